Source: an optimization exercise on an open RTL-to-GDS flow (aim: small area). Production flows keep margins and buffers that such runs may drop.
Only simulation tests tie the RTL to the original design; equivalence was not proved.
Runs are listed by start time; runs that overlapped did not see each other's results, and the first one shown may already differ from the original design.
Not every run is shown, and edits may drop behaviour that the tests do not exercise.
No activity file was given, so power comes from the tool's default toggle rates.

==> flow/design.v <==
module font_rom ( input [10:0]	addr,
						output logic [7:0]	data
					 );
	always_comb
	begin
		case (addr)
			11'h000: data = 8'b00000000;
			11'h001: data = 8'b00000000;
			11'h002: data = 8'b00000000;
			11'h003: data = 8'b00000000;
			11'h004: data = 8'b00000000;
			11'h005: data = 8'b00000000;
			11'h006: data = 8'b00000000;
			11'h007: data = 8'b00000000;
			11'h008: data = 8'b00000000;
			11'h009: data = 8'b00000000;
			11'h00a: data = 8'b00000000;
			11'h00b: data = 8'b00000000;
			11'h00c: data = 8'b00000000;
			11'h00d: data = 8'b00000000;
			11'h00e: data = 8'b00000000;
			11'h00f: data = 8'b00000000;
			11'h010: data = 8'b00000000;
			11'h011: data = 8'b00000000;
			11'h012: data = 8'b01111110;
			11'h013: data = 8'b10000001;
			11'h014: data = 8'b10100101;
			11'h015: data = 8'b10000001;
			11'h016: data = 8'b10000001;
			11'h017: data = 8'b10111101;
			11'h018: data = 8'b10011001;
			11'h019: data = 8'b10000001;
			11'h01a: data = 8'b10000001;
			11'h01b: data = 8'b01111110;
			11'h01c: data = 8'b00000000;
			11'h01d: data = 8'b00000000;
			11'h01e: data = 8'b00000000;
			11'h01f: data = 8'b00000000;
			11'h020: data = 8'b00000000;
			11'h021: data = 8'b00000000;
			11'h022: data = 8'b01111110;
			11'h023: data = 8'b11111111;
			11'h024: data = 8'b11011011;
			11'h025: data = 8'b11111111;
			11'h026: data = 8'b11111111;
			11'h027: data = 8'b11000011;
			11'h028: data = 8'b11100111;
			11'h029: data = 8'b11111111;
			11'h02a: data = 8'b11111111;
			11'h02b: data = 8'b01111110;
			11'h02c: data = 8'b00000000;
			11'h02d: data = 8'b00000000;
			11'h02e: data = 8'b00000000;
			11'h02f: data = 8'b00000000;
			11'h030: data = 8'b00000000;
			11'h031: data = 8'b00000000;
			11'h032: data = 8'b00000000;
			11'h033: data = 8'b00000000;
			11'h034: data = 8'b01101100;
			11'h035: data = 8'b11111110;
			11'h036: data = 8'b11111110;
			11'h037: data = 8'b11111110;
			11'h038: data = 8'b11111110;
			11'h039: data = 8'b01111100;
			11'h03a: data = 8'b00111000;
			11'h03b: data = 8'b00010000;
			11'h03c: data = 8'b00000000;
			11'h03d: data = 8'b00000000;
			11'h03e: data = 8'b00000000;
			11'h03f: data = 8'b00000000;
			11'h040: data = 8'b00000000;
			11'h041: data = 8'b00000000;
			11'h042: data = 8'b00000000;
			11'h043: data = 8'b00000000;
			11'h044: data = 8'b00010000;
			11'h045: data = 8'b00111000;
			11'h046: data = 8'b01111100;
			11'h047: data = 8'b11111110;
			11'h048: data = 8'b01111100;
			11'h049: data = 8'b00111000;
			11'h04a: data = 8'b00010000;
			11'h04b: data = 8'b00000000;
			11'h04c: data = 8'b00000000;
			11'h04d: data = 8'b00000000;
			11'h04e: data = 8'b00000000;
			11'h04f: data = 8'b00000000;
			11'h050: data = 8'b00000000;
			11'h051: data = 8'b00000000;
			11'h052: data = 8'b00000000;
			11'h053: data = 8'b00011000;
			11'h054: data = 8'b00111100;
			11'h055: data = 8'b00111100;
			11'h056: data = 8'b11100111;
			11'h057: data = 8'b11100111;
			11'h058: data = 8'b11100111;
			11'h059: data = 8'b00011000;
			11'h05a: data = 8'b00011000;
			11'h05b: data = 8'b00111100;
			11'h05c: data = 8'b00000000;
			11'h05d: data = 8'b00000000;
			11'h05e: data = 8'b00000000;
			11'h05f: data = 8'b00000000;
			11'h060: data = 8'b00000000;
			11'h061: data = 8'b00000000;
			11'h062: data = 8'b00000000;
			11'h063: data = 8'b00011000;
			11'h064: data = 8'b00111100;
			11'h065: data = 8'b01111110;
			11'h066: data = 8'b11111111;
			11'h067: data = 8'b11111111;
			11'h068: data = 8'b01111110;
			11'h069: data = 8'b00011000;
			11'h06a: data = 8'b00011000;
			11'h06b: data = 8'b00111100;
			11'h06c: data = 8'b00000000;
			11'h06d: data = 8'b00000000;
			11'h06e: data = 8'b00000000;
			11'h06f: data = 8'b00000000;
			11'h070: data = 8'b00000000;
			11'h071: data = 8'b00000000;
			11'h072: data = 8'b00000000;
			11'h073: data = 8'b00000000;
			11'h074: data = 8'b00000000;
			11'h075: data = 8'b00000000;
			11'h076: data = 8'b00011000;
			11'h077: data = 8'b00111100;
			11'h078: data = 8'b00111100;
			11'h079: data = 8'b00011000;
			11'h07a: data = 8'b00000000;
			11'h07b: data = 8'b00000000;
			11'h07c: data = 8'b00000000;
			11'h07d: data = 8'b00000000;
			11'h07e: data = 8'b00000000;
			11'h07f: data = 8'b00000000;
			11'h080: data = 8'b11111111;
			11'h081: data = 8'b11111111;
			11'h082: data = 8'b11111111;
			11'h083: data = 8'b11111111;
			11'h084: data = 8'b11111111;
			11'h085: data = 8'b11111111;
			11'h086: data = 8'b11100111;
			11'h087: data = 8'b11000011;
			11'h088: data = 8'b11000011;
			11'h089: data = 8'b11100111;
			11'h08a: data = 8'b11111111;
			11'h08b: data = 8'b11111111;
			11'h08c: data = 8'b11111111;
			11'h08d: data = 8'b11111111;
			11'h08e: data = 8'b11111111;
			11'h08f: data = 8'b11111111;
			11'h090: data = 8'b00000000;
			11'h091: data = 8'b00000000;
			11'h092: data = 8'b00000000;
			11'h093: data = 8'b00000000;
			11'h094: data = 8'b00000000;
			11'h095: data = 8'b00111100;
			11'h096: data = 8'b01100110;
			11'h097: data = 8'b01000010;
			11'h098: data = 8'b01000010;
			11'h099: data = 8'b01100110;
			11'h09a: data = 8'b00111100;
			11'h09b: data = 8'b00000000;
			11'h09c: data = 8'b00000000;
			11'h09d: data = 8'b00000000;
			11'h09e: data = 8'b00000000;
			11'h09f: data = 8'b00000000;
			11'h0a0: data = 8'b11111111;
			11'h0a1: data = 8'b11111111;
			11'h0a2: data = 8'b11111111;
			11'h0a3: data = 8'b11111111;
			11'h0a4: data = 8'b11111111;
			11'h0a5: data = 8'b11000011;
			11'h0a6: data = 8'b10011001;
			11'h0a7: data = 8'b10111101;
			11'h0a8: data = 8'b10111101;
			11'h0a9: data = 8'b10011001;
			11'h0aa: data = 8'b11000011;
			11'h0ab: data = 8'b11111111;
			11'h0ac: data = 8'b11111111;
			11'h0ad: data = 8'b11111111;
			11'h0ae: data = 8'b11111111;
			11'h0af: data = 8'b11111111;
			11'h0b0: data = 8'b00000000;
			11'h0b1: data = 8'b00000000;
			11'h0b2: data = 8'b00011110;
			11'h0b3: data = 8'b00001110;
			11'h0b4: data = 8'b00011010;
			11'h0b5: data = 8'b00110010;
			11'h0b6: data = 8'b01111000;
			11'h0b7: data = 8'b11001100;
			11'h0b8: data = 8'b11001100;
			11'h0b9: data = 8'b11001100;
			11'h0ba: data = 8'b11001100;
			11'h0bb: data = 8'b01111000;
			11'h0bc: data = 8'b00000000;
			11'h0bd: data = 8'b00000000;
			11'h0be: data = 8'b00000000;
			11'h0bf: data = 8'b00000000;
			11'h0c0: data = 8'b00000000;
			11'h0c1: data = 8'b00000000;
			11'h0c2: data = 8'b00111100;
			11'h0c3: data = 8'b01100110;
			11'h0c4: data = 8'b01100110;
			11'h0c5: data = 8'b01100110;
			11'h0c6: data = 8'b01100110;
			11'h0c7: data = 8'b00111100;
			11'h0c8: data = 8'b00011000;
			11'h0c9: data = 8'b01111110;
			11'h0ca: data = 8'b00011000;
			11'h0cb: data = 8'b00011000;
			11'h0cc: data = 8'b00000000;
			11'h0cd: data = 8'b00000000;
			11'h0ce: data = 8'b00000000;
			11'h0cf: data = 8'b00000000;
			11'h0d0: data = 8'b00000000;
			11'h0d1: data = 8'b00000000;
			11'h0d2: data = 8'b00111111;
			11'h0d3: data = 8'b00110011;
			11'h0d4: data = 8'b00111111;
			11'h0d5: data = 8'b00110000;
			11'h0d6: data = 8'b00110000;
			11'h0d7: data = 8'b00110000;
			11'h0d8: data = 8'b00110000;
			11'h0d9: data = 8'b01110000;
			11'h0da: data = 8'b11110000;
			11'h0db: data = 8'b11100000;
			11'h0dc: data = 8'b00000000;
			11'h0dd: data = 8'b00000000;
			11'h0de: data = 8'b00000000;
			11'h0df: data = 8'b00000000;
			11'h0e0: data = 8'b00000000;
			11'h0e1: data = 8'b00000000;
			11'h0e2: data = 8'b01111111;
			11'h0e3: data = 8'b01100011;
			11'h0e4: data = 8'b01111111;
			11'h0e5: data = 8'b01100011;
			11'h0e6: data = 8'b01100011;
			11'h0e7: data = 8'b01100011;
			11'h0e8: data = 8'b01100011;
			11'h0e9: data = 8'b01100111;
			11'h0ea: data = 8'b11100111;
			11'h0eb: data = 8'b11100110;
			11'h0ec: data = 8'b11000000;
			11'h0ed: data = 8'b00000000;
			11'h0ee: data = 8'b00000000;
			11'h0ef: data = 8'b00000000;
			11'h0f0: data = 8'b00000000;
			11'h0f1: data = 8'b00000000;
			11'h0f2: data = 8'b00000000;
			11'h0f3: data = 8'b00011000;
			11'h0f4: data = 8'b00011000;
			11'h0f5: data = 8'b11011011;
			11'h0f6: data = 8'b00111100;
			11'h0f7: data = 8'b11100111;
			11'h0f8: data = 8'b00111100;
			11'h0f9: data = 8'b11011011;
			11'h0fa: data = 8'b00011000;
			11'h0fb: data = 8'b00011000;
			11'h0fc: data = 8'b00000000;
			11'h0fd: data = 8'b00000000;
			11'h0fe: data = 8'b00000000;
			11'h0ff: data = 8'b00000000;
			11'h100: data = 8'b00000000;
			11'h101: data = 8'b10000000;
			11'h102: data = 8'b11000000;
			11'h103: data = 8'b11100000;
			11'h104: data = 8'b11110000;
			11'h105: data = 8'b11111000;
			11'h106: data = 8'b11111110;
			11'h107: data = 8'b11111000;
			11'h108: data = 8'b11110000;
			11'h109: data = 8'b11100000;
			11'h10a: data = 8'b11000000;
			11'h10b: data = 8'b10000000;
			11'h10c: data = 8'b00000000;
			11'h10d: data = 8'b00000000;
			11'h10e: data = 8'b00000000;
			11'h10f: data = 8'b00000000;
			11'h110: data = 8'b00000000;
			11'h111: data = 8'b00000010;
			11'h112: data = 8'b00000110;
			11'h113: data = 8'b00001110;
			11'h114: data = 8'b00011110;
			11'h115: data = 8'b00111110;
			11'h116: data = 8'b11111110;
			11'h117: data = 8'b00111110;
			11'h118: data = 8'b00011110;
			11'h119: data = 8'b00001110;
			11'h11a: data = 8'b00000110;
			11'h11b: data = 8'b00000010;
			11'h11c: data = 8'b00000000;
			11'h11d: data = 8'b00000000;
			11'h11e: data = 8'b00000000;
			11'h11f: data = 8'b00000000;
			11'h120: data = 8'b00000000;
			11'h121: data = 8'b00000000;
			11'h122: data = 8'b00011000;
			11'h123: data = 8'b00111100;
			11'h124: data = 8'b01111110;
			11'h125: data = 8'b00011000;
			11'h126: data = 8'b00011000;
			11'h127: data = 8'b00011000;
			11'h128: data = 8'b01111110;
			11'h129: data = 8'b00111100;
			11'h12a: data = 8'b00011000;
			11'h12b: data = 8'b00000000;
			11'h12c: data = 8'b00000000;
			11'h12d: data = 8'b00000000;
			11'h12e: data = 8'b00000000;
			11'h12f: data = 8'b00000000;
			11'h130: data = 8'b00000000;
			11'h131: data = 8'b00000000;
			11'h132: data = 8'b01100110;
			11'h133: data = 8'b01100110;
			11'h134: data = 8'b01100110;
			11'h135: data = 8'b01100110;
			11'h136: data = 8'b01100110;
			11'h137: data = 8'b01100110;
			11'h138: data = 8'b01100110;
			11'h139: data = 8'b00000000;
			11'h13a: data = 8'b01100110;
			11'h13b: data = 8'b01100110;
			11'h13c: data = 8'b00000000;
			11'h13d: data = 8'b00000000;
			11'h13e: data = 8'b00000000;
			11'h13f: data = 8'b00000000;
			11'h140: data = 8'b00000000;
			11'h141: data = 8'b00000000;
			11'h142: data = 8'b01111111;
			11'h143: data = 8'b11011011;
			11'h144: data = 8'b11011011;
			11'h145: data = 8'b11011011;
			11'h146: data = 8'b01111011;
			11'h147: data = 8'b00011011;
			11'h148: data = 8'b00011011;
			11'h149: data = 8'b00011011;
			11'h14a: data = 8'b00011011;
			11'h14b: data = 8'b00011011;
			11'h14c: data = 8'b00000000;
			11'h14d: data = 8'b00000000;
			11'h14e: data = 8'b00000000;
			11'h14f: data = 8'b00000000;
			11'h150: data = 8'b00000000;
			11'h151: data = 8'b01111100;
			11'h152: data = 8'b11000110;
			11'h153: data = 8'b01100000;
			11'h154: data = 8'b00111000;
			11'h155: data = 8'b01101100;
			11'h156: data = 8'b11000110;
			11'h157: data = 8'b11000110;
			11'h158: data = 8'b01101100;
			11'h159: data = 8'b00111000;
			11'h15a: data = 8'b00001100;
			11'h15b: data = 8'b11000110;
			11'h15c: data = 8'b01111100;
			11'h15d: data = 8'b00000000;
			11'h15e: data = 8'b00000000;
			11'h15f: data = 8'b00000000;
			11'h160: data = 8'b00000000;
			11'h161: data = 8'b00000000;
			11'h162: data = 8'b00000000;
			11'h163: data = 8'b00000000;
			11'h164: data = 8'b00000000;
			11'h165: data = 8'b00000000;
			11'h166: data = 8'b00000000;
			11'h167: data = 8'b00000000;
			11'h168: data = 8'b11111110;
			11'h169: data = 8'b11111110;
			11'h16a: data = 8'b11111110;
			11'h16b: data = 8'b11111110;
			11'h16c: data = 8'b00000000;
			11'h16d: data = 8'b00000000;
			11'h16e: data = 8'b00000000;
			11'h16f: data = 8'b00000000;
			11'h170: data = 8'b00000000;
			11'h171: data = 8'b00000000;
			11'h172: data = 8'b00011000;
			11'h173: data = 8'b00111100;
			11'h174: data = 8'b01111110;
			11'h175: data = 8'b00011000;
			11'h176: data = 8'b00011000;
			11'h177: data = 8'b00011000;
			11'h178: data = 8'b01111110;
			11'h179: data = 8'b00111100;
			11'h17a: data = 8'b00011000;
			11'h17b: data = 8'b01111110;
			11'h17c: data = 8'b00110000;
			11'h17d: data = 8'b00000000;
			11'h17e: data = 8'b00000000;
			11'h17f: data = 8'b00000000;
			11'h180: data = 8'b00000000;
			11'h181: data = 8'b00000000;
			11'h182: data = 8'b00011000;
			11'h183: data = 8'b00111100;
			11'h184: data = 8'b01111110;
			11'h185: data = 8'b00011000;
			11'h186: data = 8'b00011000;
			11'h187: data = 8'b00011000;
			11'h188: data = 8'b00011000;
			11'h189: data = 8'b00011000;
			11'h18a: data = 8'b00011000;
			11'h18b: data = 8'b00011000;
			11'h18c: data = 8'b00000000;
			11'h18d: data = 8'b00000000;
			11'h18e: data = 8'b00000000;
			11'h18f: data = 8'b00000000;
			11'h190: data = 8'b00000000;
			11'h191: data = 8'b00000000;
			11'h192: data = 8'b00011000;
			11'h193: data = 8'b00011000;
			11'h194: data = 8'b00011000;
			11'h195: data = 8'b00011000;
			11'h196: data = 8'b00011000;
			11'h197: data = 8'b00011000;
			11'h198: data = 8'b00011000;
			11'h199: data = 8'b01111110;
			11'h19a: data = 8'b00111100;
			11'h19b: data = 8'b00011000;
			11'h19c: data = 8'b00000000;
			11'h19d: data = 8'b00000000;
			11'h19e: data = 8'b00000000;
			11'h19f: data = 8'b00000000;
			11'h1a0: data = 8'b00000000;
			11'h1a1: data = 8'b00000000;
			11'h1a2: data = 8'b00000000;
			11'h1a3: data = 8'b00000000;
			11'h1a4: data = 8'b00000000;
			11'h1a5: data = 8'b00011000;
			11'h1a6: data = 8'b00001100;
			11'h1a7: data = 8'b11111110;
			11'h1a8: data = 8'b00001100;
			11'h1a9: data = 8'b00011000;
			11'h1aa: data = 8'b00000000;
			11'h1ab: data = 8'b00000000;
			11'h1ac: data = 8'b00000000;
			11'h1ad: data = 8'b00000000;
			11'h1ae: data = 8'b00000000;
			11'h1af: data = 8'b00000000;
			11'h1b0: data = 8'b00000000;
			11'h1b1: data = 8'b00000000;
			11'h1b2: data = 8'b00000000;
			11'h1b3: data = 8'b00000000;
			11'h1b4: data = 8'b00000000;
			11'h1b5: data = 8'b00110000;
			11'h1b6: data = 8'b01100000;
			11'h1b7: data = 8'b11111110;
			11'h1b8: data = 8'b01100000;
			11'h1b9: data = 8'b00110000;
			11'h1ba: data = 8'b00000000;
			11'h1bb: data = 8'b00000000;
			11'h1bc: data = 8'b00000000;
			11'h1bd: data = 8'b00000000;
			11'h1be: data = 8'b00000000;
			11'h1bf: data = 8'b00000000;
			11'h1c0: data = 8'b00000000;
			11'h1c1: data = 8'b00000000;
			11'h1c2: data = 8'b00000000;
			11'h1c3: data = 8'b00000000;
			11'h1c4: data = 8'b00000000;
			11'h1c5: data = 8'b00000000;
			11'h1c6: data = 8'b11000000;
			11'h1c7: data = 8'b11000000;
			11'h1c8: data = 8'b11000000;
			11'h1c9: data = 8'b11111110;
			11'h1ca: data = 8'b00000000;
			11'h1cb: data = 8'b00000000;
			11'h1cc: data = 8'b00000000;
			11'h1cd: data = 8'b00000000;
			11'h1ce: data = 8'b00000000;
			11'h1cf: data = 8'b00000000;
			11'h1d0: data = 8'b00000000;
			11'h1d1: data = 8'b00000000;
			11'h1d2: data = 8'b00000000;
			11'h1d3: data = 8'b00000000;
			11'h1d4: data = 8'b00000000;
			11'h1d5: data = 8'b00100100;
			11'h1d6: data = 8'b01100110;
			11'h1d7: data = 8'b11111111;
			11'h1d8: data = 8'b01100110;
			11'h1d9: data = 8'b00100100;
			11'h1da: data = 8'b00000000;
			11'h1db: data = 8'b00000000;
			11'h1dc: data = 8'b00000000;
			11'h1dd: data = 8'b00000000;
			11'h1de: data = 8'b00000000;
			11'h1df: data = 8'b00000000;
			11'h1e0: data = 8'b00000000;
			11'h1e1: data = 8'b00000000;
			11'h1e2: data = 8'b00000000;
			11'h1e3: data = 8'b00000000;
			11'h1e4: data = 8'b00010000;
			11'h1e5: data = 8'b00111000;
			11'h1e6: data = 8'b00111000;
			11'h1e7: data = 8'b01111100;
			11'h1e8: data = 8'b01111100;
			11'h1e9: data = 8'b11111110;
			11'h1ea: data = 8'b11111110;
			11'h1eb: data = 8'b00000000;
			11'h1ec: data = 8'b00000000;
			11'h1ed: data = 8'b00000000;
			11'h1ee: data = 8'b00000000;
			11'h1ef: data = 8'b00000000;
			11'h1f0: data = 8'b00000000;
			11'h1f1: data = 8'b00000000;
			11'h1f2: data = 8'b00000000;
			11'h1f3: data = 8'b00000000;
			11'h1f4: data = 8'b11111110;
			11'h1f5: data = 8'b11111110;
			11'h1f6: data = 8'b01111100;
			11'h1f7: data = 8'b01111100;
			11'h1f8: data = 8'b00111000;
			11'h1f9: data = 8'b00111000;
			11'h1fa: data = 8'b00010000;
			11'h1fb: data = 8'b00000000;
			11'h1fc: data = 8'b00000000;
			11'h1fd: data = 8'b00000000;
			11'h1fe: data = 8'b00000000;
			11'h1ff: data = 8'b00000000;
			11'h200: data = 8'b00000000;
			11'h201: data = 8'b00000000;
			11'h202: data = 8'b00000000;
			11'h203: data = 8'b00000000;
			11'h204: data = 8'b00000000;
			11'h205: data = 8'b00000000;
			11'h206: data = 8'b00000000;
			11'h207: data = 8'b00000000;
			11'h208: data = 8'b00000000;
			11'h209: data = 8'b00000000;
			11'h20a: data = 8'b00000000;
			11'h20b: data = 8'b00000000;
			11'h20c: data = 8'b00000000;
			11'h20d: data = 8'b00000000;
			11'h20e: data = 8'b00000000;
			11'h20f: data = 8'b00000000;
			11'h210: data = 8'b00000000;
			11'h211: data = 8'b00000000;
			11'h212: data = 8'b00011000;
			11'h213: data = 8'b00111100;
			11'h214: data = 8'b00111100;
			11'h215: data = 8'b00111100;
			11'h216: data = 8'b00011000;
			11'h217: data = 8'b00011000;
			11'h218: data = 8'b00011000;
			11'h219: data = 8'b00000000;
			11'h21a: data = 8'b00011000;
			11'h21b: data = 8'b00011000;
			11'h21c: data = 8'b00000000;
			11'h21d: data = 8'b00000000;
			11'h21e: data = 8'b00000000;
			11'h21f: data = 8'b00000000;
			11'h220: data = 8'b00000000;
			11'h221: data = 8'b01100110;
			11'h222: data = 8'b01100110;
			11'h223: data = 8'b01100110;
			11'h224: data = 8'b00100100;
			11'h225: data = 8'b00000000;
			11'h226: data = 8'b00000000;
			11'h227: data = 8'b00000000;
			11'h228: data = 8'b00000000;
			11'h229: data = 8'b00000000;
			11'h22a: data = 8'b00000000;
			11'h22b: data = 8'b00000000;
			11'h22c: data = 8'b00000000;
			11'h22d: data = 8'b00000000;
			11'h22e: data = 8'b00000000;
			11'h22f: data = 8'b00000000;
			11'h230: data = 8'b00000000;
			11'h231: data = 8'b00000000;
			11'h232: data = 8'b00000000;
			11'h233: data = 8'b01101100;
			11'h234: data = 8'b01101100;
			11'h235: data = 8'b11111110;
			11'h236: data = 8'b01101100;
			11'h237: data = 8'b01101100;
			11'h238: data = 8'b01101100;
			11'h239: data = 8'b11111110;
			11'h23a: data = 8'b01101100;
			11'h23b: data = 8'b01101100;
			11'h23c: data = 8'b00000000;
			11'h23d: data = 8'b00000000;
			11'h23e: data = 8'b00000000;
			11'h23f: data = 8'b00000000;
			11'h240: data = 8'b00011000;
			11'h241: data = 8'b00011000;
			11'h242: data = 8'b01111100;
			11'h243: data = 8'b11000110;
			11'h244: data = 8'b11000010;
			11'h245: data = 8'b11000000;
			11'h246: data = 8'b01111100;
			11'h247: data = 8'b00000110;
			11'h248: data = 8'b00000110;
			11'h249: data = 8'b10000110;
			11'h24a: data = 8'b11000110;
			11'h24b: data = 8'b01111100;
			11'h24c: data = 8'b00011000;
			11'h24d: data = 8'b00011000;
			11'h24e: data = 8'b00000000;
			11'h24f: data = 8'b00000000;
			11'h250: data = 8'b00000000;
			11'h251: data = 8'b00000000;
			11'h252: data = 8'b00000000;
			11'h253: data = 8'b00000000;
			11'h254: data = 8'b11000010;
			11'h255: data = 8'b11000110;
			11'h256: data = 8'b00001100;
			11'h257: data = 8'b00011000;
			11'h258: data = 8'b00110000;
			11'h259: data = 8'b01100000;
			11'h25a: data = 8'b11000110;
			11'h25b: data = 8'b10000110;
			11'h25c: data = 8'b00000000;
			11'h25d: data = 8'b00000000;
			11'h25e: data = 8'b00000000;
			11'h25f: data = 8'b00000000;
			11'h260: data = 8'b00000000;
			11'h261: data = 8'b00000000;
			11'h262: data = 8'b00111000;
			11'h263: data = 8'b01101100;
			11'h264: data = 8'b01101100;
			11'h265: data = 8'b00111000;
			11'h266: data = 8'b01110110;
			11'h267: data = 8'b11011100;
			11'h268: data = 8'b11001100;
			11'h269: data = 8'b11001100;
			11'h26a: data = 8'b11001100;
			11'h26b: data = 8'b01110110;
			11'h26c: data = 8'b00000000;
			11'h26d: data = 8'b00000000;
			11'h26e: data = 8'b00000000;
			11'h26f: data = 8'b00000000;
			11'h270: data = 8'b00000000;
			11'h271: data = 8'b00110000;
			11'h272: data = 8'b00110000;
			11'h273: data = 8'b00110000;
			11'h274: data = 8'b01100000;
			11'h275: data = 8'b00000000;
			11'h276: data = 8'b00000000;
			11'h277: data = 8'b00000000;
			11'h278: data = 8'b00000000;
			11'h279: data = 8'b00000000;
			11'h27a: data = 8'b00000000;
			11'h27b: data = 8'b00000000;
			11'h27c: data = 8'b00000000;
			11'h27d: data = 8'b00000000;
			11'h27e: data = 8'b00000000;
			11'h27f: data = 8'b00000000;
			11'h280: data = 8'b00000000;
			11'h281: data = 8'b00000000;
			11'h282: data = 8'b00001100;
			11'h283: data = 8'b00011000;
			11'h284: data = 8'b00110000;
			11'h285: data = 8'b00110000;
			11'h286: data = 8'b00110000;
			11'h287: data = 8'b00110000;
			11'h288: data = 8'b00110000;
			11'h289: data = 8'b00110000;
			11'h28a: data = 8'b00011000;
			11'h28b: data = 8'b00001100;
			11'h28c: data = 8'b00000000;
			11'h28d: data = 8'b00000000;
			11'h28e: data = 8'b00000000;
			11'h28f: data = 8'b00000000;
			11'h290: data = 8'b00000000;
			11'h291: data = 8'b00000000;
			11'h292: data = 8'b00110000;
			11'h293: data = 8'b00011000;
			11'h294: data = 8'b00001100;
			11'h295: data = 8'b00001100;
			11'h296: data = 8'b00001100;
			11'h297: data = 8'b00001100;
			11'h298: data = 8'b00001100;
			11'h299: data = 8'b00001100;
			11'h29a: data = 8'b00011000;
			11'h29b: data = 8'b00110000;
			11'h29c: data = 8'b00000000;
			11'h29d: data = 8'b00000000;
			11'h29e: data = 8'b00000000;
			11'h29f: data = 8'b00000000;
			11'h2a0: data = 8'b00000000;
			11'h2a1: data = 8'b00000000;
			11'h2a2: data = 8'b00000000;
			11'h2a3: data = 8'b00000000;
			11'h2a4: data = 8'b00000000;
			11'h2a5: data = 8'b01100110;
			11'h2a6: data = 8'b00111100;
			11'h2a7: data = 8'b11111111;
			11'h2a8: data = 8'b00111100;
			11'h2a9: data = 8'b01100110;
			11'h2aa: data = 8'b00000000;
			11'h2ab: data = 8'b00000000;
			11'h2ac: data = 8'b00000000;
			11'h2ad: data = 8'b00000000;
			11'h2ae: data = 8'b00000000;
			11'h2af: data = 8'b00000000;
			11'h2b0: data = 8'b00000000;
			11'h2b1: data = 8'b00000000;
			11'h2b2: data = 8'b00000000;
			11'h2b3: data = 8'b00000000;
			11'h2b4: data = 8'b00000000;
			11'h2b5: data = 8'b00011000;
			11'h2b6: data = 8'b00011000;
			11'h2b7: data = 8'b01111110;
			11'h2b8: data = 8'b00011000;
			11'h2b9: data = 8'b00011000;
			11'h2ba: data = 8'b00000000;
			11'h2bb: data = 8'b00000000;
			11'h2bc: data = 8'b00000000;
			11'h2bd: data = 8'b00000000;
			11'h2be: data = 8'b00000000;
			11'h2bf: data = 8'b00000000;
			11'h2c0: data = 8'b00000000;
			11'h2c1: data = 8'b00000000;
			11'h2c2: data = 8'b00000000;
			11'h2c3: data = 8'b00000000;
			11'h2c4: data = 8'b00000000;
			11'h2c5: data = 8'b00000000;
			11'h2c6: data = 8'b00000000;
			11'h2c7: data = 8'b00000000;
			11'h2c8: data = 8'b00000000;
			11'h2c9: data = 8'b00011000;
			11'h2ca: data = 8'b00011000;
			11'h2cb: data = 8'b00011000;
			11'h2cc: data = 8'b00110000;
			11'h2cd: data = 8'b00000000;
			11'h2ce: data = 8'b00000000;
			11'h2cf: data = 8'b00000000;
			11'h2d0: data = 8'b00000000;
			11'h2d1: data = 8'b00000000;
			11'h2d2: data = 8'b00000000;
			11'h2d3: data = 8'b00000000;
			11'h2d4: data = 8'b00000000;
			11'h2d5: data = 8'b00000000;
			11'h2d6: data = 8'b00000000;
			11'h2d7: data = 8'b01111110;
			11'h2d8: data = 8'b00000000;
			11'h2d9: data = 8'b00000000;
			11'h2da: data = 8'b00000000;
			11'h2db: data = 8'b00000000;
			11'h2dc: data = 8'b00000000;
			11'h2dd: data = 8'b00000000;
			11'h2de: data = 8'b00000000;
			11'h2df: data = 8'b00000000;
			11'h2e0: data = 8'b00000000;
			11'h2e1: data = 8'b00000000;
			11'h2e2: data = 8'b00000000;
			11'h2e3: data = 8'b00000000;
			11'h2e4: data = 8'b00000000;
			11'h2e5: data = 8'b00000000;
			11'h2e6: data = 8'b00000000;
			11'h2e7: data = 8'b00000000;
			11'h2e8: data = 8'b00000000;
			11'h2e9: data = 8'b00000000;
			11'h2ea: data = 8'b00011000;
			11'h2eb: data = 8'b00011000;
			11'h2ec: data = 8'b00000000;
			11'h2ed: data = 8'b00000000;
			11'h2ee: data = 8'b00000000;
			11'h2ef: data = 8'b00000000;
			11'h2f0: data = 8'b00000000;
			11'h2f1: data = 8'b00000000;
			11'h2f2: data = 8'b00000000;
			11'h2f3: data = 8'b00000000;
			11'h2f4: data = 8'b00000010;
			11'h2f5: data = 8'b00000110;
			11'h2f6: data = 8'b00001100;
			11'h2f7: data = 8'b00011000;
			11'h2f8: data = 8'b00110000;
			11'h2f9: data = 8'b01100000;
			11'h2fa: data = 8'b11000000;
			11'h2fb: data = 8'b10000000;
			11'h2fc: data = 8'b00000000;
			11'h2fd: data = 8'b00000000;
			11'h2fe: data = 8'b00000000;
			11'h2ff: data = 8'b00000000;
			11'h300: data = 8'b00000000;
			11'h301: data = 8'b00000000;
			11'h302: data = 8'b01111100;
			11'h303: data = 8'b11000110;
			11'h304: data = 8'b11000110;
			11'h305: data = 8'b11001110;
			11'h306: data = 8'b11011110;
			11'h307: data = 8'b11110110;
			11'h308: data = 8'b11100110;
			11'h309: data = 8'b11000110;
			11'h30a: data = 8'b11000110;
			11'h30b: data = 8'b01111100;
			11'h30c: data = 8'b00000000;
			11'h30d: data = 8'b00000000;
			11'h30e: data = 8'b00000000;
			11'h30f: data = 8'b00000000;
			11'h310: data = 8'b00000000;
			11'h311: data = 8'b00000000;
			11'h312: data = 8'b00011000;
			11'h313: data = 8'b00111000;
			11'h314: data = 8'b01111000;
			11'h315: data = 8'b00011000;
			11'h316: data = 8'b00011000;
			11'h317: data = 8'b00011000;
			11'h318: data = 8'b00011000;
			11'h319: data = 8'b00011000;
			11'h31a: data = 8'b00011000;
			11'h31b: data = 8'b01111110;
			11'h31c: data = 8'b00000000;
			11'h31d: data = 8'b00000000;
			11'h31e: data = 8'b00000000;
			11'h31f: data = 8'b00000000;
			11'h320: data = 8'b00000000;
			11'h321: data = 8'b00000000;
			11'h322: data = 8'b01111100;
			11'h323: data = 8'b11000110;
			11'h324: data = 8'b00000110;
			11'h325: data = 8'b00001100;
			11'h326: data = 8'b00011000;
			11'h327: data = 8'b00110000;
			11'h328: data = 8'b01100000;
			11'h329: data = 8'b11000000;
			11'h32a: data = 8'b11000110;
			11'h32b: data = 8'b11111110;
			11'h32c: data = 8'b00000000;
			11'h32d: data = 8'b00000000;
			11'h32e: data = 8'b00000000;
			11'h32f: data = 8'b00000000;
			11'h330: data = 8'b00000000;
			11'h331: data = 8'b00000000;
			11'h332: data = 8'b01111100;
			11'h333: data = 8'b11000110;
			11'h334: data = 8'b00000110;
			11'h335: data = 8'b00000110;
			11'h336: data = 8'b00111100;
			11'h337: data = 8'b00000110;
			11'h338: data = 8'b00000110;
			11'h339: data = 8'b00000110;
			11'h33a: data = 8'b11000110;
			11'h33b: data = 8'b01111100;
			11'h33c: data = 8'b00000000;
			11'h33d: data = 8'b00000000;
			11'h33e: data = 8'b00000000;
			11'h33f: data = 8'b00000000;
			11'h340: data = 8'b00000000;
			11'h341: data = 8'b00000000;
			11'h342: data = 8'b00001100;
			11'h343: data = 8'b00011100;
			11'h344: data = 8'b00111100;
			11'h345: data = 8'b01101100;
			11'h346: data = 8'b11001100;
			11'h347: data = 8'b11111110;
			11'h348: data = 8'b00001100;
			11'h349: data = 8'b00001100;
			11'h34a: data = 8'b00001100;
			11'h34b: data = 8'b00011110;
			11'h34c: data = 8'b00000000;
			11'h34d: data = 8'b00000000;
			11'h34e: data = 8'b00000000;
			11'h34f: data = 8'b00000000;
			11'h350: data = 8'b00000000;
			11'h351: data = 8'b00000000;
			11'h352: data = 8'b11111110;
			11'h353: data = 8'b11000000;
			11'h354: data = 8'b11000000;
			11'h355: data = 8'b11000000;
			11'h356: data = 8'b11111100;
			11'h357: data = 8'b00000110;
			11'h358: data = 8'b00000110;
			11'h359: data = 8'b00000110;
			11'h35a: data = 8'b11000110;
			11'h35b: data = 8'b01111100;
			11'h35c: data = 8'b00000000;
			11'h35d: data = 8'b00000000;
			11'h35e: data = 8'b00000000;
			11'h35f: data = 8'b00000000;
			11'h360: data = 8'b00000000;
			11'h361: data = 8'b00000000;
			11'h362: data = 8'b00111000;
			11'h363: data = 8'b01100000;
			11'h364: data = 8'b11000000;
			11'h365: data = 8'b11000000;
			11'h366: data = 8'b11111100;
			11'h367: data = 8'b11000110;
			11'h368: data = 8'b11000110;
			11'h369: data = 8'b11000110;
			11'h36a: data = 8'b11000110;
			11'h36b: data = 8'b01111100;
			11'h36c: data = 8'b00000000;
			11'h36d: data = 8'b00000000;
			11'h36e: data = 8'b00000000;
			11'h36f: data = 8'b00000000;
			11'h370: data = 8'b00000000;
			11'h371: data = 8'b00000000;
			11'h372: data = 8'b11111110;
			11'h373: data = 8'b11000110;
			11'h374: data = 8'b00000110;
			11'h375: data = 8'b00000110;
			11'h376: data = 8'b00001100;
			11'h377: data = 8'b00011000;
			11'h378: data = 8'b00110000;
			11'h379: data = 8'b00110000;
			11'h37a: data = 8'b00110000;
			11'h37b: data = 8'b00110000;
			11'h37c: data = 8'b00000000;
			11'h37d: data = 8'b00000000;
			11'h37e: data = 8'b00000000;
			11'h37f: data = 8'b00000000;
			11'h380: data = 8'b00000000;
			11'h381: data = 8'b00000000;
			11'h382: data = 8'b01111100;
			11'h383: data = 8'b11000110;
			11'h384: data = 8'b11000110;
			11'h385: data = 8'b11000110;
			11'h386: data = 8'b01111100;
			11'h387: data = 8'b11000110;
			11'h388: data = 8'b11000110;
			11'h389: data = 8'b11000110;
			11'h38a: data = 8'b11000110;
			11'h38b: data = 8'b01111100;
			11'h38c: data = 8'b00000000;
			11'h38d: data = 8'b00000000;
			11'h38e: data = 8'b00000000;
			11'h38f: data = 8'b00000000;
			11'h390: data = 8'b00000000;
			11'h391: data = 8'b00000000;
			11'h392: data = 8'b01111100;
			11'h393: data = 8'b11000110;
			11'h394: data = 8'b11000110;
			11'h395: data = 8'b11000110;
			11'h396: data = 8'b01111110;
			11'h397: data = 8'b00000110;
			11'h398: data = 8'b00000110;
			11'h399: data = 8'b00000110;
			11'h39a: data = 8'b00001100;
			11'h39b: data = 8'b01111000;
			11'h39c: data = 8'b00000000;
			11'h39d: data = 8'b00000000;
			11'h39e: data = 8'b00000000;
			11'h39f: data = 8'b00000000;
			11'h3a0: data = 8'b00000000;
			11'h3a1: data = 8'b00000000;
			11'h3a2: data = 8'b00000000;
			11'h3a3: data = 8'b00000000;
			11'h3a4: data = 8'b00011000;
			11'h3a5: data = 8'b00011000;
			11'h3a6: data = 8'b00000000;
			11'h3a7: data = 8'b00000000;
			11'h3a8: data = 8'b00000000;
			11'h3a9: data = 8'b00011000;
			11'h3aa: data = 8'b00011000;
			11'h3ab: data = 8'b00000000;
			11'h3ac: data = 8'b00000000;
			11'h3ad: data = 8'b00000000;
			11'h3ae: data = 8'b00000000;
			11'h3af: data = 8'b00000000;
			11'h3b0: data = 8'b00000000;
			11'h3b1: data = 8'b00000000;
			11'h3b2: data = 8'b00000000;
			11'h3b3: data = 8'b00000000;
			11'h3b4: data = 8'b00011000;
			11'h3b5: data = 8'b00011000;
			11'h3b6: data = 8'b00000000;
			11'h3b7: data = 8'b00000000;
			11'h3b8: data = 8'b00000000;
			11'h3b9: data = 8'b00011000;
			11'h3ba: data = 8'b00011000;
			11'h3bb: data = 8'b00110000;
			11'h3bc: data = 8'b00000000;
			11'h3bd: data = 8'b00000000;
			11'h3be: data = 8'b00000000;
			11'h3bf: data = 8'b00000000;
			11'h3c0: data = 8'b00000000;
			11'h3c1: data = 8'b00000000;
			11'h3c2: data = 8'b00000000;
			11'h3c3: data = 8'b00000110;
			11'h3c4: data = 8'b00001100;
			11'h3c5: data = 8'b00011000;
			11'h3c6: data = 8'b00110000;
			11'h3c7: data = 8'b01100000;
			11'h3c8: data = 8'b00110000;
			11'h3c9: data = 8'b00011000;
			11'h3ca: data = 8'b00001100;
			11'h3cb: data = 8'b00000110;
			11'h3cc: data = 8'b00000000;
			11'h3cd: data = 8'b00000000;
			11'h3ce: data = 8'b00000000;
			11'h3cf: data = 8'b00000000;
			11'h3d0: data = 8'b00000000;
			11'h3d1: data = 8'b00000000;
			11'h3d2: data = 8'b00000000;
			11'h3d3: data = 8'b00000000;
			11'h3d4: data = 8'b00000000;
			11'h3d5: data = 8'b01111110;
			11'h3d6: data = 8'b00000000;
			11'h3d7: data = 8'b00000000;
			11'h3d8: data = 8'b01111110;
			11'h3d9: data = 8'b00000000;
			11'h3da: data = 8'b00000000;
			11'h3db: data = 8'b00000000;
			11'h3dc: data = 8'b00000000;
			11'h3dd: data = 8'b00000000;
			11'h3de: data = 8'b00000000;
			11'h3df: data = 8'b00000000;
			11'h3e0: data = 8'b00000000;
			11'h3e1: data = 8'b00000000;
			11'h3e2: data = 8'b00000000;
			11'h3e3: data = 8'b01100000;
			11'h3e4: data = 8'b00110000;
			11'h3e5: data = 8'b00011000;
			11'h3e6: data = 8'b00001100;
			11'h3e7: data = 8'b00000110;
			11'h3e8: data = 8'b00001100;
			11'h3e9: data = 8'b00011000;
			11'h3ea: data = 8'b00110000;
			11'h3eb: data = 8'b01100000;
			11'h3ec: data = 8'b00000000;
			11'h3ed: data = 8'b00000000;
			11'h3ee: data = 8'b00000000;
			11'h3ef: data = 8'b00000000;
			11'h3f0: data = 8'b00000000;
			11'h3f1: data = 8'b00000000;
			11'h3f2: data = 8'b01111100;
			11'h3f3: data = 8'b11000110;
			11'h3f4: data = 8'b11000110;
			11'h3f5: data = 8'b00001100;
			11'h3f6: data = 8'b00011000;
			11'h3f7: data = 8'b00011000;
			11'h3f8: data = 8'b00011000;
			11'h3f9: data = 8'b00000000;
			11'h3fa: data = 8'b00011000;
			11'h3fb: data = 8'b00011000;
			11'h3fc: data = 8'b00000000;
			11'h3fd: data = 8'b00000000;
			11'h3fe: data = 8'b00000000;
			11'h3ff: data = 8'b00000000;
			11'h400: data = 8'b00000000;
			11'h401: data = 8'b00000000;
			11'h402: data = 8'b01111100;
			11'h403: data = 8'b11000110;
			11'h404: data = 8'b11000110;
			11'h405: data = 8'b11000110;
			11'h406: data = 8'b11011110;
			11'h407: data = 8'b11011110;
			11'h408: data = 8'b11011110;
			11'h409: data = 8'b11011100;
			11'h40a: data = 8'b11000000;
			11'h40b: data = 8'b01111100;
			11'h40c: data = 8'b00000000;
			11'h40d: data = 8'b00000000;
			11'h40e: data = 8'b00000000;
			11'h40f: data = 8'b00000000;
			11'h410: data = 8'b00000000;
			11'h411: data = 8'b00000000;
			11'h412: data = 8'b00010000;
			11'h413: data = 8'b00111000;
			11'h414: data = 8'b01101100;
			11'h415: data = 8'b11000110;
			11'h416: data = 8'b11000110;
			11'h417: data = 8'b11111110;
			11'h418: data = 8'b11000110;
			11'h419: data = 8'b11000110;
			11'h41a: data = 8'b11000110;
			11'h41b: data = 8'b11000110;
			11'h41c: data = 8'b00000000;
			11'h41d: data = 8'b00000000;
			11'h41e: data = 8'b00000000;
			11'h41f: data = 8'b00000000;
			11'h420: data = 8'b00000000;
			11'h421: data = 8'b00000000;
			11'h422: data = 8'b11111100;
			11'h423: data = 8'b01100110;
			11'h424: data = 8'b01100110;
			11'h425: data = 8'b01100110;
			11'h426: data = 8'b01111100;
			11'h427: data = 8'b01100110;
			11'h428: data = 8'b01100110;
			11'h429: data = 8'b01100110;
			11'h42a: data = 8'b01100110;
			11'h42b: data = 8'b11111100;
			11'h42c: data = 8'b00000000;
			11'h42d: data = 8'b00000000;
			11'h42e: data = 8'b00000000;
			11'h42f: data = 8'b00000000;
			11'h430: data = 8'b00000000;
			11'h431: data = 8'b00000000;
			11'h432: data = 8'b00111100;
			11'h433: data = 8'b01100110;
			11'h434: data = 8'b11000010;
			11'h435: data = 8'b11000000;
			11'h436: data = 8'b11000000;
			11'h437: data = 8'b11000000;
			11'h438: data = 8'b11000000;
			11'h439: data = 8'b11000010;
			11'h43a: data = 8'b01100110;
			11'h43b: data = 8'b00111100;
			11'h43c: data = 8'b00000000;
			11'h43d: data = 8'b00000000;
			11'h43e: data = 8'b00000000;
			11'h43f: data = 8'b00000000;
			11'h440: data = 8'b00000000;
			11'h441: data = 8'b00000000;
			11'h442: data = 8'b11111000;
			11'h443: data = 8'b01101100;
			11'h444: data = 8'b01100110;
			11'h445: data = 8'b01100110;
			11'h446: data = 8'b01100110;
			11'h447: data = 8'b01100110;
			11'h448: data = 8'b01100110;
			11'h449: data = 8'b01100110;
			11'h44a: data = 8'b01101100;
			11'h44b: data = 8'b11111000;
			11'h44c: data = 8'b00000000;
			11'h44d: data = 8'b00000000;
			11'h44e: data = 8'b00000000;
			11'h44f: data = 8'b00000000;
			11'h450: data = 8'b00000000;
			11'h451: data = 8'b00000000;
			11'h452: data = 8'b11111110;
			11'h453: data = 8'b01100110;
			11'h454: data = 8'b01100010;
			11'h455: data = 8'b01101000;
			11'h456: data = 8'b01111000;
			11'h457: data = 8'b01101000;
			11'h458: data = 8'b01100000;
			11'h459: data = 8'b01100010;
			11'h45a: data = 8'b01100110;
			11'h45b: data = 8'b11111110;
			11'h45c: data = 8'b00000000;
			11'h45d: data = 8'b00000000;
			11'h45e: data = 8'b00000000;
			11'h45f: data = 8'b00000000;
			11'h460: data = 8'b00000000;
			11'h461: data = 8'b00000000;
			11'h462: data = 8'b11111110;
			11'h463: data = 8'b01100110;
			11'h464: data = 8'b01100010;
			11'h465: data = 8'b01101000;
			11'h466: data = 8'b01111000;
			11'h467: data = 8'b01101000;
			11'h468: data = 8'b01100000;
			11'h469: data = 8'b01100000;
			11'h46a: data = 8'b01100000;
			11'h46b: data = 8'b11110000;
			11'h46c: data = 8'b00000000;
			11'h46d: data = 8'b00000000;
			11'h46e: data = 8'b00000000;
			11'h46f: data = 8'b00000000;
			11'h470: data = 8'b00000000;
			11'h471: data = 8'b00000000;
			11'h472: data = 8'b00111100;
			11'h473: data = 8'b01100110;
			11'h474: data = 8'b11000010;
			11'h475: data = 8'b11000000;
			11'h476: data = 8'b11000000;
			11'h477: data = 8'b11011110;
			11'h478: data = 8'b11000110;
			11'h479: data = 8'b11000110;
			11'h47a: data = 8'b01100110;
			11'h47b: data = 8'b00111010;
			11'h47c: data = 8'b00000000;
			11'h47d: data = 8'b00000000;
			11'h47e: data = 8'b00000000;
			11'h47f: data = 8'b00000000;
			11'h480: data = 8'b00000000;
			11'h481: data = 8'b00000000;
			11'h482: data = 8'b11000110;
			11'h483: data = 8'b11000110;
			11'h484: data = 8'b11000110;
			11'h485: data = 8'b11000110;
			11'h486: data = 8'b11111110;
			11'h487: data = 8'b11000110;
			11'h488: data = 8'b11000110;
			11'h489: data = 8'b11000110;
			11'h48a: data = 8'b11000110;
			11'h48b: data = 8'b11000110;
			11'h48c: data = 8'b00000000;
			11'h48d: data = 8'b00000000;
			11'h48e: data = 8'b00000000;
			11'h48f: data = 8'b00000000;
			11'h490: data = 8'b00000000;
			11'h491: data = 8'b00000000;
			11'h492: data = 8'b00111100;
			11'h493: data = 8'b00011000;
			11'h494: data = 8'b00011000;
			11'h495: data = 8'b00011000;
			11'h496: data = 8'b00011000;
			11'h497: data = 8'b00011000;
			11'h498: data = 8'b00011000;
			11'h499: data = 8'b00011000;
			11'h49a: data = 8'b00011000;
			11'h49b: data = 8'b00111100;
			11'h49c: data = 8'b00000000;
			11'h49d: data = 8'b00000000;
			11'h49e: data = 8'b00000000;
			11'h49f: data = 8'b00000000;
			11'h4a0: data = 8'b00000000;
			11'h4a1: data = 8'b00000000;
			11'h4a2: data = 8'b00011110;
			11'h4a3: data = 8'b00001100;
			11'h4a4: data = 8'b00001100;
			11'h4a5: data = 8'b00001100;
			11'h4a6: data = 8'b00001100;
			11'h4a7: data = 8'b00001100;
			11'h4a8: data = 8'b11001100;
			11'h4a9: data = 8'b11001100;
			11'h4aa: data = 8'b11001100;
			11'h4ab: data = 8'b01111000;
			11'h4ac: data = 8'b00000000;
			11'h4ad: data = 8'b00000000;
			11'h4ae: data = 8'b00000000;
			11'h4af: data = 8'b00000000;
			11'h4b0: data = 8'b00000000;
			11'h4b1: data = 8'b00000000;
			11'h4b2: data = 8'b11100110;
			11'h4b3: data = 8'b01100110;
			11'h4b4: data = 8'b01100110;
			11'h4b5: data = 8'b01101100;
			11'h4b6: data = 8'b01111000;
			11'h4b7: data = 8'b01111000;
			11'h4b8: data = 8'b01101100;
			11'h4b9: data = 8'b01100110;
			11'h4ba: data = 8'b01100110;
			11'h4bb: data = 8'b11100110;
			11'h4bc: data = 8'b00000000;
			11'h4bd: data = 8'b00000000;
			11'h4be: data = 8'b00000000;
			11'h4bf: data = 8'b00000000;
			11'h4c0: data = 8'b00000000;
			11'h4c1: data = 8'b00000000;
			11'h4c2: data = 8'b11110000;
			11'h4c3: data = 8'b01100000;
			11'h4c4: data = 8'b01100000;
			11'h4c5: data = 8'b01100000;
			11'h4c6: data = 8'b01100000;
			11'h4c7: data = 8'b01100000;
			11'h4c8: data = 8'b01100000;
			11'h4c9: data = 8'b01100010;
			11'h4ca: data = 8'b01100110;
			11'h4cb: data = 8'b11111110;
			11'h4cc: data = 8'b00000000;
			11'h4cd: data = 8'b00000000;
			11'h4ce: data = 8'b00000000;
			11'h4cf: data = 8'b00000000;
			11'h4d0: data = 8'b00000000;
			11'h4d1: data = 8'b00000000;
			11'h4d2: data = 8'b11000011;
			11'h4d3: data = 8'b11100111;
			11'h4d4: data = 8'b11111111;
			11'h4d5: data = 8'b11111111;
			11'h4d6: data = 8'b11011011;
			11'h4d7: data = 8'b11000011;
			11'h4d8: data = 8'b11000011;
			11'h4d9: data = 8'b11000011;
			11'h4da: data = 8'b11000011;
			11'h4db: data = 8'b11000011;
			11'h4dc: data = 8'b00000000;
			11'h4dd: data = 8'b00000000;
			11'h4de: data = 8'b00000000;
			11'h4df: data = 8'b00000000;
			11'h4e0: data = 8'b00000000;
			11'h4e1: data = 8'b00000000;
			11'h4e2: data = 8'b11000110;
			11'h4e3: data = 8'b11100110;
			11'h4e4: data = 8'b11110110;
			11'h4e5: data = 8'b11111110;
			11'h4e6: data = 8'b11011110;
			11'h4e7: data = 8'b11001110;
			11'h4e8: data = 8'b11000110;
			11'h4e9: data = 8'b11000110;
			11'h4ea: data = 8'b11000110;
			11'h4eb: data = 8'b11000110;
			11'h4ec: data = 8'b00000000;
			11'h4ed: data = 8'b00000000;
			11'h4ee: data = 8'b00000000;
			11'h4ef: data = 8'b00000000;
			11'h4f0: data = 8'b00000000;
			11'h4f1: data = 8'b00000000;
			11'h4f2: data = 8'b01111100;
			11'h4f3: data = 8'b11000110;
			11'h4f4: data = 8'b11000110;
			11'h4f5: data = 8'b11000110;
			11'h4f6: data = 8'b11000110;
			11'h4f7: data = 8'b11000110;
			11'h4f8: data = 8'b11000110;
			11'h4f9: data = 8'b11000110;
			11'h4fa: data = 8'b11000110;
			11'h4fb: data = 8'b01111100;
			11'h4fc: data = 8'b00000000;
			11'h4fd: data = 8'b00000000;
			11'h4fe: data = 8'b00000000;
			11'h4ff: data = 8'b00000000;
			11'h500: data = 8'b00000000;
			11'h501: data = 8'b00000000;
			11'h502: data = 8'b11111100;
			11'h503: data = 8'b01100110;
			11'h504: data = 8'b01100110;
			11'h505: data = 8'b01100110;
			11'h506: data = 8'b01111100;
			11'h507: data = 8'b01100000;
			11'h508: data = 8'b01100000;
			11'h509: data = 8'b01100000;
			11'h50a: data = 8'b01100000;
			11'h50b: data = 8'b11110000;
			11'h50c: data = 8'b00000000;
			11'h50d: data = 8'b00000000;
			11'h50e: data = 8'b00000000;
			11'h50f: data = 8'b00000000;
			11'h510: data = 8'b00000000;
			11'h511: data = 8'b00000000;
			11'h512: data = 8'b01111100;
			11'h513: data = 8'b11000110;
			11'h514: data = 8'b11000110;
			11'h515: data = 8'b11000110;
			11'h516: data = 8'b11000110;
			11'h517: data = 8'b11000110;
			11'h518: data = 8'b11000110;
			11'h519: data = 8'b11010110;
			11'h51a: data = 8'b11011110;
			11'h51b: data = 8'b01111100;
			11'h51c: data = 8'b00001100;
			11'h51d: data = 8'b00001110;
			11'h51e: data = 8'b00000000;
			11'h51f: data = 8'b00000000;
			11'h520: data = 8'b00000000;
			11'h521: data = 8'b00000000;
			11'h522: data = 8'b11111100;
			11'h523: data = 8'b01100110;
			11'h524: data = 8'b01100110;
			11'h525: data = 8'b01100110;
			11'h526: data = 8'b01111100;
			11'h527: data = 8'b01101100;
			11'h528: data = 8'b01100110;
			11'h529: data = 8'b01100110;
			11'h52a: data = 8'b01100110;
			11'h52b: data = 8'b11100110;
			11'h52c: data = 8'b00000000;
			11'h52d: data = 8'b00000000;
			11'h52e: data = 8'b00000000;
			11'h52f: data = 8'b00000000;
			11'h530: data = 8'b00000000;
			11'h531: data = 8'b00000000;
			11'h532: data = 8'b01111100;
			11'h533: data = 8'b11000110;
			11'h534: data = 8'b11000110;
			11'h535: data = 8'b01100000;
			11'h536: data = 8'b00111000;
			11'h537: data = 8'b00001100;
			11'h538: data = 8'b00000110;
			11'h539: data = 8'b11000110;
			11'h53a: data = 8'b11000110;
			11'h53b: data = 8'b01111100;
			11'h53c: data = 8'b00000000;
			11'h53d: data = 8'b00000000;
			11'h53e: data = 8'b00000000;
			11'h53f: data = 8'b00000000;
			11'h540: data = 8'b00000000;
			11'h541: data = 8'b00000000;
			11'h542: data = 8'b11111111;
			11'h543: data = 8'b11011011;
			11'h544: data = 8'b10011001;
			11'h545: data = 8'b00011000;
			11'h546: data = 8'b00011000;
			11'h547: data = 8'b00011000;
			11'h548: data = 8'b00011000;
			11'h549: data = 8'b00011000;
			11'h54a: data = 8'b00011000;
			11'h54b: data = 8'b00111100;
			11'h54c: data = 8'b00000000;
			11'h54d: data = 8'b00000000;
			11'h54e: data = 8'b00000000;
			11'h54f: data = 8'b00000000;
			11'h550: data = 8'b00000000;
			11'h551: data = 8'b00000000;
			11'h552: data = 8'b11000110;
			11'h553: data = 8'b11000110;
			11'h554: data = 8'b11000110;
			11'h555: data = 8'b11000110;
			11'h556: data = 8'b11000110;
			11'h557: data = 8'b11000110;
			11'h558: data = 8'b11000110;
			11'h559: data = 8'b11000110;
			11'h55a: data = 8'b11000110;
			11'h55b: data = 8'b01111100;
			11'h55c: data = 8'b00000000;
			11'h55d: data = 8'b00000000;
			11'h55e: data = 8'b00000000;
			11'h55f: data = 8'b00000000;
			11'h560: data = 8'b00000000;
			11'h561: data = 8'b00000000;
			11'h562: data = 8'b11000011;
			11'h563: data = 8'b11000011;
			11'h564: data = 8'b11000011;
			11'h565: data = 8'b11000011;
			11'h566: data = 8'b11000011;
			11'h567: data = 8'b11000011;
			11'h568: data = 8'b11000011;
			11'h569: data = 8'b01100110;
			11'h56a: data = 8'b00111100;
			11'h56b: data = 8'b00011000;
			11'h56c: data = 8'b00000000;
			11'h56d: data = 8'b00000000;
			11'h56e: data = 8'b00000000;
			11'h56f: data = 8'b00000000;
			11'h570: data = 8'b00000000;
			11'h571: data = 8'b00000000;
			11'h572: data = 8'b11000011;
			11'h573: data = 8'b11000011;
			11'h574: data = 8'b11000011;
			11'h575: data = 8'b11000011;
			11'h576: data = 8'b11000011;
			11'h577: data = 8'b11011011;
			11'h578: data = 8'b11011011;
			11'h579: data = 8'b11111111;
			11'h57a: data = 8'b01100110;
			11'h57b: data = 8'b01100110;
			11'h57c: data = 8'b00000000;
			11'h57d: data = 8'b00000000;
			11'h57e: data = 8'b00000000;
			11'h57f: data = 8'b00000000;
			11'h580: data = 8'b00000000;
			11'h581: data = 8'b00000000;
			11'h582: data = 8'b11000011;
			11'h583: data = 8'b11000011;
			11'h584: data = 8'b01100110;
			11'h585: data = 8'b00111100;
			11'h586: data = 8'b00011000;
			11'h587: data = 8'b00011000;
			11'h588: data = 8'b00111100;
			11'h589: data = 8'b01100110;
			11'h58a: data = 8'b11000011;
			11'h58b: data = 8'b11000011;
			11'h58c: data = 8'b00000000;
			11'h58d: data = 8'b00000000;
			11'h58e: data = 8'b00000000;
			11'h58f: data = 8'b00000000;
			11'h590: data = 8'b00000000;
			11'h591: data = 8'b00000000;
			11'h592: data = 8'b11000011;
			11'h593: data = 8'b11000011;
			11'h594: data = 8'b11000011;
			11'h595: data = 8'b01100110;
			11'h596: data = 8'b00111100;
			11'h597: data = 8'b00011000;
			11'h598: data = 8'b00011000;
			11'h599: data = 8'b00011000;
			11'h59a: data = 8'b00011000;
			11'h59b: data = 8'b00111100;
			11'h59c: data = 8'b00000000;
			11'h59d: data = 8'b00000000;
			11'h59e: data = 8'b00000000;
			11'h59f: data = 8'b00000000;
			11'h5a0: data = 8'b00000000;
			11'h5a1: data = 8'b00000000;
			11'h5a2: data = 8'b11111111;
			11'h5a3: data = 8'b11000011;
			11'h5a4: data = 8'b10000110;
			11'h5a5: data = 8'b00001100;
			11'h5a6: data = 8'b00011000;
			11'h5a7: data = 8'b00110000;
			11'h5a8: data = 8'b01100000;
			11'h5a9: data = 8'b11000001;
			11'h5aa: data = 8'b11000011;
			11'h5ab: data = 8'b11111111;
			11'h5ac: data = 8'b00000000;
			11'h5ad: data = 8'b00000000;
			11'h5ae: data = 8'b00000000;
			11'h5af: data = 8'b00000000;
			11'h5b0: data = 8'b00000000;
			11'h5b1: data = 8'b00000000;
			11'h5b2: data = 8'b00111100;
			11'h5b3: data = 8'b00110000;
			11'h5b4: data = 8'b00110000;
			11'h5b5: data = 8'b00110000;
			11'h5b6: data = 8'b00110000;
			11'h5b7: data = 8'b00110000;
			11'h5b8: data = 8'b00110000;
			11'h5b9: data = 8'b00110000;
			11'h5ba: data = 8'b00110000;
			11'h5bb: data = 8'b00111100;
			11'h5bc: data = 8'b00000000;
			11'h5bd: data = 8'b00000000;
			11'h5be: data = 8'b00000000;
			11'h5bf: data = 8'b00000000;
			11'h5c0: data = 8'b00000000;
			11'h5c1: data = 8'b00000000;
			11'h5c2: data = 8'b00000000;
			11'h5c3: data = 8'b10000000;
			11'h5c4: data = 8'b11000000;
			11'h5c5: data = 8'b11100000;
			11'h5c6: data = 8'b01110000;
			11'h5c7: data = 8'b00111000;
			11'h5c8: data = 8'b00011100;
			11'h5c9: data = 8'b00001110;
			11'h5ca: data = 8'b00000110;
			11'h5cb: data = 8'b00000010;
			11'h5cc: data = 8'b00000000;
			11'h5cd: data = 8'b00000000;
			11'h5ce: data = 8'b00000000;
			11'h5cf: data = 8'b00000000;
			11'h5d0: data = 8'b00000000;
			11'h5d1: data = 8'b00000000;
			11'h5d2: data = 8'b00111100;
			11'h5d3: data = 8'b00001100;
			11'h5d4: data = 8'b00001100;
			11'h5d5: data = 8'b00001100;
			11'h5d6: data = 8'b00001100;
			11'h5d7: data = 8'b00001100;
			11'h5d8: data = 8'b00001100;
			11'h5d9: data = 8'b00001100;
			11'h5da: data = 8'b00001100;
			11'h5db: data = 8'b00111100;
			11'h5dc: data = 8'b00000000;
			11'h5dd: data = 8'b00000000;
			11'h5de: data = 8'b00000000;
			11'h5df: data = 8'b00000000;
			11'h5e0: data = 8'b00010000;
			11'h5e1: data = 8'b00111000;
			11'h5e2: data = 8'b01101100;
			11'h5e3: data = 8'b11000110;
			11'h5e4: data = 8'b00000000;
			11'h5e5: data = 8'b00000000;
			11'h5e6: data = 8'b00000000;
			11'h5e7: data = 8'b00000000;
			11'h5e8: data = 8'b00000000;
			11'h5e9: data = 8'b00000000;
			11'h5ea: data = 8'b00000000;
			11'h5eb: data = 8'b00000000;
			11'h5ec: data = 8'b00000000;
			11'h5ed: data = 8'b00000000;
			11'h5ee: data = 8'b00000000;
			11'h5ef: data = 8'b00000000;
			11'h5f0: data = 8'b00000000;
			11'h5f1: data = 8'b00000000;
			11'h5f2: data = 8'b00000000;
			11'h5f3: data = 8'b00000000;
			11'h5f4: data = 8'b00000000;
			11'h5f5: data = 8'b00000000;
			11'h5f6: data = 8'b00000000;
			11'h5f7: data = 8'b00000000;
			11'h5f8: data = 8'b00000000;
			11'h5f9: data = 8'b00000000;
			11'h5fa: data = 8'b00000000;
			11'h5fb: data = 8'b00000000;
			11'h5fc: data = 8'b00000000;
			11'h5fd: data = 8'b11111111;
			11'h5fe: data = 8'b00000000;
			11'h5ff: data = 8'b00000000;
			11'h600: data = 8'b00110000;
			11'h601: data = 8'b00110000;
			11'h602: data = 8'b00011000;
			11'h603: data = 8'b00000000;
			11'h604: data = 8'b00000000;
			11'h605: data = 8'b00000000;
			11'h606: data = 8'b00000000;
			11'h607: data = 8'b00000000;
			11'h608: data = 8'b00000000;
			11'h609: data = 8'b00000000;
			11'h60a: data = 8'b00000000;
			11'h60b: data = 8'b00000000;
			11'h60c: data = 8'b00000000;
			11'h60d: data = 8'b00000000;
			11'h60e: data = 8'b00000000;
			11'h60f: data = 8'b00000000;
			11'h610: data = 8'b00000000;
			11'h611: data = 8'b00000000;
			11'h612: data = 8'b00000000;
			11'h613: data = 8'b00000000;
			11'h614: data = 8'b00000000;
			11'h615: data = 8'b01111000;
			11'h616: data = 8'b00001100;
			11'h617: data = 8'b01111100;
			11'h618: data = 8'b11001100;
			11'h619: data = 8'b11001100;
			11'h61a: data = 8'b11001100;
			11'h61b: data = 8'b01110110;
			11'h61c: data = 8'b00000000;
			11'h61d: data = 8'b00000000;
			11'h61e: data = 8'b00000000;
			11'h61f: data = 8'b00000000;
			11'h620: data = 8'b00000000;
			11'h621: data = 8'b00000000;
			11'h622: data = 8'b11100000;
			11'h623: data = 8'b01100000;
			11'h624: data = 8'b01100000;
			11'h625: data = 8'b01111000;
			11'h626: data = 8'b01101100;
			11'h627: data = 8'b01100110;
			11'h628: data = 8'b01100110;
			11'h629: data = 8'b01100110;
			11'h62a: data = 8'b01100110;
			11'h62b: data = 8'b01111100;
			11'h62c: data = 8'b00000000;
			11'h62d: data = 8'b00000000;
			11'h62e: data = 8'b00000000;
			11'h62f: data = 8'b00000000;
			11'h630: data = 8'b00000000;
			11'h631: data = 8'b00000000;
			11'h632: data = 8'b00000000;
			11'h633: data = 8'b00000000;
			11'h634: data = 8'b00000000;
			11'h635: data = 8'b01111100;
			11'h636: data = 8'b11000110;
			11'h637: data = 8'b11000000;
			11'h638: data = 8'b11000000;
			11'h639: data = 8'b11000000;
			11'h63a: data = 8'b11000110;
			11'h63b: data = 8'b01111100;
			11'h63c: data = 8'b00000000;
			11'h63d: data = 8'b00000000;
			11'h63e: data = 8'b00000000;
			11'h63f: data = 8'b00000000;
			11'h640: data = 8'b00000000;
			11'h641: data = 8'b00000000;
			11'h642: data = 8'b00011100;
			11'h643: data = 8'b00001100;
			11'h644: data = 8'b00001100;
			11'h645: data = 8'b00111100;
			11'h646: data = 8'b01101100;
			11'h647: data = 8'b11001100;
			11'h648: data = 8'b11001100;
			11'h649: data = 8'b11001100;
			11'h64a: data = 8'b11001100;
			11'h64b: data = 8'b01110110;
			11'h64c: data = 8'b00000000;
			11'h64d: data = 8'b00000000;
			11'h64e: data = 8'b00000000;
			11'h64f: data = 8'b00000000;
			11'h650: data = 8'b00000000;
			11'h651: data = 8'b00000000;
			11'h652: data = 8'b00000000;
			11'h653: data = 8'b00000000;
			11'h654: data = 8'b00000000;
			11'h655: data = 8'b01111100;
			11'h656: data = 8'b11000110;
			11'h657: data = 8'b11111110;
			11'h658: data = 8'b11000000;
			11'h659: data = 8'b11000000;
			11'h65a: data = 8'b11000110;
			11'h65b: data = 8'b01111100;
			11'h65c: data = 8'b00000000;
			11'h65d: data = 8'b00000000;
			11'h65e: data = 8'b00000000;
			11'h65f: data = 8'b00000000;
			11'h660: data = 8'b00000000;
			11'h661: data = 8'b00000000;
			11'h662: data = 8'b00111000;
			11'h663: data = 8'b01101100;
			11'h664: data = 8'b01100100;
			11'h665: data = 8'b01100000;
			11'h666: data = 8'b11110000;
			11'h667: data = 8'b01100000;
			11'h668: data = 8'b01100000;
			11'h669: data = 8'b01100000;
			11'h66a: data = 8'b01100000;
			11'h66b: data = 8'b11110000;
			11'h66c: data = 8'b00000000;
			11'h66d: data = 8'b00000000;
			11'h66e: data = 8'b00000000;
			11'h66f: data = 8'b00000000;
			11'h670: data = 8'b00000000;
			11'h671: data = 8'b00000000;
			11'h672: data = 8'b00000000;
			11'h673: data = 8'b00000000;
			11'h674: data = 8'b00000000;
			11'h675: data = 8'b01110110;
			11'h676: data = 8'b11001100;
			11'h677: data = 8'b11001100;
			11'h678: data = 8'b11001100;
			11'h679: data = 8'b11001100;
			11'h67a: data = 8'b11001100;
			11'h67b: data = 8'b01111100;
			11'h67c: data = 8'b00001100;
			11'h67d: data = 8'b11001100;
			11'h67e: data = 8'b01111000;
			11'h67f: data = 8'b00000000;
			11'h680: data = 8'b00000000;
			11'h681: data = 8'b00000000;
			11'h682: data = 8'b11100000;
			11'h683: data = 8'b01100000;
			11'h684: data = 8'b01100000;
			11'h685: data = 8'b01101100;
			11'h686: data = 8'b01110110;
			11'h687: data = 8'b01100110;
			11'h688: data = 8'b01100110;
			11'h689: data = 8'b01100110;
			11'h68a: data = 8'b01100110;
			11'h68b: data = 8'b11100110;
			11'h68c: data = 8'b00000000;
			11'h68d: data = 8'b00000000;
			11'h68e: data = 8'b00000000;
			11'h68f: data = 8'b00000000;
			11'h690: data = 8'b00000000;
			11'h691: data = 8'b00000000;
			11'h692: data = 8'b00011000;
			11'h693: data = 8'b00011000;
			11'h694: data = 8'b00000000;
			11'h695: data = 8'b00111000;
			11'h696: data = 8'b00011000;
			11'h697: data = 8'b00011000;
			11'h698: data = 8'b00011000;
			11'h699: data = 8'b00011000;
			11'h69a: data = 8'b00011000;
			11'h69b: data = 8'b00111100;
			11'h69c: data = 8'b00000000;
			11'h69d: data = 8'b00000000;
			11'h69e: data = 8'b00000000;
			11'h69f: data = 8'b00000000;
			11'h6a0: data = 8'b00000000;
			11'h6a1: data = 8'b00000000;
			11'h6a2: data = 8'b00000110;
			11'h6a3: data = 8'b00000110;
			11'h6a4: data = 8'b00000000;
			11'h6a5: data = 8'b00001110;
			11'h6a6: data = 8'b00000110;
			11'h6a7: data = 8'b00000110;
			11'h6a8: data = 8'b00000110;
			11'h6a9: data = 8'b00000110;
			11'h6aa: data = 8'b00000110;
			11'h6ab: data = 8'b00000110;
			11'h6ac: data = 8'b01100110;
			11'h6ad: data = 8'b01100110;
			11'h6ae: data = 8'b00111100;
			11'h6af: data = 8'b00000000;
			11'h6b0: data = 8'b00000000;
			11'h6b1: data = 8'b00000000;
			11'h6b2: data = 8'b11100000;
			11'h6b3: data = 8'b01100000;
			11'h6b4: data = 8'b01100000;
			11'h6b5: data = 8'b01100110;
			11'h6b6: data = 8'b01101100;
			11'h6b7: data = 8'b01111000;
			11'h6b8: data = 8'b01111000;
			11'h6b9: data = 8'b01101100;
			11'h6ba: data = 8'b01100110;
			11'h6bb: data = 8'b11100110;
			11'h6bc: data = 8'b00000000;
			11'h6bd: data = 8'b00000000;
			11'h6be: data = 8'b00000000;
			11'h6bf: data = 8'b00000000;
			11'h6c0: data = 8'b00000000;
			11'h6c1: data = 8'b00000000;
			11'h6c2: data = 8'b00111000;
			11'h6c3: data = 8'b00011000;
			11'h6c4: data = 8'b00011000;
			11'h6c5: data = 8'b00011000;
			11'h6c6: data = 8'b00011000;
			11'h6c7: data = 8'b00011000;
			11'h6c8: data = 8'b00011000;
			11'h6c9: data = 8'b00011000;
			11'h6ca: data = 8'b00011000;
			11'h6cb: data = 8'b00111100;
			11'h6cc: data = 8'b00000000;
			11'h6cd: data = 8'b00000000;
			11'h6ce: data = 8'b00000000;
			11'h6cf: data = 8'b00000000;
			11'h6d0: data = 8'b00000000;
			11'h6d1: data = 8'b00000000;
			11'h6d2: data = 8'b00000000;
			11'h6d3: data = 8'b00000000;
			11'h6d4: data = 8'b00000000;
			11'h6d5: data = 8'b11100110;
			11'h6d6: data = 8'b11111111;
			11'h6d7: data = 8'b11011011;
			11'h6d8: data = 8'b11011011;
			11'h6d9: data = 8'b11011011;
			11'h6da: data = 8'b11011011;
			11'h6db: data = 8'b11011011;
			11'h6dc: data = 8'b00000000;
			11'h6dd: data = 8'b00000000;
			11'h6de: data = 8'b00000000;
			11'h6df: data = 8'b00000000;
			11'h6e0: data = 8'b00000000;
			11'h6e1: data = 8'b00000000;
			11'h6e2: data = 8'b00000000;
			11'h6e3: data = 8'b00000000;
			11'h6e4: data = 8'b00000000;
			11'h6e5: data = 8'b11011100;
			11'h6e6: data = 8'b01100110;
			11'h6e7: data = 8'b01100110;
			11'h6e8: data = 8'b01100110;
			11'h6e9: data = 8'b01100110;
			11'h6ea: data = 8'b01100110;
			11'h6eb: data = 8'b01100110;
			11'h6ec: data = 8'b00000000;
			11'h6ed: data = 8'b00000000;
			11'h6ee: data = 8'b00000000;
			11'h6ef: data = 8'b00000000;
			11'h6f0: data = 8'b00000000;
			11'h6f1: data = 8'b00000000;
			11'h6f2: data = 8'b00000000;
			11'h6f3: data = 8'b00000000;
			11'h6f4: data = 8'b00000000;
			11'h6f5: data = 8'b01111100;
			11'h6f6: data = 8'b11000110;
			11'h6f7: data = 8'b11000110;
			11'h6f8: data = 8'b11000110;
			11'h6f9: data = 8'b11000110;
			11'h6fa: data = 8'b11000110;
			11'h6fb: data = 8'b01111100;
			11'h6fc: data = 8'b00000000;
			11'h6fd: data = 8'b00000000;
			11'h6fe: data = 8'b00000000;
			11'h6ff: data = 8'b00000000;
			11'h700: data = 8'b00000000;
			11'h701: data = 8'b00000000;
			11'h702: data = 8'b00000000;
			11'h703: data = 8'b00000000;
			11'h704: data = 8'b00000000;
			11'h705: data = 8'b11011100;
			11'h706: data = 8'b01100110;
			11'h707: data = 8'b01100110;
			11'h708: data = 8'b01100110;
			11'h709: data = 8'b01100110;
			11'h70a: data = 8'b01100110;
			11'h70b: data = 8'b01111100;
			11'h70c: data = 8'b01100000;
			11'h70d: data = 8'b01100000;
			11'h70e: data = 8'b11110000;
			11'h70f: data = 8'b00000000;
			11'h710: data = 8'b00000000;
			11'h711: data = 8'b00000000;
			11'h712: data = 8'b00000000;
			11'h713: data = 8'b00000000;
			11'h714: data = 8'b00000000;
			11'h715: data = 8'b01110110;
			11'h716: data = 8'b11001100;
			11'h717: data = 8'b11001100;
			11'h718: data = 8'b11001100;
			11'h719: data = 8'b11001100;
			11'h71a: data = 8'b11001100;
			11'h71b: data = 8'b01111100;
			11'h71c: data = 8'b00001100;
			11'h71d: data = 8'b00001100;
			11'h71e: data = 8'b00011110;
			11'h71f: data = 8'b00000000;
			11'h720: data = 8'b00000000;
			11'h721: data = 8'b00000000;
			11'h722: data = 8'b00000000;
			11'h723: data = 8'b00000000;
			11'h724: data = 8'b00000000;
			11'h725: data = 8'b11011100;
			11'h726: data = 8'b01110110;
			11'h727: data = 8'b01100110;
			11'h728: data = 8'b01100000;
			11'h729: data = 8'b01100000;
			11'h72a: data = 8'b01100000;
			11'h72b: data = 8'b11110000;
			11'h72c: data = 8'b00000000;
			11'h72d: data = 8'b00000000;
			11'h72e: data = 8'b00000000;
			11'h72f: data = 8'b00000000;
			11'h730: data = 8'b00000000;
			11'h731: data = 8'b00000000;
			11'h732: data = 8'b00000000;
			11'h733: data = 8'b00000000;
			11'h734: data = 8'b00000000;
			11'h735: data = 8'b01111100;
			11'h736: data = 8'b11000110;
			11'h737: data = 8'b01100000;
			11'h738: data = 8'b00111000;
			11'h739: data = 8'b00001100;
			11'h73a: data = 8'b11000110;
			11'h73b: data = 8'b01111100;
			11'h73c: data = 8'b00000000;
			11'h73d: data = 8'b00000000;
			11'h73e: data = 8'b00000000;
			11'h73f: data = 8'b00000000;
			11'h740: data = 8'b00000000;
			11'h741: data = 8'b00000000;
			11'h742: data = 8'b00010000;
			11'h743: data = 8'b00110000;
			11'h744: data = 8'b00110000;
			11'h745: data = 8'b11111100;
			11'h746: data = 8'b00110000;
			11'h747: data = 8'b00110000;
			11'h748: data = 8'b00110000;
			11'h749: data = 8'b00110000;
			11'h74a: data = 8'b00110110;
			11'h74b: data = 8'b00011100;
			11'h74c: data = 8'b00000000;
			11'h74d: data = 8'b00000000;
			11'h74e: data = 8'b00000000;
			11'h74f: data = 8'b00000000;
			11'h750: data = 8'b00000000;
			11'h751: data = 8'b00000000;
			11'h752: data = 8'b00000000;
			11'h753: data = 8'b00000000;
			11'h754: data = 8'b00000000;
			11'h755: data = 8'b11001100;
			11'h756: data = 8'b11001100;
			11'h757: data = 8'b11001100;
			11'h758: data = 8'b11001100;
			11'h759: data = 8'b11001100;
			11'h75a: data = 8'b11001100;
			11'h75b: data = 8'b01110110;
			11'h75c: data = 8'b00000000;
			11'h75d: data = 8'b00000000;
			11'h75e: data = 8'b00000000;
			11'h75f: data = 8'b00000000;
			11'h760: data = 8'b00000000;
			11'h761: data = 8'b00000000;
			11'h762: data = 8'b00000000;
			11'h763: data = 8'b00000000;
			11'h764: data = 8'b00000000;
			11'h765: data = 8'b11000011;
			11'h766: data = 8'b11000011;
			11'h767: data = 8'b11000011;
			11'h768: data = 8'b11000011;
			11'h769: data = 8'b01100110;
			11'h76a: data = 8'b00111100;
			11'h76b: data = 8'b00011000;
			11'h76c: data = 8'b00000000;
			11'h76d: data = 8'b00000000;
			11'h76e: data = 8'b00000000;
			11'h76f: data = 8'b00000000;
			11'h770: data = 8'b00000000;
			11'h771: data = 8'b00000000;
			11'h772: data = 8'b00000000;
			11'h773: data = 8'b00000000;
			11'h774: data = 8'b00000000;
			11'h775: data = 8'b11000011;
			11'h776: data = 8'b11000011;
			11'h777: data = 8'b11000011;
			11'h778: data = 8'b11011011;
			11'h779: data = 8'b11011011;
			11'h77a: data = 8'b11111111;
			11'h77b: data = 8'b01100110;
			11'h77c: data = 8'b00000000;
			11'h77d: data = 8'b00000000;
			11'h77e: data = 8'b00000000;
			11'h77f: data = 8'b00000000;
			11'h780: data = 8'b00000000;
			11'h781: data = 8'b00000000;
			11'h782: data = 8'b00000000;
			11'h783: data = 8'b00000000;
			11'h784: data = 8'b00000000;
			11'h785: data = 8'b11000011;
			11'h786: data = 8'b01100110;
			11'h787: data = 8'b00111100;
			11'h788: data = 8'b00011000;
			11'h789: data = 8'b00111100;
			11'h78a: data = 8'b01100110;
			11'h78b: data = 8'b11000011;
			11'h78c: data = 8'b00000000;
			11'h78d: data = 8'b00000000;
			11'h78e: data = 8'b00000000;
			11'h78f: data = 8'b00000000;
			11'h790: data = 8'b00000000;
			11'h791: data = 8'b00000000;
			11'h792: data = 8'b00000000;
			11'h793: data = 8'b00000000;
			11'h794: data = 8'b00000000;
			11'h795: data = 8'b11000110;
			11'h796: data = 8'b11000110;
			11'h797: data = 8'b11000110;
			11'h798: data = 8'b11000110;
			11'h799: data = 8'b11000110;
			11'h79a: data = 8'b11000110;
			11'h79b: data = 8'b01111110;
			11'h79c: data = 8'b00000110;
			11'h79d: data = 8'b00001100;
			11'h79e: data = 8'b11111000;
			11'h79f: data = 8'b00000000;
			11'h7a0: data = 8'b00000000;
			11'h7a1: data = 8'b00000000;
			11'h7a2: data = 8'b00000000;
			11'h7a3: data = 8'b00000000;
			11'h7a4: data = 8'b00000000;
			11'h7a5: data = 8'b11111110;
			11'h7a6: data = 8'b11001100;
			11'h7a7: data = 8'b00011000;
			11'h7a8: data = 8'b00110000;
			11'h7a9: data = 8'b01100000;
			11'h7aa: data = 8'b11000110;
			11'h7ab: data = 8'b11111110;
			11'h7ac: data = 8'b00000000;
			11'h7ad: data = 8'b00000000;
			11'h7ae: data = 8'b00000000;
			11'h7af: data = 8'b00000000;
			11'h7b0: data = 8'b00000000;
			11'h7b1: data = 8'b00000000;
			11'h7b2: data = 8'b00001110;
			11'h7b3: data = 8'b00011000;
			11'h7b4: data = 8'b00011000;
			11'h7b5: data = 8'b00011000;
			11'h7b6: data = 8'b01110000;
			11'h7b7: data = 8'b00011000;
			11'h7b8: data = 8'b00011000;
			11'h7b9: data = 8'b00011000;
			11'h7ba: data = 8'b00011000;
			11'h7bb: data = 8'b00001110;
			11'h7bc: data = 8'b00000000;
			11'h7bd: data = 8'b00000000;
			11'h7be: data = 8'b00000000;
			11'h7bf: data = 8'b00000000;
			11'h7c0: data = 8'b00000000;
			11'h7c1: data = 8'b00000000;
			11'h7c2: data = 8'b00011000;
			11'h7c3: data = 8'b00011000;
			11'h7c4: data = 8'b00011000;
			11'h7c5: data = 8'b00011000;
			11'h7c6: data = 8'b00000000;
			11'h7c7: data = 8'b00011000;
			11'h7c8: data = 8'b00011000;
			11'h7c9: data = 8'b00011000;
			11'h7ca: data = 8'b00011000;
			11'h7cb: data = 8'b00011000;
			11'h7cc: data = 8'b00000000;
			11'h7cd: data = 8'b00000000;
			11'h7ce: data = 8'b00000000;
			11'h7cf: data = 8'b00000000;
			11'h7d0: data = 8'b00000000;
			11'h7d1: data = 8'b00000000;
			11'h7d2: data = 8'b01110000;
			11'h7d3: data = 8'b00011000;
			11'h7d4: data = 8'b00011000;
			11'h7d5: data = 8'b00011000;
			11'h7d6: data = 8'b00001110;
			11'h7d7: data = 8'b00011000;
			11'h7d8: data = 8'b00011000;
			11'h7d9: data = 8'b00011000;
			11'h7da: data = 8'b00011000;
			11'h7db: data = 8'b01110000;
			11'h7dc: data = 8'b00000000;
			11'h7dd: data = 8'b00000000;
			11'h7de: data = 8'b00000000;
			11'h7df: data = 8'b00000000;
			11'h7e0: data = 8'b00000000;
			11'h7e1: data = 8'b00000000;
			11'h7e2: data = 8'b01110110;
			11'h7e3: data = 8'b11011100;
			11'h7e4: data = 8'b00000000;
			11'h7e5: data = 8'b00000000;
			11'h7e6: data = 8'b00000000;
			11'h7e7: data = 8'b00000000;
			11'h7e8: data = 8'b00000000;
			11'h7e9: data = 8'b00000000;
			11'h7ea: data = 8'b00000000;
			11'h7eb: data = 8'b00000000;
			11'h7ec: data = 8'b00000000;
			11'h7ed: data = 8'b00000000;
			11'h7ee: data = 8'b00000000;
			11'h7ef: data = 8'b00000000;
			11'h7f0: data = 8'b00000000;
			11'h7f1: data = 8'b00000000;
			11'h7f2: data = 8'b00000000;
			11'h7f3: data = 8'b00000000;
			11'h7f4: data = 8'b00010000;
			11'h7f5: data = 8'b00111000;
			11'h7f6: data = 8'b01101100;
			11'h7f7: data = 8'b11000110;
			11'h7f8: data = 8'b11000110;
			11'h7f9: data = 8'b11000110;
			11'h7fa: data = 8'b11111110;
			11'h7fb: data = 8'b00000000;
			11'h7fc: data = 8'b00000000;
			11'h7fd: data = 8'b00000000;
			11'h7fe: data = 8'b00000000;
			11'h7ff: data = 8'b00000000;
			default: data = 8'b00000000;
		endcase
	end
endmodule
module score_ram(
		input [9:0] score,
		input [31:0] counter,
		input [7:0] lives,
		input [7:0] data_In,
		input [7:0] write_address, read_address,
		input win, lose,
		input we, Clk,
		output logic [7:0] data_Out
);
	logic [7:0] mem [255:0];
	logic [9:0] temp_score;
	logic [7:0] hundreds;
	logic [7:0] tens;
	logic [7:0] ones;
	logic [31:0] temp_counter;
	logic [7:0] chundreds;
	logic [7:0] ctens;
	logic [7:0] cones;
	always_comb
		begin
			temp_score = score;
			ones <= temp_score % 10;
			temp_score /= 10;
			tens <= temp_score % 10;
			temp_score /= 10;
			hundreds <= temp_score % 10;
			temp_counter = counter;
			cones <= temp_counter % 10;
			temp_counter /= 10;
			ctens <= temp_counter % 10;
			temp_counter /= 10;
			chundreds <= temp_counter % 10;
		end
	always_ff @ (posedge Clk) begin
		if (we)
			mem[write_address] <= data_In;
		data_Out<= mem[read_address];
		mem[0] <= 8'h53;  
		mem[1] <= 8'h63;  
		mem[2] <= 8'h6f;  
		mem[3] <= 8'h72;  
		mem[4] <= 8'h65;  
		mem[5] <= 8'h3a;  
		mem[6] <= 8'h00;
		mem[7] <= 8'h30 + hundreds;
		mem[8] <= 8'h30 + tens;
		mem[9] <= 8'h30 + ones;
		mem[10] <= 8'h00;
		for(int i = 11; i < 25; i+= 1)
			begin
				mem[i] <= 8'h00;
			end
		mem[25] <= 8'h4c;  
		mem[26] <= 8'h69;  
		mem[27] <= 8'h76;  
		mem[28] <= 8'h65;  
		mem[29] <= 8'h73;  
		mem[30] <= 8'h3a;  
		mem[31] <= 8'h00;
		mem[32] <= 8'h33 - lives;
		for(int j = 33; j < 80; j+= 1)
			begin
				mem[j] <= 8'h00;
			end
		mem[80] <= 8'h54;  
		mem[81] <= 8'h69;  
		mem[82] <= 8'h6d;  
		mem[83] <= 8'h65;  
		mem[84] <= 8'h72;  
		mem[85] <= 8'h3a;  
		mem[86] <= 8'h00;
		mem[87] <= 8'h30 + chundreds;
		mem[88] <= 8'h30 + ctens;
		mem[89] <= 8'h30 + cones;
		for (int k = 90; k < 105; k++)
			begin
				mem[k] <= 8'h00;
			end
		mem[105] <= 8'h53;  
		mem[106] <= 8'h74;  
		mem[107] <= 8'h61;  
		mem[108] <= 8'h74;  
		mem[109] <= 8'h75;  
		mem[110] <= 8'h73;  
		mem[111] <= 8'h3a;  
		mem[112] <= 8'h00;
		if(win || lose)
			begin
				mem[113] <= 8'h47;  
				mem[114] <= 8'h61;  
				mem[115] <= 8'h6d;  
				mem[116] <= 8'h65;  
				mem[117] <= 8'h00; 
			end
		else
			begin
				mem[113] <= 8'h50;  
				mem[114] <= 8'h6c;  
				mem[115] <= 8'h61;  
				mem[116] <= 8'h79;  
				mem[117] <= 8'h21;  
			end
		if(win)
			begin
				mem[118] <= 8'h57;  
				mem[119] <= 8'h6f;  
				mem[120] <= 8'h6e;  
				mem[121] <= 8'h00;  
			end
		else if (lose)
			begin
				mem[118] <= 8'h4f;  
				mem[119] <= 8'h76;  
				mem[120] <= 8'h65;  
				mem[121] <= 8'h72;  
			end
		else
			begin
				mem[118] <= 8'h00;
				mem[119] <= 8'h00;
				mem[120] <= 8'h00;
				mem[121] <= 8'h00;
			end
		for(int l = 122; l < 256; l++)
			begin
				mem[l] = 8'h00;
			end
	end
endmodule
module  pacman_ram
(
		input [23:0] data_In,
		input [11:0] write_address, read_address,
		input we, Clk,
		output logic [23:0] data_Out
);
logic [23:0] mem [0:4095];
initial
begin
	 $readmemh("pac.hex", mem);
end
always_ff @ (posedge Clk) begin
	data_Out<= mem[read_address];
end
endmodule
module  items_ram
(
		input [23:0] data_In,
		input [11:0] write_address, read_address,
		input we, Clk,
		output logic [23:0] data_Out
);
logic [23:0] mem [0:4095];
initial
begin
	 $readmemh("items.hex", mem);
end
always_ff @ (posedge Clk) begin
	data_Out<= mem[read_address];
end
endmodule
module  redghost_ram
(
		input [23:0] data_In,
		input [9:0] write_address, read_address,
		input we, Clk,
		output logic [23:0] data_Out
);
logic [23:0] mem [0:675];
initial
begin
	$readmemh("redghost.hex", mem);
end
always_ff @ (posedge Clk) begin
	data_Out<= mem[read_address];
end
endmodule
module  orangeghost_ram
(
		input [23:0] data_In,
		input [9:0] write_address, read_address,
		input we, Clk,
		output logic [23:0] data_Out
);
logic [23:0] mem [0:675];
initial
begin
	$readmemh("orangeghost.hex", mem);
end
always_ff @ (posedge Clk) begin
	data_Out<= mem[read_address];
end
endmodule
module  blueghost_ram
(
		input [23:0] data_In,
		input [9:0] write_address, read_address,
		input we, Clk,
		output logic [23:0] data_Out
);
logic [23:0] mem [0:675];
initial
begin
	$readmemh("blueghost.hex", mem);
end
always_ff @ (posedge Clk) begin
	data_Out<= mem[read_address];
end
endmodule
module  color_mapper ( input        [9:0] BallX, BallY, DrawX, DrawY, Ball_size,
							  input 			[9:0] redghostX, redghostY, redghost_size,
							  input 			[9:0] orangeghostX, orangeghostY, orangeghost_size,
							  input 			[9:0] blueghostX, blueghostY, blueghost_size,
							  input maze_px,
							  input			[9:0] score,
							  input			[3:0] fruits,
							  input			[7:0] lives,
							  input			[63:0] counter,
							  input 			[31:0] dots_left,
							  input win, lose,
								input logic blank, Clk, VGA_Clk,
								input logic [3:0] l_dirX, l_dirY,
                       output logic [7:0]  Red, Green, Blue);
    logic ball_on;
	logic [0:31][9:0] dX;
	logic [0:31][9:0] dY;
	assign dX = {
		10'd90,    
		10'd175,
		10'd220,
		10'd307,
		10'd18,
		10'd90,
		10'd307,
		10'd379,
		10'd18,
		10'd135,
		10'd258,
		10'd379,
		10'd90,
		10'd307,
		10'd90,
		10'd307,
		10'd90,
		10'd307,
		10'd90,
		10'd307,
		10'd18,
		10'd135,
		10'd262,
		10'd379,
		10'd18,
		10'd135,
		10'd258,
		10'd379,
		10'd85,    
		10'd175,
		10'd220,
		10'd302
	};
	assign dY = {
		10'd20,
		10'd20,
		10'd20,
		10'd20,
		10'd48,
		10'd48,
		10'd48,
		10'd48,
		10'd120,
		10'd120,
		10'd120,
		10'd120,
		10'd148,
		10'd148,
		10'd186,
		10'd186,
		10'd228,
		10'd228,
		10'd258,
		10'd258,
		10'd292,
		10'd292,
		10'd292,
		10'd292,
		10'd380,
		10'd380,
		10'd380,
		10'd380,
		10'd423,
		10'd423,
		10'd423,
		10'd423
	};
    int DistX, DistY, Size;
	 int RedX, RedY, RedSize;
	 int OrangeX, OrangeY;
	 int BlueX, BlueY;
	 assign DistX = DrawX - BallX;
    assign DistY = DrawY - BallY;
    assign Size = Ball_size;
	 assign RedX = DrawX - redghostX;
	 assign RedY = DrawY - redghostY;
	 assign RedSize = redghost_size;
	 assign OrangeX = DrawX - orangeghostX;
	 assign OrangeY = DrawY - orangeghostY;
	 assign BlueX = DrawX - blueghostX;
	 assign BlueY = DrawY - blueghostY;
	 logic map_mask;
	 logic [7:0] font_data_out;
	 logic [7:0] font_read_addr;
	 logic text_mask;
	 logic [10:0] sprite_addr;
	 logic [7:0] sprite_data;
	 logic [9:0] font_y;
	 logic [23:0] pacman_color;
	 logic [11:0] pacman_addr;
	 logic [23:0] items_color;
	 logic [11:0] items_addr;
	 logic apple_mask;
	 logic peas_mask;
	 logic grapes_mask;
	 logic drink_mask;
	 logic [23:0] redghost_color;
	 logic [8:0] redghost_addr;
	 logic redghost_mask;
	 logic [23:0] orangeghost_color;
	 logic [8:0] orangeghost_addr;
	 logic orangeghost_mask;
	 logic [23:0] blueghost_color;
	 logic [8:0] blueghost_addr;
	 logic blueghost_mask;
	 logic dots_mask;
	 score_ram sr(.win(win), .lose(lose), .score(score), .lives(lives), .counter(counter), .data_In(), .write_address(), .read_address(font_read_addr), .we(1'b0), .Clk(Clk), .data_Out(font_data_out));
	 assign map_mask = maze_px;   
	 font_rom fr(.addr(sprite_addr), .data(sprite_data));
	 pacman_ram pr(.data_In(), .write_address(), .read_address(pacman_addr), .we(1'b0), .Clk(Clk), .data_Out(pacman_color));
	 items_ram ir(.data_In(), .write_address(), .read_address(items_addr), .we(1'b0), .Clk(Clk), .data_Out(items_color));
	 redghost_ram rr(.data_In(), .write_address(), .read_address(redghost_addr), .we(1'b0), .Clk(Clk), .data_Out(redghost_color));
	 orangeghost_ram orr(.data_In(), .write_address(), .read_address(orangeghost_addr), .we(1'b0), .Clk(Clk), .data_Out(orangeghost_color));
	 blueghost_ram bgr(.data_In(), .write_address(), .read_address(blueghost_addr), .we(1'b0), .Clk(Clk), .data_Out(blueghost_color));
    always_comb
    begin:PacMan_outline
        if ( ( DistX*DistX + DistY*DistY) <= (Size * Size) ) 
            ball_on = 1'b1;
        else 
            ball_on = 1'b0;
     end
	  always_comb
	  begin:rg_outline
	   if((RedX*RedX + RedY*RedY) <= (RedSize * RedSize))
			redghost_mask = 1'b1;
		else
			redghost_mask = 1'b0;
		end
	  always_comb
	  begin:og_outline
		if((OrangeX*OrangeX + OrangeY*OrangeY) <= (orangeghost_size * orangeghost_size))
			orangeghost_mask = 1'b1;
		else
			orangeghost_mask = 1'b0;
		end
	  always_comb
	  begin:bg_outline
		if((BlueX*BlueX + BlueY*BlueY) <= (blueghost_size * blueghost_size))
			blueghost_mask = 1'b1;
		else
			blueghost_mask = 1'b0;
		end
	 always_comb
	 begin
		if(fruits[0] == 0)
			begin
				if(DrawX >= 12 && DrawX <= 38 && DrawY >= 10 && DrawY <= 35)
					apple_mask = 1'b1;
				else
					apple_mask = 1'b0;
			end
		else
			apple_mask = 1'b0;
		if(fruits[1] == 0)
			begin
				if(DrawX >= 371 && DrawX <= 396 && DrawY >= 10 && DrawY <= 34)
					peas_mask = 1'b1;
				else
					peas_mask = 1'b0;
			end
		else
			peas_mask = 1'b0;
		if(fruits[2] == 0)
			begin
				if(DrawX >= 12 && DrawX <= 38 && DrawY >= 414 && DrawY <= 439)
					grapes_mask = 1'b1;
				else
					grapes_mask = 1'b0;
			end
		else
			grapes_mask = 1'b0;
		if(fruits[3] == 0)
			begin
				if(DrawX >= 370 && DrawX <= 396 && DrawY >= 413 && DrawY <= 439)
					drink_mask = 1'b1;
				else
					drink_mask = 1'b0;
			end
		else
			drink_mask = 1'b0;
	 end
	always_comb
	begin
		dots_mask = 1'b0;
		for(int dots_i = 0; dots_i < 32; dots_i++)
			begin
				if(DrawX <= dX[dots_i] + 5 && DrawX >= dX[dots_i] && 
					DrawY <= dY[dots_i] + 5 && DrawY >= dY[dots_i] && dots_left[dots_i] == 1'b0)
					begin
						if((DrawX == dX[dots_i] && DrawY == dY[dots_i]) ||  
						   (DrawX == dX[dots_i] + 5 && DrawY == dY[dots_i]) ||  
							(DrawX == dX[dots_i] && DrawY == dY[dots_i] + 5) ||  
							(DrawX == dX[dots_i] + 5 && DrawY == dY[dots_i] + 5))  
							dots_mask = 1'b0;
						else
							dots_mask = 1'b1;					
					end
			end
	end
	always_comb
	begin: Text_outline
		font_y = 10'b0;
		font_read_addr = 6'b0;
		sprite_addr = 11'b0;
		text_mask = 1'b0;
		if(DrawY > 447)
			begin
				font_y = DrawY-447;
				font_read_addr = font_y[9:4] * 80 + DrawX[9:3];
				sprite_addr = 16 * font_data_out + (DrawY[3:0]);
				if(sprite_data[7 - DrawX[2:0]] == 1'b1)
					text_mask = 1'b1;
			end
	end
    always_ff @(posedge VGA_Clk)
    begin:RGB_Display
		Red <= 8'h00;
		Green <= 8'h00;
		Blue <= 8'h00;
		if(blank == 0)
			begin
				Red <= 8'h00;
				Green <= 8'h00;
				Blue <= 8'h00;
			end
		else
			begin
				if(DrawX > 404)
					begin
						Red <= 8'h00;
						Green <= 8'h00;
						Blue <= 8'h00;
					end
				else
					begin
					if ((ball_on == 1'b1)) 
						begin
							if(l_dirX == 0 && l_dirY == 0)
								pacman_addr <= (DrawY-(BallY-Ball_size)) * 26 + DrawX-(BallX-Ball_size) + (2*676);
							if(l_dirX == 1 || l_dirX == 3)
								begin
									if(l_dirX == 3)
										begin
										pacman_addr <= (DrawY-(BallY-Ball_size)) * 26 + DrawX-(BallX-Ball_size);
										end
									else
										begin
										pacman_addr <= (DrawY-(BallY-Ball_size)) * 26 + DrawX-(BallX-Ball_size) + 676 + 1;
										end
								end
							if(l_dirY == 1 || l_dirY == 3)
								begin
									if(l_dirY == 3)
										begin
										pacman_addr <= (DrawY-(BallY-Ball_size)) * 26 + DrawX-(BallX-Ball_size) + (3*676);
										end
									else
										begin
										pacman_addr <= (DrawY-(BallY-Ball_size) - 1) * 26 + DrawX-(BallX-Ball_size) + (2*676);
										end
								end
							Red <= pacman_color[23:16];
							Green <= pacman_color[15:8];
							Blue <= pacman_color[7:0];
						end
					else if ((redghost_mask == 1'b1))
						begin
							redghost_addr <= (DrawY-(redghostY-redghost_size)) * 26 + DrawX-(redghostX-redghost_size);
							Red <= redghost_color[23:16];
							Green <= redghost_color[15:8];
							Blue <= redghost_color[7:0];
						end
					else if ((orangeghost_mask == 1'b1))
						begin
							orangeghost_addr <= (DrawY-(orangeghostY-orangeghost_size)) * 26 + DrawX-(orangeghostX-orangeghost_size);
							Red <= orangeghost_color[23:16];
							Green <= orangeghost_color[15:8];
							Blue <= orangeghost_color[7:0];
						end
					else if ((blueghost_mask == 1'b1))
						begin
							blueghost_addr <= (DrawY-(blueghostY-blueghost_size)) * 26 + DrawX-(blueghostX-blueghost_size);
							Red <= blueghost_color[23:16];
							Green <= blueghost_color[15:8];
							Blue <= blueghost_color[7:0];
						end
					else if ((apple_mask == 1'b1))
						begin
							items_addr <= (DrawY-10) * 26 + (DrawX-12) - 1;
							Red <= items_color[23:16];
							Green <= items_color[15:8];
							Blue <= items_color[7:0];
						end
					else if ((peas_mask == 1'b1))
						begin
							items_addr <= (DrawY-10) * 26 + (DrawX-370) + 676 - 2;
							Red <= items_color[23:16];
							Green <= items_color[15:8];
							Blue <= items_color[7:0];
						end
					else if ((grapes_mask == 1'b1))
						begin
							items_addr <= (DrawY-413-4) * 26 + (DrawX-12) + (2*676);
							Red <= items_color[23:16];
							Green <= items_color[15:8];
							Blue <= items_color[7:0];
						end
					else if ((drink_mask == 1'b1))
						begin
							items_addr <= (DrawY-413-4) * 26 + (DrawX-370) + (3*676);
							Red <= items_color[23:16];
							Green <= items_color[15:8];
							Blue <= items_color[7:0];
						end
					else if ((dots_mask == 1'b1))
						begin
							Red <= 8'hff;
							Green <= 8'hff;
							Blue <= 8'h00;
						end
					else if ((text_mask == 1'b1))
						begin
							Red <= 8'hff;
							Green <= 8'hff;
							Blue <= 8'hff;
						end
					else if((map_mask == 1'b1))
						begin 
							Red <= 8'h47; 
							Green <= 8'hb7;
							Blue <= 8'hae;
						end
					else
						begin
							Red <= 8'h00; 
							Green <= 8'h00;
							Blue <= 8'h00;			
						end
					end
			end
    end 
endmodule
module pixel_renderer (
	input  logic        clk,
	input  logic [9:0]  draw_x, draw_y,
	input  logic        blank,
	input  logic        maze_px,
	input  logic [9:0]  pac_x, pac_y,
	input  logic [3:0]  pac_dir_x, pac_dir_y,
	input  logic [9:0]  rg_x, rg_y,
	input  logic [9:0]  og_x, og_y,
	input  logic [9:0]  bg_x, bg_y,
	input  logic [9:0]  score,
	input  logic [3:0]  fruits,
	input  logic [7:0]  lives,
	input  logic [31:0] timer,
	input  logic [31:0] dots_left,
	input  logic        win, lose,
	output logic [7:0]  red, green, blue
);
	color_mapper cm(.Clk(clk), .VGA_Clk(clk), .maze_px(maze_px),
		.blueghostX(bg_x), .blueghostY(bg_y), .blueghost_size(10'd13),
		.redghostX(rg_x), .redghostY(rg_y), .redghost_size(10'd13),
		.orangeghostX(og_x), .orangeghostY(og_y), .orangeghost_size(10'd13),
		.BallX(pac_x), .BallY(pac_y), .DrawX(draw_x), .DrawY(draw_y), .Ball_size(10'd13),
		.Red(red), .Green(green), .Blue(blue), .blank(blank), .l_dirX(pac_dir_x), .l_dirY(pac_dir_y),
		.score(score), .fruits(fruits), .lives(lives), .counter({32'd0, timer}),
		.lose(lose), .win(win), .dots_left(dots_left));
endmodule
==> flow/blueghost.hex <==
000000
000000
000000
000000
000000
000000
000000
000000
000000
00ffff
00ffff
00ffff
00ffff
00ffff
00ffff
00ffff
00ffff
000000
000000
000000
000000
000000
000000
000000
000000
000000
000000
000000
000000
000000
000000
000000
000000
000000
000000
00ffff
00ffff
00ffff
00ffff
00ffff
00ffff
00ffff
00ffff
000000
000000
000000
000000
000000
000000
000000
000000
000000
000000
000000
000000
000000
000000
000000
00ffff
00ffff
00ffff
00ffff
00ffff
00ffff
00ffff
00ffff
00ffff
00ffff
00ffff
00ffff
00ffff
00ffff
000000
000000
000000
000000
000000
000000
000000
000000
000000
000000
000000
000000
00ffff
00ffff
00ffff
00ffff
00ffff
00ffff
00ffff
00ffff
00ffff
00ffff
00ffff
00ffff
00ffff
00ffff
000000
000000
000000
000000
000000
000000
000000
000000
000000
000000
00ffff
00ffff
00ffff
00ffff
00ffff
00ffff
00ffff
00ffff
00ffff
00ffff
00ffff
00ffff
00ffff
00ffff
00ffff
00ffff
00ffff
00ffff
000000
000000
000000
000000
000000
000000
000000
000000
00ffff
00ffff
00ffff
00ffff
00ffff
00ffff
00ffff
00ffff
00ffff
00ffff
00ffff
00ffff
00ffff
00ffff
00ffff
00ffff
00ffff
00ffff
000000
000000
000000
000000
000000
000000
00ffff
00ffff
00ffff
00ffff
00ffff
00ffff
00ffff
00ffff
00ffff
00ffff
00ffff
00ffff
00ffff
00ffff
00ffff
00ffff
00ffff
00ffff
00ffff
00ffff
00ffff
00ffff
000000
000000
000000
000000
00ffff
00ffff
00ffff
00ffff
dedeff
dedeff
dedeff
00ffff
00ffff
00ffff
00ffff
00ffff
00ffff
00ffff
00ffff
dedeff
dedeff
dedeff
00ffff
00ffff
00ffff
00ffff
000000
000000
000000
000000
00ffff
00ffff
00ffff
00ffff
dedeff
dedeff
dedeff
00ffff
00ffff
00ffff
00ffff
00ffff
00ffff
00ffff
00ffff
dedeff
dedeff
dedeff
00ffff
00ffff
00ffff
00ffff
000000
000000
000000
000000
00ffff
00ffff
dedeff
dedeff
dedeff
dedeff
dedeff
dedeff
dedeff
00ffff
00ffff
00ffff
00ffff
dedeff
dedeff
dedeff
dedeff
dedeff
dedeff
dedeff
00ffff
00ffff
000000
000000
000000
000000
00ffff
00ffff
dedeff
dedeff
dedeff
dedeff
dedeff
dedeff
dedeff
00ffff
00ffff
00ffff
00ffff
dedeff
dedeff
dedeff
dedeff
dedeff
dedeff
dedeff
00ffff
00ffff
000000
000000
00ffff
00ffff
00ffff
00ffff
dedeff
dedeff
dedeff
dedeff
dedeff
dedeff
dedeff
00ffff
00ffff
00ffff
00ffff
dedeff
dedeff
dedeff
dedeff
dedeff
dedeff
dedeff
00ffff
00ffff
00ffff
00ffff
00ffff
00ffff
00ffff
00ffff
dedeff
dedeff
dedeff
dedeff
dedeff
dedeff
dedeff
00ffff
00ffff
00ffff
00ffff
dedeff
dedeff
dedeff
dedeff
dedeff
dedeff
dedeff
00ffff
00ffff
00ffff
00ffff
00ffff
00ffff
00ffff
00ffff
dedeff
dedeff
2121ff
2121ff
2121ff
dedeff
dedeff
00ffff
00ffff
00ffff
00ffff
dedeff
dedeff
2121ff
2121ff
2121ff
dedeff
dedeff
00ffff
00ffff
00ffff
00ffff
00ffff
00ffff
00ffff
00ffff
dedeff
dedeff
2121ff
2121ff
2121ff
dedeff
dedeff
00ffff
00ffff
00ffff
00ffff
dedeff
dedeff
2121ff
2121ff
2121ff
dedeff
dedeff
00ffff
00ffff
00ffff
00ffff
00ffff
00ffff
00ffff
00ffff
00ffff
00ffff
2121ff
2121ff
2121ff
00ffff
00ffff
00ffff
00ffff
00ffff
00ffff
00ffff
00ffff
2121ff
2121ff
2121ff
00ffff
00ffff
00ffff
00ffff
00ffff
00ffff
00ffff
00ffff
00ffff
00ffff
00ffff
00ffff
2121ff
2121ff
2121ff
00ffff
00ffff
00ffff
00ffff
00ffff
00ffff
00ffff
00ffff
2121ff
2121ff
2121ff
00ffff
00ffff
00ffff
00ffff
00ffff
00ffff
00ffff
00ffff
00ffff
00ffff
00ffff
00ffff
00ffff
00ffff
00ffff
00ffff
00ffff
00ffff
00ffff
00ffff
00ffff
00ffff
00ffff
00ffff
00ffff
00ffff
00ffff
00ffff
00ffff
00ffff
00ffff
00ffff
00ffff
00ffff
00ffff
00ffff
00ffff
00ffff
00ffff
00ffff
00ffff
00ffff
00ffff
00ffff
00ffff
00ffff
00ffff
00ffff
00ffff
00ffff
00ffff
00ffff
00ffff
00ffff
00ffff
00ffff
00ffff
00ffff
00ffff
00ffff
00ffff
00ffff
00ffff
00ffff
00ffff
00ffff
00ffff
00ffff
00ffff
00ffff
00ffff
00ffff
00ffff
00ffff
00ffff
00ffff
00ffff
00ffff
00ffff
00ffff
00ffff
00ffff
00ffff
00ffff
00ffff
00ffff
00ffff
00ffff
00ffff
00ffff
00ffff
00ffff
00ffff
00ffff
00ffff
00ffff
00ffff
00ffff
00ffff
00ffff
00ffff
00ffff
00ffff
00ffff
00ffff
00ffff
00ffff
00ffff
00ffff
00ffff
00ffff
00ffff
00ffff
00ffff
00ffff
00ffff
00ffff
00ffff
00ffff
00ffff
00ffff
00ffff
00ffff
00ffff
00ffff
00ffff
00ffff
00ffff
00ffff
00ffff
00ffff
00ffff
00ffff
00ffff
00ffff
00ffff
00ffff
00ffff
00ffff
00ffff
000000
000000
00ffff
00ffff
00ffff
00ffff
00ffff
000000
000000
000000
000000
00ffff
00ffff
00ffff
00ffff
00ffff
000000
000000
00ffff
00ffff
00ffff
00ffff
00ffff
00ffff
00ffff
00ffff
000000
000000
00ffff
00ffff
00ffff
00ffff
00ffff
000000
000000
000000
000000
00ffff
00ffff
00ffff
00ffff
00ffff
000000
000000
00ffff
00ffff
00ffff
00ffff
00ffff
00ffff
000000
000000
000000
000000
000000
00ffff
00ffff
00ffff
00ffff
000000
000000
000000
000000
00ffff
00ffff
00ffff
00ffff
000000
000000
000000
000000
000000
00ffff
00ffff
00ffff
00ffff
000000
000000
000000
000000
000000
00ffff
00ffff
00ffff
00ffff
000000
000000
000000
000000
00ffff
00ffff
00ffff
00ffff
000000
000000
000000
000000
000000
00ffff
00ffff
==> flow/items.hex <==
000000
000000
000000
000000
000000
000000
000000
000000
000000
000000
000000
000000
000000
b76751
b76751
000000
000000
000000
000000
000000
000000
000000
000000
000000
000000
000000
000000
000000
000000
000000
000000
000000
000000
000000
000000
000000
000000
000000
000000
b76751
b76751
000000
000000
000000
000000
000000
000000
000000
000000
000000
000000
000000
000000
000000
ff0000
ff0000
ff0000
ff0000
ff0000
ff0000
ff0000
000000
000000
b76751
b76751
000000
000000
ff0000
ff0000
ff0000
ff0000
ff0000
ff0000
ff0000
000000
000000
000000
000000
000000
000000
ff0000
ff0000
ff0000
ff0000
ff0000
ff0000
ff0000
000000
000000
b76751
b76751
000000
000000
ff0000
ff0000
ff0000
ff0000
ff0000
ff0000
ff0000
000000
000000
000000
000000
ff0000
ff0000
ff0000
ff0000
ff0000
ff0000
ff0000
ff0000
ff0000
ff0000
ff0000
b76751
b76751
ff0000
ff0000
ff0000
ff0000
ff0000
ff0000
ff0000
ff0000
ff0000
ff0000
ff0000
000000
000000
ff0000
ff0000
ff0000
ff0000
ff0000
ff0000
ff0000
ff0000
ff0000
ff0000
ff0000
b76751
b76751
ff0000
ff0000
ff0000
ff0000
ff0000
ff0000
ff0000
ff0000
ff0000
ff0000
ff0000
000000
000000
ff0000
ff0000
ff0000
ff0000
ff0000
ff0000
ff0000
ff0000
ff0000
ff0000
ff0000
ff0000
ff0000
ff0000
ff0000
ff0000
ff0000
ff0000
ff0000
ff0000
ff0000
ff0000
ff0000
ff0000
ff0000
ff0000
ff0000
ff0000
ff0000
ff0000
ff0000
ff0000
ff0000
ff0000
ff0000
ff0000
ff0000
ff0000
ff0000
ff0000
ff0000
ff0000
ff0000
ff0000
ff0000
ff0000
ff0000
ff0000
ff0000
ff0000
ff0000
ff0000
ff0000
ff0000
ff0000
ff0000
ff0000
ff0000
ff0000
ff0000
ff0000
ff0000
ff0000
ff0000
ff0000
ff0000
ff0000
ff0000
ff0000
ff0000
ff0000
ff0000
ff0000
ff0000
ff0000
ff0000
ff0000
ff0000
ff0000
ff0000
ff0000
ff0000
ff0000
ff0000
ff0000
ff0000
ff0000
ff0000
ff0000
ff0000
ff0000
ff0000
ff0000
ff0000
ff0000
ff0000
ff0000
ff0000
ff0000
ff0000
ff0000
ff0000
ff0000
ff0000
ff0000
ff0000
ff0000
ff0000
ff0000
ff0000
ff0000
ff0000
ff0000
ff0000
ff0000
ff0000
ff0000
ff0000
ff0000
ff0000
ff0000
ff0000
ff0000
ff0000
ff0000
ff0000
ff0000
ff0000
ff0000
ff0000
ff0000
ff0000
ff0000
ff0000
ff0000
ff0000
ff0000
ff0000
ff0000
ff0000
ff0000
ff0000
ff0000
ff0000
ff0000
ff0000
ff0000
ff0000
ff0000
ff0000
ff0000
ff0000
ff0000
ff0000
ff0000
ff0000
ff0000
ff0000
ff0000
ff0000
ff0000
ff0000
ff0000
ff0000
ff0000
ff0000
ff0000
ff0000
ff0000
ff0000
ff0000
ff0000
ff0000
ff0000
ff0000
ff0000
ff0000
ff0000
ff0000
ff0000
ff0000
ff0000
ff0000
ff0000
ff0000
ff0000
ff0000
ff0000
ff0000
ff0000
ff0000
ff0000
ff0000
ff0000
ff0000
ff0000
ff0000
ff0000
ff0000
ff0000
ff0000
dedeff
dedeff
dedeff
ff0000
ff0000
ff0000
ff0000
ff0000
ff0000
ff0000
ff0000
ff0000
ff0000
ff0000
ff0000
ff0000
ff0000
ff0000
ff0000
ff0000
ff0000
ff0000
ff0000
ff0000
ff0000
ff0000
dedeff
dedeff
dedeff
ff0000
ff0000
ff0000
ff0000
ff0000
ff0000
ff0000
ff0000
ff0000
ff0000
ff0000
ff0000
ff0000
ff0000
ff0000
ff0000
ff0000
ff0000
ff0000
ff0000
ff0000
ff0000
ff0000
dedeff
dedeff
dedeff
ff0000
ff0000
ff0000
ff0000
ff0000
ff0000
ff0000
ff0000
ff0000
ff0000
ff0000
ff0000
ff0000
ff0000
ff0000
ff0000
ff0000
ff0000
ff0000
ff0000
ff0000
ff0000
ff0000
dedeff
dedeff
dedeff
ff0000
ff0000
ff0000
ff0000
000000
000000
ff0000
ff0000
ff0000
ff0000
ff0000
ff0000
ff0000
ff0000
ff0000
ff0000
ff0000
ff0000
ff0000
ff0000
ff0000
dedeff
dedeff
ff0000
ff0000
ff0000
ff0000
ff0000
000000
000000
000000
000000
ff0000
ff0000
ff0000
ff0000
ff0000
ff0000
ff0000
ff0000
ff0000
ff0000
ff0000
ff0000
ff0000
ff0000
ff0000
dedeff
dedeff
ff0000
ff0000
ff0000
ff0000
ff0000
000000
000000
000000
000000
ff0000
ff0000
ff0000
ff0000
ff0000
ff0000
ff0000
ff0000
ff0000
ff0000
ff0000
ff0000
ff0000
ff0000
ff0000
ff0000
ff0000
ff0000
ff0000
ff0000
ff0000
ff0000
000000
000000
000000
000000
ff0000
ff0000
ff0000
ff0000
ff0000
ff0000
ff0000
ff0000
ff0000
ff0000
ff0000
ff0000
ff0000
ff0000
ff0000
ff0000
ff0000
ff0000
ff0000
ff0000
ff0000
ff0000
000000
000000
000000
000000
ff0000
ff0000
ff0000
ff0000
ff0000
ff0000
ff0000
ff0000
ff0000
ff0000
ff0000
ff0000
ff0000
ff0000
ff0000
ff0000
ff0000
ff0000
ff0000
ff0000
ff0000
ff0000
000000
000000
000000
000000
000000
000000
ff0000
ff0000
ff0000
ff0000
ff0000
ff0000
ff0000
ff0000
ff0000
ff0000
ff0000
ff0000
ff0000
ff0000
ff0000
ff0000
ff0000
ff0000
000000
000000
000000
000000
000000
000000
000000
000000
ff0000
ff0000
ff0000
ff0000
ff0000
ff0000
ff0000
ff0000
ff0000
ff0000
ff0000
ff0000
ff0000
ff0000
ff0000
ff0000
ff0000
ff0000
000000
000000
000000
000000
000000
000000
000000
000000
000000
000000
ff0000
ff0000
ff0000
ff0000
ff0000
000000
000000
ff0000
ff0000
ff0000
ff0000
ff0000
ff0000
000000
000000
000000
000000
000000
000000
000000
000000
000000
000000
000000
000000
000000
ff0000
ff0000
ff0000
ff0000
ff0000
000000
000000
ff0000
ff0000
ff0000
ff0000
ff0000
ff0000
000000
000000
000000
000000
000000
000000
000000
000000
000000
000000
000000
000000
000000
000000
000000
000000
000000
000000
000000
000000
000000
000000
000000
00ff00
00ff00
00ff00
009700
009700
000000
000000
00ff00
00ff00
00ff00
000000
000000
000000
000000
000000
000000
000000
000000
000000
000000
000000
000000
000000
000000
000000
000000
00ff00
00ff00
00ff00
009700
009700
000000
000000
00ff00
00ff00
00ff00
000000
000000
000000
000000
000000
000000
000000
000000
000000
000000
000000
000000
000000
009700
009700
00ff00
dedeff
dedeff
009700
00ff00
00ff00
00ff00
00ff00
00ff00
000000
000000
000000
000000
000000
000000
000000
000000
000000
000000
000000
000000
000000
009700
009700
009700
009700
00ff00
dedeff
dedeff
00ff00
00ff00
00ff00
00ff00
00ff00
00ff00
000000
000000
000000
000000
000000
000000
000000
000000
000000
000000
000000
000000
000000
009700
009700
009700
009700
00ff00
dedeff
dedeff
00ff00
00ff00
00ff00
00ff00
00ff00
00ff00
000000
000000
000000
000000
000000
000000
000000
000000
000000
000000
000000
000000
00ff00
00ff00
00ff00
009700
009700
009700
00ff00
00ff00
00ff00
00ff00
00ff00
009700
009700
00ff00
000000
000000
000000
000000
000000
000000
000000
000000
000000
000000
00ff00
00ff00
dedeff
009700
009700
00ff00
00ff00
00ff00
00ff00
00ff00
00ff00
009700
009700
00ff00
00ff00
000000
000000
000000
000000
000000
000000
000000
000000
000000
000000
000000
00ff00
00ff00
dedeff
009700
009700
00ff00
00ff00
00ff00
00ff00
00ff00
00ff00
009700
009700
00ff00
00ff00
000000
000000
000000
000000
000000
000000
000000
000000
000000
009700
009700
00ff00
00ff00
dedeff
00ff00
00ff00
00ff00
00ff00
00ff00
00ff00
00ff00
00ff00
00ff00
00ff00
00ff00
00ff00
000000
000000
000000
000000
000000
000000
000000
000000
009700
009700
009700
009700
009700
00ff00
00ff00
00ff00
00ff00
00ff00
00ff00
009700
009700
00ff00
00ff00
00ff00
000000
000000
000000
000000
000000
000000
000000
000000
000000
000000
009700
009700
009700
009700
009700
00ff00
00ff00
00ff00
00ff00
00ff00
00ff00
009700
009700
00ff00
00ff00
00ff00
000000
000000
000000
000000
000000
000000
000000
000000
00ff00
00ff00
00ff00
009700
009700
009700
009700
00ff00
00ff00
00ff00
00ff00
00ff00
00ff00
009700
009700
00ff00
00ff00
00ff00
000000
000000
000000
000000
000000
000000
000000
00ff00
dedeff
dedeff
009700
00ff00
00ff00
00ff00
00ff00
00ff00
00ff00
00ff00
009700
009700
009700
00ff00
00ff00
00ff00
000000
000000
000000
000000
000000
000000
000000
000000
000000
00ff00
dedeff
dedeff
009700
00ff00
00ff00
00ff00
00ff00
00ff00
00ff00
00ff00
009700
009700
009700
00ff00
00ff00
00ff00
000000
000000
000000
000000
000000
000000
000000
000000
000000
00ff00
dedeff
dedeff
00ff00
00ff00
00ff00
00ff00
00ff00
00ff00
00ff00
00ff00
00ff00
00ff00
00ff00
00ff00
00ff00
000000
000000
000000
000000
000000
000000
000000
000000
000000
000000
00ff00
dedeff
dedeff
00ff00
00ff00
00ff00
00ff00
00ff00
00ff00
00ff00
00ff00
00ff00
00ff00
00ff00
00ff00
00ff00
000000
000000
000000
000000
000000
000000
000000
000000
000000
000000
009700
00ff00
00ff00
00ff00
00ff00
00ff00
009700
009700
00ff00
00ff00
00ff00
00ff00
00ff00
00ff00
000000
000000
000000
000000
000000
000000
000000
000000
000000
000000
000000
000000
009700
00ff00
00ff00
00ff00
009700
009700
00ff00
00ff00
00ff00
00ff00
00ff00
000000
000000
000000
000000
000000
000000
000000
000000
000000
000000
000000
000000
000000
000000
000000
009700
00ff00
00ff00
00ff00
009700
009700
00ff00
00ff00
00ff00
00ff00
00ff00
000000
000000
000000
000000
000000
000000
000000
000000
000000
000000
000000
000000
000000
000000
000000
00ff00
00ff00
00ff00
00ff00
00ff00
00ff00
00ff00
00ff00
000000
000000
000000
000000
000000
000000
000000
000000
000000
000000
000000
000000
000000
000000
000000
000000
000000
000000
00ff00
00ff00
00ff00
000000
000000
000000
000000
000000
000000
000000
000000
000000
000000
000000
000000
000000
000000
000000
000000
000000
000000
000000
000000
000000
000000
000000
00ff00
00ff00
00ff00
000000
000000
000000
000000
000000
000000
000000
000000
000000
000000
000000
000000
000000
000000
000000
000000
000000
000000
000000
000000
000000
00ff00
00ff00
000000
000000
000000
000000
000000
000000
000000
000000
000000
000000
000000
000000
000000
000000
000000
000000
000000
000000
000000
000000
000000
000000
000000
000000
000000
000000
000000
000000
000000
000000
000000
000000
000000
000000
000000
000000
000000
000000
000000
000000
000000
000000
000000
000000
000000
000000
000000
000000
000000
000000
000000
000000
000000
000000
000000
000000
000000
000000
000000
000000
000000
000000
000000
000000
000000
000000
000000
000000
000000
000000
000000
000000
000000
000000
000000
000000
000000
000000
000000
000000
000000
000000
000000
000000
000000
000000
000000
000000
000000
000000
000000
000000
b76751
b76751
000000
000000
000000
000000
000000
000000
000000
000000
000000
000000
000000
000000
000000
000000
000000
000000
000000
000000
b76751
b76751
b76751
b76751
b76751
b76751
000000
000000
000000
000000
000000
000000
000000
000000
000000
000000
000000
000000
000000
000000
000000
000000
000000
000000
000000
000000
b76751
b76751
b76751
b76751
b76751
b76751
000000
000000
000000
000000
000000
000000
000000
000000
000000
000000
000000
000000
000000
000000
000000
000000
000000
000000
000000
000000
000000
000000
000000
b76751
b76751
000000
000000
000000
000000
000000
000000
000000
000000
000000
000000
000000
000000
000000
000000
000000
000000
b747ff
b747ff
b747ff
000000
000000
000000
b747ff
b747ff
b747ff
b747ff
000000
000000
000000
b747ff
b747ff
b747ff
000000
000000
000000
000000
000000
000000
000000
000000
000000
000000
b747ff
b747ff
b747ff
000000
000000
000000
b747ff
b747ff
b747ff
b747ff
000000
000000
000000
b747ff
b747ff
b747ff
000000
000000
000000
000000
000000
000000
000000
000000
b747ff
b747ff
dedeff
dedeff
dedeff
b747ff
b747ff
b747ff
dedeff
dedeff
dedeff
dedeff
b747ff
b747ff
b747ff
dedeff
dedeff
dedeff
b747ff
b747ff
000000
000000
000000
000000
000000
000000
b747ff
b747ff
dedeff
b747ff
b747ff
b747ff
b747ff
b747ff
dedeff
dedeff
b747ff
b747ff
b747ff
b747ff
b747ff
dedeff
b747ff
b747ff
b747ff
b747ff
000000
000000
000000
000000
000000
000000
b747ff
b747ff
dedeff
b747ff
b747ff
b747ff
b747ff
b747ff
dedeff
dedeff
b747ff
b747ff
b747ff
b747ff
b747ff
dedeff
b747ff
b747ff
b747ff
b747ff
000000
000000
000000
000000
000000
000000
000000
000000
b747ff
b747ff
b747ff
000000
000000
000000
b747ff
b747ff
b747ff
b747ff
000000
000000
000000
b747ff
b747ff
b747ff
000000
000000
000000
000000
000000
000000
000000
000000
000000
000000
000000
000000
000000
b747ff
b747ff
b747ff
000000
000000
000000
000000
b747ff
b747ff
b747ff
000000
000000
000000
000000
000000
000000
000000
000000
000000
000000
000000
000000
000000
000000
000000
000000
b747ff
b747ff
b747ff
000000
000000
000000
000000
b747ff
b747ff
b747ff
000000
000000
000000
000000
000000
000000
000000
000000
000000
000000
000000
000000
000000
000000
b747ff
b747ff
dedeff
dedeff
dedeff
b747ff
b747ff
b747ff
b747ff
dedeff
dedeff
dedeff
b747ff
000000
000000
000000
000000
000000
000000
000000
000000
000000
000000
000000
000000
000000
b747ff
b747ff
dedeff
dedeff
b747ff
b747ff
b747ff
b747ff
b747ff
dedeff
b747ff
b747ff
b747ff
000000
000000
000000
000000
000000
000000
000000
000000
000000
000000
000000
000000
000000
b747ff
b747ff
dedeff
dedeff
b747ff
b747ff
b747ff
b747ff
b747ff
dedeff
b747ff
b747ff
b747ff
000000
000000
000000
000000
000000
000000
000000
000000
000000
000000
000000
000000
000000
000000
000000
b747ff
b747ff
b747ff
000000
000000
000000
000000
b747ff
b747ff
b747ff
000000
000000
000000
000000
000000
000000
000000
000000
000000
000000
000000
000000
000000
000000
000000
000000
000000
000000
000000
b747ff
b747ff
b747ff
b747ff
000000
000000
000000
000000
000000
000000
000000
000000
000000
000000
000000
000000
000000
000000
000000
000000
000000
000000
000000
000000
000000
000000
b747ff
b747ff
b747ff
b747ff
000000
000000
000000
000000
000000
000000
000000
000000
000000
000000
000000
000000
000000
000000
000000
000000
000000
000000
000000
000000
000000
b747ff
dedeff
dedeff
dedeff
dedeff
b747ff
000000
000000
000000
000000
000000
000000
000000
000000
000000
000000
000000
000000
000000
000000
000000
000000
000000
000000
000000
000000
b747ff
dedeff
dedeff
b747ff
b747ff
b747ff
000000
000000
000000
000000
000000
000000
000000
000000
000000
000000
000000
000000
000000
000000
000000
000000
000000
000000
000000
000000
b747ff
dedeff
dedeff
b747ff
b747ff
b747ff
000000
000000
000000
000000
000000
000000
000000
000000
000000
000000
000000
000000
000000
000000
000000
000000
000000
000000
000000
000000
000000
b747ff
b747ff
b747ff
b747ff
000000
000000
000000
000000
000000
000000
000000
000000
000000
000000
000000
000000
000000
000000
000000
000000
000000
000000
000000
000000
000000
000000
000000
000000
000000
000000
000000
000000
000000
000000
000000
000000
000000
000000
000000
000000
000000
000000
000000
000000
000000
000000
000000
000000
000000
000000
000000
000000
000000
000000
000000
000000
000000
000000
000000
000000
000000
000000
000000
000000
000000
000000
000000
000000
000000
000000
000000
000000
ffff00
ffff00
ffff00
ffff00
ffff00
000000
000000
000000
000000
000000
000000
000000
000000
000000
000000
000000
000000
000000
000000
000000
000000
000000
000000
000000
000000
000000
ffff00
ffff00
ffff00
ffff00
ffff00
000000
000000
000000
000000
000000
000000
000000
000000
000000
000000
000000
000000
000000
000000
000000
000000
000000
000000
000000
ffff00
ffff00
ffff00
ffff00
ffff00
ffff00
ffff00
ffff00
ffff00
000000
000000
000000
000000
000000
000000
000000
000000
000000
000000
000000
000000
000000
000000
000000
000000
000000
ffff00
ffff00
ffff00
ffff00
ffff00
ffff00
ffff00
ffff00
ffff00
000000
000000
000000
000000
000000
000000
000000
000000
000000
000000
000000
000000
000000
000000
000000
000000
000000
ffff00
ffff00
ffff00
ffff00
ffff00
ffff00
dedeff
ffff01
ffff01
000000
000000
000000
000000
000000
000000
000000
dedeff
dedeff
000000
000000
000000
000000
000000
000000
000000
000000
ffff00
ffff00
ffff00
ffff00
ffff00
ffff00
dedeff
ffff01
ffff01
000000
000000
000000
000000
000000
000000
000000
dedeff
dedeff
000000
000000
000000
000000
000000
000000
000000
000000
ffff00
ffff00
ffff00
ffff00
ffff00
ffff00
dedeff
b747ff
b747ff
b747ff
b747ff
b747ff
b747ff
b747ff
b747ff
b747ff
dedeff
dedeff
000000
000000
000000
000000
000000
000000
000000
000000
ffff00
ffff00
ffff00
ffff00
ffff00
ffff00
dedeff
b747ff
b747ff
b747ff
b747ff
b747ff
b747ff
b747ff
b747ff
b747ff
dedeff
dedeff
000000
000000
000000
000000
000000
000000
000000
000000
000000
000000
ffff00
ffff00
ffff00
ffff00
dedeff
b747ff
b747ff
b747ff
b747ff
b747ff
b747ff
b747ff
b747ff
b747ff
dedeff
dedeff
000000
000000
000000
000000
000000
000000
000000
000000
000000
000000
ffff00
ffff00
ffff00
ffff00
dedeff
b747ff
b747ff
b747ff
b747ff
b747ff
b747ff
b747ff
b747ff
b747ff
dedeff
dedeff
000000
000000
000000
000000
000000
000000
000000
000000
000000
000000
000000
000000
000000
000000
dedeff
b747ff
b747ff
b747ff
b747ff
b747ff
b747ff
b747ff
b747ff
b747ff
dedeff
dedeff
000000
000000
000000
000000
000000
000000
000000
000000
000000
000000
000000
000000
000000
000000
dedeff
b747ff
b747ff
b747ff
b747ff
b747ff
b747ff
b747ff
b747ff
b747ff
dedeff
dedeff
000000
000000
000000
000000
000000
000000
000000
000000
000000
000000
000000
000000
000000
000000
dedeff
b747ff
b747ff
b747ff
b747ff
b747ff
b747ff
dedeff
b747ff
b747ff
dedeff
dedeff
000000
000000
000000
000000
000000
000000
000000
000000
000000
000000
000000
000000
000000
000000
dedeff
b747ff
b747ff
b747ff
b747ff
b747ff
b747ff
dedeff
b747ff
b747ff
dedeff
dedeff
000000
000000
000000
000000
000000
000000
000000
000000
000000
000000
000000
000000
000000
000000
dedeff
b747ff
b747ff
b747ff
b747ff
b747ff
b747ff
dedeff
b747ff
b747ff
dedeff
dedeff
000000
000000
000000
000000
000000
000000
000000
000000
000000
000000
000000
000000
000000
000000
dedeff
b747ff
b747ff
b747ff
b747ff
dedeff
dedeff
b747ff
b747ff
b747ff
dedeff
dedeff
000000
000000
000000
000000
000000
000000
000000
000000
000000
000000
000000
000000
000000
000000
dedeff
b747ff
b747ff
b747ff
b747ff
dedeff
dedeff
b747ff
b747ff
b747ff
dedeff
dedeff
000000
000000
000000
000000
000000
000000
000000
000000
000000
000000
000000
000000
000000
000000
dedeff
dedeff
dedeff
b747ff
b747ff
b747ff
b747ff
b747ff
dedeff
dedeff
dedeff
dedeff
000000
000000
000000
000000
000000
000000
000000
000000
000000
000000
000000
000000
000000
000000
dedeff
dedeff
dedeff
b747ff
b747ff
b747ff
b747ff
b747ff
dedeff
dedeff
dedeff
dedeff
000000
000000
000000
000000
000000
000000
000000
000000
000000
000000
000000
000000
000000
000000
000000
dedeff
dedeff
dedeff
dedeff
dedeff
dedeff
dedeff
dedeff
dedeff
000000
000000
000000
000000
000000
000000
000000
000000
000000
000000
000000
000000
000000
000000
000000
000000
000000
dedeff
dedeff
dedeff
dedeff
dedeff
dedeff
dedeff
dedeff
dedeff
000000
000000
000000
000000
000000
000000
000000
000000
000000
000000
000000
000000
000000
000000
000000
000000
000000
000000
000000
000000
000000
dedeff
dedeff
000000
000000
000000
000000
000000
000000
000000
000000
000000
000000
000000
000000
000000
000000
000000
000000
000000
000000
000000
000000
000000
000000
000000
000000
dedeff
dedeff
000000
000000
000000
000000
000000
000000
000000
000000
000000
000000
000000
000000
000000
000000
000000
000000
000000
000000
000000
000000
000000
000000
000000
000000
dedeff
dedeff
000000
000000
000000
000000
000000
000000
000000
000000
000000
000000
000000
000000
000000
000000
000000
000000
000000
000000
000000
000000
000000
000000
000000
000000
dedeff
dedeff
000000
000000
000000
000000
000000
000000
000000
000000
000000
000000
000000
000000
000000
000000
000000
000000
000000
000000
000000
000000
dedeff
dedeff
dedeff
dedeff
dedeff
dedeff
dedeff
dedeff
dedeff
000000
000000
000000
000000
000000
000000
000000
000000
000000
000000
000000
000000
000000
000000
000000
000000
000000
dedeff
dedeff
dedeff
dedeff
dedeff
dedeff
dedeff
dedeff
dedeff
000000
000000
000000
000000
000000
000000
000000
000000
000000
000000
000000
000000
000000
000000
000000
000000
000000
000000
000000
000000
000000
000000
000000
000000
000000
000000
000000
000000
000000
000000
000000
000000
000000
000000
000000
000000
000000
000000
000000
000000
000000
000000
000000
000000
000000
000000
000000
000000
000000
000000
000000
000000
000000
000000
000000
000000
000000
000000
000000
000000
000000
000000
000000
000000
000000
000000
000000
000000
000000
000000
000000
000000
000000
000000
000000
000000
000000
000000
000000
000000
000000
000000
000000
000000
000000
000000
000000
000000
000000
000000
000000
000000
000000
000000
000000
000000
000000
000000
000000
000000
000000
000000
000000
000000
000000
000000
000000
000000
000000
000000
000000
000000
000000
000000
000000
000000
000000
000000
000000
000000
000000
000000
000000
000000
000000
000000
000000
000000
000000
000000
000000
000000
000000
000000
000000
000000
000000
000000
000000
000000
000000
000000
000000
000000
000000
000000
000000
000000
000000
000000
000000
000000
000000
000000
000000
000000
000000
000000
000000
000000
000000
000000
000000
000000
000000
000000
000000
000000
000000
000000
000000
000000
000000
000000
000000
000000
000000
000000
000000
000000
000000
000000
000000
000000
000000
000000
000000
000000
000000
000000
000000
000000
000000
000000
000000
000000
000000
000000
000000
000000
000000
000000
000000
000000
000000
000000
000000
000000
000000
000000
000000
000000
000000
000000
000000
000000
000000
000000
000000
000000
000000
000000
000000
000000
000000
000000
000000
000000
000000
000000
000000
000000
000000
000000
000000
000000
000000
000000
000000
000000
000000
000000
000000
000000
000000
000000
000000
000000
000000
000000
000000
000000
000000
000000
000000
000000
000000
000000
000000
000000
000000
000000
000000
000000
000000
000000
000000
000000
000000
000000
000000
000000
000000
000000
000000
000000
000000
000000
000000
000000
000000
000000
000000
000000
000000
000000
000000
000000
000000
000000
000000
000000
000000
000000
000000
000000
000000
000000
000000
000000
000000
000000
000000
000000
000000
000000
000000
000000
000000
000000
000000
000000
000000
000000
000000
000000
000000
000000
000000
000000
000000
000000
000000
000000
000000
000000
000000
000000
000000
000000
000000
000000
000000
000000
000000
000000
000000
000000
000000
000000
000000
000000
000000
000000
000000
000000
000000
000000
000000
000000
000000
000000
000000
000000
000000
000000
000000
000000
000000
000000
000000
000000
000000
000000
000000
000000
000000
000000
000000
000000
000000
000000
000000
000000
000000
000000
000000
000000
000000
000000
000000
000000
000000
000000
000000
000000
000000
000000
000000
000000
000000
000000
000000
000000
000000
000000
000000
000000
000000
000000
000000
000000
000000
000000
000000
000000
000000
000000
000000
000000
000000
000000
000000
000000
000000
000000
000000
000000
000000
000000
000000
000000
000000
000000
000000
000000
000000
000000
000000
000000
000000
000000
000000
000000
000000
000000
000000
000000
000000
000000
000000
000000
000000
000000
000000
000000
000000
000000
000000
000000
000000
000000
000000
000000
000000
000000
000000
000000
000000
000000
000000
000000
000000
000000
000000
000000
000000
000000
000000
000000
000000
000000
000000
000000
000000
000000
000000
000000
000000
000000
000000
000000
000000
000000
000000
000000
000000
000000
000000
000000
000000
000000
000000
000000
000000
000000
000000
000000
000000
000000
000000
000000
000000
000000
000000
000000
000000
000000
000000
000000
000000
000000
000000
000000
000000
000000
000000
000000
000000
000000
000000
000000
000000
000000
000000
000000
000000
000000
000000
000000
000000
000000
000000
000000
000000
000000
000000
000000
000000
000000
000000
000000
000000
000000
000000
000000
000000
000000
000000
000000
000000
000000
000000
000000
000000
000000
000000
000000
000000
000000
000000
000000
000000
000000
000000
000000
000000
000000
000000
000000
000000
000000
000000
000000
000000
000000
000000
000000
000000
000000
000000
000000
000000
000000
000000
000000
000000
000000
000000
000000
000000
000000
000000
000000
000000
000000
000000
000000
000000
000000
000000
000000
000000
000000
000000
000000
000000
000000
000000
000000
000000
000000
000000
000000
000000
000000
000000
000000
000000
000000
000000
000000
000000
000000
000000
000000
000000
000000
000000
000000
000000
000000
000000
000000
000000
000000
000000
000000
000000
000000
000000
000000
000000
000000
000000
000000
000000
000000
000000
000000
000000
000000
000000
000000
000000
000000
000000
000000
000000
000000
000000
000000
000000
000000
000000
000000
000000
000000
000000
000000
000000
000000
000000
000000
000000
000000
000000
000000
000000
000000
000000
000000
000000
000000
000000
000000
000000
000000
000000
000000
000000
000000
000000
000000
000000
000000
000000
000000
000000
000000
000000
000000
000000
000000
000000
000000
000000
000000
000000
000000
000000
000000
000000
000000
000000
000000
000000
000000
000000
000000
000000
000000
000000
000000
000000
000000
000000
000000
000000
000000
000000
000000
000000
000000
000000
000000
000000
000000
000000
000000
000000
000000
000000
000000
000000
000000
000000
000000
000000
000000
000000
000000
000000
000000
000000
000000
000000
000000
000000
000000
000000
000000
000000
000000
000000
000000
000000
000000
000000
000000
000000
000000
000000
000000
000000
000000
000000
000000
000000
000000
000000
000000
000000
000000
000000
000000
000000
000000
000000
000000
000000
000000
000000
000000
000000
000000
000000
000000
000000
000000
000000
000000
000000
000000
000000
000000
000000
000000
000000
000000
000000
000000
000000
000000
000000
000000
000000
000000
000000
000000
000000
000000
000000
000000
000000
000000
000000
000000
000000
000000
000000
000000
000000
000000
000000
000000
000000
000000
000000
000000
000000
000000
000000
000000
000000
000000
000000
000000
000000
000000
000000
000000
000000
000000
000000
000000
000000
000000
000000
000000
000000
000000
000000
000000
000000
000000
000000
000000
000000
000000
000000
000000
000000
000000
000000
000000
000000
000000
000000
000000
000000
000000
000000
000000
000000
000000
000000
000000
000000
000000
000000
000000
000000
000000
000000
000000
000000
000000
000000
000000
000000
000000
000000
000000
000000
000000
000000
000000
000000
000000
000000
000000
000000
000000
000000
000000
000000
000000
000000
000000
000000
000000
000000
000000
000000
000000
000000
000000
000000
000000
000000
000000
000000
000000
000000
000000
000000
000000
000000
000000
000000
000000
000000
000000
000000
000000
000000
000000
000000
000000
000000
000000
000000
000000
000000
000000
000000
000000
000000
000000
000000
000000
000000
000000
000000
000000
000000
000000
000000
000000
000000
000000
000000
000000
000000
000000
000000
000000
000000
000000
000000
000000
000000
000000
000000
000000
000000
000000
000000
000000
000000
000000
000000
000000
000000
000000
000000
000000
000000
000000
000000
000000
000000
000000
000000
000000
000000
000000
000000
000000
000000
000000
000000
000000
000000
000000
000000
000000
000000
000000
000000
000000
000000
000000
000000
000000
000000
000000
000000
000000
000000
000000
000000
000000
000000
000000
000000
000000
000000
000000
000000
000000
000000
000000
000000
000000
000000
000000
000000
000000
000000
000000
000000
000000
000000
000000
000000
000000
000000
000000
000000
000000
000000
000000
000000
000000
000000
000000
000000
000000
000000
000000
000000
000000
000000
000000
000000
000000
000000
000000
000000
000000
000000
000000
000000
000000
000000
000000
000000
000000
000000
000000
000000
000000
000000
000000
000000
000000
000000
000000
000000
000000
000000
000000
000000
000000
000000
000000
000000
000000
000000
000000
000000
000000
000000
000000
000000
000000
000000
000000
000000
000000
000000
000000
000000
000000
000000
000000
000000
000000
000000
000000
000000
000000
000000
000000
000000
000000
000000
000000
000000
000000
000000
000000
000000
000000
000000
000000
000000
000000
000000
000000
000000
000000
000000
000000
000000
000000
000000
000000
000000
000000
000000
000000
000000
000000
000000
000000
000000
000000
000000
000000
000000
000000
000000
000000
000000
000000
000000
000000
000000
000000
000000
000000
000000
000000
000000
000000
000000
000000
000000
000000
000000
000000
000000
000000
000000
000000
000000
000000
000000
000000
000000
000000
000000
000000
000000
000000
000000
000000
000000
000000
000000
000000
000000
000000
000000
000000
000000
000000
000000
000000
000000
000000
000000
000000
000000
000000
000000
000000
000000
000000
000000
000000
000000
000000
000000
000000
000000
000000
000000
000000
000000
000000
000000
000000
000000
000000
000000
000000
000000
000000
000000
000000
000000
000000
000000
000000
000000
000000
000000
000000
000000
000000
000000
000000
000000
000000
000000
000000
000000
000000
000000
000000
000000
000000
000000
000000
000000
000000
000000
000000
000000
000000
000000
000000
000000
000000
000000
000000
000000
000000
000000
000000
000000
000000
000000
000000
000000
000000
000000
000000
000000
000000
000000
000000
000000
000000
000000
000000
000000
000000
000000
000000
000000
000000
000000
000000
000000
000000
000000
000000
000000
000000
000000
000000
000000
000000
000000
000000
000000
000000
000000
000000
000000
000000
000000
000000
000000
000000
000000
000000
000000
000000
000000
000000
000000
000000
000000
000000
000000
000000
000000
000000
000000
000000
000000
000000
000000
000000
000000
000000
000000
000000
000000
000000
000000
000000
000000
000000
000000
000000
000000
000000
000000
000000
000000
000000
000000
000000
000000
000000
000000
000000
000000
000000
000000
000000
000000
000000
000000
000000
000000
000000
000000
000000
000000
000000
000000
000000
000000
000000
000000
000000
000000
000000
000000
000000
000000
000000
000000
000000
000000
000000
000000
000000
000000
000000
000000
000000
000000
000000
000000
000000
000000
000000
000000
000000
000000
000000
000000
000000
000000
000000
000000
000000
000000
000000
000000
000000
000000
000000
000000
000000
000000
000000
000000
000000
000000
000000
000000
==> flow/orangeghost.hex <==
000000
000000
000000
000000
000000
000000
000000
000000
000000
ffB852
ffB852
ffB852
ffB852
ffB852
ffB852
ffB852
ffB852
000000
000000
000000
000000
000000
000000
000000
000000
000000
000000
000000
000000
000000
000000
000000
000000
000000
000000
ffB852
ffB852
ffB852
ffB852
ffB852
ffB852
ffB852
ffB852
000000
000000
000000
000000
000000
000000
000000
000000
000000
000000
000000
000000
000000
000000
000000
ffB852
ffB852
ffB852
ffB852
ffB852
ffB852
ffB852
ffB852
ffB852
ffB852
ffB852
ffB852
ffB852
ffB852
000000
000000
000000
000000
000000
000000
000000
000000
000000
000000
000000
000000
ffB852
ffB852
ffB852
ffB852
ffB852
ffB852
ffB852
ffB852
ffB852
ffB852
ffB852
ffB852
ffB852
ffB852
000000
000000
000000
000000
000000
000000
000000
000000
000000
000000
ffB852
ffB852
ffB852
ffB852
ffB852
ffB852
ffB852
ffB852
ffB852
ffB852
ffB852
ffB852
ffB852
ffB852
ffB852
ffB852
ffB852
ffB852
000000
000000
000000
000000
000000
000000
000000
000000
ffB852
ffB852
ffB852
ffB852
ffB852
ffB852
ffB852
ffB852
ffB852
ffB852
ffB852
ffB852
ffB852
ffB852
ffB852
ffB852
ffB852
ffB852
000000
000000
000000
000000
000000
000000
ffB852
ffB852
ffB852
ffB852
ffB852
ffB852
ffB852
ffB852
ffB852
ffB852
ffB852
ffB852
ffB852
ffB852
ffB852
ffB852
ffB852
ffB852
ffB852
ffB852
ffB852
ffB852
000000
000000
000000
000000
ffB852
ffB852
ffB852
ffB852
dedeff
dedeff
dedeff
ffB852
ffB852
ffB852
ffB852
ffB852
ffB852
ffB852
ffB852
dedeff
dedeff
dedeff
ffB852
ffB852
ffB852
ffB852
000000
000000
000000
000000
ffB852
ffB852
ffB852
ffB852
dedeff
dedeff
dedeff
ffB852
ffB852
ffB852
ffB852
ffB852
ffB852
ffB852
ffB852
dedeff
dedeff
dedeff
ffB852
ffB852
ffB852
ffB852
000000
000000
000000
000000
ffB852
ffB852
dedeff
dedeff
dedeff
dedeff
dedeff
dedeff
dedeff
ffB852
ffB852
ffB852
ffB852
dedeff
dedeff
dedeff
dedeff
dedeff
dedeff
dedeff
ffB852
ffB852
000000
000000
000000
000000
ffB852
ffB852
dedeff
dedeff
dedeff
dedeff
dedeff
dedeff
dedeff
ffB852
ffB852
ffB852
ffB852
dedeff
dedeff
dedeff
dedeff
dedeff
dedeff
dedeff
ffB852
ffB852
000000
000000
ffB852
ffB852
ffB852
ffB852
dedeff
dedeff
dedeff
dedeff
dedeff
dedeff
dedeff
ffB852
ffB852
ffB852
ffB852
dedeff
dedeff
dedeff
dedeff
dedeff
dedeff
dedeff
ffB852
ffB852
ffB852
ffB852
ffB852
ffB852
ffB852
ffB852
dedeff
dedeff
dedeff
dedeff
dedeff
dedeff
dedeff
ffB852
ffB852
ffB852
ffB852
dedeff
dedeff
dedeff
dedeff
dedeff
dedeff
dedeff
ffB852
ffB852
ffB852
ffB852
ffB852
ffB852
ffB852
ffB852
dedeff
dedeff
2121ff
2121ff
2121ff
dedeff
dedeff
ffB852
ffB852
ffB852
ffB852
dedeff
dedeff
2121ff
2121ff
2121ff
dedeff
dedeff
ffB852
ffB852
ffB852
ffB852
ffB852
ffB852
ffB852
ffB852
dedeff
dedeff
2121ff
2121ff
2121ff
dedeff
dedeff
ffB852
ffB852
ffB852
ffB852
dedeff
dedeff
2121ff
2121ff
2121ff
dedeff
dedeff
ffB852
ffB852
ffB852
ffB852
ffB852
ffB852
ffB852
ffB852
ffB852
ffB852
2121ff
2121ff
2121ff
ffB852
ffB852
ffB852
ffB852
ffB852
ffB852
ffB852
ffB852
2121ff
2121ff
2121ff
ffB852
ffB852
ffB852
ffB852
ffB852
ffB852
ffB852
ffB852
ffB852
ffB852
ffB852
ffB852
2121ff
2121ff
2121ff
ffB852
ffB852
ffB852
ffB852
ffB852
ffB852
ffB852
ffB852
2121ff
2121ff
2121ff
ffB852
ffB852
ffB852
ffB852
ffB852
ffB852
ffB852
ffB852
ffB852
ffB852
ffB852
ffB852
ffB852
ffB852
ffB852
ffB852
ffB852
ffB852
ffB852
ffB852
ffB852
ffB852
ffB852
ffB852
ffB852
ffB852
ffB852
ffB852
ffB852
ffB852
ffB852
ffB852
ffB852
ffB852
ffB852
ffB852
ffB852
ffB852
ffB852
ffB852
ffB852
ffB852
ffB852
ffB852
ffB852
ffB852
ffB852
ffB852
ffB852
ffB852
ffB852
ffB852
ffB852
ffB852
ffB852
ffB852
ffB852
ffB852
ffB852
ffB852
ffB852
ffB852
ffB852
ffB852
ffB852
ffB852
ffB852
ffB852
ffB852
ffB852
ffB852
ffB852
ffB852
ffB852
ffB852
ffB852
ffB852
ffB852
ffB852
ffB852
ffB852
ffB852
ffB852
ffB852
ffB852
ffB852
ffB852
ffB852
ffB852
ffB852
ffB852
ffB852
ffB852
ffB852
ffB852
ffB852
ffB852
ffB852
ffB852
ffB852
ffB852
ffB852
ffB852
ffB852
ffB852
ffB852
ffB852
ffB852
ffB852
ffB852
ffB852
ffB852
ffB852
ffB852
ffB852
ffB852
ffB852
ffB852
ffB852
ffB852
ffB852
ffB852
ffB852
ffB852
ffB852
ffB852
ffB852
ffB852
ffB852
ffB852
ffB852
ffB852
ffB852
ffB852
ffB852
ffB852
ffB852
ffB852
ffB852
ffB852
000000
000000
ffB852
ffB852
ffB852
ffB852
ffB852
000000
000000
000000
000000
ffB852
ffB852
ffB852
ffB852
ffB852
000000
000000
ffB852
ffB852
ffB852
ffB852
ffB852
ffB852
ffB852
ffB852
000000
000000
ffB852
ffB852
ffB852
ffB852
ffB852
000000
000000
000000
000000
ffB852
ffB852
ffB852
ffB852
ffB852
000000
000000
ffB852
ffB852
ffB852
ffB852
ffB852
ffB852
000000
000000
000000
000000
000000
ffB852
ffB852
ffB852
ffB852
000000
000000
000000
000000
ffB852
ffB852
ffB852
ffB852
000000
000000
000000
000000
000000
ffB852
ffB852
ffB852
ffB852
000000
000000
000000
000000
000000
ffB852
ffB852
ffB852
ffB852
000000
000000
000000
000000
ffB852
ffB852
ffB852
ffB852
000000
000000
000000
000000
000000
ffB852
ffB852
==> flow/pac.hex <==
000000
000000
000000
000000
000000
000000
000000
000000
ffff00
ffff00
ffff00
ffff00
ffff00
ffff00
ffff00
ffff00
ffff00
ffff00
000000
000000
000000
000000
000000
000000
000000
000000
000000
000000
000000
000000
000000
000000
000000
000000
ffff00
ffff00
ffff00
ffff00
ffff00
ffff00
ffff00
ffff00
ffff00
ffff00
000000
000000
000000
000000
000000
000000
000000
000000
000000
000000
000000
000000
ffff00
ffff00
ffff00
ffff00
ffff00
ffff00
ffff00
ffff00
ffff00
ffff00
ffff00
ffff00
ffff00
ffff00
ffff00
ffff00
ffff00
ffff00
000000
000000
000000
000000
000000
000000
000000
000000
ffff00
ffff00
ffff00
ffff00
ffff00
ffff00
ffff00
ffff00
ffff00
ffff00
ffff00
ffff00
ffff00
ffff00
ffff00
ffff00
ffff00
ffff00
000000
000000
000000
000000
000000
000000
ffff00
ffff00
ffff00
ffff00
ffff00
ffff00
ffff00
ffff00
ffff00
ffff00
ffff00
ffff00
ffff00
ffff00
ffff00
ffff00
ffff00
ffff00
ffff00
ffff00
ffff00
ffff00
000000
000000
000000
000000
ffff00
ffff00
ffff00
ffff00
ffff00
ffff00
ffff00
ffff00
ffff00
ffff00
ffff00
ffff00
ffff00
ffff00
ffff00
ffff00
ffff00
ffff00
ffff00
ffff00
ffff00
ffff00
000000
000000
000000
000000
ffff00
ffff00
ffff00
ffff00
ffff00
ffff00
ffff00
ffff00
ffff00
ffff00
ffff00
ffff00
ffff00
ffff00
ffff00
ffff00
ffff00
ffff00
ffff00
ffff00
ffff00
ffff00
000000
000000
000000
000000
ffff00
ffff00
ffff00
ffff00
ffff00
ffff00
ffff00
ffff00
ffff00
ffff00
ffff00
ffff00
ffff00
ffff00
ffff00
ffff00
ffff00
ffff00
ffff00
ffff00
ffff00
ffff00
000000
000000
ffff00
ffff00
ffff00
ffff00
ffff00
ffff00
ffff00
ffff00
ffff00
ffff00
ffff00
ffff00
ffff00
ffff00
ffff00
ffff00
ffff00
ffff00
ffff00
ffff00
000000
000000
000000
000000
000000
000000
ffff00
ffff00
ffff00
ffff00
ffff00
ffff00
ffff00
ffff00
ffff00
ffff00
ffff00
ffff00
ffff00
ffff00
ffff00
ffff00
ffff00
ffff00
ffff00
ffff00
000000
000000
000000
000000
000000
000000
ffff00
ffff00
ffff00
ffff00
ffff00
ffff00
ffff00
ffff00
ffff00
ffff00
ffff00
ffff00
ffff00
ffff00
ffff00
ffff00
000000
000000
000000
000000
000000
000000
000000
000000
000000
000000
ffff00
ffff00
ffff00
ffff00
ffff00
ffff00
ffff00
ffff00
ffff00
ffff00
ffff00
ffff00
ffff00
ffff00
ffff00
ffff00
000000
000000
000000
000000
000000
000000
000000
000000
000000
000000
ffff00
ffff00
ffff00
ffff00
ffff00
ffff00
ffff00
ffff00
ffff00
ffff00
ffff00
ffff00
000000
000000
000000
000000
000000
000000
000000
000000
000000
000000
000000
000000
000000
000000
ffff00
ffff00
ffff00
ffff00
ffff00
ffff00
ffff00
ffff00
ffff00
ffff00
ffff00
ffff00
000000
000000
000000
000000
000000
000000
000000
000000
000000
000000
000000
000000
000000
000000
ffff00
ffff00
ffff00
ffff00
ffff00
ffff00
ffff00
ffff00
ffff00
ffff00
ffff00
ffff00
ffff00
ffff00
ffff00
ffff00
000000
000000
000000
000000
000000
000000
000000
000000
000000
000000
ffff00
ffff00
ffff00
ffff00
ffff00
ffff00
ffff00
ffff00
ffff00
ffff00
ffff00
ffff00
ffff00
ffff00
ffff00
ffff00
000000
000000
000000
000000
000000
000000
000000
000000
000000
000000
ffff00
ffff00
ffff00
ffff00
ffff00
ffff00
ffff00
ffff00
ffff00
ffff00
ffff00
ffff00
ffff00
ffff00
ffff00
ffff00
ffff00
ffff00
ffff00
ffff00
000000
000000
000000
000000
000000
000000
ffff00
ffff00
ffff00
ffff00
ffff00
ffff00
ffff00
ffff00
ffff00
ffff00
ffff00
ffff00
ffff00
ffff00
ffff00
ffff00
ffff00
ffff00
ffff00
ffff00
000000
000000
000000
000000
000000
000000
000000
000000
ffff00
ffff00
ffff00
ffff00
ffff00
ffff00
ffff00
ffff00
ffff00
ffff00
ffff00
ffff00
ffff00
ffff00
ffff00
ffff00
ffff00
ffff00
ffff00
ffff00
ffff00
ffff00
000000
000000
000000
000000
ffff00
ffff00
ffff00
ffff00
ffff00
ffff00
ffff00
ffff00
ffff00
ffff00
ffff00
ffff00
ffff00
ffff00
ffff00
ffff00
ffff00
ffff00
ffff00
ffff00
ffff00
ffff00
000000
000000
000000
000000
ffff00
ffff00
ffff00
ffff00
ffff00
ffff00
ffff00
ffff00
ffff00
ffff00
ffff00
ffff00
ffff00
ffff00
ffff00
ffff00
ffff00
ffff00
ffff00
ffff00
ffff00
ffff00
000000
000000
000000
000000
ffff00
ffff00
ffff00
ffff00
ffff00
ffff00
ffff00
ffff00
ffff00
ffff00
ffff00
ffff00
ffff00
ffff00
ffff00
ffff00
ffff00
ffff00
ffff00
ffff00
ffff00
ffff00
000000
000000
000000
000000
000000
000000
ffff00
ffff00
ffff00
ffff00
ffff00
ffff00
ffff00
ffff00
ffff00
ffff00
ffff00
ffff00
ffff00
ffff00
ffff00
ffff00
ffff00
ffff00
000000
000000
000000
000000
000000
000000
000000
000000
ffff00
ffff00
ffff00
ffff00
ffff00
ffff00
ffff00
ffff00
ffff00
ffff00
ffff00
ffff00
ffff00
ffff00
ffff00
ffff00
ffff00
ffff00
000000
000000
000000
000000
000000
000000
000000
000000
000000
000000
000000
000000
ffff00
ffff00
ffff00
ffff00
ffff00
ffff00
ffff00
ffff00
ffff00
ffff00
000000
000000
000000
000000
000000
000000
000000
000000
000000
000000
000000
000000
000000
000000
000000
000000
ffff00
ffff00
ffff00
ffff00
ffff00
ffff00
ffff00
ffff00
ffff00
ffff00
000000
000000
000000
000000
000000
000000
000000
000000
000000
000000
000000
000000
000000
000000
000000
000000
ffff00
ffff00
ffff00
ffff00
ffff00
ffff00
ffff00
ffff00
ffff00
ffff00
000000
000000
000000
000000
000000
000000
000000
000000
000000
000000
000000
000000
000000
000000
000000
000000
ffff00
ffff00
ffff00
ffff00
ffff00
ffff00
ffff00
ffff00
ffff00
ffff00
000000
000000
000000
000000
000000
000000
000000
000000
000000
000000
000000
000000
ffff00
ffff00
ffff00
ffff00
ffff00
ffff00
ffff00
ffff00
ffff00
ffff00
ffff00
ffff00
ffff00
ffff00
ffff00
ffff00
ffff00
ffff00
000000
000000
000000
000000
000000
000000
000000
000000
ffff00
ffff00
ffff00
ffff00
ffff00
ffff00
ffff00
ffff00
ffff00
ffff00
ffff00
ffff00
ffff00
ffff00
ffff00
ffff00
ffff00
ffff00
000000
000000
000000
000000
000000
000000
ffff00
ffff00
ffff00
ffff00
ffff00
ffff00
ffff00
ffff00
ffff00
ffff00
ffff00
ffff00
ffff00
ffff00
ffff00
ffff00
ffff00
ffff00
ffff00
ffff00
ffff00
ffff00
000000
000000
000000
000000
ffff00
ffff00
ffff00
ffff00
ffff00
ffff00
ffff00
ffff00
ffff00
ffff00
ffff00
ffff00
ffff00
ffff00
ffff00
ffff00
ffff00
ffff00
ffff00
ffff00
ffff00
ffff00
000000
000000
000000
000000
ffff00
ffff00
ffff00
ffff00
ffff00
ffff00
ffff00
ffff00
ffff00
ffff00
ffff00
ffff00
ffff00
ffff00
ffff00
ffff00
ffff00
ffff00
ffff00
ffff00
ffff00
ffff00
000000
000000
000000
000000
ffff00
ffff00
ffff00
ffff00
ffff00
ffff00
ffff00
ffff00
ffff00
ffff00
ffff00
ffff00
ffff00
ffff00
ffff00
ffff00
ffff00
ffff00
ffff00
ffff00
ffff00
ffff00
000000
000000
000000
000000
000000
000000
000000
000000
ffff00
ffff00
ffff00
ffff00
ffff00
ffff00
ffff00
ffff00
ffff00
ffff00
ffff00
ffff00
ffff00
ffff00
ffff00
ffff00
ffff00
ffff00
ffff00
ffff00
000000
000000
000000
000000
000000
000000
ffff00
ffff00
ffff00
ffff00
ffff00
ffff00
ffff00
ffff00
ffff00
ffff00
ffff00
ffff00
ffff00
ffff00
ffff00
ffff00
ffff00
ffff00
ffff00
ffff00
000000
000000
000000
000000
000000
000000
000000
000000
000000
000000
ffff00
ffff00
ffff00
ffff00
ffff00
ffff00
ffff00
ffff00
ffff00
ffff00
ffff00
ffff00
ffff00
ffff00
ffff00
ffff00
000000
000000
000000
000000
000000
000000
000000
000000
000000
000000
ffff00
ffff00
ffff00
ffff00
ffff00
ffff00
ffff00
ffff00
ffff00
ffff00
ffff00
ffff00
ffff00
ffff00
ffff00
ffff00
000000
000000
000000
000000
000000
000000
000000
000000
000000
000000
000000
000000
000000
000000
ffff00
ffff00
ffff00
ffff00
ffff00
ffff00
ffff00
ffff00
ffff00
ffff00
ffff00
ffff00
000000
000000
000000
000000
000000
000000
000000
000000
000000
000000
000000
000000
000000
000000
ffff00
ffff00
ffff00
ffff00
ffff00
ffff00
ffff00
ffff00
ffff00
ffff00
ffff00
ffff00
000000
000000
000000
000000
000000
000000
000000
000000
000000
000000
ffff00
ffff00
ffff00
ffff00
ffff00
ffff00
ffff00
ffff00
ffff00
ffff00
ffff00
ffff00
ffff00
ffff00
ffff00
ffff00
000000
000000
000000
000000
000000
000000
000000
000000
000000
000000
ffff00
ffff00
ffff00
ffff00
ffff00
ffff00
ffff00
ffff00
ffff00
ffff00
ffff00
ffff00
ffff00
ffff00
ffff00
ffff00
000000
000000
000000
000000
000000
000000
ffff00
ffff00
ffff00
ffff00
ffff00
ffff00
ffff00
ffff00
ffff00
ffff00
ffff00
ffff00
ffff00
ffff00
ffff00
ffff00
ffff00
ffff00
ffff00
ffff00
000000
000000
000000
000000
000000
000000
ffff00
ffff00
ffff00
ffff00
ffff00
ffff00
ffff00
ffff00
ffff00
ffff00
ffff00
ffff00
ffff00
ffff00
ffff00
ffff00
ffff00
ffff00
ffff00
ffff00
000000
000000
ffff00
ffff00
ffff00
ffff00
ffff00
ffff00
ffff00
ffff00
ffff00
ffff00
ffff00
ffff00
ffff00
ffff00
ffff00
ffff00
ffff00
ffff00
ffff00
ffff00
ffff00
ffff00
000000
000000
000000
000000
ffff00
ffff00
ffff00
ffff00
ffff00
ffff00
ffff00
ffff00
ffff00
ffff00
ffff00
ffff00
ffff00
ffff00
ffff00
ffff00
ffff00
ffff00
ffff00
ffff00
ffff00
ffff00
000000
000000
000000
000000
ffff00
ffff00
ffff00
ffff00
ffff00
ffff00
ffff00
ffff00
ffff00
ffff00
ffff00
ffff00
ffff00
ffff00
ffff00
ffff00
ffff00
ffff00
ffff00
ffff00
ffff00
ffff00
000000
000000
000000
000000
ffff00
ffff00
ffff00
ffff00
ffff00
ffff00
ffff00
ffff00
ffff00
ffff00
ffff00
ffff00
ffff00
ffff00
ffff00
ffff00
ffff00
ffff00
ffff00
ffff00
ffff00
ffff00
000000
000000
000000
000000
000000
000000
ffff00
ffff00
ffff00
ffff00
ffff00
ffff00
ffff00
ffff00
ffff00
ffff00
ffff00
ffff00
ffff00
ffff00
ffff00
ffff00
ffff00
ffff00
000000
000000
000000
000000
000000
000000
000000
000000
ffff00
ffff00
ffff00
ffff00
ffff00
ffff00
ffff00
ffff00
ffff00
ffff00
ffff00
ffff00
ffff00
ffff00
ffff00
ffff00
ffff00
ffff00
000000
000000
000000
000000
000000
000000
000000
000000
000000
000000
000000
000000
ffff00
ffff00
ffff00
ffff00
ffff00
ffff00
ffff00
ffff00
ffff00
ffff00
000000
000000
000000
000000
000000
000000
000000
000000
000000
000000
000000
000000
000000
000000
000000
000000
ffff00
ffff00
ffff00
ffff00
ffff00
ffff00
ffff00
ffff00
ffff00
ffff00
000000
000000
000000
000000
000000
000000
000000
000000
000000
000000
000000
000000
000000
000000
000000
000000
000000
000000
000000
000000
000000
000000
000000
000000
000000
000000
000000
000000
000000
000000
000000
000000
000000
000000
000000
000000
000000
000000
000000
000000
000000
000000
000000
000000
000000
000000
000000
000000
000000
000000
000000
000000
000000
000000
000000
000000
000000
000000
000000
000000
000000
000000
000000
000000
ffff00
ffff00
ffff00
ffff00
000000
000000
000000
000000
000000
000000
000000
000000
000000
000000
ffff00
ffff00
ffff00
ffff00
000000
000000
000000
000000
000000
000000
000000
000000
ffff00
ffff00
ffff00
ffff00
000000
000000
000000
000000
000000
000000
000000
000000
000000
000000
ffff00
ffff00
ffff00
ffff00
000000
000000
000000
000000
000000
000000
ffff00
ffff00
ffff00
ffff00
ffff00
ffff00
000000
000000
000000
000000
000000
000000
000000
000000
000000
000000
ffff00
ffff00
ffff00
ffff00
ffff00
ffff00
000000
000000
000000
000000
ffff00
ffff00
ffff00
ffff00
ffff00
ffff00
000000
000000
000000
000000
000000
000000
000000
000000
000000
000000
ffff00
ffff00
ffff00
ffff00
ffff00
ffff00
000000
000000
000000
000000
ffff00
ffff00
ffff00
ffff00
ffff00
ffff00
ffff00
ffff00
000000
000000
000000
000000
000000
000000
ffff00
ffff00
ffff00
ffff00
ffff00
ffff00
ffff00
ffff00
000000
000000
000000
000000
ffff00
ffff00
ffff00
ffff00
ffff00
ffff00
ffff00
ffff00
000000
000000
000000
000000
000000
000000
ffff00
ffff00
ffff00
ffff00
ffff00
ffff00
ffff00
ffff00
000000
000000
ffff00
ffff00
ffff00
ffff00
ffff00
ffff00
ffff00
ffff00
ffff00
ffff00
000000
000000
000000
000000
000000
000000
ffff00
ffff00
ffff00
ffff00
ffff00
ffff00
ffff00
ffff00
ffff00
ffff00
ffff00
ffff00
ffff00
ffff00
ffff00
ffff00
ffff00
ffff00
ffff00
ffff00
000000
000000
000000
000000
000000
000000
ffff00
ffff00
ffff00
ffff00
ffff00
ffff00
ffff00
ffff00
ffff00
ffff00
ffff00
ffff00
ffff00
ffff00
ffff00
ffff00
ffff00
ffff00
ffff00
ffff00
ffff00
ffff00
000000
000000
ffff00
ffff00
ffff00
ffff00
ffff00
ffff00
ffff00
ffff00
ffff00
ffff00
ffff00
ffff00
ffff00
ffff00
ffff00
ffff00
ffff00
ffff00
ffff00
ffff00
ffff00
ffff00
ffff00
ffff00
000000
000000
ffff00
ffff00
ffff00
ffff00
ffff00
ffff00
ffff00
ffff00
ffff00
ffff00
ffff00
ffff00
ffff00
ffff00
ffff00
ffff00
ffff00
ffff00
ffff00
ffff00
ffff00
ffff00
ffff00
ffff00
000000
000000
ffff00
ffff00
ffff00
ffff00
ffff00
ffff00
ffff00
ffff00
ffff00
ffff00
ffff00
ffff00
ffff00
ffff00
ffff00
ffff00
ffff00
ffff00
ffff00
ffff00
ffff00
ffff00
ffff00
ffff00
000000
000000
ffff00
ffff00
ffff00
ffff00
ffff00
ffff00
ffff00
ffff00
ffff00
ffff00
ffff00
ffff00
ffff00
ffff00
ffff00
ffff00
ffff00
ffff00
ffff00
ffff00
ffff00
ffff00
ffff00
ffff00
ffff00
ffff00
ffff00
ffff00
ffff00
ffff00
ffff00
ffff00
ffff00
ffff00
ffff00
ffff00
ffff00
ffff00
ffff00
ffff00
ffff00
ffff00
ffff00
ffff00
ffff00
ffff00
ffff00
ffff00
ffff00
ffff00
ffff00
ffff00
ffff00
ffff00
ffff00
ffff00
ffff00
ffff00
ffff00
ffff00
ffff00
ffff00
ffff00
ffff00
ffff00
ffff00
ffff00
ffff00
ffff00
ffff00
ffff00
ffff00
ffff00
ffff00
ffff00
ffff00
ffff00
ffff00
ffff00
ffff00
ffff00
ffff00
ffff00
ffff00
ffff00
ffff00
ffff00
ffff00
ffff00
ffff00
ffff00
ffff00
ffff00
ffff00
ffff00
ffff00
ffff00
ffff00
ffff00
ffff00
ffff00
ffff00
ffff00
ffff00
ffff00
ffff00
ffff00
ffff00
ffff00
ffff00
ffff00
ffff00
ffff00
ffff00
ffff00
ffff00
000000
000000
ffff00
ffff00
ffff00
ffff00
ffff00
ffff00
ffff00
ffff00
ffff00
ffff00
ffff00
ffff00
ffff00
ffff00
ffff00
ffff00
ffff00
ffff00
ffff00
ffff00
ffff00
ffff00
000000
000000
000000
000000
ffff00
ffff00
ffff00
ffff00
ffff00
ffff00
ffff00
ffff00
ffff00
ffff00
ffff00
ffff00
ffff00
ffff00
ffff00
ffff00
ffff00
ffff00
ffff00
ffff00
ffff00
ffff00
000000
000000
000000
000000
ffff00
ffff00
ffff00
ffff00
ffff00
ffff00
ffff00
ffff00
ffff00
ffff00
ffff00
ffff00
ffff00
ffff00
ffff00
ffff00
ffff00
ffff00
ffff00
ffff00
ffff00
ffff00
000000
000000
000000
000000
ffff00
ffff00
ffff00
ffff00
ffff00
ffff00
ffff00
ffff00
ffff00
ffff00
ffff00
ffff00
ffff00
ffff00
ffff00
ffff00
ffff00
ffff00
ffff00
ffff00
ffff00
ffff00
000000
000000
000000
000000
000000
000000
ffff00
ffff00
ffff00
ffff00
ffff00
ffff00
ffff00
ffff00
ffff00
ffff00
ffff00
ffff00
ffff00
ffff00
ffff00
ffff00
ffff00
ffff00
000000
000000
000000
000000
000000
000000
000000
000000
ffff00
ffff00
ffff00
ffff00
ffff00
ffff00
ffff00
ffff00
ffff00
ffff00
ffff00
ffff00
ffff00
ffff00
ffff00
ffff00
ffff00
ffff00
000000
000000
000000
000000
000000
000000
000000
000000
000000
000000
000000
000000
ffff00
ffff00
ffff00
ffff00
ffff00
ffff00
ffff00
ffff00
ffff00
ffff00
000000
000000
000000
000000
000000
000000
000000
000000
000000
000000
000000
000000
000000
000000
000000
000000
ffff00
ffff00
ffff00
ffff00
ffff00
ffff00
ffff00
ffff00
ffff00
ffff00
000000
000000
000000
000000
000000
000000
000000
000000
000000
000000
000000
000000
000000
000000
000000
000000
ffff00
ffff00
ffff00
ffff00
ffff00
ffff00
ffff00
ffff00
ffff00
ffff00
000000
000000
000000
000000
000000
000000
000000
000000
000000
000000
000000
000000
000000
000000
000000
000000
ffff00
ffff00
ffff00
ffff00
ffff00
ffff00
ffff00
ffff00
ffff00
ffff00
000000
000000
000000
000000
000000
000000
000000
000000
000000
000000
000000
000000
ffff00
ffff00
ffff00
ffff00
ffff00
ffff00
ffff00
ffff00
ffff00
ffff00
ffff00
ffff00
ffff00
ffff00
ffff00
ffff00
ffff00
ffff00
000000
000000
000000
000000
000000
000000
000000
000000
ffff00
ffff00
ffff00
ffff00
ffff00
ffff00
ffff00
ffff00
ffff00
ffff00
ffff00
ffff00
ffff00
ffff00
ffff00
ffff00
ffff00
ffff00
000000
000000
000000
000000
000000
000000
ffff00
ffff00
ffff00
ffff00
ffff00
ffff00
ffff00
ffff00
ffff00
ffff00
ffff00
ffff00
ffff00
ffff00
ffff00
ffff00
ffff00
ffff00
ffff00
ffff00
ffff00
ffff00
000000
000000
000000
000000
ffff00
ffff00
ffff00
ffff00
ffff00
ffff00
ffff00
ffff00
ffff00
ffff00
ffff00
ffff00
ffff00
ffff00
ffff00
ffff00
ffff00
ffff00
ffff00
ffff00
ffff00
ffff00
000000
000000
000000
000000
ffff00
ffff00
ffff00
ffff00
ffff00
ffff00
ffff00
ffff00
ffff00
ffff00
ffff00
ffff00
ffff00
ffff00
ffff00
ffff00
ffff00
ffff00
ffff00
ffff00
ffff00
ffff00
000000
000000
000000
000000
ffff00
ffff00
ffff00
ffff00
ffff00
ffff00
ffff00
ffff00
ffff00
ffff00
ffff00
ffff00
ffff00
ffff00
ffff00
ffff00
ffff00
ffff00
ffff00
ffff00
ffff00
ffff00
000000
000000
ffff00
ffff00
ffff00
ffff00
ffff00
ffff00
ffff00
ffff00
ffff00
ffff00
ffff00
ffff00
ffff00
ffff00
ffff00
ffff00
ffff00
ffff00
ffff00
ffff00
ffff00
ffff00
ffff00
ffff00
ffff00
ffff00
ffff00
ffff00
ffff00
ffff00
ffff00
ffff00
ffff00
ffff00
ffff00
ffff00
ffff00
ffff00
ffff00
ffff00
ffff00
ffff00
ffff00
ffff00
ffff00
ffff00
ffff00
ffff00
ffff00
ffff00
ffff00
ffff00
ffff00
ffff00
ffff00
ffff00
ffff00
ffff00
ffff00
ffff00
ffff00
ffff00
ffff00
ffff00
ffff00
ffff00
ffff00
ffff00
ffff00
ffff00
ffff00
ffff00
ffff00
ffff00
ffff00
ffff00
ffff00
ffff00
ffff00
ffff00
ffff00
ffff00
ffff00
ffff00
ffff00
ffff00
ffff00
ffff00
ffff00
ffff00
ffff00
ffff00
ffff00
ffff00
ffff00
ffff00
ffff00
ffff00
ffff00
ffff00
ffff00
ffff00
ffff00
ffff00
ffff00
ffff00
ffff00
ffff00
ffff00
ffff00
ffff00
ffff00
ffff00
ffff00
ffff00
ffff00
000000
000000
ffff00
ffff00
ffff00
ffff00
ffff00
ffff00
ffff00
ffff00
ffff00
ffff00
ffff00
ffff00
ffff00
ffff00
ffff00
ffff00
ffff00
ffff00
ffff00
ffff00
ffff00
ffff00
ffff00
ffff00
000000
000000
ffff00
ffff00
ffff00
ffff00
ffff00
ffff00
ffff00
ffff00
ffff00
ffff00
ffff00
ffff00
ffff00
ffff00
ffff00
ffff00
ffff00
ffff00
ffff00
ffff00
ffff00
ffff00
ffff00
ffff00
000000
000000
ffff00
ffff00
ffff00
ffff00
ffff00
ffff00
ffff00
ffff00
ffff00
ffff00
ffff00
ffff00
ffff00
ffff00
ffff00
ffff00
ffff00
ffff00
ffff00
ffff00
ffff00
ffff00
ffff00
ffff00
000000
000000
ffff00
ffff00
ffff00
ffff00
ffff00
ffff00
ffff00
ffff00
ffff00
ffff00
ffff00
ffff00
ffff00
ffff00
ffff00
ffff00
ffff00
ffff00
ffff00
ffff00
ffff00
ffff00
000000
000000
000000
000000
000000
000000
ffff00
ffff00
ffff00
ffff00
ffff00
ffff00
ffff00
ffff00
ffff00
ffff00
ffff00
ffff00
ffff00
ffff00
ffff00
ffff00
ffff00
ffff00
ffff00
ffff00
000000
000000
000000
000000
000000
000000
ffff00
ffff00
ffff00
ffff00
ffff00
ffff00
ffff00
ffff00
ffff00
ffff00
000000
000000
ffff00
ffff00
ffff00
ffff00
ffff00
ffff00
ffff00
ffff00
000000
000000
000000
000000
000000
000000
ffff00
ffff00
ffff00
ffff00
ffff00
ffff00
ffff00
ffff00
000000
000000
000000
000000
ffff00
ffff00
ffff00
ffff00
ffff00
ffff00
ffff00
ffff00
000000
000000
000000
000000
000000
000000
ffff00
ffff00
ffff00
ffff00
ffff00
ffff00
ffff00
ffff00
000000
000000
000000
000000
ffff00
ffff00
ffff00
ffff00
ffff00
ffff00
000000
000000
000000
000000
000000
000000
000000
000000
000000
000000
ffff00
ffff00
ffff00
ffff00
ffff00
ffff00
000000
000000
000000
000000
ffff00
ffff00
ffff00
ffff00
ffff00
ffff00
000000
000000
000000
000000
000000
000000
000000
000000
000000
000000
ffff00
ffff00
ffff00
ffff00
ffff00
ffff00
000000
000000
000000
000000
000000
000000
ffff00
ffff00
ffff00
ffff00
000000
000000
000000
000000
000000
000000
000000
000000
000000
000000
ffff00
ffff00
ffff00
ffff00
000000
000000
000000
000000
000000
000000
000000
000000
ffff00
ffff00
ffff00
ffff00
000000
000000
000000
000000
000000
000000
000000
000000
000000
000000
ffff00
ffff00
ffff00
ffff00
000000
000000
000000
000000
000000
000000
000000
000000
000000
000000
000000
000000
000000
000000
000000
000000
000000
000000
000000
000000
000000
000000
000000
000000
000000
000000
000000
000000
000000
000000
000000
000000
000000
000000
000000
000000
000000
000000
000000
000000
000000
000000
000000
000000
000000
000000
000000
000000
000000
000000
000000
000000
000000
000000
000000
000000
000000
000000
000000
000000
000000
000000
000000
000000
000000
000000
000000
000000
000000
000000
000000
000000
000000
000000
000000
000000
000000
000000
000000
000000
000000
000000
000000
000000
000000
000000
000000
000000
000000
000000
000000
000000
000000
000000
000000
000000
000000
000000
000000
000000
000000
000000
000000
000000
000000
000000
000000
000000
000000
000000
000000
000000
000000
000000
000000
000000
000000
000000
000000
000000
000000
000000
000000
000000
000000
000000
000000
000000
000000
000000
000000
000000
000000
000000
000000
000000
000000
000000
000000
000000
000000
000000
000000
000000
000000
000000
000000
000000
000000
000000
000000
000000
000000
000000
000000
000000
000000
000000
000000
000000
000000
000000
000000
000000
000000
000000
000000
000000
000000
000000
000000
000000
000000
000000
000000
000000
000000
000000
000000
000000
000000
000000
000000
000000
000000
000000
000000
000000
000000
000000
000000
000000
000000
000000
000000
000000
000000
000000
000000
000000
000000
000000
000000
000000
000000
000000
000000
000000
000000
000000
000000
000000
000000
000000
000000
000000
000000
000000
000000
000000
000000
000000
000000
000000
000000
000000
000000
000000
000000
000000
000000
000000
000000
000000
000000
000000
000000
000000
000000
000000
000000
000000
000000
000000
000000
000000
000000
000000
000000
000000
000000
000000
000000
000000
000000
000000
000000
000000
000000
000000
000000
000000
000000
000000
000000
000000
000000
000000
000000
000000
000000
000000
000000
000000
000000
000000
000000
000000
000000
000000
000000
000000
000000
000000
000000
000000
000000
000000
000000
000000
000000
000000
000000
000000
000000
000000
000000
000000
000000
000000
000000
000000
000000
000000
000000
000000
000000
000000
000000
000000
000000
000000
000000
000000
000000
000000
000000
000000
000000
000000
000000
000000
000000
000000
000000
000000
000000
000000
000000
000000
000000
000000
000000
000000
000000
000000
000000
000000
000000
000000
000000
000000
000000
000000
000000
000000
000000
000000
000000
000000
000000
000000
000000
000000
000000
000000
000000
000000
000000
000000
000000
000000
000000
000000
000000
000000
000000
000000
000000
000000
000000
000000
000000
000000
000000
000000
000000
000000
000000
000000
000000
000000
000000
000000
000000
000000
000000
000000
000000
000000
000000
000000
000000
000000
000000
000000
000000
000000
000000
000000
000000
000000
000000
000000
000000
000000
000000
000000
000000
000000
000000
000000
000000
000000
000000
000000
000000
000000
000000
000000
000000
000000
000000
000000
000000
000000
000000
000000
000000
000000
000000
000000
000000
000000
000000
000000
000000
000000
000000
000000
000000
000000
000000
000000
000000
000000
000000
000000
000000
000000
000000
000000
000000
000000
000000
000000
000000
000000
000000
000000
000000
000000
000000
000000
000000
000000
000000
000000
000000
000000
000000
000000
000000
000000
000000
000000
000000
000000
000000
000000
000000
000000
000000
000000
000000
000000
000000
000000
000000
000000
000000
000000
000000
000000
000000
000000
000000
000000
000000
000000
000000
000000
000000
000000
000000
000000
000000
000000
000000
000000
000000
000000
000000
000000
000000
000000
000000
000000
000000
000000
000000
000000
000000
000000
000000
000000
000000
000000
000000
000000
000000
000000
000000
000000
000000
000000
000000
000000
000000
000000
000000
000000
000000
000000
000000
000000
000000
000000
000000
000000
000000
000000
000000
000000
000000
000000
000000
000000
000000
000000
000000
000000
000000
000000
000000
000000
000000
000000
000000
000000
000000
000000
000000
000000
000000
000000
000000
000000
000000
000000
000000
000000
000000
000000
000000
000000
000000
000000
000000
000000
000000
000000
000000
000000
000000
000000
000000
000000
000000
000000
000000
000000
000000
000000
000000
000000
000000
000000
000000
000000
000000
000000
000000
000000
000000
000000
000000
000000
000000
000000
000000
000000
000000
000000
000000
000000
000000
000000
000000
000000
000000
000000
000000
000000
000000
000000
000000
000000
000000
000000
000000
000000
000000
000000
000000
000000
000000
000000
000000
000000
000000
000000
000000
000000
000000
000000
000000
000000
000000
000000
000000
000000
000000
000000
000000
000000
000000
000000
000000
000000
000000
000000
000000
000000
000000
000000
000000
000000
000000
000000
000000
000000
000000
000000
000000
000000
000000
000000
000000
000000
000000
000000
000000
000000
000000
000000
000000
000000
000000
000000
000000
000000
000000
000000
000000
000000
000000
000000
000000
000000
000000
000000
000000
000000
000000
000000
000000
000000
000000
000000
000000
000000
000000
000000
000000
000000
000000
000000
000000
000000
000000
000000
000000
000000
000000
000000
000000
000000
000000
000000
000000
000000
000000
000000
000000
000000
000000
000000
000000
000000
000000
000000
000000
000000
000000
000000
000000
000000
000000
000000
000000
000000
000000
000000
000000
000000
000000
000000
000000
000000
000000
000000
000000
000000
000000
000000
000000
000000
000000
000000
000000
000000
000000
000000
000000
000000
000000
000000
000000
000000
000000
000000
000000
000000
000000
000000
000000
000000
000000
000000
000000
000000
000000
000000
000000
000000
000000
000000
000000
000000
000000
000000
000000
000000
000000
000000
000000
000000
000000
000000
000000
000000
000000
000000
000000
000000
000000
000000
000000
000000
000000
000000
000000
000000
000000
000000
000000
000000
000000
000000
000000
000000
000000
000000
000000
000000
000000
000000
000000
000000
000000
000000
000000
000000
000000
000000
000000
000000
000000
000000
000000
000000
000000
000000
000000
000000
000000
000000
000000
000000
000000
000000
000000
000000
000000
000000
000000
000000
000000
000000
000000
000000
000000
000000
000000
000000
000000
000000
000000
000000
000000
000000
000000
000000
000000
000000
000000
000000
000000
000000
000000
000000
000000
000000
000000
000000
000000
000000
000000
000000
000000
000000
000000
000000
000000
000000
000000
000000
000000
000000
000000
000000
000000
000000
000000
000000
000000
000000
000000
000000
000000
000000
000000
000000
000000
000000
000000
000000
000000
000000
000000
000000
000000
000000
000000
000000
000000
000000
000000
000000
000000
000000
000000
000000
000000
000000
000000
000000
000000
000000
000000
000000
000000
000000
000000
000000
000000
000000
000000
000000
000000
000000
000000
000000
000000
000000
000000
000000
000000
000000
000000
000000
000000
000000
000000
000000
000000
000000
000000
000000
000000
000000
000000
000000
000000
000000
000000
000000
000000
000000
000000
000000
000000
000000
000000
000000
000000
000000
000000
000000
000000
000000
000000
000000
000000
000000
000000
000000
000000
000000
000000
000000
000000
000000
000000
000000
000000
000000
000000
000000
000000
000000
000000
000000
000000
000000
000000
000000
000000
000000
000000
000000
000000
000000
000000
000000
000000
000000
000000
000000
000000
000000
000000
000000
000000
000000
000000
000000
000000
000000
000000
000000
000000
000000
000000
000000
000000
000000
000000
000000
000000
000000
000000
000000
000000
000000
000000
000000
000000
000000
000000
000000
000000
000000
000000
000000
000000
000000
000000
000000
000000
000000
000000
000000
000000
000000
000000
000000
000000
000000
000000
000000
000000
000000
000000
000000
000000
000000
000000
000000
000000
000000
000000
000000
000000
000000
000000
000000
000000
000000
000000
000000
000000
000000
000000
000000
000000
000000
000000
000000
000000
000000
000000
000000
000000
000000
000000
000000
000000
000000
000000
000000
000000
000000
000000
000000
000000
000000
000000
000000
000000
000000
000000
000000
000000
000000
000000
000000
000000
000000
000000
000000
000000
000000
000000
000000
000000
000000
000000
000000
000000
000000
000000
000000
000000
000000
000000
000000
000000
000000
000000
000000
000000
000000
000000
000000
000000
000000
000000
000000
000000
000000
000000
000000
000000
000000
000000
000000
000000
000000
000000
000000
000000
000000
000000
000000
000000
000000
000000
000000
000000
000000
000000
000000
000000
000000
000000
000000
000000
000000
000000
000000
000000
000000
000000
000000
000000
000000
000000
000000
000000
000000
000000
000000
000000
000000
000000
000000
000000
000000
000000
000000
000000
000000
000000
000000
000000
000000
000000
000000
000000
000000
000000
000000
000000
000000
000000
000000
000000
000000
000000
000000
000000
000000
000000
000000
000000
000000
000000
000000
000000
000000
000000
000000
000000
000000
000000
000000
000000
000000
000000
000000
000000
000000
000000
000000
000000
000000
000000
000000
000000
000000
000000
000000
000000
000000
000000
000000
000000
000000
000000
000000
000000
000000
000000
000000
000000
000000
000000
000000
000000
000000
000000
000000
000000
000000
000000
000000
000000
000000
000000
000000
000000
000000
000000
000000
000000
000000
000000
000000
000000
000000
000000
000000
000000
000000
000000
000000
000000
000000
000000
000000
000000
000000
000000
000000
000000
000000
000000
000000
000000
000000
000000
000000
000000
000000
000000
000000
000000
000000
000000
000000
000000
000000
000000
000000
000000
000000
000000
000000
000000
000000
000000
000000
000000
000000
000000
000000
000000
000000
000000
000000
000000
000000
000000
000000
000000
000000
000000
000000
000000
000000
000000
000000
000000
000000
000000
000000
000000
000000
000000
000000
000000
000000
000000
000000
000000
000000
000000
000000
000000
000000
000000
000000
000000
000000
000000
000000
000000
000000
000000
000000
000000
000000
000000
000000
000000
000000
000000
000000
000000
000000
000000
000000
000000
000000
000000
000000
000000
000000
000000
000000
000000
000000
000000
000000
000000
000000
==> flow/redghost.hex <==
000000
000000
000000
000000
000000
000000
000000
000000
000000
ff0000
ff0000
ff0000
ff0000
ff0000
ff0000
ff0000
ff0000
000000
000000
000000
000000
000000
000000
000000
000000
000000
000000
000000
000000
000000
000000
000000
000000
000000
000000
ff0000
ff0000
ff0000
ff0000
ff0000
ff0000
ff0000
ff0000
000000
000000
000000
000000
000000
000000
000000
000000
000000
000000
000000
000000
000000
000000
000000
ff0000
ff0000
ff0000
ff0000
ff0000
ff0000
ff0000
ff0000
ff0000
ff0000
ff0000
ff0000
ff0000
ff0000
000000
000000
000000
000000
000000
000000
000000
000000
000000
000000
000000
000000
ff0000
ff0000
ff0000
ff0000
ff0000
ff0000
ff0000
ff0000
ff0000
ff0000
ff0000
ff0000
ff0000
ff0000
000000
000000
000000
000000
000000
000000
000000
000000
000000
000000
ff0000
ff0000
ff0000
ff0000
ff0000
ff0000
ff0000
ff0000
ff0000
ff0000
ff0000
ff0000
ff0000
ff0000
ff0000
ff0000
ff0000
ff0000
000000
000000
000000
000000
000000
000000
000000
000000
ff0000
ff0000
ff0000
ff0000
ff0000
ff0000
ff0000
ff0000
ff0000
ff0000
ff0000
ff0000
ff0000
ff0000
ff0000
ff0000
ff0000
ff0000
000000
000000
000000
000000
000000
000000
ff0000
ff0000
ff0000
ff0000
ff0000
ff0000
ff0000
ff0000
ff0000
ff0000
ff0000
ff0000
ff0000
ff0000
ff0000
ff0000
ff0000
ff0000
ff0000
ff0000
ff0000
ff0000
000000
000000
000000
000000
ff0000
ff0000
ff0000
ff0000
dedeff
dedeff
dedeff
ff0000
ff0000
ff0000
ff0000
ff0000
ff0000
ff0000
ff0000
dedeff
dedeff
dedeff
ff0000
ff0000
ff0000
ff0000
000000
000000
000000
000000
ff0000
ff0000
ff0000
ff0000
dedeff
dedeff
dedeff
ff0000
ff0000
ff0000
ff0000
ff0000
ff0000
ff0000
ff0000
dedeff
dedeff
dedeff
ff0000
ff0000
ff0000
ff0000
000000
000000
000000
000000
ff0000
ff0000
dedeff
dedeff
dedeff
dedeff
dedeff
dedeff
dedeff
ff0000
ff0000
ff0000
ff0000
dedeff
dedeff
dedeff
dedeff
dedeff
dedeff
dedeff
ff0000
ff0000
000000
000000
000000
000000
ff0000
ff0000
dedeff
dedeff
dedeff
dedeff
dedeff
dedeff
dedeff
ff0000
ff0000
ff0000
ff0000
dedeff
dedeff
dedeff
dedeff
dedeff
dedeff
dedeff
ff0000
ff0000
000000
000000
ff0000
ff0000
ff0000
ff0000
dedeff
dedeff
dedeff
dedeff
dedeff
dedeff
dedeff
ff0000
ff0000
ff0000
ff0000
dedeff
dedeff
dedeff
dedeff
dedeff
dedeff
dedeff
ff0000
ff0000
ff0000
ff0000
ff0000
ff0000
ff0000
ff0000
dedeff
dedeff
dedeff
dedeff
dedeff
dedeff
dedeff
ff0000
ff0000
ff0000
ff0000
dedeff
dedeff
dedeff
dedeff
dedeff
dedeff
dedeff
ff0000
ff0000
ff0000
ff0000
ff0000
ff0000
ff0000
ff0000
dedeff
dedeff
2121ff
2121ff
2121ff
dedeff
dedeff
ff0000
ff0000
ff0000
ff0000
dedeff
dedeff
2121ff
2121ff
2121ff
dedeff
dedeff
ff0000
ff0000
ff0000
ff0000
ff0000
ff0000
ff0000
ff0000
dedeff
dedeff
2121ff
2121ff
2121ff
dedeff
dedeff
ff0000
ff0000
ff0000
ff0000
dedeff
dedeff
2121ff
2121ff
2121ff
dedeff
dedeff
ff0000
ff0000
ff0000
ff0000
ff0000
ff0000
ff0000
ff0000
ff0000
ff0000
2121ff
2121ff
2121ff
ff0000
ff0000
ff0000
ff0000
ff0000
ff0000
ff0000
ff0000
2121ff
2121ff
2121ff
ff0000
ff0000
ff0000
ff0000
ff0000
ff0000
ff0000
ff0000
ff0000
ff0000
ff0000
ff0000
2121ff
2121ff
2121ff
ff0000
ff0000
ff0000
ff0000
ff0000
ff0000
ff0000
ff0000
2121ff
2121ff
2121ff
ff0000
ff0000
ff0000
ff0000
ff0000
ff0000
ff0000
ff0000
ff0000
ff0000
ff0000
ff0000
ff0000
ff0000
ff0000
ff0000
ff0000
ff0000
ff0000
ff0000
ff0000
ff0000
ff0000
ff0000
ff0000
ff0000
ff0000
ff0000
ff0000
ff0000
ff0000
ff0000
ff0000
ff0000
ff0000
ff0000
ff0000
ff0000
ff0000
ff0000
ff0000
ff0000
ff0000
ff0000
ff0000
ff0000
ff0000
ff0000
ff0000
ff0000
ff0000
ff0000
ff0000
ff0000
ff0000
ff0000
ff0000
ff0000
ff0000
ff0000
ff0000
ff0000
ff0000
ff0000
ff0000
ff0000
ff0000
ff0000
ff0000
ff0000
ff0000
ff0000
ff0000
ff0000
ff0000
ff0000
ff0000
ff0000
ff0000
ff0000
ff0000
ff0000
ff0000
ff0000
ff0000
ff0000
ff0000
ff0000
ff0000
ff0000
ff0000
ff0000
ff0000
ff0000
ff0000
ff0000
ff0000
ff0000
ff0000
ff0000
ff0000
ff0000
ff0000
ff0000
ff0000
ff0000
ff0000
ff0000
ff0000
ff0000
ff0000
ff0000
ff0000
ff0000
ff0000
ff0000
ff0000
ff0000
ff0000
ff0000
ff0000
ff0000
ff0000
ff0000
ff0000
ff0000
ff0000
ff0000
ff0000
ff0000
ff0000
ff0000
ff0000
ff0000
ff0000
ff0000
ff0000
ff0000
ff0000
ff0000
000000
000000
ff0000
ff0000
ff0000
ff0000
ff0000
000000
000000
000000
000000
ff0000
ff0000
ff0000
ff0000
ff0000
000000
000000
ff0000
ff0000
ff0000
ff0000
ff0000
ff0000
ff0000
ff0000
000000
000000
ff0000
ff0000
ff0000
ff0000
ff0000
000000
000000
000000
000000
ff0000
ff0000
ff0000
ff0000
ff0000
000000
000000
ff0000
ff0000
ff0000
ff0000
ff0000
ff0000
000000
000000
000000
000000
000000
ff0000
ff0000
ff0000
ff0000
000000
000000
000000
000000
ff0000
ff0000
ff0000
ff0000
000000
000000
000000
000000
000000
ff0000
ff0000
ff0000
ff0000
000000
000000
000000
000000
000000
ff0000
ff0000
ff0000
ff0000
000000
000000
000000
000000
ff0000
ff0000
ff0000
ff0000
000000
000000
000000
000000
000000
ff0000
ff0000
==> flow/run.sh <==
#!/bin/bash
# synth_recipe.tcl (not shown) runs the flow's synth.tcl, then flattens the netlist and writes it again
# the make line also repeats each setting of config.mk as NAME=value (left out here)
make -C /OpenROAD-flow-scripts/flow DESIGN_CONFIG=/design/flow/config.mk WORK_HOME=/design/flow/orfs CLKGATE_MAP_FILE= SYNTH_SCRIPT=/design/flow/synth_recipe.tcl finish
==> flow/config.mk <==
export PLATFORM = sky130hd
export DESIGN_NAME = pixel_renderer
export DESIGN_NICKNAME = pixel_renderer
export VERILOG_FILES = /design/flow/design.v
export SDC_FILE = /design/flow/constraint.sdc
export NUM_CORES = 4
export LEC_CHECK = 0
export CAP_MARGIN = 20
export CORE_MARGIN = 2
export CORE_UTILIZATION = 40
export PLACE_DENSITY = 0.6
export SLEW_MARGIN = 20
export SYNTH_MEMORY_MAX_BITS = 1048576
==> flow/constraint.sdc <==
create_clock -name core_clock -period 25.0 [get_ports {clk}]
set_input_delay 5.0000 -clock core_clock [delete_from_list [all_inputs] [get_ports {clk}]]
set_output_delay 5.0000 -clock core_clock [all_outputs]
set_load 0.01 [all_outputs]
==> impl_metrics.env, run 1 <==
export IMPL_synth_cell_type_count=165
export IMPL_unrepaired_setup_endpoints_after_global_routing="false"
export IMPL_layout_cells_most_common_list="inv_1, fa_1, ha_1"
export IMPL_cpPeakStageDelay_ns=1.07
export IMPL_numCtsBuffers=17
export IMPL_final_max_slew_violation_count=0
export IMPL_antenna_found_initial=33
export IMPL_clock_sinks=156
export IMPL_timing_setup_tns_ns=0
export IMPL_crit_path_top_delay_cell="clkdlybuf4s50_1"
export IMPL_kind_of_end_point_of_the_critical_path="flip-flop"
export IMPL_clkLatencyLatePin_ns=0.51
export IMPL_gate_count_post_synth=12840
export IMPL_synth_adder_area_share_pct=45.65
export IMPL_startpoint_type="input pin"
export IMPL_port_buffers=221
export IMPL_route_detailed_wl_per_inst_um=22.37
export IMPL_grt_max_degree=71
export IMPL_grt_use_total_pct=27.07
export IMPL_post_cts_resize_count=0
export IMPL_dpl_hpwl_mm=293.5
export IMPL_tritoncts_clock_tree="yes"
export IMPL_drt_pass1_iterations=9
export IMPL_hold_buffers_post_cts=0
export IMPL_route_final_wire_length_mm=361.5
export IMPL_synth_simple_gate_area_share_pct=13.57
export IMPL_max_cap_violations=0
export IMPL_grt_pass1_wl_mm=554.8
export IMPL_worstPathRequired_ns=25.42
export IMPL_final_period_minus_worst_setup_slack_ns=21.55
export IMPL_critical_path_buf_inv_count=3
export IMPL_cp_top_family="compound AO/OA/AOI/OAI gates"
export IMPL_combined_area_of_the_multi_input_logic_cells_mm2=0.08931
export IMPL_timing_final_setup_violations=0
export IMPL_mostFrequentLayoutCell="inv_1"
export IMPL_grt_met1_usage_pct=37.15
export IMPL_first_global_vias=90370
export IMPL_post_synth_xor_area_fraction_pct=5.188
export IMPL_status="timing/DRC/antenna clean"
export IMPL_clock_root_buffer="clkbuf_16"
export IMPL_timing_setup_critical_path_class="input pin to flip-flop"
export IMPL_synth_top_family_by_area="adder cells"
export IMPL_first_iter_violations=10550
export IMPL_die_height_um=514.9
export IMPL_seq_area_mm2=0.003655
export IMPL_layout_drive_gt1_share_pct=4.126
export IMPL_number_of_setup_buffers_added_after_cts=0
export IMPL_min_period_over_period_pct=86.20
export IMPL_synth_edff_count=53
export IMPL_cts_path_max_buffers=2
export IMPL_achievable_frequency_mhz=46.40
export IMPL_detail_route_vias_per_cell=5.730
export IMPL_mappedNetlistArea_mm2=0.1044
export IMPL_synth_compound_gate_area_share_pct=19.93
export IMPL_gpl_final_weighted_congestion=1.104
export IMPL_ant_nets=0
export IMPL_rows=187
export IMPL_chipWidth_um=514.9
export IMPL_grtUsageMet2_pct=41.27
export IMPL_final_hold_viol_count=0
export IMPL_overflow=0
export IMPL_finish_net_count=15740
export IMPL_nFillCells=26360
export IMPL_met3_usage_pct=5.338
export IMPL_clkSlewWorstSetupHoldPaths_ns=0.09
export IMPL_mux_contribution_to_synthesized_area_pct=1.038
export IMPL_type_of_the_tightest_min_delay_check="flip-flop to flip-flop"
export IMPL_die_area_mm2=0.2651
export IMPL_drt_drc_violations_left=0
export IMPL_worst_clock_skew_ns=0.01988
export IMPL_maxSlewHeadroom_pct=15.49
export IMPL_initial_core_util_pct=40.24
export IMPL_worstMarginPinSlew_ns=1.248
export IMPL_worstPathArrival_ns=21.97
export IMPL_postSynthAreaPerCell_um2=8.132
export IMPL_top_usage_layer="met2"
export IMPL_critPathMaxFanout=28
export IMPL_async_reset_ff_share_pct=0
export IMPL_detailroute_via_count=92600
export IMPL_area_growth_pct=5.985
export IMPL_core_area_mm2=0.2595
export IMPL_postSynthRegisterBits=156
export IMPL_htree_num_levels=4
export IMPL_i_o_pin_count=223
export IMPL_yosys_warnings=12
export IMPL_synth_yosys_seq_area_share_pct=3.499
export IMPL_synthFlopType="dfxtp_1"
worst paths after layout:
check | startpoint | end | slack [ns] | depth (start not counted)
max reg2reg | cm.sr.data_Out[0]$_SDFF_PP0_ | cm.Green[0]$_SDFF_PP0_ | 16.68 | 24
min | cm.ir.data_Out[6]$_DFF_P_ | cm.Blue[6]$_SDFF_PP0_ | 0.56 | 4
min reg2reg | cm.ir.data_Out[6]$_DFF_P_ | cm.Blue[6]$_SDFF_PP0_ | 0.56 | 4
max | timer[30] | cm.sr.mem[87][5]$_DFF_P_ | 3.45 | 46
synth_stat cells, types with 136 or more instances:
cell      number  area [µm²]
a211oi_1     136        1021
a21o_1       174        1306
a21oi_1      781        3909
a31oi_1      154       963.4
clkbuf_1     400        1501
fa_1        1647       32970
ha_1        1161       14530
inv_1       2374        8911
nand2_1      991        3720
nand3_1      237        1186
nor2_1       909        3412
nor3_1       244        1221
o21ai_0      632        3163
xnor2_1      471        4125
xor2_1       140        1226
registers in the layout, indices dropped and copies added, names as in the netlist, 7 cells and up:
name                 count
cm.sr.data_Out           7
cm.blueghost_addr        9
cm.pacman_addr          11
cm.redghost_addr         9
cm.ir.data_Out          12
cm.sr.mem               54
cm.orangeghost_addr      9
cm.items_addr           12
metrics by stage:
| stage | hold slack [ns] | cells | worst slack, ns | instance area, µm² | utilization, % |
|---|---|---|---|---|---|
| 2_1_floorplan | 0.4271 | 12850 | 5.356 | 104400 | - |
| 3_3_place_gp | 0.5421 | 16120 | 3.084 | 110000 | 42.40 |
| 3_5_place_dp | 0.5315 | 16120 | 3.045 | 110000 | 42.40 |
| 4_1_cts | 0.5508 | 16150 | 3.560 | 110600 | 42.63 |
| 5_1_grt | 0.5789 | 16150 | 1.747 | 110600 | 42.64 |
| 6_report | 0.5575 | 16160 | 3.450 | 110700 | 42.64 |
worst min-delay path, stage by stage (launching register included):
cell     delay, ns
dfxtp_1       0.30
nand2_1       0.05
nand2_1       0.05
nand2_1       0.05
o21ai_0       0.06
per-layer routing:
layer,share of wire (%),wire [µm],up-vias
met5,0.023,82,-
met2,43,156600,4070
met4,5.5,19880,14
met3,8.5,30860,958
li1,-,-,42740
met1,43,154100,44820
kinds of logic (layout without fill, tap and decap cells):
kind of cell / Yosys count / count (layout)
other: 2 / 25
DFF: 156 / 156
xor gates and xnor gates: 615 / 615
AOI/OAI and AO/OA: 3098 / 3098
muxes: 96 / 96
adders and majority gates: 2824 / 2824
and+or+nand+nor: 3059 / 3059
buffers and inverters: 2988 / 2886
area by class of cell:
type / instances / share of cell area, %
multi-input combinational: 9706 / 80.72
inverter: 2418 / 8.207
tap: 3402 / 3.847
antenna: 11 / 0.02488
clock buffer: 18 / 0.3969
clock inverter: 14 / 0.1334
sequential: 156 / 3.303
timing repair buffer: 436 / 3.372
Power of run 1 is left out: the tool's default activity adds up to more than one toggle a clock period on the data nets, which glitch-free logic cannot reach.
==> run 2: too many edits to list; what changed since run 1 <==
flow/design.v: 2655 -> 6055 lines; modules unchanged: 0
  font_rom: edited, 2058 -> 1092 lines, not shown
  score_ram: edited, 130 -> 82 lines
  pacman_rom: new, 2357 lines, shown in part
  items_rom: new, 1292 lines, not shown
  ghost_rom: new, 546 lines, not shown
  palette: new, 21 lines
  circle_rom: new, 536 lines, not shown
  sprite_hit: new, 14 lines
  pixel_renderer: edited, 27 -> 115 lines
  removed: pacman_ram, items_ram, redghost_ram, orangeghost_ram, blueghost_ram, color_mapper
==> module score_ram as of run 2 <==
module score_ram (
	input  logic        clk,
	input  logic [9:0]  draw_x, draw_y,
	input  logic [9:0]  score,
	input  logic [31:0] timer,
	input  logic [7:0]  lives,
	input  logic        win, lose,
	output logic [6:0]  chr
);
	logic [9:0] sc_q, tm_q;
	logic [6:0] lv_q;
	logic       win_q, lose_q;
	logic [28:0] y;
	logic [12:0] s1;
	logic [8:0]  s2;
	logic [7:0]  s3;
	logic [6:0]  m125;
	assign y  = timer[31:3];
	assign s1 = y[6:0] + 13'd3 * y[13:7] + 13'd9 * y[20:14] + 13'd27 * y[27:21] + 13'd81 * y[28];
	assign s2 = s1[6:0] + 9'd3 * s1[12:7];
	assign s3 = s2[6:0] + 8'd3 * s2[8:7];
	assign m125 = (s3 >= 8'd125) ? 7'(s3 - 8'd125) : s3[6:0];
	always_ff @(posedge clk) begin
		sc_q   <= score;
		tm_q   <= {m125, timer[2:0]};
		lv_q   <= lives[6:0];
		win_q  <= win;
		lose_q <= lose;
	end
	logic [9:0] fy;
	logic [7:0] ra;
	assign fy = draw_y - 10'd447;
	always_comb begin
		if (draw_y > 10'd447)
			ra = {4'(fy[7:4] * 3'd5), 4'd0} + {1'b0, draw_x[9:3]};
		else
			ra = 8'd0;
	end
	logic [9:0]  v;
	logic [15:0] bcd;
	logic [3:0]  dig;
	assign v = ra[6] ? tm_q : sc_q;    
	always_comb begin
		bcd = 16'd0;
		for (int i = 9; i >= 0; i--) begin
			if (bcd[3:0] >= 4'd5) bcd[3:0] = bcd[3:0] + 4'd3;
			if (bcd[7:4] >= 4'd5) bcd[7:4] = bcd[7:4] + 4'd3;
			if (bcd[11:8] >= 4'd5) bcd[11:8] = bcd[11:8] + 4'd3;
			bcd = {bcd[14:0], v[i]};
		end
	end
	always_comb begin
		case (ra[1:0])
			2'd3:    dig = bcd[11:8];    
			2'd0:    dig = bcd[7:4];     
			default: dig = bcd[3:0];     
		endcase
	end
	logic [6:0] c;
	always_comb begin
		case (ra)
			8'd0: c = 7'h53; 8'd1: c = 7'h63; 8'd2: c = 7'h6f; 8'd3: c = 7'h72; 8'd4: c = 7'h65; 8'd5: c = 7'h3a;
			8'd7, 8'd8, 8'd9, 8'd87, 8'd88, 8'd89: c = {3'b011, dig};
			8'd25: c = 7'h4c; 8'd26: c = 7'h69; 8'd27: c = 7'h76; 8'd28: c = 7'h65; 8'd29: c = 7'h73; 8'd30: c = 7'h3a;
			8'd32: c = 7'h33 - lv_q;
			8'd80: c = 7'h54; 8'd81: c = 7'h69; 8'd82: c = 7'h6d; 8'd83: c = 7'h65; 8'd84: c = 7'h72; 8'd85: c = 7'h3a;
			8'd105: c = 7'h53; 8'd106: c = 7'h74; 8'd107: c = 7'h61; 8'd108: c = 7'h74; 8'd109: c = 7'h75;
			8'd110: c = 7'h73; 8'd111: c = 7'h3a;
			8'd113: c = (win_q | lose_q) ? 7'h47 : 7'h50;
			8'd114: c = (win_q | lose_q) ? 7'h61 : 7'h6c;
			8'd115: c = (win_q | lose_q) ? 7'h6d : 7'h61;
			8'd116: c = (win_q | lose_q) ? 7'h65 : 7'h79;
			8'd117: c = (win_q | lose_q) ? 7'h00 : 7'h21;
			8'd118: c = win_q ? 7'h57 : lose_q ? 7'h4f : 7'h00;
			8'd119: c = win_q ? 7'h6f : lose_q ? 7'h76 : 7'h00;
			8'd120: c = win_q ? 7'h6e : lose_q ? 7'h65 : 7'h00;
			8'd121: c = win_q ? 7'h00 : lose_q ? 7'h72 : 7'h00;
			default: c = 7'h00;
		endcase
	end
	always_ff @(posedge clk) chr <= c;
endmodule
==> module pacman_rom as of run 2, first 82 of 2357 lines <==
module pacman_rom (input logic [12:0] a, output logic [0:0] d);
	always_comb begin
		case (a)
			13'd8: d = 1'd1;
			13'd9: d = 1'd1;
			13'd10: d = 1'd1;
			13'd11: d = 1'd1;
			13'd12: d = 1'd1;
			13'd13: d = 1'd1;
			13'd14: d = 1'd1;
			13'd15: d = 1'd1;
			13'd16: d = 1'd1;
			13'd17: d = 1'd1;
			13'd40: d = 1'd1;
			13'd41: d = 1'd1;
			13'd42: d = 1'd1;
			13'd43: d = 1'd1;
			13'd44: d = 1'd1;
			13'd45: d = 1'd1;
			13'd46: d = 1'd1;
			13'd47: d = 1'd1;
			13'd48: d = 1'd1;
			13'd49: d = 1'd1;
			13'd68: d = 1'd1;
			13'd69: d = 1'd1;
			13'd70: d = 1'd1;
			13'd71: d = 1'd1;
			13'd72: d = 1'd1;
			13'd73: d = 1'd1;
			13'd74: d = 1'd1;
			13'd75: d = 1'd1;
			13'd76: d = 1'd1;
			13'd77: d = 1'd1;
			13'd78: d = 1'd1;
			13'd79: d = 1'd1;
			13'd80: d = 1'd1;
			13'd81: d = 1'd1;
			13'd82: d = 1'd1;
			13'd83: d = 1'd1;
			13'd84: d = 1'd1;
			13'd85: d = 1'd1;
			13'd100: d = 1'd1;
			13'd101: d = 1'd1;
			13'd102: d = 1'd1;
			13'd103: d = 1'd1;
			13'd104: d = 1'd1;
			13'd105: d = 1'd1;
			13'd106: d = 1'd1;
			13'd107: d = 1'd1;
			13'd108: d = 1'd1;
			13'd109: d = 1'd1;
			13'd110: d = 1'd1;
			13'd111: d = 1'd1;
			13'd112: d = 1'd1;
			13'd113: d = 1'd1;
			13'd114: d = 1'd1;
			13'd115: d = 1'd1;
			13'd116: d = 1'd1;
			13'd117: d = 1'd1;
			13'd130: d = 1'd1;
			13'd131: d = 1'd1;
			13'd132: d = 1'd1;
			13'd133: d = 1'd1;
			13'd134: d = 1'd1;
			13'd135: d = 1'd1;
			13'd136: d = 1'd1;
			13'd137: d = 1'd1;
			13'd138: d = 1'd1;
			13'd139: d = 1'd1;
			13'd140: d = 1'd1;
			13'd141: d = 1'd1;
			13'd142: d = 1'd1;
			13'd143: d = 1'd1;
			13'd144: d = 1'd1;
			13'd145: d = 1'd1;
			13'd146: d = 1'd1;
			13'd147: d = 1'd1;
			13'd148: d = 1'd1;
			13'd149: d = 1'd1;
			13'd150: d = 1'd1;
			13'd151: d = 1'd1;
			13'd162: d = 1'd1;
==> module palette as of run 2 <==
module palette (input logic [3:0] i, output logic [23:0] rgb);
	always_comb begin
		case (i)
			4'd0: rgb = 24'h000000;
			4'd1: rgb = 24'hffff00;
			4'd2: rgb = 24'hffffff;
			4'd3: rgb = 24'h47b7ae;
			4'd4: rgb = 24'hff0000;
			4'd5: rgb = 24'hffb852;
			4'd6: rgb = 24'h00ffff;
			4'd7: rgb = 24'hdedeff;
			4'd8: rgb = 24'h2121ff;
			4'd9: rgb = 24'hb747ff;
			4'd10: rgb = 24'h00ff00;
			4'd11: rgb = 24'h009700;
			4'd12: rgb = 24'hb76751;
			4'd13: rgb = 24'hffff01;
			default: rgb = 24'h000000;
		endcase
	end
endmodule
==> module sprite_hit as of run 2 <==
module sprite_hit (
	input  logic [9:0] draw_x, draw_y, cx, cy,
	output logic       on,
	output logic [4:0] r, c
);
	logic [11:0] ux, uy;
	logic        circ;
	assign ux = {2'b0, draw_x} - {2'b0, cx} + 12'd13;
	assign uy = {2'b0, draw_y} - {2'b0, cy} + 12'd13;
	assign c  = ux[4:0];
	assign r  = uy[4:0];
	circle_rom cr(.a({r, c}), .d(circ));
	assign on = (ux <= 12'd26) && (uy <= 12'd26) && circ;
endmodule
==> module pixel_renderer as of run 2 <==
module pixel_renderer (
	input  logic        clk,
	input  logic [9:0]  draw_x, draw_y,
	input  logic        blank,
	input  logic        maze_px,
	input  logic [9:0]  pac_x, pac_y,
	input  logic [3:0]  pac_dir_x, pac_dir_y,
	input  logic [9:0]  rg_x, rg_y,
	input  logic [9:0]  og_x, og_y,
	input  logic [9:0]  bg_x, bg_y,
	input  logic [9:0]  score,
	input  logic [3:0]  fruits,
	input  logic [7:0]  lives,
	input  logic [31:0] timer,
	input  logic [31:0] dots_left,
	input  logic        win, lose,
	output logic [7:0]  red, green, blue
);
	logic vis;
	assign vis = blank && (draw_x <= 10'd404);
	logic pac_on, rg_on, og_on, bg_on;
	logic [4:0] pac_r, pac_c, rg_r, rg_c, og_r, og_c, bg_r, bg_c;
	sprite_hit hp(.draw_x(draw_x), .draw_y(draw_y), .cx(pac_x), .cy(pac_y), .on(pac_on), .r(pac_r), .c(pac_c));
	sprite_hit hr(.draw_x(draw_x), .draw_y(draw_y), .cx(rg_x),  .cy(rg_y),  .on(rg_on),  .r(rg_r),  .c(rg_c));
	sprite_hit ho(.draw_x(draw_x), .draw_y(draw_y), .cx(og_x),  .cy(og_y),  .on(og_on),  .r(og_r),  .c(og_c));
	sprite_hit hb(.draw_x(draw_x), .draw_y(draw_y), .cx(bg_x),  .cy(bg_y),  .on(bg_on),  .r(bg_r),  .c(bg_c));
	logic x13, y13, pac_en;
	logic [2:0] mode;
	assign x13 = (pac_dir_x == 4'd1) || (pac_dir_x == 4'd3);
	assign y13 = (pac_dir_y == 4'd1) || (pac_dir_y == 4'd3);
	assign pac_en = x13 || y13 || (pac_dir_x == 4'd0 && pac_dir_y == 4'd0);
	assign mode = y13 ? (pac_dir_y == 4'd3 ? 3'd4 : 3'd3) : x13 ? (pac_dir_x == 4'd3 ? 3'd0 : 3'd1) : 3'd2;
	logic pac_px;
	pacman_rom pr(.a({mode, pac_r, pac_c}), .d(pac_px));
	logic [4:0] g_r, g_c;
	logic [1:0] g_px;
	always_comb begin
		if (rg_on)      begin g_r = rg_r; g_c = rg_c; end
		else if (og_on) begin g_r = og_r; g_c = og_c; end
		else            begin g_r = bg_r; g_c = bg_c; end
	end
	ghost_rom gr(.a({g_r, g_c}), .d(g_px));
	logic apple, peas, grapes, drink, it_on;
	assign apple  = !fruits[0] && draw_x >= 10'd12  && draw_x <= 10'd38  && draw_y >= 10'd10  && draw_y <= 10'd35;
	assign peas   = !fruits[1] && draw_x >= 10'd371 && draw_x <= 10'd396 && draw_y >= 10'd10  && draw_y <= 10'd34;
	assign grapes = !fruits[2] && draw_x >= 10'd12  && draw_x <= 10'd38  && draw_y >= 10'd414 && draw_y <= 10'd439;
	assign drink  = !fruits[3] && draw_x >= 10'd370 && draw_x <= 10'd396 && draw_y >= 10'd413 && draw_y <= 10'd439;
	assign it_on = apple || peas || grapes || drink;
	logic [1:0] box;
	assign box = apple ? 2'd0 : peas ? 2'd1 : grapes ? 2'd2 : 2'd3;
	logic [3:0] it_px;
	items_rom ir(.a({box, draw_x[4:0], draw_y[4:0]}), .d(it_px));
	logic [0:31][9:0] DX, DY;
	assign DX = {10'd90, 10'd175, 10'd220, 10'd307, 10'd18, 10'd90, 10'd307, 10'd379,
		10'd18, 10'd135, 10'd258, 10'd379, 10'd90, 10'd307, 10'd90, 10'd307, 10'd90, 10'd307, 10'd90, 10'd307,
		10'd18, 10'd135, 10'd262, 10'd379, 10'd18, 10'd135, 10'd258, 10'd379, 10'd85, 10'd175, 10'd220, 10'd302};
	assign DY = {10'd20, 10'd20, 10'd20, 10'd20, 10'd48, 10'd48, 10'd48, 10'd48,
		10'd120, 10'd120, 10'd120, 10'd120, 10'd148, 10'd148, 10'd186, 10'd186, 10'd228, 10'd228, 10'd258, 10'd258,
		10'd292, 10'd292, 10'd292, 10'd292, 10'd380, 10'd380, 10'd380, 10'd380, 10'd423, 10'd423, 10'd423, 10'd423};
	logic dot_on;
	always_comb begin
		dot_on = 1'b0;
		for (int i = 0; i < 32; i++)
			if (!dots_left[i] && draw_x >= DX[i] && draw_x <= DX[i] + 10'd5 && draw_y >= DY[i] && draw_y <= DY[i] + 10'd5
			    && !((draw_x == DX[i] || draw_x == DX[i] + 10'd5) && (draw_y == DY[i] || draw_y == DY[i] + 10'd5)))
				dot_on = 1'b1;
	end
	logic [6:0] chr;
	logic [7:0] font_row;
	logic text_on;
	score_ram sr(.clk(clk), .draw_x(draw_x), .draw_y(draw_y), .score(score), .timer(timer), .lives(lives),
		.win(win), .lose(lose), .chr(chr));
	font_rom fr(.a({chr, draw_y[3:0]}), .d(font_row));
	assign text_on = (draw_y > 10'd447) && font_row[~draw_x[2:0]];
	logic       p_pac, d_pac;
	logic [1:0] p_rg, p_og, p_bg, d_rg, d_og, d_bg;
	logic [3:0] p_it, d_it;
	always_ff @(posedge clk) begin
		if (vis) begin
			if (pac_on) begin
				if (pac_en) p_pac <= pac_px;
			end else if (rg_on) p_rg <= g_px;
			else if (og_on) p_og <= g_px;
			else if (bg_on) p_bg <= g_px;
			else if (it_on) p_it <= it_px;
		end
		d_pac <= p_pac;
		d_rg <= p_rg;
		d_og <= p_og;
		d_bg <= p_bg;
		d_it <= p_it;
	end
	function automatic logic [3:0] ghost_col(input logic [1:0] g, input logic [3:0] b);
		case (g)
			2'd0: ghost_col = 4'd0;
			2'd1: ghost_col = b;
			2'd2: ghost_col = 4'd7;
			default: ghost_col = 4'd8;
		endcase
	endfunction
	logic [3:0] idx;
	always_ff @(posedge clk) begin
		if (!vis)         idx <= 4'd0;
		else if (pac_on)  idx <= d_pac ? 4'd1 : 4'd0;
		else if (rg_on)   idx <= ghost_col(d_rg, 4'd4);
		else if (og_on)   idx <= ghost_col(d_og, 4'd5);
		else if (bg_on)   idx <= ghost_col(d_bg, 4'd6);
		else if (it_on)   idx <= d_it;
		else if (dot_on)  idx <= 4'd1;
		else if (text_on) idx <= 4'd2;
		else if (maze_px) idx <= 4'd3;
		else              idx <= 4'd0;
	end
	palette pl(.i(idx), .rgb({red, green, blue}));
endmodule
removed: flow/blueghost.hex
removed: flow/items.hex
removed: flow/orangeghost.hex
removed: flow/pac.hex
removed: flow/redghost.hex
--- a/flow/config.mk
+++ b/flow/config.mk
@@ -5,6 +5,7 @@
 export SDC_FILE = /design/flow/constraint.sdc
 export NUM_CORES = 4
 export LEC_CHECK = 0
+export ABC_AREA = 1
 export CAP_MARGIN = 20
 export CORE_MARGIN = 2
 export CORE_UTILIZATION = 40
==> impl_metrics.env, run 2 <==
export IMPL_status="timing/DRC/antenna clean"
export IMPL_die_area_mm2=0.06860
export IMPL_final_max_slew_violation_count=0
export IMPL_final_period_minus_worst_setup_slack_ns=14.94
export IMPL_cp_top_family="adder cells"
export IMPL_synth_top_cells_by_count="nand2_1, inv_1, nor2_1"
export IMPL_final_hold_viol_count=0
export IMPL_postSynthAreaPerCell_um2=5.674
export IMPL_mappedNetlistArea_mm2=0.02661
export IMPL_worst_clock_skew_ns=0.003028
export IMPL_type_of_the_tightest_min_delay_check="flip-flop to flip-flop"
export IMPL_r2r_setup_slack_ns=18.80
export IMPL_clkSlewWorstSetupHoldPaths_ns=0.06
export IMPL_yosys_warnings=8
export IMPL_chipWidth_um=261.9
export IMPL_seq_area_mm2=0.001356
export IMPL_top_usage_layer="met2"
export IMPL_async_reset_ff_share_pct=0
export IMPL_cpPeakStageDelay_ns=0.57
export IMPL_numCtsBuffers=9
export IMPL_area_growth_pct=13.53
export IMPL_detail_route_vias_per_cell=6.218
export IMPL_post_cts_resize_count=0
export IMPL_mostFrequentLayoutCell="nand2_1"
export IMPL_synthDominantCellAreaShare_pct=13.17
export IMPL_synth_cell_type_count=76
export IMPL_die_height_um=261.9
export IMPL_combined_area_of_the_multi_input_logic_cells_mm2=0.02146
export IMPL_worstPathRequired_ns=25.29
export IMPL_area_contributors_post_synth="ha_1, nand2_1, inv_1, nor2_1, o21ai_0"
export IMPL_synth_edff_count=11
export IMPL_gpl_final_weighted_congestion=1.126
export IMPL_crit_path_top_delay_cell="fa_1"
export IMPL_worstSetupPathDepth=47
export IMPL_critical_path_reg2reg_endpoint="sr.chr[3]$_DFF_P_"
export IMPL_cts_path_max_buffers=2
export IMPL_worst_path_most_repeated_cell="inv_1"
export IMPL_dpl_hpwl_mm=117.7
export IMPL_grt_max_degree=57
export IMPL_grt_met1_usage_pct=52.32
export IMPL_layout_cells_most_common_list="nand2_1, inv_1, nor2_1"
export IMPL_min_period_over_period_pct=59.75
export IMPL_fin_util_pct=45.87
export IMPL_postSynthRegisterBits=62
export IMPL_achievable_frequency_mhz=66.95
export IMPL_largestRegisters="sr.sc_q: 10 flops, sr.tm_q: 10 flops"
export IMPL_synthFlopType="dfxtp_1"
export IMPL_hold_buffers_post_cts=0
export IMPL_first_iter_violations=4538
export IMPL_gate_count_post_synth=4690
export IMPL_dpl_cell_area_mm2=0.02989
export IMPL_first_global_vias=32830
export IMPL_timing_hold_worst_start="p_bg[1]$_DFFE_PP_"
export IMPL_timing_setup_tns_ns=0
export IMPL_max_cap_violations=0
export IMPL_htree_num_levels=3
export IMPL_startpoint_type="input pin"
export IMPL_worstPathArrival_ns=15.23
export IMPL_reg2reg_depth=48
export IMPL_critical_path_buf_inv_count=11
export IMPL_critical_path_reg2reg_startpoint="sr.tm_q[8]$_DFF_P_"
export IMPL_number_of_setup_buffers_added_after_cts=0
export IMPL_maxSlewHeadroom_pct=18.53
export IMPL_drt_pass1_iterations=6
export IMPL_critPathMaxFanout=6
export IMPL_grtUsageMet2_pct=64.37
export IMPL_kind_of_end_point_of_the_critical_path="flip-flop"
export IMPL_port_buffers=221
export IMPL_core_area_mm2=0.06586
export IMPL_ant_nets=0
export IMPL_clkLatencyLatePin_ns=0.36
export IMPL_i_o_pin_count=223
export IMPL_timing_setup_critical_path_class="input pin to flip-flop"
export IMPL_synth_most_common_cell="nand2_1"
export IMPL_met3_usage_pct=13.09
export IMPL_worst_hold_path_endpoint="d_bg[1]$_DFF_P_"
export IMPL_nFillCells=7211
export IMPL_antenna_found_initial=12
export IMPL_initial_core_util_pct=40.40
export IMPL_detailroute_via_count=35680
export IMPL_unrepaired_setup_endpoints_after_global_routing="false"
export IMPL_clock_sinks=62
export IMPL_finish_net_count=5378
export IMPL_rows=94
export IMPL_grt_pass1_wl_mm=213.1
export IMPL_worstHoldPathCells=0
export IMPL_grt_use_total_pct=42.14
export IMPL_drt_drc_violations_left=0
export IMPL_worstMarginPinSlew_ns=1.209
export IMPL_route_detailed_wl_per_inst_um=26.13
export IMPL_synth_yosys_seq_area_share_pct=5.078
export IMPL_clock_root_buffer="clkbuf_16"
export IMPL_overflow=0
export IMPL_post_synth_top_area_cell="ha_1"
export IMPL_layout_drive_gt1_share_pct=5.285
export IMPL_route_final_wire_length_mm=149.9
export IMPL_timing_final_setup_violations=0
export IMPL_tritoncts_clock_tree="yes"
export IMPL_post_route_standard_cell_area_excluding_fillers_mm2=0.03021
run 2: worst max path at each step:
| stage | start | to | slack [ns] |
|---|---|---|---|
| detailed placement | timer[26] | sr.tm_q[7]$_DFF_P_ | 9.82 |
| global placement | timer[26] | sr.tm_q[7]$_DFF_P_ | 10.08 |
| CTS | timer[26] | sr.tm_q[7]$_DFF_P_ | 10.18 |
| global route | timer[26] | sr.tm_q[7]$_DFF_P_ | 9.42 |
| finish | timer[26] | sr.tm_q[7]$_DFF_P_ | 10.06 |
| floorplan | timer[25] | sr.tm_q[7]$_DFF_P_ | 11.18 |
run 2: cell families (layout without fill, tap and decap cells):
family          count (synthesis)  count (layout)  share of synthesized area (%)
simple gates                 2013            2013                          32.91
compound gates               1172            1172                          27.05
buf+inv                       992            1165                          14.32
fa+ha+maj                     321             321                          16.25
xor+xnor                      129             129                          4.359
flops                          62              62                          5.078
mux                             1               1                        0.03762
other cells                     0              11                              0
run 2: metal layers:
layer	up-vias	wire length, µm
met5	-	64
met4	10	10130
met3	593	18550
met2	2468	62850
met1	16470	58330
li1	16140	-
run 2: through the flow:
stage,std cells,hold WS [ns],setup slack [ns]
3_5_place_dp,5711,0.3269,9.824
4_1_cts,5727,0.3389,10.18
2_1_floorplan,4690,0.3233,11.18
5_1_grt,5727,0.3440,9.416
6_report,5738,0.3395,10.06
3_3_place_gp,5711,0.3249,10.08
run 2: final cells by class:
cell class                      instances  area share [%]
Multi-Input combinational cell       3636           71.03
Inverter                              848           10.54
Timing Repair Buffer                  301           9.319
Sequential cell                        62           4.490
Tap cell                              864           3.578
Clock buffer                           10          0.7579
Clock inverter                          6          0.2029
Antenna cell                           11         0.09112
Power of run 2 is left out for the same reason.
--- run 3: outline of the changes from run 2 ---
flow/design.v: 6055 -> 16085 lines; modules unchanged: 0
  pixel_renderer: edited, 115 -> 16085 lines, shown in part
  removed: font_rom, score_ram, pacman_rom, items_rom, ghost_rom, palette, circle_rom, sprite_hit
==> module pixel_renderer as of run 3, first 13 of 16085 lines <==
module pixel_renderer(clk, draw_x, draw_y, blank, maze_px, pac_x, pac_y, pac_dir_x, pac_dir_y, rg_x, rg_y, og_x, og_y, bg_x, bg_y, score, fruits, lives, timer, dots_left, win
, lose, red, green, blue);
  wire n1, n2, n3, n4, n5, n6, n7, n8, n9, n10, n11, n12, n13, n14, n15, n16, n17, n18, n19, n20, n21, n22, n23, n24;
  wire n25, n26, n27, n28, n29, n30, n31, n32, n33, n34, n35, n36, n37, n38, n39, n40, n41, n42, n43, n44, n45, n46, n47, n48;
  wire n49, n50, n51, n52, n53, n54, n55, n56, n57, n58, n59, n60, n61, n62, n63, n64, n65, n66, n67, n68, n69, n70, n71, n72;
  wire n73, n74, n75, n76, n77, n78, n79, n80, n81, n82, n83, n84, n85, n86, n87, n88, n89, n90, n91, n92, n93, n94, n95, n96;
  wire n97, n98, n99, n100, n101, n102, n103, n104, n105, n106, n107, n108, n109, n110, n111, n112, n113, n114, n115, n116, n117, n118, n119, n120;
  wire n121, n122, n123, n124, n125, n126, n127, n128, n129, n130, n131, n132, n133, n134, n135, n136, n137, n138, n139, n140, n141, n142, n143, n144;
  wire n145, n146, n147, n148, n149, n150, n151, n152, n153, n154, n155, n156, n157, n158, n159, n160, n161, n162, n163, n164, n165, n166, n167, n168;
  wire n169, n170, n171, n172, n173, n174, n175, n176, n177, n178, n179, n180, n181, n182, n183, n184, n185, n186, n187, n188, n189, n190, n191, n192;
  wire n193, n194, n195, n196, n197, n198, n199, n200, n201, n202, n203, n204, n205, n206, n207, n208, n209, n210, n211, n212, n213, n214, n215, n216;
  wire n217, n218, n219, n220, n221, n222, n223, n224, n225, n226, n227, n228, n229, n230, n231, n232, n233, n234, n235, n236, n237, n238, n239, n240;
  wire n241, n242, n243, n244, n245, n246, n247, n248, n249, n250, n251, n252, n253, n254, n255, n256, n257, n258, n259, n260, n261, n262, n263, n264;
==> impl_metrics.env, run 3 <==
export IMPL_status="timing/DRC/antenna clean"
export IMPL_pwr_share_comb_pct=84.3
export IMPL_synth_top_cells_by_count="nand2_1, inv_1, nor2_1"
export IMPL_ant_nets=0
export IMPL_mostFrequentLayoutCell="nand2_1"
export IMPL_r2r_setup_slack_ns=20.78
export IMPL_layout_drive_gt1_share_pct=3.951
export IMPL_number_of_setup_buffers_added_after_cts=0
export IMPL_port_buffers=221
export IMPL_peak_supply_drop_mv=0.1351
export IMPL_type_of_the_tightest_min_delay_check="flip-flop to flip-flop"
export IMPL_layout_cells_most_common_list="nand2_1, inv_1, nor2_1"
export IMPL_worstPathRequired_ns=25.23
export IMPL_synth_edff_count=11
export IMPL_clock_root_buffer="clkbuf_16"
export IMPL_synthDominantCellAreaShare_pct=13.39
export IMPL_cpPeakStageDelay_ns=0.68
export IMPL_p_clk_share_pct=7.8
export IMPL_first_global_vias=26310
export IMPL_post_cts_resize_count=0
export IMPL_postSynthRegisterBits=62
export IMPL_power_leakage_nw=11.76
export IMPL_swShare_pct=57.87
export IMPL_max_cap_violations=0
export IMPL_hold_buffers_post_cts=0
export IMPL_overflow=0
export IMPL_synth_cell_type_count=73
export IMPL_critPathMaxFanout=34
export IMPL_design_power_total_mw=1.679
export IMPL_grt_max_degree=46
export IMPL_async_reset_ff_share_pct=0
export IMPL_numCtsBuffers=9
export IMPL_worstMarginPinSlew_ns=1.082
export IMPL_worstPathArrival_ns=12.88
export IMPL_seq_area_mm2=0.001353
export IMPL_rows=83
export IMPL_route_final_wire_length_mm=116.6
export IMPL_nFillCells=5707
export IMPL_synth_most_common_cell="nand2_1"
export IMPL_core_area_mm2=0.05120
export IMPL_die_height_um=231.3
export IMPL_postSynthAreaPerCell_um2=5.668
export IMPL_unrepaired_setup_endpoints_after_global_routing="false"
export IMPL_die_area_mm2=0.05350
export IMPL_area_contributors_post_synth="nand2_1, inv_1, ha_1, nor2_1, fa_1"
export IMPL_antenna_found_initial=5
export IMPL_timing_final_setup_violations=0
export IMPL_dp_worst_setup_slack_ns=12.11
export IMPL_finish_net_count=4271
export IMPL_detailroute_via_count=27850
export IMPL_tritoncts_clock_tree="yes"
export IMPL_largestRegisters="sr.sc_q: 10 flops, sr.tm_q: 10 flops"
export IMPL_clkLatencyLatePin_ns=0.35
export IMPL_combined_area_of_the_multi_input_logic_cells_mm2=0.01631
export IMPL_gpl_final_weighted_congestion=1.113
export IMPL_synthFlopType="dfxtp_1"
export IMPL_mappedNetlistArea_mm2=0.02066
export IMPL_setup_ws_ns=12.35
export IMPL_startpoint_type="input pin"
export IMPL_instances_no_fill=4504
export IMPL_detail_route_vias_per_cell=6.183
export IMPL_post_place_cells=4487
export IMPL_clock_sinks=62
export IMPL_dpl_hpwl_mm=89.79
export IMPL_timing_setup_critical_path_class="input pin to flip-flop"
export IMPL_drt_pass1_iterations=9
export IMPL_synth_yosys_seq_area_share_pct=6.539
export IMPL_drt_drc_violations_left=0
export IMPL_first_iter_violations=4463
export IMPL_yosys_warnings=1
export IMPL_powerDensity_mw_per_mm2=70.18
export IMPL_p_switching_mw=0.9719
export IMPL_clkSlewWorstSetupHoldPaths_ns=0.05
export IMPL_crit_path_top_delay_cell="fa_1"
export IMPL_timing_setup_tns_ns=0
export IMPL_final_max_slew_violation_count=0
export IMPL_gate_count_post_synth=3646
export IMPL_i_o_pin_count=223
export IMPL_achievable_frequency_mhz=79.07
export IMPL_worst_path_most_repeated_cell="nand2_1"
export IMPL_worst_clock_skew_ns=0.005138
export IMPL_chipWidth_um=231.3
export IMPL_area_growth_pct=15.79
export IMPL_route_detailed_wl_per_inst_um=25.89
export IMPL_initial_core_util_pct=40.36
export IMPL_post_synth_top_area_cell="nand2_1"
export IMPL_grt_use_total_pct=42.58
export IMPL_min_period_over_period_pct=50.58
export IMPL_kind_of_end_point_of_the_critical_path="flip-flop"
export IMPL_power_report_internal_total_mw=0.7074
export IMPL_final_period_minus_worst_setup_slack_ns=12.65
export IMPL_maxSlewHeadroom_pct=27.67
export IMPL_grt_pass1_wl_mm=169.9
export IMPL_cts_path_max_buffers=2
export IMPL_htree_num_levels=3
export IMPL_final_hold_viol_count=0
export IMPL_share_seq_of_total_power_pct=7.9
[run 3: cell types whose count changed in the layout (fill, tap and decap cells not counted), moves of 26 or more]
cell	change
nor2_1	-52
nand4_1	-35
a21oi_1	-118
o21ai_0	-54
inv_1	-159
ha_1	-105
xor2_1	-72
buf_4	-26
nand2_1	-156
xnor2_1	-27
fa_1	+38
[run 3: final timing paths]
kind,cells after the start,end,startpoint
min,0,d_og[1]$_DFF_P_,p_og[1]$_DFFE_PP_
min reg2reg,0,d_og[1]$_DFF_P_,p_og[1]$_DFFE_PP_
max reg2reg,33,sr.chr[1]$_DFF_P_,sr.tm_q[6]$_DFF_P_
max,46,sr.chr[1]$_DFF_P_,draw_y[0]
[run 3: stage by stage]
step / hold slack (ns) / utilization [%] / instance area, µm²
2_1_floorplan: 0.3233 / - / 20660
3_3_place_gp: 0.3235 / 46.12 / 23610
3_5_place_dp: 0.3269 / 46.12 / 23610
4_1_cts: 0.3400 / 46.73 / 23920
5_1_grt: 0.3397 / 46.73 / 23920
6_report: 0.3399 / 46.74 / 23930
[run 3: kinds of logic (layout without fill, tap and decap cells)]
| family | after synthesis | in the layout | share of synthesized area (%) |
|---|---|---|---|
| xor+xnor | 26 | 26 | 1.102 |
| compound gates | 834 | 834 | 24.26 |
| other cells | 0 | 2 | 0 |
| fa+ha+maj | 255 | 255 | 18.30 |
| flops | 62 | 62 | 6.539 |
| simple gates | 1685 | 1685 | 35.01 |
| buf+inv | 779 | 955 | 14.55 |
| mux | 5 | 5 | 0.2422 |
[run 3: final cells by class]
type,instances,area share (%)
diodes,2,0.02092
clock buffers,14,1.281
clock inverters,1,0.02615
inverters,666,10.46
multi-input cells,2805,68.16
flip-flops and latches,62,5.653
well taps,680,3.556
repair buffers,274,10.85
[run 3: power by group through the flow]
stage          registers [mW]  logic [mW]  clock network, mW
4_1_cts                 0.132        1.38              0.132
2_1_floorplan           0.132       0.997                  0
6_report                0.132        1.42              0.131
3_5_place_dp            0.134        1.38                  0
5_1_grt                 0.133        1.62              0.137
3_3_place_gp            0.134        1.37                  0
[run 3: worst max-delay path, delay by kind of cell]
family          cells  cell delay, ns
compound gates      2            0.47
xor+xnor            1            0.16
fa+ha+maj           5            1.85
buf+inv            10            2.12
simple gates       28            3.18
[run 3: metal layers]
| metal | track usage, % | routed length [µm] | up-vias |
|---|---|---|---|
| met2 | 63.48 | 47180 | 2097 |
| li1 | - | - | 12440 |
| met4 | 23.99 | 8307 | 6 |
| met1 | 53.56 | 45260 | 12720 |
| met3 | 14.23 | 15810 | 581 |
| met5 | 0 | 38 | - |
--- run 4: outline of the changes from run 3 ---
flow/design.v: 16085 -> 13804 lines; modules unchanged: 0
  pixel_renderer: edited, 16085 -> 13804 lines, shown in part
==> module pixel_renderer as of run 4, first 13 of 13804 lines <==
module pixel_renderer(clk, draw_x, draw_y, blank, maze_px, pac_x, pac_y, pac_dir_x, pac_dir_y, rg_x, rg_y, og_x, og_y, bg_x, bg_y, score, fruits, lives, timer, dots_left, win
, lose, red, green, blue);
  wire n1, n2, n3, n4, n5, n6, n7, n8, n9, n10, n11, n12, n13, n14, n15, n16, n17, n18, n19, n20, n21, n22, n23, n24;
  wire n25, n26, n27, n28, n29, n30, n31, n32, n33, n34, n35, n36, n37, n38, n39, n40, n41, n42, n43, n44, n45, n46, n47, n48;
  wire n49, n50, n51, n52, n53, n54, n55, n56, n57, n58, n59, n60, n61, n62, n63, n64, n65, n66, n67, n68, n69, n70, n71, n72;
  wire n73, n74, n75, n76, n77, n78, n79, n80, n81, n82, n83, n84, n85, n86, n87, n88, n89, n90, n91, n92, n93, n94, n95, n96;
  wire n97, n98, n99, n100, n101, n102, n103, n104, n105, n106, n107, n108, n109, n110, n111, n112, n113, n114, n115, n116, n117, n118, n119, n120;
  wire n121, n122, n123, n124, n125, n126, n127, n128, n129, n130, n131, n132, n133, n134, n135, n136, n137, n138, n139, n140, n141, n142, n143, n144;
  wire n145, n146, n147, n148, n149, n150, n151, n152, n153, n154, n155, n156, n157, n158, n159, n160, n161, n162, n163, n164, n165, n166, n167, n168;
  wire n169, n170, n171, n172, n173, n174, n175, n176, n177, n178, n179, n180, n181, n182, n183, n184, n185, n186, n187, n188, n189, n190, n191, n192;
  wire n193, n194, n195, n196, n197, n198, n199, n200, n201, n202, n203, n204, n205, n206, n207, n208, n209, n210, n211, n212, n213, n214, n215, n216;
  wire n217, n218, n219, n220, n221, n222, n223, n224, n225, n226, n227, n228, n229, n230, n231, n232, n233, n234, n235, n236, n237, n238, n239, n240;
  wire n241, n242, n243, n244, n245, n246, n247, n248, n249, n250, n251, n252, n253, n254, n255, n256, n257, n258, n259, n260, n261, n262, n263, n264;
==> impl_metrics.env, run 4 <==
export IMPL_status="timing/DRC/antenna clean"
export IMPL_crit_path_top_delay_cell="fa_1"
export IMPL_timing_critical_path_from="timer[10]"
export IMPL_clkLatencyLatePin_ns=0.36
export IMPL_mostFrequentLayoutCell="nand2_1"
export IMPL_timing_setup_critical_path_class="input pin to flip-flop"
export IMPL_hold_buffers_post_cts=0
export IMPL_timing_final_setup_violations=0
export IMPL_nFillCells=4764
export IMPL_synth_top_family_by_area="simple AND/OR/NAND/NOR gates"
export IMPL_kind_of_end_point_of_the_critical_path="flip-flop"
export IMPL_synthDominantCellAreaShare_pct=14.41
export IMPL_grt_max_degree=32
export IMPL_rows=79
export IMPL_min_period_over_period_pct=50.27
export IMPL_drt_pass1_iterations=10
export IMPL_synth_edff_count=11
export IMPL_synth_simple_gate_area_share_pct=33.76
export IMPL_detail_route_vias_per_cell=6.480
export IMPL_worstPathRequired_ns=25.25
export IMPL_layout_drive_gt1_share_pct=5.056
export IMPL_core_area_mm2=0.04636
export IMPL_synth_adder_area_share_pct=17.20
export IMPL_die_area_mm2=0.04842
export IMPL_postSynthRegisterBits=62
export IMPL_detailroute_via_count=26130
export IMPL_swShare_pct=58.01
export IMPL_port_buffers=221
export IMPL_area_contributors_post_synth="ha_1, nand2_1, inv_1, nor2_1, nand3_1"
export IMPL_share_seq_of_total_power_pct=9.4
export IMPL_grt_pass1_wl_mm=161.2
export IMPL_max_cap_violations=0
export IMPL_timing_hold_ws_ns=0.3452
export IMPL_pwr_share_comb_pct=81.8
export IMPL_clock_root_buffer="clkbuf_16"
export IMPL_first_iter_violations=4096
export IMPL_synth_cell_type_count=73
export IMPL_critical_path_reg2reg_startpoint="sr.chr[1]$_DFF_P_"
export IMPL_antenna_found_initial=5
export IMPL_powerDensity_mw_per_mm2=62.31
export IMPL_unrepaired_setup_endpoints_after_global_routing="false"
export IMPL_post_synth_top_area_cell="ha_1"
export IMPL_worst_clock_skew_ns=0.009294
export IMPL_startpoint_type="input pin"
export IMPL_maxSlewHeadroom_pct=13.34
export IMPL_overflow=0
export IMPL_initial_core_util_pct=40.27
export IMPL_synth_top_cells_by_count="nand2_1, inv_1, nor2_1"
export IMPL_number_of_setup_buffers_added_after_cts=0
export IMPL_tritoncts_clock_tree="yes"
export IMPL_largestRegisters="sr.sc_q: 10 flops, sr.tm_q: 10 flops"
export IMPL_critPathMaxFanout=3
export IMPL_gate_count_post_synth=3222
export IMPL_ant_nets=0
export IMPL_chipWidth_um=220.0
export IMPL_drt_drc_violations_left=0
export IMPL_synthFlopType="dfxtp_1"
export IMPL_first_global_vias=24590
export IMPL_synth_compound_gate_area_share_pct=24.54
export IMPL_achievable_frequency_mhz=79.57
export IMPL_die_height_um=220.0
export IMPL_p_switching_mw=0.7914
export IMPL_final_hold_viol_count=0
export IMPL_i_o_pin_count=223
export IMPL_clkSlewWorstSetupHoldPaths_ns=0.06
export IMPL_worst_path_most_repeated_cell="inv_1"
export IMPL_post_cts_resize_count=0
export IMPL_peak_supply_drop_mv=0.09887
export IMPL_numCtsBuffers=9
export IMPL_power_report_internal_total_mw=0.5728
export IMPL_async_reset_ff_share_pct=0
export IMPL_timing_setup_tns_ns=0
export IMPL_mappedNetlistArea_mm2=0.01867
export IMPL_dpl_hpwl_mm=86.34
export IMPL_layout_cells_most_common_list="nand2_1, inv_1, nor2_1"
export IMPL_type_of_the_tightest_min_delay_check="flip-flop to flip-flop"
export IMPL_route_detailed_wl_per_inst_um=28.02
export IMPL_grt_use_total_pct=45.53
export IMPL_htree_num_levels=3
export IMPL_finish_net_count=3857
export IMPL_post_synth_xor_area_fraction_pct=2.989
export IMPL_clock_sinks=62
export IMPL_worstPathArrival_ns=12.81
export IMPL_area_growth_pct=17.26
export IMPL_worstMarginPinSlew_ns=1.290
export IMPL_gpl_final_weighted_congestion=1.131
export IMPL_route_final_wire_length_mm=113.0
export IMPL_postSynthAreaPerCell_um2=5.795
export IMPL_seq_area_mm2=0.001351
export IMPL_timing_hold_worst_start="p_bg[1]$_DFFE_PP_"
export IMPL_synth_most_common_cell="nand2_1"
export IMPL_mux_contribution_to_synthesized_area_pct=0.1139
export IMPL_synth_yosys_seq_area_share_pct=7.238
export IMPL_combined_area_of_the_multi_input_logic_cells_mm2=0.01468
export IMPL_cts_path_max_buffers=2
export IMPL_final_max_slew_violation_count=0
export IMPL_power_leakage_nw=10.72
export IMPL_yosys_warnings=1
export IMPL_final_period_minus_worst_setup_slack_ns=12.57
export IMPL_cpPeakStageDelay_ns=0.50
export IMPL_p_clk_share_pct=8.8
==> run 4: cell types whose count changed in the layout (fill, tap and decap cells not counted), moves of 11 or more <==
cell / previous run / this run
nand2_1: 737 / 620
nor2_1: 471 / 357
inv_1: 643 / 547
o21ai_0: 306 / 232
fa_1: 79 / 26
ha_1: 175 / 215
a21oi_1: 206 / 187
xnor2_1: 7 / 26
xor2_1: 19 / 34
a211oi_1: 24 / 10
nand3_1: 253 / 240
nor3_1: 82 / 70
a31oi_1: 44 / 33
nand3b_1: 6 / 17
==> run 4: kinds of logic (layout without fill, tap and decap cells) <==
kind of cell	after synthesis	in the layout
compound gates	742	742
xor+xnor	62	62
fa+ha+maj	241	241
buf+inv	674	874
flops	62	62
mux	2	2
other cells	0	4
simple gates	1439	1439
==> run 4: final timing paths <==
path | to | slack, ns | cells past startpoint
worst max register to register | idx[0]$_SDFF_PP0_ | 19.32 | 18
worst min-delay path | d_bg[1]$_DFF_P_ | 0.35 | 0
worst max-delay path | sr.tm_q[4]$_DFF_P_ | 12.43 | 41
worst min register to register | d_bg[1]$_DFF_P_ | 0.35 | 0
==> run 4: through the flow <==
step | worst slack [ns] | instances | util (%) | power, mW | instance area (µm²)
6_report | 12.43 | 4033 | 47.23 | 1.364 | 21890
5_1_grt | 11.90 | 4029 | 47.21 | 1.474 | 21880
4_1_cts | 12.45 | 4029 | 47.19 | 1.325 | 21880
3_5_place_dp | 12.07 | 4013 | 46.60 | 1.202 | 21600
3_3_place_gp | 12.30 | 4013 | 46.60 | 1.155 | 21600
2_1_floorplan | 13.14 | 3222 | - | 0.8810 | 18670
==> run 4: power by group through the flow <==
stage / Clock [mW] / Combinational, mW / Sequential (mW)
after floorplan: 0 / 0.753 / 0.128
after global placement: 0 / 1.02 / 0.130
after detailed placement: 0 / 1.07 / 0.130
after CTS: 0.120 / 1.08 / 0.128
after global routing: 0.124 / 1.22 / 0.129
final: 0.120 / 1.12 / 0.128
==> run 4: metal layers <==
| layer | vias up | track usage (%) | wire length [µm] |
|---|---|---|---|
| met3 | 657 | 14.35 | 15470 |
| li1 | 11200 | - | - |
| met5 | - | 0 | 95 |
| met4 | 14 | 31.23 | 9728 |
| met1 | 11980 | 56.27 | 42120 |
| met2 | 2283 | 67.05 | 45590 |
==> run 4: area by class of cell <==
type,count,share of cell area (%)
inverter,581,9.984
antenna,4,0.04572
sequential,62,6.172
timing repair buffer,277,12.00
clock inverter,6,0.2172
multi-input combinational,2486,67.06
clock buffer,10,1.046
tap,607,3.469
==> run 4: critical path, delay by kind of cell <==
family / cells / cell delay (ns)
buffers and inverters: 11 / 0.98
AO/OA/AOI/OAI: 8 / 1.55
AND/OR/NAND/NOR: 5 / 0.57
adder cells (fa/ha/maj): 16 / 4.54
XOR/XNOR: 1 / 0.16
## Run 5: large edit since run 4, in outline
flow/design.v: 13804 -> 8975 lines; modules unchanged: 0
  font_rom: new, 3984 lines, shown in part
  score_ram: new, 84 lines
  pacman_rom: new, 2357 lines, not shown
  items_rom: new, 1292 lines, not shown
  ghost_rom: new, 546 lines, not shown
  nib_res: new, 22 lines
  palette: new, 21 lines
  circle_rom: new, 536 lines, not shown
  sprite_hit: new, 15 lines
  pixel_renderer: edited, 13804 -> 118 lines
==> module font_rom as of run 5, first 80 of 3984 lines <==
module font_rom (input logic [13:0] a, output logic [0:0] d);
	always_comb begin
		case (a)
			14'd145: d = 1'd1;
			14'd146: d = 1'd1;
			14'd147: d = 1'd1;
			14'd148: d = 1'd1;
			14'd149: d = 1'd1;
			14'd150: d = 1'd1;
			14'd152: d = 1'd1;
			14'd159: d = 1'd1;
			14'd160: d = 1'd1;
			14'd162: d = 1'd1;
			14'd165: d = 1'd1;
			14'd167: d = 1'd1;
			14'd168: d = 1'd1;
			14'd175: d = 1'd1;
			14'd176: d = 1'd1;
			14'd183: d = 1'd1;
			14'd184: d = 1'd1;
			14'd186: d = 1'd1;
			14'd187: d = 1'd1;
			14'd188: d = 1'd1;
			14'd189: d = 1'd1;
			14'd191: d = 1'd1;
			14'd192: d = 1'd1;
			14'd195: d = 1'd1;
			14'd196: d = 1'd1;
			14'd199: d = 1'd1;
			14'd200: d = 1'd1;
			14'd207: d = 1'd1;
			14'd208: d = 1'd1;
			14'd215: d = 1'd1;
			14'd217: d = 1'd1;
			14'd218: d = 1'd1;
			14'd219: d = 1'd1;
			14'd220: d = 1'd1;
			14'd221: d = 1'd1;
			14'd222: d = 1'd1;
			14'd273: d = 1'd1;
			14'd274: d = 1'd1;
			14'd275: d = 1'd1;
			14'd276: d = 1'd1;
			14'd277: d = 1'd1;
			14'd278: d = 1'd1;
			14'd280: d = 1'd1;
			14'd281: d = 1'd1;
			14'd282: d = 1'd1;
			14'd283: d = 1'd1;
			14'd284: d = 1'd1;
			14'd285: d = 1'd1;
			14'd286: d = 1'd1;
			14'd287: d = 1'd1;
			14'd288: d = 1'd1;
			14'd289: d = 1'd1;
			14'd291: d = 1'd1;
			14'd292: d = 1'd1;
			14'd294: d = 1'd1;
			14'd295: d = 1'd1;
			14'd296: d = 1'd1;
			14'd297: d = 1'd1;
			14'd298: d = 1'd1;
			14'd299: d = 1'd1;
			14'd300: d = 1'd1;
			14'd301: d = 1'd1;
			14'd302: d = 1'd1;
			14'd303: d = 1'd1;
			14'd304: d = 1'd1;
			14'd305: d = 1'd1;
			14'd306: d = 1'd1;
			14'd307: d = 1'd1;
			14'd308: d = 1'd1;
			14'd309: d = 1'd1;
			14'd310: d = 1'd1;
			14'd311: d = 1'd1;
			14'd312: d = 1'd1;
			14'd313: d = 1'd1;
			14'd318: d = 1'd1;
			14'd319: d = 1'd1;
			14'd320: d = 1'd1;
==> module score_ram as of run 5 <==
module score_ram (
	input  logic        clk,
	input  logic [9:0]  draw_x, draw_y,
	input  logic [9:0]  score,
	input  logic [31:0] timer,
	input  logic [7:0]  lives,
	input  logic        win, lose,
	output logic [6:0]  chr
);
	logic [9:0] sc_q, tm_q;
	logic [6:0] lv_q;
	logic       win_q, lose_q;
	logic [31:0] y;
	logic [6:0]  res [8];
	logic [9:0]  s1;
	logic [7:0]  s2;
	logic [6:0]  m125;
	assign y = {3'b0, timer[31:3]};
	for (genvar j = 0; j < 8; j++) begin : g_res
		nib_res #(.J(j)) nr(.n(y[4*j+3:4*j]), .r(res[j]));
	end
	assign s1 = 10'(res[0]) + 10'(res[1]) + 10'(res[2]) + 10'(res[3]) + 10'(res[4]) + 10'(res[5]) + 10'(res[6]) + 10'(res[7]);
	assign s2 = s1[6:0] + 8'd3 * s1[9:7];    
	assign m125 = (s2 >= 8'd125) ? 7'(s2 - 8'd125) : s2[6:0];
	always_ff @(posedge clk) begin
		sc_q   <= score;
		tm_q   <= {m125, timer[2:0]};
		lv_q   <= lives[6:0];
		win_q  <= win;
		lose_q <= lose;
	end
	logic [9:0] fy;
	logic [7:0] ra;
	assign fy = draw_y - 10'd447;
	always_comb begin
		if (draw_y > 10'd447)
			ra = {4'(fy[7:4] * 3'd5), 4'd0} + {1'b0, draw_x[9:3]};
		else
			ra = 8'd0;
	end
	logic [9:0]  v;
	logic [15:0] bcd;
	logic [3:0]  dig;
	assign v = ra[6] ? tm_q : sc_q;    
	always_comb begin
		bcd = 16'd0;
		for (int i = 9; i >= 0; i--) begin
			if (bcd[3:0] >= 4'd5) bcd[3:0] = bcd[3:0] + 4'd3;
			if (bcd[7:4] >= 4'd5) bcd[7:4] = bcd[7:4] + 4'd3;
			if (bcd[11:8] >= 4'd5) bcd[11:8] = bcd[11:8] + 4'd3;
			bcd = {bcd[14:0], v[i]};
		end
	end
	always_comb begin
		case (ra[1:0])
			2'd3:    dig = bcd[11:8];    
			2'd0:    dig = bcd[7:4];     
			default: dig = bcd[3:0];     
		endcase
	end
	logic [6:0] c;
	always_comb begin
		case (ra)
			8'd0: c = 7'h53; 8'd1: c = 7'h63; 8'd2: c = 7'h6f; 8'd3: c = 7'h72; 8'd4: c = 7'h65; 8'd5: c = 7'h3a;
			8'd7, 8'd8, 8'd9, 8'd87, 8'd88, 8'd89: c = {3'b011, dig};
			8'd25: c = 7'h4c; 8'd26: c = 7'h69; 8'd27: c = 7'h76; 8'd28: c = 7'h65; 8'd29: c = 7'h73; 8'd30: c = 7'h3a;
			8'd32: c = 7'h33 - lv_q;
			8'd80: c = 7'h54; 8'd81: c = 7'h69; 8'd82: c = 7'h6d; 8'd83: c = 7'h65; 8'd84: c = 7'h72; 8'd85: c = 7'h3a;
			8'd105: c = 7'h53; 8'd106: c = 7'h74; 8'd107: c = 7'h61; 8'd108: c = 7'h74; 8'd109: c = 7'h75;
			8'd110: c = 7'h73; 8'd111: c = 7'h3a;
			8'd113: c = (win_q | lose_q) ? 7'h47 : 7'h50;
			8'd114: c = (win_q | lose_q) ? 7'h61 : 7'h6c;
			8'd115: c = (win_q | lose_q) ? 7'h6d : 7'h61;
			8'd116: c = (win_q | lose_q) ? 7'h65 : 7'h79;
			8'd117: c = (win_q | lose_q) ? 7'h00 : 7'h21;
			8'd118: c = win_q ? 7'h57 : lose_q ? 7'h4f : 7'h00;
			8'd119: c = win_q ? 7'h6f : lose_q ? 7'h76 : 7'h00;
			8'd120: c = win_q ? 7'h6e : lose_q ? 7'h65 : 7'h00;
			8'd121: c = win_q ? 7'h00 : lose_q ? 7'h72 : 7'h00;
			default: c = 7'h00;
		endcase
	end
	always_ff @(posedge clk) chr <= c;
endmodule
==> module nib_res as of run 5 <==
module nib_res #(parameter int J = 0) (input logic [3:0] n, output logic [6:0] r);
	always_comb begin
		case (n)
			4'd0: r = 7'(0 * ((16 ** J) % 125) % 125);
			4'd1: r = 7'(1 * ((16 ** J) % 125) % 125);
			4'd2: r = 7'(2 * ((16 ** J) % 125) % 125);
			4'd3: r = 7'(3 * ((16 ** J) % 125) % 125);
			4'd4: r = 7'(4 * ((16 ** J) % 125) % 125);
			4'd5: r = 7'(5 * ((16 ** J) % 125) % 125);
			4'd6: r = 7'(6 * ((16 ** J) % 125) % 125);
			4'd7: r = 7'(7 * ((16 ** J) % 125) % 125);
			4'd8: r = 7'(8 * ((16 ** J) % 125) % 125);
			4'd9: r = 7'(9 * ((16 ** J) % 125) % 125);
			4'd10: r = 7'(10 * ((16 ** J) % 125) % 125);
			4'd11: r = 7'(11 * ((16 ** J) % 125) % 125);
			4'd12: r = 7'(12 * ((16 ** J) % 125) % 125);
			4'd13: r = 7'(13 * ((16 ** J) % 125) % 125);
			4'd14: r = 7'(14 * ((16 ** J) % 125) % 125);
			4'd15: r = 7'(15 * ((16 ** J) % 125) % 125);
		endcase
	end
endmodule
==> module palette as of run 5 <==
module palette (input logic [3:0] i, output logic [23:0] rgb);
	always_comb begin
		case (i)
			4'd0: rgb = 24'h000000;
			4'd1: rgb = 24'hffff00;
			4'd2: rgb = 24'hffffff;
			4'd3: rgb = 24'h47b7ae;
			4'd4: rgb = 24'hff0000;
			4'd5: rgb = 24'hffb852;
			4'd6: rgb = 24'h00ffff;
			4'd7: rgb = 24'hdedeff;
			4'd8: rgb = 24'h2121ff;
			4'd9: rgb = 24'hb747ff;
			4'd10: rgb = 24'h00ff00;
			4'd11: rgb = 24'h009700;
			4'd12: rgb = 24'hb76751;
			4'd13: rgb = 24'hffff01;
			default: rgb = 24'h000000;
		endcase
	end
endmodule
==> module sprite_hit as of run 5 <==
module sprite_hit (
	input  logic [11:0] px13, py13,    
	input  logic [9:0] cx, cy,
	output logic       on,
	output logic [4:0] r, c
);
	logic [11:0] ux, uy;
	logic        circ;
	assign ux = px13 - {2'b0, cx};
	assign uy = py13 - {2'b0, cy};
	assign c  = ux[4:0];
	assign r  = uy[4:0];
	circle_rom cr(.a({r, c}), .d(circ));
	assign on = (ux <= 12'd26) && (uy <= 12'd26) && circ;
endmodule
==> module pixel_renderer as of run 5 <==
module pixel_renderer (
	input  logic        clk,
	input  logic [9:0]  draw_x, draw_y,
	input  logic        blank,
	input  logic        maze_px,
	input  logic [9:0]  pac_x, pac_y,
	input  logic [3:0]  pac_dir_x, pac_dir_y,
	input  logic [9:0]  rg_x, rg_y,
	input  logic [9:0]  og_x, og_y,
	input  logic [9:0]  bg_x, bg_y,
	input  logic [9:0]  score,
	input  logic [3:0]  fruits,
	input  logic [7:0]  lives,
	input  logic [31:0] timer,
	input  logic [31:0] dots_left,
	input  logic        win, lose,
	output logic [7:0]  red, green, blue
);
	logic vis;
	assign vis = blank && (draw_x <= 10'd404);
	logic [11:0] px13, py13;
	assign px13 = {2'b0, draw_x} + 12'd13;
	assign py13 = {2'b0, draw_y} + 12'd13;
	logic pac_on, rg_on, og_on, bg_on;
	logic [4:0] pac_r, pac_c, rg_r, rg_c, og_r, og_c, bg_r, bg_c;
	sprite_hit hp(.px13(px13), .py13(py13), .cx(pac_x), .cy(pac_y), .on(pac_on), .r(pac_r), .c(pac_c));
	sprite_hit hr(.px13(px13), .py13(py13), .cx(rg_x),  .cy(rg_y),  .on(rg_on),  .r(rg_r),  .c(rg_c));
	sprite_hit ho(.px13(px13), .py13(py13), .cx(og_x),  .cy(og_y),  .on(og_on),  .r(og_r),  .c(og_c));
	sprite_hit hb(.px13(px13), .py13(py13), .cx(bg_x),  .cy(bg_y),  .on(bg_on),  .r(bg_r),  .c(bg_c));
	logic x13, y13, pac_en;
	logic [2:0] mode;
	assign x13 = (pac_dir_x == 4'd1) || (pac_dir_x == 4'd3);
	assign y13 = (pac_dir_y == 4'd1) || (pac_dir_y == 4'd3);
	assign pac_en = x13 || y13 || (pac_dir_x == 4'd0 && pac_dir_y == 4'd0);
	assign mode = y13 ? (pac_dir_y == 4'd3 ? 3'd4 : 3'd3) : x13 ? (pac_dir_x == 4'd3 ? 3'd0 : 3'd1) : 3'd2;
	logic pac_px;
	pacman_rom pr(.a({mode, pac_r, pac_c}), .d(pac_px));
	logic [4:0] g_r, g_c;
	logic [1:0] g_px;
	always_comb begin
		if (rg_on)      begin g_r = rg_r; g_c = rg_c; end
		else if (og_on) begin g_r = og_r; g_c = og_c; end
		else            begin g_r = bg_r; g_c = bg_c; end
	end
	ghost_rom gr(.a({g_r, g_c}), .d(g_px));
	logic apple, peas, grapes, drink, it_on;
	assign apple  = !fruits[0] && draw_x >= 10'd12  && draw_x <= 10'd38  && draw_y >= 10'd10  && draw_y <= 10'd35;
	assign peas   = !fruits[1] && draw_x >= 10'd371 && draw_x <= 10'd396 && draw_y >= 10'd10  && draw_y <= 10'd34;
	assign grapes = !fruits[2] && draw_x >= 10'd12  && draw_x <= 10'd38  && draw_y >= 10'd414 && draw_y <= 10'd439;
	assign drink  = !fruits[3] && draw_x >= 10'd370 && draw_x <= 10'd396 && draw_y >= 10'd413 && draw_y <= 10'd439;
	assign it_on = apple || peas || grapes || drink;
	logic [1:0] box;
	assign box = apple ? 2'd0 : peas ? 2'd1 : grapes ? 2'd2 : 2'd3;
	logic [3:0] it_px;
	items_rom ir(.a({box, draw_x[4:0], draw_y[4:0]}), .d(it_px));
	logic [0:31][9:0] DX, DY;
	assign DX = {10'd90, 10'd175, 10'd220, 10'd307, 10'd18, 10'd90, 10'd307, 10'd379,
		10'd18, 10'd135, 10'd258, 10'd379, 10'd90, 10'd307, 10'd90, 10'd307, 10'd90, 10'd307, 10'd90, 10'd307,
		10'd18, 10'd135, 10'd262, 10'd379, 10'd18, 10'd135, 10'd258, 10'd379, 10'd85, 10'd175, 10'd220, 10'd302};
	assign DY = {10'd20, 10'd20, 10'd20, 10'd20, 10'd48, 10'd48, 10'd48, 10'd48,
		10'd120, 10'd120, 10'd120, 10'd120, 10'd148, 10'd148, 10'd186, 10'd186, 10'd228, 10'd228, 10'd258, 10'd258,
		10'd292, 10'd292, 10'd292, 10'd292, 10'd380, 10'd380, 10'd380, 10'd380, 10'd423, 10'd423, 10'd423, 10'd423};
	logic dot_on;
	always_comb begin
		dot_on = 1'b0;
		for (int i = 0; i < 32; i++)
			if (!dots_left[i] && draw_x >= DX[i] && draw_x <= DX[i] + 10'd5 && draw_y >= DY[i] && draw_y <= DY[i] + 10'd5
			    && !((draw_x == DX[i] || draw_x == DX[i] + 10'd5) && (draw_y == DY[i] || draw_y == DY[i] + 10'd5)))
				dot_on = 1'b1;
	end
	logic [6:0] chr;
	logic font_px;
	logic text_on;
	score_ram sr(.clk(clk), .draw_x(draw_x), .draw_y(draw_y), .score(score), .timer(timer), .lives(lives),
		.win(win), .lose(lose), .chr(chr));
	font_rom fr(.a({chr, draw_y[3:0], draw_x[2:0]}), .d(font_px));
	assign text_on = (draw_y > 10'd447) && font_px;
	logic       p_pac, d_pac;
	logic [1:0] p_rg, p_og, p_bg, d_rg, d_og, d_bg;
	logic [3:0] p_it, d_it;
	always_ff @(posedge clk) begin
		if (vis) begin
			if (pac_on) begin
				if (pac_en) p_pac <= pac_px;
			end else if (rg_on) p_rg <= g_px;
			else if (og_on) p_og <= g_px;
			else if (bg_on) p_bg <= g_px;
			else if (it_on) p_it <= it_px;
		end
		d_pac <= p_pac;
		d_rg <= p_rg;
		d_og <= p_og;
		d_bg <= p_bg;
		d_it <= p_it;
	end
	function automatic logic [3:0] ghost_col(input logic [1:0] g, input logic [3:0] b);
		case (g)
			2'd0: ghost_col = 4'd0;
			2'd1: ghost_col = b;
			2'd2: ghost_col = 4'd7;
			default: ghost_col = 4'd8;
		endcase
	endfunction
	logic [3:0] idx;
	always_ff @(posedge clk) begin
		if (!vis)         idx <= 4'd0;
		else if (pac_on)  idx <= d_pac ? 4'd1 : 4'd0;
		else if (rg_on)   idx <= ghost_col(d_rg, 4'd4);
		else if (og_on)   idx <= ghost_col(d_og, 4'd5);
		else if (bg_on)   idx <= ghost_col(d_bg, 4'd6);
		else if (it_on)   idx <= d_it;
		else if (dot_on)  idx <= 4'd1;
		else if (text_on) idx <= 4'd2;
		else if (maze_px) idx <= 4'd3;
		else              idx <= 4'd0;
	end
	palette pl(.i(idx), .rgb({red, green, blue}));
endmodule
removed: flow/run.sh
==> flow/flow/run.sh (new file) <==
#!/bin/bash
# Layout flow: the standard synthesis, then the combinational logic is re-mapped with a
# stronger ABC script (flow/deep.abc, by flow/reopt.sh; flip-flops are kept exactly as the
# standard synthesis made them), then the standard layout from that netlist, with every
# port buffered by the smallest buffer cell (sky130_fd_sc_hd__buf_1).
set -euo pipefail
R=orfs/results/${FLOW_PLATFORM}/pixel_renderer/base
bash standard.sh synth > synth.log 2>&1
cp $R/1_2_yosys.v std_1_2_yosys.v
bash flow/reopt.sh std_1_2_yosys.v reopt_1_2_yosys.v flow/deep.abc reopt.log
cp reopt_1_2_yosys.v $R/1_2_yosys.v
rm -f $R/1_synth.odb $R/1_synth.sdc
export BUFFER_PORTS_ARGS="-buffer_cell sky130_fd_sc_hd__buf_1"
bash standard.sh > layout.log 2>&1
==> flow/flow/deep.abc (new file) <==
strash
dc2
&get -n; &deepsyn -T 1500; &put
dch -f
map -a
mfs2 -a
strash
dch -f
map -a
mfs2 -a
strash
dch -f
map -a
topo
==> flow/flow/reopt.sh (new file) <==
#!/bin/bash
# reopt.sh IN.v OUT.v ABC_SCRIPT LOG
# Re-maps the combinational logic of a sky130hd gate netlist with the ABC script given.
# Flip-flop instances (names, cell types, connections) are kept unchanged.
set -euo pipefail
IN=$(realpath $1); OUT=$2; SCR=$(realpath $3); LOG=$4
LIB=${FLOW_HOME:-/OpenROAD-flow-scripts/flow}/platforms/sky130hd/lib/sky130_fd_sc_hd__tt_025C_1v80.lib
TOP=${FLOW_TOP:-pixel_renderer}
KEEP=$(grep -o 'sky130_fd_sc_hd__[a-z0-9_]*' $IN | sort -u | grep -E 'sky130_fd_sc_hd__(e?dfx|dfr|dfs|dfb|sdf|sedf|dl|conb)' | tr '\n' ' ')
cat > reopt.ys <<EOT
read_liberty -ignore_miss_func $LIB
read_verilog $IN
hierarchy -top $TOP
setattr -mod -set keep_hierarchy 1 $KEEP
flatten
opt_clean
abc -liberty $LIB -dont_use sky130_fd_sc_hd__lpflow_bleeder_1 -dont_use sky130_fd_sc_hd__lpflow_clkbufkapwr_1 -dont_use sky130_fd_sc_hd__lpflow_clkbufkapwr_16 -dont_use sky130_fd_sc_hd__lpflow_clkbufkapwr_2 -dont_use sky130_fd_sc_hd__lpflow_clkbufkapwr_4 -dont_use sky130_fd_sc_hd__lpflow_clkbufkapwr_8 -dont_use sky130_fd_sc_hd__lpflow_clkinvkapwr_1 -dont_use sky130_fd_sc_hd__lpflow_clkinvkapwr_16 -dont_use sky130_fd_sc_hd__lpflow_clkinvkapwr_2 -dont_use sky130_fd_sc_hd__lpflow_clkinvkapwr_4 -dont_use sky130_fd_sc_hd__lpflow_clkinvkapwr_8 -dont_use sky130_fd_sc_hd__lpflow_decapkapwr_12 -dont_use sky130_fd_sc_hd__lpflow_decapkapwr_3 -dont_use sky130_fd_sc_hd__lpflow_decapkapwr_4 -dont_use sky130_fd_sc_hd__lpflow_decapkapwr_6 -dont_use sky130_fd_sc_hd__lpflow_decapkapwr_8 -dont_use sky130_fd_sc_hd__lpflow_inputiso0n_1 -dont_use sky130_fd_sc_hd__lpflow_inputiso0p_1 -dont_use sky130_fd_sc_hd__lpflow_inputiso1n_1 -dont_use sky130_fd_sc_hd__lpflow_inputiso1p_1 -dont_use sky130_fd_sc_hd__lpflow_inputisolatch_1 -dont_use sky130_fd_sc_hd__lpflow_isobufsrc_1 -dont_use sky130_fd_sc_hd__lpflow_isobufsrc_16 -dont_use sky130_fd_sc_hd__lpflow_isobufsrc_2 -dont_use sky130_fd_sc_hd__lpflow_isobufsrc_4 -dont_use sky130_fd_sc_hd__lpflow_isobufsrc_8 -dont_use sky130_fd_sc_hd__lpflow_isobufsrckapwr_16 -dont_use sky130_fd_sc_hd__lpflow_lsbuf_lh_hl_isowell_tap_1 -dont_use sky130_fd_sc_hd__lpflow_lsbuf_lh_hl_isowell_tap_2 -dont_use sky130_fd_sc_hd__lpflow_lsbuf_lh_hl_isowell_tap_4 -dont_use sky130_fd_sc_hd__lpflow_lsbuf_lh_isowell_4 -dont_use sky130_fd_sc_hd__lpflow_lsbuf_lh_isowell_tap_1 -dont_use sky130_fd_sc_hd__lpflow_lsbuf_lh_isowell_tap_2 -dont_use sky130_fd_sc_hd__lpflow_lsbuf_lh_isowell_tap_4 -dont_use sky130_fd_sc_hd__probe_p_8 -dont_use sky130_fd_sc_hd__probec_p_8  -script $SCR $TOP
opt_clean -purge
hilomap -singleton -hicell sky130_fd_sc_hd__conb_1 HI -locell sky130_fd_sc_hd__conb_1 LO
insbuf -buf sky130_fd_sc_hd__buf_4 A X
opt_clean -purge
rename -enumerate -pattern ro_% w:\$* c:\$*
select -module $TOP
stat -liberty $LIB
write_verilog -noattr -nohex -nodec -selected reopt_out.v
EOT
yosys -s reopt.ys > $LOG 2>&1
# keep only the top module
awk -v top="$TOP" '/^module /{keep=($2==top || index($2, top"(")==1)} keep' reopt_out.v > $OUT
==> flow/standard.sh (new file) <==
#!/bin/bash
# synth_recipe.tcl (not shown) runs the flow's synth.tcl, then flattens the netlist and writes it again
# the make line also repeats each setting of config.mk as NAME=value (left out here)
make -C /OpenROAD-flow-scripts/flow DESIGN_CONFIG=/design/flow/config.mk WORK_HOME=/design/flow/orfs CLKGATE_MAP_FILE= SYNTH_SCRIPT=/design/flow/synth_recipe.tcl "${@:-finish}"
--- a/flow/config.mk
+++ b/flow/config.mk
@@ -6,9 +6,9 @@
 export NUM_CORES = 4
 export LEC_CHECK = 0
 export ABC_AREA = 1
-export CAP_MARGIN = 20
+export CAP_MARGIN = 0
 export CORE_MARGIN = 2
 export CORE_UTILIZATION = 40
 export PLACE_DENSITY = 0.6
-export SLEW_MARGIN = 20
+export SLEW_MARGIN = 0
 export SYNTH_MEMORY_MAX_BITS = 1048576
==> impl_metrics.env, run 5 <==
export IMPL_number_of_setup_buffers_added_after_cts=0
export IMPL_clock_root_buffer="clkbuf_16"
export IMPL_grt_max_degree=31
export IMPL_overflow=0
export IMPL_htree_num_levels=3
export IMPL_ant_nets=0
export IMPL_critPathMaxFanout=14
export IMPL_swShare_pct=57.74
export IMPL_share_seq_of_total_power_pct=11.3
export IMPL_critical_path_reg2reg_startpoint="sr.chr[1]$_DFF_P_"
export IMPL_p_clk_share_pct=11.0
export IMPL_p_switching_mw=0.6341
export IMPL_cts_path_max_buffers=2
export IMPL_rows=72
export IMPL_final_period_minus_worst_setup_slack_ns=13.67
export IMPL_worst_path_most_repeated_cell="nor2_1"
export IMPL_grt_use_total_pct=47.99
export IMPL_status="timing/DRC/antenna clean"
export IMPL_timing_final_setup_violations=0
export IMPL_mostFrequentLayoutCell="nor2_1"
export IMPL_pwr_share_comb_pct=77.6
export IMPL_die_height_um=202
export IMPL_finish_net_count=3518
export IMPL_worstPathRequired_ns=25.00
export IMPL_r2r_setup_slack_ns=19.65
export IMPL_initial_core_util_pct=40.58
export IMPL_gate_count_post_synth=3025
export IMPL_i_o_pin_count=223
export IMPL_postSynthAreaPerCell_um2=5.184
export IMPL_peak_supply_drop_mv=0.2235
export IMPL_powerDensity_mw_per_mm2=61.21
export IMPL_maxSlewHeadroom_pct=11.72
export IMPL_detailroute_via_count=24710
export IMPL_layout_cells_most_common_list="nor2_1, clkinv_1, nand2_1"
export IMPL_final_max_slew_violation_count=0
export IMPL_combined_area_of_the_multi_input_logic_cells_mm2=0.01236
export IMPL_clock_sinks=62
export IMPL_clkLatencyLatePin_ns=0.36
export IMPL_power_report_internal_total_mw=0.4642
export IMPL_layout_drive_gt1_share_pct=4.422
export IMPL_kind_of_end_point_of_the_critical_path="flip-flop"
export IMPL_die_area_mm2=0.04080
export IMPL_chipWidth_um=202
export IMPL_clkSlewWorstSetupHoldPaths_ns=0.05
export IMPL_startpoint_type="input pin"
export IMPL_worst_hold_path_endpoint="d_og[0]$_DFF_P_"
export IMPL_timing_setup_tns_ns=0
export IMPL_route_final_wire_length_mm=101.5
export IMPL_grt_pass1_wl_mm=144.6
export IMPL_min_period_over_period_pct=54.70
export IMPL_setup_ws_ns=11.33
export IMPL_worstPathArrival_ns=13.68
export IMPL_largestRegisters="sr.sc_q: 10 flops, sr.tm_q: 10 flops"
export IMPL_worstHoldPathCells=0
export IMPL_detail_route_vias_per_cell=6.425
export IMPL_gpl_final_weighted_congestion=1.131
export IMPL_yosys_warnings=17
export IMPL_port_buffers=221
export IMPL_antenna_found_initial=6
export IMPL_power_leakage_nw=6.538
export IMPL_timing_hold_worst_start="p_og[0]$_DFFE_PP_"
export IMPL_drt_pass1_iterations=7
export IMPL_dp_worst_setup_slack_ns=11.62
export IMPL_cpPeakStageDelay_ns=0.95
export IMPL_post_cts_resize_count=0
export IMPL_crit_path_top_delay_cell="a2111oi_2"
export IMPL_first_iter_violations=4221
export IMPL_critical_path_reg2reg_endpoint="idx[0]$_SDFF_PN0_"
export IMPL_worstMarginPinSlew_ns=1.307
export IMPL_unrepaired_setup_endpoints_after_global_routing="false"
export IMPL_final_hold_viol_count=0
export IMPL_seq_area_mm2=0.001351
export IMPL_numCtsBuffers=9
export IMPL_timing_setup_critical_path_class="input pin to flip-flop"
export IMPL_core_area_mm2=0.03865
export IMPL_first_global_vias=22420
export IMPL_achievable_frequency_mhz=73.13
export IMPL_reg2reg_depth=16
export IMPL_dpl_hpwl_mm=78.32
export IMPL_tritoncts_clock_tree="yes"
export IMPL_route_detailed_wl_per_inst_um=26.39
export IMPL_type_of_the_tightest_min_delay_check="flip-flop to flip-flop"
export IMPL_worst_clock_skew_ns=0.01095
export IMPL_hold_buffers_post_cts=0
export IMPL_mappedNetlistArea_mm2=0.01568
export IMPL_drt_drc_violations_left=0
export IMPL_max_cap_violations=0
export IMPL_area_growth_pct=14.43
export IMPL_nFillCells=4310
[run 5: per-layer routing]
layer / share of wire, % / up-vias / track usage [%]
li1: - / 11000 / -
met1: 36 / 11030 / 56.02
met2: 41 / 2137 / 72.25
met3: 15 / 534 / 20.12
met4: 7.7 / 6 / 30.65
met5: 0.038 / - / 0
[run 5: power groups by stage]
stage	clock [mW]	combinational, mW	sequential (mW)
after detailed placement	0	0.818	0.126
after global routing	0.128	0.931	0.125
after global placement	0	0.818	0.126
after floorplan	0	0.582	0.125
after CTS	0.123	0.821	0.124
final	0.121	0.853	0.124
[run 5: stage by stage]
step	instance area, µm²	utilization, %	cells	power [mW]	hold slack [ns]
finish	17940	46.43	3845	1.098	0.3382
global route	17940	46.42	3843	1.184	0.3444
CTS	17940	46.41	3842	1.069	0.3371
detailed placement	17650	45.67	3826	0.9441	0.3269
global placement	17650	45.67	3826	0.9438	0.3239
floorplan	15680	-	3025	0.7075	0.3233
[run 5: final cells by class]
cell class	instances	share of cell area, %
antenna	3	0.04184
timing repair buffer	291	7.573
inverter	514	10.75
multi-input combinational	2441	68.89
sequential	62	7.531
tap	518	3.612
clock buffer	12	1.436
clock inverter	4	0.1604
[run 5: how the worst max path moves through the flow]
stage | from | end
CTS | draw_y[0] | sr.chr[1]$_DFF_P_
finish | draw_x[3] | p_rg[1]$_DFFE_PP_
detailed placement | draw_y[0] | sr.chr[1]$_DFF_P_
global placement | draw_x[3] | p_og[1]$_DFFE_PP_
global route | draw_y[0] | sr.chr[1]$_DFF_P_
floorplan | draw_y[0] | sr.chr[1]$_DFF_P_
[run 5: critical path: cells and delay by family]
family | cells | cell delay [ns]
buffers and inverters | 12 | 2.67
AO/OA/AOI/OAI | 7 | 3.28
XOR/XNOR | 1 | 0.21
AND/OR/NAND/NOR | 13 | 2.50
==> inputs of run 6 (changes only) <==
==> flow/flow/run.sh (replaced) <==
#!/bin/bash
# Layout flow: the standard synthesis, then the combinational logic is re-mapped with a
# stronger ABC script (flow/deep.abc, by flow/reopt.sh; flip-flops are kept exactly as the
# standard synthesis made them), then the standard layout from that netlist.
set -euo pipefail
R=orfs/results/${FLOW_PLATFORM}/pixel_renderer/base
bash standard.sh synth > synth.log 2>&1
cp $R/1_2_yosys.v std_1_2_yosys.v
bash flow/reopt.sh std_1_2_yosys.v reopt_1_2_yosys.v flow/deep.abc reopt.log
cp reopt_1_2_yosys.v $R/1_2_yosys.v
rm -f $R/1_synth.odb $R/1_synth.sdc
bash standard.sh > layout.log 2>&1
==> impl_metrics.env, run 6 <==
export IMPL_p_switching_mw=0.6864
export IMPL_power_leakage_nw=7.106
export IMPL_power_report_internal_total_mw=0.4988
export IMPL_kind_of_end_point_of_the_critical_path="flip-flop"
export IMPL_peak_supply_drop_mv=0.1584
export IMPL_achievable_frequency_mhz=68.63
export IMPL_grt_max_degree=39
export IMPL_mappedNetlistArea_mm2=0.01568
export IMPL_powerDensity_mw_per_mm2=61.36
export IMPL_timing_setup_critical_path_class="input pin to flip-flop"
export IMPL_critical_path_buf_inv_count=11
export IMPL_maxSlewHeadroom_pct=18.30
export IMPL_timing_final_setup_violations=0
export IMPL_ant_nets=0
export IMPL_dp_worst_setup_slack_ns=11.03
export IMPL_first_iter_violations=5310
export IMPL_cts_path_max_buffers=2
export IMPL_timing_setup_tns_ns=0
export IMPL_gate_count_post_synth=3025
export IMPL_worstPathRequired_ns=25.23
export IMPL_reg2reg_depth=24
export IMPL_combined_area_of_the_multi_input_logic_cells_mm2=0.01237
export IMPL_max_cap_violations=0
export IMPL_antenna_found_initial=13
export IMPL_first_global_vias=24690
export IMPL_startpoint_type="input pin"
export IMPL_clkLatencyLatePin_ns=0.36
export IMPL_htree_num_levels=3
export IMPL_postSynthAreaPerCell_um2=5.184
export IMPL_tritoncts_clock_tree="yes"
export IMPL_worstSetupPathDepth=39
export IMPL_cpPeakStageDelay_ns=0.84
export IMPL_unrepaired_setup_endpoints_after_global_routing="false"
export IMPL_drt_pass1_iterations=28
export IMPL_worstMarginPinSlew_ns=1.221
export IMPL_drt_drc_violations_left=0
export IMPL_r2r_setup_slack_ns=19.24
export IMPL_mostFrequentLayoutCell="nor2_1"
export IMPL_critical_path_reg2reg_endpoint="sr.chr[3]$_DFF_P_"
export IMPL_route_final_wire_length_mm=107.6
export IMPL_timing_hold_ws_ns=0.3442
export IMPL_pwr_share_comb_pct=78.0
export IMPL_clkSlewWorstSetupHoldPaths_ns=0.06
export IMPL_initial_core_util_pct=40.58
export IMPL_dpl_hpwl_mm=80.71
export IMPL_swShare_pct=57.91
export IMPL_numCtsBuffers=9
export IMPL_p_clk_share_pct=11.5
export IMPL_route_detailed_wl_per_inst_um=27.99
export IMPL_grt_use_total_pct=50.35
export IMPL_seq_area_mm2=0.001351
export IMPL_cp_top_family="compound AO/OA/AOI/OAI gates"
export IMPL_worst_setup_path_endpoint="sr.chr[3]$_DFF_P_"
export IMPL_crit_path_top_delay_cell="o21ai_0"
export IMPL_finish_net_count=3511
export IMPL_status="timing/DRC/antenna clean"
export IMPL_type_of_the_tightest_min_delay_check="flip-flop to flip-flop"
export IMPL_die_height_um=202
export IMPL_worst_clock_skew_ns=0.01125
export IMPL_setup_ws_ns=10.43
export IMPL_rows=72
export IMPL_timing_critical_path_from="draw_y[0]"
export IMPL_nFillCells=3907
export IMPL_final_hold_viol_count=0
export IMPL_overflow=0
export IMPL_detail_route_vias_per_cell=6.872
export IMPL_clock_sinks=62
export IMPL_clock_root_buffer="clkbuf_16"
export IMPL_die_area_mm2=0.04080
export IMPL_layout_drive_gt1_share_pct=4.251
export IMPL_critPathMaxFanout=23
export IMPL_hold_buffers_post_cts=0
export IMPL_layout_cells_most_common_list="nor2_1, clkinv_1, nand2_1"
export IMPL_final_max_slew_violation_count=0
export IMPL_post_cts_resize_count=0
export IMPL_number_of_setup_buffers_added_after_cts=0
export IMPL_largestRegisters="sr.sc_q: 10 flops, sr.tm_q: 10 flops"
export IMPL_worstPathArrival_ns=14.80
export IMPL_design_power_total_mw=1.185
export IMPL_gpl_final_weighted_congestion=1.163
export IMPL_critical_path_reg2reg_startpoint="sr.tm_q[7]$_DFF_P_"
export IMPL_yosys_warnings=17
export IMPL_core_area_mm2=0.03865
export IMPL_i_o_pin_count=223
export IMPL_detailroute_via_count=26410
export IMPL_chipWidth_um=202
export IMPL_port_buffers=221
export IMPL_min_period_over_period_pct=58.28
export IMPL_final_period_minus_worst_setup_slack_ns=14.57
export IMPL_grt_pass1_wl_mm=154.3
export IMPL_share_seq_of_total_power_pct=10.6
export IMPL_area_growth_pct=23.17
-- run 6: area by class of cell --
cell class	instances	area share (%)
clock buffer	10	1.296
antenna	8	0.1036
timing repair buffer	284	13.90
sequential	62	6.996
clock inverter	6	0.3304
inverter	514	9.989
multi-input combinational	2441	64.03
tap	518	3.356
-- run 6: worst min path at each step --
stage                       from         endpoint  slack (ns)  cells past startpoint
2_1_floorplan  p_bg[0]$_DFFE_PP_  d_bg[0]$_DFF_P_        0.32                      0
5_1_grt        p_it[1]$_DFFE_PP_  d_it[1]$_DFF_P_        0.36                      0
3_5_place_dp   p_og[1]$_DFFE_PP_  d_og[1]$_DFF_P_        0.33                      0
4_1_cts        p_it[0]$_DFFE_PP_  d_it[0]$_DFF_P_        0.35                      0
6_report       p_it[3]$_DFFE_PP_  d_it[3]$_DFF_P_        0.34                      0
3_3_place_gp   p_og[0]$_DFFE_PP_  d_og[0]$_DFF_P_        0.32                      0
-- run 6: worst register-to-register path, delay by kind of cell, from the launching register on --
kind / cells / cell delay [ns]
AOI/OAI and AO/OA: 9 / 2.88
xor gates and xnor gates: 2 / 0.32
buffers and inverters: 4 / 0.52
DFF: 1 / 0.32
and+or+nand+nor: 9 / 1.59
-- run 6: stage by stage --
| step | instances | util, % | cell area [µm²] |
|---|---|---|---|
| 3_5_place_dp | 3819 | 49.11 | 18980 |
| 3_3_place_gp | 3819 | 49.11 | 18980 |
| 5_1_grt | 3840 | 49.96 | 19310 |
| 2_1_floorplan | 3025 | - | 15680 |
| 4_1_cts | 3835 | 49.93 | 19290 |
| 6_report | 3843 | 49.98 | 19310 |
-- run 6: power by group through the flow --
stage	Combinational (mW)	Clock (mW)	Sequential (mW)
final	0.924	0.136	0.125
after CTS	0.871	0.134	0.125
after global routing	0.986	0.140	0.126
after floorplan	0.582	0	0.125
after global placement	0.825	0	0.127
after detailed placement	0.862	0	0.127
-- run 6: metal layers --
metal / vias to the layer above / track usage (%) / part of all wire [%]
met5: - / 0 / 0.15
met4: 12 / 36.74 / 9.9
met3: 979 / 22.27 / 16
met2: 2663 / 76.39 / 41
met1: 11750 / 55.88 / 33
li1: 11000 / - / -
==> inputs of run 7 (changes only) <==
--- a/flow/design.v
+++ b/flow/design.v
@@ -8910,21 +8910,64 @@
 	assign box = apple ? 2'd0 : peas ? 2'd1 : grapes ? 2'd2 : 2'd3;
 	logic [3:0] it_px;
 	items_rom ir(.a({box, draw_x[4:0], draw_y[4:0]}), .d(it_px));
-	logic [0:31][9:0] DX, DY;
-	assign DX = {10'd90, 10'd175, 10'd220, 10'd307, 10'd18, 10'd90, 10'd307, 10'd379,
-		10'd18, 10'd135, 10'd258, 10'd379, 10'd90, 10'd307, 10'd90, 10'd307, 10'd90, 10'd307, 10'd90, 10'd307,
-		10'd18, 10'd135, 10'd262, 10'd379, 10'd18, 10'd135, 10'd258, 10'd379, 10'd85, 10'd175, 10'd220, 10'd302};
-	assign DY = {10'd20, 10'd20, 10'd20, 10'd20, 10'd48, 10'd48, 10'd48, 10'd48,
-		10'd120, 10'd120, 10'd120, 10'd120, 10'd148, 10'd148, 10'd186, 10'd186, 10'd228, 10'd228, 10'd258, 10'd258,
-		10'd292, 10'd292, 10'd292, 10'd292, 10'd380, 10'd380, 10'd380, 10'd380, 10'd423, 10'd423, 10'd423, 10'd423};
+	logic [10:0] dix, dex;
+	logic [9:0] diy, dey;
+	assign dix[0] = draw_x >= 10'd18 && draw_x <= 10'd23;  assign dex[0] = draw_x == 10'd18 || draw_x == 10'd23;
+	assign dix[1] = draw_x >= 10'd85 && draw_x <= 10'd90;  assign dex[1] = draw_x == 10'd85 || draw_x == 10'd90;
+	assign dix[2] = draw_x >= 10'd90 && draw_x <= 10'd95;  assign dex[2] = draw_x == 10'd90 || draw_x == 10'd95;
+	assign dix[3] = draw_x >= 10'd135 && draw_x <= 10'd140;  assign dex[3] = draw_x == 10'd135 || draw_x == 10'd140;
+	assign dix[4] = draw_x >= 10'd175 && draw_x <= 10'd180;  assign dex[4] = draw_x == 10'd175 || draw_x == 10'd180;
+	assign dix[5] = draw_x >= 10'd220 && draw_x <= 10'd225;  assign dex[5] = draw_x == 10'd220 || draw_x == 10'd225;
+	assign dix[6] = draw_x >= 10'd258 && draw_x <= 10'd263;  assign dex[6] = draw_x == 10'd258 || draw_x == 10'd263;
+	assign dix[7] = draw_x >= 10'd262 && draw_x <= 10'd267;  assign dex[7] = draw_x == 10'd262 || draw_x == 10'd267;
+	assign dix[8] = draw_x >= 10'd302 && draw_x <= 10'd307;  assign dex[8] = draw_x == 10'd302 || draw_x == 10'd307;
+	assign dix[9] = draw_x >= 10'd307 && draw_x <= 10'd312;  assign dex[9] = draw_x == 10'd307 || draw_x == 10'd312;
+	assign dix[10] = draw_x >= 10'd379 && draw_x <= 10'd384;  assign dex[10] = draw_x == 10'd379 || draw_x == 10'd384;
+	assign diy[0] = draw_y >= 10'd20 && draw_y <= 10'd25;  assign dey[0] = draw_y == 10'd20 || draw_y == 10'd25;
+	assign diy[1] = draw_y >= 10'd48 && draw_y <= 10'd53;  assign dey[1] = draw_y == 10'd48 || draw_y == 10'd53;
+	assign diy[2] = draw_y >= 10'd120 && draw_y <= 10'd125;  assign dey[2] = draw_y == 10'd120 || draw_y == 10'd125;
+	assign diy[3] = draw_y >= 10'd148 && draw_y <= 10'd153;  assign dey[3] = draw_y == 10'd148 || draw_y == 10'd153;
+	assign diy[4] = draw_y >= 10'd186 && draw_y <= 10'd191;  assign dey[4] = draw_y == 10'd186 || draw_y == 10'd191;
+	assign diy[5] = draw_y >= 10'd228 && draw_y <= 10'd233;  assign dey[5] = draw_y == 10'd228 || draw_y == 10'd233;
+	assign diy[6] = draw_y >= 10'd258 && draw_y <= 10'd263;  assign dey[6] = draw_y == 10'd258 || draw_y == 10'd263;
+	assign diy[7] = draw_y >= 10'd292 && draw_y <= 10'd297;  assign dey[7] = draw_y == 10'd292 || draw_y == 10'd297;
+	assign diy[8] = draw_y >= 10'd380 && draw_y <= 10'd385;  assign dey[8] = draw_y == 10'd380 || draw_y == 10'd385;
+	assign diy[9] = draw_y >= 10'd423 && draw_y <= 10'd428;  assign dey[9] = draw_y == 10'd423 || draw_y == 10'd428;
+	logic [31:0] dot_hit;
+	assign dot_hit[0] = !dots_left[0] && dix[2] && diy[0] && !(dex[2] && dey[0]);
+	assign dot_hit[1] = !dots_left[1] && dix[4] && diy[0] && !(dex[4] && dey[0]);
+	assign dot_hit[2] = !dots_left[2] && dix[5] && diy[0] && !(dex[5] && dey[0]);
+	assign dot_hit[3] = !dots_left[3] && dix[9] && diy[0] && !(dex[9] && dey[0]);
+	assign dot_hit[4] = !dots_left[4] && dix[0] && diy[1] && !(dex[0] && dey[1]);
+	assign dot_hit[5] = !dots_left[5] && dix[2] && diy[1] && !(dex[2] && dey[1]);
+	assign dot_hit[6] = !dots_left[6] && dix[9] && diy[1] && !(dex[9] && dey[1]);
+	assign dot_hit[7] = !dots_left[7] && dix[10] && diy[1] && !(dex[10] && dey[1]);
+	assign dot_hit[8] = !dots_left[8] && dix[0] && diy[2] && !(dex[0] && dey[2]);
+	assign dot_hit[9] = !dots_left[9] && dix[3] && diy[2] && !(dex[3] && dey[2]);
+	assign dot_hit[10] = !dots_left[10] && dix[6] && diy[2] && !(dex[6] && dey[2]);
+	assign dot_hit[11] = !dots_left[11] && dix[10] && diy[2] && !(dex[10] && dey[2]);
+	assign dot_hit[12] = !dots_left[12] && dix[2] && diy[3] && !(dex[2] && dey[3]);
+	assign dot_hit[13] = !dots_left[13] && dix[9] && diy[3] && !(dex[9] && dey[3]);
+	assign dot_hit[14] = !dots_left[14] && dix[2] && diy[4] && !(dex[2] && dey[4]);
+	assign dot_hit[15] = !dots_left[15] && dix[9] && diy[4] && !(dex[9] && dey[4]);
+	assign dot_hit[16] = !dots_left[16] && dix[2] && diy[5] && !(dex[2] && dey[5]);
+	assign dot_hit[17] = !dots_left[17] && dix[9] && diy[5] && !(dex[9] && dey[5]);
+	assign dot_hit[18] = !dots_left[18] && dix[2] && diy[6] && !(dex[2] && dey[6]);
+	assign dot_hit[19] = !dots_left[19] && dix[9] && diy[6] && !(dex[9] && dey[6]);
+	assign dot_hit[20] = !dots_left[20] && dix[0] && diy[7] && !(dex[0] && dey[7]);
+	assign dot_hit[21] = !dots_left[21] && dix[3] && diy[7] && !(dex[3] && dey[7]);
+	assign dot_hit[22] = !dots_left[22] && dix[7] && diy[7] && !(dex[7] && dey[7]);
+	assign dot_hit[23] = !dots_left[23] && dix[10] && diy[7] && !(dex[10] && dey[7]);
+	assign dot_hit[24] = !dots_left[24] && dix[0] && diy[8] && !(dex[0] && dey[8]);
+	assign dot_hit[25] = !dots_left[25] && dix[3] && diy[8] && !(dex[3] && dey[8]);
+	assign dot_hit[26] = !dots_left[26] && dix[6] && diy[8] && !(dex[6] && dey[8]);
+	assign dot_hit[27] = !dots_left[27] && dix[10] && diy[8] && !(dex[10] && dey[8]);
+	assign dot_hit[28] = !dots_left[28] && dix[1] && diy[9] && !(dex[1] && dey[9]);
+	assign dot_hit[29] = !dots_left[29] && dix[4] && diy[9] && !(dex[4] && dey[9]);
+	assign dot_hit[30] = !dots_left[30] && dix[5] && diy[9] && !(dex[5] && dey[9]);
+	assign dot_hit[31] = !dots_left[31] && dix[8] && diy[9] && !(dex[8] && dey[9]);
 	logic dot_on;
-	always_comb begin
-		dot_on = 1'b0;
-		for (int i = 0; i < 32; i++)
-			if (!dots_left[i] && draw_x >= DX[i] && draw_x <= DX[i] + 10'd5 && draw_y >= DY[i] && draw_y <= DY[i] + 10'd5
-			    && !((draw_x == DX[i] || draw_x == DX[i] + 10'd5) && (draw_y == DY[i] || draw_y == DY[i] + 10'd5)))
-				dot_on = 1'b1;
-	end
+	assign dot_on = |dot_hit;
 	logic [6:0] chr;
 	logic font_px;
 	logic text_on;
==> flow/flow/run.sh (replaced) <==
#!/bin/bash
# Layout flow: the standard synthesis, then the combinational logic is re-mapped with a
# stronger ABC script (flow/deep.abc, by flow/reopt.sh; flip-flops are kept exactly as the
# standard synthesis made them), then the standard layout from that netlist, with every
# port buffered by the smallest buffer cell (sky130_fd_sc_hd__buf_1).
set -euo pipefail
R=orfs/results/${FLOW_PLATFORM}/pixel_renderer/base
bash standard.sh synth > synth.log 2>&1
cp $R/1_2_yosys.v std_1_2_yosys.v
bash flow/reopt.sh std_1_2_yosys.v reopt_1_2_yosys.v flow/deep.abc reopt.log
cp reopt_1_2_yosys.v $R/1_2_yosys.v
rm -f $R/1_synth.odb $R/1_synth.sdc
export BUFFER_PORTS_ARGS="-buffer_cell sky130_fd_sc_hd__buf_1"
bash standard.sh > layout.log 2>&1
==> flow/flow/deep.abc (replaced) <==
strash
dc2
&get -n; &deepsyn -T 1800; &put
dch -f
map -a
mfs2 -a
strash
dch -f
map -a
mfs2 -a
strash
dch -f
map -a
topo
==> impl_metrics.env, run 7 <==
export IMPL_status="timing/DRC/antenna clean"
export IMPL_clkSlewWorstSetupHoldPaths_ns=0.06
export IMPL_achievable_frequency_mhz=75.00
export IMPL_cpPeakStageDelay_ns=0.69
export IMPL_grt_pass1_wl_mm=145.6
export IMPL_timing_setup_critical_path_class="input pin to flip-flop"
export IMPL_worstMarginPinSlew_ns=1.312
export IMPL_critical_path_reg2reg_endpoint="idx[0]$_SDFF_PN0_"
export IMPL_drt_drc_violations_left=0
export IMPL_pwr_share_comb_pct=77.0
export IMPL_die_height_um=201.6
export IMPL_worstPathRequired_ns=25.30
export IMPL_critPathMaxFanout=23
export IMPL_swShare_pct=57.35
export IMPL_nFillCells=4319
export IMPL_power_report_internal_total_mw=0.4750
export IMPL_power_leakage_nw=6.591
export IMPL_kind_of_end_point_of_the_critical_path="flip-flop"
export IMPL_share_seq_of_total_power_pct=11.1
export IMPL_chipWidth_um=201.6
export IMPL_drt_pass1_iterations=11
export IMPL_crit_path_top_delay_cell="clkinv_1"
export IMPL_startpoint_type="input pin"
export IMPL_clock_sinks=62
export IMPL_critical_path_reg2reg_startpoint="sr.chr[0]$_DFF_P_"
export IMPL_initial_core_util_pct=40.51
export IMPL_rows=72
export IMPL_cts_path_max_buffers=2
export IMPL_antenna_found_initial=9
export IMPL_numCtsBuffers=9
export IMPL_hold_buffers_post_cts=0
export IMPL_number_of_setup_buffers_added_after_cts=0
export IMPL_layout_cells_most_common_list="nor2_1, clkinv_1, nand2_1"
export IMPL_port_buffers=221
export IMPL_yosys_warnings=17
export IMPL_combined_area_of_the_multi_input_logic_cells_mm2=0.01225
export IMPL_mostFrequentLayoutCell="nor2_1"
export IMPL_clkLatencyLatePin_ns=0.36
export IMPL_peak_supply_drop_mv=0.2115
export IMPL_finish_net_count=3544
export IMPL_postSynthAreaPerCell_um2=5.125
export IMPL_worst_hold_path_endpoint="d_it[2]$_DFF_P_"
export IMPL_area_growth_pct=14.67
export IMPL_met3_length_mm=16.58
export IMPL_tritoncts_clock_tree="yes"
export IMPL_worst_clock_skew_ns=0.007749
export IMPL_layout_drive_gt1_share_pct=4.448
export IMPL_p_clk_share_pct=11.9
export IMPL_final_hold_viol_count=0
export IMPL_dpl_cell_area_mm2=0.01760
export IMPL_timing_final_setup_violations=0
export IMPL_highest_signal_layer="met5"
export IMPL_mappedNetlistArea_mm2=0.01562
export IMPL_htree_num_levels=3
export IMPL_ant_nets=0
export IMPL_met2_length_mm=40.66
export IMPL_die_area_mm2=0.04065
export IMPL_design_power_total_mw=1.114
export IMPL_grt_max_degree=32
export IMPL_dpl_hpwl_mm=78.84
export IMPL_detail_route_vias_per_cell=6.508
export IMPL_worstPathArrival_ns=13.63
export IMPL_clock_root_buffer="clkbuf_16"
export IMPL_p_switching_mw=0.6387
export IMPL_final_period_minus_worst_setup_slack_ns=13.33
export IMPL_core_area_mm2=0.03856
export IMPL_grt_use_total_pct=48.52
export IMPL_met1Wirelength_mm=38.44
export IMPL_seq_area_mm2=0.001351
export IMPL_route_detailed_wl_per_inst_um=26.65
export IMPL_maxSlewHeadroom_pct=11.63
export IMPL_i_o_pin_count=223
export IMPL_worstHoldPathCells=0
export IMPL_detailroute_via_count=25180
export IMPL_post_cts_resize_count=0
export IMPL_final_max_slew_violation_count=0
export IMPL_overflow=0
export IMPL_timing_setup_tns_ns=0
export IMPL_first_global_vias=22330
export IMPL_powerDensity_mw_per_mm2=62.18
export IMPL_type_of_the_tightest_min_delay_check="flip-flop to flip-flop"
export IMPL_first_iter_violations=4492
export IMPL_min_period_over_period_pct=53.34
export IMPL_unrepaired_setup_endpoints_after_global_routing="false"
export IMPL_timing_hold_worst_start="p_it[2]$_DFFE_PP_"
export IMPL_reg2reg_depth=19
export IMPL_r2r_setup_slack_ns=18.99
export IMPL_worst_path_most_repeated_cell="nor2_1"
export IMPL_max_cap_violations=0
export IMPL_post_route_standard_cell_area_excluding_fillers_mm2=0.01791
export IMPL_largestRegisters="sr.sc_q: 10 flops, sr.tm_q: 10 flops"
export IMPL_gpl_final_weighted_congestion=1.130
export IMPL_gate_count_post_synth=3048
export IMPL_route_final_wire_length_mm=103.1
run 7: worst max-delay path by stage:
| stage | start | endpoint | slack, ns | cells after the start |
|---|---|---|---|---|
| finish | draw_y[3] | sr.chr[1]$_DFF_P_ | 11.67 | 38 |
| global route | draw_y[3] | sr.chr[1]$_DFF_P_ | 10.99 | 45 |
| detailed placement | draw_y[3] | sr.chr[1]$_DFF_P_ | 11.88 | 38 |
| global placement | draw_y[3] | sr.chr[1]$_DFF_P_ | 11.82 | 37 |
| floorplan | draw_y[1] | sr.chr[1]$_DFF_P_ | 13.53 | 39 |
| CTS | draw_y[3] | sr.chr[1]$_DFF_P_ | 12.20 | 45 |
run 7: power by group through the flow:
stage	registers (mW)	logic, mW	clock network, mW
after global placement	0.126	0.814	0
after floorplan	0.125	0.595	0
after global routing	0.124	0.939	0.137
final	0.124	0.858	0.133
after CTS	0.123	0.824	0.133
after detailed placement	0.126	0.818	0
run 7: layout make-up:
| type | instances | area share, % |
|---|---|---|
| multi-input combinational | 2451 | 68.37 |
| clock inverter | 1 | 0.03493 |
| timing repair buffer | 294 | 7.698 |
| antenna | 1 | 0.01397 |
| clock buffer | 15 | 1.677 |
| sequential | 62 | 7.545 |
| inverter | 527 | 11.04 |
| tap | 518 | 3.619 |
run 7: critical path: cells and delay by family:
kind | cells | cell delay [ns]
simple gates | 17 | 3.98
buf+inv | 11 | 2.47
compound gates | 10 | 2.14
run 7: stage by stage:
step                      hold slack [ns]  instances  worst slack (ns)  utilization, %
after floorplan                    0.3233       3048             13.53               -
after global placement             0.3239       3852             11.82           45.65
after detailed placement           0.3269       3852             11.88           45.65
after CTS                          0.3373       3868             12.20           46.45
after global routing               0.3422       3868             10.99           46.45
final                              0.3334       3869             11.67           46.45
run 7: metal layers:
layer | track usage [%] | up-vias
met1 | 60.67 | 11320
met2 | 70.22 | 2201
met4 | 25.81 | 12
met3 | 20.60 | 544
li1 | - | 11100
met5 | 0.1190 | -

port drivers added, routing unchanged:
No port has a modelled driver above. Below, the same layouts with a new extraction and two added sets of constraints. Step 1: set_driving_cell puts a clkbuf_16 on clk and a buf_2 on each other input, an assumption about the parent block. Step 2 times the ports against the registers' clock, not the clock port: input delays grow and output delays shrink by t, the midpoint of the rising clock arrivals with the driver on. a / b / c = ideal ports / drivers / drivers and shift; a / b = the first two.
run	t (ns)	setup WS [ns]	clock arrival spread, ns
run 1	0.559	3.450 / 3.485 / 2.926	0.025 / 0.026
run 2	0.411	10.063 / 10.096 / 9.684	0.005 / 0.005
run 3	0.411	12.354 / 12.393 / 11.982	0.006 / 0.006
run 4	0.405	12.433 / 12.450 / 12.044	0.009 / 0.009
run 5	0.402	11.326 / 11.351 / 10.949	0.011 / 0.012
run 6	0.400	10.429 / 10.450 / 10.050	0.016 / 0.016
run 7	0.409	11.666 / 11.697 / 11.287	0.008 / 0.009
After both steps every run listed still meets setup and hold. For run 1, which loses most, drivers alone change the setup slack by +0.035 ns; drivers and shift together by -0.524 ns.
